Background: an optimization exercise with open tools, aiming at small area and a short achievable clock period. Do not read the settings as production practice. At most, simulation tests tie the RTL to the original design; equivalence was not proved. The runs stand in the order in which they began. Some may have run side by side, so a run need not build on the results above it, and the first need not be the original design. The series may have gaps, and a smaller design here may also do less where the tests do not look. Only the layout flow was run in runs 11, 12, 16 and 33; the RTL was not checked for function there. No driver is modelled on the clock port, so clocking that relies on it looks cheaper here than on a real chip.

`flow/design.v`:
```
module keyboard_filter(input key_ready,
                       input make,
                       input ext,
                       input [7:0] key_input,
                       output key_ok,
                       output [7:0] key_output);
    parameter KEY_EMPTY = 8'h0;
	 wire key_inside_range, key_release;
    assign key_inside_range = (ext == 0) && (key_input >= "A" && key_input <= "Z");
    assign key_release = (make == 0);
    assign key_ok = key_inside_range && key_release && key_ready;
    assign key_output = (key_inside_range && key_release) ? key_input : KEY_EMPTY;
endmodule
module machine_controller (input clk,
                           input reset,
                           input key_ok,
                           input [7:0] key,
                           output [4:0] _befor,           
                           input [4:0] _after,            
                           output reg [4:0] befor,        
                           output reg [4:0] after,        
                           output reg save_history,       
                           output reg [4:0] shift0,       
                           output reg [4:0] shift1,
                           output reg [4:0] shift2,
                           output reg [2:0] type0,        
                           output reg [2:0] type1,
                           output reg [2:0] type2,
                           input increase_shift_or_type,
                           input increase0,
                           input increase1,
                           input increase2);
    reg [1:0] save_next_counter;  
	 wire save_next;
	 assign save_next = save_next_counter == 2'b11;
    assign _befor = key - "A";
    always @(posedge clk) begin
        if (reset) begin
            befor             <= 0;
            after             <= 0;
            shift0            <= 0;
            shift1            <= 0;
            shift2            <= 0;
            type0             <= 0;
            type1             <= 0;
            type2             <= 0;
				save_history      <= 0;
            save_next_counter <= 0;
        end
        else begin
            if (save_next_counter == 2'b11) begin  
                after             <= _after;
                save_next_counter <= 0;  
					 save_history      <= 1;  
                if (shift0 == 25 && shift1 == 25)
                    shift2 <= (shift2 == 25) ? 0 : (shift2 + 1);
                else
                    shift2 <= shift2;
                if (shift0 == 25)
                    shift1 <= (shift1 == 25) ? 0 : (shift1 + 1);
                else
                    shift1 <= shift1;
                shift0 <= (shift0 == 25) ? 0 : (shift0 + 1);
            end
				else if (save_next_counter != 2'b00) begin  
					save_next_counter <= save_next_counter + 1;
				end
				else begin  
					save_history <= 0;  
					if (key_ok) begin  
						 befor             <= _befor;
						 save_next_counter <= 2'b01;
					end
					else begin
						 if (increase_shift_or_type == 0) begin  
							  if (increase0)
									shift0 <= (shift0 == 25) ? 0 : (shift0 + 1);
							  if (increase1)
									shift1 <= (shift1 == 25) ? 0 : (shift1 + 1);
							  if (increase2)
									shift2 <= (shift2 == 25) ? 0 : (shift2 + 1);
						 end
						 else begin  
							  if (increase0)
									type0 <= (type0 == 4) ? 0 : (type0 + 1);
							  if (increase1)
									type1 <= (type1 == 4) ? 0 : (type1 + 1);
							  if (increase2)
									type2 <= (type2 == 4) ? 0 : (type2 + 1);
						 end     
					end
				end
        end
    end
endmodule
module rotor_rom (input [8:0] addr0,
                  input [8:0] addr1,
                  input [8:0] addr2,
                  input [8:0] addr3,
                  input [8:0] addr4,
                  input [8:0] addr5,
                  output [15:0] dout0,
                  output [15:0] dout1,
                  output [15:0] dout2,
                  output [15:0] dout3,
                  output [15:0] dout4,
                  output [15:0] dout5);
    reg [15:0] mem_array [259:0];
    initial $readmemh("rotor_types.hex", mem_array);
    assign dout0 = mem_array[addr0];
    assign dout1 = mem_array[addr1];
    assign dout2 = mem_array[addr2];
    assign dout3 = mem_array[addr3];
    assign dout4 = mem_array[addr4];
    assign dout5 = mem_array[addr5];
endmodule
module rotor (input [15:0] rtype,
              input [15:0] shift,
              input [15:0] first_in,
              output [15:0] first_out,
              input [15:0] second_in,
              output [15:0] second_out,
              output [8:0] first_addr,
              input [15:0] first_din,
              output [8:0] second_addr,
              input [15:0] second_din);
    assign first_addr = ((first_in + shift) % 16'd26) + 16'd52 * rtype;
    assign first_out  = first_din;
    assign second_addr = second_in + 16'd26 + (16'd52 * rtype);
    assign second_out  = (second_din + (16'd26 - shift)) % 16'd26;
endmodule
module reflector(input [15:0] in,
                 output [15:0] out);
    assign out = 25 - in;
endmodule
module history_keeper (input clk,
                       input reset,
                       input save_history,
                       input [4:0] befor,
                       input [4:0] after,
                       output reg [4:0] waddr,
                       output reg we,
                       output reg [7:0] dout);
    parameter WAIT       = 2'h0;  
    parameter SAVE       = 2'h1;  
    parameter CLEAR_NEXT = 2'h2;  
    parameter CLEAR_ALL  = 2'h3;  
    reg [1:0] state, next_state;
    reg [4:0] index, next_index;
    reg [4:0] to_save, next_to_save;
    wire [4:0] index_plus_1;  
    assign index_plus_1 = index + 1;
    always @(posedge clk)
        if (reset) begin
            state   <= CLEAR_ALL;
            index   <= 0;
            to_save <= 0;
        end
        else begin
            state   <= next_state;
            index   <= next_index;
            to_save <= next_to_save;
        end
    always @(*) begin
        waddr = index;
        we    = 1'h0;
        dout  = " ";
        case (state)
            WAIT: begin
                if (save_history) begin  
                    next_state   = SAVE;
                    next_index   = index;
                    next_to_save = befor;
                end
                else begin  
                    next_state   = WAIT;
                    next_index   = index;
                    next_to_save = to_save;
                end
            end
            SAVE: begin
                we   = 1;
                dout = to_save + "A";
                if (index[4] == 0) begin 
                    next_state   = SAVE;
                    next_index   = {1'b1, index[3:0]};  
                    next_to_save = after;
                end
                else begin
                    next_state   = CLEAR_NEXT;
                    next_index   = {1'b0, index_plus_1[3:0]};  
                    next_to_save = 0;
                end
            end
            CLEAR_NEXT: begin
                we   = 1;
                dout = " ";
                if (index[4] == 0) begin  
                    next_state   = CLEAR_NEXT;
                    next_index   = {1'b1, index[3:0]};  
                    next_to_save = 0;
                end
                else begin  
                    next_state   = WAIT;
                    next_index   = {1'b0, index[3:0]};  
                    next_to_save = 0;
                end
            end
            CLEAR_ALL: begin
                we   = 1;
                dout = " ";
                if (index == 5'h1f) begin  
                    next_state   = WAIT;
                    next_index   = 5'h0;
                    next_to_save = 0;
                end
                else begin  
                    next_state   = CLEAR_ALL;
                    next_index   = index + 1;
                    next_to_save = 0;
                end
            end
        endcase
    end
endmodule
module history_ram (input clk,
                    input [4:0] raddr,
                    input [7:0] din,
                    input [4:0] waddr,
                    input we,
                    output [7:0] dout);
    reg [7:0] m [0:31];
    always@(posedge clk)
        if (we)
            m[waddr] <= din;
    assign dout = m[raddr];
endmodule
module system(input clk,
              input reset,
              input key_ready,
              input make,
              input ext,
              input [7:0] key_input,
              output [4:0] befor,
              output [4:0] after,
              output [4:0] shift0,
              output [4:0] shift1,
              output [4:0] shift2,
              output [2:0] type0,
              output [2:0] type1,
              output [2:0] type2,
              input increase_shift_or_type,
              input increase0,
              input increase1,
              input increase2,
              input [4:0] history_raddr,
              output [7:0] history_dout);
    wire key_ok;
    wire [7:0] key;
    wire [15:0] from0to1, from1to2, from2toR, fromRto2, from2to1, from1to0;
    wire [4:0] _befor, _after;
    wire [8:0] addr0, addr1, addr2, addr3, addr4, addr5;
    wire [15:0] dout0, dout1, dout2, dout3, dout4, dout5;
    wire save_history;
    wire [7:0] history_din;
    wire [4:0] history_waddr;
    wire history_we;
    keyboard_filter keyboard_filter(
        .key_ready(key_ready),
        .make(make),
        .ext(ext),
        .key_input(key_input),
        .key_ok(key_ok),
        .key_output(key)
    );
    machine_controller machine_controller(
        .clk(clk),
        .reset(reset),
        .key_ok(key_ok),
        .key(key),
        ._befor(_befor),
        ._after(_after),
        .befor(befor),
        .after(after),
        .save_history(save_history),
        .shift0(shift0),
        .shift1(shift1),
        .shift2(shift2),
        .type0(type0),
        .type1(type1),
        .type2(type2),
        .increase_shift_or_type(increase_shift_or_type),
        .increase0(increase0),
        .increase1(increase1),
        .increase2(increase2)
    );
    rotor_rom rotor_rom(
        .addr0(addr0),
        .addr1(addr1),
        .addr2(addr2),
        .addr3(addr3),
        .addr4(addr4),
        .addr5(addr5),
        .dout0(dout0),
        .dout1(dout1),
        .dout2(dout2),
        .dout3(dout3),
        .dout4(dout4),
        .dout5(dout5)
    );
    rotor rotor0(
        .rtype({13'd0,type0}),  
        .shift({11'd0,shift0}),
        .first_in({11'd0,befor}),    
        .first_out(from0to1),
        .second_in(from1to0),
        .second_out(_after),
        .first_addr(addr0),
        .first_din(dout0),
        .second_addr(addr1),
        .second_din(dout1)
    );
    rotor rotor1(
        .rtype({13'd0,type1}),
        .shift({11'd0,shift1}),
        .first_in(from0to1),
        .first_out(from1to2),
        .second_in(from2to1),
        .second_out(from1to0),
        .first_addr(addr2),
        .first_din(dout2),
        .second_addr(addr3),
        .second_din(dout3)
    );
    rotor rotor2(
        .rtype({13'd0,type2}),
        .shift({11'd0,shift2}),
        .first_in(from1to2),
        .first_out(from2toR),
        .second_in(fromRto2),
        .second_out(from2to1),
        .first_addr(addr4),
        .first_din(dout4),
        .second_addr(addr5),
        .second_din(dout5)
    );
    reflector reflector(
        .in(from2toR),
        .out(fromRto2)
    );
    history_keeper history_keeper(
        .clk(clk),
        .reset(reset),
        .save_history(save_history),
        .befor(befor),
        .after(after),
        .dout(history_din),
        .waddr(history_waddr),
        .we(history_we)
    );
    history_ram history_ram(
        .clk(clk),
        .raddr(history_raddr),
        .dout(history_dout),
        .waddr(history_waddr),
        .we(history_we),
        .din(history_din)
    );
endmodule
```
`flow/rotor_types.hex`:
```
04
0a
0c
05
0b
06
03
10
15
19
0d
13
0e
16
18
07
17
14
12
0f
00
08
01
11
02
09
14
16
18
06
00
03
05
0f
15
19
01
04
02
0a
0c
13
07
17
12
0b
11
08
0d
10
0e
09
00
09
03
0a
12
08
11
14
17
01
0b
07
16
13
0c
02
10
06
19
0d
0f
18
05
15
0e
04
00
09
0f
02
19
16
11
0b
05
01
03
0a
0e
13
18
14
10
06
04
0d
07
17
0c
08
15
12
01
03
05
07
09
0b
02
0f
11
13
17
15
19
0d
18
04
08
16
06
00
0a
0c
14
12
10
0e
13
00
06
01
0f
02
12
03
10
04
14
05
15
0d
19
07
18
08
17
09
16
0b
11
0a
0e
0c
04
12
0e
15
0f
19
09
00
18
10
14
08
11
07
17
0b
0d
05
13
06
0a
03
02
0c
16
01
07
19
16
15
00
11
13
0d
0b
06
14
0f
17
10
02
04
09
0c
01
12
0a
03
18
0e
08
05
15
19
01
11
06
08
13
18
14
0f
12
03
0d
07
0b
17
00
16
0c
09
10
0e
05
04
02
0a
10
02
18
0b
17
16
04
0d
05
13
19
0e
12
0c
15
09
14
03
0a
06
08
00
11
0f
07
01
```
`flow/run.sh`:
```
#!/bin/bash
# synth_recipe.tcl (not shown) runs the flow's synth.tcl, then flattens the netlist and writes it again
# the make line also repeats each setting of config.mk as NAME=value (left out here)
make -C /OpenROAD-flow-scripts/flow DESIGN_CONFIG=/design/flow/config.mk WORK_HOME=/design/flow/orfs CLKGATE_MAP_FILE= SYNTH_SCRIPT=/design/flow/synth_recipe.tcl finish
```
`flow/config.mk`:
```
export PLATFORM = sky130hd
export DESIGN_NAME = system
export DESIGN_NICKNAME = system
export VERILOG_FILES = /design/flow/design.v
export SDC_FILE = /design/flow/constraint.sdc
export NUM_CORES = 4
export LEC_CHECK = 0
export CAP_MARGIN = 20
export CORE_MARGIN = 2
export CORE_UTILIZATION = 40
export SLEW_MARGIN = 20
```
`flow/constraint.sdc`:
```
create_clock -name core_clock -period 48.0 [get_ports {clk}]
set_input_delay 9.6000 -clock core_clock [delete_from_list [all_inputs] [get_ports {clk}]]
set_output_delay 9.6000 -clock core_clock [all_outputs]
set_load 0.01 [all_outputs]
```
==> summary.txt, run 1 <==
Root Driver clkbuf_16; GRT Overall Usage 24.94%; Synth warnings 5; Worst-Margin Slew 1079 ps; largest net degree at the start of global routing 100; worst hold slack 518.6 ps; count leader, synth nor2_1; TritonCTS clock tree done; flops & latches, synth 273; critical path peak fanout 48; Initial Utilization 40.43%; Syn-to-layout area delta 9.988%; footprint of the multi-input gates 24720 µm²; mux contribution to synthesized area 7.669%; Synth Area in Adders 8.864%; Post-synth EDFFs 224; Nets 4477; fin. max-slew vios 0; Top Ports 64; ranking of synthesized cells by area edfxtp_1 20%, ha_1 7.8%, mux4_2 6.2%; sequential share of the synthesized area 22.78%; cell area after layout 37220 µm²; main flop type after synthesis edfxtp_1; final wirelength 115300 µm; CP dominant cell by count a21oi_1; GRT Residual Overflow 0; antenna violations before repair 2; Critical Path AT 45520 ps; Worst-path clk slew 70 ps; share of layout cells above drive strength 1 11.16%; Syn Std Cell Area 33840 µm²; row count 106; Syn Inst Count 4327; Reg area 7709 µm²; Avg Cell Area, Syn 7.820 µm²; Final Cycle Share 93.72%; endpoint class of the critical path flip-flop; Post-Place Cells 5296; FILL cells 8314; final setup violation count 0; setup ws final 3015 ps; CP Launch Type flip-flop; XOR/XNOR Fraction of Synth Area 3.646%; slew margin rel. 27.58%; full die area 86930 µm²; Synth Area in Compound Gates 31.46%; initial detailed-routing violation count 5279; Area after DPL 35640 µm²; first drt pass iteration count 7; cts bufs inserted 29; HP Class reg -> reg; IO buf count 62; Post-Layout Cell Count 5382; crit-path max cell delay 810 ps; Die H 294.8 µm; Clk Latency, worst-skew pair 590 ps; placer congestion estimate 0.9930; pre-CTS setup slack 1011 ps; commonest cells in the netlist 508 x nor2_1, 423 x nand2_1, 378 x a21oi_1; simple-gate area share of the yosys netlist 19.79%; Synth top area share 19.88%; Worst path slowest cell fa_4; Clock Sinks 273; top cell family by delay on the critical path compound AO/OA/AOI/OAI gates; wire per inst 21.42 µm; Unique masters post-synth 123; DP Wirelength 79950 µm; global-route wire length before repair 178500 µm; post-layout min period 44980 ps; CP bufs+invs 14; Crit Path Class reg -> reg; CORE AREA 83690 µm²; largest family of logic cells by synthesized area compound AO/OA/AOI/OAI gates; Fin. Hold Viols 0; Via-to-Cell Ratio 6.567; via count 35346; area leader, netlist edfxtp_1; Reg2Reg Setup Slack 3020 ps; vias in the first global route 31808; Die W 294.8 µm; antenna-violating nets left 0; status no timing/DRC/antenna violations; # hold bufs at CTS 0; Crit path required time 48530 ps; Bufs on Longest Clock Path 3; fmax 0.02223 GHz; CTS HTree Levels 1; max cap viols 0; asr flop ratio synth 0%; skew final 32.25 ps; # DRC 0; diode count 0
[kinds of logic (layout without fill, tap and decap cells)]
| logic type | count (synthesis) | after routing |
|---|---|---|
| compound gates | 1569 | 1569 |
| simple gates | 1473 | 1473 |
| buf+inv | 500 | 414 |
| flops | 273 | 273 |
| fa+ha+maj | 230 | 230 |
| mux | 141 | 141 |
| xor+xnor | 140 | 141 |
| other cells | 1 | 7 |
[area by class of cell]
cell class / instances / area share, %
Timing Repair Buffer: 218 / 5.087
Tap cell: 1134 / 3.813
Timing Repair inverter: 3 / 0.04034
Clock inverter: 16 / 0.4135
Sequential cell: 273 / 20.71
Clock buffer: 35 / 2.010
Inverter: 142 / 1.513
Multi-Input combinational cell: 3561 / 66.41
[per-stage QoR]
stage,util [%],TNS [ps]
after detailed placement,42.59,0
final,44.47,0
after floorplan,-,0
after global routing,44.47,-9.809
after global placement,42.57,0
after CTS,43.67,0
[what timing repair did]
item / CTS / global route
resized for setup: 0 / 74
endpoints found under the hold margin: 0 / 0
setup endpoints to repair: 0 / 4
buffers inserted: 0 / 30
[sequential cells by signal, indices dropped and copies added, names as in the netlist]
signal	count
history_keeper.index	5
history_keeper.state	2
history_keeper.to_save	5
history_ram.m	224
machine_controller.after	5
machine_controller.befor	5
machine_controller.save_history	1
machine_controller.save_next_counter	2
machine_controller.shift0	5
machine_controller.shift1	5
machine_controller.shift2	5
machine_controller.type0	3
machine_controller.type1	3
machine_controller.type2	3
[layer usage]
layer,track usage [%],up-vias,routed length [µm]
met5,0,-,23
met4,7.143,4,3803
met1,34.90,16563,48340
li1,-,16322,-
met2,39.53,2098,51310
met3,3.982,359,11810
[layout by cell type, fill, tap and decap left out, drive strengths merged, types with 19 or more instances in the layout]
cell type	netlist	layout
o21bai	20	20
a211oi	117	117
nor3	116	116
or2	19	19
mux4	93	93
o221ai	32	32
and2	28	28
o22ai	43	43
clkbuf	276	35
or3	36	36
nand4	36	36
buf	82	159
o2111ai	20	20
ha	210	210
nor2	511	511
a311oi	50	50
nor4	25	25
a211o	26	26
and3	30	30
nand2	425	425
a31oi	92	92
a2111oi	24	24
o21ai	332	332
xor2	46	47
mux2i	32	32
nand2b	40	40
clkdlybuf4s50	0	59
o311ai	54	54
o211ai	79	79
inv	134	132
dfxtp	49	49
a21oi	381	381
edfxtp	224	224
o31ai	28	28
a21o	44	44
xnor2	94	94
a22oi	25	25
nor2b	29	29
nand3	129	129
[final timing paths]
path                                                   from                     endpoint  depth (start not counted)
worst min register to register    history_keeper.to_save[4]    history_keeper.to_save[4]                          2
worst max-delay path            machine_controller.befor[0]  machine_controller.after[2]                        181
worst min-delay path              history_keeper.to_save[4]    history_keeper.to_save[4]                          2
worst max register to register  machine_controller.befor[0]  machine_controller.after[2]                        181
[worst register-to-register path, delay by kind of cell, from the launching register on]
kind	cells	cell delay, ps
adder cells (fa/ha/maj)	27	9710
buffers and inverters	14	3040
XOR/XNOR	7	1690
AO/OA/AOI/OAI	80	18640
AND/OR/NAND/NOR	46	9080
multiplexers	7	2280
flip-flops	1	460
Power of run 1 is not shown: default switching activity piles up to over one toggle a cycle in this logic, so the estimate is an artifact.
==> run 2: changes to the inputs <==
==> flow/design.v (replaced) <==
module keyboard_filter(input key_ready,
                       input make,
                       input ext,
                       input [7:0] key_input,
                       output key_ok,
                       output [4:0] letter);
    wire key_inside_range = (ext == 0) && (key_input >= "A" && key_input <= "Z");
    assign key_ok = key_inside_range && (make == 0) && key_ready;
    assign letter = key_input[4:0] - 5'd1;
endmodule
module machine_controller (input clk,
                           input reset,
                           input key_ok,
                           input [4:0] letter,
                           output reg [4:0] befor,
                           output reg [4:0] after,
                           output reg save_history,
                           output reg [4:0] shift0,
                           output reg [4:0] shift1,
                           output reg [4:0] shift2,
                           output reg [2:0] type0,
                           output reg [2:0] type1,
                           output reg [2:0] type2,
                           input increase_shift_or_type,
                           input increase0,
                           input increase1,
                           input increase2);
    reg [1:0] save_next_counter;
    reg [4:0] x;                  
    wire [4:0] next_x, result;
    rotor rotor(.slot(save_next_counter), .letter(letter), .x(x),
                .shift0(shift0), .shift1(shift1), .shift2(shift2),
                .type0(type0), .type1(type1), .type2(type2),
                .next_x(next_x), .result(result));
    function [4:0] inc26(input [4:0] s);
        inc26 = (s == 5'd25) ? 5'd0 : s + 5'd1;
    endfunction
    function [2:0] inc5(input [2:0] t);
        inc5 = (t == 3'd4) ? 3'd0 : t + 3'd1;
    endfunction
    always @(posedge clk)
        x <= next_x;
    always @(posedge clk) begin
        if (reset) begin
            befor             <= 0;
            after             <= 0;
            shift0            <= 0;
            shift1            <= 0;
            shift2            <= 0;
            type0             <= 0;
            type1             <= 0;
            type2             <= 0;
            save_history      <= 0;
            save_next_counter <= 0;
        end
        else if (save_next_counter == 2'b11) begin
            after             <= result;
            save_next_counter <= 0;
            save_history      <= 1;
            if (shift0 == 25 && shift1 == 25)
                shift2 <= inc26(shift2);
            if (shift0 == 25)
                shift1 <= inc26(shift1);
            shift0 <= inc26(shift0);
        end
        else if (save_next_counter != 2'b00) begin
            save_next_counter <= save_next_counter + 1;
        end
        else begin
            save_history <= 0;
            if (key_ok) begin
                befor             <= letter;
                save_next_counter <= 2'b01;
            end
            else if (increase_shift_or_type == 0) begin
                if (increase0) shift0 <= inc26(shift0);
                if (increase1) shift1 <= inc26(shift1);
                if (increase2) shift2 <= inc26(shift2);
            end
            else begin
                if (increase0) type0 <= inc5(type0);
                if (increase1) type1 <= inc5(type1);
                if (increase2) type2 <= inc5(type2);
            end
        end
    end
endmodule
module rotor_u1 (input dir, input [2:0] rtype, input [4:0] idx, output reg [4:0] dout);
    wire [2:0] t = rtype[2] ? 3'd4 : {1'b0, rtype[1:0]};
    always @(*)
        case ({dir, t, idx})
            9'd0: dout = 5'd4;
            9'd1: dout = 5'd10;
            9'd2: dout = 5'd12;
            9'd3: dout = 5'd5;
            9'd4: dout = 5'd11;
            9'd5: dout = 5'd6;
            9'd6: dout = 5'd3;
            9'd7: dout = 5'd16;
            9'd8: dout = 5'd21;
            9'd9: dout = 5'd25;
            9'd10: dout = 5'd13;
            9'd11: dout = 5'd19;
            9'd12: dout = 5'd14;
            9'd13: dout = 5'd22;
            9'd14: dout = 5'd24;
            9'd15: dout = 5'd7;
            9'd16: dout = 5'd23;
            9'd17: dout = 5'd20;
            9'd18: dout = 5'd18;
            9'd19: dout = 5'd15;
            9'd20: dout = 5'd0;
            9'd21: dout = 5'd8;
            9'd22: dout = 5'd1;
            9'd23: dout = 5'd17;
            9'd24: dout = 5'd2;
            9'd25: dout = 5'd9;
            9'd32: dout = 5'd0;
            9'd33: dout = 5'd9;
            9'd34: dout = 5'd3;
            9'd35: dout = 5'd10;
            9'd36: dout = 5'd18;
            9'd37: dout = 5'd8;
            9'd38: dout = 5'd17;
            9'd39: dout = 5'd20;
            9'd40: dout = 5'd23;
            9'd41: dout = 5'd1;
            9'd42: dout = 5'd11;
            9'd43: dout = 5'd7;
            9'd44: dout = 5'd22;
            9'd45: dout = 5'd19;
            9'd46: dout = 5'd12;
            9'd47: dout = 5'd2;
            9'd48: dout = 5'd16;
            9'd49: dout = 5'd6;
            9'd50: dout = 5'd25;
            9'd51: dout = 5'd13;
            9'd52: dout = 5'd15;
            9'd53: dout = 5'd24;
            9'd54: dout = 5'd5;
            9'd55: dout = 5'd21;
            9'd56: dout = 5'd14;
            9'd57: dout = 5'd4;
            9'd64: dout = 5'd1;
            9'd65: dout = 5'd3;
            9'd66: dout = 5'd5;
            9'd67: dout = 5'd7;
            9'd68: dout = 5'd9;
            9'd69: dout = 5'd11;
            9'd70: dout = 5'd2;
            9'd71: dout = 5'd15;
            9'd72: dout = 5'd17;
            9'd73: dout = 5'd19;
            9'd74: dout = 5'd23;
            9'd75: dout = 5'd21;
            9'd76: dout = 5'd25;
            9'd77: dout = 5'd13;
            9'd78: dout = 5'd24;
            9'd79: dout = 5'd4;
            9'd80: dout = 5'd8;
            9'd81: dout = 5'd22;
            9'd82: dout = 5'd6;
            9'd83: dout = 5'd0;
            9'd84: dout = 5'd10;
            9'd85: dout = 5'd12;
            9'd86: dout = 5'd20;
            9'd87: dout = 5'd18;
            9'd88: dout = 5'd16;
            9'd89: dout = 5'd14;
            9'd96: dout = 5'd4;
            9'd97: dout = 5'd18;
            9'd98: dout = 5'd14;
            9'd99: dout = 5'd21;
            9'd100: dout = 5'd15;
            9'd101: dout = 5'd25;
            9'd102: dout = 5'd9;
            9'd103: dout = 5'd0;
            9'd104: dout = 5'd24;
            9'd105: dout = 5'd16;
            9'd106: dout = 5'd20;
            9'd107: dout = 5'd8;
            9'd108: dout = 5'd17;
            9'd109: dout = 5'd7;
            9'd110: dout = 5'd23;
            9'd111: dout = 5'd11;
            9'd112: dout = 5'd13;
            9'd113: dout = 5'd5;
            9'd114: dout = 5'd19;
            9'd115: dout = 5'd6;
            9'd116: dout = 5'd10;
            9'd117: dout = 5'd3;
            9'd118: dout = 5'd2;
            9'd119: dout = 5'd12;
            9'd120: dout = 5'd22;
            9'd121: dout = 5'd1;
            9'd128: dout = 5'd21;
            9'd129: dout = 5'd25;
            9'd130: dout = 5'd1;
            9'd131: dout = 5'd17;
            9'd132: dout = 5'd6;
            9'd133: dout = 5'd8;
            9'd134: dout = 5'd19;
            9'd135: dout = 5'd24;
            9'd136: dout = 5'd20;
            9'd137: dout = 5'd15;
            9'd138: dout = 5'd18;
            9'd139: dout = 5'd3;
            9'd140: dout = 5'd13;
            9'd141: dout = 5'd7;
            9'd142: dout = 5'd11;
            9'd143: dout = 5'd23;
            9'd144: dout = 5'd0;
            9'd145: dout = 5'd22;
            9'd146: dout = 5'd12;
            9'd147: dout = 5'd9;
            9'd148: dout = 5'd16;
            9'd149: dout = 5'd14;
            9'd150: dout = 5'd5;
            9'd151: dout = 5'd4;
            9'd152: dout = 5'd2;
            9'd153: dout = 5'd10;
            9'd256: dout = 5'd5;
            9'd257: dout = 5'd3;
            9'd258: dout = 5'd1;
            9'd259: dout = 5'd19;
            9'd260: dout = 5'd25;
            9'd261: dout = 5'd22;
            9'd262: dout = 5'd20;
            9'd263: dout = 5'd10;
            9'd264: dout = 5'd4;
            9'd265: dout = 5'd0;
            9'd266: dout = 5'd24;
            9'd267: dout = 5'd21;
            9'd268: dout = 5'd23;
            9'd269: dout = 5'd15;
            9'd270: dout = 5'd13;
            9'd271: dout = 5'd6;
            9'd272: dout = 5'd18;
            9'd273: dout = 5'd2;
            9'd274: dout = 5'd7;
            9'd275: dout = 5'd14;
            9'd276: dout = 5'd8;
            9'd277: dout = 5'd17;
            9'd278: dout = 5'd12;
            9'd279: dout = 5'd9;
            9'd280: dout = 5'd11;
            9'd281: dout = 5'd16;
            9'd288: dout = 5'd25;
            9'd289: dout = 5'd16;
            9'd290: dout = 5'd10;
            9'd291: dout = 5'd23;
            9'd292: dout = 5'd0;
            9'd293: dout = 5'd3;
            9'd294: dout = 5'd8;
            9'd295: dout = 5'd14;
            9'd296: dout = 5'd20;
            9'd297: dout = 5'd24;
            9'd298: dout = 5'd22;
            9'd299: dout = 5'd15;
            9'd300: dout = 5'd11;
            9'd301: dout = 5'd6;
            9'd302: dout = 5'd1;
            9'd303: dout = 5'd5;
            9'd304: dout = 5'd9;
            9'd305: dout = 5'd19;
            9'd306: dout = 5'd21;
            9'd307: dout = 5'd12;
            9'd308: dout = 5'd18;
            9'd309: dout = 5'd2;
            9'd310: dout = 5'd13;
            9'd311: dout = 5'd17;
            9'd312: dout = 5'd4;
            9'd313: dout = 5'd7;
            9'd320: dout = 5'd6;
            9'd321: dout = 5'd25;
            9'd322: dout = 5'd19;
            9'd323: dout = 5'd24;
            9'd324: dout = 5'd10;
            9'd325: dout = 5'd23;
            9'd326: dout = 5'd7;
            9'd327: dout = 5'd22;
            9'd328: dout = 5'd9;
            9'd329: dout = 5'd21;
            9'd330: dout = 5'd5;
            9'd331: dout = 5'd20;
            9'd332: dout = 5'd4;
            9'd333: dout = 5'd12;
            9'd334: dout = 5'd0;
            9'd335: dout = 5'd18;
            9'd336: dout = 5'd1;
            9'd337: dout = 5'd17;
            9'd338: dout = 5'd2;
            9'd339: dout = 5'd16;
            9'd340: dout = 5'd3;
            9'd341: dout = 5'd14;
            9'd342: dout = 5'd8;
            9'd343: dout = 5'd15;
            9'd344: dout = 5'd11;
            9'd345: dout = 5'd13;
            9'd352: dout = 5'd18;
            9'd353: dout = 5'd0;
            9'd354: dout = 5'd3;
            9'd355: dout = 5'd4;
            9'd356: dout = 5'd25;
            9'd357: dout = 5'd8;
            9'd358: dout = 5'd6;
            9'd359: dout = 5'd12;
            9'd360: dout = 5'd14;
            9'd361: dout = 5'd19;
            9'd362: dout = 5'd5;
            9'd363: dout = 5'd10;
            9'd364: dout = 5'd2;
            9'd365: dout = 5'd9;
            9'd366: dout = 5'd23;
            9'd367: dout = 5'd21;
            9'd368: dout = 5'd16;
            9'd369: dout = 5'd13;
            9'd370: dout = 5'd24;
            9'd371: dout = 5'd7;
            9'd372: dout = 5'd15;
            9'd373: dout = 5'd22;
            9'd374: dout = 5'd1;
            9'd375: dout = 5'd11;
            9'd376: dout = 5'd17;
            9'd377: dout = 5'd20;
            9'd384: dout = 5'd9;
            9'd385: dout = 5'd23;
            9'd386: dout = 5'd1;
            9'd387: dout = 5'd14;
            9'd388: dout = 5'd2;
            9'd389: dout = 5'd3;
            9'd390: dout = 5'd21;
            9'd391: dout = 5'd12;
            9'd392: dout = 5'd20;
            9'd393: dout = 5'd6;
            9'd394: dout = 5'd0;
            9'd395: dout = 5'd11;
            9'd396: dout = 5'd7;
            9'd397: dout = 5'd13;
            9'd398: dout = 5'd4;
            9'd399: dout = 5'd16;
            9'd400: dout = 5'd5;
            9'd401: dout = 5'd22;
            9'd402: dout = 5'd15;
            9'd403: dout = 5'd19;
            9'd404: dout = 5'd17;
            9'd405: dout = 5'd25;
            9'd406: dout = 5'd8;
            9'd407: dout = 5'd10;
            9'd408: dout = 5'd18;
            9'd409: dout = 5'd24;
            default: dout = 5'd0;
        endcase
endmodule
module rotor_u2 (input dir, input [2:0] rtype, input [4:0] idx, output reg [4:0] dout);
    wire [2:0] t = rtype[2] ? 3'd4 : {1'b0, rtype[1:0]};
    always @(*)
        case ({dir, t, idx})
            9'd0: dout = 5'd9;
            9'd1: dout = 5'd14;
            9'd2: dout = 5'd16;
            9'd3: dout = 5'd13;
            9'd4: dout = 5'd8;
            9'd5: dout = 5'd17;
            9'd6: dout = 5'd11;
            9'd7: dout = 5'd18;
            9'd8: dout = 5'd23;
            9'd9: dout = 5'd7;
            9'd10: dout = 5'd19;
            9'd11: dout = 5'd12;
            9'd12: dout = 5'd10;
            9'd13: dout = 5'd2;
            9'd14: dout = 5'd4;
            9'd15: dout = 5'd1;
            9'd16: dout = 5'd25;
            9'd17: dout = 5'd21;
            9'd18: dout = 5'd15;
            9'd19: dout = 5'd5;
            9'd20: dout = 5'd3;
            9'd21: dout = 5'd0;
            9'd22: dout = 5'd6;
            9'd23: dout = 5'd24;
            9'd24: dout = 5'd22;
            9'd25: dout = 5'd20;
            9'd32: dout = 5'd18;
            9'd33: dout = 5'd21;
            9'd34: dout = 5'd8;
            9'd35: dout = 5'd12;
            9'd36: dout = 5'd23;
            9'd37: dout = 5'd7;
            9'd38: dout = 5'd13;
            9'd39: dout = 5'd4;
            9'd40: dout = 5'd6;
            9'd41: dout = 5'd16;
            9'd42: dout = 5'd20;
            9'd43: dout = 5'd24;
            9'd44: dout = 5'd19;
            9'd45: dout = 5'd14;
            9'd46: dout = 5'd10;
            9'd47: dout = 5'd3;
            9'd48: dout = 5'd1;
            9'd49: dout = 5'd5;
            9'd50: dout = 5'd11;
            9'd51: dout = 5'd17;
            9'd52: dout = 5'd22;
            9'd53: dout = 5'd25;
            9'd54: dout = 5'd2;
            9'd55: dout = 5'd15;
            9'd56: dout = 5'd9;
            9'd57: dout = 5'd0;
            9'd64: dout = 5'd12;
            9'd65: dout = 5'd14;
            9'd66: dout = 5'd10;
            9'd67: dout = 5'd17;
            9'd68: dout = 5'd11;
            9'd69: dout = 5'd22;
            9'd70: dout = 5'd9;
            9'd71: dout = 5'd23;
            9'd72: dout = 5'd8;
            9'd73: dout = 5'd24;
            9'd74: dout = 5'd7;
            9'd75: dout = 5'd25;
            9'd76: dout = 5'd13;
            9'd77: dout = 5'd21;
            9'd78: dout = 5'd5;
            9'd79: dout = 5'd20;
            9'd80: dout = 5'd4;
            9'd81: dout = 5'd16;
            9'd82: dout = 5'd3;
            9'd83: dout = 5'd18;
            9'd84: dout = 5'd2;
            9'd85: dout = 5'd15;
            9'd86: dout = 5'd1;
            9'd87: dout = 5'd6;
            9'd88: dout = 5'd0;
            9'd89: dout = 5'd19;
            9'd96: dout = 5'd5;
            9'd97: dout = 5'd8;
            9'd98: dout = 5'd14;
            9'd99: dout = 5'd24;
            9'd100: dout = 5'd3;
            9'd101: dout = 5'd10;
            9'd102: dout = 5'd18;
            9'd103: dout = 5'd1;
            9'd104: dout = 5'd12;
            9'd105: dout = 5'd9;
            9'd106: dout = 5'd4;
            9'd107: dout = 5'd2;
            9'd108: dout = 5'd16;
            9'd109: dout = 5'd23;
            9'd110: dout = 5'd15;
            9'd111: dout = 5'd20;
            9'd112: dout = 5'd6;
            9'd113: dout = 5'd11;
            9'd114: dout = 5'd13;
            9'd115: dout = 5'd19;
            9'd116: dout = 5'd17;
            9'd117: dout = 5'd0;
            9'd118: dout = 5'd21;
            9'd119: dout = 5'd22;
            9'd120: dout = 5'd25;
            9'd121: dout = 5'd7;
            9'd128: dout = 5'd1;
            9'd129: dout = 5'd7;
            9'd130: dout = 5'd15;
            9'd131: dout = 5'd17;
            9'd132: dout = 5'd0;
            9'd133: dout = 5'd8;
            9'd134: dout = 5'd6;
            9'd135: dout = 5'd10;
            9'd136: dout = 5'd3;
            9'd137: dout = 5'd20;
            9'd138: dout = 5'd9;
            9'd139: dout = 5'd21;
            9'd140: dout = 5'd12;
            9'd141: dout = 5'd18;
            9'd142: dout = 5'd14;
            9'd143: dout = 5'd25;
            9'd144: dout = 5'd19;
            9'd145: dout = 5'd5;
            9'd146: dout = 5'd13;
            9'd147: dout = 5'd4;
            9'd148: dout = 5'd22;
            9'd149: dout = 5'd23;
            9'd150: dout = 5'd11;
            9'd151: dout = 5'd24;
            9'd152: dout = 5'd2;
            9'd153: dout = 5'd16;
            default: dout = 5'd0;
        endcase
endmodule
module rotor (input [1:0] slot,
              input [4:0] letter,
              input [4:0] x,
              input [4:0] shift0, input [4:0] shift1, input [4:0] shift2,
              input [2:0] type0, input [2:0] type1, input [2:0] type2,
              output [4:0] next_x,
              output [4:0] result);
    function [4:0] add26(input [4:0] a, input [4:0] b);
        reg [5:0] s;
        begin
            s = a + b;
            add26 = (s >= 6'd26) ? s - 6'd26 : s[4:0];
        end
    endfunction
    wire p0 = (slot == 2'd0);
    wire p3 = (slot == 2'd3);
    wire [4:0] a1 = p0 ? letter : x;
    reg  [4:0] d1;
    reg  [2:0] t1;
    always @(*)
        case (slot)
            2'd0: begin d1 = shift0;          t1 = type0; end
            2'd1: begin d1 = shift1;          t1 = type1; end
            2'd2: begin d1 = shift2;          t1 = type2; end
            2'd3: begin d1 = 5'd26 - shift2;  t1 = type1; end
        endcase
    wire [4:0] o1;
    rotor_u1 u1(.dir(p3), .rtype(t1), .idx(add26(a1, d1)), .dout(o1));
    wire [4:0] o2;
    rotor_u2 u2(.dir(1'b0), .rtype(p3 ? type0 : type2), .idx(add26(o1, p3 ? shift1 : 5'd0)), .dout(o2));
    assign next_x = slot[1] ? o2 : o1;
    assign result = add26(o2, 5'd26 - shift0);
endmodule
module history_keeper (input clk,
                       input reset,
                       input save_history,
                       input [4:0] befor,
                       input [4:0] after,
                       output [4:0] waddr,
                       output reg we,
                       output reg [4:0] dout);
    parameter WAIT       = 2'h0;
    parameter SAVE       = 2'h1;
    parameter CLEAR_NEXT = 2'h2;
    parameter CLEAR_ALL  = 2'h3;
    reg [1:0] state, next_state;
    reg [4:0] index, next_index;
    reg [4:0] to_save, next_to_save;
    wire [4:0] index_plus_1 = index + 1;
    assign waddr = index;
    always @(posedge clk)
        if (reset) begin
            state   <= CLEAR_ALL;
            index   <= 0;
            to_save <= 0;
        end
        else begin
            state   <= next_state;
            index   <= next_index;
            to_save <= next_to_save;
        end
    always @(*) begin
        we           = 1'b1;
        dout         = 5'd0;
        next_state   = state;
        next_index   = index;
        next_to_save = 0;
        case (state)
            WAIT: begin
                we = 1'b0;
                if (save_history) begin
                    next_state   = SAVE;
                    next_to_save = befor;
                end
                else
                    next_to_save = to_save;
            end
            SAVE: begin
                dout = to_save + 5'd1;
                if (index[4] == 0) begin
                    next_index   = {1'b1, index[3:0]};
                    next_to_save = after;
                end
                else begin
                    next_state = CLEAR_NEXT;
                    next_index = {1'b0, index_plus_1[3:0]};
                end
            end
            CLEAR_NEXT: begin
                if (index[4] == 0)
                    next_index = {1'b1, index[3:0]};
                else begin
                    next_state = WAIT;
                    next_index = {1'b0, index[3:0]};
                end
            end
            CLEAR_ALL: begin
                if (index == 5'h1f) begin
                    next_state = WAIT;
                    next_index = 5'h0;
                end
                else
                    next_index = index_plus_1;
            end
        endcase
    end
endmodule
module history_ram (input clk,
                    input [4:0] raddr,
                    input [4:0] din,
                    input [4:0] waddr,
                    input we,
                    output [7:0] dout);
    reg [4:0] m [0:31];
    always @(posedge clk)
        if (we)
            m[waddr] <= din;
    wire [4:0] e = m[raddr];
    wire letter = |e;
    assign dout = {1'b0, letter, ~letter, e};
endmodule
module system(input clk,
              input reset,
              input key_ready,
              input make,
              input ext,
              input [7:0] key_input,
              output [4:0] befor,
              output [4:0] after,
              output [4:0] shift0,
              output [4:0] shift1,
              output [4:0] shift2,
              output [2:0] type0,
              output [2:0] type1,
              output [2:0] type2,
              input increase_shift_or_type,
              input increase0,
              input increase1,
              input increase2,
              input [4:0] history_raddr,
              output [7:0] history_dout);
    wire key_ok;
    wire [4:0] letter;
    wire save_history;
    wire [4:0] history_din;
    wire [4:0] history_waddr;
    wire history_we;
    keyboard_filter keyboard_filter(
        .key_ready(key_ready),
        .make(make),
        .ext(ext),
        .key_input(key_input),
        .key_ok(key_ok),
        .letter(letter)
    );
    machine_controller machine_controller(
        .clk(clk),
        .reset(reset),
        .key_ok(key_ok),
        .letter(letter),
        .befor(befor),
        .after(after),
        .save_history(save_history),
        .shift0(shift0),
        .shift1(shift1),
        .shift2(shift2),
        .type0(type0),
        .type1(type1),
        .type2(type2),
        .increase_shift_or_type(increase_shift_or_type),
        .increase0(increase0),
        .increase1(increase1),
        .increase2(increase2)
    );
    history_keeper history_keeper(
        .clk(clk),
        .reset(reset),
        .save_history(save_history),
        .befor(befor),
        .after(after),
        .dout(history_din),
        .waddr(history_waddr),
        .we(history_we)
    );
    history_ram history_ram(
        .clk(clk),
        .raddr(history_raddr),
        .dout(history_dout),
        .waddr(history_waddr),
        .we(history_we),
        .din(history_din)
    );
endmodule
removed: flow/rotor_types.hex
==> run 2 against run 1 <==
Compared with the run above: still clean on timing, DRC and antenna; worst hold slack lost 17 ps; synthesized area fell by 57%; worst setup slack improved by 22000 ps; critical path depth is 172 lower; register-to-register slack improved by 31000 ps; die area fell by 56%; clock-buffer cell count fell by 2; core utilization up 0.95 points; global-route usage down 0.77 points; first-iteration DRC count is 63% lower; clock skew is 9.5 ps lower; critical path type is now in -> out.
==> summary.txt, run 2 <==
Reg2Reg Setup Slack 34440 ps (+31420 ps); setup tns final 0 ps (unchanged); simple-gate area share of the yosys netlist 14.04% (-5.7 points); asr flop ratio synth 0% (unchanged); largest net degree at the start of global routing 41 (-59%); GRT Residual Overflow 0 (unchanged); crit-path max cell delay 600 ps (-210 ps); CTS HTree Levels 1 (unchanged); XOR/XNOR Fraction of Synth Area 2.499% (-1.1 points); post-cts sizing count 0 (unchanged); Clock Sinks 214 (-22%); commonest cells in the netlist 160 x edfxtp_1, 154 x nor2_1, 107 x a21oi_1; fmax 0.04413 GHz (+98%); Synth Area in Compound Gates 22.66% (-8.8 points); CP Launch Type primary input; share of layout cells above drive strength 1 11.41% (+0.25 points); GRT Overall Usage 24.17% (-0.77 points); max cap viols 0 (unchanged); Unique masters post-synth 95 (-23%); # DRC 0 (unchanged); Top Ports 64 (unchanged); global-route wire length before repair 73130 µm (-59%); via count 12924 (-63%); Post-CTS Setup Inserts 0 (unchanged); Clk Latency, worst-skew pair 530 ps (-60 ps); commonest non-fill, non-tap cell in the layout edfxtp_1; main flop type after synthesis edfxtp_1; Worst path slowest cell mux4_2; Synth warnings 6 (+1); Initial Utilization 40.39% (about the same); Worst-Margin Slew 1102 ps (+23.16 ps); skew final 22.78 ps (-9.471 ps); fin. max-slew vios 0 (unchanged); Nets 1586 (-65%); IO buf count 62 (unchanged); wire per inst 23.92 µm (+12%); Die W 195.8 µm (-34%); mux contribution to synthesized area 10.21% (+2.5 points); critical path peak fanout 40 (-17%); largest family of logic cells by synthesized area compound AO/OA/AOI/OAI gates; Hold Crit Endpoint machine_controller.befor[4]; # hold bufs at CTS 0 (unchanged); Bufs on Longest Clock Path 3 (unchanged); reg-to-reg critical path endpoint machine_controller.after[3]; HP Class reg -> reg; Synth top area share 32.64% (+13 points); final setup violation count 0 (unchanged); Syn-to-layout area delta 12.45%; Syn Std Cell Area 14720 µm² (-57%); Critical Path AT 13060 ps (-32460 ps); Syn Inst Count 1477 (-66%); Post-synth EDFFs 160 (-29%); flops & latches, synth 214 (-22%); DP Wirelength 32400 µm (-59%); cts bufs inserted 23 (-21%); antenna-violating nets left 0 (unchanged); Die H 195.8 µm (-34%); largest register by flop count history_ram.m; FF-to-FF path depth 44 (-76%); Crit Reg-Reg Startpoint machine_controller.save_next_counter[1]; Avg Cell Area, Syn 9.965 µm² (+27%); max reg flops 160 (-29%); commonest cells after routing, fill and taps aside 160 x edfxtp_1, 149 x nor2_1, 107 x a21oi_1, 94 x nand2_1, 83 x o21ai_0; worst min-delay path startpoint machine_controller.befor[4]; Synth Area in Adders 6.359% (-2.5 points); Fin. Hold Viols 0 (unchanged); post-layout min period 22660 ps (-22320 ps); Worst-path clk slew 60 ps (about the same); Hold Crit Depth 2 (unchanged); endpoint class of the critical path output port; CORE AREA 36430 µm² (-56%); initial detailed-routing violation count 1977 (-63%); Crit Path Class in -> out; CP dominant cell by count mux4_2; full die area 38350 µm² (-56%); area leader, netlist edfxtp_1; final wirelength 47260 µm (-59%); count leader, synth edfxtp_1; Root Driver clkbuf_16; unrepaired setup endpoints after global routing no; TritonCTS clock tree done; placer congestion estimate 1.008 (+1.5%); first drt pass iteration count 7 (unchanged); vias in the first global route 12244 (-62%); antenna violations before repair 0 (-2); diode count 0 (unchanged); slew margin rel. 26.06% (-1.5 points); Via-to-Cell Ratio 6.540 (-0.41%); sequential share of the synthesized area 39.99% (+17 points); Crit path required time 38400 ps (-10130 ps); status no timing/DRC/antenna violations; Final Cycle Share 47.21% (-47 points); ranking of synthesized cells by area edfxtp_1 33%, mux4_2 7.8%, dfxtp_1 7.3%; row count 70 (-34%); Cell Chain, Critical Path buf_2, buf_4, mux4_2, mux4_2, mux2_2, or4_1, or2_2, inv_1, clkdlybuf4s50_1
## run 2: cell types whose count changed after synthesis, moves of 90 or more
cell / before / now
clkbuf_1: 275 / 66
a21oi_1: 378 / 107
ha_1: 210 / 70
o21ai_0: 320 / 83
nor2_1: 508 / 154
inv_1: 133 / 43
nand2_1: 423 / 94
## run 2: cell families (layout without fill, tap and decap cells)
logic type / after synthesis / count (layout)
other: 1 / 1
multiplexers: 85 / 85
XOR/XNOR: 39 / 39
flip-flops: 214 / 214
AO/OA/AOI/OAI: 475 / 475
adder cells (fa/ha/maj): 73 / 73
buffers and inverters: 152 / 183
AND/OR/NAND/NOR: 438 / 438
## run 2: per-layer routing
| layer | wire length [µm] | global-route usage, % |
|---|---|---|
| met1 | 19390 | 32.74 |
| met2 | 21290 | 38.45 |
| met3 | 4151 | 3.954 |
| met4 | 2439 | 10.33 |
| met5 | 0 | 0 |
## run 2: critical path: cells and delay by family
family,cells,cell delay [ps]
buf+inv,4,1240
mux,3,1390
simple gates,2,810
## run 2: layout make-up
class	count	area [µm²]
clock buffers	33	654.4
fillers	3405	19890
clock inverters	9	166.4
multi-input cells	1111	8238
flip-flops and latches	214	5886
well taps	468	585.6
inverters	49	183.9
repair buffers	92	835.8
## run 2: worst max-delay path by stage
stage	from	endpoint	slack, ps	cells after the start
after floorplan	history_raddr[0]	history_dout[6]	25890	8
after global placement	history_raddr[0]	history_dout[5]	25350	9
after detailed placement	history_raddr[0]	history_dout[5]	25300	9
after CTS	history_raddr[0]	history_dout[5]	25290	9
after global routing	key_input[1]	machine_controller.after[2]	25080	45
final	history_raddr[0]	history_dout[5]	25340	9
## run 2: through the flow
stage	util [%]	worst slack (ps)	instance area (µm²)	instances	hold WS (ps)
4_1_cts	45.42	25290	16550	1976	507.5
6_report	45.42	25340	16550	1976	501.3
3_3_place_gp	43.17	25350	15730	1934	492.2
3_5_place_dp	43.17	25300	15730	1934	498.3
5_1_grt	45.42	25080	16550	1976	515.2
2_1_floorplan	-	25890	14720	1477	477.4
Power of run 2 is left out for the same reason.
==> run 3: changes to the inputs <==
--- a/flow/design.v
+++ b/flow/design.v
@@ -8,3 +8,4 @@
     assign key_ok = key_inside_range && (make == 0) && key_ready;
-    assign letter = key_input[4:0] - 5'd1;
+    wire [4:0] k = key_input[4:0];
+    assign letter = {k[4] ^ ~|k[3:0], k[3] ^ ~|k[2:0], k[2] ^ ~|k[1:0], k[1] ^ ~k[0], ~k[0]};
 endmodule
@@ -35,6 +36,7 @@
     function [4:0] inc26(input [4:0] s);
-        inc26 = (s == 5'd25) ? 5'd0 : s + 5'd1;
+        inc26 = (s[4] & s[3] & s[0]) ? 5'd0 :
+                {s[4] ^ &s[3:0], s[3] ^ &s[2:0], s[2] ^ &s[1:0], s[1] ^ s[0], ~s[0]};
     endfunction
     function [2:0] inc5(input [2:0] t);
-        inc5 = (t == 3'd4) ? 3'd0 : t + 3'd1;
+        inc5 = t[2] ? 3'd0 : {t[1] & t[0], t[1] ^ t[0], ~t[0]};
     endfunction
@@ -66,3 +68,3 @@
         else if (save_next_counter != 2'b00) begin
-            save_next_counter <= save_next_counter + 1;
+            save_next_counter <= {save_next_counter[1] ^ save_next_counter[0], ~save_next_counter[0]};
         end
@@ -500,5 +502,31 @@
         reg [5:0] s;
+        reg [4:0] m;
+        reg c;
+        integer i;
         begin
-            s = a + b;
-            add26 = (s >= 6'd26) ? s - 6'd26 : s[4:0];
+            c = 1'b0;
+            for (i = 0; i < 5; i = i + 1) begin
+                s[i] = a[i] ^ b[i] ^ c;
+                c = (a[i] & b[i]) | (c & (a[i] ^ b[i]));
+            end
+            s[5] = c;
+            c = 1'b0;
+            for (i = 0; i < 5; i = i + 1) begin
+                m[i] = s[i] ^ (6'b100110 >> i) & 1'b1 ^ c;
+                c = (s[i] & ((6'b100110 >> i) & 1'b1)) | (c & (s[i] ^ ((6'b100110 >> i) & 1'b1)));
+            end
+            add26 = (s[5] | (s[4] & s[3] & (s[2] | s[1]))) ? m : s[4:0];
+        end
+    endfunction
+    function [4:0] neg26(input [4:0] v);
+        reg [4:0] r;
+        reg c;
+        integer i;
+        begin
+            c = 1'b0;
+            for (i = 0; i < 5; i = i + 1) begin
+                r[i] = ~v[i] ^ ((5'd27 >> i) & 1'b1) ^ c;
+                c = (~v[i] & ((5'd27 >> i) & 1'b1)) | (c & (~v[i] ^ ((5'd27 >> i) & 1'b1)));
+            end
+            neg26 = r;
         end
@@ -515,3 +543,3 @@
             2'd2: begin d1 = shift2;          t1 = type2; end
-            2'd3: begin d1 = 5'd26 - shift2;  t1 = type1; end
+            2'd3: begin d1 = neg26(shift2);  t1 = type1; end
         endcase
@@ -522,3 +550,3 @@
     assign next_x = slot[1] ? o2 : o1;
-    assign result = add26(o2, 5'd26 - shift0);
+    assign result = add26(o2, neg26(shift0));
 endmodule
@@ -539,3 +567,3 @@
     reg [4:0] to_save, next_to_save;
-    wire [4:0] index_plus_1 = index + 1;
+    wire [4:0] index_plus_1 = {index[4] ^ &index[3:0], index[3] ^ &index[2:0], index[2] ^ &index[1:0], index[1] ^ index[0], ~index[0]};
     assign waddr = index;
@@ -569,3 +597,3 @@
             SAVE: begin
-                dout = to_save + 5'd1;
+                dout = {to_save[4] ^ &to_save[3:0], to_save[3] ^ &to_save[2:0], to_save[2] ^ &to_save[1:0], to_save[1] ^ to_save[0], ~to_save[0]};
                 if (index[4] == 0) begin
--- a/flow/config.mk
+++ b/flow/config.mk
@@ -7,2 +7,3 @@
 export LEC_CHECK = 0
+export ABC_AREA = 1
 export CAP_MARGIN = 20
@@ -10,2 +11,4 @@
 export CORE_UTILIZATION = 40
+export CTS_BUF_LIST = sky130_fd_sc_hd__clkbuf_8
+export CTS_CLUSTER_SIZE = 20
 export SLEW_MARGIN = 20
==> run 3 against run 2 <==
Compared with the run above: cell count is 11% higher; wire length down 13%; worst setup slack better by 340 ps; synthesized area fell by 8.6%; register-to-register slack better by 1200 ps; global-route usage down 1.0 points; clock-buffer cell count up 8; final area fell by 8.6%; critical path depth up 4; sequential share of layout area increased by 3.3 points; largest cell class unchanged.
==> summary.txt, run 3 <==
Crit Path Class in -> out; reg-to-reg critical path endpoint machine_controller.after[4]; Die H 187.4 µm (-4.3%); status no timing/DRC/antenna violations; first drt pass iteration count 6 (-1); global-route wire length before repair 64790 µm (-11%); Syn Inst Count 1665 (+13%); Initial Utilization 40.34% (-0.055 points); Top Ports 64 (unchanged); GRT Residual Overflow 0 (unchanged); area leader, netlist edfxtp_1; main flop type after synthesis edfxtp_1; mux contribution to synthesized area 0% (-10 points); Critical Path AT 12720 ps (-340 ps); top cell family by delay on the critical path buffers and inverters; count leader, synth nand2_1; Synth Area in Adders 8.013% (+1.7 points); final wirelength 41230 µm (-13%); sequential share of the synthesized area 43.73% (+3.7 points); row count 67 (-4.3%); Hold Crit Depth 2 (unchanged); skew final 23.14 ps (+0.3678 ps); largest net degree at the start of global routing 82 (+100%); critical path peak fanout 41 (+2.5%); share of layout cells above drive strength 1 6.106% (-5.3 points); ranking of synthesized cells by area edfxtp_1 36%, nand2_1 9.2%, dfxtp_1 8.0%; Synth top area share 35.70% (+3.1 points); Clock Sinks 214 (unchanged); CP Launch Type primary input; post-cts sizing count 0 (unchanged); wire per inst 18.88 µm (-21%); post-layout min period 22320 ps (-341.7 ps); crit-path max cell delay 750 ps (+150 ps); Die W 187.4 µm (-4.3%); Cell Chain, Critical Path clkdlybuf4s50_1, buf_4, inv_1, o21ai_0, o22ai_1, nor2_1, o31ai_1, nand2_1, o21a_1, nand2_1, nor2_1, nand2_1, clkdlybuf4s50_1; Syn Std Cell Area 13460 µm² (-8.6%); HP Class reg -> reg; Root Driver clkbuf_8; # hold bufs at CTS 0 (unchanged); commonest cells after routing, fill and taps aside 330 x nand2_1, 194 x nor2_1, 186 x o21ai_0, 176 x nand3_1, 160 x edfxtp_1; Clk Latency, worst-skew pair 550 ps (+20 ps); max cap viols 0 (unchanged); diode count 0 (unchanged); largest family of logic cells by synthesized area simple AND/OR/NAND/NOR gates; Bufs on Longest Clock Path 3 (unchanged); Worst-path clk slew 60 ps (about the same); Via-to-Cell Ratio 5.613 (-14%); fmax 0.04480 GHz (+1.5%); max reg flops 160 (unchanged); Crit Reg-Reg Startpoint machine_controller.save_next_counter[1]; Synth warnings 6 (unchanged); FF-to-FF path depth 61 (+39%); Synth Area in Compound Gates 16.94% (-5.7 points); unrepaired setup endpoints after global routing no; Hold Crit Endpoint machine_controller.after[0]; IO buf count 62 (unchanged); TritonCTS clock tree done; Syn-to-layout area delta 12.42% (about the same); Avg Cell Area, Syn 8.084 µm² (-19%); Post-synth EDFFs 160 (unchanged); Post-CTS Setup Inserts 0 (unchanged); commonest cells in the netlist 330 x nand2_1, 199 x nor2_1, 186 x o21ai_0; CP bufs+invs 4 (unchanged); asr flop ratio synth 0% (unchanged); # DRC 0 (unchanged); Crit path required time 38400 ps (about the same); Worst-Margin Slew 1055 ps (-46.31 ps); antenna violations before repair 0 (unchanged); Unique masters post-synth 50 (-47%); via count 12259 (-5.1%); DP Wirelength 28510 µm (-12%); initial detailed-routing violation count 1480 (-25%); endpoint class of the critical path output port; Reg2Reg Setup Slack 35660 ps (+1220 ps); XOR/XNOR Fraction of Synth Area 0.9668% (-1.5 points); CORE AREA 33360 µm² (-8.4%); fin. max-slew vios 0 (unchanged); GRT Overall Usage 23.12% (-1.0 points); flops & latches, synth 214 (unchanged); commonest non-fill, non-tap cell in the layout nand2_1; simple-gate area share of the yosys netlist 23.13% (+9.1 points); cts bufs inserted 37 (+61%); final setup violation count 0 (unchanged); Worst path slowest cell inv_1; Final Cycle Share 46.50% (-0.71 points); CP dominant cell by count nand2_1; final core utilization 45.35% (-0.073 points); setup tns final 0 ps (unchanged); antenna-violating nets left 0 (unchanged); vias in the first global route 11842 (-3.3%); Fin. Hold Viols 0 (unchanged); Nets 1808 (+14%); full die area 35130 µm² (-8.4%); largest register by flop count history_ram.m; placer congestion estimate 0.9687 (-3.9%); slew margin rel. 29.38% (+3.3 points); CTS HTree Levels 2 (+1); worst min-delay path startpoint machine_controller.after[0]
-- run 3: cell count changes after synthesis, sizes merged, moves of 40 or more --
cell	previous run	this run
o21ai	91	200
nand2	95	338
inv	44	148
a21oi	109	69
nand3	53	178
mux4	51	0
nor2	156	201
-- run 3: how the worst max path moves through the flow --
stage,start,end,slack (ps),cells past startpoint
2_1_floorplan,history_raddr[0],history_dout[6],27280,10
3_3_place_gp,history_raddr[1],history_dout[6],25730,13
3_5_place_dp,history_raddr[1],history_dout[6],25690,13
4_1_cts,history_raddr[1],history_dout[6],25680,13
5_1_grt,history_raddr[1],history_dout[6],25460,13
6_report,history_raddr[1],history_dout[6],25680,13
-- run 3: cells by family after synthesis --
logic type | after synthesis
AO/OA/AOI/OAI | 388
XOR/XNOR | 14
adder cells (fa/ha/maj) | 79
buffers and inverters | 229
flip-flops | 214
other | 1
AND/OR/NAND/NOR | 740
-- run 3: worst reg2reg max path, delay by kind of cell (launching register included) --
family	cells	cell delay (ps)
AOI/OAI and AO/OA	5	970
xor gates and xnor gates	1	640
adders and majority gates	18	5790
buffers and inverters	9	1090
DFF	1	500
and+or+nand+nor	28	3310
-- run 3: area by class of cell --
class | count | area, µm²
Inverter | 150 | 565.5
Timing Repair Buffer | 82 | 765.7
Sequential cell | 214 | 5886
Multi-Input combinational cell | 1222 | 6640
Fill cell | 3357 | 18230
Clock buffer | 41 | 564.3
Tap cell | 448 | 560.5
Clock inverter | 27 | 148.9
-- run 3: per-stage QoR --
stage               instance area [µm²]  hold slack (ps)  setup slack, ps  instances
floorplan                         13460            462.6            27280       1665
global placement                  14420            481.3            25730       2116
detailed placement                14420            494.0            25690       2116
CTS                               15130            502.7            25680       2184
global route                      15130            520.0            25460       2184
finish                            15130            496.1            25680       2184
-- run 3: metal layers --
metal	GRT usage (%)	share of wire, %	vias to the layer above
met1	30.02	42	5690
met5	0	0	-
met4	8.964	3.6	0
met3	3.940	8.2	111
met2	38.58	47	605
li1	-	-	5853
Power of run 3 is left out for the same reason.
==> run 4: changes to the inputs <==
==> flow/flow/run.sh (new file) <==
#!/bin/bash
# Layout flow: the standard ORFS flow (standard.sh) with
#  - a stronger, area-oriented ABC script in synthesis (flow/abc_area.script,
#    used through a copy of the ORFS scripts folder; nothing else changes),
#  - plain buffers (buf_2) as the port buffers,
#  - CTS with clkbuf_8 and no dummy loads,
#  - repair_timing asked for a larger setup margin, so that it also speeds up
#    the combinational history read path (history_raddr -> history_dout).
# Each tool's output goes to the ORFS logs under orfs/logs; make's to flow_run.log.
set -euo pipefail
W=$PWD
rm -rf "$W/scripts_own"
cp -r "$FLOW_HOME/scripts" "$W/scripts_own"
cp "$W/flow/abc_area.script" "$W/scripts_own/abc_area.script"
export BUFFER_PORTS_ARGS="-buffer_cell sky130_fd_sc_hd__buf_2"
export CTS_ARGS="-sink_clustering_enable -repair_clock_nets -buf_list sky130_fd_sc_hd__clkbuf_8 -dont_use_dummy_load"
export SETUP_SLACK_MARGIN=27
bash standard.sh SCRIPTS_DIR="$W/scripts_own" ABC_AREA=1 finish > "$W/flow_run.log" 2>&1
==> flow/flow/abc_area.script (new file) <==
strash
&get -n
&deepsyn -T 120
&put
dch
amap
topo
stime -c
buffer -c
upsize -c
dnsize -c
==> flow/standard.sh (new file) <==
#!/bin/bash
# synth_recipe.tcl (not shown) runs the flow's synth.tcl, then flattens the netlist and writes it again
# the make line also repeats each setting of config.mk as NAME=value (left out here)
make -C /OpenROAD-flow-scripts/flow DESIGN_CONFIG=/design/flow/config.mk WORK_HOME=/design/flow/orfs CLKGATE_MAP_FILE= SYNTH_SCRIPT=/design/flow/synth_recipe.tcl "${@:-finish}"
--- a/flow/config.mk
+++ b/flow/config.mk
@@ -7,3 +7,2 @@
 export LEC_CHECK = 0
-export ABC_AREA = 1
 export CAP_MARGIN = 20
@@ -11,4 +10,2 @@
 export CORE_UTILIZATION = 40
-export CTS_BUF_LIST = sky130_fd_sc_hd__clkbuf_8
-export CTS_CLUSTER_SIZE = 20
 export SLEW_MARGIN = 20
removed: flow/run.sh
==> run 4 against run 3 <==
Compared with the run above: core utilization increased by 2.4 points; worst setup slack improved by 1200 ps; worst hold slack improved by 1.3 ps; maximum frequency increased by 5.9%; first-iteration DRC count decreased by 15%; clock skew increased by 8.6 ps; register-to-register slack got worse by 400 ps; synthesized cell count decreased by 21%; sequential share of layout area increased by 1.3 points; wire length increased by 8.1%; non-clock buffer count increased by 41; sequential cell count unchanged.
==> summary.txt, run 4 <==
HP Class reg -> reg; fin. max-slew vios 0 (unchanged); Reg area 5886 µm² (unchanged); Crit Path Class in -> out; Syn Std Cell Area 12500 µm² (-7.1%); antenna violations before repair 0 (unchanged); GRT Residual Overflow 0 (unchanged); Synth top area share 38.44% (+2.7 points); wire per inst 24.25 µm (+28%); worst hold slack 497.5 ps (+1.320 ps); Cell Chain, Critical Path buf_12, clkinv_8, nor2_4, buf_12, buf_8, a22o_4, a221oi_4, nor2_2, nor4_4, nor4_4, nor3_2, nand2_1, inv_1, buf_2; critical path peak fanout 4 (-90%); Fin. Hold Viols 0 (unchanged); post-layout min period 21080 ps (-1237 ps); fmax 0.04743 GHz (+5.9%); crit-path max cell delay 380 ps (-370 ps); commonest non-fill, non-tap cell in the layout nor2_1; Worst path slowest cell nor4_4; footprint of the multi-input gates 6140 µm² (-7.5%); asr flop ratio synth 0% (unchanged); skew final 31.76 ps (+8.614 ps); placer congestion estimate 1.058 (+9.2%); Worst-Margin Slew 830.5 ps (-224.9 ps); first drt pass iteration count 7 (+1); Syn-to-layout area delta 17.20%; vias in the first global route 11048 (-6.7%); row count 64 (-4.5%); TritonCTS clock tree done; Avg Cell Area, Syn 9.469 µm² (+17%); CTS HTree Levels 2 (unchanged); IO buf count 62 (unchanged); # DRC 0 (unchanged); Area after DPL 13280 µm² (-7.9%); setup tns final 0 ps (unchanged); Root Driver clkbuf_8; commonest cells in the netlist 243 x nor2_1, 160 x edfxtp_1, 130 x inv_1; Clk Latency, worst-skew pair 530 ps (-20 ps); Post-synth EDFFs 160 (unchanged); Top Ports 64 (unchanged); CORE AREA 30670 µm² (-8.1%); antenna-violating nets left 0 (unchanged); largest net degree at the start of global routing 33 (-60%); slew margin rel. 44.63% (+15 points); flops & latches, synth 214 (unchanged); max cap viols 0 (unchanged); Unique masters post-synth 77 (+54%); ranking of synthesized cells by area edfxtp_1 38%, dfxtp_1 8.6%, nor2_1 7.3%; area leader, netlist edfxtp_1; Synth warnings 6 (unchanged); diode count 0 (unchanged); share of layout cells above drive strength 1 18.59% (+12 points); sequential share of the synthesized area 47.09% (+3.4 points); GRT Overall Usage 26.64% (+3.5 points); Via-to-Cell Ratio 6.255 (+11%); full die area 32680 µm² (-7.0%); Die H 180.8 µm (-3.6%); final setup violation count 0 (unchanged); count leader, synth nor2_1; Clock Sinks 214 (unchanged); Worst-path clk slew 50 ps (about the same); unrepaired setup endpoints after global routing yes; CP bufs+invs 6 (+2); Die W 180.8 µm (-3.6%); # hold bufs at CTS 0 (unchanged); cts bufs inserted 36 (-2.7%); commonest cells after routing, fill and taps aside 224 x nor2_1, 160 x edfxtp_1, 120 x inv_1, 77 x nand2_1, 64 x ha_1; top cell family by delay on the critical path simple AND/OR/NAND/NOR gates; max reg flops 160 (unchanged); global-route wire length before repair 67690 µm (+4.5%); DP Wirelength 30840 µm (+8.2%); CP Launch Type primary input; Final Cycle Share 43.92% (-2.6 points); via count 11497 (-6.2%); Initial Utilization 40.76% (+0.42 points); main flop type after synthesis edfxtp_1; Nets 1545 (-15%); status no timing/DRC/antenna violations; Crit path required time 38400 ps (about the same); Bufs on Longest Clock Path 3 (unchanged); FILL cells 2939 (-12%); initial detailed-routing violation count 1259 (-15%); endpoint class of the critical path output port; largest register by flop count history_ram.m; final wirelength 44570 µm (+8.1%); cell area after layout 14650 µm² (-3.2%); Reg2Reg Setup Slack 35260 ps (-400 ps); Syn Inst Count 1320 (-21%); Critical Path AT 11480 ps (-1240 ps)
run 4: cell types whose count changed in the layout (fill, tap and decap cells not counted), sizes merged, moves of 22 or more:
cell	previous run	this run
a22o	2	31
buf	21	121
clkdlybuf4s50	61	0
nand2	338	80
nand3	178	20
nor2	201	257
nor3	7	47
nor4	1	28
o21a	3	26
o21ai	200	70
o221ai	32	10
o22ai	19	66
run 4: timing repair:
item                       in CTS  in global routing
setup buffers                  25                 15
setup endpoints to repair       7                  6
gates cloned                    4                  0
pin swaps                      14                 16
resized for setup              59                 53
run 4: final timing paths:
check / depth (start not counted) / startpoint / end
worst min register to register: 1 / history_keeper.to_save[1] / history_keeper.to_save[1]
worst max register to register: 58 / machine_controller.save_next_counter[1] / machine_controller.after[4]
worst min-delay path: 1 / history_keeper.to_save[1] / history_keeper.to_save[1]
worst max-delay path: 14 / history_raddr[0] / history_dout[5]
run 4: cell type report:
cell class / count / share of cell area, %
well taps: 396 / 3.382
clock buffers: 36 / 3.382
flip-flops and latches: 214 / 40.18
inverters: 150 / 4.330
multi-input cells: 919 / 41.91
repair buffers: 123 / 6.816
run 4: routing by layer:
layer	vias to the layer above	wire, µm	global-route usage (%)
met1	5485	17110	32.82
met2	706	21720	45.95
li1	5111	-	-
met3	195	3360	3.830
met4	0	2384	12.61
met5	-	0	0
run 4: cells by family (layout without fill, tap and decap cells):
family                     Yosys count  count (layout)  synth area share [%]
other                                1               1               0.03000
DFF                                214             214                 47.09
buffers and inverters              187             309                 6.236
and+or+nand+nor                    471             471                 17.04
AOI/OAI and AO/OA                  368             368                 20.98
adders and majority gates           79              79                 8.629
run 4: metrics by stage:
step,cells,utilization (%),setup slack (ps)
6_report,1838,47.76,26920
5_1_grt,1838,47.76,26790
4_1_cts,1823,46.74,27000
3_5_place_dp,1758,43.29,26230
3_3_place_gp,1758,43.29,26190
2_1_floorplan,1320,-,27110
Power of run 4 is left out for the same reason.
==> run 5: changes to the inputs <==
--- a/flow/flow/run.sh
+++ b/flow/flow/run.sh
@@ -15,4 +15,4 @@
 export BUFFER_PORTS_ARGS="-buffer_cell sky130_fd_sc_hd__buf_2"
-export CTS_ARGS="-sink_clustering_enable -repair_clock_nets -buf_list sky130_fd_sc_hd__clkbuf_8 -dont_use_dummy_load"
-export SETUP_SLACK_MARGIN=27
+export CTS_ARGS="-sink_clustering_enable -repair_clock_nets -buf_list sky130_fd_sc_hd__clkbuf_8 -dont_use_dummy_load -sink_clustering_size 18 -sink_clustering_max_diameter 60"
+export SETUP_SLACK_MARGIN=26.5
 bash standard.sh SCRIPTS_DIR="$W/scripts_own" ABC_AREA=1 finish > "$W/flow_run.log" 2>&1
==> run 5 against run 4 <==
Compared with the run above: global-route usage fell by 0.58 points; non-clock buffer count decreased by 24; sequential cell count stayed put; wire length down 2.6%; clock-buffer cell count shrank 13.
==> summary.txt, run 5 <==
status no timing/DRC/antenna violations; vias in the first global route 10660 (-3.5%); CTS HTree Levels 1 (-1); Avg Cell Area, Syn 9.469 µm² (unchanged); largest register by flop count history_ram.m; final wirelength 43420 µm (-2.6%); footprint of the multi-input gates 5924 µm² (-3.5%); TritonCTS clock tree done; commonest non-fill, non-tap cell in the layout nor2_1; Worst-path clk slew 30 ps (-20 ps); placer congestion estimate 1.026 (-3.0%); row count 64 (unchanged); Syn Std Cell Area 12500 µm² (unchanged); share of layout cells above drive strength 1 13.88% (-4.7 points); full die area 32680 µm² (unchanged); area leader, netlist edfxtp_1; Reg area 5886 µm² (unchanged); asr flop ratio synth 0% (unchanged); Unique masters post-synth 77 (unchanged); cts bufs inserted 23 (-36%); Die W 180.8 µm (unchanged); mux contribution to synthesized area 0% (unchanged); skew final 118.3 ps (+86.51 ps); Synth Area in Adders 8.629% (unchanged); FILL cells 2938 (-0.034%); HP Class reg -> reg; largest net degree at the start of global routing 33 (unchanged); critical path peak fanout 23 (+19); endpoint class of the critical path output port; Final Cycle Share 44.40% (+0.48 points); unrepaired setup endpoints after global routing yes; largest family of logic cells by synthesized area compound AO/OA/AOI/OAI gates; first drt pass iteration count 7 (unchanged); final setup violation count 0 (unchanged); Die H 180.8 µm (unchanged); simple-gate area share of the yosys netlist 17.04% (unchanged); post-layout min period 21310 ps (+229.8 ps); Top Ports 64 (unchanged); DP Wirelength 31860 µm (+3.3%); XOR/XNOR Fraction of Synth Area 0% (unchanged); Syn Inst Count 1320 (unchanged); Initial Utilization 40.76% (unchanged); max reg flops 160 (unchanged); ranking of synthesized cells by area edfxtp_1 38%, dfxtp_1 8.6%, nor2_1 7.3%; antenna violations before repair 0 (unchanged); Worst-Margin Slew 1021 ps (+190.6 ps); Post-Place Cells 1757 (-0.057%); Fin. Hold Viols 0 (unchanged); Bufs on Longest Clock Path 3 (unchanged); GRT Residual Overflow 0 (unchanged); Syn-to-layout area delta 10.79%; antenna-violating nets left 0 (unchanged); Crit Path Class in -> out; Synth top area share 38.44% (unchanged); commonest cells in the netlist 243 x nor2_1, 160 x edfxtp_1, 130 x inv_1; cell area after layout 13850 µm² (-5.5%); initial detailed-routing violation count 1153 (-8.4%); wire per inst 24.11 µm (-0.58%); CP Launch Type primary input; sequential share of the synthesized area 47.09% (unchanged); IO buf count 62 (unchanged); Root Driver clkbuf_8; via count 11155 (-3.0%); Clk Latency, worst-skew pair 580 ps (+50 ps); commonest cells after routing, fill and taps aside 234 x nor2_1, 160 x edfxtp_1, 125 x inv_1, 79 x nand2_1, 66 x ha_1; Nets 1508 (-2.4%); setup tns final 0 ps (unchanged); global-route wire length before repair 65900 µm (-2.6%); flops & latches, synth 214 (unchanged); Clock Sinks 214 (unchanged); # DRC 0 (unchanged); Post-Layout Cell Count 1801 (-2.0%); Critical Path AT 11710 ps (+230 ps); Post-synth EDFFs 160 (unchanged); CORE AREA 30670 µm² (unchanged); Via-to-Cell Ratio 6.194 (-0.98%); slew margin rel. 31.40% (-13 points); max cap viols 0 (unchanged); count leader, synth nor2_1; Crit path required time 38400 ps (about the same); fmax 0.04692 GHz (-1.1%); fin. max-slew vios 0 (unchanged); main flop type after synthesis edfxtp_1; Synth Area in Compound Gates 20.98% (unchanged); Synth warnings 6 (unchanged); GRT Overall Usage 26.06% (-0.58 points); Area after DPL 13260 µm² (-0.10%); diode count 0 (unchanged)
run 5: cell counts after synthesis:
No cell type changed its count.
run 5: per-layer routing:
layer  routed length [µm]  vias to the layer above  global-route usage, %
met3                 2895                      157                  3.749
li1                     -                     5044                      -
met4                 2041                        0                  10.74
met5                    0                        -                      0
met1                17460                     5391                  33.10
met2                21020                      563                  44.55
run 5: worst paths after layout:
path | cells past startpoint | slack [ps] | to | startpoint
hold / removal | 1 | 500 | history_keeper.to_save[1] | history_keeper.to_save[1]
setup / recovery | 13 | 26690 | history_dout[5] | history_raddr[1]
hold reg to reg | 1 | 500 | history_keeper.to_save[1] | history_keeper.to_save[1]
setup reg to reg | 52 | 34890 | machine_controller.after[4] | machine_controller.save_next_counter[1]
run 5: stage by stage:
| stage | hold WS [ps] | setup WS [ps] | util (%) |
|---|---|---|---|
| after floorplan | 456.1 | 26960 | - |
| after global placement | 481.2 | 26160 | 43.25 |
| after detailed placement | 489.4 | 26200 | 43.25 |
| after CTS | 510.3 | 26580 | 44.47 |
| after global routing | 524.9 | 26450 | 45.15 |
| final | 502.0 | 26690 | 45.15 |
run 5: timing repair:
action | CTS | global route
pin swaps | 0 | 3
gates resized for setup | 3 | 20
hold buffers | 0 | 0
setup endpoints to repair | 2 | 6
buffers inserted | 5 | 16
run 5: final cells by class:
class	count	area share (%)
Clock buffer	23	2.286
Inverter	150	4.373
Multi-Input combinational cell	919	42.78
Sequential cell	214	42.50
Tap cell	396	3.578
Timing Repair Buffer	99	4.481
run 5: critical path, stage by stage:
cell and delay, ps:
buf_2 120, inv_1 90, nor2_2 40, buf_4 230, a22o_1 240, a221oi_1 460
o31ai_1 190, nor4_1 190, a31oi_1 130, nor3_1 170, nand2_1 80, inv_1 50
buf_2 110
run 5: kinds of logic (layout without fill, tap and decap cells):
| kind of cell | count (synthesis) | in the layout |
|---|---|---|
| AND/OR/NAND/NOR | 471 | 471 |
| AO/OA/AOI/OAI | 368 | 368 |
| flip-flops | 214 | 214 |
| buffers and inverters | 187 | 272 |
| adder cells (fa/ha/maj) | 79 | 79 |
| other | 1 | 1 |
Power of run 5 is left out for the same reason.
==> run 6: changes to the inputs <==
--- a/flow/flow/run.sh
+++ b/flow/flow/run.sh
@@ -15,3 +15,3 @@
 export BUFFER_PORTS_ARGS="-buffer_cell sky130_fd_sc_hd__buf_2"
-export CTS_ARGS="-sink_clustering_enable -repair_clock_nets -buf_list sky130_fd_sc_hd__clkbuf_8 -dont_use_dummy_load -sink_clustering_size 18 -sink_clustering_max_diameter 60"
+export CTS_ARGS="-sink_clustering_enable -repair_clock_nets -buf_list sky130_fd_sc_hd__clkbuf_16 -dont_use_dummy_load -sink_clustering_size 30 -sink_clustering_max_diameter 80"
 export SETUP_SLACK_MARGIN=26.5
==> run 6 against run 5 <==
Compared with the run above: still clean; first-iteration DRC count grew 3.7%; global-route usage shrank 0.21 points; core utilization grew 0.15 points; sequential cell count is the same; worst hold slack is essentially flat; wire length shrank 0.54%; via count shrank 1.5%; sequential share of layout area shrank 0.14 points; register-to-register slack gained 160 ps; worst setup slack gained 10 ps; critical path type unchanged; critical endpoint unchanged.
==> summary.txt, run 6 <==
unrepaired setup endpoints after global routing yes; fmax 0.04694 GHz (about the same); Post-Place Cells 1757 (unchanged); Worst-path clk slew 80 ps (+50 ps); final setup violation count 0 (unchanged); wire per inst 24.08 µm (about the same); commonest cells in the netlist 243 x nor2_1, 160 x edfxtp_1, 130 x inv_1; GRT Residual Overflow 0 (unchanged); Die H 180.8 µm (unchanged); Synth warnings 6 (unchanged); Unique masters post-synth 77 (unchanged); # hold bufs at CTS 0 (unchanged); Worst-Margin Slew 1016 ps (-4.949 ps); Via-to-Cell Ratio 6.125 (-1.1%); full die area 32680 µm² (unchanged); vias in the first global route 10563 (-0.91%); IO buf count 62 (unchanged); Syn Inst Count 1320 (unchanged); Final Cycle Share 44.38% (about the same); commonest non-fill, non-tap cell in the layout nor2_1; asr flop ratio synth 0% (unchanged); DP Wirelength 31860 µm (unchanged); ranking of synthesized cells by area edfxtp_1 38%, dfxtp_1 8.6%, nor2_1 7.3%; final wirelength 43180 µm (-0.54%); placer congestion estimate 1.026 (unchanged); Reg area 5886 µm² (unchanged); area leader, netlist edfxtp_1; Initial Utilization 40.76% (unchanged); CP Launch Type primary input; Post-Layout Cell Count 1793 (-0.44%); diode count 0 (unchanged); largest register by flop count history_ram.m; Nets 1500 (-0.53%); via count 10983 (-1.5%); Syn-to-layout area delta 11.15%; Syn Std Cell Area 12500 µm² (unchanged); endpoint class of the critical path output port; worst hold slack 501.6 ps (-0.3560 ps); # DRC 0 (unchanged); Crit path required time 38400 ps (about the same); Clock Sinks 214 (unchanged); sequential share of the synthesized area 47.09% (unchanged); skew final 54.76 ps (-63.50 ps); setup tns final 0 ps (unchanged); Critical Path AT 11700 ps (about the same); TritonCTS clock tree done; HP Class reg -> reg; global-route wire length before repair 65490 µm (-0.62%); Top Ports 64 (unchanged); CORE AREA 30670 µm² (unchanged); footprint of the multi-input gates 5928 µm² (about the same); GRT Overall Usage 25.85% (-0.21 points); critical path peak fanout 23 (unchanged); share of layout cells above drive strength 1 13.46% (-0.42 points); Bufs on Longest Clock Path 3 (unchanged); status no timing/DRC/antenna violations; antenna-violating nets left 0 (unchanged); initial detailed-routing violation count 1196 (+3.7%); fin. max-slew vios 0 (unchanged); Fin. Hold Viols 0 (unchanged); Synth top area share 38.44% (unchanged); first drt pass iteration count 6 (-1); CTS HTree Levels 1 (unchanged); largest net degree at the start of global routing 33 (unchanged); Avg Cell Area, Syn 9.469 µm² (unchanged); Crit Path Class in -> out; main flop type after synthesis edfxtp_1; flops & latches, synth 214 (unchanged); row count 64 (unchanged); Root Driver clkbuf_16; count leader, synth nor2_1; slew margin rel. 31.73% (+0.33 points); Post-synth EDFFs 160 (unchanged); max cap viols 0 (unchanged); FILL cells 2933 (-0.17%); post-layout min period 21300 ps (-10.40 ps); max reg flops 160 (unchanged); commonest cells after routing, fill and taps aside 234 x nor2_1, 160 x edfxtp_1, 125 x inv_1, 79 x nand2_1, 66 x ha_1; antenna violations before repair 0 (unchanged); Die W 180.8 µm (unchanged); cts bufs inserted 14 (-39%); Clk Latency, worst-skew pair 500 ps (-80 ps)
[run 6: cell count changes in the layout (fill, tap and decap cells not counted)]
cell	change
clkbuf_8	-23
clkbuf_16	+14
a21oi_1	-1
a21oi_2	+1
buf_4	+1
[run 6: logic make-up after synthesis]
kind of cell	after synthesis	synth area share, %
simple gates	471	17.04
flops	214	47.09
fa+ha+maj	79	8.629
buf+inv	187	6.236
other cells	1	0.03000
compound gates	368	20.98
[run 6: through the flow]
stage               instance area, µm²  worst slack (ps)  utilization, %
global placement                 13260             26160           43.25
floorplan                        12500             26960               -
finish                           13890             26700           45.30
global route                     13890             26460           45.30
CTS                              13670             26580           44.58
detailed placement               13260             26200           43.25
[run 6: area by class of cell]
cell class	count	share of cell area, %
Multi-Input combinational cell	919	42.67
Sequential cell	214	42.36
Timing Repair Buffer	100	4.521
Inverter	150	4.359
Tap cell	396	3.566
Clock buffer	14	2.522
[run 6: critical path: stages]
cell and delay, ps:
buf_2 120, inv_1 90, nor2_2 40, buf_4 230, a22o_1 230, a221oi_1 470
o31ai_1 180, nor4_1 190, a31oi_1 120, nor3_1 170, nand2_1 80, inv_1 50
buf_2 110
[run 6: timing repair]
| action | CTS | global route |
|---|---|---|
| pin swaps | 0 | 3 |
| endpoints found under the setup margin | 2 | 6 |
| setup buffers | 5 | 17 |
| gates resized for setup | 3 | 21 |
[run 6: layer usage]
layer	part of all wire, %	vias to the layer above	GRT usage (%)
li1	-	5026	-
met1	40	5281	32.91
met2	48	551	44.47
met3	6.5	125	3.467
met4	4.6	0	10.26
met5	0	-	0
[run 6: worst paths after layout]
check / start / end / slack (ps) / cells past startpoint
setup / recovery: history_raddr[1] / history_dout[5] / 26700 / 13
hold / removal: history_keeper.to_save[1] / history_keeper.to_save[1] / 500 / 1
setup reg to reg: machine_controller.save_next_counter[1] / machine_controller.after[4] / 35050 / 54
hold reg to reg: history_keeper.to_save[1] / history_keeper.to_save[1] / 500 / 1
Power of run 6 is left out for the same reason.
==> run 7: changes to the inputs <==
--- a/flow/design.v
+++ b/flow/design.v
@@ -636,3 +636,11 @@
             m[waddr] <= din;
-    wire [4:0] e = m[raddr];
+    wire [3:0] dlo = 4'b0001 << raddr[1:0];
+    wire [7:0] dhi = 8'b00000001 << raddr[4:2];
+    reg  [4:0] e;
+    integer i;
+    always @(*) begin
+        e = 5'd0;
+        for (i = 0; i < 32; i = i + 1)
+            e = e | ({5{dlo[i % 4] & dhi[i / 4]}} & m[i]);
+    end
     wire letter = |e;
--- a/flow/flow/run.sh
+++ b/flow/flow/run.sh
@@ -4,4 +4,4 @@
 #    used through a copy of the ORFS scripts folder; nothing else changes),
-#  - plain buffers (buf_2) as the port buffers,
-#  - CTS with clkbuf_8 and no dummy loads,
+#  - plain buffers (buf_1) as the port buffers,
+#  - CTS with clkbuf_16 in clusters of up to 30 flip-flops and no dummy loads,
 #  - repair_timing asked for a larger setup margin, so that it also speeds up
@@ -14,3 +14,3 @@
 cp "$W/flow/abc_area.script" "$W/scripts_own/abc_area.script"
-export BUFFER_PORTS_ARGS="-buffer_cell sky130_fd_sc_hd__buf_2"
+export BUFFER_PORTS_ARGS="-buffer_cell sky130_fd_sc_hd__buf_1"
 export CTS_ARGS="-sink_clustering_enable -repair_clock_nets -buf_list sky130_fd_sc_hd__clkbuf_16 -dont_use_dummy_load -sink_clustering_size 30 -sink_clustering_max_diameter 80"
==> run 7 against run 6 <==
Compared with the run above: maximum frequency fell by 0.54%; worst hold slack got worse by 3.7 ps; worst setup slack got worse by 120 ps; sequential cell count did not move; via count rose by 1.1%; final area fell by 0.80%; largest cell class unchanged; wire length rose by 9.7%; cell count fell by 2.3%; non-clock buffer count fell by 21.
==> summary.txt, run 7 <==
Die H 179.3 µm (-0.82%); Clk Latency, worst-skew pair 500 ps (about the same); Fin. Hold Viols 0 (unchanged); final setup violation count 0 (unchanged); row count 64 (unchanged); critical path peak fanout 5 (-78%); commonest cells after routing, fill and taps aside 232 x nor2_1, 160 x edfxtp_1, 109 x inv_1, 72 x nand2_1, 68 x ha_1; initial detailed-routing violation count 1425 (+19%); Crit path required time 38400 ps (about the same); Post-synth EDFFs 160 (unchanged); flops & latches, synth 214 (unchanged); antenna violations before repair 0 (unchanged); Cell Chain, Critical Path clkbuf_4, inv_2, nand3_2, nor2_2, a22o_1, a221oi_4, nand4_1, or4b_4, nor3_2, nand2_1, inv_1, buf_2; main flop type after synthesis edfxtp_1; Bufs on Longest Clock Path 3 (unchanged); GRT Overall Usage 29.09% (+3.2 points); post-layout min period 21420 ps (+116.4 ps); share of layout cells above drive strength 1 11.96% (-1.5 points); asr flop ratio synth 0% (unchanged); Crit Path Class in -> out; max reg flops 160 (unchanged); Avg Cell Area, Syn 9.573 µm² (+1.1%); Syn-to-layout area delta 12.12%; vias in the first global route 10630 (+0.63%); commonest non-fill, non-tap cell in the layout nor2_1; unrepaired setup endpoints after global routing no; Top Ports 64 (unchanged); crit-path max cell delay 550 ps (+80 ps); fmax 0.04669 GHz (-0.54%); Syn Inst Count 1284 (-2.7%); # DRC 0 (unchanged); Critical Path AT 11820 ps (+120 ps); count leader, synth nor2_1; full die area 32150 µm² (-1.6%); DP Wirelength 36270 µm (+14%); wire per inst 27.06 µm (+12%); Unique masters post-synth 73 (-5.2%); largest register by flop count history_ram.m; fin. max-slew vios 0 (unchanged); HP Class reg -> reg; area leader, netlist edfxtp_1; Hold Crit Depth 2 (+1); Final Cycle Share 44.62% (+0.24 points); Clock Sinks 214 (unchanged); Syn Std Cell Area 12290 µm² (-1.7%); cts bufs inserted 13 (-1); Worst path slowest cell or4b_4; status no timing/DRC/antenna violations; CORE AREA 30430 µm² (-0.78%); Root Driver clkbuf_16; Hold Crit Endpoint machine_controller.after[1]; max cap viols 0 (unchanged); worst min-delay path startpoint machine_controller.after[1]; CP Launch Type primary input; largest net degree at the start of global routing 33 (unchanged); global-route wire length before repair 68870 µm (+5.2%); placer congestion estimate 1.058 (+3.1%); slew margin rel. 32.08% (+0.35 points); GRT Residual Overflow 0 (unchanged); CTS HTree Levels 1 (unchanged); via count 11103 (+1.1%); IO buf count 62 (unchanged); Crit Reg-Reg Startpoint machine_controller.save_next_counter[1]; final wirelength 47380 µm (+9.7%); reg-to-reg critical path endpoint machine_controller.after[2]; Worst-path clk slew 80 ps (about the same); Initial Utilization 40.39% (-0.36 points); setup tns final 0 ps (unchanged); # hold bufs at CTS 0 (unchanged); Reg2Reg Setup Slack 34820 ps (-230 ps); TritonCTS clock tree done; Via-to-Cell Ratio 6.341 (+3.5%); Nets 1460 (-2.7%); first drt pass iteration count 6 (unchanged); diode count 0 (unchanged); sequential share of the synthesized area 47.88% (+0.80 points); antenna-violating nets left 0 (unchanged); ranking of synthesized cells by area edfxtp_1 39%, dfxtp_1 8.8%, nor2_1 7.8%; commonest cells in the netlist 256 x nor2_1, 160 x edfxtp_1, 114 x inv_1; Synth top area share 39.09% (+0.65 points); Die W 179.3 µm (-0.82%); skew final 72.40 ps (+17.64 ps); Worst-Margin Slew 993.2 ps (-23.07 ps); FF-to-FF path depth 60 (+11%); endpoint class of the critical path output port; Synth warnings 6 (unchanged)
## run 7: worst max-delay path by stage
stage	from	to	slack [ps]	cells after the start
2_1_floorplan	history_raddr[3]	history_dout[6]	26720	11
3_3_place_gp	key_input[0]	machine_controller.after[2]	25810	56
3_5_place_dp	history_raddr[0]	history_dout[5]	25990	11
4_1_cts	history_raddr[4]	history_dout[5]	26500	13
5_1_grt	key_input[0]	machine_controller.after[4]	26450	61
6_report	history_raddr[0]	history_dout[5]	26580	12
## run 7: routing by layer
layer	track usage, %	part of all wire [%]	routed length [µm]	vias to the layer above
met4	13.44	5.8	2741	0
met2	49.74	48	22710	643
met3	4.644	7.3	3449	173
li1	-	-	-	4918
met5	0	0	0	-
met1	35.99	39	18480	5369
## run 7: area by class of cell
type / count / area [µm²]
Multi-Input combinational cell: 906 / 6148
Sequential cell: 214 / 5886
Timing Repair Buffer: 79 / 381.6
Inverter: 143 / 545.5
Fill cell: 2997 / 16650
Clock buffer: 13 / 325.3
Tap cell: 396 / 495.5
## run 7: cells by family after synthesis
logic type               count (synthesis)  share of synthesized area [%]
AO/OA/AOI/OAI                          342                          20.20
buffers and inverters                  164                          5.212
AND/OR/NAND/NOR                        481                          17.63
adder cells (fa/ha/maj)                 81                          8.978
other                                    1                        0.03051
flip-flops                             214                          47.88
XOR/XNOR                                 1                        0.07127
## run 7: timing repair
item / in CTS / in global routing
setup endpoints to repair: 4 / 6
setup buffers: 0 / 4
resized for setup: 48 / 52
pin swaps: 9 / 14
cloned: 0 / 0
## run 7: critical path, delay by kind of cell
family,cells,cell delay [ps]
simple gates,6,1220
buf+inv,4,430
compound gates,2,560
## run 7: metrics by stage
step	setup slack (ps)	hold WS [ps]	std cells	utilization (%)	area, µm²
floorplan	26720	449.8	1284	-	12290
detailed placement	25990	487.4	1734	42.87	13050
global placement	25810	482.9	1734	42.87	13050
finish	26580	497.9	1751	45.29	13780
global route	26450	516.3	1751	45.29	13780
CTS	26500	499.6	1747	44.52	13550
Power of run 7 is left out for the same reason.
==> run 8: changes to the inputs <==
--- a/flow/flow/run.sh
+++ b/flow/flow/run.sh
@@ -16,3 +16,3 @@
 export CTS_ARGS="-sink_clustering_enable -repair_clock_nets -buf_list sky130_fd_sc_hd__clkbuf_16 -dont_use_dummy_load -sink_clustering_size 30 -sink_clustering_max_diameter 80"
-export SETUP_SLACK_MARGIN=26.5
+export SETUP_SLACK_MARGIN=27.2
 bash standard.sh SCRIPTS_DIR="$W/scripts_own" ABC_AREA=1 finish > "$W/flow_run.log" 2>&1
==> run 8 against run 7 <==
Compared with the run above: die area is the same; maximum frequency grew 0.57%; global-route usage grew 0.31 points; non-clock buffer count grew 35; worst hold slack lost 1.4 ps; core utilization grew 2.2 points; via count grew 2.3%; synthesized area is the same; highest routed layer unchanged.
==> summary.txt, run 8 <==
status no timing/DRC/antenna violations; sequential share of the synthesized area 47.88% (unchanged); Cell Chain, Critical Path buf_12, clkinv_8, or2_4, buf_6, nor2_4, a222oi_1, nand4_1, or3_4, nor3_2, nand2_1, inv_1, buf_2; slew margin rel. 30.88% (-1.2 points); Synth top area share 39.09% (unchanged); footprint of the multi-input gates 6396 µm² (+4.0%); Initial Utilization 40.39% (unchanged); Top Ports 64 (unchanged); critical path peak fanout 6 (+1); skew final 55.68 ps (-16.73 ps); Worst-path clk slew 80 ps (about the same); Die H 179.3 µm (unchanged); Crit path required time 38400 ps (about the same); Avg Cell Area, Syn 9.573 µm² (unchanged); FILL cells 2888 (-3.6%); Final Cycle Share 44.37% (-0.25 points); Die W 179.3 µm (unchanged); Unique masters post-synth 73 (unchanged); cts bufs inserted 14 (+1); max reg flops 160 (unchanged); via count 11354 (+2.3%); GRT Overall Usage 29.40% (+0.31 points); final setup violation count 0 (unchanged); largest register by flop count history_ram.m; flops & latches, synth 214 (unchanged); fin. max-slew vios 0 (unchanged); wire per inst 26.93 µm (-0.48%); TritonCTS clock tree done; Worst path slowest cell a222oi_1; post-layout min period 21300 ps (-120.7 ps); HP Class reg -> reg; antenna violations before repair 0 (unchanged); commonest cells in the netlist 256 x nor2_1, 160 x edfxtp_1, 114 x inv_1; IO buf count 62 (unchanged); largest net degree at the start of global routing 33 (unchanged); Bufs on Longest Clock Path 3 (unchanged); Nets 1497 (+2.5%); Reg area 5886 µm² (unchanged); Worst-Margin Slew 1037 ps (+43.69 ps); DP Wirelength 35740 µm (-1.5%); Syn Inst Count 1284 (unchanged); global-route wire length before repair 69870 µm (+1.5%); CP Launch Type primary input; setup tns final 0 ps (unchanged); fmax 0.04695 GHz (+0.57%); unrepaired setup endpoints after global routing yes; Syn-to-layout area delta 17.59%; Root Driver clkbuf_16; asr flop ratio synth 0% (unchanged); Syn Std Cell Area 12290 µm² (unchanged); Crit Path Class in -> out; endpoint class of the critical path output port; share of layout cells above drive strength 1 17.89% (+5.9 points); antenna-violating nets left 0 (unchanged); CORE AREA 30430 µm² (unchanged); Critical Path AT 11700 ps (-120 ps); area leader, netlist edfxtp_1; Post-synth EDFFs 160 (unchanged); main flop type after synthesis edfxtp_1; placer congestion estimate 1.076 (+1.8%); Fin. Hold Viols 0 (unchanged); Clk Latency, worst-skew pair 500 ps (about the same); # DRC 0 (unchanged); vias in the first global route 10820 (+1.8%); max cap viols 0 (unchanged); crit-path max cell delay 570 ps (+20 ps); ranking of synthesized cells by area edfxtp_1 39%, dfxtp_1 8.8%, nor2_1 7.8%; commonest non-fill, non-tap cell in the layout nor2_1; Clock Sinks 214 (unchanged); diode count 0 (unchanged); commonest cells after routing, fill and taps aside 216 x nor2_1, 160 x edfxtp_1, 105 x inv_1, 70 x nand2_1, 65 x ha_1; CTS HTree Levels 1 (unchanged); count leader, synth nor2_1; full die area 32150 µm² (unchanged); GRT Residual Overflow 0 (unchanged); Synth warnings 6 (unchanged); cell area after layout 14450 µm² (+4.9%); initial detailed-routing violation count 1361 (-4.5%); first drt pass iteration count 7 (+1); worst hold slack 496.5 ps (-1.422 ps); Area after DPL 13160 µm² (+0.85%); row count 64 (unchanged); Via-to-Cell Ratio 6.350 (+0.14%); final wirelength 48140 µm (+1.6%)
-- run 8: cell counts after synthesis --
Identical to the previous run, type by type.
-- run 8: final timing paths --
kind | start | end | slack, ps | depth (start not counted)
max | history_raddr[3] | history_dout[5] | 26700 | 12
min | machine_controller.after[4] | machine_controller.after[4] | 500 | 2
max reg2reg | machine_controller.save_next_counter[1] | machine_controller.after[2] | 35400 | 56
min reg2reg | machine_controller.after[4] | machine_controller.after[4] | 500 | 2
-- run 8: kinds of logic after synthesis --
| group | count (synthesis) | synth area share, % |
|---|---|---|
| AOI/OAI and AO/OA | 342 | 20.20 |
| and+or+nand+nor | 481 | 17.63 |
| other | 1 | 0.03051 |
| adders and majority gates | 81 | 8.978 |
| DFF | 214 | 47.88 |
| buffers and inverters | 164 | 5.212 |
| xor gates and xnor gates | 1 | 0.07127 |
-- run 8: final cells by class --
cell class                 count  area share (%)
timing repair buffer         114           5.133
multi-input combinational    906           44.25
inverter                     143           4.008
timing repair inverter         1         0.03463
tap                          396           3.428
clock buffer                  14           2.424
sequential                   214           40.72
-- run 8: stage by stage --
stage	cells	utilization (%)	setup slack, ps
6_report	1788	47.50	26700
5_1_grt	1788	47.50	26620
4_1_cts	1757	45.76	26780
3_5_place_dp	1736	43.24	25920
3_3_place_gp	1736	43.24	25790
2_1_floorplan	1284	-	27150
-- run 8: what timing repair did --
| item | 4_1_cts | 5_1_grt |
|---|---|---|
| pin swaps | 28 | 20 |
| buffers inserted | 7 | 30 |
| hold buffers | 0 | 0 |
| resized for setup | 97 | 73 |
| cloned | 0 | 1 |
| setup endpoints to repair | 11 | 11 |
-- run 8: critical path: cells and delay by family --
kind                   cells  cell delay [ps]
AND/OR/NAND/NOR            6             1090
AO/OA/AOI/OAI              1              570
buffers and inverters      5              430
-- run 8: routing by layer --
layer | vias up | global-route usage [%] | wire length, µm
li1 | 5008 | - | -
met1 | 5477 | 37.16 | 19000
met2 | 704 | 49.76 | 22810
met3 | 165 | 4.919 | 3935
met4 | 0 | 12.37 | 2399
met5 | - | 0 | 0
Power of run 8 is left out for the same reason.
==> run 9: changes to the inputs <==
--- a/flow/flow/run.sh
+++ b/flow/flow/run.sh
@@ -16,3 +16,3 @@
 export CTS_ARGS="-sink_clustering_enable -repair_clock_nets -buf_list sky130_fd_sc_hd__clkbuf_16 -dont_use_dummy_load -sink_clustering_size 30 -sink_clustering_max_diameter 80"
-export SETUP_SLACK_MARGIN=27.2
+export SETUP_SLACK_MARGIN=26.1
 bash standard.sh SCRIPTS_DIR="$W/scripts_own" ABC_AREA=1 finish > "$W/flow_run.log" 2>&1
==> run 9 against run 8 <==
Compared with the run above: synthesized area unchanged; critical path depth unchanged; global-route usage down 0.51 points; sequential cell count unchanged; clock skew up 18 ps; highest routed layer unchanged; synthesized cell count unchanged; cell count down 2.3%; wire length down 2.5%.
==> summary.txt, run 9 <==
Syn Inst Count 1284 (unchanged); max cap viols 0 (unchanged); global-route wire length before repair 68410 µm (-2.1%); Synth top area share 39.09% (unchanged); final core utilization 44.22% (-3.3 points); max reg flops 160 (unchanged); commonest non-fill, non-tap cell in the layout nor2_1; first drt pass iteration count 8 (+1); Top Ports 64 (unchanged); final setup violation count 0 (unchanged); Die W 179.3 µm (unchanged); CTS HTree Levels 1 (unchanged); diode count 0 (unchanged); largest net degree at the start of global routing 33 (unchanged); status no timing/DRC/antenna violations; Crit Path Class in -> out; final wirelength 46950 µm (-2.5%); commonest cells in the netlist 256 x nor2_1, 160 x edfxtp_1, 114 x inv_1; endpoint class of the critical path output port; Initial Utilization 40.39% (unchanged); Worst-path clk slew 80 ps (about the same); Synth warnings 6 (unchanged); Bufs on Longest Clock Path 3 (unchanged); cts bufs inserted 13 (-1); Reg2Reg Setup Slack 34600 ps (-800 ps); share of layout cells above drive strength 1 7.772% (-10 points); largest register by flop count history_ram.m; main flop type after synthesis edfxtp_1; area leader, netlist edfxtp_1; ranking of synthesized cells by area edfxtp_1 39%, dfxtp_1 8.8%, nor2_1 7.8%; skew final 73.47 ps (+17.79 ps); CORE AREA 30430 µm² (unchanged); setup tns final 0 ps (unchanged); # hold bufs at CTS 0 (unchanged); CP Launch Type primary input; HP Class reg -> reg; fmax 0.04603 GHz (-2.0%); TritonCTS clock tree done; Post-CTS Setup Inserts 0 (-7); antenna-violating nets left 0 (unchanged); sequential share of the synthesized area 47.88% (unchanged); count leader, synth nor2_1; top cell family by delay on the critical path simple AND/OR/NAND/NOR gates; vias in the first global route 10604 (-2.0%); Unique masters post-synth 73 (unchanged); Final Cycle Share 45.26% (+0.88 points); via count 11028 (-2.9%); Root Driver clkbuf_16; Die H 179.3 µm (unchanged); critical path peak fanout 5 (-1); Syn Std Cell Area 12290 µm² (unchanged); GRT Residual Overflow 0 (unchanged); asr flop ratio synth 0% (unchanged); unrepaired setup endpoints after global routing yes; antenna violations before repair 0 (unchanged); crit-path max cell delay 670 ps (+100 ps); Avg Cell Area, Syn 9.573 µm² (unchanged); # DRC 0 (unchanged); Via-to-Cell Ratio 6.313 (-0.59%); Worst path slowest cell or4b_2; Critical Path AT 12120 ps (+420 ps); wire per inst 26.87 µm (-0.20%); FILL cells 3044 (+5.4%); initial detailed-routing violation count 1372 (+0.81%); Cell Chain, Critical Path buf_1, inv_1, nand3_1, nor2_2, a22o_1, a221oi_4, nand4_1, or4b_2, nor3_1, nand2_1, inv_1, buf_1; placer congestion estimate 1.058 (-1.7%); Post-synth EDFFs 160 (unchanged); CP bufs+invs 4 (-1); IO buf count 62 (unchanged); slew margin rel. 31.78% (+0.90 points); post-layout min period 21720 ps (+424.4 ps); full die area 32150 µm² (unchanged); flops & latches, synth 214 (unchanged); fin. max-slew vios 0 (unchanged); Worst-Margin Slew 1010 ps (-26.74 ps); Crit path required time 38400 ps (about the same); Syn-to-layout area delta 9.467%; DP Wirelength 36270 µm (+1.5%); commonest cells after routing, fill and taps aside 249 x nor2_1, 160 x edfxtp_1, 114 x inv_1, 75 x nand2_1, 69 x ha_1; row count 64 (unchanged); GRT Overall Usage 28.89% (-0.51 points); Clk Latency, worst-skew pair 500 ps (about the same); Clock Sinks 214 (unchanged); Fin. Hold Viols 0 (unchanged); Nets 1456 (-2.7%)
==> run 9: cell counts after synthesis <==
Identical to the previous run, type by type.
==> run 9: repair_timing <==
item,CTS,global route
endpoints found under the setup margin,2,6
gates resized for setup,2,16
pin swaps,0,1
==> run 9: cell families (layout without fill, tap and decap cells) <==
| kind of cell | count (synthesis) | in the layout | synth area share (%) |
|---|---|---|---|
| xor+xnor | 1 | 1 | 0.07127 |
| fa+ha+maj | 81 | 81 | 8.978 |
| compound gates | 342 | 342 | 20.20 |
| flops | 214 | 214 | 47.88 |
| simple gates | 481 | 481 | 17.63 |
| buf+inv | 164 | 231 | 5.212 |
| other cells | 1 | 1 | 0.03051 |
==> run 9: cell type report <==
| cell class | instances | area (µm²) | share of cell area [%] |
|---|---|---|---|
| sequential | 214 | 5886 | 43.74 |
| inverter | 143 | 536.8 | 3.989 |
| tap | 396 | 495.5 | 3.682 |
| clock buffer | 13 | 325.3 | 2.418 |
| multi-input combinational | 906 | 5882 | 43.71 |
| timing repair buffer | 75 | 330.3 | 2.455 |
==> run 9: layer usage <==
layer	GRT usage, %	routed length, µm
met5	0	0
met4	13.21	2636
met3	4.538	3319
met2	49.49	22530
met1	35.79	18460
==> run 9: worst register-to-register path, delay by kind of cell (launching register included) <==
family	cells	cell delay, ps
compound gates	15	2560
fa+ha+maj	17	5230
buf+inv	16	2350
flops	1	490
simple gates	12	2650
==> run 9: path summary, 6_finish.rpt <==
path                                                    end  cells after the start                                    start
worst min-delay path            machine_controller.after[1]                      2              machine_controller.after[1]
worst min register to register  machine_controller.after[1]                      2              machine_controller.after[1]
worst max-delay path                        history_dout[5]                     12                         history_raddr[0]
worst max register to register  machine_controller.after[4]                     60  machine_controller.save_next_counter[1]
==> run 9: stage by stage <==
stage / std cells / hold WS [ps] / instance area (µm²) / setup WS, ps
final: 1747 / 496.5 / 13460 / 26280
after global routing: 1747 / 516.3 / 13460 / 26100
after CTS: 1747 / 499.6 / 13380 / 26110
after detailed placement: 1734 / 487.4 / 13050 / 25990
after global placement: 1734 / 482.9 / 13050 / 25810
after floorplan: 1284 / 449.8 / 12290 / 26720
Power of run 9 is left out for the same reason.
==> run 10: changes to the inputs <==
--- a/flow/flow/run.sh
+++ b/flow/flow/run.sh
@@ -16,3 +16,3 @@
 export CTS_ARGS="-sink_clustering_enable -repair_clock_nets -buf_list sky130_fd_sc_hd__clkbuf_16 -dont_use_dummy_load -sink_clustering_size 30 -sink_clustering_max_diameter 80"
-export SETUP_SLACK_MARGIN=26.1
+export SETUP_SLACK_MARGIN=0
 bash standard.sh SCRIPTS_DIR="$W/scripts_own" ABC_AREA=1 finish > "$W/flow_run.log" 2>&1
==> run 10 against run 9 <==
Compared with the run above: still clean; worst hold slack about the same; synthesized cell count is the same; clock skew down 5.2 ps; first-iteration DRC count grew 7.0%; cell count unchanged; highest routed layer unchanged.
==> summary.txt, run 10 <==
Initial Utilization 40.39% (unchanged); count leader, synth nor2_1; Synth warnings 6 (unchanged); Fin. Hold Viols 0 (unchanged); CTS HTree Levels 1 (unchanged); Via-to-Cell Ratio 6.341 (+0.44%); pre-CTS setup slack 25990 ps (unchanged); HP Class reg -> reg; simple-gate area share of the yosys netlist 17.63% (unchanged); Reg2Reg Setup Slack 34220 ps (-380 ps); endpoint class of the critical path output port; commonest cells in the netlist 256 x nor2_1, 160 x edfxtp_1, 114 x inv_1; CORE AREA 30430 µm² (unchanged); FILL cells 3056 (+0.39%); worst min-delay path startpoint machine_controller.after[1]; Post-Layout Cell Count 1747 (unchanged); status no timing/DRC/antenna violations; cts bufs inserted 13 (unchanged); commonest non-fill, non-tap cell in the layout nor2_1; setup ws final 25920 ps (-353.3 ps); largest net degree at the start of global routing 33 (unchanged); Worst-path clk slew 80 ps (about the same); mux contribution to synthesized area 0% (unchanged); skew final 68.31 ps (-5.155 ps); Crit Path Class in -> out; final core utilization 43.94% (-0.28 points); Clk Latency, worst-skew pair 500 ps (about the same); largest family of logic cells by synthesized area compound AO/OA/AOI/OAI gates; share of layout cells above drive strength 1 6.884% (-0.89 points); diode count 0 (unchanged); Syn Std Cell Area 12290 µm² (unchanged); Post-synth EDFFs 160 (unchanged); global-route wire length before repair 68450 µm (about the same); critical path peak fanout 5 (unchanged); TritonCTS clock tree done; Final Cycle Share 45.99% (+0.74 points); FF-to-FF path depth 61 (+1.7%); Syn Inst Count 1284 (unchanged); vias in the first global route 10577 (-0.25%); Top Ports 64 (unchanged); Synth top area share 39.09% (unchanged); XOR/XNOR Fraction of Synth Area 0.07125% (unchanged); Die W 179.3 µm (unchanged); Post-Place Cells 1734 (unchanged); IO buf count 62 (unchanged); post-cts sizing count 0 (-2); Critical Path AT 12480 ps (+360 ps); fmax 0.04530 GHz (-1.6%); antenna-violating nets left 0 (unchanged); initial detailed-routing violation count 1468 (+7.0%); antenna violations before repair 0 (unchanged); Nets 1456 (unchanged); setup tns final 0 ps (unchanged); placer congestion estimate 1.058 (unchanged); Die H 179.3 µm (unchanged); first drt pass iteration count 7 (-1); sequential share of the synthesized area 47.88% (unchanged); DP Wirelength 36270 µm (unchanged); Crit path required time 38400 ps (about the same); row count 64 (unchanged); unrepaired setup endpoints after global routing no; # DRC 0 (unchanged); asr flop ratio synth 0% (unchanged); max cap viols 0 (unchanged); commonest cells after routing, fill and taps aside 255 x nor2_1, 160 x edfxtp_1, 114 x inv_1, 75 x nand2_1, 69 x ha_1; final setup violation count 0 (unchanged); flops & latches, synth 214 (unchanged); Hold Crit Endpoint machine_controller.after[1]; Hold Crit Depth 2 (unchanged); area leader, netlist edfxtp_1; post-layout min period 22080 ps (+353.3 ps); # hold bufs at CTS 0 (unchanged); via count 11077 (+0.44%); wire per inst 26.87 µm (about the same); reg-to-reg critical path endpoint machine_controller.after[2]; largest register by flop count history_ram.m; main flop type after synthesis edfxtp_1; Synth Area in Compound Gates 20.20% (unchanged); Worst-Margin Slew 1011 ps (+0.7348 ps); max reg flops 160 (unchanged); ranking of synthesized cells by area edfxtp_1 39%, dfxtp_1 8.8%, nor2_1 7.8%; Root Driver clkbuf_16; final wirelength 46940 µm (about the same); Bufs on Longest Clock Path 3 (unchanged); GRT Overall Usage 28.91% (about the same); full die area 32150 µm² (unchanged); Post-CTS Setup Inserts 0 (unchanged); slew margin rel. 30.87% (-0.91 points); GRT Residual Overflow 0 (unchanged); CP Launch Type primary input; Unique masters post-synth 73 (unchanged); Syn-to-layout area delta 8.785%; Crit Reg-Reg Startpoint machine_controller.save_next_counter[1]; Clock Sinks 214 (unchanged); fin. max-slew vios 0 (unchanged); Synth Area in Adders 8.978% (unchanged); Avg Cell Area, Syn 9.573 µm² (unchanged)
-- run 10: cell type report --
class	instances	area, µm²	area share (%)
flip-flops and latches	214	5886	44.02
repair buffers	75	330.3	2.470
inverters	143	536.8	4.014
multi-input cells	906	5798	43.36
clock buffers	13	325.3	2.433
well taps	396	495.5	3.705
-- run 10: worst max path at each step --
stage	start	to	slack [ps]	cells past startpoint
after floorplan	history_raddr[3]	history_dout[6]	26720	11
after global placement	key_input[0]	machine_controller.after[2]	25810	56
after detailed placement	history_raddr[0]	history_dout[5]	25990	11
after CTS	history_raddr[0]	history_dout[5]	25980	11
after global routing	key_input[0]	machine_controller.after[4]	25720	60
final	history_raddr[0]	history_dout[5]	25920	11
-- run 10: kinds of logic after synthesis --
kind of cell               after synthesis
AOI/OAI and AO/OA                      342
xor gates and xnor gates                 1
and+or+nand+nor                        481
DFF                                    214
adders and majority gates               81
buffers and inverters                  164
other                                    1
-- run 10: stage by stage --
step | hold WS, ps | cell area (µm²)
5_1_grt | 516.3 | 13370
6_report | 496.6 | 13370
3_5_place_dp | 487.4 | 13050
3_3_place_gp | 482.9 | 13050
4_1_cts | 499.6 | 13370
2_1_floorplan | 449.8 | 12290
-- run 10: per-layer routing --
layer	track usage, %	up-vias	routed length [µm]
met5	0	-	0
met4	13.37	0	2548
met3	4.517	156	3531
met2	49.44	648	22580
met1	35.83	5362	18280
li1	-	4911	-
-- run 10: critical path, cell delays in order --
cell and delay [ps]:
buf_1 180, inv_1 110, nand3_1 200, nor2_1 200
a22o_1 240, a2111oi_0 770, or4b_2 660, nor3_1 230
nand2_1 90, inv_1 50, buf_1 140
Power of run 10 is left out for the same reason.
==> run 11: changes to the inputs <==
--- a/flow/design.v
+++ b/flow/design.v
@@ -636,2 +636,14 @@
             m[waddr] <= din;
+    wire [159:0] entries;
+    genvar g;
+    generate
+        for (g = 0; g < 32; g = g + 1) begin : flat
+            assign entries[5*g +: 5] = m[g];
+        end
+    endgenerate
+    history_read history_read(.raddr(raddr), .entries(entries), .dout(dout));
+endmodule
+module history_read (input [4:0] raddr,
+                     input [159:0] entries,
+                     output [7:0] dout);
     wire [3:0] dlo = 4'b0001 << raddr[1:0];
@@ -643,3 +655,3 @@
         for (i = 0; i < 32; i = i + 1)
-            e = e | ({5{dlo[i % 4] & dhi[i / 4]}} & m[i]);
+            e = e | ({5{dlo[i % 4] & dhi[i / 4]}} & entries[5*i +: 5]);
     end
--- a/flow/flow/run.sh
+++ b/flow/flow/run.sh
@@ -4,2 +4,4 @@
 #    used through a copy of the ORFS scripts folder; nothing else changes),
+#  - the history read port (module history_read) kept apart in synthesis and
+#    mapped for delay (flow/abc_read.script),
 #  - plain buffers (buf_1) as the port buffers,
@@ -14,2 +16,8 @@
 cp "$W/flow/abc_area.script" "$W/scripts_own/abc_area.script"
+cp "$W/flow/abc_read.script" "$W/scripts_own/abc_read.script"
+# map the kept module history_read with flow/abc_read.script (area recovery under a
+# 1.3 ns delay target), the rest with the area script
+sed -i 's|^  log_cmd abc {\*}\$abc_args$|  log_cmd abc -script $::env(SCRIPTS_DIR)/abc_read.script {*}[lrange $abc_args 2 end] history_read\n  log_cmd abc {*}$abc_args system|' "$W/scripts_own/synth.tcl"
+grep -q "abc_read.script {\*}\[lrange" "$W/scripts_own/synth.tcl"
+export SYNTH_KEEP_MODULES=history_read
 export BUFFER_PORTS_ARGS="-buffer_cell sky130_fd_sc_hd__buf_1"
==> flow/flow/abc_read.script (new file) <==
strash
&get -n
&deepsyn -T 30
&put
dch
map -D 1300
topo
stime -c
==> run 11 against run 10 <==
Compared with the run above: still clean on timing, DRC and antenna; register-to-register slack worse by 180 ps; final area grew 2.0%; core utilization up 0.31 points; sequential share of layout area shrank 0.88 points; synthesized cell count grew 3.9%; sequential cell count unchanged.
==> summary.txt, run 11 <==
CTS HTree Levels 1 (unchanged); max cap viols 0 (unchanged); # hold bufs at CTS 0 (unchanged); wire per inst 23.87 µm (-11%); critical path peak fanout 7 (+2); ranking of synthesized cells by area edfxtp_1 38%, dfxtp_1 8.6%, nor2_1 7.2%; diode count 0 (unchanged); Clk Latency, worst-skew pair 500 ps (about the same); Fin. Hold Viols 0 (unchanged); # DRC 0 (unchanged); Root Driver clkbuf_16; Avg Cell Area, Syn 9.449 µm² (-1.3%); largest register by flop count history_ram.m; max reg flops 160 (unchanged); commonest cells in the netlist 242 x nor2_1, 160 x edfxtp_1, 113 x inv_1; cts bufs inserted 14 (+1); Worst path slowest cell nor4_1; area leader, netlist edfxtp_1; asr flop ratio synth 0% (unchanged); Nets 1498 (+2.9%); via count 11124 (+0.42%); Critical Path AT 12170 ps (-310 ps); final core utilization 44.25% (+0.31 points); CP bufs+invs 4 (unchanged); sequential share of the synthesized area 46.69% (-1.2 points); fin. max-slew vios 0 (unchanged); skew final 70.89 ps (+2.572 ps); antenna-violating nets left 0 (unchanged); post-layout min period 21770 ps (-307.3 ps); Top Ports 64 (unchanged); vias in the first global route 10810 (+2.2%); Initial Utilization 40.88% (+0.49 points); commonest cells after routing, fill and taps aside 241 x nor2_1, 160 x edfxtp_1, 113 x inv_1, 106 x nand2_1, 67 x ha_1; worst min-delay path startpoint machine_controller.save_history; main flop type after synthesis edfxtp_1; unrepaired setup endpoints after global routing no; Final Cycle Share 45.35% (-0.64 points); Die H 181.5 µm (+1.2%); initial detailed-routing violation count 1344 (-8.4%); Crit path required time 38400 ps (about the same); TritonCTS clock tree done; Hold Crit Depth 2 (unchanged); Synth warnings 7 (+1); full die area 32950 µm² (+2.5%); CORE AREA 30830 µm² (+1.3%); status no timing/DRC/antenna violations; slew margin rel. 31.27% (+0.40 points); Worst-path clk slew 100 ps (+20 ps); flops & latches, synth 214 (unchanged); share of layout cells above drive strength 1 8.530% (+1.6 points); Bufs on Longest Clock Path 3 (unchanged); global-route wire length before repair 65490 µm (-4.3%); post-cts sizing count 0 (unchanged); Post-CTS Setup Inserts 0 (unchanged); CP Launch Type primary input; Crit Path Class in -> out; Via-to-Cell Ratio 6.211 (-2.0%); HP Class reg -> reg; Clock Sinks 214 (unchanged); Cell Chain, Critical Path buf_1, clkinv_1, nand2_1, nor2_1, a22oi_1, nand3_1, nor4_1, nand4_1, nor3_1, clkinv_1, buf_1; Syn Std Cell Area 12600 µm² (+2.5%); Syn Inst Count 1334 (+3.9%); Hold Crit Endpoint machine_controller.save_history; FF-to-FF path depth 60 (-1.6%); DP Wirelength 31980 µm (-12%); worst hold slack 498.4 ps (+1.756 ps); commonest non-fill, non-tap cell in the layout nor2_1; top cell family by delay on the critical path simple AND/OR/NAND/NOR gates; Reg2Reg Setup Slack 34040 ps (-180 ps); antenna violations before repair 0 (unchanged); Crit Reg-Reg Startpoint machine_controller.save_next_counter[1]; largest net degree at the start of global routing 33 (unchanged); endpoint class of the critical path output port; Unique masters post-synth 75 (+2.7%); Worst-Margin Slew 1005 ps (-5.866 ps); Syn-to-layout area delta 8.239%; Post-Layout Cell Count 1791 (+2.5%); GRT Overall Usage 25.69% (-3.2 points); final wirelength 42750 µm (-8.9%); first drt pass iteration count 6 (-1); Post-Place Cells 1777 (+2.5%); Die W 181.5 µm (+1.2%); crit-path max cell delay 570 ps (-200 ps); fmax 0.04594 GHz (+1.4%); reg-to-reg critical path endpoint machine_controller.after[2]; IO buf count 62 (unchanged); setup tns final 0 ps (unchanged); row count 64 (unchanged); count leader, synth nor2_1; placer congestion estimate 1.006 (-4.9%); Synth top area share 38.12% (-0.97 points); final setup violation count 0 (unchanged); Post-synth EDFFs 160 (unchanged); GRT Residual Overflow 0 (unchanged)
## run 11: cell count changes in the layout (fill, tap and decap cells not counted), moves of 8 or more
cell,before,now
a222oi_1,14,3
a22o_1,19,7
a22o_2,0,24
a22oi_1,38,46
clkinv_1,5,19
nand2_1,75,106
nor2_1,255,241
o21ai_0,44,59
## run 11: cell families after synthesis
| group | count (synthesis) | synth area share, % |
|---|---|---|
| adders and majority gates | 79 | 8.557 |
| other | 1 | 0.02975 |
| and+or+nand+nor | 498 | 18.08 |
| AOI/OAI and AO/OA | 358 | 20.58 |
| buffers and inverters | 184 | 6.065 |
| DFF | 214 | 46.69 |
## run 11: per-module statistics from Yosys (local to each module, per instance)
module        times used  cells  area (µm²)
history_read           1    206        1195
system                 1   1128       11410
## run 11: worst max path at each step
stage / slack (ps) / startpoint / end / cells past startpoint
4_1_cts: 26260 / history_raddr[4] / history_dout[6] / 11
3_3_place_gp: 26020 / key_input[0] / machine_controller.after[2] / 58
3_5_place_dp: 26000 / key_input[0] / machine_controller.after[2] / 58
6_report: 26230 / history_raddr[4] / history_dout[6] / 11
2_1_floorplan: 26980 / history_raddr[4] / history_dout[6] / 10
5_1_grt: 25370 / key_input[0] / machine_controller.after[4] / 60
## run 11: per-layer routing
| layer | up-vias | wire [µm] | global-route usage (%) |
|---|---|---|---|
| met2 | 627 | 20660 | 44.12 |
| met3 | 137 | 3196 | 3.028 |
| met4 | 0 | 1747 | 9.398 |
| met5 | - | 0 | 0 |
| li1 | 5020 | - | - |
| met1 | 5340 | 17150 | 33.39 |
## run 11: area by class of cell
| class | count | area, µm² |
|---|---|---|
| multi-input cells | 936 | 5983 |
| flip-flops and latches | 214 | 5886 |
| fillers | 2994 | 17190 |
| well taps | 396 | 495.5 |
| repair buffers | 75 | 330.3 |
| clock buffers | 14 | 350.3 |
| inverters | 156 | 598.1 |
## run 11: metrics by stage
stage / setup slack, ps / area (µm²)
6_report: 26230 / 13640
3_5_place_dp: 26000 / 13290
3_3_place_gp: 26020 / 13290
4_1_cts: 26260 / 13640
2_1_floorplan: 26980 / 12600
5_1_grt: 25370 / 13640
## run 11: worst reg2reg max path: cells and delay by family (launching register included)
family                     cells  cell delay (ps)
buffers and inverters         17             2490
DFF                            1              490
and+or+nand+nor                7              650
AOI/OAI and AO/OA             18             4070
adders and majority gates     18             6260
Power of run 11 is left out for the same reason.
==> run 12: changes to the inputs <==
--- a/flow/flow/run.sh
+++ b/flow/flow/run.sh
@@ -24,3 +24,3 @@
 export CTS_ARGS="-sink_clustering_enable -repair_clock_nets -buf_list sky130_fd_sc_hd__clkbuf_16 -dont_use_dummy_load -sink_clustering_size 30 -sink_clustering_max_diameter 80"
-export SETUP_SLACK_MARGIN=0
+export SETUP_SLACK_MARGIN=26.9
 bash standard.sh SCRIPTS_DIR="$W/scripts_own" ABC_AREA=1 finish > "$W/flow_run.log" 2>&1
==> run 12 against run 11 <==
Compared with the run above: still clean; clock skew fell by 13 ps; wire length is 6.1% higher; first-iteration DRC count up 29%; die area fell by 0.98%; worst hold slack worse by 19 ps; largest cell class unchanged.
==> summary.txt, run 12 <==
initial detailed-routing violation count 1736 (+29%); largest register by flop count history_ram.m; critical path peak fanout 9 (+2); full die area 32620 µm² (-0.98%); Post-Place Cells 1817 (+2.3%); Syn Std Cell Area 12480 µm² (-1.0%); CORE AREA 30670 µm² (-0.52%); Crit Path Class in -> out; max reg flops 160 (unchanged); commonest cells in the netlist 269 x nor2_1, 160 x edfxtp_1, 138 x inv_1; # hold bufs at CTS 0 (unchanged); fmax 0.04760 GHz (+3.6%); share of layout cells above drive strength 1 15.57% (+7.0 points); skew final 57.58 ps (-13.31 ps); asr flop ratio synth 0% (unchanged); Syn-to-layout area delta 15.44%; setup ws final 26990 ps (+761.2 ps); Post-synth EDFFs 160 (unchanged); GRT Residual Overflow 0 (unchanged); Bufs on Longest Clock Path 3 (unchanged); flops & latches, synth 214 (unchanged); GRT Overall Usage 26.80% (+1.1 points); wire per inst 24.21 µm (+1.4%); Root Driver clkbuf_16; max cap viols 0 (unchanged); largest net degree at the start of global routing 33 (unchanged); Crit path required time 38400 ps (about the same); Syn Inst Count 1367 (+2.5%); sequential share of the synthesized area 47.17% (+0.47 points); Critical Path AT 11410 ps (-760 ps); Reg area 5886 µm² (unchanged); Area after DPL 13260 µm² (-0.27%); Worst-Margin Slew 846.9 ps (-158.0 ps); antenna-violating nets left 0 (unchanged); first drt pass iteration count 6 (unchanged); ranking of synthesized cells by area edfxtp_1 39%, dfxtp_1 8.7%, nor2_1 8.1%; Via-to-Cell Ratio 6.184 (-0.43%); IO buf count 62 (unchanged); post-layout min period 21010 ps (-761.2 ps); largest family of logic cells by synthesized area compound AO/OA/AOI/OAI gates; endpoint class of the critical path output port; Worst-path clk slew 50 ps (-50 ps); area leader, netlist edfxtp_1; final setup violation count 0 (unchanged); commonest cells after routing, fill and taps aside 239 x nor2_1, 160 x edfxtp_1, 131 x inv_1, 112 x nand2_1, 67 x o21ai_0; footprint of the multi-input gates 6251 µm² (+4.5%); Initial Utilization 40.69% (-0.20 points); Synth warnings 7 (unchanged); commonest non-fill, non-tap cell in the layout nor2_1; row count 64 (unchanged); count leader, synth nor2_1; antenna violations before repair 0 (unchanged); setup tns final 0 ps (unchanged); vias in the first global route 11223 (+3.8%); Nets 1580 (+5.5%); DP Wirelength 33460 µm (+4.6%); Post-Layout Cell Count 1873 (+4.6%); unrepaired setup endpoints after global routing yes; cts bufs inserted 14 (unchanged); Unique masters post-synth 64 (-15%); CTS HTree Levels 1 (unchanged); Clk Latency, worst-skew pair 500 ps (about the same); slew margin rel. 43.54% (+12 points); Synth Area in Adders 8.643% (+0.087 points); # DRC 0 (unchanged); Synth Area in Compound Gates 19.89% (-0.68 points); final wirelength 45350 µm (+6.1%); XOR/XNOR Fraction of Synth Area 0% (unchanged); Die W 180.6 µm (-0.49%); CP Launch Type primary input; FILL cells 2977 (-0.57%); placer congestion estimate 1.083 (+7.6%); main flop type after synthesis edfxtp_1; via count 11583 (+4.1%); Avg Cell Area, Syn 9.128 µm² (-3.4%); diode count 0 (unchanged); Top Ports 64 (unchanged); Fin. Hold Viols 0 (unchanged); fin. max-slew vios 0 (unchanged); simple-gate area share of the yosys netlist 18.29% (+0.21 points); Synth top area share 38.50% (+0.39 points); mux contribution to synthesized area 0% (unchanged); TritonCTS clock tree done; Die H 180.6 µm (-0.49%); pre-CTS setup slack 25660 ps (-337.7 ps); HP Class reg -> reg; global-route wire length before repair 67650 µm (+3.3%); status no timing/DRC/antenna violations; cell area after layout 14410 µm² (+5.6%); Final Cycle Share 43.77% (-1.6 points); Clock Sinks 214 (unchanged)
## run 12: routing by layer
layer	routed length [µm]	vias up	global-route usage, %
met5	0	-	0
met4	2658	0	11.48
met3	3104	211	3.537
met2	21710	651	46.43
met1	17880	5520	33.48
li1	-	5201	-
## run 12: modules after synthesis, one instance, submodules excluded
| module | copies in the design | flops+latches | cells inside |
|---|---|---|---|
| history_read | 1 | 0 | 206 |
| system | 1 | 214 | 1161 |
## run 12: final timing paths
check / from / end / slack, ps / cells after the start
hold / removal: history_keeper.to_save[4] / history_keeper.to_save[4] / 480 / 2
setup reg to reg: machine_controller.save_next_counter[1] / machine_controller.after[4] / 34680 / 57
hold reg to reg: history_keeper.to_save[4] / history_keeper.to_save[4] / 480 / 2
setup / recovery: history_raddr[1] / history_dout[5] / 26990 / 10
## run 12: cell families (layout without fill, tap and decap cells)
| logic type | Yosys count | count (layout) |
|---|---|---|
| simple gates | 524 | 524 |
| buf+inv | 196 | 306 |
| flops | 214 | 214 |
| other cells | 1 | 1 |
| fa+ha+maj | 79 | 79 |
| compound gates | 353 | 353 |
## run 12: final cells by class
type | instances | share of cell area (%)
flip-flops and latches | 214 | 40.86
repair buffers | 117 | 4.803
well taps | 396 | 3.440
repair inverters | 2 | 0.06949
clock buffers | 14 | 2.432
inverters | 173 | 5.003
multi-input cells | 957 | 43.39
## run 12: critical path, stage by stage
cell and delay [ps]:
buf_6 100, nor2_1 80, clkinv_2 170, nor3b_1 80
or2_2 330, a221oi_1 280, and2_2 200, nand4_1 150
nor3_2 260, buf_2 160
## run 12: timing repair
action	CTS	global route
setup buffers	4	36
hold endpoints to repair	0	0
setup endpoints to repair	9	7
cloned	0	2
pin swaps	7	28
resized for setup	48	115
## run 12: stage by stage
stage	util, %	hold slack, ps
6_report	46.97	479.0
5_1_grt	46.97	518.8
4_1_cts	44.91	478.3
3_5_place_dp	43.22	459.2
3_3_place_gp	43.22	462.7
2_1_floorplan	-	432.6
Power of run 12 is left out for the same reason.
==> run 13: changes to the inputs <==
--- a/flow/design.v
+++ b/flow/design.v
@@ -636,14 +636,2 @@
             m[waddr] <= din;
-    wire [159:0] entries;
-    genvar g;
-    generate
-        for (g = 0; g < 32; g = g + 1) begin : flat
-            assign entries[5*g +: 5] = m[g];
-        end
-    endgenerate
-    history_read history_read(.raddr(raddr), .entries(entries), .dout(dout));
-endmodule
-module history_read (input [4:0] raddr,
-                     input [159:0] entries,
-                     output [7:0] dout);
     wire [3:0] dlo = 4'b0001 << raddr[1:0];
@@ -655,3 +643,3 @@
         for (i = 0; i < 32; i = i + 1)
-            e = e | ({5{dlo[i % 4] & dhi[i / 4]}} & entries[5*i +: 5]);
+            e = e | ({5{dlo[i % 4] & dhi[i / 4]}} & m[i]);
     end
==> flow/flow/run.sh (replaced) <==
#!/bin/bash
# Layout flow: the standard ORFS flow (standard.sh) with
#  - a stronger, area-oriented ABC script in synthesis (flow/abc_area.script,
#    used through a copy of the ORFS scripts folder; nothing else changes),
#  - plain buffers (buf_1) as the port buffers,
#  - CTS with clkbuf_16 in clusters of up to 30 flip-flops and no dummy loads,
#  - repair_timing asked for a larger setup margin, so that it also speeds up
#    the combinational history read path (history_raddr -> history_dout).
# Each tool's output goes to the ORFS logs under orfs/logs; make's to flow_run.log.
set -euo pipefail
W=$PWD
rm -rf "$W/scripts_own"
cp -r "$FLOW_HOME/scripts" "$W/scripts_own"
cp "$W/flow/abc_area.script" "$W/scripts_own/abc_area.script"
export BUFFER_PORTS_ARGS="-buffer_cell sky130_fd_sc_hd__buf_1"
export CTS_ARGS="-sink_clustering_enable -repair_clock_nets -buf_list sky130_fd_sc_hd__clkbuf_16 -dont_use_dummy_load -sink_clustering_size 30 -sink_clustering_max_diameter 80"
export SETUP_SLACK_MARGIN=0
export POST_CTS_TCL="$W/flow/post_cts.tcl"
bash standard.sh SCRIPTS_DIR="$W/scripts_own" ABC_AREA=1 finish > "$W/flow_run.log" 2>&1
==> flow/flow/abc_area.script (replaced) <==
strash
&get -n
&deepsyn -T 120
&put
dch
amap -F 3
topo
stime -c
buffer -c
upsize -c
dnsize -c
==> flow/flow/post_cts.tcl (new file) <==
# Sizing-only timing repair with a setup margin that reaches the combinational
# history read path; no buffering or cloning.
repair_timing -setup -setup_margin 26.6 -skip_buffering -skip_gate_cloning -verbose
detailed_placement
check_placement -verbose
removed: flow/flow/abc_read.script
==> run 13 against run 12 <==
Compared with the run above: worst hold slack gained 26 ps; maximum frequency is 3.0% lower; register-to-register slack worse by 700 ps; synthesized cell count down 7.1%; die area decreased by 2.0%; critical path depth is 51 higher; non-clock buffer count is 40 lower; core utilization is 2.1 points lower; critical path type is now in -> reg; highest routed layer unchanged.
==> summary.txt, run 13 <==
status no timing/DRC/antenna violations; Worst-Margin Slew 923.3 ps (+76.35 ps); largest register by flop count history_ram.m; Crit path required time 48360 ps (+9960 ps); commonest cells in the netlist 237 x nor2_1, 160 x edfxtp_1, 138 x inv_1; reg-to-reg critical path endpoint machine_controller.after[4]; antenna-violating nets left 0 (unchanged); sequential share of the synthesized area 48.13% (+0.97 points); final setup violation count 0 (unchanged); unrepaired setup endpoints after global routing no; cell area after layout 13610 µm² (-5.5%); GRT Overall Usage 28.37% (+1.6 points); final core utilization 44.86% (-2.1 points); critical path peak fanout 15 (+6); endpoint class of the critical path flip-flop; CORE AREA 30350 µm² (-1.0%); Initial Utilization 40.29% (-0.40 points); area leader, netlist edfxtp_1; DP Wirelength 34110 µm (+1.9%); Clock Sinks 214 (unchanged); crit-path max cell delay 540 ps (+210 ps); max cap viols 0 (unchanged); Clk Latency, worst-skew pair 500 ps (about the same); vias in the first global route 10685 (-4.8%); Unique masters post-synth 71 (+11%); post-layout min period 21670 ps (+660.6 ps); TritonCTS clock tree done; commonest cells after routing, fill and taps aside 222 x nor2_1, 160 x edfxtp_1, 130 x inv_1, 67 x ha_1, 64 x nand2_1; Synth top area share 39.29% (+0.79 points); full die area 31980 µm² (-2.0%); setup tns final 0 ps (unchanged); Avg Cell Area, Syn 9.628 µm² (+5.5%); Syn-to-layout area delta 11.34%; antenna violations before repair 0 (unchanged); ranking of synthesized cells by area edfxtp_1 39%, dfxtp_1 8.8%, nor2_1 7.3%; flops & latches, synth 214 (unchanged); first drt pass iteration count 7 (+1); Fin. Hold Viols 0 (unchanged); Crit Reg-Reg Startpoint machine_controller.save_next_counter[1]; max reg flops 160 (unchanged); FILL cells 2936 (-1.4%); wire per inst 26.16 µm (+8.1%); Area after DPL 12990 µm² (-2.0%); Nets 1443 (-8.7%); Synth warnings 6 (-1); placer congestion estimate 1.012 (-6.5%); Syn Inst Count 1270 (-7.1%); IO buf count 62 (unchanged); global-route wire length before repair 67870 µm (+0.33%); commonest non-fill, non-tap cell in the layout nor2_1; Die H 178.8 µm (-0.99%); via count 11098 (-4.2%); main flop type after synthesis edfxtp_1; row count 64 (unchanged); Post-synth EDFFs 160 (unchanged); Post-Layout Cell Count 1734 (-7.4%); share of layout cells above drive strength 1 10.39% (-5.2 points); skew final 92.34 ps (+34.77 ps); Syn Std Cell Area 12230 µm² (-2.0%); fmax 0.04615 GHz (-3.0%); Worst-path clk slew 110 ps (+60 ps); slew margin rel. 36.86% (-6.7 points); Top Ports 64 (unchanged); Critical path origin key_input[0]; Die W 178.8 µm (-0.99%); Via-to-Cell Ratio 6.400 (+3.5%); Post-Place Cells 1720 (-5.3%); CP Launch Type primary input; Worst path slowest cell fa_1; final wirelength 45370 µm (about the same); # DRC 0 (unchanged); count leader, synth nor2_1; Final Cycle Share 45.14% (+1.4 points); GRT Residual Overflow 0 (unchanged); initial detailed-routing violation count 1852 (+6.7%); Setup crit end machine_controller.after[4]; largest net degree at the start of global routing 33 (unchanged); Critical Path AT 22030 ps (+10620 ps); Crit Path Class in -> reg; fin. max-slew vios 0 (unchanged); FF-to-FF path depth 64 (+12%); HP Class reg -> reg; Reg2Reg Setup Slack 33980 ps (-700 ps); diode count 0 (unchanged); asr flop ratio synth 0% (unchanged)
[run 13: cell types whose count changed in the layout (fill, tap and decap cells not counted), moves of 11 or more]
cell      before  now
nor2_1       239  222
buf_4         52   15
a211oi_1      20    6
nand2_1      112   64
a222oi_1       6   33
a22o_2        23    0
a21oi_1       38   49
[run 13: per-stage QoR]
stage / setup slack, ps / hold WS [ps]
after global placement: 25080 / 485.4
final: 26330 / 504.6
after detailed placement: 25160 / 495.4
after global routing: 25620 / 525.6
after floorplan: 26430 / 461.8
[run 13: worst min path at each step]
stage,slack (ps),cells after the start,end,from
after floorplan,460,1,history_keeper.index[0],history_keeper.index[0]
after global placement,490,2,machine_controller.befor[4],machine_controller.befor[4]
after detailed placement,500,2,history_keeper.to_save[1],history_keeper.to_save[1]
after global routing,530,2,history_keeper.to_save[0],machine_controller.befor[0]
final,500,2,history_keeper.to_save[0],machine_controller.befor[0]
[run 13: layout make-up]
type	count	area (µm²)	share of cell area, %
flip-flops and latches	214	5886	43.23
multi-input cells	874	5868	43.10
inverters	159	624.3	4.586
well taps	396	495.5	3.639
repair buffers	77	390.4	2.867
clock buffers	14	350.3	2.573
[run 13: critical path, delay by kind of cell]
family | cells | cell delay (ps)
adders and majority gates | 16 | 5520
AOI/OAI and AO/OA | 15 | 2850
buffers and inverters | 18 | 2370
and+or+nand+nor | 12 | 1650
[run 13: cell families after synthesis]
group	share of synthesized area (%)
other	0.03067
xor gates and xnor gates	0.07164
buffers and inverters	5.853
AOI/OAI and AO/OA	20.32
adders and majority gates	9.025
DFF	48.13
and+or+nand+nor	16.57
[run 13: routing by layer]
metal / routed length [µm] / global-route usage [%] / vias to the layer above
met1: 18140 / 37.44 / 5353
met4: 2017 / 10.57 / 0
met2: 21200 / 46.81 / 691
met3: 4009 / 4.665 / 153
met5: 0 / 0 / -
li1: - / - / 4901
Power of run 13 is left out for the same reason.
==> run 14: changes to the inputs <==
--- a/flow/flow/run.sh
+++ b/flow/flow/run.sh
@@ -16,4 +16,3 @@
 export CTS_ARGS="-sink_clustering_enable -repair_clock_nets -buf_list sky130_fd_sc_hd__clkbuf_16 -dont_use_dummy_load -sink_clustering_size 30 -sink_clustering_max_diameter 80"
-export SETUP_SLACK_MARGIN=0
-export POST_CTS_TCL="$W/flow/post_cts.tcl"
+export SETUP_SLACK_MARGIN=26.1
 bash standard.sh SCRIPTS_DIR="$W/scripts_own" ABC_AREA=1 finish > "$W/flow_run.log" 2>&1
removed: flow/flow/post_cts.tcl
==> run 14 against run 13 <==
Compared with the run above: first-iteration DRC count is 3.3% lower; sequential share of layout area increased by 0.19 points; sequential cell count did not move; cell count increased by 0.69%; global-route usage fell by 0.36 points; die area unchanged; largest cell class unchanged.
==> summary.txt, run 14 <==
post-layout min period 21770 ps (+105.5 ps); CTS HTree Levels 1; CORE AREA 30350 µm² (unchanged); largest register by flop count history_ram.m; Worst-path clk slew 110 ps (about the same); initial detailed-routing violation count 1791 (-3.3%); Bufs on Longest Clock Path 3; row count 64 (unchanged); commonest non-fill, non-tap cell in the layout nor2_1; critical path peak fanout 5 (-10); placer congestion estimate 1.012 (unchanged); Final Cycle Share 45.36% (+0.22 points); largest net degree at the start of global routing 33 (unchanged); max reg flops 160 (unchanged); Post-synth EDFFs 160 (unchanged); antenna violations before repair 0 (unchanged); DP Wirelength 34110 µm (unchanged); first drt pass iteration count 6 (-1); Syn-to-layout area delta 10.86%; fin. max-slew vios 0 (unchanged); sequential share of the synthesized area 48.13% (unchanged); Die W 178.8 µm (unchanged); main flop type after synthesis edfxtp_1; commonest cells after routing, fill and taps aside 223 x nor2_1, 160 x edfxtp_1, 131 x inv_1, 69 x ha_1, 65 x nand2_1; area leader, netlist edfxtp_1; skew final 91.69 ps (-0.6549 ps); asr flop ratio synth 0% (unchanged); CP Launch Type primary input; Nets 1455 (+0.83%); Initial Utilization 40.29% (unchanged); diode count 0 (unchanged); # DRC 0 (unchanged); slew margin rel. 38.97% (+2.1 points); full die area 31980 µm² (unchanged); setup tns final 0 ps (unchanged); Syn Inst Count 1270 (unchanged); final setup violation count 0 (unchanged); wire per inst 26.06 µm (-0.39%); Crit Path Class in -> out; final wirelength 45500 µm (+0.30%); Clk Latency, worst-skew pair 500 ps (about the same); flops & latches, synth 214 (unchanged); Root Driver clkbuf_16; count leader, synth nor2_1; vias in the first global route 10492 (-1.8%); fmax 0.04593 GHz (-0.48%); unrepaired setup endpoints after global routing no; GRT Residual Overflow 0 (unchanged); TritonCTS clock tree done; Syn Std Cell Area 12230 µm² (unchanged); Crit path required time 38400 ps (-9960 ps); Unique masters post-synth 71 (unchanged); ranking of synthesized cells by area edfxtp_1 39%, dfxtp_1 8.8%, nor2_1 7.3%; antenna-violating nets left 0 (unchanged); endpoint class of the critical path output port; Worst-Margin Slew 915.4 ps (-7.910 ps); FILL cells 2947 (+0.37%); max cap viols 0 (unchanged); Die H 178.8 µm (unchanged); HP Class reg -> reg; Critical Path AT 12170 ps (-9860 ps); GRT Overall Usage 28.01% (-0.36 points); cts bufs inserted 14; global-route wire length before repair 66940 µm (-1.4%); via count 11146 (+0.43%); Top Ports 64 (unchanged); commonest cells in the netlist 237 x nor2_1, 160 x edfxtp_1, 138 x inv_1; Via-to-Cell Ratio 6.384 (-0.26%); Fin. Hold Viols 0 (unchanged); Synth top area share 39.29% (unchanged); status no timing/DRC/antenna violations; IO buf count 62 (unchanged); Clock Sinks 214 (unchanged); share of layout cells above drive strength 1 9.778% (-0.61 points); Synth warnings 6 (unchanged); Avg Cell Area, Syn 9.628 µm² (unchanged)
==> run 14: what timing repair did <==
action,4_1_cts,5_1_grt
gates cloned,0,0
gates resized for setup,2,36
endpoints found under the setup margin,4,6
hold buffers,0,0
endpoints found under the hold margin,0,0
pin swaps,0,6
setup buffers,0,12
==> run 14: critical path, stage by stage <==
cell,delay [ps]
buf_1,170
inv_1,130
nand3_2,130
nor2_2,100
a222oi_1,700
nand2_1,80
or4_1,540
or3_1,400
nor3_2,130
inv_1,50
buf_1,120
==> run 14: path summary, 6_finish.rpt <==
check | depth (start not counted) | endpoint | slack [ps] | start
min reg2reg | 2 | history_keeper.to_save[0] | 500 | machine_controller.befor[0]
min | 2 | history_keeper.to_save[0] | 500 | machine_controller.befor[0]
max reg2reg | 64 | machine_controller.after[4] | 34340 | machine_controller.save_next_counter[1]
max | 11 | history_dout[6] | 26230 | history_raddr[1]
==> run 14: layout make-up <==
type	instances	area (µm²)	area share, %
clock buffers	14	350.3	2.584
inverters	159	618.1	4.560
multi-input cells	874	5763	42.51
flip-flops and latches	214	5886	43.42
well taps	396	495.5	3.655
repair buffers	89	442.9	3.267
==> run 14: cells by family (layout without fill, tap and decap cells) <==
| family | count (synthesis) | count (layout) | share of synthesized area (%) |
|---|---|---|---|
| compound gates | 341 | 341 | 20.32 |
| simple gates | 450 | 450 | 16.57 |
| flops | 214 | 214 | 48.13 |
| other cells | 1 | 1 | 0.03067 |
| fa+ha+maj | 81 | 81 | 9.025 |
| xor+xnor | 1 | 1 | 0.07164 |
| buf+inv | 182 | 262 | 5.853 |
==> run 14: stage by stage <==
step           hold WS (ps)  util [%]  worst slack [ps]  std cells  instance area (µm²)
6_report              502.8     44.67             26230       1746                13560
5_1_grt               525.7     44.67             25980       1746                13560
4_1_cts               508.2     43.97             26120       1734                13340
2_1_floorplan         461.8         -             26430       1270                12230
3_5_place_dp          495.4     42.79             25160       1720                12990
3_3_place_gp          485.4     42.79             25080       1720                12990
==> run 14: routing by layer <==
metal	global-route usage, %	part of all wire [%]	vias up
met1	37.37	40	5384
met2	46.76	48	724
met4	9.146	3.9	0
met5	0	0	-
met3	4.050	9.0	126
li1	-	-	4912
Power of run 14 is left out for the same reason.
==> run 15: changes to the inputs <==
--- a/flow/design.v
+++ b/flow/design.v
@@ -573,3 +573,2 @@
             index   <= 0;
-            to_save <= 0;
         end
@@ -578,4 +577,5 @@
             index   <= next_index;
-            to_save <= next_to_save;
         end
+    always @(posedge clk)
+        to_save <= next_to_save;
     always @(*) begin
@@ -585,3 +585,3 @@
         next_index   = index;
-        next_to_save = 0;
+        next_to_save = (state == WAIT) ? befor : after;
         case (state)
@@ -589,8 +589,4 @@
                 we = 1'b0;
-                if (save_history) begin
-                    next_state   = SAVE;
-                    next_to_save = befor;
-                end
-                else
-                    next_to_save = to_save;
+                if (save_history)
+                    next_state = SAVE;
             end
@@ -598,6 +594,4 @@
                 dout = {to_save[4] ^ &to_save[3:0], to_save[3] ^ &to_save[2:0], to_save[2] ^ &to_save[1:0], to_save[1] ^ to_save[0], ~to_save[0]};
-                if (index[4] == 0) begin
-                    next_index   = {1'b1, index[3:0]};
-                    next_to_save = after;
-                end
+                if (index[4] == 0)
+                    next_index = {1'b1, index[3:0]};
                 else begin
@@ -616,8 +610,5 @@
             CLEAR_ALL: begin
-                if (index == 5'h1f) begin
+                next_index = index_plus_1;
+                if (index == 5'h1f)
                     next_state = WAIT;
-                    next_index = 5'h0;
-                end
-                else
-                    next_index = index_plus_1;
             end
--- a/flow/config.mk
+++ b/flow/config.mk
@@ -9,3 +9,3 @@
 export CORE_MARGIN = 2
-export CORE_UTILIZATION = 40
+export CORE_UTILIZATION = 65
 export SLEW_MARGIN = 20
==> run 15 against run 14 <==
Compared with the run above: sequential cell count unchanged; clock-buffer cell count unchanged; register-to-register slack improved by 60 ps; cell count decreased by 9.5%; critical path type unchanged; largest cell class unchanged.
==> summary.txt, run 15 <==
status no timing/DRC/antenna violations; Via-to-Cell Ratio 7.473 (+17%); TritonCTS clock tree done; setup tns final 0 ps (unchanged); largest net degree at the start of global routing 33 (unchanged); cell area after layout 13250 µm² (-2.3%); Critical path origin history_raddr[0]; Die W 141.3 µm (-21%); skew final 79.62 ps (-12.07 ps); Area after DPL 12760 µm² (-1.8%); Cell Chain, Critical Path buf_1, inv_1, nand2_1, nor2_1, a22oi_1, nand4_1, nor2_1, nand4b_1, or3_1, nor3_2, inv_1, buf_1; footprint of the multi-input gates 5774 µm² (+0.20%); fmax 0.04565 GHz (-0.61%); ranking of synthesized cells by area edfxtp_1 39%, dfxtp_1 8.8%, ha_1 7.0%; # DRC 0 (unchanged); Root Driver clkbuf_16; Critical Path AT 12310 ps (+140 ps); Post-synth EDFFs 160 (unchanged); Syn Std Cell Area 12260 µm² (+0.23%); post-layout min period 21910 ps (+133.3 ps); Synth warnings 6 (unchanged); commonest cells in the netlist 227 x nor2_1, 160 x edfxtp_1, 130 x inv_1; CTS HTree Levels 1 (unchanged); full die area 19970 µm² (-38%); max cap viols 0 (unchanged); first drt pass iteration count 10 (+4); CP bufs+invs 4 (unchanged); commonest non-fill, non-tap cell in the layout nor2_1; worst min-delay path startpoint machine_controller.after[2]; Post-Place Cells 1557 (-9.5%); Worst-path clk slew 100 ps (about the same); Reg area 5886 µm² (unchanged); Top Ports 64 (unchanged); unrepaired setup endpoints after global routing yes; slew margin rel. 31.93% (-7.0 points); sequential share of the synthesized area 48.02% (-0.11 points); placer congestion estimate 1.140 (+13%); critical path peak fanout 8 (+3); asr flop ratio synth 0% (unchanged); Crit Reg-Reg Startpoint machine_controller.save_next_counter[1]; worst hold slack 487.4 ps (-15.43 ps); HP Class reg -> reg; wire per inst 27.30 µm (+4.8%); flops & latches, synth 214 (unchanged); top cell family by delay on the critical path simple AND/OR/NAND/NOR gates; Worst-Margin Slew 1021 ps (+105.7 ps); endpoint class of the critical path output port; Fin. Hold Viols 0 (unchanged); max reg flops 160 (unchanged); Synth top area share 39.20% (-0.088 points); diode count 0 (unchanged); CORE AREA 18580 µm² (-39%); Worst path slowest cell a22oi_1; IO buf count 62 (unchanged); share of layout cells above drive strength 1 7.801% (-2.0 points); DP Wirelength 30890 µm (-9.4%); Final Cycle Share 45.64% (+0.28 points); final setup violation count 0 (unchanged); count leader, synth nor2_1; via count 11808 (+5.9%); vias in the first global route 11061 (+5.4%); Die H 141.3 µm (-21%); Nets 1451 (-0.27%); GRT Overall Usage 42.53% (+15 points); crit-path max cell delay 700 ps (about the same); antenna violations before repair 0 (unchanged); final wirelength 43140 µm (-5.2%); Crit Path Class in -> out; Unique masters post-synth 70 (-1.4%); Syn Inst Count 1277 (+0.55%); global-route wire length before repair 64330 µm (-3.9%); Syn-to-layout area delta 8.076%; GRT Residual Overflow 0 (unchanged); Initial Utilization 65.96% (+26 points); Crit path required time 38400 ps (about the same); FILL cells 1307 (-56%); row count 50 (-22%); Clock Sinks 214 (unchanged); largest register by flop count history_ram.m; antenna-violating nets left 0 (unchanged); initial detailed-routing violation count 2234 (+25%); CP Launch Type primary input; fin. max-slew vios 0 (unchanged); cts bufs inserted 14 (unchanged); Avg Cell Area, Syn 9.597 µm² (-0.32%); main flop type after synthesis edfxtp_1; area leader, netlist edfxtp_1; Bufs on Longest Clock Path 3 (unchanged); Post-Layout Cell Count 1580 (-9.5%); commonest cells after routing, fill and taps aside 224 x nor2_1, 160 x edfxtp_1, 130 x inv_1, 77 x nand2_1, 69 x ha_1; Clk Latency, worst-skew pair 500 ps (about the same)
[run 15: cell types whose count changed in the layout (fill, tap and decap cells not counted), sizes merged, moves of 4 or more]
cell     delta
a222oi     -10
a21oi      -10
o21ai      +10
nand3       +6
a2111oi     -4
o22ai      +15
a22oi      +10
nand2      +13
nor2       -11
buf        -10
[run 15: worst paths after layout]
check,endpoint,cells past startpoint,slack [ps]
setup reg to reg,machine_controller.after[2],58,34400
hold / removal,history_keeper.to_save[2],2,490
setup / recovery,history_dout[6],12,26090
hold reg to reg,history_keeper.to_save[2],2,490
[run 15: area by class of cell]
type / count / share of cell area, %
clock buffers: 14 / 2.645
inverters: 154 / 4.364
multi-input cells: 885 / 43.60
flip-flops and latches: 214 / 44.44
well taps: 234 / 2.210
repair buffers: 79 / 2.749
[run 15: what timing repair did]
action	in CTS	in global routing
hold buffers	0	0
endpoints found under the setup margin	0	6
resized for setup	0	17
buffers inserted	0	9
[run 15: per-stage QoR]
stage                     util, %  worst slack, ps
final                       71.29            26090
after global routing        71.29            26060
after CTS                   70.55            26140
after detailed placement    68.66            25740
after global placement      68.66            26140
after floorplan                 -            26730
[run 15: cells by family after synthesis]
| group | after synthesis | share of synthesized area [%] |
|---|---|---|
| simple gates | 461 | 17.06 |
| compound gates | 341 | 20.20 |
| flops | 214 | 48.02 |
| buf+inv | 178 | 5.605 |
| fa+ha+maj | 81 | 9.005 |
| xor+xnor | 1 | 0.07148 |
| other cells | 1 | 0.03060 |
[run 15: layer usage]
metal  global-route usage, %  up-vias  routed length, µm
met2                   67.19     1240              19230
met4                   26.05        0               3774
met5                       0        -                  0
met3                   13.67      335               6062
met1                   50.93     5344              14070
li1                        -     4889                  -
[run 15: worst register-to-register path, delay by kind of cell (launching register included)]
kind	cells	cell delay, ps
AOI/OAI and AO/OA	15	3230
adders and majority gates	16	5390
buffers and inverters	16	2310
DFF	1	440
and+or+nand+nor	11	2140
Power of run 15 is left out for the same reason.
==> run 16: changes to the inputs <==
--- a/flow/design.v
+++ b/flow/design.v
@@ -15,2 +15,3 @@
                            input [4:0] letter,
+                           input [4:0] key5,
                            output reg [4:0] befor,
@@ -31,3 +32,3 @@
     wire [4:0] next_x, result;
-    rotor rotor(.slot(save_next_counter), .letter(letter), .x(x),
+    rotor rotor(.slot(save_next_counter), .key5(key5), .x(x),
                 .shift0(shift0), .shift1(shift1), .shift2(shift2),
@@ -44,2 +45,4 @@
         x <= next_x;
+    always @(posedge clk)
+        save_history <= !reset && (save_next_counter == 2'b11);
     always @(posedge clk) begin
@@ -54,3 +57,2 @@
             type2             <= 0;
-            save_history      <= 0;
             save_next_counter <= 0;
@@ -60,3 +62,2 @@
             save_next_counter <= 0;
-            save_history      <= 1;
             if (shift0 == 25 && shift1 == 25)
@@ -71,3 +72,2 @@
         else begin
-            save_history <= 0;
             if (key_ok) begin
@@ -494,3 +494,3 @@
 module rotor (input [1:0] slot,
-              input [4:0] letter,
+              input [4:0] key5,              
               input [4:0] x,
@@ -520,2 +520,6 @@
     endfunction
+    function [4:0] dec26(input [4:0] v);
+        dec26 = (v == 5'd0) ? 5'd25 :
+                {v[4] ^ ~|v[3:0], v[3] ^ ~|v[2:0], v[2] ^ ~|v[1:0], v[1] ^ ~v[0], ~v[0]};
+    endfunction
     function [4:0] neg26(input [4:0] v);
@@ -535,3 +539,3 @@
     wire p3 = (slot == 2'd3);
-    wire [4:0] a1 = p0 ? letter : x;
+    wire [4:0] a1 = p0 ? key5 : x;
     reg  [4:0] d1;
@@ -540,3 +544,3 @@
         case (slot)
-            2'd0: begin d1 = shift0;          t1 = type0; end
+            2'd0: begin d1 = dec26(shift0);   t1 = type0; end
             2'd1: begin d1 = shift1;          t1 = type1; end
@@ -678,2 +682,3 @@
         .letter(letter),
+        .key5(key_input[4:0]),
         .befor(befor),
--- a/flow/config.mk
+++ b/flow/config.mk
@@ -9,3 +9,3 @@
 export CORE_MARGIN = 2
-export CORE_UTILIZATION = 65
+export CORE_UTILIZATION = 40
 export SLEW_MARGIN = 20
==> run 16 against run 15 <==
Compared with the run above: still clean on timing, DRC and antenna; first-iteration DRC count shrank 18%; final area grew 2.5%; cell count grew 11%; clock-buffer cell count is the same; sequential cell count is the same; maximum frequency grew 0.51%; synthesized area grew 0.94%; clock skew shrank 24 ps; via count shrank 5.7%; core utilization shrank 27 points; global-route usage shrank 18 points; worst setup slack gained 110 ps.
==> summary.txt, run 16 <==
status no timing/DRC/antenna violations; met2 GRT Util 40.26% (-27 points); CP Launch Type primary input; Post-synth EDFFs 160 (unchanged); CTS HTree Levels 1 (unchanged); share of layout cells above drive strength 1 8.776% (+0.97 points); commonest non-fill, non-tap cell in the layout nor2_1; # DRC 0 (unchanged); area leader, netlist edfxtp_1; Clk Latency, worst-skew pair 500 ps (about the same); fin. max-slew vios 0 (unchanged); unrepaired setup endpoints after global routing no; critical path peak fanout 6 (-2); Syn Inst Count 1291 (+1.1%); Synth warnings 6 (unchanged); antenna-violating nets left 0 (unchanged); CP bufs+invs 5 (+1); Crit path required time 38400 ps (about the same); Synth top area share 38.84% (-0.36 points); final wirelength 41780 µm (-3.2%); met3 usage 4.680% (-9.0 points); TritonCTS clock tree done; Unique masters post-synth 75 (+7.1%); pre-CTS setup slack 25880 ps (+143.3 ps); largest net degree at the start of global routing 33 (unchanged); DP Wirelength 29970 µm (-3.0%); Area after DPL 13110 µm² (+2.8%); asr flop ratio synth 0% (unchanged); main flop type after synthesis edfxtp_1; Via-to-Cell Ratio 6.353 (-15%); antenna violations before repair 1 (+1); Initial Utilization 40.55% (-25 points); cell area after layout 13580 µm² (+2.5%); Final Cycle Share 45.41% (-0.23 points); Clock Sinks 214 (unchanged); Worst-path clk slew 110 ps (about the same); Avg Cell Area, Syn 9.582 µm² (-0.16%); row count 64 (+28%); diode count 0 (unchanged); crit-path max cell delay 420 ps (-280 ps); largest register by flop count history_ram.m; placer congestion estimate 1.071 (-6.0%); max cap viols 0 (unchanged); ranking of synthesized cells by area edfxtp_1 39%, dfxtp_1 8.7%, ha_1 7.2%; via count 11130 (-5.7%); Top Ports 64 (unchanged); Die W 179.9 µm (+27%); count leader, synth nor2_1; skew final 55.51 ps (-24.11 ps); commonest cells after routing, fill and taps aside 217 x nor2_1, 160 x edfxtp_1, 136 x inv_1; initial detailed-routing violation count 1843 (-18%); sequential share of the synthesized area 47.58% (-0.45 points); Worst-Margin Slew 975.3 ps (-45.77 ps); fmax 0.04588 GHz (+0.51%); first drt pass iteration count 8 (-2); global-route wire length before repair 63230 µm (-1.7%); Nets 1463 (+0.83%); worst hold slack 469.5 ps (-17.83 ps); wire per inst 23.84 µm (-13%); CORE AREA 30510 µm² (+64%); Cell Chain, Critical Path buf_4, nor2_1, inv_1, nor2_2, buf_6, a22o_1, a221o_1, a221oi_4, o221ai_2, or4_4, or3_4, nor3_2, inv_1, clkbuf_2; Bufs on Longest Clock Path 3 (unchanged); commonest cells in the netlist 222 x nor2_1, 160 x edfxtp_1, 137 x inv_1; setup tns final 0 ps (unchanged); flops & latches, synth 214 (unchanged); IO buf count 62 (unchanged); final setup violation count 0 (unchanged); cts bufs inserted 14 (unchanged); Syn-to-layout area delta 9.740%; GRT busiest layer met2; slew margin rel. 34.98% (+3.1 points); GRT met1 Usage 33.28% (-18 points); setup ws final 26200 ps (+112.0 ps); # hold bufs at CTS 0 (unchanged); Worst path slowest cell or4_4; Syn Std Cell Area 12370 µm² (+0.94%); top cell family by delay on the critical path simple AND/OR/NAND/NOR gates; vias in the first global route 10616 (-4.0%); Fin. Hold Viols 0 (unchanged); GRT Residual Overflow 0 (unchanged); CP dominant cell by count inv_1; HP Class reg -> reg; GRT Overall Usage 24.68% (-18 points); Die H 179.9 µm (+27%); Crit Path Class in -> out; full die area 32350 µm² (+62%); max reg flops 160 (unchanged); Root Driver clkbuf_16; post-layout min period 21800 ps (-112.0 ps); endpoint class of the critical path output port; Critical Path AT 12200 ps (-110 ps)
-- run 16: cell count changes in the layout (fill, tap and decap cells not counted), sizes merged, moves of 5 or more --
cell    change
o22ai      -14
or4         -5
a22oi      -22
a31oi       +7
a21oi      +15
nand3       -8
inv        +10
nand4      -11
nor3        -6
nand2      -11
buf         +8
o21ai      +11
a221oi     +11
-- run 16: area by class of cell --
cell class                 count  area, µm²
sequential                   214       5886
clock buffer                  14      350.3
tap                          396      495.5
inverter                     166      634.4
fill                        2917      16930
multi-input combinational    876       5781
timing repair buffer          86      429.2
-- run 16: worst paths after layout --
check	endpoint	from	depth (start not counted)	slack, ps
worst max-delay path	history_dout[6]	history_raddr[1]	14	26200
worst min-delay path	history_keeper.state[0]	machine_controller.save_history	2	470
worst max register to register	machine_controller.after[2]	machine_controller.save_next_counter[1]	59	34180
worst min register to register	history_keeper.state[0]	machine_controller.save_history	2	470
-- run 16: metal layers --
| layer | up-vias | part of all wire, % |
|---|---|---|
| li1 | 4915 | - |
| met1 | 5306 | 41 |
| met2 | 753 | 46 |
| met3 | 154 | 9.9 |
| met4 | 2 | 3.9 |
| met5 | - | 0.026 |
-- run 16: through the flow --
step                util, %  std cells
finish                44.50       1752
global route          44.50       1752
CTS                   44.16       1747
detailed placement    42.98       1733
global placement      42.97       1733
floorplan                 -       1291
-- run 16: worst register-to-register path: cells and delay by family (launching register included) --
| kind | cells | cell delay, ps |
|---|---|---|
| AO/OA/AOI/OAI | 17 | 3640 |
| adder cells (fa/ha/maj) | 15 | 5450 |
| buffers and inverters | 14 | 2070 |
| flip-flops | 1 | 410 |
| AND/OR/NAND/NOR | 13 | 2230 |
-- run 16: cell families after synthesis --
group | share of synthesized area, %
flops | 47.58
fa+ha+maj | 9.123
other cells | 0.03031
simple gates | 15.30
buf+inv | 6.392
compound gates | 21.50
xor+xnor | 0.07081
-- run 16: repair_timing --
item                                    4_1_cts  5_1_grt
gates resized for setup                       3       17
endpoints found under the setup margin        2        6
pin swaps                                     0        3
buffers inserted                              0        4
endpoints found under the hold margin         0        0
cloned                                        0        1
Power of run 16 is left out for the same reason.
==> run 17: changes to the inputs <==
--- a/flow/design.v
+++ b/flow/design.v
@@ -15,3 +15,2 @@
                            input [4:0] letter,
-                           input [4:0] key5,
                            output reg [4:0] befor,
@@ -32,3 +31,3 @@
     wire [4:0] next_x, result;
-    rotor rotor(.slot(save_next_counter), .key5(key5), .x(x),
+    rotor rotor(.slot(save_next_counter), .letter(letter), .x(x),
                 .shift0(shift0), .shift1(shift1), .shift2(shift2),
@@ -45,4 +44,2 @@
         x <= next_x;
-    always @(posedge clk)
-        save_history <= !reset && (save_next_counter == 2'b11);
     always @(posedge clk) begin
@@ -57,2 +54,3 @@
             type2             <= 0;
+            save_history      <= 0;
             save_next_counter <= 0;
@@ -62,2 +60,3 @@
             save_next_counter <= 0;
+            save_history      <= 1;
             if (shift0 == 25 && shift1 == 25)
@@ -72,2 +71,3 @@
         else begin
+            save_history <= 0;
             if (key_ok) begin
@@ -494,3 +494,3 @@
 module rotor (input [1:0] slot,
-              input [4:0] key5,              
+              input [4:0] letter,
               input [4:0] x,
@@ -520,6 +520,2 @@
     endfunction
-    function [4:0] dec26(input [4:0] v);
-        dec26 = (v == 5'd0) ? 5'd25 :
-                {v[4] ^ ~|v[3:0], v[3] ^ ~|v[2:0], v[2] ^ ~|v[1:0], v[1] ^ ~v[0], ~v[0]};
-    endfunction
     function [4:0] neg26(input [4:0] v);
@@ -539,3 +535,3 @@
     wire p3 = (slot == 2'd3);
-    wire [4:0] a1 = p0 ? key5 : x;
+    wire [4:0] a1 = p0 ? letter : x;
     reg  [4:0] d1;
@@ -544,3 +540,3 @@
         case (slot)
-            2'd0: begin d1 = dec26(shift0);   t1 = type0; end
+            2'd0: begin d1 = shift0;          t1 = type0; end
             2'd1: begin d1 = shift1;          t1 = type1; end
@@ -682,3 +678,2 @@
         .letter(letter),
-        .key5(key_input[4:0]),
         .befor(befor),
==> run 17 against run 16 <==
Compared with the run above: critical endpoint unchanged; clock skew grew 7.2 ps; final area down 0.67%; wire length is 2.7% higher; register-to-register slack better by 310 ps; critical path depth fell by 4; synthesized area decreased by 0.93%; cell count decreased by 0.29%; global-route usage up 1.7 points; maximum frequency up 0.18%; worst hold slack worse by 28 ps; die area down 0.91%; sequential share of layout area up 0.29 points.
==> summary.txt, run 17 <==
status no timing/DRC/antenna violations; first drt pass iteration count 6 (-2); slew margin rel. 29.21% (-5.8 points); Synth top area share 39.20% (+0.36 points); GRT Residual Overflow 0 (unchanged); ranking of synthesized cells by area edfxtp_1 39%, dfxtp_1 8.8%, ha_1 7.0%; share of layout cells above drive strength 1 8.216% (-0.56 points); Initial Utilization 40.38% (-0.17 points); fmax 0.04596 GHz (+0.18%); Worst path slowest cell a222oi_1; Critical Path AT 12160 ps (-40 ps); cts bufs inserted 14 (unchanged); sequential share of the synthesized area 48.02% (+0.45 points); vias in the first global route 10376 (-2.3%); # hold bufs at CTS 0 (unchanged); unrepaired setup endpoints after global routing no; GRT Overall Usage 26.42% (+1.7 points); antenna violations before repair 0 (-1); flops & latches, synth 214 (unchanged); largest net degree at the start of global routing 33 (unchanged); CORE AREA 30350 µm² (-0.53%); Cell Chain, Critical Path buf_1, inv_1, nand2_2, nor2_2, a222oi_1, nand4_1, or4_4, nor3_2, inv_1, buf_1; diode count 0 (unchanged); max reg flops 160 (unchanged); commonest cells in the netlist 227 x nor2_1, 160 x edfxtp_1, 130 x inv_1; Fin. Hold Viols 0 (unchanged); TritonCTS clock tree done; antenna-violating nets left 0 (unchanged); Crit path required time 38400 ps (about the same); Worst-Margin Slew 1062 ps (+86.56 ps); final wirelength 42890 µm (+2.7%); pre-CTS setup slack 25680 ps (-201.5 ps); Unique masters post-synth 70 (-6.7%); Post-synth EDFFs 160 (unchanged); fin. max-slew vios 0 (unchanged); Final Cycle Share 45.33% (-0.082 points); commonest cells after routing, fill and taps aside 223 x nor2_1, 160 x edfxtp_1, 129 x inv_1, 77 x nand2_1, 69 x ha_1; max cap viols 0 (unchanged); via count 11051 (-0.71%); Die W 179.0 µm (-0.46%); # DRC 0 (unchanged); Die H 179.0 µm (-0.46%); skew final 62.67 ps (+7.158 ps); initial detailed-routing violation count 1489 (-19%); main flop type after synthesis edfxtp_1; Worst-path clk slew 100 ps (about the same); IO buf count 62 (unchanged); Syn-to-layout area delta 10.03%; worst hold slack 441.3 ps (-28.19 ps); setup ws final 26240 ps (+39.20 ps); row count 64 (unchanged); crit-path max cell delay 730 ps (+310 ps); area leader, netlist edfxtp_1; Bufs on Longest Clock Path 3 (unchanged); Crit Path Class in -> out; Syn Std Cell Area 12260 µm² (-0.93%); setup tns final 0 ps (unchanged); Nets 1456 (-0.48%); HP Class reg -> reg; asr flop ratio synth 0% (unchanged); Area after DPL 12980 µm² (-1.0%); post-layout min period 21760 ps (-39.20 ps); Top Ports 64 (unchanged); CTS HTree Levels 1 (unchanged); CP Launch Type primary input; DP Wirelength 32320 µm (+7.8%); placer congestion estimate 0.9999 (-6.7%); Clk Latency, worst-skew pair 490 ps (about the same); largest register by flop count history_ram.m; Avg Cell Area, Syn 9.597 µm² (+0.16%); Synth warnings 6 (unchanged); Clock Sinks 214 (unchanged); final setup violation count 0 (unchanged); commonest non-fill, non-tap cell in the layout nor2_1; full die area 32060 µm² (-0.91%); critical path peak fanout 8 (+2); Root Driver clkbuf_16; Syn Inst Count 1277 (-1.1%); global-route wire length before repair 63570 µm (+0.53%); count leader, synth nor2_1; cell area after layout 13480 µm² (-0.67%); endpoint class of the critical path output port; wire per inst 24.55 µm (+3.0%); Via-to-Cell Ratio 6.326 (-0.43%)
==> run 17: cell count changes in the layout (fill, tap and decap cells not counted), moves of 7 or more <==
cell,change
inv_1,-7
nand4_1,+11
a22oi_1,+22
a21oi_1,-15
nor2_4,-9
nor3_1,+7
o21ai_0,-7
a221oi_1,-10
a31oi_1,-9
o22ai_1,+11
==> run 17: kinds of logic after synthesis <==
group           synth area share [%]
compound gates                 20.20
other cells                  0.03060
flops                          48.02
xor+xnor                     0.07148
fa+ha+maj                      9.005
buf+inv                        5.605
simple gates                   17.06
==> run 17: area by class of cell <==
| class | count | area [µm²] |
|---|---|---|
| tap | 396 | 495.5 |
| multi-input combinational | 885 | 5773 |
| inverter | 154 | 578.1 |
| sequential | 214 | 5886 |
| clock buffer | 14 | 350.3 |
| timing repair buffer | 84 | 401.6 |
| fill | 2929 | 16860 |
==> run 17: critical path, delay by kind of cell <==
kind                   cells  cell delay (ps)
AOI/OAI and AO/OA          1              730
buffers and inverters      4              480
and+or+nand+nor            5             1340
==> run 17: worst paths after layout <==
check | start | to | slack [ps] | cells past startpoint
hold reg to reg | machine_controller.after[4] | history_keeper.to_save[4] | 440 | 2
setup reg to reg | machine_controller.save_next_counter[1] | machine_controller.after[4] | 34490 | 59
hold / removal | machine_controller.after[4] | history_keeper.to_save[4] | 440 | 2
setup / recovery | history_raddr[1] | history_dout[6] | 26240 | 10
==> run 17: routing by layer <==
layer | track usage, % | wire length (µm)
met5 | 0 | 0
met4 | 10.09 | 2124
met3 | 3.690 | 3742
met2 | 44.63 | 20180
met1 | 34.31 | 16840
==> run 17: stage by stage <==
step | cells | util [%]
2_1_floorplan | 1277 | -
3_3_place_gp | 1722 | 42.78
3_5_place_dp | 1722 | 42.78
4_1_cts | 1736 | 43.93
5_1_grt | 1747 | 44.43
6_report | 1747 | 44.43
==> run 17: repair_timing <==
item	4_1_cts	5_1_grt
setup endpoints to repair	0	6
gates resized for setup	0	20
setup buffers	0	11
Power of run 17 is left out for the same reason.
==> run 18: changes to the inputs <==
--- a/flow/design.v
+++ b/flow/design.v
@@ -44,2 +44,4 @@
         x <= next_x;
+    always @(posedge clk)
+        save_history <= !reset && (save_next_counter == 2'b11);
     always @(posedge clk) begin
@@ -54,3 +56,2 @@
             type2             <= 0;
-            save_history      <= 0;
             save_next_counter <= 0;
@@ -60,3 +61,2 @@
             save_next_counter <= 0;
-            save_history      <= 1;
             if (shift0 == 25 && shift1 == 25)
@@ -71,3 +71,2 @@
         else begin
-            save_history <= 0;
             if (key_ok) begin
==> run 18 against run 17 <==
Compared with the run above: worst hold slack worse by 8.6 ps; clock-buffer cell count is the same; first-iteration DRC count decreased by 13%; wire length decreased by 0.35%; cell count fell by 0.23%; non-clock buffer count rose by 19; clock skew grew 9.6 ps; via count is 1.3% lower; worst setup slack improved by 100 ps; final area increased by 1.2%; synthesized area rose by 0.16%; critical path type unchanged.
==> summary.txt, run 18 <==
commonest cells after routing, fill and taps aside 194 x nor2_1, 160 x edfxtp_1, 140 x inv_1, 71 x nand2_1, 68 x ha_1; HP Class reg -> reg; commonest non-fill, non-tap cell in the layout nor2_1; Fin. Hold Viols 0 (unchanged); CTS HTree Levels 1 (unchanged); Syn-to-layout area delta 11.21%; main flop type after synthesis edfxtp_1; diode count 0 (unchanged); Final Cycle Share 45.11% (-0.22 points); Post-synth EDFFs 160 (unchanged); Hold Crit Depth 2 (unchanged); flops & latches, synth 214 (unchanged); Bufs on Longest Clock Path 3 (unchanged); Via-to-Cell Ratio 6.256 (-1.1%); via count 10905 (-1.3%); status no timing/DRC/antenna violations; CP Launch Type primary input; Top Ports 64 (unchanged); setup tns final 0 ps (unchanged); first drt pass iteration count 8 (+2); Crit Path Class in -> out; commonest cells in the netlist 202 x nor2_1, 160 x edfxtp_1, 144 x inv_1; # DRC 0 (unchanged); largest net degree at the start of global routing 33 (unchanged); Initial Utilization 40.34% (-0.040 points); Crit path required time 38400 ps (about the same); Syn Std Cell Area 12280 µm² (+0.16%); Clock Sinks 214 (unchanged); Avg Cell Area, Syn 9.681 µm² (+0.87%); Critical Path AT 12050 ps (-110 ps); vias in the first global route 10480 (+1.0%); share of layout cells above drive strength 1 9.280% (+1.1 points); Die H 179.2 µm (about the same); final setup violation count 0 (unchanged); GRT Overall Usage 26.33% (-0.083 points); row count 64 (unchanged); Hold Crit Endpoint history_keeper.to_save[1]; global-route wire length before repair 63870 µm (+0.47%); Synth warnings 6 (unchanged); reg-to-reg critical path endpoint machine_controller.after[4]; GRT Residual Overflow 0 (unchanged); Synth top area share 39.14% (-0.064 points); endpoint class of the critical path output port; antenna violations before repair 0 (unchanged); FILL cells 3041 (+3.8%); fmax 0.04618 GHz (+0.48%); count leader, synth nor2_1; placer congestion estimate 1.037 (+3.7%); IO buf count 62 (unchanged); max reg flops 160 (unchanged); # hold bufs at CTS 0 (unchanged); Reg2Reg Setup Slack 34720 ps (+230 ps); Worst-path clk slew 110 ps (about the same); fin. max-slew vios 0 (unchanged); DP Wirelength 31590 µm (-2.2%); CORE AREA 30430 µm² (+0.26%); antenna-violating nets left 0 (unchanged); asr flop ratio synth 0% (unchanged); FF-to-FF path depth 63 (+6.8%); sequential share of the synthesized area 47.95% (-0.078 points); worst min-delay path startpoint machine_controller.after[1]; skew final 72.27 ps (+9.600 ps); largest register by flop count history_ram.m; area leader, netlist edfxtp_1; Root Driver clkbuf_16; Die W 179.2 µm (about the same); cts bufs inserted 14 (unchanged); critical path peak fanout 19 (+11); Crit Reg-Reg Startpoint machine_controller.save_next_counter[1]; final wirelength 42740 µm (-0.35%); post-layout min period 21650 ps (-103.4 ps); initial detailed-routing violation count 1292 (-13%); Nets 1451 (-0.34%); Syn Inst Count 1268 (-0.70%); full die area 32110 µm² (+0.16%); unrepaired setup endpoints after global routing yes; TritonCTS clock tree done; Unique masters post-synth 77 (+10%); Worst-Margin Slew 826.2 ps (-235.7 ps); slew margin rel. 44.75% (+16 points); ranking of synthesized cells by area edfxtp_1 39%, dfxtp_1 8.8%, ha_1 6.9%; wire per inst 24.52 µm (-0.12%); Clk Latency, worst-skew pair 490 ps (about the same); max cap viols 0 (unchanged)
-- run 18: worst max-delay path by stage --
stage / from / end / slack, ps / depth (start not counted)
6_report: history_raddr[4] / history_dout[6] / 26350 / 12
4_1_cts: key_input[0] / machine_controller.after[4] / 26080 / 61
3_3_place_gp: key_input[0] / machine_controller.after[2] / 25180 / 60
5_1_grt: key_input[0] / machine_controller.after[4] / 26010 / 61
3_5_place_dp: key_input[0] / machine_controller.after[2] / 25190 / 60
2_1_floorplan: history_raddr[4] / history_dout[6] / 26310 / 12
-- run 18: logic make-up (layout without fill, tap and decap cells) --
| logic type | count (synthesis) | count (layout) | synth area share [%] |
|---|---|---|---|
| AOI/OAI and AO/OA | 371 | 371 | 22.06 |
| adders and majority gates | 80 | 80 | 8.888 |
| and+or+nand+nor | 398 | 398 | 14.57 |
| buffers and inverters | 203 | 282 | 6.442 |
| other | 1 | 1 | 0.03055 |
| DFF | 214 | 214 | 47.95 |
| xor gates and xnor gates | 1 | 1 | 0.07136 |
-- run 18: routing by layer --
layer  track usage (%)  vias to the layer above  routed length, µm
li1                  -                     4913                  -
met1             34.13                     5283              17430
met2             44.60                      581              20280
met3             4.389                      128               3422
met4             8.905                        0               1609
met5                 0                        -                  0
-- run 18: through the flow --
step	util (%)	worst slack (ps)	hold slack (ps)	instances	instance area, µm²
6_report	44.86	26350	432.7	1743	13650
5_1_grt	44.86	26010	451.4	1743	13650
4_1_cts	44.23	26080	428.5	1729	13460
3_5_place_dp	42.85	25190	488.0	1711	13040
3_3_place_gp	42.85	25180	499.9	1711	13040
2_1_floorplan	-	26310	474.9	1268	12280
-- run 18: repair_timing --
| item | 4_1_cts | 5_1_grt |
|---|---|---|
| pin swaps | 0 | 5 |
| gates cloned | 0 | 0 |
| setup endpoints to repair | 8 | 6 |
| setup buffers | 4 | 14 |
| gates resized for setup | 9 | 22 |
| hold endpoints to repair | 0 | 0 |
-- run 18: cell type report --
type	count	area (µm²)	share of cell area [%]
well taps	396	495.5	3.629
repair buffers	103	546.8	4.005
inverters	165	643.1	4.711
clock buffers	14	350.3	2.566
multi-input cells	851	5731	41.98
flip-flops and latches	214	5886	43.11
-- run 18: critical path, cell delays in order --
cell and delay [ps]:
clkbuf_2 170, clkinvlp_4 200, nor2_1 70, buf_4 230, a22o_1 260, a221oi_1 320, a32o_1 260, o221ai_1 160
or3_1 400, nor3_1 190, inv_1 60, buf_1 120
Power of run 18 is left out for the same reason.
==> run 19: changes to the inputs <==
--- a/flow/flow/run.sh
+++ b/flow/flow/run.sh
@@ -3,2 +3,3 @@
 #  - a stronger, area-oriented ABC script in synthesis (flow/abc_area.script,
+#    without ABC's own buffering and sizing, left to the placer's repair;
 #    used through a copy of the ORFS scripts folder; nothing else changes),
==> flow/flow/abc_area.script (replaced) <==
strash
&get -n
&deepsyn -T 120
&put
dch
amap -F 3
topo
==> run 19 against run 18 <==
Compared with the run above: non-clock buffer count down 1; critical path depth unchanged; sequential cell count unchanged; wire length down 0.12%; via count up 0.51%; worst hold slack better by 69 ps; maximum frequency down 0.24%; core utilization up 1.2 points; clock skew up 26 ps; critical path type unchanged.
==> summary.txt, run 19 <==
mux contribution to synthesized area 0% (unchanged); TritonCTS clock tree done; commonest cells in the netlist 216 x nor2_1, 165 x clkinv_1, 160 x edfxtp_1; Top Ports 64 (unchanged); Worst-Margin Slew 953.7 ps (+127.5 ps); largest family of logic cells by synthesized area compound AO/OA/AOI/OAI gates; XOR/XNOR Fraction of Synth Area 0.07319% (+0.0018 points); Clk Latency, worst-skew pair 500 ps (about the same); Post-Layout Cell Count 1735 (-0.46%); Avg Cell Area, Syn 9.713 µm² (+0.33%); final setup violation count 0 (unchanged); row count 63 (-1.6%); # DRC 0 (unchanged); post-layout min period 21710 ps (+52.00 ps); fmax 0.04607 GHz (-0.24%); GRT Overall Usage 27.12% (+0.79 points); Syn Inst Count 1232 (-2.8%); Unique masters post-synth 55 (-29%); IO buf count 62 (unchanged); main flop type after synthesis edfxtp_1; Initial Utilization 40.48% (+0.14 points); first drt pass iteration count 6 (-2); largest register by flop count history_ram.m; Synth Area in Compound Gates 22.00% (-0.058 points); max reg flops 160 (unchanged); asr flop ratio synth 0% (unchanged); Cell Chain, Critical Path clkbuf_2, clkinvlp_4, nor2_1, buf_4, a222oi_1, nand3_1, a21oi_1, o221ai_1, or3_1, nor3_1, clkinv_1, buf_1; Critical Path AT 12100 ps (+50 ps); slew margin rel. 34.77% (-10 points); GRT Residual Overflow 0 (unchanged); Worst-path clk slew 110 ps (about the same); Fin. Hold Viols 0 (unchanged); Clock Sinks 214 (unchanged); max cap viols 0 (unchanged); Crit Path Class in -> out; unrepaired setup endpoints after global routing yes; Bufs on Longest Clock Path 3 (unchanged); diode count 0 (unchanged); Post-synth EDFFs 160 (unchanged); area leader, netlist edfxtp_1; HP Class reg -> reg; Syn Std Cell Area 11970 µm² (-2.5%); commonest non-fill, non-tap cell in the layout nor2_1; placer congestion estimate 1.046 (+0.85%); Final Cycle Share 45.22% (+0.11 points); ranking of synthesized cells by area edfxtp_1 40%, dfxtp_1 9.0%, ha_1 7.1%; wire per inst 24.61 µm (+0.34%); Reg2Reg Setup Slack 33750 ps (-970 ps); final wirelength 42690 µm (-0.12%); setup tns final 0 ps (unchanged); CORE AREA 29560 µm² (-2.9%); Reg area 5886 µm² (unchanged); Crit path required time 38400 ps (about the same); crit-path max cell delay 390 ps (about the same); antenna-violating nets left 0 (unchanged); Synth Area in Adders 9.118% (+0.23 points); Nets 1449 (-0.14%); Post-Place Cells 1706 (-0.29%); setup ws final 26300 ps (-52.00 ps); initial detailed-routing violation count 1313 (+1.6%); via count 10961 (+0.51%); skew final 98.02 ps (+25.75 ps); global-route wire length before repair 64630 µm (+1.2%); simple-gate area share of the yosys netlist 14.29% (-0.27 points); full die area 31310 µm² (-2.5%); sequential share of the synthesized area 49.18% (+1.2 points); CP Launch Type primary input; FILL cells 2871 (-5.6%); flops & latches, synth 214 (unchanged); Worst path slowest cell or3_1; DP Wirelength 31470 µm (-0.38%); endpoint class of the critical path output port; Die W 177.0 µm (-1.2%); pre-CTS setup slack 23350 ps (-1838 ps); Synth top area share 40.15% (+1.0 points); fin. max-slew vios 0 (unchanged); Root Driver clkbuf_16; largest net degree at the start of global routing 33 (unchanged); antenna violations before repair 0 (unchanged); Syn-to-layout area delta 13.79%; Synth warnings 6 (unchanged); critical path peak fanout 12 (-7); vias in the first global route 10581 (+0.96%); commonest cells after routing, fill and taps aside 198 x nor2_1, 160 x edfxtp_1, 145 x clkinv_1, 70 x nand2_1, 67 x o21ai_0; CTS HTree Levels 1 (unchanged); count leader, synth nor2_1; cts bufs inserted 13 (-1); status no timing/DRC/antenna violations; Die H 177.0 µm (-1.2%); share of layout cells above drive strength 1 9.145% (-0.13 points); footprint of the multi-input gates 5705 µm² (-0.44%); Via-to-Cell Ratio 6.318 (+0.98%)
## run 19: cell types whose count changed after synthesis, sizes merged
cell,change
and2b,-1
buf,-6
clkbuf,-30
clkinv,+158
inv,-158
nor2b,+1
## run 19: cells by family (layout without fill, tap and decap cells)
group,Yosys count,count (layout)
AND/OR/NAND/NOR,398,398
AO/OA/AOI/OAI,371,371
flip-flops,214,214
buffers and inverters,167,280
adder cells (fa/ha/maj),80,80
other,1,1
XOR/XNOR,1,1
## run 19: worst paths after layout
kind | from | end | cells after the start
setup / recovery | history_raddr[4] | history_dout[6] | 12
hold / removal | machine_controller.befor[0] | machine_controller.befor[0] | 2
setup reg to reg | machine_controller.save_next_counter[1] | machine_controller.after[2] | 56
hold reg to reg | machine_controller.befor[0] | machine_controller.befor[0] | 2
## run 19: worst max-delay path: cells and delay by family
| kind | cells | cell delay [ps] |
|---|---|---|
| buffers and inverters | 5 | 820 |
| and+or+nand+nor | 4 | 920 |
| AOI/OAI and AO/OA | 3 | 770 |
## run 19: layout make-up
| type | instances | share of cell area, % |
|---|---|---|
| Clock buffer | 13 | 2.389 |
| Sequential cell | 214 | 43.22 |
| Timing Repair Buffer | 102 | 4.061 |
| Tap cell | 390 | 3.584 |
| Multi-Input combinational cell | 851 | 41.90 |
| Inverter | 165 | 4.842 |
## run 19: layer usage
metal | share of wire [%] | routed length, µm | global-route usage [%]
met1 | 41 | 17630 | 37.01
met2 | 46 | 19570 | 43.35
met3 | 8.3 | 3544 | 4.489
met4 | 4.6 | 1946 | 10.09
met5 | 0 | 0 | 0
## run 19: what timing repair did
action,4_1_cts,5_1_grt
pin swaps,2,8
setup endpoints to repair,10,7
gates resized for setup,45,44
setup buffers,5,11
hold buffers,0,0
## run 19: metrics by stage
| stage | util, % | area, µm² | hold slack (ps) |
|---|---|---|---|
| global route | 46.07 | 13620 | 523.5 |
| floorplan | - | 11990 | 470.8 |
| global placement | 43.63 | 12900 | 485.0 |
| CTS | 45.32 | 13400 | 504.7 |
| finish | 46.07 | 13620 | 501.3 |
| detailed placement | 43.63 | 12900 | 486.5 |
Power of run 19 is left out for the same reason.
==> run 20: changes to the inputs <==
--- a/flow/design.v
+++ b/flow/design.v
@@ -44,4 +44,2 @@
         x <= next_x;
-    always @(posedge clk)
-        save_history <= !reset && (save_next_counter == 2'b11);
     always @(posedge clk) begin
@@ -56,2 +54,3 @@
             type2             <= 0;
+            save_history      <= 0;
             save_next_counter <= 0;
@@ -61,2 +60,3 @@
             save_next_counter <= 0;
+            save_history      <= 1;
             if (shift0 == 25 && shift1 == 25)
@@ -71,2 +71,3 @@
         else begin
+            save_history <= 0;
             if (key_ok) begin
==> run 20 against run 19 <==
Compared with the run above: clock-buffer cell count is the same; synthesized cell count grew 1.9%; core utilization shrank 0.83 points; sequential share of layout area increased by 0.80 points; maximum frequency down 0.46%; synthesized area hardly changed; wire length is 3.8% higher; worst setup slack lost 100 ps; largest cell class unchanged; global-route usage increased by 1.1 points; register-to-register slack improved by 200 ps; critical path depth fell by 2; non-clock buffer count decreased by 21.
==> summary.txt, run 20 <==
status no timing/DRC/antenna violations; via count 11143 (+1.7%); antenna violations before repair 1 (+1); skew final 84.65 ps (-13.36 ps); slew margin rel. 41.67% (+6.9 points); antenna-violating nets left 0 (unchanged); final wirelength 44300 µm (+3.8%); Avg Cell Area, Syn 9.537 µm² (-1.8%); final setup violation count 0 (unchanged); largest net degree at the start of global routing 33 (unchanged); max reg flops 160 (unchanged); FILL cells 2887 (+0.56%); Hold Crit Depth 2 (unchanged); FF-to-FF path depth 51 (-8.9%); # DRC 0 (unchanged); GRT Residual Overflow 0 (unchanged); simple-gate area share of the yosys netlist 16.92% (+2.6 points); count leader, synth nor2_1; Critical Path AT 12210 ps (+110 ps); Die H 177.0 µm (about the same); HP Class reg -> reg; initial detailed-routing violation count 1642 (+25%); mux contribution to synthesized area 0% (unchanged); diode count 0 (unchanged); Clock Sinks 214 (unchanged); CTS HTree Levels 1 (unchanged); endpoint class of the critical path output port; Initial Utilization 40.49% (about the same); wire per inst 25.51 µm (+3.7%); Nets 1452 (+0.21%); worst min-delay path startpoint machine_controller.after[1]; Fin. Hold Viols 0 (unchanged); cts bufs inserted 13 (unchanged); sequential share of the synthesized area 49.17% (about the same); Syn Inst Count 1255 (+1.9%); fin. max-slew vios 0 (unchanged); Cell Chain, Critical Path clkbuf_2, clkinv_1, nand3_1, nor2_1, a222oi_1, nand4_1, or4_4, nor3_2, clkinv_1, buf_1; main flop type after synthesis edfxtp_1; Synth Area in Adders 9.220% (+0.10 points); first drt pass iteration count 5 (-1); Worst-path clk slew 100 ps (about the same); Synth Area in Compound Gates 19.62% (-2.4 points); Hold Crit Endpoint history_keeper.to_save[1]; Top Ports 64 (unchanged); reg-to-reg critical path endpoint machine_controller.after[2]; DP Wirelength 33620 µm (+6.8%); CORE AREA 29560 µm² (unchanged); Clk Latency, worst-skew pair 490 ps (about the same); commonest non-fill, non-tap cell in the layout nor2_1; global-route wire length before repair 66280 µm (+2.6%); critical path peak fanout 5 (-7); flops & latches, synth 214 (unchanged); Final Cycle Share 45.43% (+0.21 points); Crit Path Class in -> out; full die area 31320 µm² (about the same); unrepaired setup endpoints after global routing no; row count 63 (unchanged); asr flop ratio synth 0% (unchanged); # hold bufs at CTS 0 (unchanged); Unique masters post-synth 52 (-5.5%); Bufs on Longest Clock Path 3 (unchanged); Worst-Margin Slew 863.7 ps (-90.08 ps); GRT Overall Usage 28.20% (+1.1 points); TritonCTS clock tree done; Worst path slowest cell a222oi_1; placer congestion estimate 1.047 (about the same); setup tns final 0 ps (unchanged); Die W 177.0 µm (about the same); crit-path max cell delay 710 ps (+320 ps); CP dominant cell by count clkinv_1; max cap viols 0 (unchanged); commonest cells after routing, fill and taps aside 227 x nor2_1, 160 x edfxtp_1, 134 x clkinv_1, 79 x nand2_1, 70 x o21ai_0; Synth warnings 6 (unchanged); ranking of synthesized cells by area edfxtp_1 40%, dfxtp_1 9.0%, nor2_1 7.4%; largest register by flop count history_ram.m; Crit path required time 38400 ps (about the same); Reg2Reg Setup Slack 33950 ps (+200 ps); vias in the first global route 10571 (-0.095%); Post-synth EDFFs 160 (unchanged); share of layout cells above drive strength 1 6.385% (-2.8 points); Via-to-Cell Ratio 6.415 (+1.5%); fmax 0.04586 GHz (-0.46%); Syn Std Cell Area 11970 µm² (about the same); post-layout min period 21810 ps (+101.3 ps); Syn-to-layout area delta 11.71%; area leader, netlist edfxtp_1; Crit Reg-Reg Startpoint machine_controller.save_next_counter[1]; Synth top area share 40.14% (about the same); commonest cells in the netlist 236 x nor2_1, 160 x edfxtp_1, 154 x clkinv_1; CP Launch Type primary input; XOR/XNOR Fraction of Synth Area 0.07318% (about the same); largest family of logic cells by synthesized area compound AO/OA/AOI/OAI gates; IO buf count 62 (unchanged); Root Driver clkbuf_16
run 20: cell types whose count changed after synthesis, moves of 11 or more:
cell and change:
nand3_1 +13, o22ai_1 +14, a221oi_1 -13, clkinv_1 -11, nor2_1 +20, a22oi_1 +14
run 20: kinds of logic (layout without fill, tap and decap cells):
logic type / count (synthesis) / count (layout)
AO/OA/AOI/OAI: 341 / 341
XOR/XNOR: 1 / 1
adder cells (fa/ha/maj): 81 / 81
buffers and inverters: 156 / 248
flip-flops: 214 / 214
other: 1 / 1
AND/OR/NAND/NOR: 461 / 461
run 20: area by class of cell:
cell class / instances / area [µm²] / area share (%)
multi-input combinational: 885 / 5680 / 42.49
tap: 390 / 488.0 / 3.650
clock buffer: 13 / 325.3 / 2.433
inverter: 154 / 609.3 / 4.557
sequential: 214 / 5886 / 44.02
timing repair buffer: 81 / 381.6 / 2.854
run 20: routing by layer:
metal | routed length (µm) | global-route usage (%)
met1 | 17650 | 36.87
met2 | 21160 | 47.63
met5 | 14 | 0
met4 | 2013 | 10.23
met3 | 3470 | 3.909
run 20: stage by stage:
step / cell area, µm² / utilization [%] / hold WS, ps / setup WS [ps] / cells
floorplan: 11980 / - / 469.4 / 26340 / 1255
global placement: 12830 / 43.40 / 479.6 / 23850 / 1721
detailed placement: 12830 / 43.40 / 485.7 / 23780 / 1721
finish: 13370 / 45.23 / 499.2 / 26190 / 1737
global route: 13370 / 45.23 / 519.9 / 26080 / 1737
CTS: 13230 / 44.75 / 499.8 / 26120 / 1734
run 20: repair_timing:
| action | in CTS | in global routing |
|---|---|---|
| resized for setup | 20 | 42 |
| pin swaps | 0 | 7 |
| gates cloned | 0 | 0 |
| buffers inserted | 0 | 3 |
| endpoints found under the hold margin | 0 | 0 |
| setup endpoints to repair | 4 | 6 |
run 20: worst max-delay path by stage:
| stage | from | to | slack (ps) |
|---|---|---|---|
| final | history_raddr[3] | history_dout[6] | 26190 |
| after global routing | history_raddr[3] | history_dout[6] | 26080 |
| after CTS | key_input[1] | machine_controller.after[2] | 26120 |
| after detailed placement | key_input[1] | machine_controller.after[2] | 23780 |
| after floorplan | key_input[1] | machine_controller.after[2] | 26340 |
| after global placement | key_input[1] | machine_controller.after[2] | 23850 |
run 20: worst max-delay path, delay by kind of cell:
family	cells	cell delay (ps)
AO/OA/AOI/OAI	1	710
buffers and inverters	4	470
AND/OR/NAND/NOR	5	1420
Power of run 20 is left out for the same reason.
==> run 21: changes to the inputs <==
--- a/flow/flow/run.sh
+++ b/flow/flow/run.sh
@@ -17,3 +17,3 @@
 export CTS_ARGS="-sink_clustering_enable -repair_clock_nets -buf_list sky130_fd_sc_hd__clkbuf_16 -dont_use_dummy_load -sink_clustering_size 30 -sink_clustering_max_diameter 80"
-export SETUP_SLACK_MARGIN=26.1
+export SETUP_SLACK_MARGIN=26.4
 bash standard.sh SCRIPTS_DIR="$W/scripts_own" ABC_AREA=1 finish > "$W/flow_run.log" 2>&1
==> run 21 against run 20 <==
Compared with the run above: clock skew fell by 16 ps; sequential share of layout area fell by 1.6 points; worst hold slack improved by 6.5 ps; critical path depth rose by 1; register-to-register slack improved by 400 ps; non-clock buffer count rose by 14; synthesized area did not move; highest routed layer unchanged; sequential cell count did not move; critical path type unchanged.
==> summary.txt, run 21 <==
endpoint class of the critical path output port; status no timing/DRC/antenna violations; first drt pass iteration count 6 (+1); GRT Overall Usage 28.79% (+0.59 points); max reg flops 160 (unchanged); main flop type after synthesis edfxtp_1; antenna-violating nets left 0 (unchanged); flops & latches, synth 214 (unchanged); vias in the first global route 10595 (+0.23%); ranking of synthesized cells by area edfxtp_1 40%, dfxtp_1 9.0%, nor2_1 7.4%; TritonCTS clock tree done; CTS HTree Levels 1 (unchanged); asr flop ratio synth 0% (unchanged); Syn Inst Count 1255 (unchanged); Post-synth EDFFs 160 (unchanged); HP Class reg -> reg; Die W 177.0 µm (unchanged); Reg2Reg Setup Slack 34350 ps (+400 ps); largest register by flop count history_ram.m; Synth Area in Compound Gates 19.62% (unchanged); Nets 1467 (+1.0%); fin. max-slew vios 0 (unchanged); Die H 177.0 µm (unchanged); Worst-path clk slew 110 ps (about the same); sequential share of the synthesized area 49.17% (unchanged); global-route wire length before repair 67250 µm (+1.5%); fmax 0.04635 GHz (+1.1%); CORE AREA 29560 µm² (unchanged); commonest non-fill, non-tap cell in the layout nor2_1; diode count 0 (unchanged); commonest cells in the netlist 236 x nor2_1, 160 x edfxtp_1, 154 x clkinv_1; IO buf count 62 (unchanged); Crit Path Class in -> out; wire per inst 26.14 µm (+2.5%); count leader, synth nor2_1; Synth Area in Adders 9.220% (unchanged); Bufs on Longest Clock Path 3 (unchanged); Fin. Hold Viols 0 (unchanged); Synth warnings 6 (unchanged); commonest cells after routing, fill and taps aside 198 x nor2_1, 160 x edfxtp_1, 129 x clkinv_1, 76 x nand2_1, 70 x o21ai_0; Syn-to-layout area delta 15.88%; # DRC 0 (unchanged); antenna violations before repair 2 (+1); Top Ports 64 (unchanged); simple-gate area share of the yosys netlist 16.92% (unchanged); full die area 31320 µm² (unchanged); mux contribution to synthesized area 0% (unchanged); skew final 68.95 ps (-15.70 ps); max cap viols 0 (unchanged); # hold bufs at CTS 0 (unchanged); Root Driver clkbuf_16; initial detailed-routing violation count 1258 (-23%); Clock Sinks 214 (unchanged); largest family of logic cells by synthesized area compound AO/OA/AOI/OAI gates; setup tns final 0 ps (unchanged); Critical Path AT 11980 ps (-230 ps); cts bufs inserted 14 (+1); area leader, netlist edfxtp_1; Final Cycle Share 44.95% (-0.48 points); unrepaired setup endpoints after global routing no; Syn Std Cell Area 11970 µm² (unchanged); Unique masters post-synth 52 (unchanged); largest net degree at the start of global routing 33 (unchanged); via count 11004 (-1.2%); Synth top area share 40.14% (unchanged); Avg Cell Area, Syn 9.537 µm² (unchanged); Worst-Margin Slew 938.8 ps (+75.11 ps); DP Wirelength 34850 µm (+3.7%); Clk Latency, worst-skew pair 490 ps (about the same); XOR/XNOR Fraction of Synth Area 0.07318% (unchanged); GRT Residual Overflow 0 (unchanged); Crit path required time 38400 ps (about the same); final setup violation count 0 (unchanged); CP Launch Type primary input; slew margin rel. 37.41% (-4.3 points); row count 63 (unchanged); Via-to-Cell Ratio 6.281 (-2.1%); final wirelength 45800 µm (+3.4%); critical path peak fanout 5 (unchanged); Initial Utilization 40.49% (unchanged); post-layout min period 21580 ps (-229.8 ps); share of layout cells above drive strength 1 11.97% (+5.6 points); placer congestion estimate 0.9893 (-5.5%)
run 21: cell types whose count changed in the layout (fill, tap and decap cells not counted), moves of 5 or more:
cell,previous run,this run
nor2_4,4,10
buf_4,18,30
nand3_1,31,24
inv_2,8,3
a22oi_2,0,8
nor2_2,5,28
nor2_1,227,198
a22oi_1,49,41
clkinv_1,134,129
run 21: cell type report:
cell class | instances | area (µm²)
clock buffer | 14 | 350.3
fill | 2839 | 15690
inverter | 154 | 633.1
multi-input combinational | 885 | 5984
sequential | 214 | 5886
tap | 390 | 488.0
timing repair buffer | 95 | 528.0
run 21: repair_timing:
| action | CTS | global route |
|---|---|---|
| gates resized for setup | 61 | 85 |
| setup endpoints to repair | 6 | 6 |
| gates cloned | 0 | 0 |
| pin swaps | 4 | 29 |
| buffers inserted | 3 | 17 |
run 21: logic make-up after synthesis:
kind of cell | count (synthesis)
xor gates and xnor gates | 1
buffers and inverters | 156
DFF | 214
and+or+nand+nor | 461
AOI/OAI and AO/OA | 341
adders and majority gates | 81
other | 1
run 21: worst paths after layout:
| path | start | endpoint | cells after the start |
|---|---|---|---|
| min | machine_controller.after[2] | history_keeper.to_save[2] | 2 |
| min reg2reg | machine_controller.after[2] | history_keeper.to_save[2] | 2 |
| max reg2reg | machine_controller.save_next_counter[1] | machine_controller.after[2] | 52 |
| max | history_raddr[4] | history_dout[6] | 11 |
run 21: stage by stage:
step	cell area, µm²	hold slack [ps]	utilization (%)	cells	setup slack (ps)
6_report	13870	505.7	46.92	1752	26420
5_1_grt	13870	526.9	46.92	1752	26380
4_1_cts	13390	502.9	45.31	1735	26410
3_5_place_dp	12820	485.9	43.37	1718	24140
3_3_place_gp	12820	477.5	43.37	1718	24380
2_1_floorplan	11990	469.4	-	1255	26440
run 21: per-layer routing:
metal	up-vias	share of wire, %	track usage [%]
met5	-	0.052	0
met4	4	5.3	11.78
met3	141	7.5	4.424
met2	603	47	48.70
met1	5290	40	36.78
li1	4966	-	-
run 21: critical path: stages:
cell	delay, ps
buf_6	110
clkinvlp_4	200
nand3_4	200
nor2_2	120
a222oi_1	600
nand4_1	160
nand4b_1	240
or3_4	370
nor3_4	180
clkinv_1	70
clkbuf_2	120
Power of run 21 is left out for the same reason.
==> run 22: changes to the inputs <==
--- a/flow/flow/run.sh
+++ b/flow/flow/run.sh
@@ -16,4 +16,4 @@
 export BUFFER_PORTS_ARGS="-buffer_cell sky130_fd_sc_hd__buf_1"
-export CTS_ARGS="-sink_clustering_enable -repair_clock_nets -buf_list sky130_fd_sc_hd__clkbuf_16 -dont_use_dummy_load -sink_clustering_size 30 -sink_clustering_max_diameter 80"
-export SETUP_SLACK_MARGIN=26.4
+export CTS_ARGS="-sink_clustering_enable -repair_clock_nets -buf_list sky130_fd_sc_hd__clkbuf_16 -dont_use_dummy_load -sink_clustering_size 30 -sink_clustering_max_diameter 120"
+export SETUP_SLACK_MARGIN=26.1
 bash standard.sh SCRIPTS_DIR="$W/scripts_own" ABC_AREA=1 finish > "$W/flow_run.log" 2>&1
==> run 22 against run 21 <==
Compared with the run above: still clean; wire length down 3.5%; maximum frequency down 1.1%; worst hold slack worse by 4.8 ps; cell count down 0.91%; via count up 0.25%; final area down 3.8%; sequential share of layout area up 1.7 points; non-clock buffer count down 14; first-iteration DRC count up 26%.
==> summary.txt, run 22 <==
DP Wirelength 33620 µm (-3.5%); largest register by flop count history_ram.m; commonest cells after routing, fill and taps aside 228 x nor2_1, 160 x edfxtp_1, 134 x clkinv_1, 79 x nand2_1, 70 x o21ai_0; final wirelength 44190 µm (-3.5%); Crit path required time 38400 ps (about the same); Die H 177.0 µm (unchanged); ranking of synthesized cells by area edfxtp_1 40%, dfxtp_1 9.0%, nor2_1 7.4%; final setup violation count 0 (unchanged); global-route wire length before repair 66290 µm (-1.4%); FF-to-FF path depth 52 (unchanged); vias in the first global route 10598 (+0.028%); Syn-to-layout area delta 11.52%; setup tns final 0 ps (unchanged); Reg2Reg Setup Slack 33920 ps (-430 ps); share of layout cells above drive strength 1 6.241% (-5.7 points); critical path peak fanout 5 (unchanged); reg-to-reg critical path endpoint machine_controller.after[2]; Final Cycle Share 45.44% (+0.49 points); max reg flops 160 (unchanged); Unique masters post-synth 52 (unchanged); Post-Layout Cell Count 1736 (-0.91%); row count 63 (unchanged); Crit Path Class in -> out; Hold Crit Depth 2 (unchanged); Root Driver clkbuf_16; CORE AREA 29560 µm² (unchanged); commonest non-fill, non-tap cell in the layout nor2_1; sequential share of the synthesized area 49.17% (unchanged); Avg Cell Area, Syn 9.537 µm² (unchanged); Critical Path AT 12210 ps (+230 ps); CP Launch Type primary input; Crit Reg-Reg Startpoint machine_controller.save_next_counter[1]; Syn Inst Count 1255 (unchanged); critical path depth 10 (-1); GRT Residual Overflow 0 (unchanged); Synth warnings 6 (unchanged); asr flop ratio synth 0% (unchanged); CP bufs+invs 4 (unchanged); largest net degree at the start of global routing 33 (unchanged); max cap viols 0 (unchanged); Syn Std Cell Area 11970 µm² (unchanged); Bufs on Longest Clock Path 3 (unchanged); setup ws final 26190 ps (-235.8 ps); Post-Place Cells 1721 (+0.17%); Clk Latency, worst-skew pair 490 ps (about the same); # DRC 0 (unchanged); full die area 31320 µm² (unchanged); status no timing/DRC/antenna violations; initial detailed-routing violation count 1584 (+26%); Worst-Margin Slew 937.7 ps (-1.122 ps); main flop type after synthesis edfxtp_1; placer congestion estimate 1.047 (+5.8%); top cell family by delay on the critical path simple AND/OR/NAND/NOR gates; unrepaired setup endpoints after global routing no; fin. max-slew vios 0 (unchanged); diode count 0 (unchanged); wire per inst 25.46 µm (-2.6%); CP dominant cell by count clkinv_1; HP Class reg -> reg; endpoint class of the critical path output port; Cell Chain, Critical Path clkbuf_2, clkinv_1, nand3_1, nor2_1, a222oi_1, nand4_1, or4_4, nor3_2, clkinv_1, buf_1; Die W 177.0 µm (unchanged); antenna-violating nets left 0 (unchanged); Top Ports 64 (unchanged); crit-path max cell delay 720 ps (+120 ps); Via-to-Cell Ratio 6.355 (+1.2%); commonest cells in the netlist 236 x nor2_1, 160 x edfxtp_1, 154 x clkinv_1; Hold Crit Endpoint history_keeper.to_save[3]; flops & latches, synth 214 (unchanged); first drt pass iteration count 6 (unchanged); Synth top area share 40.14% (unchanged); fmax 0.04585 GHz (-1.1%); CTS HTree Levels 1 (unchanged); Post-synth EDFFs 160 (unchanged); pre-CTS setup slack 23780 ps (-365.0 ps); Worst-path clk slew 110 ps (about the same); Worst path slowest cell a222oi_1; Nets 1451 (-1.1%); antenna violations before repair 1 (-1); post-layout min period 21810 ps (+235.8 ps); slew margin rel. 37.49% (+0.075 points); via count 11032 (+0.25%); IO buf count 62 (unchanged); skew final 88.37 ps (+19.42 ps); cts bufs inserted 12 (-2); area leader, netlist edfxtp_1; Fin. Hold Viols 0 (unchanged); Initial Utilization 40.49% (unchanged); GRT Overall Usage 28.15% (-0.64 points); count leader, synth nor2_1; Clock Sinks 214 (unchanged); TritonCTS clock tree done; worst min-delay path startpoint machine_controller.after[3]
==> run 22: changes by cell type in the layout (fill, tap and decap cells not counted), moves of 7 or more <==
cell	previous run	this run
a22oi_2	8	0
nor2_1	198	228
buf_4	30	18
nor2_2	28	4
a22oi_1	41	49
nand3_1	24	31
==> run 22: tightest hold or removal path: stages (launching register included) <==
cell      delay (ps)
dfxtp_1          340
clkinv_1          60
o22ai_1           70
==> run 22: cell families (layout without fill, tap and decap cells) <==
logic type / after synthesis / count (layout) / synth area share (%)
AND/OR/NAND/NOR: 461 / 461 / 16.92
AO/OA/AOI/OAI: 341 / 341 / 19.62
flip-flops: 214 / 214 / 49.17
buffers and inverters: 156 / 247 / 4.955
adder cells (fa/ha/maj): 81 / 81 / 9.220
other: 1 / 1 / 0.03133
XOR/XNOR: 1 / 1 / 0.07319
==> run 22: cell type report <==
type,instances,area (µm²)
Sequential cell,214,5886
Inverter,154,609.3
Multi-Input combinational cell,885,5683
Fill cell,2898,16210
Timing Repair Buffer,81,381.6
Tap cell,390,488.0
Clock buffer,12,300.3
==> run 22: through the flow <==
| step | cell area (µm²) | hold WS (ps) | utilization (%) |
|---|---|---|---|
| 6_report | 13350 | 500.9 | 45.16 |
| 5_1_grt | 13350 | 520.6 | 45.16 |
| 4_1_cts | 13200 | 501.0 | 44.66 |
| 3_5_place_dp | 12830 | 485.7 | 43.40 |
| 3_3_place_gp | 12830 | 479.6 | 43.40 |
| 2_1_floorplan | 11980 | 469.4 | - |
==> run 22: worst max-delay path by stage <==
| stage | start | to | slack [ps] |
|---|---|---|---|
| floorplan | key_input[1] | machine_controller.after[2] | 26340 |
| global placement | key_input[1] | machine_controller.after[2] | 23850 |
| detailed placement | key_input[1] | machine_controller.after[2] | 23780 |
| CTS | key_input[1] | machine_controller.after[2] | 26120 |
| global route | history_raddr[3] | history_dout[6] | 26080 |
| finish | history_raddr[3] | history_dout[6] | 26190 |
==> run 22: metal layers <==
layer / vias up / global-route usage, % / part of all wire, %
li1: 4918 / - / -
met1: 5310 / 36.74 / 40
met2: 670 / 47.80 / 48
met3: 132 / 3.995 / 7.9
met4: 2 / 9.711 / 4.3
met5: - / 0 / 0.043
==> run 22: what timing repair did <==
action / 4_1_cts / 5_1_grt
endpoints found under the setup margin: 4 / 6
setup buffers: 0 / 3
gates resized for setup: 20 / 42
pin swaps: 0 / 7
hold buffers: 0 / 0
Power of run 22 is left out for the same reason.
==> run 23: changes to the inputs <==
--- a/flow/design.v
+++ b/flow/design.v
@@ -119,2 +119,8 @@
             9'd25: dout = 5'd9;
+            9'd26: dout = 5'd18;
+            9'd27: dout = 5'd15;
+            9'd28: dout = 5'd0;
+            9'd29: dout = 5'd8;
+            9'd30: dout = 5'd1;
+            9'd31: dout = 5'd17;
             9'd32: dout = 5'd0;
@@ -145,2 +151,8 @@
             9'd57: dout = 5'd4;
+            9'd58: dout = 5'd25;
+            9'd59: dout = 5'd13;
+            9'd60: dout = 5'd15;
+            9'd61: dout = 5'd24;
+            9'd62: dout = 5'd5;
+            9'd63: dout = 5'd21;
             9'd64: dout = 5'd1;
@@ -171,2 +183,8 @@
             9'd89: dout = 5'd14;
+            9'd90: dout = 5'd6;
+            9'd91: dout = 5'd0;
+            9'd92: dout = 5'd10;
+            9'd93: dout = 5'd12;
+            9'd94: dout = 5'd20;
+            9'd95: dout = 5'd18;
             9'd96: dout = 5'd4;
@@ -197,2 +215,8 @@
             9'd121: dout = 5'd1;
+            9'd122: dout = 5'd19;
+            9'd123: dout = 5'd6;
+            9'd124: dout = 5'd10;
+            9'd125: dout = 5'd3;
+            9'd126: dout = 5'd2;
+            9'd127: dout = 5'd12;
             9'd128: dout = 5'd21;
@@ -223,2 +247,8 @@
             9'd153: dout = 5'd10;
+            9'd154: dout = 5'd12;
+            9'd155: dout = 5'd9;
+            9'd156: dout = 5'd16;
+            9'd157: dout = 5'd14;
+            9'd158: dout = 5'd5;
+            9'd159: dout = 5'd4;
             9'd256: dout = 5'd5;
@@ -249,2 +279,8 @@
             9'd281: dout = 5'd16;
+            9'd282: dout = 5'd7;
+            9'd283: dout = 5'd14;
+            9'd284: dout = 5'd8;
+            9'd285: dout = 5'd17;
+            9'd286: dout = 5'd12;
+            9'd287: dout = 5'd9;
             9'd288: dout = 5'd25;
@@ -275,2 +311,8 @@
             9'd313: dout = 5'd7;
+            9'd314: dout = 5'd21;
+            9'd315: dout = 5'd12;
+            9'd316: dout = 5'd18;
+            9'd317: dout = 5'd2;
+            9'd318: dout = 5'd13;
+            9'd319: dout = 5'd17;
             9'd320: dout = 5'd6;
@@ -301,2 +343,8 @@
             9'd345: dout = 5'd13;
+            9'd346: dout = 5'd2;
+            9'd347: dout = 5'd16;
+            9'd348: dout = 5'd3;
+            9'd349: dout = 5'd14;
+            9'd350: dout = 5'd8;
+            9'd351: dout = 5'd15;
             9'd352: dout = 5'd18;
@@ -327,2 +375,8 @@
             9'd377: dout = 5'd20;
+            9'd378: dout = 5'd24;
+            9'd379: dout = 5'd7;
+            9'd380: dout = 5'd15;
+            9'd381: dout = 5'd22;
+            9'd382: dout = 5'd1;
+            9'd383: dout = 5'd11;
             9'd384: dout = 5'd9;
@@ -353,2 +407,8 @@
             9'd409: dout = 5'd24;
+            9'd410: dout = 5'd15;
+            9'd411: dout = 5'd19;
+            9'd412: dout = 5'd17;
+            9'd413: dout = 5'd25;
+            9'd414: dout = 5'd8;
+            9'd415: dout = 5'd10;
             default: dout = 5'd0;
@@ -386,2 +446,8 @@
             9'd25: dout = 5'd20;
+            9'd26: dout = 5'd15;
+            9'd27: dout = 5'd5;
+            9'd28: dout = 5'd3;
+            9'd29: dout = 5'd0;
+            9'd30: dout = 5'd6;
+            9'd31: dout = 5'd24;
             9'd32: dout = 5'd18;
@@ -412,2 +478,8 @@
             9'd57: dout = 5'd0;
+            9'd58: dout = 5'd11;
+            9'd59: dout = 5'd17;
+            9'd60: dout = 5'd22;
+            9'd61: dout = 5'd25;
+            9'd62: dout = 5'd2;
+            9'd63: dout = 5'd15;
             9'd64: dout = 5'd12;
@@ -438,2 +510,8 @@
             9'd89: dout = 5'd19;
+            9'd90: dout = 5'd3;
+            9'd91: dout = 5'd18;
+            9'd92: dout = 5'd2;
+            9'd93: dout = 5'd15;
+            9'd94: dout = 5'd1;
+            9'd95: dout = 5'd6;
             9'd96: dout = 5'd5;
@@ -464,2 +542,8 @@
             9'd121: dout = 5'd7;
+            9'd122: dout = 5'd13;
+            9'd123: dout = 5'd19;
+            9'd124: dout = 5'd17;
+            9'd125: dout = 5'd0;
+            9'd126: dout = 5'd21;
+            9'd127: dout = 5'd22;
             9'd128: dout = 5'd1;
@@ -490,2 +574,8 @@
             9'd153: dout = 5'd16;
+            9'd154: dout = 5'd13;
+            9'd155: dout = 5'd4;
+            9'd156: dout = 5'd22;
+            9'd157: dout = 5'd23;
+            9'd158: dout = 5'd11;
+            9'd159: dout = 5'd24;
             default: dout = 5'd0;
--- a/flow/flow/run.sh
+++ b/flow/flow/run.sh
@@ -6,3 +6,3 @@
 #  - plain buffers (buf_1) as the port buffers,
-#  - CTS with clkbuf_16 in clusters of up to 30 flip-flops and no dummy loads,
+#  - CTS with clkbuf_16 in clusters of up to 30 flip-flops within 120 um and no dummy loads,
 #  - repair_timing asked for a larger setup margin, so that it also speeds up
==> run 23 against run 22 <==
Compared with the run above: still clean; worst hold slack got worse by 36 ps; synthesized area increased by 2.4%; final area increased by 3.2%; die area increased by 2.4%; wire length increased by 3.1%; global-route usage increased by 0.096 points; via count increased by 3.4%.
==> summary.txt, run 23 <==
CP Launch Type primary input; Die H 179.1 µm (+1.2%); HP Class reg -> reg; setup tns final 0 ps (unchanged); worst hold slack 464.4 ps (-36.48 ps); Die W 179.1 µm (+1.2%); commonest non-fill, non-tap cell in the layout nor2_1; Worst path slowest cell a222oi_1; CP dominant cell by count nand4_1; unrepaired setup endpoints after global routing no; Top Ports 64 (unchanged); critical path peak fanout 6 (+1); flops & latches, synth 214 (unchanged); slew margin rel. 34.65% (-2.8 points); TritonCTS clock tree done; Syn Std Cell Area 12260 µm² (+2.4%); area leader, netlist edfxtp_1; Root Driver clkbuf_16; GRT Overall Usage 28.24% (+0.096 points); GRT Residual Overflow 0 (unchanged); largest register by flop count history_ram.m; Worst-Margin Slew 980.3 ps (+42.61 ps); Clock Sinks 214 (unchanged); Post-synth EDFFs 160 (unchanged); Clk Latency, worst-skew pair 480 ps (about the same); Initial Utilization 40.39% (-0.097 points); final setup violation count 0 (unchanged); commonest cells after routing, fill and taps aside 219 x nor2_1, 160 x clkinv_1, 160 x edfxtp_1, 89 x nand2_1, 69 x ha_1; Syn Inst Count 1312 (+4.5%); crit-path max cell delay 800 ps (+80 ps); Cell Chain, Critical Path clkbuf_2, inv_2, nand2_4, nor2_2, a222oi_1, nand4_1, a2111oi_4, nand4_1, nor3_2, clkinv_1, buf_1; Crit Path Class in -> out; asr flop ratio synth 0% (unchanged); DP Wirelength 34540 µm (+2.7%); final core utilization 45.40% (+0.25 points); vias in the first global route 10872 (+2.6%); fin. max-slew vios 0 (unchanged); Reg area 5886 µm² (unchanged); fmax 0.04597 GHz (+0.27%); max cap viols 0 (unchanged); largest net degree at the start of global routing 33 (unchanged); Nets 1522 (+4.9%); Unique masters post-synth 54 (+3.8%); global-route wire length before repair 67530 µm (+1.9%); ranking of synthesized cells by area edfxtp_1 39%, dfxtp_1 8.8%, nor2_1 7.3%; footprint of the multi-input gates 5918 µm² (+4.1%); # hold bufs at CTS 0 (unchanged); Synth top area share 39.19% (-0.95 points); CORE AREA 30350 µm² (+2.7%); max reg flops 160 (unchanged); IO buf count 62 (unchanged); cts bufs inserted 11 (-1); share of layout cells above drive strength 1 8.198% (+2.0 points); Crit path required time 38400 ps (about the same); Bufs on Longest Clock Path 3 (unchanged); placer congestion estimate 1.068 (+2.1%); via count 11404 (+3.4%); top cell family by delay on the critical path compound AO/OA/AOI/OAI gates; # DRC 0 (unchanged); sequential share of the synthesized area 48.01% (-1.2 points); Post-Layout Cell Count 1811 (+4.3%); Worst-path clk slew 100 ps (about the same); final wirelength 45550 µm (+3.1%); Post-Place Cells 1790 (+4.0%); count leader, synth nor2_1; endpoint class of the critical path output port; Critical Path AT 12150 ps (-60 ps); Syn-to-layout area delta 12.40%; Final Cycle Share 45.32% (-0.12 points); antenna-violating nets left 0 (unchanged); Avg Cell Area, Syn 9.344 µm² (-2.0%); Via-to-Cell Ratio 6.297 (-0.91%); initial detailed-routing violation count 1210 (-24%); Fin. Hold Viols 0 (unchanged); antenna violations before repair 0 (-1); diode count 0 (unchanged); status no timing/DRC/antenna violations; post-layout min period 21750 ps (-59.30 ps); CTS HTree Levels 1 (unchanged); main flop type after synthesis edfxtp_1; CP bufs+invs 4 (unchanged); Synth warnings 6 (unchanged); first drt pass iteration count 6 (unchanged); FILL cells 2971 (+2.5%); skew final 34.87 ps (-53.50 ps); wire per inst 25.15 µm (-1.2%); full die area 32060 µm² (+2.4%); row count 64 (+1.6%); commonest cells in the netlist 239 x nor2_1, 183 x clkinv_1, 160 x edfxtp_1
## run 23: cell count changes in the layout (fill, tap and decap cells not counted), moves of 6 or more
cell	before	now
nor2_4	4	10
nand2_1	79	89
nor2_1	228	219
o211ai_1	3	9
buf_4	18	31
a21oi_1	46	58
nand4_1	24	17
nor2_2	4	10
o22ai_1	48	57
a22oi_1	49	25
clkinv_1	134	160
## run 23: per-layer routing
layer,track usage (%),routed length [µm],vias to the layer above
li1,-,-,5118
met1,35.98,17920,5454
met2,47.04,21210,658
met3,4.283,3711,174
met4,13.41,2720,0
met5,0,0,-
## run 23: final timing paths
kind	from	to	slack (ps)	depth (start not counted)
setup / recovery	history_raddr[3]	history_dout[6]	26250	11
hold / removal	machine_controller.befor[1]	history_keeper.to_save[1]	460	2
setup reg to reg	machine_controller.save_next_counter[1]	machine_controller.after[2]	34250	55
hold reg to reg	machine_controller.befor[1]	history_keeper.to_save[1]	460	2
## run 23: worst register-to-register path: cells and delay by family (launching register included)
family	cells	cell delay (ps)
AOI/OAI and AO/OA	15	3850
adders and majority gates	16	5640
buffers and inverters	16	2810
DFF	1	400
and+or+nand+nor	8	960
## run 23: area by class of cell
type,count,share of cell area [%]
multi-input cells,913,42.95
well taps,396,3.596
repair buffers,94,3.505
inverters,183,5.239
flip-flops and latches,214,42.71
clock buffers,11,1.998
## run 23: cells by family (layout without fill, tap and decap cells)
logic type | Yosys count | after routing | share of synthesized area (%)
xor gates and xnor gates | 1 | 1 | 0.07146
adders and majority gates | 83 | 83 | 9.206
and+or+nand+nor | 458 | 458 | 16.10
buffers and inverters | 185 | 288 | 5.726
AOI/OAI and AO/OA | 370 | 370 | 20.86
other | 1 | 1 | 0.03059
DFF | 214 | 214 | 48.01
## run 23: metrics by stage
step / setup slack (ps) / area [µm²]
3_3_place_gp: 24360 / 13170
2_1_floorplan: 26120 / 12270
3_5_place_dp: 24760 / 13170
5_1_grt: 26090 / 13780
4_1_cts: 26100 / 13560
6_report: 26250 / 13780
## run 23: timing repair
action	4_1_cts	5_1_grt
pin swaps	4	10
gates resized for setup	35	57
setup buffers	2	8
setup endpoints to repair	6	6
Power of run 23 is left out for the same reason.
==> run 24: changes to the inputs <==
==> flow/design.v: back to that of run 15 <==
==> run 24 against run 23 <==
Compared with the run above: worst setup slack worse by 59 ps; core utilization down 0.25 points; clock-buffer cell count up 1; sequential share of layout area up 1.4 points; synthesized area down 2.4%; synthesized cell count down 4.3%; global-route usage down 0.096 points; largest cell class is now sequential cells.
==> summary.txt, run 24 <==
post-layout min period 21810 ps (+59.30 ps); antenna violations before repair 1 (+1); Final Cycle Share 45.44% (+0.12 points); GRT Residual Overflow 0 (unchanged); Worst-Margin Slew 937.7 ps (-42.61 ps); final setup violation count 0 (unchanged); antenna-violating nets left 0 (unchanged); slew margin rel. 37.49% (+2.8 points); Synth top area share 40.14% (+0.95 points); fmax 0.04585 GHz (-0.27%); CORE AREA 29560 µm² (-2.6%); Cell Chain, Critical Path clkbuf_2, clkinv_1, nand3_1, nor2_1, a222oi_1, nand4_1, or4_4, nor3_2, clkinv_1, buf_1; HP Class reg -> reg; Fin. Hold Viols 0 (unchanged); skew final 88.37 ps (+53.50 ps); Avg Cell Area, Syn 9.537 µm² (+2.1%); met3 usage 3.995% (-0.29 points); max cap viols 0 (unchanged); setup tns final 0 ps (unchanged); Nets 1451 (-4.7%); initial detailed-routing violation count 1584 (+31%); footprint of the multi-input gates 5683 µm² (-4.0%); share of layout cells above drive strength 1 6.241% (-2.0 points); Crit path required time 38400 ps (about the same); crit-path max cell delay 720 ps (-80 ps); GRT met1 Usage 36.74% (+0.76 points); fin. max-slew vios 0 (unchanged); unrepaired setup endpoints after global routing no; Worst-path clk slew 110 ps (about the same); via count 11032 (-3.3%); met2 GRT Util 47.80% (+0.76 points); Synth warnings 6 (unchanged); Top Ports 64 (unchanged); worst min-delay path startpoint machine_controller.after[3]; CP Launch Type primary input; row count 63 (-1.6%); Syn-to-layout area delta 11.52%; Worst path slowest cell a222oi_1; TritonCTS clock tree done; DP Wirelength 33620 µm (-2.7%); main flop type after synthesis edfxtp_1; endpoint class of the critical path output port; reg-to-reg critical path endpoint machine_controller.after[2]; placer congestion estimate 1.047 (-2.0%); Initial Utilization 40.49% (+0.097 points); sequential share of the synthesized area 49.17% (+1.2 points); Hold Crit Endpoint history_keeper.to_save[3]; critical path peak fanout 5 (-1); # DRC 0 (unchanged); largest net degree at the start of global routing 33 (unchanged); first drt pass iteration count 6 (unchanged); final wirelength 44190 µm (-3.0%); diode count 0 (unchanged); commonest cells after routing, fill and taps aside 228 x nor2_1, 160 x edfxtp_1, 134 x clkinv_1, 79 x nand2_1, 70 x o21ai_0; full die area 31320 µm² (-2.3%); Reg2Reg Setup Slack 33920 ps (-330 ps); GRT Overall Usage 28.15% (-0.096 points); Post-synth EDFFs 160 (unchanged); Die H 177.0 µm (-1.2%); global-route wire length before repair 66290 µm (-1.8%); Syn Inst Count 1255 (-4.3%); Via-to-Cell Ratio 6.355 (+0.92%); Hold Crit Depth 2 (unchanged); Clock Sinks 214 (unchanged); top cell family by delay on the critical path simple AND/OR/NAND/NOR gates; # hold bufs at CTS 0 (unchanged); area leader, netlist edfxtp_1; count leader, synth nor2_1; largest register by flop count history_ram.m; flops & latches, synth 214 (unchanged); Clk Latency, worst-skew pair 490 ps (about the same); Crit Reg-Reg Startpoint machine_controller.save_next_counter[1]; vias in the first global route 10598 (-2.5%); Syn Std Cell Area 11970 µm² (-2.4%); Root Driver clkbuf_16; cts bufs inserted 12 (+1); FF-to-FF path depth 52 (-5.5%); Die W 177.0 µm (-1.2%); Critical Path AT 12210 ps (+60 ps); commonest cells in the netlist 236 x nor2_1, 160 x edfxtp_1, 154 x clkinv_1; wire per inst 25.46 µm (+1.2%); FILL cells 2898 (-2.5%); CP bufs+invs 4 (unchanged); Reg area 5886 µm² (unchanged); IO buf count 62 (unchanged); CP dominant cell by count clkinv_1; Crit Path Class in -> out; asr flop ratio synth 0% (unchanged); CTS HTree Levels 1 (unchanged); Bufs on Longest Clock Path 3 (unchanged); max reg flops 160 (unchanged); GRT busiest layer met2; Unique masters post-synth 52 (-3.7%); status no timing/DRC/antenna violations; ranking of synthesized cells by area edfxtp_1 40%, dfxtp_1 9.0%, nor2_1 7.4%; commonest non-fill, non-tap cell in the layout nor2_1
run 24: changes by cell type after synthesis, moves of 6 or more:
cell / before / now
a21oi_1: 58 / 46
a22oi_1: 25 / 49
clkinv_1: 183 / 154
nand2_1: 94 / 82
nand4_1: 17 / 24
o211ai_1: 9 / 3
o22ai_1: 58 / 52
run 24: cell type report:
cell class / instances / share of cell area [%]
clock buffer: 12 / 2.250
inverter: 154 / 4.565
multi-input combinational: 885 / 42.58
sequential: 214 / 44.09
tap: 390 / 3.656
timing repair buffer: 81 / 2.859
run 24: timing repair:
| action | 4_1_cts | 5_1_grt |
|---|---|---|
| gates cloned | 0 | 0 |
| setup endpoints to repair | 4 | 6 |
| buffers inserted | 0 | 3 |
| pin swaps | 0 | 7 |
| gates resized for setup | 20 | 42 |
run 24: worst reg2reg max path, delay by kind of cell (launching register included):
family                   cells  cell delay, ps
flip-flops                   1             460
AND/OR/NAND/NOR              7            1610
buffers and inverters       15            3110
AO/OA/AOI/OAI               15            3440
adder cells (fa/ha/maj)     15            5400
run 24: worst max-delay path by stage:
stage / slack (ps) / start / endpoint / cells after the start
2_1_floorplan: 26340 / key_input[1] / machine_controller.after[2] / 55
3_3_place_gp: 23850 / key_input[1] / machine_controller.after[2] / 57
3_5_place_dp: 23780 / key_input[1] / machine_controller.after[2] / 57
4_1_cts: 26120 / key_input[1] / machine_controller.after[2] / 58
5_1_grt: 26080 / history_raddr[3] / history_dout[6] / 10
6_report: 26190 / history_raddr[3] / history_dout[6] / 10
run 24: cell families (layout without fill, tap and decap cells):
logic type / Yosys count / count (layout) / synth area share, %
buf+inv: 156 / 247 / 4.955
other cells: 1 / 1 / 0.03133
flops: 214 / 214 / 49.17
compound gates: 341 / 341 / 19.62
simple gates: 461 / 461 / 16.92
fa+ha+maj: 81 / 81 / 9.220
xor+xnor: 1 / 1 / 0.07319
run 24: metrics by stage:
stage / hold slack (ps) / worst slack, ps / cells / cell area [µm²] / util, %
3_3_place_gp: 479.6 / 23850 / 1721 / 12830 / 43.40
3_5_place_dp: 485.7 / 23780 / 1721 / 12830 / 43.40
4_1_cts: 501.0 / 26120 / 1733 / 13200 / 44.66
6_report: 500.9 / 26190 / 1736 / 13350 / 45.16
5_1_grt: 520.6 / 26080 / 1736 / 13350 / 45.16
2_1_floorplan: 469.4 / 26340 / 1255 / 11980 / -
run 24: metal layers:
layer	wire length (µm)	share of wire [%]
met4	1892	4.3
met2	21200	48
met5	19	0.043
met3	3509	7.9
met1	17570	40
Power of run 24 is left out for the same reason.
==> run 25: changes to the inputs <==
--- a/flow/flow/run.sh
+++ b/flow/flow/run.sh
@@ -3,3 +3,5 @@
 #  - a stronger, area-oriented ABC script in synthesis (flow/abc_area.script,
-#    without ABC's own buffering and sizing, left to the placer's repair;
+#    without ABC's own buffering and sizing, left to the placer's repair,
+#    and with no adder-cell mapping (ADDER_MAP_FILE empty), so that all the
+#    arithmetic goes through ABC with the rest of the logic;
 #    used through a copy of the ORFS scripts folder; nothing else changes),
@@ -18,2 +20,2 @@
 export SETUP_SLACK_MARGIN=26.1
-bash standard.sh SCRIPTS_DIR="$W/scripts_own" ABC_AREA=1 finish > "$W/flow_run.log" 2>&1
+bash standard.sh SCRIPTS_DIR="$W/scripts_own" ABC_AREA=1 ADDER_MAP_FILE= finish > "$W/flow_run.log" 2>&1
==> run 25 against run 24 <==
Compared with the run above: sequential cell count unchanged; maximum frequency up 0.22%; critical path depth increased by 1.
==> summary.txt, run 25 <==
share of layout cells above drive strength 1 9.174% (+2.9 points); placer congestion estimate 1.045 (-0.15%); cts bufs inserted 11 (-1); fmax 0.04595 GHz (+0.22%); Syn Std Cell Area 11040 µm² (-7.8%); global-route wire length before repair 58020 µm (-12%); IO buf count 62 (unchanged); Post-Place Cells 1627 (-5.5%); sequential share of the synthesized area 53.32% (+4.1 points); Post-synth EDFFs 160 (unchanged); initial detailed-routing violation count 1363 (-14%); footprint of the multi-input gates 5012 µm² (-12%); main flop type after synthesis edfxtp_1; Die W 170.1 µm (-3.9%); Critical Path AT 12160 ps (-50 ps); antenna violations before repair 0 (-1); DP Wirelength 28670 µm (-15%); FILL cells 2618 (-9.7%); Syn Inst Count 1204 (-4.1%); Final Cycle Share 45.34% (-0.10 points); Worst-Margin Slew 811.2 ps (-126.5 ps); Area after DPL 11880 µm² (-7.4%); row count 60 (-4.8%); Synth warnings 6 (unchanged); cell area after layout 12540 µm² (-6.0%); full die area 28940 µm² (-7.6%); final wirelength 39280 µm (-11%); Crit Path Class in -> out; max reg flops 160 (unchanged); Via-to-Cell Ratio 6.377 (+0.34%); commonest cells in the netlist 296 x nor2_1, 160 x edfxtp_1, 114 x clkinv_1; final setup violation count 0 (unchanged); ranking of synthesized cells by area edfxtp_1 44%, nor2_1 10%, dfxtp_1 9.8%; Clk Latency, worst-skew pair 490 ps (about the same); Avg Cell Area, Syn 9.169 µm² (-3.9%); Root Driver clkbuf_16; Die H 170.1 µm (-3.9%); Reg area 5886 µm² (unchanged); HP Class reg -> reg; Top Ports 64 (unchanged); flops & latches, synth 214 (unchanged); commonest non-fill, non-tap cell in the layout nor2_1; wire per inst 23.82 µm (-6.4%); CORE AREA 27030 µm² (-8.6%); Synth top area share 43.52% (+3.4 points); GRT Residual Overflow 0 (unchanged); unrepaired setup endpoints after global routing yes; Crit path required time 38400 ps (about the same); max cap viols 0 (unchanged); area leader, netlist edfxtp_1; commonest cells after routing, fill and taps aside 273 x nor2_1, 160 x edfxtp_1, 103 x clkinv_1, 88 x o21ai_0, 65 x nand2_1; CTS HTree Levels 1 (unchanged); asr flop ratio synth 0% (unchanged); vias in the first global route 9403 (-11%); Worst-path clk slew 120 ps (about the same); CP Launch Type primary input; count leader, synth nor2_1; Unique masters post-synth 46 (-12%); endpoint class of the critical path output port; slew margin rel. 45.92% (+8.4 points); antenna-violating nets left 0 (unchanged); largest net degree at the start of global routing 33 (unchanged); critical path peak fanout 5 (unchanged); post-layout min period 21760 ps (-48.40 ps); setup tns final 0 ps (unchanged); # hold bufs at CTS 0 (unchanged); Syn-to-layout area delta 13.60%; Initial Utilization 40.85% (+0.36 points); via count 10515 (-4.7%); fin. max-slew vios 0 (unchanged); Post-Layout Cell Count 1649 (-5.0%); # DRC 0 (unchanged); largest register by flop count history_ram.m; Nets 1332 (-8.2%); first drt pass iteration count 8 (+2); Fin. Hold Viols 0 (unchanged); skew final 53.15 ps (-35.22 ps); status no timing/DRC/antenna violations; diode count 0 (unchanged); Clock Sinks 214 (unchanged); GRT Overall Usage 26.33% (-1.8 points); Bufs on Longest Clock Path 3 (unchanged); TritonCTS clock tree done
[run 25: cell types whose count changed after synthesis, moves of 22 or more]
| cell | delta |
|---|---|
| clkinv_1 | -40 |
| ha_1 | -69 |
| nor2_1 | +60 |
| o21ai_0 | +27 |
| o22ai_1 | -22 |
[run 25: per-stage QoR]
stage | hold slack, ps | setup slack (ps) | util, %
5_1_grt | 525.7 | 25990 | 46.40
6_report | 486.8 | 26240 | 46.40
2_1_floorplan | 421.9 | 26450 | -
3_3_place_gp | 474.3 | 25840 | 43.94
4_1_cts | 498.4 | 26100 | 45.11
3_5_place_dp | 481.5 | 25900 | 43.94
[run 25: cell families (layout without fill, tap and decap cells)]
logic type,after synthesis,in the layout,share of synthesized area (%)
compound gates,389,390,24.14
buf+inv,116,219,4.012
flops,214,214,53.32
other cells,1,1,0.03397
simple gates,484,484,18.50
[run 25: critical path: stages]
cell      delay, ps
clkbuf_2        170
clkinv_2        120
nand3_2         120
nor2_2           90
a222oi_1        530
nand3_1         190
or4_4           590
or3_1           400
nor3_2          150
clkinv_1         80
buf_1           120
[run 25: worst paths after layout]
path | start | end | slack, ps | cells past startpoint
setup / recovery | history_raddr[1] | history_dout[6] | 26240 | 11
hold / removal | machine_controller.save_history | machine_controller.save_history | 490 | 2
setup reg to reg | machine_controller.save_next_counter[1] | machine_controller.after[2] | 34110 | 74
hold reg to reg | machine_controller.save_history | machine_controller.save_history | 490 | 2
[run 25: area by class of cell]
type,instances,area share (%)
inverters,114,3.572
flip-flops and latches,214,46.93
well taps,341,3.402
clock buffers,11,2.195
multi-input cells,875,39.97
repair buffers,94,3.931
[run 25: per-layer routing]
layer	global-route usage (%)	wire, µm
met4	8.621	1635
met1	35.87	16060
met5	0	0
met2	43.66	18230
met3	3.256	3351
[run 25: repair_timing]
action	CTS	global route
gates resized for setup	10	82
setup endpoints to repair	2	6
pin swaps	3	7
gates cloned	0	2
setup buffers	0	9
Power of run 25 is left out for the same reason.
==> run 26: changes to the inputs <==
--- a/flow/flow/run.sh
+++ b/flow/flow/run.sh
@@ -19,3 +19,3 @@
 export CTS_ARGS="-sink_clustering_enable -repair_clock_nets -buf_list sky130_fd_sc_hd__clkbuf_16 -dont_use_dummy_load -sink_clustering_size 30 -sink_clustering_max_diameter 120"
-export SETUP_SLACK_MARGIN=26.1
+export SETUP_SLACK_MARGIN=0
 bash standard.sh SCRIPTS_DIR="$W/scripts_own" ABC_AREA=1 ADDER_MAP_FILE= finish > "$W/flow_run.log" 2>&1
==> run 26 against run 25 <==
Compared with the run above: critical path depth rose by 1; cell count fell by 0.67%; first-iteration DRC count rose by 2.6%; critical endpoint unchanged.
==> summary.txt, run 26 <==
asr flop ratio synth 0% (unchanged); post-layout min period 22070 ps (+308.3 ps); area leader, netlist edfxtp_1; commonest cells in the netlist 296 x nor2_1, 160 x edfxtp_1, 114 x clkinv_1; Critical path origin history_raddr[0]; GRT Residual Overflow 0 (unchanged); fin. max-slew vios 0 (unchanged); Post-Place Cells 1627 (unchanged); commonest non-fill, non-tap cell in the layout nor2_1; worst min-delay path startpoint machine_controller.save_history; fmax 0.04531 GHz (-1.4%); largest register by flop count history_ram.m; Hold Crit Endpoint machine_controller.save_history; largest net degree at the start of global routing 33 (unchanged); Crit path required time 38400 ps (about the same); placer congestion estimate 1.045 (unchanged); Post-synth EDFFs 160 (unchanged); Via-to-Cell Ratio 6.368 (-0.13%); sequential share of the synthesized area 53.32% (unchanged); FF-to-FF path depth 72 (-2.7%); Clk Latency, worst-skew pair 490 ps (about the same); Worst-path clk slew 120 ps (about the same); Top Ports 64 (unchanged); Synth top area share 43.52% (unchanged); slew margin rel. 41.88% (-4.0 points); DP Wirelength 28670 µm (unchanged); CTS HTree Levels 1 (unchanged); Syn Std Cell Area 11040 µm² (unchanged); count leader, synth nor2_1; Post-Layout Cell Count 1638 (-0.67%); ranking of synthesized cells by area edfxtp_1 44%, nor2_1 10%, dfxtp_1 9.8%; # DRC 0 (unchanged); HP Class reg -> reg; Synth Area in Compound Gates 24.14% (unchanged); Root Driver clkbuf_16; Synth warnings 6 (unchanged); Crit Path Class in -> out; Nets 1321 (-0.83%); global-route wire length before repair 58000 µm (about the same); first drt pass iteration count 7 (-1); Crit Reg-Reg Startpoint machine_controller.save_next_counter[1]; Die H 170.1 µm (unchanged); Avg Cell Area, Syn 9.169 µm² (unchanged); Initial Utilization 40.85% (unchanged); initial detailed-routing violation count 1398 (+2.6%); full die area 28940 µm² (unchanged); main flop type after synthesis edfxtp_1; Final Cycle Share 45.98% (+0.64 points); critical path peak fanout 5 (unchanged); Worst path slowest cell or4_1; Cell Chain, Critical Path buf_1, clkinv_1, nand3_1, nor2_1, a22o_1, a221oi_1, nand3_1, or4_1, or3_1, nor3_1, clkinv_1, buf_1; Unique masters post-synth 46 (unchanged); IO buf count 62 (unchanged); endpoint class of the critical path output port; Clock Sinks 214 (unchanged); row count 60 (unchanged); TritonCTS clock tree done; mux contribution to synthesized area 0% (unchanged); commonest cells after routing, fill and taps aside 295 x nor2_1, 160 x edfxtp_1, 114 x clkinv_1, 97 x o21ai_0, 69 x nand2_1; cts bufs inserted 11 (unchanged); diode count 0 (unchanged); antenna-violating nets left 0 (unchanged); crit-path max cell delay 590 ps (about the same); vias in the first global route 9376 (-0.29%); Syn Inst Count 1204 (unchanged); status no timing/DRC/antenna violations; wire per inst 23.55 µm (-1.1%); CORE AREA 27030 µm² (unchanged); Synth Area in Adders 0% (unchanged); flops & latches, synth 214 (unchanged); Fin. Hold Viols 0 (unchanged); reg-to-reg critical path endpoint machine_controller.after[2]; final wirelength 38580 µm (-1.8%); GRT Overall Usage 26.32% (about the same); unrepaired setup endpoints after global routing no; simple-gate area share of the yosys netlist 18.50% (unchanged); Die W 170.1 µm (unchanged); Reg2Reg Setup Slack 33080 ps (-1030 ps); # hold bufs at CTS 0 (unchanged); post-cts sizing count 0 (-10); antenna violations before repair 0 (unchanged); Hold Crit Depth 2 (unchanged); Syn-to-layout area delta 10.08%; setup tns final 0 ps (unchanged); Worst-Margin Slew 871.8 ps (+60.64 ps); largest family of logic cells by synthesized area compound AO/OA/AOI/OAI gates; Post-CTS Setup Inserts 0 (unchanged); max reg flops 160 (unchanged); skew final 50.06 ps (-3.091 ps); via count 10431 (-0.80%); CP Launch Type primary input; final setup violation count 0 (unchanged); Critical Path AT 12470 ps (+310 ps); share of layout cells above drive strength 1 3.007% (-6.2 points); Bufs on Longest Clock Path 3 (unchanged); max cap viols 0 (unchanged); XOR/XNOR Fraction of Synth Area 0% (unchanged)
[run 26: metal layers]
| layer | track usage [%] | vias to the layer above | wire, µm |
|---|---|---|---|
| met5 | 0 | - | 0 |
| met4 | 8.621 | 0 | 1413 |
| met3 | 3.279 | 99 | 3335 |
| met2 | 43.57 | 630 | 17860 |
| met1 | 35.90 | 4950 | 15970 |
| li1 | - | 4752 | - |
[run 26: kinds of logic after synthesis]
group / Yosys count
other: 1
AOI/OAI and AO/OA: 389
DFF: 214
buffers and inverters: 116
and+or+nand+nor: 484
[run 26: area by class of cell]
type	instances	area, µm²
Multi-Input combinational cell	874	4738
Tap cell	341	426.7
Clock buffer	11	275.3
Timing Repair Buffer	84	397.9
Sequential cell	214	5886
Inverter	114	427.9
Fill cell	2638	14870
[run 26: worst max-delay path by stage]
stage / to / slack [ps] / depth (start not counted)
after floorplan: history_dout[6] / 26450 / 11
after global placement: machine_controller.after[2] / 25840 / 68
after detailed placement: machine_controller.after[2] / 25900 / 76
after CTS: history_dout[6] / 25980 / 12
after global routing: machine_controller.after[2] / 24580 / 73
final: history_dout[6] / 25930 / 12
[run 26: critical path: cells and delay by family]
kind | cells | cell delay (ps)
compound gates | 2 | 650
buf+inv | 4 | 560
simple gates | 6 | 1670
[run 26: metrics by stage]
| step | util [%] | setup WS, ps | area, µm² | hold slack [ps] |
|---|---|---|---|---|
| final | 44.96 | 25930 | 12150 | 490.4 |
| after global routing | 44.96 | 24580 | 12150 | 525.7 |
| after CTS | 44.96 | 25980 | 12150 | 498.4 |
| after detailed placement | 43.94 | 25900 | 11880 | 481.5 |
| after global placement | 43.94 | 25840 | 11880 | 474.3 |
| after floorplan | - | 26450 | 11040 | 421.9 |
Power of run 26 is left out for the same reason.
==> run 27: changes to the inputs <==
--- a/flow/flow/run.sh
+++ b/flow/flow/run.sh
@@ -8,3 +8,3 @@
 #  - plain buffers (buf_1) as the port buffers,
-#  - CTS with clkbuf_16 in clusters of up to 30 flip-flops within 120 um and no dummy loads,
+#  - CTS with clkbuf_16 in clusters of up to 30 flip-flops and no dummy loads,
 #  - repair_timing asked for a larger setup margin, so that it also speeds up
@@ -18,3 +18,3 @@
 export BUFFER_PORTS_ARGS="-buffer_cell sky130_fd_sc_hd__buf_1"
-export CTS_ARGS="-sink_clustering_enable -repair_clock_nets -buf_list sky130_fd_sc_hd__clkbuf_16 -dont_use_dummy_load -sink_clustering_size 30 -sink_clustering_max_diameter 120"
+export CTS_ARGS="-sink_clustering_enable -repair_clock_nets -buf_list sky130_fd_sc_hd__clkbuf_16 -dont_use_dummy_load -sink_clustering_size 30 -sink_clustering_max_diameter 80"
 export SETUP_SLACK_MARGIN=0
==> run 27 against run 26 <==
Compared with the run above: synthesized area did not move; maximum frequency is 0.10% higher; cell count up 0.12%; clock skew is 29 ps higher; die area unchanged; clock-buffer cell count up 2; final area up 0.41%; synthesized cell count is the same.
==> summary.txt, run 27 <==
wire per inst 23.51 µm (-0.18%); sequential share of the synthesized area 53.32% (unchanged); Syn Std Cell Area 11040 µm² (unchanged); Crit Reg-Reg Startpoint machine_controller.save_next_counter[1]; footprint of the multi-input gates 4738 µm² (unchanged); flops & latches, synth 214 (unchanged); Worst path slowest cell or4_1; Clock Sinks 214 (unchanged); share of layout cells above drive strength 1 3.156% (+0.15 points); Worst-Margin Slew 859.8 ps (-12.05 ps); Reg area 5886 µm² (unchanged); Nets 1323 (+0.15%); max cap viols 0 (unchanged); Final Cycle Share 45.94% (-0.048 points); top cell family by delay on the critical path simple AND/OR/NAND/NOR gates; unrepaired setup endpoints after global routing no; # hold bufs at CTS 0 (unchanged); DP Wirelength 28670 µm (unchanged); fmax 0.04535 GHz (+0.10%); antenna violations before repair 0 (unchanged); via count 10391 (-0.38%); HP Class reg -> reg; FILL cells 2635 (-0.11%); Critical path origin history_raddr[0]; # DRC 0 (unchanged); Initial Utilization 40.85% (unchanged); Crit Path Class in -> out; Clk Latency, worst-skew pair 490 ps (about the same); Avg Cell Area, Syn 9.169 µm² (unchanged); Die H 170.1 µm (unchanged); Synth top area share 43.52% (unchanged); Crit path required time 38400 ps (about the same); global-route wire length before repair 58070 µm (+0.12%); Synth warnings 6 (unchanged); status no timing/DRC/antenna violations; CORE AREA 27030 µm² (unchanged); fin. max-slew vios 0 (unchanged); Critical Path AT 12450 ps (-20 ps); worst min-delay path startpoint machine_controller.save_history; IO buf count 62 (unchanged); Unique masters post-synth 46 (unchanged); setup tns final 0 ps (unchanged); count leader, synth nor2_1; full die area 28940 µm² (unchanged); GRT Overall Usage 26.34% (about the same); CP Launch Type primary input; initial detailed-routing violation count 1458 (+4.3%); Post-Place Cells 1627 (unchanged); Post-Layout Cell Count 1640 (+0.12%); ranking of synthesized cells by area edfxtp_1 44%, nor2_1 10%, dfxtp_1 9.8%; antenna-violating nets left 0 (unchanged); Cell Chain, Critical Path buf_1, clkinv_1, nand3_1, nor2_1, a22o_1, a221oi_1, nand3_1, or4_1, or3_1, nor3_1, clkinv_1, buf_1; Bufs on Longest Clock Path 3 (unchanged); GRT Residual Overflow 0 (unchanged); Top Ports 64 (unchanged); area leader, netlist edfxtp_1; Via-to-Cell Ratio 6.336 (-0.50%); critical path peak fanout 5 (unchanged); slew margin rel. 42.68% (+0.80 points); Worst-path clk slew 110 ps (about the same); largest net degree at the start of global routing 33 (unchanged); largest register by flop count history_ram.m; Fin. Hold Viols 0 (unchanged); Post-synth EDFFs 160 (unchanged); vias in the first global route 9441 (+0.69%); Die W 170.1 µm (unchanged); crit-path max cell delay 590 ps (about the same); commonest cells in the netlist 296 x nor2_1, 160 x edfxtp_1, 114 x clkinv_1; final wirelength 38560 µm (about the same); final setup violation count 0 (unchanged); placer congestion estimate 1.045 (unchanged); commonest cells after routing, fill and taps aside 295 x nor2_1, 160 x edfxtp_1, 114 x clkinv_1, 97 x o21ai_0, 69 x nand2_1; endpoint class of the critical path output port; skew final 79.23 ps (+29.17 ps); CP bufs+invs 4 (unchanged); cts bufs inserted 13 (+2); Syn Inst Count 1204 (unchanged); commonest non-fill, non-tap cell in the layout nor2_1; diode count 0 (unchanged); TritonCTS clock tree done; post-cts sizing count 0 (unchanged); CTS HTree Levels 1 (unchanged); max reg flops 160 (unchanged); Syn-to-layout area delta 10.53%; row count 60 (unchanged); Post-CTS Setup Inserts 0 (unchanged); asr flop ratio synth 0% (unchanged); Root Driver clkbuf_16; post-layout min period 22050 ps (-22.80 ps); first drt pass iteration count 6 (-1); main flop type after synthesis edfxtp_1
-- run 27: cell counts after synthesis --
Identical to the previous run, type by type.
-- run 27: per-stage QoR --
| stage | cell area, µm² | hold slack [ps] | setup slack (ps) | utilization, % |
|---|---|---|---|---|
| 2_1_floorplan | 11040 | 421.9 | 26450 | - |
| 3_3_place_gp | 11880 | 474.3 | 25840 | 43.94 |
| 3_5_place_dp | 11880 | 481.5 | 25900 | 43.94 |
| 4_1_cts | 12200 | 496.4 | 25980 | 45.15 |
| 5_1_grt | 12200 | 524.4 | 24580 | 45.15 |
| 6_report | 12200 | 486.4 | 25950 | 45.15 |
-- run 27: final timing paths --
check / endpoint / slack [ps] / depth (start not counted)
min reg2reg: machine_controller.save_history / 490 / 2
min: machine_controller.save_history / 490 / 2
max: history_dout[6] / 25950 / 12
max reg2reg: machine_controller.after[2] / 33170 / 74
-- run 27: cells by family (layout without fill, tap and decap cells) --
kind of cell | after synthesis | count (layout) | synth area share (%)
other | 1 | 1 | 0.03397
AND/OR/NAND/NOR | 484 | 484 | 18.50
flip-flops | 214 | 214 | 53.32
AO/OA/AOI/OAI | 389 | 389 | 24.14
buffers and inverters | 116 | 211 | 4.012
-- run 27: tightest hold or removal path, cell delays in order (launching register included) --
cell      delay, ps
dfxtp_1         310
clkinv_1         70
a211oi_1         60
-- run 27: layout make-up --
| class | count | share of cell area [%] |
|---|---|---|
| inverter | 114 | 3.507 |
| tap | 341 | 3.497 |
| multi-input combinational | 874 | 38.83 |
| sequential | 214 | 48.24 |
| timing repair buffer | 84 | 3.261 |
| clock buffer | 13 | 2.666 |
-- run 27: layer usage --
| layer | part of all wire (%) | up-vias | track usage (%) |
|---|---|---|---|
| met4 | 3.5 | 0 | 8.287 |
| li1 | - | 4761 | - |
| met3 | 7.8 | 85 | 3.302 |
| met5 | 0 | - | 0 |
| met2 | 46 | 584 | 43.64 |
| met1 | 42 | 4961 | 36.02 |
Power of run 27 is left out for the same reason.
==> run 28: changes to the inputs <==
--- a/flow/flow/run.sh
+++ b/flow/flow/run.sh
@@ -19,3 +19,3 @@
 export CTS_ARGS="-sink_clustering_enable -repair_clock_nets -buf_list sky130_fd_sc_hd__clkbuf_16 -dont_use_dummy_load -sink_clustering_size 30 -sink_clustering_max_diameter 80"
-export SETUP_SLACK_MARGIN=0
+export SETUP_SLACK_MARGIN=25.8
 bash standard.sh SCRIPTS_DIR="$W/scripts_own" ABC_AREA=1 ADDER_MAP_FILE= finish > "$W/flow_run.log" 2>&1
==> run 28 against run 27 <==
Compared with the run above: sequential share of layout area shrank 0.82 points; first-iteration DRC count down 4.6%; still clean; cell count grew 0.43%; largest cell class unchanged; register-to-register slack better by 730 ps; non-clock buffer count increased by 6; global-route usage stayed put; via count up 1.4%; sequential cell count stayed put.
==> summary.txt, run 28 <==
final wirelength 39090 µm (+1.4%); commonest cells after routing, fill and taps aside 284 x nor2_1, 160 x edfxtp_1, 108 x clkinv_1, 91 x o21ai_0, 69 x nand2_1; via count 10534 (+1.4%); wire per inst 23.74 µm (+0.96%); Setup crit end history_dout[6]; Post-synth EDFFs 160 (unchanged); Reg area 5886 µm² (unchanged); cts bufs inserted 13 (unchanged); Crit path required time 38400 ps (about the same); vias in the first global route 9441 (unchanged); fmax 0.04554 GHz (+0.41%); asr flop ratio synth 0% (unchanged); Top Ports 64 (unchanged); flops & latches, synth 214 (unchanged); Die H 170.1 µm (unchanged); reg-to-reg critical path endpoint machine_controller.after[2]; commonest cells in the netlist 296 x nor2_1, 160 x edfxtp_1, 114 x clkinv_1; TritonCTS clock tree done; worst hold slack 486.5 ps (+0.05400 ps); Avg Cell Area, Syn 9.169 µm² (unchanged); skew final 81.04 ps (+1.809 ps); area leader, netlist edfxtp_1; commonest non-fill, non-tap cell in the layout nor2_1; ranking of synthesized cells by area edfxtp_1 44%, nor2_1 10%, dfxtp_1 9.8%; HP Class reg -> reg; fin. max-slew vios 0 (unchanged); Synth warnings 6 (unchanged); Synth top area share 43.52% (unchanged); count leader, synth nor2_1; Crit Path Class in -> out; unrepaired setup endpoints after global routing yes; Area after DPL 11880 µm² (unchanged); FILL cells 2623 (-0.46%); diode count 0 (unchanged); Worst-Margin Slew 811.1 ps (-48.71 ps); sequential share of the synthesized area 53.32% (unchanged); share of layout cells above drive strength 1 6.049% (+2.9 points); Root Driver clkbuf_16; # DRC 0 (unchanged); Final Cycle Share 45.75% (-0.19 points); Initial Utilization 40.85% (unchanged); placer congestion estimate 1.045 (unchanged); first drt pass iteration count 11 (+5); Syn-to-layout area delta 12.43%; Die W 170.1 µm (unchanged); slew margin rel. 45.36% (+2.7 points); IO buf count 62 (unchanged); row count 60 (unchanged); Fin. Hold Viols 0 (unchanged); max reg flops 160 (unchanged); initial detailed-routing violation count 1391 (-4.6%); GRT Overall Usage 26.34% (unchanged); Nets 1330 (+0.53%); antenna-violating nets left 0 (unchanged); post-layout min period 21960 ps (-89.90 ps); global-route wire length before repair 58070 µm (unchanged); full die area 28940 µm² (unchanged); Reg2Reg Setup Slack 33900 ps (+730 ps); FF-to-FF path depth 74 (unchanged); Crit Reg-Reg Startpoint machine_controller.save_next_counter[1]; Clock Sinks 214 (unchanged); Worst-path clk slew 110 ps (about the same); status no timing/DRC/antenna violations; max cap viols 0 (unchanged); Unique masters post-synth 46 (unchanged); setup tns final 0 ps (unchanged); cell area after layout 12410 µm² (+1.7%); GRT Residual Overflow 0 (unchanged); CORE AREA 27030 µm² (unchanged); Syn Inst Count 1204 (unchanged); CP Launch Type primary input; final core utilization 45.93% (+0.78 points); Bufs on Longest Clock Path 3 (unchanged); main flop type after synthesis edfxtp_1; Critical Path AT 12360 ps (-90 ps); # hold bufs at CTS 0 (unchanged); largest register by flop count history_ram.m; Via-to-Cell Ratio 6.396 (+0.95%); Critical path origin history_raddr[1]; antenna violations before repair 0 (unchanged); Syn Std Cell Area 11040 µm² (unchanged); Clk Latency, worst-skew pair 490 ps (about the same); CTS HTree Levels 1 (unchanged); footprint of the multi-input gates 4875 µm² (+2.9%); final setup violation count 0 (unchanged); largest net degree at the start of global routing 33 (unchanged); critical path peak fanout 5 (unchanged); endpoint class of the critical path output port; DP Wirelength 28670 µm (unchanged)
==> run 28: cell counts after synthesis <==
No cell type changed its count.
==> run 28: cell families after synthesis <==
group,share of synthesized area (%)
AO/OA/AOI/OAI,24.14
buffers and inverters,4.012
flip-flops,53.32
other,0.03397
AND/OR/NAND/NOR,18.50
==> run 28: worst min path at each step <==
stage	from	end	cells after the start	slack [ps]
floorplan	machine_controller.save_history	machine_controller.save_history	2	420
global placement	history_keeper.index[3]	history_keeper.index[3]	1	470
detailed placement	machine_controller.save_history	machine_controller.save_history	2	480
CTS	machine_controller.save_history	machine_controller.save_history	2	500
global route	machine_controller.save_history	machine_controller.save_history	2	520
finish	machine_controller.save_history	machine_controller.save_history	2	490
==> run 28: layout make-up <==
type                       instances  share of cell area, %
sequential                       214                  47.42
multi-input combinational        875                  39.27
timing repair buffer              90                  3.679
inverter                         114                  3.569
tap                              341                  3.437
clock buffer                      13                  2.621
==> run 28: critical path, stage by stage <==
cell and delay (ps):
buf_1 170, clkinv_1 150, nand3_1 180, nor2_1 160
a222oi_1 540, nand3_1 160, or4_1 620, or3_1 410
nor3_2 150, clkinv_1 80, buf_1 120
==> run 28: per-stage QoR <==
step	setup WS, ps	cells
6_report	26040	1647
3_3_place_gp	25840	1627
5_1_grt	25600	1647
4_1_cts	25980	1640
2_1_floorplan	26450	1204
3_5_place_dp	25900	1627
==> run 28: repair_timing <==
action	CTS	global route
buffers inserted	0	5
setup endpoints to repair	0	6
resized for setup	0	43
==> run 28: per-layer routing <==
metal	share of wire (%)	vias to the layer above	GRT usage, %
met5	0	-	0
met4	3.8	0	8.287
met3	8.5	104	3.302
met2	46	649	43.64
met1	41	4999	36.02
li1	-	4782	-
Power of run 28 is left out for the same reason.
==> run 29: changes to the inputs <==
==> flow/design.v: back to that of run 23 <==
==> run 29 against run 28 <==
Compared with the run above: non-clock buffer count down 13; clock-buffer cell count decreased by 1; critical path type unchanged; worst setup slack worse by 140 ps; register-to-register slack improved by 860 ps; highest routed layer unchanged; first-iteration DRC count up 19%; critical path depth unchanged; cell count grew 2.7%; sequential cell count unchanged; critical endpoint unchanged.
==> summary.txt, run 29 <==
antenna-violating nets left 0 (unchanged); Syn Inst Count 1231 (+2.2%); Post-synth EDFFs 160 (unchanged); Root Driver clkbuf_16; slew margin rel. 33.51% (-12 points); Die W 170.4 µm (+0.15%); placer congestion estimate 1.110 (+6.2%); Critical Path AT 12500 ps (+140 ps); asr flop ratio synth 0% (unchanged); Top Ports 64 (unchanged); max reg flops 160 (unchanged); final wirelength 41160 µm (+5.3%); commonest cells after routing, fill and taps aside 277 x nor2_1, 160 x edfxtp_1, 139 x clkinv_1, 103 x nand2_1, 93 x o21ai_0; Post-CTS Setup Inserts 0 (unchanged); GRT Residual Overflow 0 (unchanged); worst hold slack 469.7 ps (-16.77 ps); endpoint class of the critical path output port; Critical path origin history_raddr[0]; Crit path required time 38400 ps (about the same); CORE AREA 27100 µm² (+0.28%); fin. max-slew vios 0 (unchanged); Worst path slowest cell a222oi_1; Worst-path clk slew 100 ps (about the same); setup tns final 0 ps (unchanged); Crit Reg-Reg Startpoint machine_controller.save_next_counter[1]; IO buf count 62 (unchanged); status no timing/DRC/antenna violations; first drt pass iteration count 6 (-5); crit-path max cell delay 600 ps (-20 ps); Avg Cell Area, Syn 8.995 µm² (-1.9%); DP Wirelength 31640 µm (+10%); GRT Overall Usage 28.03% (+1.7 points); full die area 29030 µm² (+0.30%); reg-to-reg critical path endpoint machine_controller.after[1]; count leader, synth nor2_1; global-route wire length before repair 61040 µm (+5.1%); fmax 0.04526 GHz (-0.61%); Hold Crit Depth 2 (unchanged); Die H 170.4 µm (+0.15%); Synth top area share 43.39% (-0.13 points); Syn Std Cell Area 11070 µm² (+0.31%); share of layout cells above drive strength 1 2.807% (-3.2 points); Clock Sinks 214 (unchanged); area leader, netlist edfxtp_1; largest net degree at the start of global routing 33 (unchanged); commonest non-fill, non-tap cell in the layout nor2_1; Bufs on Longest Clock Path 3 (unchanged); Cell Chain, Critical Path buf_1, clkinv_1, nand3_1, nor2_1, a222oi_1, nand4_1, or4_1, or3_1, nor3_1, clkinv_1, buf_1; wire per inst 24.34 µm (+2.6%); Crit Path Class in -> out; antenna violations before repair 1 (+1); # DRC 0 (unchanged); sequential share of the synthesized area 53.15% (-0.16 points); Clk Latency, worst-skew pair 500 ps (about the same); Synth warnings 6 (unchanged); skew final 65.95 ps (-15.09 ps); Via-to-Cell Ratio 6.261 (-2.1%); Final Cycle Share 46.03% (+0.28 points); main flop type after synthesis edfxtp_1; max cap viols 0 (unchanged); CP bufs+invs 4 (unchanged); Syn-to-layout area delta 10.34%; TritonCTS clock tree done; row count 60 (unchanged); largest register by flop count history_ram.m; via count 10587 (+0.50%); flops & latches, synth 214 (unchanged); Reg2Reg Setup Slack 34760 ps (+860 ps); final setup violation count 0 (unchanged); post-layout min period 22100 ps (+135.8 ps); top cell family by delay on the critical path simple AND/OR/NAND/NOR gates; ranking of synthesized cells by area edfxtp_1 43%, dfxtp_1 9.8%, nor2_1 9.4%; CTS HTree Levels 1 (unchanged); worst min-delay path startpoint machine_controller.save_history; Initial Utilization 40.86% (about the same); CP Launch Type primary input; initial detailed-routing violation count 1650 (+19%); vias in the first global route 10047 (+6.4%); FILL cells 2675 (+2.0%); Hold Crit Endpoint machine_controller.save_history; Fin. Hold Viols 0 (unchanged); FF-to-FF path depth 65 (-12%); critical path peak fanout 5 (unchanged); Nets 1342 (+0.90%); HP Class reg -> reg; cts bufs inserted 12 (-1); Worst-Margin Slew 997.4 ps (+186.4 ps); unrepaired setup endpoints after global routing no; commonest cells in the netlist 278 x nor2_1, 160 x edfxtp_1, 140 x clkinv_1; critical path depth 11 (unchanged); Unique masters post-synth 50 (+8.7%)
## run 29: worst max path at each step
stage,end,slack (ps)
5_1_grt,history_dout[6],25810
3_5_place_dp,history_dout[6],25960
6_report,history_dout[6],25900
4_1_cts,history_dout[6],25960
3_3_place_gp,history_dout[6],25960
2_1_floorplan,history_dout[6],26450
## run 29: through the flow
| stage | instance area (µm²) | util (%) | setup WS, ps | instances |
|---|---|---|---|---|
| detailed placement | 11890 | 43.87 | 25960 | 1678 |
| floorplan | 11070 | - | 26450 | 1231 |
| global placement | 11890 | 43.87 | 25960 | 1678 |
| finish | 12220 | 45.08 | 25900 | 1691 |
| CTS | 12190 | 44.98 | 25960 | 1690 |
| global route | 12220 | 45.07 | 25810 | 1690 |
## run 29: what timing repair did
action                                  4_1_cts  5_1_grt
hold buffers                                  0        0
endpoints found under the setup margin        0        5
gates resized for setup                       0        8
## run 29: worst reg2reg max path: cells and delay by family (launching register included)
kind / cells / cell delay (ps)
simple gates: 29 / 5400
compound gates: 27 / 5230
buf+inv: 9 / 2020
flops: 1 / 470
## run 29: cell type report
type | count | area, µm² | area share, %
clock buffers | 12 | 300.3 | 2.458
repair buffers | 77 | 345.3 | 2.826
flip-flops and latches | 214 | 5886 | 48.17
diodes | 1 | 2.502 | 0.02048
well taps | 372 | 465.4 | 3.810
inverters | 140 | 529.3 | 4.332
multi-input cells | 875 | 4690 | 38.38
## run 29: kinds of logic (layout without fill, tap and decap cells)
logic type      count (synthesis)  count (layout)  share of synthesized area [%]
flops                         214             214                          53.15
other cells                     1               2                        0.03387
compound gates                377             377                          22.93
simple gates                  496             496                          18.93
buf+inv                       142             229                          4.881
xor+xnor                        1               1                        0.07911
## run 29: layer usage
metal | GRT usage (%) | routed length [µm] | up-vias
li1 | - | - | 4783
met4 | 14.38 | 2597 | 0
met3 | 3.488 | 3177 | 177
met1 | 34.23 | 15680 | 4976
met2 | 48.67 | 19710 | 651
met5 | 0 | 0 | -
Power of run 29 is not shown: the default activity estimate is doubtful for this run.
==> run 30: changes to the inputs <==
==> flow/design.v: back to that of run 18 <==
==> run 30 against run 29 <==
Compared with the run above: first-iteration DRC count grew 4.3%; global-route usage shrank 0.52 points; clock-buffer cell count grew 2; critical path depth is the same; sequential share of layout area grew 0.14 points; worst setup slack gained 120 ps; non-clock buffer count grew 3; worst hold slack lost 1.8 ps.
==> summary.txt, run 30 <==
area leader, netlist edfxtp_1; crit-path max cell delay 580 ps (-20 ps); Die H 169.5 µm (-0.50%); status no timing/DRC/antenna violations; Initial Utilization 40.67% (-0.19 points); diode count 0 (-1); Syn Inst Count 1207 (-1.9%); flops & latches, synth 214 (unchanged); # hold bufs at CTS 0 (unchanged); Die W 169.5 µm (-0.50%); Post-Layout Cell Count 1640 (-3.0%); max reg flops 160 (unchanged); CORE AREA 26950 µm² (-0.55%); Post-CTS Setup Inserts 0 (unchanged); full die area 28740 µm² (-0.99%); post-layout min period 21980 ps (-118.7 ps); GRT Overall Usage 27.51% (-0.52 points); CP bufs+invs 4 (unchanged); HP Class reg -> reg; Via-to-Cell Ratio 6.466 (+3.3%); endpoint class of the critical path output port; Worst path slowest cell or4_1; Hold Crit Depth 1 (-1); Reg area 5886 µm² (unchanged); fin. max-slew vios 0 (unchanged); share of layout cells above drive strength 1 4.157% (+1.3 points); critical path depth 11 (unchanged); reg-to-reg critical path endpoint machine_controller.after[2]; skew final 73.07 ps (+7.118 ps); initial detailed-routing violation count 1721 (+4.3%); antenna-violating nets left 0 (unchanged); final wirelength 40320 µm (-2.1%); antenna violations before repair 0 (-1); CTS HTree Levels 1 (unchanged); slew margin rel. 37.49% (+4.0 points); Synth top area share 43.84% (+0.45 points); largest register by flop count history_ram.m; via count 10604 (+0.16%); Crit Reg-Reg Startpoint machine_controller.save_next_counter[1]; # DRC 0 (unchanged); largest net degree at the start of global routing 33 (unchanged); DP Wirelength 30160 µm (-4.7%); FILL cells 2642 (-1.2%); Bufs on Longest Clock Path 3 (unchanged); top cell family by delay on the critical path simple AND/OR/NAND/NOR gates; ranking of synthesized cells by area edfxtp_1 44%, dfxtp_1 9.9%, nor2_1 9.9%; count leader, synth nor2_1; Worst-path clk slew 100 ps (about the same); main flop type after synthesis edfxtp_1; Post-Place Cells 1626 (-3.1%); Synth warnings 6 (unchanged); row count 60 (unchanged); wire per inst 24.58 µm (+0.99%); sequential share of the synthesized area 53.70% (+0.55 points); IO buf count 62 (unchanged); commonest non-fill, non-tap cell in the layout nor2_1; first drt pass iteration count 7 (+1); global-route wire length before repair 60330 µm (-1.2%); fmax 0.04550 GHz (+0.54%); commonest cells in the netlist 288 x nor2_1, 160 x edfxtp_1, 125 x clkinv_1; Syn Std Cell Area 10960 µm² (-1.0%); placer congestion estimate 1.096 (-1.2%); CP Launch Type primary input; TritonCTS clock tree done; final setup violation count 0 (unchanged); Root Driver clkbuf_16; Unique masters post-synth 52 (+4.0%); Fin. Hold Viols 0 (unchanged); setup tns final 0 ps (unchanged); Critical path origin history_raddr[0]; Final Cycle Share 45.78% (-0.25 points); Reg2Reg Setup Slack 34770 ps (about the same); Crit Path Class in -> out; Setup crit end history_dout[6]; Clock Sinks 214 (unchanged); footprint of the multi-input gates 4682 µm² (-0.16%); Nets 1323 (-1.4%); cts bufs inserted 14 (+2); Post-synth EDFFs 160 (unchanged); Cell Chain, Critical Path buf_1, clkinv_1, nand3_1, nor2_1, a222oi_1, nand4_1, or4_1, or3_1, nor3_2, clkinv_1, buf_1; critical path peak fanout 5 (unchanged); commonest cells after routing, fill and taps aside 278 x nor2_1, 160 x edfxtp_1, 125 x clkinv_1, 91 x nand2_1, 76 x o21ai_0; Worst-Margin Slew 925.6 ps (-71.82 ps); Top Ports 64 (unchanged); vias in the first global route 9985 (-0.62%); post-cts sizing count 0 (unchanged); Avg Cell Area, Syn 9.081 µm² (+0.95%); FF-to-FF path depth 71 (+9.2%); asr flop ratio synth 0% (unchanged); Crit path required time 38400 ps (about the same); Critical Path AT 12380 ps (-120 ps); Syn-to-layout area delta 11.15%; max cap viols 0 (unchanged); unrepaired setup endpoints after global routing yes; GRT Residual Overflow 0 (unchanged); Clk Latency, worst-skew pair 490 ps (about the same); worst hold slack 467.9 ps (-1.759 ps)
[run 30: layout make-up]
type | instances | area share [%]
clock buffer | 14 | 2.876
multi-input combinational | 866 | 38.43
inverter | 125 | 3.851
tap | 341 | 3.502
sequential | 214 | 48.31
timing repair buffer | 80 | 3.030
[run 30: worst reg2reg max path: cells and delay by family (launching register included)]
family / cells / cell delay (ps)
xor gates and xnor gates: 1 / 150
and+or+nand+nor: 35 / 5920
buffers and inverters: 9 / 2110
AOI/OAI and AO/OA: 26 / 4360
DFF: 1 / 610
[run 30: kinds of logic after synthesis]
kind of cell    after synthesis  share of synthesized area [%]
compound gates              354                          21.94
xor+xnor                      3                         0.2398
buf+inv                     127                          4.418
flops                       214                          53.70
other cells                   1                        0.03421
simple gates                508                          19.67
[run 30: per-layer routing]
layer | wire [µm] | global-route usage [%]
met1 | 15510 | 34.52
met2 | 19110 | 47.20
met3 | 3310 | 3.405
met4 | 2386 | 13.27
met5 | 0 | 0
[run 30: worst min path at each step]
stage,startpoint,endpoint,slack (ps)
5_1_grt,machine_controller.save_history,history_keeper.state[0],480
3_3_place_gp,machine_controller.save_history,history_keeper.state[0],440
2_1_floorplan,machine_controller.save_history,history_keeper.state[0],430
4_1_cts,machine_controller.save_history,history_keeper.state[0],470
6_report,machine_controller.save_history,history_keeper.state[0],470
3_5_place_dp,machine_controller.save_history,history_keeper.state[0],450
[run 30: stage by stage]
step	worst slack [ps]	cell area (µm²)	utilization [%]
2_1_floorplan	26490	10960	-
3_3_place_gp	26030	11760	43.64
3_5_place_dp	25990	11760	43.64
4_1_cts	26000	12110	44.94
5_1_grt	25770	12180	45.20
6_report	26020	12180	45.20
Power of run 30 is not shown: the default activity estimate is doubtful for this run.
==> run 31: changes to the inputs <==
--- a/flow/design.v
+++ b/flow/design.v
@@ -118,2 +118,8 @@
             9'd25: dout = 5'd9;
+            9'd26: dout = 5'd18;
+            9'd27: dout = 5'd15;
+            9'd28: dout = 5'd0;
+            9'd29: dout = 5'd8;
+            9'd30: dout = 5'd1;
+            9'd31: dout = 5'd17;
             9'd32: dout = 5'd0;
@@ -144,2 +150,8 @@
             9'd57: dout = 5'd4;
+            9'd58: dout = 5'd25;
+            9'd59: dout = 5'd13;
+            9'd60: dout = 5'd15;
+            9'd61: dout = 5'd24;
+            9'd62: dout = 5'd5;
+            9'd63: dout = 5'd21;
             9'd64: dout = 5'd1;
@@ -170,2 +182,8 @@
             9'd89: dout = 5'd14;
+            9'd90: dout = 5'd6;
+            9'd91: dout = 5'd0;
+            9'd92: dout = 5'd10;
+            9'd93: dout = 5'd12;
+            9'd94: dout = 5'd20;
+            9'd95: dout = 5'd18;
             9'd96: dout = 5'd4;
@@ -196,2 +214,8 @@
             9'd121: dout = 5'd1;
+            9'd122: dout = 5'd19;
+            9'd123: dout = 5'd6;
+            9'd124: dout = 5'd10;
+            9'd125: dout = 5'd3;
+            9'd126: dout = 5'd2;
+            9'd127: dout = 5'd12;
             9'd128: dout = 5'd21;
@@ -222,2 +246,8 @@
             9'd153: dout = 5'd10;
+            9'd154: dout = 5'd12;
+            9'd155: dout = 5'd9;
+            9'd156: dout = 5'd16;
+            9'd157: dout = 5'd14;
+            9'd158: dout = 5'd5;
+            9'd159: dout = 5'd4;
             9'd256: dout = 5'd5;
@@ -248,2 +278,8 @@
             9'd281: dout = 5'd16;
+            9'd282: dout = 5'd7;
+            9'd283: dout = 5'd14;
+            9'd284: dout = 5'd8;
+            9'd285: dout = 5'd17;
+            9'd286: dout = 5'd12;
+            9'd287: dout = 5'd9;
             9'd288: dout = 5'd25;
@@ -274,2 +310,8 @@
             9'd313: dout = 5'd7;
+            9'd314: dout = 5'd21;
+            9'd315: dout = 5'd12;
+            9'd316: dout = 5'd18;
+            9'd317: dout = 5'd2;
+            9'd318: dout = 5'd13;
+            9'd319: dout = 5'd17;
             9'd320: dout = 5'd6;
@@ -300,2 +342,8 @@
             9'd345: dout = 5'd13;
+            9'd346: dout = 5'd2;
+            9'd347: dout = 5'd16;
+            9'd348: dout = 5'd3;
+            9'd349: dout = 5'd14;
+            9'd350: dout = 5'd8;
+            9'd351: dout = 5'd15;
             9'd352: dout = 5'd18;
@@ -326,2 +374,8 @@
             9'd377: dout = 5'd20;
+            9'd378: dout = 5'd24;
+            9'd379: dout = 5'd7;
+            9'd380: dout = 5'd15;
+            9'd381: dout = 5'd22;
+            9'd382: dout = 5'd1;
+            9'd383: dout = 5'd11;
             9'd384: dout = 5'd9;
@@ -352,2 +406,8 @@
             9'd409: dout = 5'd24;
+            9'd410: dout = 5'd15;
+            9'd411: dout = 5'd19;
+            9'd412: dout = 5'd17;
+            9'd413: dout = 5'd25;
+            9'd414: dout = 5'd8;
+            9'd415: dout = 5'd10;
             default: dout = 5'd0;
@@ -385,2 +445,8 @@
             9'd25: dout = 5'd20;
+            9'd26: dout = 5'd15;
+            9'd27: dout = 5'd5;
+            9'd28: dout = 5'd3;
+            9'd29: dout = 5'd0;
+            9'd30: dout = 5'd6;
+            9'd31: dout = 5'd24;
             9'd32: dout = 5'd18;
@@ -411,2 +477,8 @@
             9'd57: dout = 5'd0;
+            9'd58: dout = 5'd11;
+            9'd59: dout = 5'd17;
+            9'd60: dout = 5'd22;
+            9'd61: dout = 5'd25;
+            9'd62: dout = 5'd2;
+            9'd63: dout = 5'd15;
             9'd64: dout = 5'd12;
@@ -437,2 +509,8 @@
             9'd89: dout = 5'd19;
+            9'd90: dout = 5'd3;
+            9'd91: dout = 5'd18;
+            9'd92: dout = 5'd2;
+            9'd93: dout = 5'd15;
+            9'd94: dout = 5'd1;
+            9'd95: dout = 5'd6;
             9'd96: dout = 5'd5;
@@ -463,2 +541,8 @@
             9'd121: dout = 5'd7;
+            9'd122: dout = 5'd13;
+            9'd123: dout = 5'd19;
+            9'd124: dout = 5'd17;
+            9'd125: dout = 5'd0;
+            9'd126: dout = 5'd21;
+            9'd127: dout = 5'd22;
             9'd128: dout = 5'd1;
@@ -489,2 +573,8 @@
             9'd153: dout = 5'd16;
+            9'd154: dout = 5'd13;
+            9'd155: dout = 5'd4;
+            9'd156: dout = 5'd22;
+            9'd157: dout = 5'd23;
+            9'd158: dout = 5'd11;
+            9'd159: dout = 5'd24;
             default: dout = 5'd0;
==> run 31 against run 30 <==
Compared with the run above: still clean on timing, DRC and antenna; sequential cell count did not move; clock skew fell by 5.8 ps; sequential share of layout area fell by 0.14 points; die area rose by 0.69%; final area rose by 0.29%; synthesized cell count rose by 1.6%; first-iteration DRC count fell by 32%.
==> summary.txt, run 31 <==
# DRC 0 (unchanged); Critical Path AT 12350 ps (-30 ps); IO buf count 62 (unchanged); main flop type after synthesis edfxtp_1; # hold bufs at CTS 0 (unchanged); worst hold slack 414.0 ps (-53.95 ps); CORE AREA 27030 µm² (+0.28%); global-route wire length before repair 61810 µm (+2.5%); Syn Inst Count 1226 (+1.6%); Worst-Margin Slew 1073 ps (+147.5 ps); Post-CTS Setup Inserts 0 (unchanged); antenna-violating nets left 0 (unchanged); commonest cells in the netlist 292 x nor2_1, 160 x edfxtp_1, 143 x clkinv_1; via count 10691 (+0.82%); antenna violations before repair 0 (unchanged); CP Launch Type primary input; area leader, netlist edfxtp_1; first drt pass iteration count 6 (-1); post-cts sizing count 0 (unchanged); sequential share of the synthesized area 53.32% (-0.38 points); Clk Latency, worst-skew pair 500 ps (about the same); Unique masters post-synth 54 (+3.8%); asr flop ratio synth 0% (unchanged); Reg2Reg Setup Slack 34620 ps (-150 ps); initial detailed-routing violation count 1163 (-32%); Final Cycle Share 45.72% (-0.064 points); Clock Sinks 214 (unchanged); commonest cells after routing, fill and taps aside 287 x nor2_1, 160 x edfxtp_1, 140 x clkinv_1, 85 x o21ai_0, 78 x nand2_1; largest net degree at the start of global routing 33 (unchanged); crit-path max cell delay 590 ps (about the same); setup tns final 0 ps (unchanged); GRT Residual Overflow 0 (unchanged); Bufs on Longest Clock Path 3 (unchanged); flops & latches, synth 214 (unchanged); DP Wirelength 32100 µm (+6.4%); status no timing/DRC/antenna violations; count leader, synth nor2_1; Fin. Hold Viols 0 (unchanged); unrepaired setup endpoints after global routing no; commonest non-fill, non-tap cell in the layout nor2_1; Die W 170.1 µm (+0.35%); TritonCTS clock tree done; critical path peak fanout 8 (+3); final setup violation count 0 (unchanged); Crit Path Class in -> out; cts bufs inserted 13 (-1); skew final 67.30 ps (-5.771 ps); fin. max-slew vios 0 (unchanged); row count 60 (unchanged); Root Driver clkbuf_16; Die H 170.1 µm (+0.35%); max reg flops 160 (unchanged); final wirelength 41840 µm (+3.8%); CTS HTree Levels 1 (unchanged); GRT Overall Usage 28.55% (+1.0 points); ranking of synthesized cells by area edfxtp_1 44%, nor2_1 9.9%, dfxtp_1 9.8%; vias in the first global route 10015 (+0.30%); Avg Cell Area, Syn 9.003 µm² (-0.85%); Synth warnings 6 (unchanged); Crit path required time 38400 ps (about the same); Worst path slowest cell or4_1; share of layout cells above drive strength 1 3.639% (-0.52 points); Initial Utilization 40.84% (+0.17 points); endpoint class of the critical path output port; Nets 1343 (+1.5%); Cell Chain, Critical Path buf_1, clkinv_1, nand2_1, nor2_1, a222oi_1, nand4_1, or4_1, or3_1, nor3_1, clkinv_1, buf_1; placer congestion estimate 1.072 (-2.2%); Post-synth EDFFs 160 (unchanged); Syn-to-layout area delta 10.69%; max cap viols 0 (unchanged); full die area 28940 µm² (+0.69%); Worst-path clk slew 70 ps (-30 ps); slew margin rel. 26.61% (-11 points); Via-to-Cell Ratio 6.436 (-0.45%); HP Class reg -> reg; post-layout min period 21950 ps (-30.70 ps); largest register by flop count history_ram.m; Synth top area share 43.53% (-0.31 points); Syn Std Cell Area 11040 µm² (+0.71%); Top Ports 64 (unchanged); fmax 0.04557 GHz (+0.14%); wire per inst 25.19 µm (+2.5%)
==> run 31: changes by cell type after synthesis, sizes merged, moves of 11 or more <==
cell    before  now
a222oi      34   14
nand3       32   15
o21ai       78   89
nand2       91   78
a22oi       35   58
nand4       14   30
clkinv     125  143
==> run 31: metal layers <==
layer / up-vias / GRT usage [%] / part of all wire (%)
met5: - / 0 / 0
met1: 5058 / 35.78 / 39
met3: 178 / 3.535 / 7.5
met2: 673 / 49.84 / 48
met4: 0 / 11.93 / 5.5
li1: 4782 / - / -
==> run 31: path summary, 6_finish.rpt <==
path                                           start                           to  depth (start not counted)
max                                 history_raddr[4]              history_dout[6]                         11
min                  machine_controller.save_history      history_keeper.state[0]                          1
max reg2reg  machine_controller.save_next_counter[1]  machine_controller.after[2]                         61
min reg2reg          machine_controller.save_history      history_keeper.state[0]                          1
==> run 31: logic make-up (layout without fill, tap and decap cells) <==
logic type | count (synthesis) | in the layout | synth area share (%)
compound gates | 374 | 374 | 22.57
buf+inv | 145 | 238 | 4.999
flops | 214 | 214 | 53.32
other cells | 1 | 2 | 0.03397
simple gates | 492 | 492 | 19.08
==> run 31: metrics by stage <==
step           std cells  worst slack [ps]  cell area (µm²)  util [%]
5_1_grt             1660             25810            12220     45.20
4_1_cts             1660             26080            12180     45.06
3_3_place_gp        1646             26050            11850     43.83
3_5_place_dp        1647             26090            11850     43.85
2_1_floorplan       1226             26470            11040         -
6_report            1661             26050            12220     45.21
==> run 31: area by class of cell <==
cell class / count / area, µm²
timing repair buffer: 82 / 380.4
multi-input combinational: 867 / 4649
sequential: 214 / 5886
inverter: 143 / 548.0
antenna: 1 / 2.502
fill: 2644 / 14810
tap: 341 / 426.7
clock buffer: 13 / 325.3
==> run 31: worst max-delay path, delay by kind of cell <==
kind / cells / cell delay, ps
AND/OR/NAND/NOR: 6 / 1910
buffers and inverters: 4 / 440
AO/OA/AOI/OAI: 1 / 390
Power of run 31 is not shown: the default activity estimate is doubtful for this run.
==> run 32: changes to the inputs <==
--- a/flow/flow/run.sh
+++ b/flow/flow/run.sh
@@ -19,3 +19,3 @@
 export CTS_ARGS="-sink_clustering_enable -repair_clock_nets -buf_list sky130_fd_sc_hd__clkbuf_16 -dont_use_dummy_load -sink_clustering_size 30 -sink_clustering_max_diameter 80"
-export SETUP_SLACK_MARGIN=25.8
+export SETUP_SLACK_MARGIN=0
 bash standard.sh SCRIPTS_DIR="$W/scripts_own" ABC_AREA=1 ADDER_MAP_FILE= finish > "$W/flow_run.log" 2>&1
==> run 32 against run 31 <==
Compared with the run above: cell count barely moved; final area fell by 0.34%; clock-buffer cell count did not move; global-route usage did not move; critical path depth did not move; core utilization fell by 0.15 points; wire length fell by 0.39%; sequential cell count did not move; non-clock buffer count did not move; critical endpoint unchanged; largest cell class unchanged.
==> summary.txt, run 32 <==
status no timing/DRC/antenna violations; Top Ports 64 (unchanged); FF-to-FF path depth 61 (unchanged); antenna violations before repair 0 (unchanged); worst min-delay path startpoint machine_controller.save_history; Syn Std Cell Area 11040 µm² (unchanged); commonest cells in the netlist 292 x nor2_1, 160 x edfxtp_1, 143 x clkinv_1; Initial Utilization 40.84% (unchanged); main flop type after synthesis edfxtp_1; Worst-Margin Slew 1055 ps (-17.95 ps); Synth warnings 6 (unchanged); unrepaired setup endpoints after global routing no; WL met1 16330 µm (+0.49%); sequential share of the synthesized area 53.32% (unchanged); Clock Sinks 214 (unchanged); # DRC 0 (unchanged); row count 60 (unchanged); placer congestion estimate 1.072 (unchanged); vias in the first global route 10015 (unchanged); Nets 1343 (unchanged); asr flop ratio synth 0% (unchanged); Bufs on Longest Clock Path 3 (unchanged); Syn Inst Count 1226 (unchanged); setup tns final 0 ps (unchanged); Final Cycle Share 45.70% (about the same); slew margin rel. 27.84% (+1.2 points); Syn-to-layout area delta 10.32%; TritonCTS clock tree done; DR WL met2 20270 µm (+0.71%); post-layout min period 21930 ps (-11.90 ps); Via-to-Cell Ratio 6.388 (-0.75%); Clk Latency, worst-skew pair 500 ps (about the same); initial detailed-routing violation count 1260 (+8.3%); cts bufs inserted 13 (unchanged); GRT Overall Usage 28.55% (unchanged); Unique masters post-synth 54 (unchanged); HP Class reg -> reg; Die W 170.1 µm (unchanged); antenna-violating nets left 0 (unchanged); fin. max-slew vios 0 (unchanged); commonest non-fill, non-tap cell in the layout nor2_1; Post-CTS Setup Inserts 0 (unchanged); Avg Cell Area, Syn 9.003 µm² (unchanged); diode count 0 (-1); first drt pass iteration count 6 (unchanged); Fin. Hold Viols 0 (unchanged); count leader, synth nor2_1; IO buf count 62 (unchanged); CP Launch Type primary input; critical path peak fanout 8 (unchanged); worst hold slack 414.2 ps (+0.2480 ps); Hold Crit Depth 1 (unchanged); Post-synth EDFFs 160 (unchanged); Crit Path Class in -> out; GRT Residual Overflow 0 (unchanged); Worst-path clk slew 70 ps (about the same); max cap viols 0 (unchanged); Crit path required time 38400 ps (about the same); largest net degree at the start of global routing 33 (unchanged); Synth top area share 43.53% (unchanged); # hold bufs at CTS 0 (unchanged); fmax 0.04559 GHz (about the same); skew final 65.93 ps (-1.369 ps); final setup violation count 0 (unchanged); largest register by flop count history_ram.m; flops & latches, synth 214 (unchanged); Crit Reg-Reg Startpoint machine_controller.save_next_counter[1]; DR top layer met4; WL met3 3036 µm (-3.7%); endpoint class of the critical path output port; Area after DPL 11850 µm² (unchanged); cell area after layout 12180 µm² (-0.34%); DP Wirelength 32100 µm (unchanged); share of layout cells above drive strength 1 2.881% (-0.76 points); Critical path origin history_raddr[4]; CORE AREA 27030 µm² (unchanged); wire per inst 25.11 µm (-0.33%); final core utilization 45.06% (-0.15 points); commonest cells after routing, fill and taps aside 291 x nor2_1, 160 x edfxtp_1, 143 x clkinv_1, 88 x o21ai_0, 78 x nand2_1; final wirelength 41680 µm (-0.39%); Die H 170.1 µm (unchanged); max reg flops 160 (unchanged); post-cts sizing count 0 (unchanged); global-route wire length before repair 61810 µm (unchanged); CTS HTree Levels 1 (unchanged); full die area 28940 µm² (unchanged); Critical Path AT 12330 ps (-20 ps); Root Driver clkbuf_16; ranking of synthesized cells by area edfxtp_1 44%, nor2_1 9.9%, dfxtp_1 9.8%; via count 10604 (-0.81%); area leader, netlist edfxtp_1
[run 32: cell counts after synthesis]
No cell type changed its count.
[run 32: critical path: stages]
cell	delay (ps)
buf_1	120
clkinv_1	90
nand2_1	270
nor2_1	210
a222oi_1	400
nand4_1	250
or4_1	590
or3_1	380
nor3_1	200
clkinv_1	100
buf_1	130
[run 32: cell type report]
| cell class | instances | area [µm²] |
|---|---|---|
| fillers | 2648 | 14850 |
| flip-flops and latches | 214 | 5886 |
| multi-input cells | 867 | 4622 |
| inverters | 143 | 536.8 |
| well taps | 341 | 426.7 |
| repair buffers | 82 | 380.4 |
| clock buffers | 13 | 325.3 |
[run 32: cell families after synthesis]
group,Yosys count,share of synthesized area (%)
other,1,0.03397
AND/OR/NAND/NOR,492,19.08
AO/OA/AOI/OAI,374,22.57
buffers and inverters,145,4.999
flip-flops,214,53.32
[run 32: layer usage]
metal,vias up,track usage (%)
met1,5055,35.78
met5,-,0
met3,133,3.535
li1,4785,-
met4,0,11.93
met2,631,49.84
[run 32: path summary, 6_finish.rpt]
kind                                  to  slack (ps)
min reg2reg      history_keeper.state[0]         410
min              history_keeper.state[0]         410
max                      history_dout[6]       26070
max reg2reg  machine_controller.after[2]       34310
[run 32: through the flow]
| step | std cells | setup slack [ps] |
|---|---|---|
| final | 1660 | 26070 |
| after global routing | 1660 | 25160 |
| after CTS | 1660 | 26080 |
| after detailed placement | 1647 | 26090 |
| after global placement | 1646 | 26050 |
| after floorplan | 1226 | 26470 |
Power of run 32 is not shown: the default activity estimate is doubtful for this run.
==> run 33: changes to the inputs <==
--- a/flow/design.v
+++ b/flow/design.v
@@ -15,2 +15,3 @@
                            input [4:0] letter,
+                           input [4:0] key5,
                            output reg [4:0] befor,
@@ -31,3 +32,3 @@
     wire [4:0] next_x, result;
-    rotor rotor(.slot(save_next_counter), .letter(letter), .x(x),
+    rotor rotor(.slot(save_next_counter), .key5(key5), .x(x),
                 .shift0(shift0), .shift1(shift1), .shift2(shift2),
@@ -583,3 +584,3 @@
 module rotor (input [1:0] slot,
-              input [4:0] letter,
+              input [4:0] key5,              
               input [4:0] x,
@@ -609,2 +610,6 @@
     endfunction
+    function [4:0] dec26(input [4:0] v);
+        dec26 = (v == 5'd0) ? 5'd25 :
+                {v[4] ^ ~|v[3:0], v[3] ^ ~|v[2:0], v[2] ^ ~|v[1:0], v[1] ^ ~v[0], ~v[0]};
+    endfunction
     function [4:0] neg26(input [4:0] v);
@@ -624,3 +629,3 @@
     wire p3 = (slot == 2'd3);
-    wire [4:0] a1 = p0 ? letter : x;
+    wire [4:0] a1 = p0 ? key5 : x;
     reg  [4:0] d1;
@@ -629,3 +634,3 @@
         case (slot)
-            2'd0: begin d1 = shift0;          t1 = type0; end
+            2'd0: begin d1 = dec26(shift0);   t1 = type0; end
             2'd1: begin d1 = shift1;          t1 = type1; end
@@ -767,2 +772,3 @@
         .letter(letter),
+        .key5(key_input[4:0]),
         .befor(befor),
--- a/flow/flow/run.sh
+++ b/flow/flow/run.sh
@@ -19,3 +19,3 @@
 export CTS_ARGS="-sink_clustering_enable -repair_clock_nets -buf_list sky130_fd_sc_hd__clkbuf_16 -dont_use_dummy_load -sink_clustering_size 30 -sink_clustering_max_diameter 80"
-export SETUP_SLACK_MARGIN=0
+export SETUP_SLACK_MARGIN=25.8
 bash standard.sh SCRIPTS_DIR="$W/scripts_own" ABC_AREA=1 ADDER_MAP_FILE= finish > "$W/flow_run.log" 2>&1
==> run 33 against run 32 <==
Compared with the run above: critical path type unchanged; final area is 2.0% higher; largest cell class unchanged; highest routed layer unchanged; critical path depth is the same; worst setup slack improved by 2.1 ps; wire length grew 2.2%; critical endpoint unchanged.
==> summary.txt, run 33 <==
status no timing/DRC/antenna violations; Critical Path AT 12330 ps (about the same); Worst-Margin Slew 1190 ps (+134.4 ps); CORE AREA 27630 µm² (+2.2%); critical path peak fanout 9 (+1); HP Class reg -> reg; antenna violations before repair 0 (unchanged); setup ws final 26070 ps (+2.100 ps); placer congestion estimate 1.033 (-3.7%); area leader, netlist edfxtp_1; Clk Latency, worst-skew pair 480 ps (-20 ps); final wirelength 42570 µm (+2.2%); pre-CTS setup slack 25930 ps (-164.7 ps); initial detailed-routing violation count 1350 (+7.1%); unrepaired setup endpoints after global routing no; skew final 46.80 ps (-19.13 ps); max reg flops 160 (unchanged); count leader, synth nor2_1; Syn Std Cell Area 11170 µm² (+1.2%); DP Wirelength 32510 µm (+1.3%); commonest cells after routing, fill and taps aside 289 x nor2_1, 160 x edfxtp_1, 132 x clkinv_1, 81 x o21ai_0, 78 x nand2_1; cell area after layout 12420 µm² (+2.0%); vias in the first global route 9969 (-0.46%); TritonCTS clock tree done; max cap viols 0 (unchanged); Cell Chain, Critical Path buf_1, clkinv_1, nand3_1, nor2_1, a22oi_1, nand4_1, or4_1, or3_1, nor3_1, clkinv_1, buf_1; Syn Inst Count 1222 (-0.33%); Worst path slowest cell or4_1; Unique masters post-synth 57 (+5.6%); Final Cycle Share 45.69% (about the same); via count 10606 (+0.019%); Fin. Hold Viols 0 (unchanged); final setup violation count 0 (unchanged); slew margin rel. 19.96% (-7.9 points); row count 61 (+1.7%); global-route wire length before repair 63000 µm (+1.9%); Clock Sinks 214 (unchanged); sequential share of the synthesized area 52.69% (-0.63 points); Area after DPL 12050 µm² (+1.6%); fin. max-slew vios 0 (unchanged); GRT Overall Usage 28.88% (+0.33 points); Avg Cell Area, Syn 9.141 µm² (+1.5%); Nets 1341 (-0.15%); top cell family by delay on the critical path simple AND/OR/NAND/NOR gates; share of layout cells above drive strength 1 3.872% (+0.99 points); Crit Path Class in -> out; Syn-to-layout area delta 11.22%; largest register by flop count history_ram.m; Bufs on Longest Clock Path 3 (unchanged); full die area 29280 µm² (+1.2%); FILL cells 2778 (+4.9%); post-layout min period 21930 ps (-2.100 ps); Synth warnings 6 (unchanged); cts bufs inserted 13 (unchanged); Synth top area share 43.01% (-0.52 points); flops & latches, synth 214 (unchanged); fmax 0.04560 GHz (about the same); wire per inst 25.12 µm (about the same); crit-path max cell delay 590 ps (about the same); setup tns final 0 ps (unchanged); IO buf count 62 (unchanged); CP bufs+invs 4 (unchanged); # hold bufs at CTS 0 (unchanged); # DRC 0 (unchanged); diode count 0 (unchanged); Root Driver clkbuf_16; Worst-path clk slew 70 ps (about the same); endpoint class of the critical path output port; worst hold slack 452.0 ps (+37.81 ps); largest net degree at the start of global routing 33 (unchanged); asr flop ratio synth 0% (unchanged); commonest cells in the netlist 292 x nor2_1, 160 x edfxtp_1, 134 x clkinv_1; Initial Utilization 40.43% (-0.41 points); ranking of synthesized cells by area edfxtp_1 43%, nor2_1 9.8%, dfxtp_1 9.7%; GRT Residual Overflow 0 (unchanged); Die H 171.1 µm (+0.58%); Die W 171.1 µm (+0.58%); first drt pass iteration count 6 (unchanged); antenna-violating nets left 0 (unchanged); main flop type after synthesis edfxtp_1; CTS HTree Levels 1 (unchanged); Crit path required time 38400 ps (about the same); Post-synth EDFFs 160 (unchanged); Top Ports 64 (unchanged); Via-to-Cell Ratio 6.257 (-2.0%); commonest non-fill, non-tap cell in the layout nor2_1; CP Launch Type primary input
## run 33: changes by cell type after synthesis, sizes merged, moves of 7 or more
cell,delta
nor3,-7
a211oi,+8
a21oi,-21
o21ai,-7
nor4,+7
clkinv,-9
a22oi,-9
## run 33: path summary, 6_finish.rpt
path / from / endpoint / slack (ps) / depth (start not counted)
worst max-delay path: history_raddr[4] / history_dout[6] / 26070 / 11
worst min-delay path: machine_controller.save_history / history_keeper.state[0] / 450 / 1
worst max register to register: machine_controller.save_next_counter[1] / machine_controller.after[2] / 34380 / 64
worst min register to register: machine_controller.save_history / history_keeper.state[0] / 450 / 1
## run 33: cells by family after synthesis
kind of cell    share of synthesized area, %
simple gates                           18.75
compound gates                         23.81
flops                                  52.69
buf+inv                                4.637
xor+xnor                             0.07842
other cells                          0.03357
## run 33: stage by stage
step,util (%),instances
floorplan,-,1222
global placement,43.60,1681
detailed placement,43.60,1681
CTS,44.77,1694
global route,44.97,1695
finish,44.97,1695
## run 33: worst reg2reg max path: cells and delay by family, from the launching register on
kind                      cells  cell delay, ps
and+or+nand+nor              27            5430
DFF                           1             460
xor gates and xnor gates      1             140
buffers and inverters        10            2150
AOI/OAI and AO/OA            26            5280
## run 33: final cells by class
type                    count  area (µm²)  share of cell area (%)
inverters                 134       506.7                   4.079
clock buffers              13       325.3                   2.618
flip-flops and latches    214        5886                   47.37
well taps                 378       473.0                   3.807
repair buffers             84       399.1                   3.212
multi-input cells         872        4835                   38.91
## run 33: layer usage
metal  global-route usage [%]  wire length, µm
met1                    37.63            17230
met2                    48.74            20220
met3                    3.308             3038
met4                    12.20             2080
met5                        0                0
## run 33: what timing repair did
| action | CTS | global route |
|---|---|---|
| gates resized for setup | 0 | 11 |
| buffers inserted | 0 | 1 |
| endpoints found under the setup margin | 0 | 6 |
Power of run 33 is not shown: the default activity estimate is doubtful for this run.
==> run 34: changes to the inputs <==
--- a/flow/design.v
+++ b/flow/design.v
@@ -15,3 +15,2 @@
                            input [4:0] letter,
-                           input [4:0] key5,
                            output reg [4:0] befor,
@@ -32,3 +31,3 @@
     wire [4:0] next_x, result;
-    rotor rotor(.slot(save_next_counter), .key5(key5), .x(x),
+    rotor rotor(.slot(save_next_counter), .letter(letter), .x(x),
                 .shift0(shift0), .shift1(shift1), .shift2(shift2),
@@ -584,3 +583,3 @@
 module rotor (input [1:0] slot,
-              input [4:0] key5,              
+              input [4:0] letter,
               input [4:0] x,
@@ -610,6 +609,2 @@
     endfunction
-    function [4:0] dec26(input [4:0] v);
-        dec26 = (v == 5'd0) ? 5'd25 :
-                {v[4] ^ ~|v[3:0], v[3] ^ ~|v[2:0], v[2] ^ ~|v[1:0], v[1] ^ ~v[0], ~v[0]};
-    endfunction
     function [4:0] neg26(input [4:0] v);
@@ -629,3 +624,3 @@
     wire p3 = (slot == 2'd3);
-    wire [4:0] a1 = p0 ? key5 : x;
+    wire [4:0] a1 = p0 ? letter : x;
     reg  [4:0] d1;
@@ -634,3 +629,3 @@
         case (slot)
-            2'd0: begin d1 = dec26(shift0);   t1 = type0; end
+            2'd0: begin d1 = shift0;          t1 = type0; end
             2'd1: begin d1 = shift1;          t1 = type1; end
@@ -772,3 +767,2 @@
         .letter(letter),
-        .key5(key_input[4:0]),
         .befor(befor),
--- a/flow/flow/run.sh
+++ b/flow/flow/run.sh
@@ -9,5 +9,2 @@
 #  - CTS with clkbuf_16 in clusters of up to 30 flip-flops and no dummy loads,
-#  - repair_timing asked for a larger setup margin, so that it also speeds up
-#    the combinational history read path (history_raddr -> history_dout).
-# Each tool's output goes to the ORFS logs under orfs/logs; make's to flow_run.log.
 set -euo pipefail
@@ -19,3 +16,3 @@
 export CTS_ARGS="-sink_clustering_enable -repair_clock_nets -buf_list sky130_fd_sc_hd__clkbuf_16 -dont_use_dummy_load -sink_clustering_size 30 -sink_clustering_max_diameter 80"
-export SETUP_SLACK_MARGIN=25.8
+export SETUP_SLACK_MARGIN=0
 bash standard.sh SCRIPTS_DIR="$W/scripts_own" ABC_AREA=1 ADDER_MAP_FILE= finish > "$W/flow_run.log" 2>&1
==> run 34 against run 33 <==
Compared with the run above: largest cell class unchanged; still clean on timing, DRC and antenna; sequential share of layout area increased by 0.96 points; synthesized cell count increased by 0.33%; clock skew increased by 19 ps; global-route usage decreased by 0.33 points; register-to-register slack got worse by 70 ps.
==> summary.txt, run 34 <==
max cap viols 0 (unchanged); Reg area 5886 µm² (unchanged); max reg flops 160 (unchanged); cell area after layout 12180 µm² (-2.0%); critical path peak fanout 8 (-1); Post-synth EDFFs 160 (unchanged); CP Launch Type primary input; status no timing/DRC/antenna violations; setup ws final 26070 ps (-2.100 ps); CTS HTree Levels 1 (unchanged); FF-to-FF path depth 61 (-4.7%); Nets 1343 (+0.15%); commonest cells in the netlist 292 x nor2_1, 160 x edfxtp_1, 143 x clkinv_1; vias in the first global route 10015 (+0.46%); share of layout cells above drive strength 1 2.881% (-0.99 points); Reg2Reg Setup Slack 34310 ps (-70 ps); FILL cells 2648 (-4.7%); Clk Latency, worst-skew pair 500 ps (+20 ps); asr flop ratio synth 0% (unchanged); antenna violations before repair 0 (unchanged); flops & latches, synth 214 (unchanged); reg-to-reg critical path endpoint machine_controller.after[2]; Crit Path Class in -> out; skew final 65.93 ps (+19.13 ps); Worst-path clk slew 70 ps (about the same); endpoint class of the critical path output port; TritonCTS clock tree done; largest net degree at the start of global routing 33 (unchanged); sequential share of the synthesized area 53.32% (+0.63 points); GRT Residual Overflow 0 (unchanged); largest register by flop count history_ram.m; placer congestion estimate 1.072 (+3.8%); row count 60 (-1.6%); via count 10604 (-0.019%); ranking of synthesized cells by area edfxtp_1 44%, nor2_1 9.9%, dfxtp_1 9.8%; Clock Sinks 214 (unchanged); Initial Utilization 40.84% (+0.41 points); commonest non-fill, non-tap cell in the layout nor2_1; Syn-to-layout area delta 10.32%; Crit path required time 38400 ps (about the same); final wirelength 41680 µm (-2.1%); main flop type after synthesis edfxtp_1; antenna-violating nets left 0 (unchanged); Fin. Hold Viols 0 (unchanged); top cell family by delay on the critical path simple AND/OR/NAND/NOR gates; # DRC 0 (unchanged); Critical Path AT 12330 ps (about the same); area leader, netlist edfxtp_1; cts bufs inserted 13 (unchanged); global-route wire length before repair 61810 µm (-1.9%); Crit Reg-Reg Startpoint machine_controller.save_next_counter[1]; HP Class reg -> reg; first drt pass iteration count 6 (unchanged); Hold Crit Depth 1 (unchanged); full die area 28940 µm² (-1.2%); Syn Inst Count 1226 (+0.33%); Cell Chain, Critical Path buf_1, clkinv_1, nand2_1, nor2_1, a222oi_1, nand4_1, or4_1, or3_1, nor3_1, clkinv_1, buf_1; Top Ports 64 (unchanged); initial detailed-routing violation count 1260 (-6.7%); Via-to-Cell Ratio 6.388 (+2.1%); crit-path max cell delay 590 ps (about the same); fin. max-slew vios 0 (unchanged); diode count 0 (unchanged); IO buf count 62 (unchanged); Area after DPL 11850 µm² (-1.6%); worst min-delay path startpoint machine_controller.save_history; count leader, synth nor2_1; Unique masters post-synth 54 (-5.3%); commonest cells after routing, fill and taps aside 291 x nor2_1, 160 x edfxtp_1, 143 x clkinv_1, 88 x o21ai_0, 78 x nand2_1; fmax 0.04559 GHz (about the same); Worst path slowest cell or4_1; Synth top area share 43.53% (+0.52 points); unrepaired setup endpoints after global routing no; Root Driver clkbuf_16; CP bufs+invs 4 (unchanged); Avg Cell Area, Syn 9.003 µm² (-1.5%); Synth warnings 6 (unchanged); Syn Std Cell Area 11040 µm² (-1.2%); final setup violation count 0 (unchanged); Hold Crit Endpoint history_keeper.state[0]; # hold bufs at CTS 0 (unchanged); footprint of the multi-input gates 4622 µm² (-4.4%); post-cts sizing count 0 (unchanged); slew margin rel. 27.84% (+7.9 points); DP Wirelength 32100 µm (-1.3%); wire per inst 25.11 µm (about the same); Post-CTS Setup Inserts 0 (unchanged); Die W 170.1 µm (-0.58%); pre-CTS setup slack 26090 ps (+164.7 ps); post-layout min period 21930 ps (+2.100 ps); CORE AREA 27030 µm² (-2.2%); GRT Overall Usage 28.55% (-0.33 points); Final Cycle Share 45.70% (about the same); Worst-Margin Slew 1055 ps (-134.4 ps); Die H 170.1 µm (-0.58%); setup tns final 0 ps (unchanged); Bufs on Longest Clock Path 3 (unchanged)
[run 34: area by class of cell]
cell class                 instances  area share, %
clock buffer                      13          2.672
sequential                       214          48.34
multi-input combinational        867          37.96
timing repair buffer              82          3.124
inverter                         143          4.408
tap                              341          3.504
[run 34: worst max-delay path by stage]
stage,startpoint,end,slack [ps],cells after the start
6_report,history_raddr[4],history_dout[6],26070,11
2_1_floorplan,history_raddr[4],history_dout[6],26470,10
3_3_place_gp,history_raddr[3],history_dout[6],26050,11
3_5_place_dp,history_raddr[3],history_dout[6],26090,11
4_1_cts,history_raddr[3],history_dout[6],26080,11
5_1_grt,key_input[0],machine_controller.after[2],25160,68
[run 34: worst reg2reg max path: cells and delay by family, from the launching register on]
kind | cells | cell delay (ps)
AND/OR/NAND/NOR | 22 | 4270
AO/OA/AOI/OAI | 24 | 5420
buffers and inverters | 15 | 3230
flip-flops | 1 | 620
[run 34: metal layers]
| layer | wire (µm) | up-vias | track usage, % |
|---|---|---|---|
| met3 | 3036 | 133 | 3.535 |
| met4 | 2034 | 0 | 11.93 |
| met2 | 20270 | 631 | 49.84 |
| met5 | 0 | - | 0 |
| met1 | 16330 | 5055 | 35.78 |
| li1 | - | 4785 | - |
[run 34: through the flow]
stage	util, %	instances	hold WS [ps]
final	45.06	1660	414.2
after global routing	45.06	1660	442.1
after CTS	45.06	1660	418.7
after detailed placement	43.85	1647	440.6
after global placement	43.83	1646	418.3
after floorplan	-	1226	412.0
[run 34: kinds of logic (layout without fill, tap and decap cells)]
group | after synthesis | after routing | synth area share (%)
AOI/OAI and AO/OA | 374 | 374 | 22.57
other | 1 | 1 | 0.03397
DFF | 214 | 214 | 53.32
buffers and inverters | 145 | 238 | 4.999
and+or+nand+nor | 492 | 492 | 19.08
Power of run 34 is not shown: the default activity estimate is doubtful for this run.
==> run 35: changes to the inputs <==
==> flow/flow/abc_area.script (replaced) <==
strash
&get -n
&deepsyn -T 120
&put
dch
amap
topo
==> run 35 against run 34 <==
Compared with the run above: critical endpoint unchanged; maximum frequency down 1.3%; final area increased by 0.88%; clock-buffer cell count rose by 1.
==> summary.txt, run 35 <==
commonest non-fill, non-tap cell in the layout nor2_1; largest register by flop count history_ram.m; Critical Path AT 12630 ps (+300 ps); setup tns final 0 ps (unchanged); CORE AREA 27100 µm² (+0.28%); max cap viols 0 (unchanged); endpoint class of the critical path output port; ranking of synthesized cells by area edfxtp_1 43%, nor2_1 11%, dfxtp_1 9.7%; crit-path max cell delay 600 ps (about the same); HP Class reg -> reg; Post-synth EDFFs 160 (unchanged); main flop type after synthesis edfxtp_1; Top Ports 64 (unchanged); GRT Residual Overflow 0 (unchanged); TritonCTS clock tree done; final setup violation count 0 (unchanged); Crit Path Class in -> out; IO buf count 62 (unchanged); placer congestion estimate 1.058 (-1.3%); Final Cycle Share 46.31% (+0.61 points); fin. max-slew vios 0 (unchanged); Root Driver clkbuf_16; top cell family by delay on the critical path simple AND/OR/NAND/NOR gates; final core utilization 45.33% (+0.27 points); asr flop ratio synth 0% (unchanged); commonest cells after routing, fill and taps aside 323 x nor2_1, 160 x edfxtp_1, 140 x clkinv_1, 104 x nand2_1, 83 x o21ai_0; sequential share of the synthesized area 53.01% (-0.31 points); # DRC 0 (unchanged); Clock Sinks 214 (unchanged); fmax 0.04499 GHz (-1.3%); Synth warnings 6 (unchanged); Syn-to-layout area delta 10.64%; status no timing/DRC/antenna violations; flops & latches, synth 214 (unchanged); Bufs on Longest Clock Path 3 (unchanged); Post-Place Cells 1703 (+3.4%); final wirelength 39790 µm (-4.5%); Via-to-Cell Ratio 6.179 (-3.3%); Die H 170.6 µm (+0.29%); initial detailed-routing violation count 1446 (+15%); Post-Layout Cell Count 1718 (+3.5%); Clk Latency, worst-skew pair 480 ps (-20 ps); largest net degree at the start of global routing 33 (unchanged); worst min-delay path startpoint machine_controller.save_history; Nets 1370 (+2.0%); max reg flops 160 (unchanged); CTS HTree Levels 1 (unchanged); antenna violations before repair 0 (unchanged); Cell Chain, Critical Path buf_1, clkinv_1, nand2_1, nor2_1, a22o_1, a221o_1, a21oi_1, nand4_1, or4_1, or3_1, nor3_1, clkinv_1, buf_1; # hold bufs at CTS 0 (unchanged); row count 60 (unchanged); share of layout cells above drive strength 1 2.600% (-0.28 points); area leader, netlist edfxtp_1; Crit path required time 38400 ps (about the same); DP Wirelength 30030 µm (-6.4%); first drt pass iteration count 8 (+2); full die area 29110 µm² (+0.57%); post-cts sizing count 0 (unchanged); Critical path origin history_raddr[4]; post-layout min period 22230 ps (+293.0 ps); wire per inst 23.16 µm (-7.7%); Crit Reg-Reg Startpoint machine_controller.save_next_counter[1]; critical path peak fanout 8 (unchanged); Syn Std Cell Area 11100 µm² (+0.59%); unrepaired setup endpoints after global routing no; count leader, synth nor2_1; Post-CTS Setup Inserts 0 (unchanged); Worst-Margin Slew 842.2 ps (-213.0 ps); Worst-path clk slew 110 ps (+40 ps); CP Launch Type primary input; via count 10616 (+0.11%); CP bufs+invs 4 (unchanged); diode count 0 (unchanged); Fin. Hold Viols 0 (unchanged); skew final 54.61 ps (-11.32 ps); Unique masters post-synth 53 (-1.9%); GRT Overall Usage 27.24% (-1.3 points); global-route wire length before repair 60200 µm (-2.6%); Syn Inst Count 1256 (+2.4%); vias in the first global route 10156 (+1.4%); Synth top area share 43.27% (-0.26 points); Worst path slowest cell or4_1; commonest cells in the netlist 324 x nor2_1, 160 x edfxtp_1, 140 x clkinv_1; Die W 170.6 µm (+0.29%); Initial Utilization 40.97% (+0.13 points); Avg Cell Area, Syn 8.840 µm² (-1.8%); cts bufs inserted 14 (+1); antenna-violating nets left 0 (unchanged); slew margin rel. 43.65% (+16 points)
-- run 35: layer usage --
| layer | up-vias | track usage [%] | part of all wire [%] |
|---|---|---|---|
| met5 | - | 0 | 0 |
| met4 | 0 | 13.08 | 5.5 |
| met3 | 164 | 4.395 | 8.6 |
| met2 | 687 | 46.35 | 47 |
| met1 | 4949 | 33.77 | 39 |
| li1 | 4816 | - | - |
-- run 35: final cells by class --
cell class	count	area, µm²
multi-input cells	900	4707
flip-flops and latches	214	5886
inverters	140	525.5
clock buffers	14	350.3
well taps	372	465.4
fillers	2642	14820
repair buffers	78	350.3
-- run 35: cell families (layout without fill, tap and decap cells) --
family | count (synthesis) | after routing | share of synthesized area [%]
AO/OA/AOI/OAI | 341 | 341 | 20.94
AND/OR/NAND/NOR | 558 | 558 | 21.15
buffers and inverters | 142 | 232 | 4.868
flip-flops | 214 | 214 | 53.01
other | 1 | 1 | 0.03377
-- run 35: path summary, 6_finish.rpt --
path                            endpoint  slack [ps]  cells after the start
min              history_keeper.state[0]         440                      1
min reg2reg      history_keeper.state[0]         440                      1
max                      history_dout[6]       25770                     13
max reg2reg  machine_controller.after[2]       34920                     59
-- run 35: per-stage QoR --
step                hold slack (ps)  cell area (µm²)  setup WS, ps
floorplan                     419.5            11100         26220
global placement              436.5            11930         25790
detailed placement            440.3            11930         25800
CTS                           450.4            12280         25810
global route                  474.6            12280         25380
finish                        441.4            12280         25770
Power of run 35 is not shown: the default activity estimate is doubtful for this run.

separate check: timing with driven ports:
The results above use ideal ports. As a check the final layouts listed here were re-extracted and re-timed, cells and wires unchanged.
Step 1 (the two cells are an assumption about what drives the block):
set clk [get_ports {clk}]
set_driving_cell -lib_cell sky130_fd_sc_hd__clkbuf_16 $clk
set_driving_cell -lib_cell sky130_fd_sc_hd__buf_2 [delete_from_list [all_inputs] $clk]
Step 2 also shifts input and output timing later by t, the mid clock arrival at the registers, as if the neighbouring blocks saw the same clock.
Three values: ideal, step 1, step 2; two values: the first two.
run | t (ns) | setup WS [ns] | slew at the worst register clock pin (ns) | worst data-port slew with drivers (ns) | cell pins on the clock port's net
run 1 | 0.642 | 3.015 / 3.016 / 3.016 | 0.07 / 0.07 | 0.08 | 1
run 2 | 0.566 | 25.337 / 25.316 / 25.316 | 0.07 / 0.07 | 0.04 | 1
run 3 | 0.583 | 25.679 / 25.654 / 25.654 | 0.06 / 0.06 | 0.06 | 1
run 4 | 0.551 | 26.916 / 26.854 / 26.746 | 0.06 / 0.06 | 0.08 | 1
run 5 | 0.572 | 26.686 / 26.666 / 26.436 | 0.11 / 0.11 | 0.04 | 1
run 6 | 0.514 | 26.697 / 26.676 / 26.534 | 0.11 / 0.11 | 0.04 | 1
run 7 | 0.507 | 26.580 / 26.555 / 26.436 | 0.11 / 0.11 | 0.05 | 1
run 8 | 0.516 | 26.701 / 26.650 / 26.650 | 0.11 / 0.11 | 0.06 | 1
run 9 | 0.507 | 26.277 / 26.252 / 26.186 | 0.11 / 0.11 | 0.05 | 1
run 10 | 0.503 | 25.923 / 25.899 / 25.811 | 0.11 / 0.11 | 0.05 | 1
run 11 | 0.516 | 26.231 / 26.200 / 25.771 | 0.11 / 0.11 | 0.03 | 1
run 12 | 0.513 | 26.992 / 26.950 / 26.776 | 0.11 / 0.11 | 0.04 | 1
run 13 | 0.506 | 26.331 / 26.347 / 25.842 | 0.11 / 0.11 | 0.05 | 1
run 14 | 0.506 | 26.226 / 26.202 / 26.202 | 0.11 / 0.11 | 0.04 | 1
run 15 | 0.510 | 26.092 / 26.070 / 26.003 | 0.11 / 0.11 | 0.04 | 1
run 16 | 0.520 | 26.204 / 26.179 / 26.179 | 0.11 / 0.11 | 0.10 | 1
run 17 | 0.499 | 26.244 / 26.217 / 26.207 | 0.11 / 0.11 | 0.04 | 1
run 18 | 0.514 | 26.347 / 26.322 / 26.125 | 0.11 / 0.11 | 0.03 | 1
run 19 | 0.504 | 26.295 / 26.275 / 25.953 | 0.11 / 0.11 | 0.03 | 1
run 20 | 0.504 | 26.194 / 26.162 / 26.107 | 0.11 / 0.11 | 0.08 | 1
run 21 | 0.505 | 26.424 / 26.384 / 26.384 | 0.11 / 0.11 | 0.09 | 1
run 22 | 0.494 | 26.188 / 26.156 / 26.104 | 0.11 / 0.11 | 0.08 | 1
run 23 | 0.510 | 26.247 / 26.222 / 26.222 | 0.12 / 0.12 | 0.05 | 1
run 24 | 0.494 | 26.188 / 26.156 / 26.104 | 0.11 / 0.11 | 0.08 | 1
run 25 | 0.512 | 26.236 / 26.210 / 26.210 | 0.12 / 0.12 | 0.05 | 1
run 26 | 0.510 | 25.928 / 25.906 / 25.457 | 0.12 / 0.12 | 0.05 | 1
run 27 | 0.500 | 25.951 / 25.929 / 25.455 | 0.11 / 0.11 | 0.05 | 1
run 28 | 0.498 | 26.040 / 26.014 / 26.014 | 0.11 / 0.11 | 0.05 | 1
run 29 | 0.512 | 25.905 / 25.878 / 25.878 | 0.11 / 0.11 | 0.06 | 1
run 30 | 0.504 | 26.023 / 25.999 / 25.999 | 0.11 / 0.11 | 0.04 | 1
run 31 | 0.509 | 26.054 / 26.031 / 26.031 | 0.11 / 0.11 | 0.03 | 1
run 32 | 0.508 | 26.066 / 26.043 / 26.043 | 0.11 / 0.11 | 0.03 | 1
run 33 | 0.512 | 26.068 / 26.043 / 26.043 | 0.11 / 0.11 | 0.04 | 1
run 34 | 0.508 | 26.066 / 26.043 / 26.043 | 0.11 / 0.11 | 0.03 | 1
run 35 | 0.507 | 25.773 / 25.746 / 25.746 | 0.11 / 0.11 | 0.04 | 1
After both steps setup and hold are still met in every run listed. For run 27, which loses most, drivers alone change the setup slack by -0.022 ns; drivers and shift together by -0.496 ns.
